What follows belongs to an exercise in optimizing a design on an open flow for small area, a short achievable clock period and few clock cycles; a production flow would make more cautious choices. Only simulation tests tie the RTL to the original design; equivalence was not proved. The runs stand in the order in which they began. Some may have run side by side, so a run need not build on the results above it, and the first need not be the original design. The series may have gaps, and a smaller design here may also do less where the tests do not look.

===== flow/design.v =====
module DnCNN (
    input wire clk,
    input wire rst_n,
    input wire compute_start,
    output reg compute_finish,
    input wire [31:0] scale_C1,
    input wire [31:0] scale_C2,
    input wire [31:0] scale_C3,
    input wire [31:0] scale_C4,
    input wire [31:0] scale_C5,
    input wire [31:0] scale_C6,
    input wire [31:0] scale_C7,
    output wire [ 3:0] sram_weight_wea0,
    output reg [15:0] sram_weight_addr0,
    output wire [31:0] sram_weight_wdata0,
    input wire [31:0] sram_weight_rdata0,
    output wire [ 3:0] sram_weight_wea1,
    output reg [15:0] sram_weight_addr1,
    output wire [31:0] sram_weight_wdata1,
    input wire [31:0] sram_weight_rdata1,
    output reg [ 3:0] sram_act_wea0,
    output reg [15:0] sram_act_addr0,
    output reg [31:0] sram_act_wdata0,
    input wire [31:0] sram_act_rdata0,
    output reg [ 3:0] sram_act_wea1,
    output reg [15:0] sram_act_addr1,
    output reg [31:0] sram_act_wdata1,
    input wire [31:0] sram_act_rdata1
);
localparam ROT_IDLE = 2'd0, ROT_PASS = 2'd1, ROT_WRITE = 2'd2;
assign sram_weight_wdata0 = 32'd0;
assign sram_weight_wdata1 = 32'd0;
assign sram_weight_wea0 = 4'd0;
assign sram_weight_wea1 = 4'd0;
function [11:0] benc8;           
    input [7:0] w;
    integer i;
    reg b2, b1, b0;
    begin
        for (i = 0; i < 4; i = i + 1) begin
            b2 = w[2*i+1];
            b1 = w[2*i];
            b0 = (i == 0) ? 1'b0 : w[2*i-1];
            benc8[3*i]   = b2 & ~(b1 & b0);
            benc8[3*i+1] = b1 ^ b0;
            benc8[3*i+2] = (b2 & ~b1 & ~b0) | (~b2 & b1 & b0);
        end
    end
endfunction
function [35:0] benc23;          
    input [22:0] x;
    integer i;
    reg b2, b1, b0;
    reg [23:0] xe;
    begin
        xe = {x[22], x};
        for (i = 0; i < 12; i = i + 1) begin
            b2 = xe[2*i+1];
            b1 = xe[2*i];
            b0 = (i == 0) ? 1'b0 : xe[2*i-1];
            benc23[3*i]   = b2 & ~(b1 & b0);
            benc23[3*i+1] = b1 ^ b0;
            benc23[3*i+2] = (b2 & ~b1 & ~b0) | (~b2 & b1 & b0);
        end
    end
endfunction
function [7:0] negs;             
    input [11:0] e;
    negs = {1'b0, e[9], 1'b0, e[6], 1'b0, e[3], 1'b0, e[0]};
endfunction
reg        run;                  
reg        init_rot;             
reg [1:0]  phi;                  
reg [1:0]  cur_type;
reg [2:0]  p_lay;
reg [4:0]  p_s;
reg [3:0]  p_c;
reg        p_flush, p_last, p_clr0, p_clr1;
reg [2:0]  n_lay;
reg [2:0]  n_g;
reg [4:0]  n_s;
reg [3:0]  n_c;
reg        n_flush, n_done;
reg [1:0]  nx_type;              
reg [4:0]  since_last;           
reg        ft_valid, ft_short, ft_final;
reg [2:0]  ft_lay, ft_g;
reg [4:0]  ft_row;
reg        pair_ready;
reg [7:0]  wt_hi;
reg [4:0]  wt_row;
reg        wt_final;
reg [31:0] bufA0, bufA1, bufA2, bufA3, bufB0, bufB1, bufB2, bufB3;
wire [3:0] n_nin1 = (n_lay == 3'd0) ? 4'd0 : 4'd15;
wire [2:0] n_ng1  = (n_lay == 3'd6) ? 3'd0 : 3'd7;
wire       n_islast = n_flush || (n_c == n_nin1);
reg [1:0] decide;
always @* begin
    if (pair_ready) decide = ROT_WRITE;
    else if (n_done) decide = ROT_IDLE;
    else if (n_islast && since_last < (ft_short ? 5'd7 : 5'd15)) decide = ROT_IDLE;
    else decide = ROT_PASS;
end
wire [2:0] prev_lay = (n_g != 3'd0) ? n_lay : n_lay - 3'd1;
wire [2:0] prev_g   = (n_g != 3'd0) ? n_g - 3'd1 : 3'd7;
wire       prev_ok  = (n_g != 3'd0) || (n_lay != 3'd0);
wire start_pass = run && phi == 2'd3 && nx_type == ROT_PASS;
always @(posedge clk or negedge rst_n) begin
    if (!rst_n) begin
        run <= 1'b0; init_rot <= 1'b0; phi <= 2'd0;
        cur_type <= ROT_IDLE; nx_type <= ROT_IDLE;
        p_lay <= 3'd0; p_s <= 5'd0; p_c <= 4'd0;
        p_flush <= 1'b0; p_last <= 1'b0; p_clr0 <= 1'b0; p_clr1 <= 1'b0;
        n_lay <= 3'd0; n_g <= 3'd0; n_s <= 5'd0; n_c <= 4'd0; n_flush <= 1'b0; n_done <= 1'b0;
        since_last <= 5'd31;
        ft_valid <= 1'b0; ft_short <= 1'b0; ft_final <= 1'b0;
        ft_lay <= 3'd0; ft_g <= 3'd0; ft_row <= 5'd0;
    end else if (!run) begin
        phi <= 2'd0;
        cur_type <= ROT_IDLE; nx_type <= ROT_IDLE;
        if (compute_start) begin
            run <= 1'b1; init_rot <= 1'b1;
            n_lay <= 3'd0; n_g <= 3'd0; n_s <= 5'd0; n_c <= 4'd0; n_flush <= 1'b0; n_done <= 1'b0;
            since_last <= 5'd31;
            ft_short <= 1'b0;
        end
    end else begin
        phi <= phi + 2'd1;
        if (phi == 2'd2) nx_type <= decide;
        if (phi == 2'd3) begin
            init_rot <= 1'b0;
            cur_type <= nx_type;
            if (start_pass && n_islast) since_last <= 5'd0;
            else if (since_last != 5'd31) since_last <= since_last + 5'd1;
            if (start_pass) begin
                p_lay <= n_lay; p_s <= n_s; p_c <= n_c;
                p_flush <= n_flush; p_last <= n_islast;
                p_clr0 <= !n_flush && n_c == 4'd0;
                p_clr1 <= !n_flush && n_c == 4'd0 && n_s == 5'd0;
                if (n_islast) begin
                    ft_final <= n_flush;
                    ft_short <= n_flush || (n_s != 5'd0 && n_lay == 3'd6);
                    if (n_flush) begin
                        ft_valid <= 1'b1; ft_lay <= 3'd6; ft_g <= 3'd0; ft_row <= 5'd31;
                    end else if (n_s != 5'd0) begin
                        ft_valid <= 1'b1; ft_lay <= n_lay; ft_g <= n_g; ft_row <= n_s - 5'd1;
                    end else begin
                        ft_valid <= prev_ok; ft_lay <= prev_lay; ft_g <= prev_g; ft_row <= 5'd31;
                    end
                end
                if (n_flush) n_done <= 1'b1;
                else if (n_c != n_nin1) n_c <= n_c + 4'd1;
                else begin
                    n_c <= 4'd0;
                    if (n_s != 5'd31) n_s <= n_s + 5'd1;
                    else begin
                        n_s <= 5'd0;
                        if (n_g != n_ng1) n_g <= n_g + 3'd1;
                        else begin
                            n_g <= 3'd0;
                            if (n_lay != 3'd6) n_lay <= n_lay + 3'd1;
                            else n_flush <= 1'b1;
                        end
                    end
                end
            end
        end
        if (compute_finish) run <= 1'b0;
    end
end
reg [15:0] wbn;                  
reg [15:0] wbn_off;
always @(posedge clk) begin
    wbn <= (n_lay == 3'd0) ? {10'd0, n_g, 1'b0} + {11'd0, n_g, 2'b0}
                           : 16'd48 + {6'd0, n_lay - 3'd1, 8'd0} + {5'd0, n_lay - 3'd1, 9'd0}
                             + {7'd0, n_g, 5'd0} + {6'd0, n_g, 6'd0} + {12'd0, n_c} + {11'd0, n_c, 1'b0};
    wbn_off <= (n_lay == 3'd0) ? 16'd3 : 16'd48;
end
wire fetch = run && (init_rot || cur_type == ROT_PASS);
reg [1:0] wcap;                  
reg       wcap_v;
reg [1:0] wreq;
reg       wreq_v;
always @(posedge clk or negedge rst_n) begin
    if (!rst_n) begin
        sram_weight_addr0 <= 16'd0; sram_weight_addr1 <= 16'd0;
        wreq_v <= 1'b0; wreq <= 2'd0; wcap_v <= 1'b0; wcap <= 2'd0;
    end else begin
        wreq_v <= 1'b0;
        if (fetch && phi == 2'd1) begin
            sram_weight_addr0 <= wbn; sram_weight_addr1 <= wbn + wbn_off; wreq_v <= 1'b1; wreq <= 2'd0;
        end else if (wreq_v && wreq != 2'd2) begin
            sram_weight_addr0 <= sram_weight_addr0 + 16'd1; sram_weight_addr1 <= sram_weight_addr1 + 16'd1;
            wreq_v <= 1'b1; wreq <= wreq + 2'd1;
        end
        wcap_v <= wreq_v; wcap <= wreq;
    end
end
reg [23:0] W00, W01, W02, W10, W11, W12;       
always @(posedge clk) begin
    if (wcap_v) begin
        case (wcap)
            2'd0: begin W00 <= sram_weight_rdata0[23:0]; W10 <= sram_weight_rdata1[23:0]; end
            2'd1: begin W01 <= sram_weight_rdata0[23:0]; W11 <= sram_weight_rdata1[23:0]; end
            default: begin W02 <= sram_weight_rdata0[23:0]; W12 <= sram_weight_rdata1[23:0]; end
        endcase
    end
end
reg [35:0] E00, E01, E10, E11, E20, E21;
reg [7:0]  N00, N01, N10, N11, N20, N21;
wire [35:0] e00 = {benc8(W00[23:16]), benc8(W00[15:8]), benc8(W00[7:0])};
wire [35:0] e01 = {benc8(W10[23:16]), benc8(W10[15:8]), benc8(W10[7:0])};
wire [35:0] e10 = {benc8(W01[23:16]), benc8(W01[15:8]), benc8(W01[7:0])};
wire [35:0] e11 = {benc8(W11[23:16]), benc8(W11[15:8]), benc8(W11[7:0])};
wire [35:0] e20 = {benc8(W02[23:16]), benc8(W02[15:8]), benc8(W02[7:0])};
wire [35:0] e21 = {benc8(W12[23:16]), benc8(W12[15:8]), benc8(W12[7:0])};
always @(posedge clk) begin
    if (run && cur_type == ROT_PASS && phi == 2'd2) begin
        E00 <= e00; N00 <= negs(e00[11:0]) + negs(e00[23:12]) + negs(e00[35:24]);
        E01 <= e01; N01 <= negs(e01[11:0]) + negs(e01[23:12]) + negs(e01[35:24]);
        E10 <= e10; N10 <= negs(e10[11:0]) + negs(e10[23:12]) + negs(e10[35:24]);
        E11 <= e11; N11 <= negs(e11[11:0]) + negs(e11[23:12]) + negs(e11[35:24]);
        if (p_s == 5'd0) begin
            E20 <= 36'd0; N20 <= 8'd0; E21 <= 36'd0; N21 <= 8'd0;
        end else begin
            E20 <= e20; N20 <= negs(e20[11:0]) + negs(e20[23:12]) + negs(e20[35:24]);
            E21 <= e21; N21 <= negs(e21[11:0]) + negs(e21[23:12]) + negs(e21[35:24]);
        end
    end
end
reg        c0_v, c1_v, c2_v, c3_v, c4_v;
reg [1:0]  c0_j, c1_j, c2_j, c3_j, c4_j;
reg        c0_last, c1_last, c2_last, c3_last, c4_last;
reg        c0_clr0, c1_clr0, c2_clr0, c3_clr0, c4_clr0;
reg        c0_clr1, c1_clr1, c2_clr1, c3_clr1, c4_clr1;
reg        wr_final;
wire [7:0] n_rdhi = (n_lay == 3'd0) ? 8'd0 : {1'b0, n_lay - 3'd1, 4'd0} + 8'd1 + {4'd0, n_c};
wire [7:0] p_rdhi = (p_lay == 3'd0) ? 8'd0 : {1'b0, p_lay - 3'd1, 4'd0} + 8'd1 + {4'd0, p_c};
wire [1:0] nt  = (phi == 2'd3) ? nx_type : cur_type;
wire [1:0] nj  = phi + 2'd1;
always @(posedge clk or negedge rst_n) begin
    if (!rst_n) begin
        sram_act_wea0 <= 4'd0; sram_act_wea1 <= 4'd0;
        sram_act_addr0 <= 16'd0; sram_act_addr1 <= 16'd0;
        sram_act_wdata0 <= 32'd0; sram_act_wdata1 <= 32'd0;
        c0_v <= 1'b0; c0_j <= 2'd0; c0_last <= 1'b0; c0_clr0 <= 1'b0; c0_clr1 <= 1'b0;
        compute_finish <= 1'b0;
        pair_ready <= 1'b0;
        wr_final <= 1'b0;
    end else begin
        sram_act_wea0 <= 4'd0; sram_act_wea1 <= 4'd0;
        c0_v <= 1'b0; c0_j <= nj; c0_last <= 1'b0; c0_clr0 <= 1'b0; c0_clr1 <= 1'b0;
        compute_finish <= 1'b0;
        if (run && nt == ROT_PASS) begin
            if (phi == 2'd3) begin
                c0_v <= !n_flush; c0_last <= n_islast;
                c0_clr0 <= !n_flush && n_c == 4'd0;
                c0_clr1 <= !n_flush && n_c == 4'd0 && n_s == 5'd0;
                sram_act_addr0 <= {n_rdhi, n_s, 2'd0, 1'b0};
                sram_act_addr1 <= {n_rdhi, n_s, 2'd0, 1'b1};
            end else begin
                c0_v <= !p_flush; c0_last <= p_last; c0_clr0 <= p_clr0; c0_clr1 <= p_clr1;
                sram_act_addr0 <= {p_rdhi, p_s, nj, 1'b0};
                sram_act_addr1 <= {p_rdhi, p_s, nj, 1'b1};
            end
        end else if (run && nt == ROT_WRITE) begin
            sram_act_wea0 <= 4'hf; sram_act_wea1 <= 4'hf;
            sram_act_addr0 <= {wt_hi, wt_row, nj, 1'b0};
            sram_act_addr1 <= {wt_hi, wt_row, nj, 1'b1};
            case (nj)
                2'd0: begin sram_act_wdata0 <= bufA0; sram_act_wdata1 <= bufB0; end
                2'd1: begin sram_act_wdata0 <= bufA1; sram_act_wdata1 <= bufB1; end
                2'd2: begin sram_act_wdata0 <= bufA2; sram_act_wdata1 <= bufB2; end
                default: begin sram_act_wdata0 <= bufA3; sram_act_wdata1 <= bufB3; end
            endcase
            if (phi == 2'd3) pair_ready <= 1'b0;
        end
        if (run && cur_type == ROT_WRITE && phi == 2'd3 && wt_final) compute_finish <= 1'b1;
        if (q_pair) pair_ready <= 1'b1;
    end
end
always @(posedge clk) begin
    c1_v <= c0_v; c1_j <= c0_j; c1_last <= c0_last; c1_clr0 <= c0_clr0; c1_clr1 <= c0_clr1;
    c2_v <= c1_v; c2_j <= c1_j; c2_last <= c1_last; c2_clr0 <= c1_clr0; c2_clr1 <= c1_clr1;
    c3_v <= c2_v; c3_j <= c2_j; c3_last <= c2_last; c3_clr0 <= c2_clr0; c3_clr1 <= c2_clr1;
    c4_v <= c3_v; c4_j <= c3_j; c4_last <= c3_last; c4_clr0 <= c3_clr0; c4_clr1 <= c3_clr1;
end
reg [63:0] in_r;                 
reg [63:0] cur_r;                
reg [7:0]  lb_r, rb_r;           
always @(posedge clk) begin
    in_r  <= {sram_act_rdata1, sram_act_rdata0};
    rb_r  <= (c1_v && c1_j != 2'd0) ? sram_act_rdata0[7:0] : 8'd0;
    cur_r <= c2_v ? in_r : 64'd0;
    lb_r  <= (c2_v && c2_j != 2'd0) ? cur_r[63:56] : 8'd0;
end
wire [79:0] av = {rb_r, cur_r, lb_r};    
wire [22:0] ps [0:47];
wire [22:0] pc [0:47];
reg  [22:0] psr [0:47];
reg  [22:0] pcr [0:47];
genvar gr, gf, gi;
generate
    for (gr = 0; gr < 3; gr = gr + 1) begin : g_row
        for (gf = 0; gf < 2; gf = gf + 1) begin : g_fil
            wire [35:0] e = (gr == 0) ? (gf == 0 ? E00 : E01) : (gr == 1) ? (gf == 0 ? E10 : E11) : (gf == 0 ? E20 : E21);
            wire [7:0]  n = (gr == 0) ? (gf == 0 ? N00 : N01) : (gr == 1) ? (gf == 0 ? N10 : N11) : (gf == 0 ? N20 : N21);
            for (gi = 0; gi < 8; gi = gi + 1) begin : g_col
                dn_pe3 pe (.a0(av[8*gi+7:8*gi]), .a1(av[8*gi+15:8*gi+8]), .a2(av[8*gi+23:8*gi+16]),
                           .e0(e[11:0]), .e1(e[23:12]), .e2(e[35:24]), .n(n),
                           .s(ps[gr*16+gf*8+gi]), .c(pc[gr*16+gf*8+gi]));
                always @(posedge clk) begin
                    psr[gr*16+gf*8+gi] <= ps[gr*16+gf*8+gi];
                    pcr[gr*16+gf*8+gi] <= pc[gr*16+gf*8+gi];
                end
            end
        end
    end
endgenerate
reg [367:0] r0s0, r0s1, r0s2, r0s3;
reg [367:0] r1s0, r1s1, r1s2, r1s3;
reg [367:0] r2s0, r2s1, r2s2, r2s3;
reg [367:0] ds0, ds1, ds2, ds3;
wire [367:0] sum0, sum1, sum2;
generate
    for (gi = 0; gi < 16; gi = gi + 1) begin : g_acc
        assign sum0[23*gi+22:23*gi] = (c4_clr0 ? 23'd0 : r0s3[23*gi+22:23*gi]) + psr[gi] + pcr[gi];
        assign sum1[23*gi+22:23*gi] = (c4_clr1 ? 23'd0 : r1s3[23*gi+22:23*gi]) + psr[16+gi] + pcr[16+gi];
        assign sum2[23*gi+22:23*gi] = r2s3[23*gi+22:23*gi] + psr[32+gi] + pcr[32+gi];
    end
endgenerate
always @(posedge clk) begin
    r0s0 <= sum0;
    r1s0 <= c4_last ? sum0 : sum1;
    r2s0 <= c4_last ? sum1 : sum2;
    ds0  <= c4_last ? sum2 : ds3;
    r0s1 <= r0s0; r0s2 <= r0s1; r0s3 <= r0s2;
    r1s1 <= r1s0; r1s2 <= r1s1; r1s3 <= r1s2;
    r2s1 <= r2s0; r2s2 <= r2s1; r2s3 <= r2s2;
    ds1  <= ds0;  ds2  <= ds1;  ds3  <= ds2;
end
reg        dr_on;
reg [5:0]  dt;
reg        d_short, d_final, d_relu;
reg [2:0]  d_lay, d_g;
reg [4:0]  d_row;
reg [31:0] scale_q;
wire drain_start = c4_last && c4_j == 2'd3;
always @(posedge clk or negedge rst_n) begin
    if (!rst_n) begin
        dr_on <= 1'b0; dt <= 6'd0;
    end else begin
        if (drain_start && ft_valid && run) begin
            dr_on <= 1'b1; dt <= 6'd0;
        end else if (dr_on) begin
            dt <= dt + 6'd1;
            if (dt == (d_short ? 6'd31 : 6'd63)) dr_on <= 1'b0;
        end
    end
end
always @(posedge clk) begin
    if (drain_start) begin
        d_short <= ft_short; d_final <= ft_final; d_lay <= ft_lay; d_g <= ft_g; d_row <= ft_row;
        d_relu <= ft_lay != 3'd6;
        case (ft_lay)
            3'd0: scale_q <= scale_C1;
            3'd1: scale_q <= scale_C2;
            3'd2: scale_q <= scale_C3;
            3'd3: scale_q <= scale_C4;
            3'd4: scale_q <= scale_C5;
            3'd5: scale_q <= scale_C6;
            default: scale_q <= scale_C7;
        endcase
    end
end
wire [3:0] qsel = {dt[5], dt[4], dt[3:2]};
reg  [22:0] qx;
always @* begin
    qx = ds3[22:0];
    case (qsel)
        4'd0:  qx = ds3[23*0+22:23*0];
        4'd1:  qx = ds3[23*1+22:23*1];
        4'd2:  qx = ds3[23*2+22:23*2];
        4'd3:  qx = ds3[23*3+22:23*3];
        4'd4:  qx = ds3[23*4+22:23*4];
        4'd5:  qx = ds3[23*5+22:23*5];
        4'd6:  qx = ds3[23*6+22:23*6];
        4'd7:  qx = ds3[23*7+22:23*7];
        4'd8:  qx = ds3[23*8+22:23*8];
        4'd9:  qx = ds3[23*9+22:23*9];
        4'd10: qx = ds3[23*10+22:23*10];
        4'd11: qx = ds3[23*11+22:23*11];
        4'd12: qx = ds3[23*12+22:23*12];
        4'd13: qx = ds3[23*13+22:23*13];
        4'd14: qx = ds3[23*14+22:23*14];
        default: qx = ds3[23*15+22:23*15];
    endcase
end
reg [35:0] qe;
reg        qv1, qv2, qv3, qv4;
reg [5:0]  qt1, qt2, qt3, qt4;
reg [31:0] qs, qc;
reg [15:0] qh;
reg [7:0]  qb;
reg        qr2, qr3;
wire [31:0] qms, qmc;
dn_qmul qm (.e(qe), .y(scale_q), .s(qms), .c(qmc));
wire [31:0] qp = qs + qc;
wire signed [15:0] qhs = qh;
always @(posedge clk or negedge rst_n) begin
    if (!rst_n) begin
        qv1 <= 1'b0; qv2 <= 1'b0; qv3 <= 1'b0; qv4 <= 1'b0;
    end else begin
        qv1 <= dr_on; qv2 <= qv1; qv3 <= qv2; qv4 <= qv3;
    end
end
always @(posedge clk) begin
    qe <= benc23(qx); qt1 <= dt;
    qs <= qms; qc <= qmc; qt2 <= qt1; qr2 <= d_relu;
    qh <= qp[31:16]; qt3 <= qt2; qr3 <= qr2;
    if (qhs > 16'sd127) qb <= 8'd127;
    else if (qhs < -16'sd128) qb <= qr3 ? 8'd0 : 8'h80;
    else if (qhs[15] && qr3) qb <= 8'd0;
    else qb <= qh[7:0];
    qt4 <= qt3;
end
reg [119:0] wsr;
wire [127:0] blk = {qb, wsr};
wire q_pair = qv4 && qt4[3:0] == 4'd15 && qt4[4];
reg [2:0] q_lay, q_g;
reg [4:0] q_row;
reg       q_final;
always @(posedge clk) begin
    if (qv4 && qt4 == 6'd0) begin
        q_lay <= d_lay; q_g <= d_g; q_row <= d_row; q_final <= d_final;
    end
end
always @(posedge clk) begin
    if (qv4) begin
        wsr <= blk[127:8];
        if (qt4[3:0] == 4'd15) begin
            if (!qt4[4]) begin
                bufA0 <= {blk[8*12+7:8*12], blk[8*8+7:8*8], blk[8*4+7:8*4], blk[8*0+7:8*0]};
                bufA1 <= {blk[8*13+7:8*13], blk[8*9+7:8*9], blk[8*5+7:8*5], blk[8*1+7:8*1]};
                bufA2 <= {blk[8*14+7:8*14], blk[8*10+7:8*10], blk[8*6+7:8*6], blk[8*2+7:8*2]};
                bufA3 <= {blk[8*15+7:8*15], blk[8*11+7:8*11], blk[8*7+7:8*7], blk[8*3+7:8*3]};
            end else begin
                bufB0 <= {blk[8*12+7:8*12], blk[8*8+7:8*8], blk[8*4+7:8*4], blk[8*0+7:8*0]};
                bufB1 <= {blk[8*13+7:8*13], blk[8*9+7:8*9], blk[8*5+7:8*5], blk[8*1+7:8*1]};
                bufB2 <= {blk[8*14+7:8*14], blk[8*10+7:8*10], blk[8*6+7:8*6], blk[8*2+7:8*2]};
                bufB3 <= {blk[8*15+7:8*15], blk[8*11+7:8*11], blk[8*7+7:8*7], blk[8*3+7:8*3]};
                wt_hi <= {1'b0, q_lay, 4'd0} + 8'd1 + {4'd0, q_g, qt4[5]};
                wt_row <= q_row;
                wt_final <= q_final;
            end
        end
    end
end
endmodule
module dn_pe3(input [7:0] a0, input [7:0] a1, input [7:0] a2, input [11:0] e0, input [11:0] e1, input [11:0] e2, input [7:0] n, output [22:0] s, output [22:0] c);
wire t0 = ((e0[1] & a0[0])) ^ e0[0];
wire t1 = ((e0[1] & a0[1]) | (e0[2] & a0[0])) ^ e0[0];
wire t2 = ((e0[1] & a0[2]) | (e0[2] & a0[1])) ^ e0[0];
wire t3 = ((e0[1] & a0[3]) | (e0[2] & a0[2])) ^ e0[0];
wire t4 = ((e0[1] & a0[4]) | (e0[2] & a0[3])) ^ e0[0];
wire t5 = ((e0[1] & a0[5]) | (e0[2] & a0[4])) ^ e0[0];
wire t6 = ((e0[1] & a0[6]) | (e0[2] & a0[5])) ^ e0[0];
wire t7 = ((e0[1] & a0[7]) | (e0[2] & a0[6])) ^ e0[0];
wire t8 = ~(((e0[1] & a0[7]) | (e0[2] & a0[7])) ^ e0[0]);
wire t9 = ((e0[4] & a0[0])) ^ e0[3];
wire t10 = ((e0[4] & a0[1]) | (e0[5] & a0[0])) ^ e0[3];
wire t11 = ((e0[4] & a0[2]) | (e0[5] & a0[1])) ^ e0[3];
wire t12 = ((e0[4] & a0[3]) | (e0[5] & a0[2])) ^ e0[3];
wire t13 = ((e0[4] & a0[4]) | (e0[5] & a0[3])) ^ e0[3];
wire t14 = ((e0[4] & a0[5]) | (e0[5] & a0[4])) ^ e0[3];
wire t15 = ((e0[4] & a0[6]) | (e0[5] & a0[5])) ^ e0[3];
wire t16 = ((e0[4] & a0[7]) | (e0[5] & a0[6])) ^ e0[3];
wire t17 = ~(((e0[4] & a0[7]) | (e0[5] & a0[7])) ^ e0[3]);
wire t18 = ((e0[7] & a0[0])) ^ e0[6];
wire t19 = ((e0[7] & a0[1]) | (e0[8] & a0[0])) ^ e0[6];
wire t20 = ((e0[7] & a0[2]) | (e0[8] & a0[1])) ^ e0[6];
wire t21 = ((e0[7] & a0[3]) | (e0[8] & a0[2])) ^ e0[6];
wire t22 = ((e0[7] & a0[4]) | (e0[8] & a0[3])) ^ e0[6];
wire t23 = ((e0[7] & a0[5]) | (e0[8] & a0[4])) ^ e0[6];
wire t24 = ((e0[7] & a0[6]) | (e0[8] & a0[5])) ^ e0[6];
wire t25 = ((e0[7] & a0[7]) | (e0[8] & a0[6])) ^ e0[6];
wire t26 = ~(((e0[7] & a0[7]) | (e0[8] & a0[7])) ^ e0[6]);
wire t27 = ((e0[10] & a0[0])) ^ e0[9];
wire t28 = ((e0[10] & a0[1]) | (e0[11] & a0[0])) ^ e0[9];
wire t29 = ((e0[10] & a0[2]) | (e0[11] & a0[1])) ^ e0[9];
wire t30 = ((e0[10] & a0[3]) | (e0[11] & a0[2])) ^ e0[9];
wire t31 = ((e0[10] & a0[4]) | (e0[11] & a0[3])) ^ e0[9];
wire t32 = ((e0[10] & a0[5]) | (e0[11] & a0[4])) ^ e0[9];
wire t33 = ((e0[10] & a0[6]) | (e0[11] & a0[5])) ^ e0[9];
wire t34 = ((e0[10] & a0[7]) | (e0[11] & a0[6])) ^ e0[9];
wire t35 = ~(((e0[10] & a0[7]) | (e0[11] & a0[7])) ^ e0[9]);
wire t36 = ((e1[1] & a1[0])) ^ e1[0];
wire t37 = ((e1[1] & a1[1]) | (e1[2] & a1[0])) ^ e1[0];
wire t38 = ((e1[1] & a1[2]) | (e1[2] & a1[1])) ^ e1[0];
wire t39 = ((e1[1] & a1[3]) | (e1[2] & a1[2])) ^ e1[0];
wire t40 = ((e1[1] & a1[4]) | (e1[2] & a1[3])) ^ e1[0];
wire t41 = ((e1[1] & a1[5]) | (e1[2] & a1[4])) ^ e1[0];
wire t42 = ((e1[1] & a1[6]) | (e1[2] & a1[5])) ^ e1[0];
wire t43 = ((e1[1] & a1[7]) | (e1[2] & a1[6])) ^ e1[0];
wire t44 = ~(((e1[1] & a1[7]) | (e1[2] & a1[7])) ^ e1[0]);
wire t45 = ((e1[4] & a1[0])) ^ e1[3];
wire t46 = ((e1[4] & a1[1]) | (e1[5] & a1[0])) ^ e1[3];
wire t47 = ((e1[4] & a1[2]) | (e1[5] & a1[1])) ^ e1[3];
wire t48 = ((e1[4] & a1[3]) | (e1[5] & a1[2])) ^ e1[3];
wire t49 = ((e1[4] & a1[4]) | (e1[5] & a1[3])) ^ e1[3];
wire t50 = ((e1[4] & a1[5]) | (e1[5] & a1[4])) ^ e1[3];
wire t51 = ((e1[4] & a1[6]) | (e1[5] & a1[5])) ^ e1[3];
wire t52 = ((e1[4] & a1[7]) | (e1[5] & a1[6])) ^ e1[3];
wire t53 = ~(((e1[4] & a1[7]) | (e1[5] & a1[7])) ^ e1[3]);
wire t54 = ((e1[7] & a1[0])) ^ e1[6];
wire t55 = ((e1[7] & a1[1]) | (e1[8] & a1[0])) ^ e1[6];
wire t56 = ((e1[7] & a1[2]) | (e1[8] & a1[1])) ^ e1[6];
wire t57 = ((e1[7] & a1[3]) | (e1[8] & a1[2])) ^ e1[6];
wire t58 = ((e1[7] & a1[4]) | (e1[8] & a1[3])) ^ e1[6];
wire t59 = ((e1[7] & a1[5]) | (e1[8] & a1[4])) ^ e1[6];
wire t60 = ((e1[7] & a1[6]) | (e1[8] & a1[5])) ^ e1[6];
wire t61 = ((e1[7] & a1[7]) | (e1[8] & a1[6])) ^ e1[6];
wire t62 = ~(((e1[7] & a1[7]) | (e1[8] & a1[7])) ^ e1[6]);
wire t63 = ((e1[10] & a1[0])) ^ e1[9];
wire t64 = ((e1[10] & a1[1]) | (e1[11] & a1[0])) ^ e1[9];
wire t65 = ((e1[10] & a1[2]) | (e1[11] & a1[1])) ^ e1[9];
wire t66 = ((e1[10] & a1[3]) | (e1[11] & a1[2])) ^ e1[9];
wire t67 = ((e1[10] & a1[4]) | (e1[11] & a1[3])) ^ e1[9];
wire t68 = ((e1[10] & a1[5]) | (e1[11] & a1[4])) ^ e1[9];
wire t69 = ((e1[10] & a1[6]) | (e1[11] & a1[5])) ^ e1[9];
wire t70 = ((e1[10] & a1[7]) | (e1[11] & a1[6])) ^ e1[9];
wire t71 = ~(((e1[10] & a1[7]) | (e1[11] & a1[7])) ^ e1[9]);
wire t72 = ((e2[1] & a2[0])) ^ e2[0];
wire t73 = ((e2[1] & a2[1]) | (e2[2] & a2[0])) ^ e2[0];
wire t74 = ((e2[1] & a2[2]) | (e2[2] & a2[1])) ^ e2[0];
wire t75 = ((e2[1] & a2[3]) | (e2[2] & a2[2])) ^ e2[0];
wire t76 = ((e2[1] & a2[4]) | (e2[2] & a2[3])) ^ e2[0];
wire t77 = ((e2[1] & a2[5]) | (e2[2] & a2[4])) ^ e2[0];
wire t78 = ((e2[1] & a2[6]) | (e2[2] & a2[5])) ^ e2[0];
wire t79 = ((e2[1] & a2[7]) | (e2[2] & a2[6])) ^ e2[0];
wire t80 = ~(((e2[1] & a2[7]) | (e2[2] & a2[7])) ^ e2[0]);
wire t81 = ((e2[4] & a2[0])) ^ e2[3];
wire t82 = ((e2[4] & a2[1]) | (e2[5] & a2[0])) ^ e2[3];
wire t83 = ((e2[4] & a2[2]) | (e2[5] & a2[1])) ^ e2[3];
wire t84 = ((e2[4] & a2[3]) | (e2[5] & a2[2])) ^ e2[3];
wire t85 = ((e2[4] & a2[4]) | (e2[5] & a2[3])) ^ e2[3];
wire t86 = ((e2[4] & a2[5]) | (e2[5] & a2[4])) ^ e2[3];
wire t87 = ((e2[4] & a2[6]) | (e2[5] & a2[5])) ^ e2[3];
wire t88 = ((e2[4] & a2[7]) | (e2[5] & a2[6])) ^ e2[3];
wire t89 = ~(((e2[4] & a2[7]) | (e2[5] & a2[7])) ^ e2[3]);
wire t90 = ((e2[7] & a2[0])) ^ e2[6];
wire t91 = ((e2[7] & a2[1]) | (e2[8] & a2[0])) ^ e2[6];
wire t92 = ((e2[7] & a2[2]) | (e2[8] & a2[1])) ^ e2[6];
wire t93 = ((e2[7] & a2[3]) | (e2[8] & a2[2])) ^ e2[6];
wire t94 = ((e2[7] & a2[4]) | (e2[8] & a2[3])) ^ e2[6];
wire t95 = ((e2[7] & a2[5]) | (e2[8] & a2[4])) ^ e2[6];
wire t96 = ((e2[7] & a2[6]) | (e2[8] & a2[5])) ^ e2[6];
wire t97 = ((e2[7] & a2[7]) | (e2[8] & a2[6])) ^ e2[6];
wire t98 = ~(((e2[7] & a2[7]) | (e2[8] & a2[7])) ^ e2[6]);
wire t99 = ((e2[10] & a2[0])) ^ e2[9];
wire t100 = ((e2[10] & a2[1]) | (e2[11] & a2[0])) ^ e2[9];
wire t101 = ((e2[10] & a2[2]) | (e2[11] & a2[1])) ^ e2[9];
wire t102 = ((e2[10] & a2[3]) | (e2[11] & a2[2])) ^ e2[9];
wire t103 = ((e2[10] & a2[4]) | (e2[11] & a2[3])) ^ e2[9];
wire t104 = ((e2[10] & a2[5]) | (e2[11] & a2[4])) ^ e2[9];
wire t105 = ((e2[10] & a2[6]) | (e2[11] & a2[5])) ^ e2[9];
wire t106 = ((e2[10] & a2[7]) | (e2[11] & a2[6])) ^ e2[9];
wire t107 = ~(((e2[10] & a2[7]) | (e2[11] & a2[7])) ^ e2[9]);
wire t108 = t4 ^ t11;
wire t109 = t4 & t11;
wire t110 = t5 ^ t12 ^ t19;
wire t111 = (t5 & t12) | (t5 & t19) | (t12 & t19);
wire t112 = t6 ^ t13 ^ t20;
wire t113 = (t6 & t13) | (t6 & t20) | (t13 & t20);
wire t114 = t27 ^ t42 ^ t49;
wire t115 = (t27 & t42) | (t27 & t49) | (t42 & t49);
wire t116 = t56 ^ t63;
wire t117 = t56 & t63;
wire t118 = t7 ^ t14 ^ t21;
wire t119 = (t7 & t14) | (t7 & t21) | (t14 & t21);
wire t120 = t28 ^ t43 ^ t50;
wire t121 = (t28 & t43) | (t28 & t50) | (t43 & t50);
wire t122 = t57 ^ t64 ^ t79;
wire t123 = (t57 & t64) | (t57 & t79) | (t64 & t79);
wire t124 = t86 ^ t93;
wire t125 = t86 & t93;
wire t126 = t8 ^ t15 ^ t22;
wire t127 = (t8 & t15) | (t8 & t22) | (t15 & t22);
wire t128 = t29 ^ t44 ^ t51;
wire t129 = (t29 & t44) | (t29 & t51) | (t44 & t51);
wire t130 = t58 ^ t65 ^ t80;
wire t131 = (t58 & t65) | (t58 & t80) | (t65 & t80);
wire t132 = t87 ^ t94 ^ t101;
wire t133 = (t87 & t94) | (t87 & t101) | (t94 & t101);
wire t134 = t16 ^ t23 ^ t30;
wire t135 = (t16 & t23) | (t16 & t30) | (t23 & t30);
wire t136 = t52 ^ t59 ^ t66;
wire t137 = (t52 & t59) | (t52 & t66) | (t59 & t66);
wire t138 = t17 ^ t24 ^ t31;
wire t139 = (t17 & t24) | (t17 & t31) | (t24 & t31);
wire t140 = t2 ^ t9;
wire t141 = t2 & t9;
wire t142 = t3 ^ t10 ^ t39;
wire t143 = (t3 & t10) | (t3 & t39) | (t10 & t39);
wire t144 = t108 ^ t18 ^ t40;
wire t145 = (t108 & t18) | (t108 & t40) | (t18 & t40);
wire t146 = t47 ^ t54 ^ t76;
wire t147 = (t47 & t54) | (t47 & t76) | (t54 & t76);
wire t148 = t109 ^ t110 ^ t41;
wire t149 = (t109 & t110) | (t109 & t41) | (t110 & t41);
wire t150 = t48 ^ t55 ^ t77;
wire t151 = (t48 & t55) | (t48 & t77) | (t55 & t77);
wire t152 = t84 ^ t91;
wire t153 = t84 & t91;
wire t154 = t111 ^ t112 ^ t114;
wire t155 = (t111 & t112) | (t111 & t114) | (t112 & t114);
wire t156 = t116 ^ t78 ^ t85;
wire t157 = (t116 & t78) | (t116 & t85) | (t78 & t85);
wire t158 = t92 ^ t99 ^ n[6];
wire t159 = (t92 & t99) | (t92 & n[6]) | (t99 & n[6]);
wire t160 = t113 ^ t115 ^ t117;
wire t161 = (t113 & t115) | (t113 & t117) | (t115 & t117);
wire t162 = t118 ^ t120 ^ t122;
wire t163 = (t118 & t120) | (t118 & t122) | (t120 & t122);
wire t164 = t124 ^ t100 ^ n[7];
wire t165 = (t124 & t100) | (t124 & n[7]) | (t100 & n[7]);
wire t166 = t119 ^ t121 ^ t123;
wire t167 = (t119 & t121) | (t119 & t123) | (t121 & t123);
wire t168 = t125 ^ t126 ^ t128;
wire t169 = (t125 & t126) | (t125 & t128) | (t126 & t128);
wire t170 = t130 ^ t132 ^ 1'b1;
wire t171 = (t130 & t132) | (t130 & 1'b1) | (t132 & 1'b1);
wire t172 = t127 ^ t129 ^ t131;
wire t173 = (t127 & t129) | (t127 & t131) | (t129 & t131);
wire t174 = t133 ^ t134 ^ t136;
wire t175 = (t133 & t134) | (t133 & t136) | (t134 & t136);
wire t176 = t88 ^ t95 ^ t102;
wire t177 = (t88 & t95) | (t88 & t102) | (t95 & t102);
wire t178 = t135 ^ t137 ^ t138;
wire t179 = (t135 & t137) | (t135 & t138) | (t137 & t138);
wire t180 = t53 ^ t60 ^ t67;
wire t181 = (t53 & t60) | (t53 & t67) | (t60 & t67);
wire t182 = t89 ^ t96 ^ t103;
wire t183 = (t89 & t96) | (t89 & t103) | (t96 & t103);
wire t184 = t139 ^ t25 ^ t32;
wire t185 = (t139 & t25) | (t139 & t32) | (t25 & t32);
wire t186 = t61 ^ t68 ^ t97;
wire t187 = (t61 & t68) | (t61 & t97) | (t68 & t97);
wire t188 = t26 ^ t33 ^ t62;
wire t189 = (t26 & t33) | (t26 & t62) | (t33 & t62);
wire t190 = t140 ^ t38 ^ t45;
wire t191 = (t140 & t38) | (t140 & t45) | (t38 & t45);
wire t192 = t141 ^ t142 ^ t46;
wire t193 = (t141 & t142) | (t141 & t46) | (t142 & t46);
wire t194 = t75 ^ t82;
wire t195 = t75 & t82;
wire t196 = t143 ^ t144 ^ t146;
wire t197 = (t143 & t144) | (t143 & t146) | (t144 & t146);
wire t198 = t83 ^ t90 ^ n[4];
wire t199 = (t83 & t90) | (t83 & n[4]) | (t90 & n[4]);
wire t200 = t145 ^ t147 ^ t148;
wire t201 = (t145 & t147) | (t145 & t148) | (t147 & t148);
wire t202 = t150 ^ t152 ^ n[5];
wire t203 = (t150 & t152) | (t150 & n[5]) | (t152 & n[5]);
wire t204 = t149 ^ t151 ^ t153;
wire t205 = (t149 & t151) | (t149 & t153) | (t151 & t153);
wire t206 = t154 ^ t156 ^ t158;
wire t207 = (t154 & t156) | (t154 & t158) | (t156 & t158);
wire t208 = t155 ^ t157 ^ t159;
wire t209 = (t155 & t157) | (t155 & t159) | (t157 & t159);
wire t210 = t160 ^ t162 ^ t164;
wire t211 = (t160 & t162) | (t160 & t164) | (t162 & t164);
wire t212 = t161 ^ t163 ^ t165;
wire t213 = (t161 & t163) | (t161 & t165) | (t163 & t165);
wire t214 = t166 ^ t168 ^ t170;
wire t215 = (t166 & t168) | (t166 & t170) | (t168 & t170);
wire t216 = t167 ^ t169 ^ t171;
wire t217 = (t167 & t169) | (t167 & t171) | (t169 & t171);
wire t218 = t172 ^ t174 ^ t176;
wire t219 = (t172 & t174) | (t172 & t176) | (t174 & t176);
wire t220 = t173 ^ t175 ^ t177;
wire t221 = (t173 & t175) | (t173 & t177) | (t175 & t177);
wire t222 = t178 ^ t180 ^ t182;
wire t223 = (t178 & t180) | (t178 & t182) | (t180 & t182);
wire t224 = t179 ^ t181 ^ t183;
wire t225 = (t179 & t181) | (t179 & t183) | (t181 & t183);
wire t226 = t184 ^ t186 ^ t104;
wire t227 = (t184 & t186) | (t184 & t104) | (t186 & t104);
wire t228 = t185 ^ t187 ^ t188;
wire t229 = (t185 & t187) | (t185 & t188) | (t187 & t188);
wire t230 = t69 ^ t98 ^ t105;
wire t231 = (t69 & t98) | (t69 & t105) | (t98 & t105);
wire t232 = t189 ^ t34 ^ t70;
wire t233 = (t189 & t34) | (t189 & t70) | (t34 & t70);
wire t234 = t0 ^ t36;
wire t235 = t0 & t36;
wire t236 = t1 ^ t37 ^ t73;
wire t237 = (t1 & t37) | (t1 & t73) | (t37 & t73);
wire t238 = t190 ^ t74 ^ t81;
wire t239 = (t190 & t74) | (t190 & t81) | (t74 & t81);
wire t240 = t191 ^ t192 ^ t194;
wire t241 = (t191 & t192) | (t191 & t194) | (t192 & t194);
wire t242 = t193 ^ t195 ^ t196;
wire t243 = (t193 & t195) | (t193 & t196) | (t195 & t196);
wire t244 = t197 ^ t199 ^ t200;
wire t245 = (t197 & t199) | (t197 & t200) | (t199 & t200);
wire t246 = t201 ^ t203 ^ t204;
wire t247 = (t201 & t203) | (t201 & t204) | (t203 & t204);
wire t248 = t205 ^ t207 ^ t208;
wire t249 = (t205 & t207) | (t205 & t208) | (t207 & t208);
wire t250 = t209 ^ t211 ^ t212;
wire t251 = (t209 & t211) | (t209 & t212) | (t211 & t212);
wire t252 = t213 ^ t215 ^ t216;
wire t253 = (t213 & t215) | (t213 & t216) | (t215 & t216);
wire t254 = t217 ^ t219 ^ t220;
wire t255 = (t217 & t219) | (t217 & t220) | (t219 & t220);
wire t256 = t221 ^ t223 ^ t224;
wire t257 = (t221 & t223) | (t221 & t224) | (t223 & t224);
wire t258 = t225 ^ t227 ^ t228;
wire t259 = (t225 & t227) | (t225 & t228) | (t227 & t228);
wire t260 = t229 ^ t231 ^ t232;
wire t261 = (t229 & t231) | (t229 & t232) | (t231 & t232);
wire t262 = t233 ^ t35 ^ t71;
wire t263 = (t233 & t35) | (t233 & t71) | (t35 & t71);
wire t264 = t234 ^ t72;
wire t265 = t234 & t72;
wire t266 = t235 ^ t236 ^ n[1];
wire t267 = (t235 & t236) | (t235 & n[1]) | (t236 & n[1]);
wire t268 = t237 ^ t238 ^ n[2];
wire t269 = (t237 & t238) | (t237 & n[2]) | (t238 & n[2]);
wire t270 = t239 ^ t240 ^ n[3];
wire t271 = (t239 & t240) | (t239 & n[3]) | (t240 & n[3]);
wire t272 = t241 ^ t242 ^ t198;
wire t273 = (t241 & t242) | (t241 & t198) | (t242 & t198);
wire t274 = t243 ^ t244 ^ t202;
wire t275 = (t243 & t244) | (t243 & t202) | (t244 & t202);
wire t276 = t245 ^ t246 ^ t206;
wire t277 = (t245 & t246) | (t245 & t206) | (t246 & t206);
wire t278 = t247 ^ t248 ^ t210;
wire t279 = (t247 & t248) | (t247 & t210) | (t248 & t210);
wire t280 = t249 ^ t250 ^ t214;
wire t281 = (t249 & t250) | (t249 & t214) | (t250 & t214);
wire t282 = t251 ^ t252 ^ t218;
wire t283 = (t251 & t252) | (t251 & t218) | (t252 & t218);
wire t284 = t253 ^ t254 ^ t222;
wire t285 = (t253 & t254) | (t253 & t222) | (t254 & t222);
wire t286 = t255 ^ t256 ^ t226;
wire t287 = (t255 & t256) | (t255 & t226) | (t256 & t226);
wire t288 = t257 ^ t258 ^ t230;
wire t289 = (t257 & t258) | (t257 & t230) | (t258 & t230);
wire t290 = t259 ^ t260 ^ t106;
wire t291 = (t259 & t260) | (t259 & t106) | (t260 & t106);
wire t292 = t261 ^ t262 ^ t107;
wire t293 = (t261 & t262) | (t261 & t107) | (t262 & t107);
assign s = {1'b1, 1'b1, 1'b1, 1'b1, 1'b1, 1'b1, 1'b1, t293, t291, t289, t287, t285, t283, t281, t279, t277, t275, t273, t271, t269, t267, t265, t264};
assign c = {1'b0, 1'b0, 1'b0, 1'b0, 1'b0, 1'b0, 1'b0, t263, t292, t290, t288, t286, t284, t282, t280, t278, t276, t274, t272, t270, t268, t266, n[0]};
endmodule
module dn_qmul(input [35:0] e, input [31:0] y, output [31:0] s, output [31:0] c);
wire u0 = ((e[1] & y[0])) ^ e[0];
wire u1 = ((e[1] & y[1]) | (e[2] & y[0])) ^ e[0];
wire u2 = ((e[1] & y[2]) | (e[2] & y[1])) ^ e[0];
wire u3 = ((e[1] & y[3]) | (e[2] & y[2])) ^ e[0];
wire u4 = ((e[1] & y[4]) | (e[2] & y[3])) ^ e[0];
wire u5 = ((e[1] & y[5]) | (e[2] & y[4])) ^ e[0];
wire u6 = ((e[1] & y[6]) | (e[2] & y[5])) ^ e[0];
wire u7 = ((e[1] & y[7]) | (e[2] & y[6])) ^ e[0];
wire u8 = ((e[1] & y[8]) | (e[2] & y[7])) ^ e[0];
wire u9 = ((e[1] & y[9]) | (e[2] & y[8])) ^ e[0];
wire u10 = ((e[1] & y[10]) | (e[2] & y[9])) ^ e[0];
wire u11 = ((e[1] & y[11]) | (e[2] & y[10])) ^ e[0];
wire u12 = ((e[1] & y[12]) | (e[2] & y[11])) ^ e[0];
wire u13 = ((e[1] & y[13]) | (e[2] & y[12])) ^ e[0];
wire u14 = ((e[1] & y[14]) | (e[2] & y[13])) ^ e[0];
wire u15 = ((e[1] & y[15]) | (e[2] & y[14])) ^ e[0];
wire u16 = ((e[1] & y[16]) | (e[2] & y[15])) ^ e[0];
wire u17 = ((e[1] & y[17]) | (e[2] & y[16])) ^ e[0];
wire u18 = ((e[1] & y[18]) | (e[2] & y[17])) ^ e[0];
wire u19 = ((e[1] & y[19]) | (e[2] & y[18])) ^ e[0];
wire u20 = ((e[1] & y[20]) | (e[2] & y[19])) ^ e[0];
wire u21 = ((e[1] & y[21]) | (e[2] & y[20])) ^ e[0];
wire u22 = ((e[1] & y[22]) | (e[2] & y[21])) ^ e[0];
wire u23 = ((e[1] & y[23]) | (e[2] & y[22])) ^ e[0];
wire u24 = ((e[1] & y[24]) | (e[2] & y[23])) ^ e[0];
wire u25 = ((e[1] & y[25]) | (e[2] & y[24])) ^ e[0];
wire u26 = ((e[1] & y[26]) | (e[2] & y[25])) ^ e[0];
wire u27 = ((e[1] & y[27]) | (e[2] & y[26])) ^ e[0];
wire u28 = ((e[1] & y[28]) | (e[2] & y[27])) ^ e[0];
wire u29 = ((e[1] & y[29]) | (e[2] & y[28])) ^ e[0];
wire u30 = ((e[1] & y[30]) | (e[2] & y[29])) ^ e[0];
wire u31 = ((e[1] & y[31]) | (e[2] & y[30])) ^ e[0];
wire u32 = ((e[4] & y[0])) ^ e[3];
wire u33 = ((e[4] & y[1]) | (e[5] & y[0])) ^ e[3];
wire u34 = ((e[4] & y[2]) | (e[5] & y[1])) ^ e[3];
wire u35 = ((e[4] & y[3]) | (e[5] & y[2])) ^ e[3];
wire u36 = ((e[4] & y[4]) | (e[5] & y[3])) ^ e[3];
wire u37 = ((e[4] & y[5]) | (e[5] & y[4])) ^ e[3];
wire u38 = ((e[4] & y[6]) | (e[5] & y[5])) ^ e[3];
wire u39 = ((e[4] & y[7]) | (e[5] & y[6])) ^ e[3];
wire u40 = ((e[4] & y[8]) | (e[5] & y[7])) ^ e[3];
wire u41 = ((e[4] & y[9]) | (e[5] & y[8])) ^ e[3];
wire u42 = ((e[4] & y[10]) | (e[5] & y[9])) ^ e[3];
wire u43 = ((e[4] & y[11]) | (e[5] & y[10])) ^ e[3];
wire u44 = ((e[4] & y[12]) | (e[5] & y[11])) ^ e[3];
wire u45 = ((e[4] & y[13]) | (e[5] & y[12])) ^ e[3];
wire u46 = ((e[4] & y[14]) | (e[5] & y[13])) ^ e[3];
wire u47 = ((e[4] & y[15]) | (e[5] & y[14])) ^ e[3];
wire u48 = ((e[4] & y[16]) | (e[5] & y[15])) ^ e[3];
wire u49 = ((e[4] & y[17]) | (e[5] & y[16])) ^ e[3];
wire u50 = ((e[4] & y[18]) | (e[5] & y[17])) ^ e[3];
wire u51 = ((e[4] & y[19]) | (e[5] & y[18])) ^ e[3];
wire u52 = ((e[4] & y[20]) | (e[5] & y[19])) ^ e[3];
wire u53 = ((e[4] & y[21]) | (e[5] & y[20])) ^ e[3];
wire u54 = ((e[4] & y[22]) | (e[5] & y[21])) ^ e[3];
wire u55 = ((e[4] & y[23]) | (e[5] & y[22])) ^ e[3];
wire u56 = ((e[4] & y[24]) | (e[5] & y[23])) ^ e[3];
wire u57 = ((e[4] & y[25]) | (e[5] & y[24])) ^ e[3];
wire u58 = ((e[4] & y[26]) | (e[5] & y[25])) ^ e[3];
wire u59 = ((e[4] & y[27]) | (e[5] & y[26])) ^ e[3];
wire u60 = ((e[4] & y[28]) | (e[5] & y[27])) ^ e[3];
wire u61 = ((e[4] & y[29]) | (e[5] & y[28])) ^ e[3];
wire u62 = ((e[7] & y[0])) ^ e[6];
wire u63 = ((e[7] & y[1]) | (e[8] & y[0])) ^ e[6];
wire u64 = ((e[7] & y[2]) | (e[8] & y[1])) ^ e[6];
wire u65 = ((e[7] & y[3]) | (e[8] & y[2])) ^ e[6];
wire u66 = ((e[7] & y[4]) | (e[8] & y[3])) ^ e[6];
wire u67 = ((e[7] & y[5]) | (e[8] & y[4])) ^ e[6];
wire u68 = ((e[7] & y[6]) | (e[8] & y[5])) ^ e[6];
wire u69 = ((e[7] & y[7]) | (e[8] & y[6])) ^ e[6];
wire u70 = ((e[7] & y[8]) | (e[8] & y[7])) ^ e[6];
wire u71 = ((e[7] & y[9]) | (e[8] & y[8])) ^ e[6];
wire u72 = ((e[7] & y[10]) | (e[8] & y[9])) ^ e[6];
wire u73 = ((e[7] & y[11]) | (e[8] & y[10])) ^ e[6];
wire u74 = ((e[7] & y[12]) | (e[8] & y[11])) ^ e[6];
wire u75 = ((e[7] & y[13]) | (e[8] & y[12])) ^ e[6];
wire u76 = ((e[7] & y[14]) | (e[8] & y[13])) ^ e[6];
wire u77 = ((e[7] & y[15]) | (e[8] & y[14])) ^ e[6];
wire u78 = ((e[7] & y[16]) | (e[8] & y[15])) ^ e[6];
wire u79 = ((e[7] & y[17]) | (e[8] & y[16])) ^ e[6];
wire u80 = ((e[7] & y[18]) | (e[8] & y[17])) ^ e[6];
wire u81 = ((e[7] & y[19]) | (e[8] & y[18])) ^ e[6];
wire u82 = ((e[7] & y[20]) | (e[8] & y[19])) ^ e[6];
wire u83 = ((e[7] & y[21]) | (e[8] & y[20])) ^ e[6];
wire u84 = ((e[7] & y[22]) | (e[8] & y[21])) ^ e[6];
wire u85 = ((e[7] & y[23]) | (e[8] & y[22])) ^ e[6];
wire u86 = ((e[7] & y[24]) | (e[8] & y[23])) ^ e[6];
wire u87 = ((e[7] & y[25]) | (e[8] & y[24])) ^ e[6];
wire u88 = ((e[7] & y[26]) | (e[8] & y[25])) ^ e[6];
wire u89 = ((e[7] & y[27]) | (e[8] & y[26])) ^ e[6];
wire u90 = ((e[10] & y[0])) ^ e[9];
wire u91 = ((e[10] & y[1]) | (e[11] & y[0])) ^ e[9];
wire u92 = ((e[10] & y[2]) | (e[11] & y[1])) ^ e[9];
wire u93 = ((e[10] & y[3]) | (e[11] & y[2])) ^ e[9];
wire u94 = ((e[10] & y[4]) | (e[11] & y[3])) ^ e[9];
wire u95 = ((e[10] & y[5]) | (e[11] & y[4])) ^ e[9];
wire u96 = ((e[10] & y[6]) | (e[11] & y[5])) ^ e[9];
wire u97 = ((e[10] & y[7]) | (e[11] & y[6])) ^ e[9];
wire u98 = ((e[10] & y[8]) | (e[11] & y[7])) ^ e[9];
wire u99 = ((e[10] & y[9]) | (e[11] & y[8])) ^ e[9];
wire u100 = ((e[10] & y[10]) | (e[11] & y[9])) ^ e[9];
wire u101 = ((e[10] & y[11]) | (e[11] & y[10])) ^ e[9];
wire u102 = ((e[10] & y[12]) | (e[11] & y[11])) ^ e[9];
wire u103 = ((e[10] & y[13]) | (e[11] & y[12])) ^ e[9];
wire u104 = ((e[10] & y[14]) | (e[11] & y[13])) ^ e[9];
wire u105 = ((e[10] & y[15]) | (e[11] & y[14])) ^ e[9];
wire u106 = ((e[10] & y[16]) | (e[11] & y[15])) ^ e[9];
wire u107 = ((e[10] & y[17]) | (e[11] & y[16])) ^ e[9];
wire u108 = ((e[10] & y[18]) | (e[11] & y[17])) ^ e[9];
wire u109 = ((e[10] & y[19]) | (e[11] & y[18])) ^ e[9];
wire u110 = ((e[10] & y[20]) | (e[11] & y[19])) ^ e[9];
wire u111 = ((e[10] & y[21]) | (e[11] & y[20])) ^ e[9];
wire u112 = ((e[10] & y[22]) | (e[11] & y[21])) ^ e[9];
wire u113 = ((e[10] & y[23]) | (e[11] & y[22])) ^ e[9];
wire u114 = ((e[10] & y[24]) | (e[11] & y[23])) ^ e[9];
wire u115 = ((e[10] & y[25]) | (e[11] & y[24])) ^ e[9];
wire u116 = ((e[13] & y[0])) ^ e[12];
wire u117 = ((e[13] & y[1]) | (e[14] & y[0])) ^ e[12];
wire u118 = ((e[13] & y[2]) | (e[14] & y[1])) ^ e[12];
wire u119 = ((e[13] & y[3]) | (e[14] & y[2])) ^ e[12];
wire u120 = ((e[13] & y[4]) | (e[14] & y[3])) ^ e[12];
wire u121 = ((e[13] & y[5]) | (e[14] & y[4])) ^ e[12];
wire u122 = ((e[13] & y[6]) | (e[14] & y[5])) ^ e[12];
wire u123 = ((e[13] & y[7]) | (e[14] & y[6])) ^ e[12];
wire u124 = ((e[13] & y[8]) | (e[14] & y[7])) ^ e[12];
wire u125 = ((e[13] & y[9]) | (e[14] & y[8])) ^ e[12];
wire u126 = ((e[13] & y[10]) | (e[14] & y[9])) ^ e[12];
wire u127 = ((e[13] & y[11]) | (e[14] & y[10])) ^ e[12];
wire u128 = ((e[13] & y[12]) | (e[14] & y[11])) ^ e[12];
wire u129 = ((e[13] & y[13]) | (e[14] & y[12])) ^ e[12];
wire u130 = ((e[13] & y[14]) | (e[14] & y[13])) ^ e[12];
wire u131 = ((e[13] & y[15]) | (e[14] & y[14])) ^ e[12];
wire u132 = ((e[13] & y[16]) | (e[14] & y[15])) ^ e[12];
wire u133 = ((e[13] & y[17]) | (e[14] & y[16])) ^ e[12];
wire u134 = ((e[13] & y[18]) | (e[14] & y[17])) ^ e[12];
wire u135 = ((e[13] & y[19]) | (e[14] & y[18])) ^ e[12];
wire u136 = ((e[13] & y[20]) | (e[14] & y[19])) ^ e[12];
wire u137 = ((e[13] & y[21]) | (e[14] & y[20])) ^ e[12];
wire u138 = ((e[13] & y[22]) | (e[14] & y[21])) ^ e[12];
wire u139 = ((e[13] & y[23]) | (e[14] & y[22])) ^ e[12];
wire u140 = ((e[16] & y[0])) ^ e[15];
wire u141 = ((e[16] & y[1]) | (e[17] & y[0])) ^ e[15];
wire u142 = ((e[16] & y[2]) | (e[17] & y[1])) ^ e[15];
wire u143 = ((e[16] & y[3]) | (e[17] & y[2])) ^ e[15];
wire u144 = ((e[16] & y[4]) | (e[17] & y[3])) ^ e[15];
wire u145 = ((e[16] & y[5]) | (e[17] & y[4])) ^ e[15];
wire u146 = ((e[16] & y[6]) | (e[17] & y[5])) ^ e[15];
wire u147 = ((e[16] & y[7]) | (e[17] & y[6])) ^ e[15];
wire u148 = ((e[16] & y[8]) | (e[17] & y[7])) ^ e[15];
wire u149 = ((e[16] & y[9]) | (e[17] & y[8])) ^ e[15];
wire u150 = ((e[16] & y[10]) | (e[17] & y[9])) ^ e[15];
wire u151 = ((e[16] & y[11]) | (e[17] & y[10])) ^ e[15];
wire u152 = ((e[16] & y[12]) | (e[17] & y[11])) ^ e[15];
wire u153 = ((e[16] & y[13]) | (e[17] & y[12])) ^ e[15];
wire u154 = ((e[16] & y[14]) | (e[17] & y[13])) ^ e[15];
wire u155 = ((e[16] & y[15]) | (e[17] & y[14])) ^ e[15];
wire u156 = ((e[16] & y[16]) | (e[17] & y[15])) ^ e[15];
wire u157 = ((e[16] & y[17]) | (e[17] & y[16])) ^ e[15];
wire u158 = ((e[16] & y[18]) | (e[17] & y[17])) ^ e[15];
wire u159 = ((e[16] & y[19]) | (e[17] & y[18])) ^ e[15];
wire u160 = ((e[16] & y[20]) | (e[17] & y[19])) ^ e[15];
wire u161 = ((e[16] & y[21]) | (e[17] & y[20])) ^ e[15];
wire u162 = ((e[19] & y[0])) ^ e[18];
wire u163 = ((e[19] & y[1]) | (e[20] & y[0])) ^ e[18];
wire u164 = ((e[19] & y[2]) | (e[20] & y[1])) ^ e[18];
wire u165 = ((e[19] & y[3]) | (e[20] & y[2])) ^ e[18];
wire u166 = ((e[19] & y[4]) | (e[20] & y[3])) ^ e[18];
wire u167 = ((e[19] & y[5]) | (e[20] & y[4])) ^ e[18];
wire u168 = ((e[19] & y[6]) | (e[20] & y[5])) ^ e[18];
wire u169 = ((e[19] & y[7]) | (e[20] & y[6])) ^ e[18];
wire u170 = ((e[19] & y[8]) | (e[20] & y[7])) ^ e[18];
wire u171 = ((e[19] & y[9]) | (e[20] & y[8])) ^ e[18];
wire u172 = ((e[19] & y[10]) | (e[20] & y[9])) ^ e[18];
wire u173 = ((e[19] & y[11]) | (e[20] & y[10])) ^ e[18];
wire u174 = ((e[19] & y[12]) | (e[20] & y[11])) ^ e[18];
wire u175 = ((e[19] & y[13]) | (e[20] & y[12])) ^ e[18];
wire u176 = ((e[19] & y[14]) | (e[20] & y[13])) ^ e[18];
wire u177 = ((e[19] & y[15]) | (e[20] & y[14])) ^ e[18];
wire u178 = ((e[19] & y[16]) | (e[20] & y[15])) ^ e[18];
wire u179 = ((e[19] & y[17]) | (e[20] & y[16])) ^ e[18];
wire u180 = ((e[19] & y[18]) | (e[20] & y[17])) ^ e[18];
wire u181 = ((e[19] & y[19]) | (e[20] & y[18])) ^ e[18];
wire u182 = ((e[22] & y[0])) ^ e[21];
wire u183 = ((e[22] & y[1]) | (e[23] & y[0])) ^ e[21];
wire u184 = ((e[22] & y[2]) | (e[23] & y[1])) ^ e[21];
wire u185 = ((e[22] & y[3]) | (e[23] & y[2])) ^ e[21];
wire u186 = ((e[22] & y[4]) | (e[23] & y[3])) ^ e[21];
wire u187 = ((e[22] & y[5]) | (e[23] & y[4])) ^ e[21];
wire u188 = ((e[22] & y[6]) | (e[23] & y[5])) ^ e[21];
wire u189 = ((e[22] & y[7]) | (e[23] & y[6])) ^ e[21];
wire u190 = ((e[22] & y[8]) | (e[23] & y[7])) ^ e[21];
wire u191 = ((e[22] & y[9]) | (e[23] & y[8])) ^ e[21];
wire u192 = ((e[22] & y[10]) | (e[23] & y[9])) ^ e[21];
wire u193 = ((e[22] & y[11]) | (e[23] & y[10])) ^ e[21];
wire u194 = ((e[22] & y[12]) | (e[23] & y[11])) ^ e[21];
wire u195 = ((e[22] & y[13]) | (e[23] & y[12])) ^ e[21];
wire u196 = ((e[22] & y[14]) | (e[23] & y[13])) ^ e[21];
wire u197 = ((e[22] & y[15]) | (e[23] & y[14])) ^ e[21];
wire u198 = ((e[22] & y[16]) | (e[23] & y[15])) ^ e[21];
wire u199 = ((e[22] & y[17]) | (e[23] & y[16])) ^ e[21];
wire u200 = ((e[25] & y[0])) ^ e[24];
wire u201 = ((e[25] & y[1]) | (e[26] & y[0])) ^ e[24];
wire u202 = ((e[25] & y[2]) | (e[26] & y[1])) ^ e[24];
wire u203 = ((e[25] & y[3]) | (e[26] & y[2])) ^ e[24];
wire u204 = ((e[25] & y[4]) | (e[26] & y[3])) ^ e[24];
wire u205 = ((e[25] & y[5]) | (e[26] & y[4])) ^ e[24];
wire u206 = ((e[25] & y[6]) | (e[26] & y[5])) ^ e[24];
wire u207 = ((e[25] & y[7]) | (e[26] & y[6])) ^ e[24];
wire u208 = ((e[25] & y[8]) | (e[26] & y[7])) ^ e[24];
wire u209 = ((e[25] & y[9]) | (e[26] & y[8])) ^ e[24];
wire u210 = ((e[25] & y[10]) | (e[26] & y[9])) ^ e[24];
wire u211 = ((e[25] & y[11]) | (e[26] & y[10])) ^ e[24];
wire u212 = ((e[25] & y[12]) | (e[26] & y[11])) ^ e[24];
wire u213 = ((e[25] & y[13]) | (e[26] & y[12])) ^ e[24];
wire u214 = ((e[25] & y[14]) | (e[26] & y[13])) ^ e[24];
wire u215 = ((e[25] & y[15]) | (e[26] & y[14])) ^ e[24];
wire u216 = ((e[28] & y[0])) ^ e[27];
wire u217 = ((e[28] & y[1]) | (e[29] & y[0])) ^ e[27];
wire u218 = ((e[28] & y[2]) | (e[29] & y[1])) ^ e[27];
wire u219 = ((e[28] & y[3]) | (e[29] & y[2])) ^ e[27];
wire u220 = ((e[28] & y[4]) | (e[29] & y[3])) ^ e[27];
wire u221 = ((e[28] & y[5]) | (e[29] & y[4])) ^ e[27];
wire u222 = ((e[28] & y[6]) | (e[29] & y[5])) ^ e[27];
wire u223 = ((e[28] & y[7]) | (e[29] & y[6])) ^ e[27];
wire u224 = ((e[28] & y[8]) | (e[29] & y[7])) ^ e[27];
wire u225 = ((e[28] & y[9]) | (e[29] & y[8])) ^ e[27];
wire u226 = ((e[28] & y[10]) | (e[29] & y[9])) ^ e[27];
wire u227 = ((e[28] & y[11]) | (e[29] & y[10])) ^ e[27];
wire u228 = ((e[28] & y[12]) | (e[29] & y[11])) ^ e[27];
wire u229 = ((e[28] & y[13]) | (e[29] & y[12])) ^ e[27];
wire u230 = ((e[31] & y[0])) ^ e[30];
wire u231 = ((e[31] & y[1]) | (e[32] & y[0])) ^ e[30];
wire u232 = ((e[31] & y[2]) | (e[32] & y[1])) ^ e[30];
wire u233 = ((e[31] & y[3]) | (e[32] & y[2])) ^ e[30];
wire u234 = ((e[31] & y[4]) | (e[32] & y[3])) ^ e[30];
wire u235 = ((e[31] & y[5]) | (e[32] & y[4])) ^ e[30];
wire u236 = ((e[31] & y[6]) | (e[32] & y[5])) ^ e[30];
wire u237 = ((e[31] & y[7]) | (e[32] & y[6])) ^ e[30];
wire u238 = ((e[31] & y[8]) | (e[32] & y[7])) ^ e[30];
wire u239 = ((e[31] & y[9]) | (e[32] & y[8])) ^ e[30];
wire u240 = ((e[31] & y[10]) | (e[32] & y[9])) ^ e[30];
wire u241 = ((e[31] & y[11]) | (e[32] & y[10])) ^ e[30];
wire u242 = ((e[34] & y[0])) ^ e[33];
wire u243 = ((e[34] & y[1]) | (e[35] & y[0])) ^ e[33];
wire u244 = ((e[34] & y[2]) | (e[35] & y[1])) ^ e[33];
wire u245 = ((e[34] & y[3]) | (e[35] & y[2])) ^ e[33];
wire u246 = ((e[34] & y[4]) | (e[35] & y[3])) ^ e[33];
wire u247 = ((e[34] & y[5]) | (e[35] & y[4])) ^ e[33];
wire u248 = ((e[34] & y[6]) | (e[35] & y[5])) ^ e[33];
wire u249 = ((e[34] & y[7]) | (e[35] & y[6])) ^ e[33];
wire u250 = ((e[34] & y[8]) | (e[35] & y[7])) ^ e[33];
wire u251 = ((e[34] & y[9]) | (e[35] & y[8])) ^ e[33];
wire u252 = u16 ^ u46;
wire u253 = u16 & u46;
wire u254 = u17 ^ u47;
wire u255 = u17 & u47;
wire u256 = u18 ^ u48 ^ u76;
wire u257 = (u18 & u48) | (u18 & u76) | (u48 & u76);
wire u258 = u102 ^ u126;
wire u259 = u102 & u126;
wire u260 = u19 ^ u49 ^ u77;
wire u261 = (u19 & u49) | (u19 & u77) | (u49 & u77);
wire u262 = u103 ^ u127;
wire u263 = u103 & u127;
wire u264 = u20 ^ u50 ^ u78;
wire u265 = (u20 & u50) | (u20 & u78) | (u50 & u78);
wire u266 = u104 ^ u128 ^ u150;
wire u267 = (u104 & u128) | (u104 & u150) | (u128 & u150);
wire u268 = u170 ^ u188;
wire u269 = u170 & u188;
wire u270 = u21 ^ u51 ^ u79;
wire u271 = (u21 & u51) | (u21 & u79) | (u51 & u79);
wire u272 = u105 ^ u129 ^ u151;
wire u273 = (u105 & u129) | (u105 & u151) | (u129 & u151);
wire u274 = u171 ^ u189;
wire u275 = u171 & u189;
wire u276 = u22 ^ u52 ^ u80;
wire u277 = (u22 & u52) | (u22 & u80) | (u52 & u80);
wire u278 = u106 ^ u130 ^ u152;
wire u279 = (u106 & u130) | (u106 & u152) | (u130 & u152);
wire u280 = u172 ^ u190 ^ u206;
wire u281 = (u172 & u190) | (u172 & u206) | (u190 & u206);
wire u282 = u220 ^ u232;
wire u283 = u220 & u232;
wire u284 = u23 ^ u53 ^ u81;
wire u285 = (u23 & u53) | (u23 & u81) | (u53 & u81);
wire u286 = u107 ^ u131 ^ u153;
wire u287 = (u107 & u131) | (u107 & u153) | (u131 & u153);
wire u288 = u173 ^ u191 ^ u207;
wire u289 = (u173 & u191) | (u173 & u207) | (u191 & u207);
wire u290 = u221 ^ u233;
wire u291 = u221 & u233;
wire u292 = u24 ^ u54 ^ u82;
wire u293 = (u24 & u54) | (u24 & u82) | (u54 & u82);
wire u294 = u108 ^ u132 ^ u154;
wire u295 = (u108 & u132) | (u108 & u154) | (u132 & u154);
wire u296 = u174 ^ u192 ^ u208;
wire u297 = (u174 & u192) | (u174 & u208) | (u192 & u208);
wire u298 = u222 ^ u234;
wire u299 = u222 & u234;
wire u300 = u25 ^ u55 ^ u83;
wire u301 = (u25 & u55) | (u25 & u83) | (u55 & u83);
wire u302 = u109 ^ u133 ^ u155;
wire u303 = (u109 & u133) | (u109 & u155) | (u133 & u155);
wire u304 = u175 ^ u193 ^ u209;
wire u305 = (u175 & u193) | (u175 & u209) | (u193 & u209);
wire u306 = u223 ^ u235;
wire u307 = u223 & u235;
wire u308 = u26 ^ u56 ^ u84;
wire u309 = (u26 & u56) | (u26 & u84) | (u56 & u84);
wire u310 = u110 ^ u134 ^ u156;
wire u311 = (u110 & u134) | (u110 & u156) | (u134 & u156);
wire u312 = u176 ^ u194 ^ u210;
wire u313 = (u176 & u194) | (u176 & u210) | (u194 & u210);
wire u314 = u224 ^ u236;
wire u315 = u224 & u236;
wire u316 = u27 ^ u57 ^ u85;
wire u317 = (u27 & u57) | (u27 & u85) | (u57 & u85);
wire u318 = u111 ^ u135 ^ u157;
wire u319 = (u111 & u135) | (u111 & u157) | (u135 & u157);
wire u320 = u177 ^ u195 ^ u211;
wire u321 = (u177 & u195) | (u177 & u211) | (u195 & u211);
wire u322 = u225 ^ u237;
wire u323 = u225 & u237;
wire u324 = u28 ^ u58 ^ u86;
wire u325 = (u28 & u58) | (u28 & u86) | (u58 & u86);
wire u326 = u112 ^ u136 ^ u158;
wire u327 = (u112 & u136) | (u112 & u158) | (u136 & u158);
wire u328 = u178 ^ u196 ^ u212;
wire u329 = (u178 & u196) | (u178 & u212) | (u196 & u212);
wire u330 = u226 ^ u238;
wire u331 = u226 & u238;
wire u332 = u29 ^ u59 ^ u87;
wire u333 = (u29 & u59) | (u29 & u87) | (u59 & u87);
wire u334 = u113 ^ u137 ^ u159;
wire u335 = (u113 & u137) | (u113 & u159) | (u137 & u159);
wire u336 = u179 ^ u197 ^ u213;
wire u337 = (u179 & u197) | (u179 & u213) | (u197 & u213);
wire u338 = u227 ^ u239;
wire u339 = u227 & u239;
wire u340 = u30 ^ u60 ^ u88;
wire u341 = (u30 & u60) | (u30 & u88) | (u60 & u88);
wire u342 = u114 ^ u138 ^ u160;
wire u343 = (u114 & u138) | (u114 & u160) | (u138 & u160);
wire u344 = u180 ^ u198 ^ u214;
wire u345 = (u180 & u198) | (u180 & u214) | (u198 & u214);
wire u346 = u228 ^ u240;
wire u347 = u228 & u240;
wire u348 = u31 ^ u61 ^ u89;
wire u349 = (u31 & u61) | (u31 & u89) | (u61 & u89);
wire u350 = u115 ^ u139 ^ u161;
wire u351 = (u115 & u139) | (u115 & u161) | (u139 & u161);
wire u352 = u181 ^ u199 ^ u215;
wire u353 = (u181 & u199) | (u181 & u215) | (u199 & u215);
wire u354 = u229 ^ u241;
wire u355 = u229 & u241;
wire u356 = u10 ^ u40;
wire u357 = u10 & u40;
wire u358 = u11 ^ u41;
wire u359 = u11 & u41;
wire u360 = u12 ^ u42 ^ u70;
wire u361 = (u12 & u42) | (u12 & u70) | (u42 & u70);
wire u362 = u96 ^ u120;
wire u363 = u96 & u120;
wire u364 = u13 ^ u43 ^ u71;
wire u365 = (u13 & u43) | (u13 & u71) | (u43 & u71);
wire u366 = u97 ^ u121;
wire u367 = u97 & u121;
wire u368 = u14 ^ u44 ^ u72;
wire u369 = (u14 & u44) | (u14 & u72) | (u44 & u72);
wire u370 = u98 ^ u122 ^ u144;
wire u371 = (u98 & u122) | (u98 & u144) | (u122 & u144);
wire u372 = u164 ^ u182;
wire u373 = u164 & u182;
wire u374 = u15 ^ u45 ^ u73;
wire u375 = (u15 & u45) | (u15 & u73) | (u45 & u73);
wire u376 = u99 ^ u123 ^ u145;
wire u377 = (u99 & u123) | (u99 & u145) | (u123 & u145);
wire u378 = u165 ^ u183;
wire u379 = u165 & u183;
wire u380 = u252 ^ u74 ^ u100;
wire u381 = (u252 & u74) | (u252 & u100) | (u74 & u100);
wire u382 = u124 ^ u146 ^ u166;
wire u383 = (u124 & u146) | (u124 & u166) | (u146 & u166);
wire u384 = u184 ^ u200 ^ e[24];
wire u385 = (u184 & u200) | (u184 & e[24]) | (u200 & e[24]);
wire u386 = u253 ^ u254 ^ u75;
wire u387 = (u253 & u254) | (u253 & u75) | (u254 & u75);
wire u388 = u101 ^ u125 ^ u147;
wire u389 = (u101 & u125) | (u101 & u147) | (u125 & u147);
wire u390 = u167 ^ u185 ^ u201;
wire u391 = (u167 & u185) | (u167 & u201) | (u185 & u201);
wire u392 = u255 ^ u256 ^ u258;
wire u393 = (u255 & u256) | (u255 & u258) | (u256 & u258);
wire u394 = u148 ^ u168 ^ u186;
wire u395 = (u148 & u168) | (u148 & u186) | (u168 & u186);
wire u396 = u202 ^ u216 ^ e[27];
wire u397 = (u202 & u216) | (u202 & e[27]) | (u216 & e[27]);
wire u398 = u257 ^ u259 ^ u260;
wire u399 = (u257 & u259) | (u257 & u260) | (u259 & u260);
wire u400 = u262 ^ u149 ^ u169;
wire u401 = (u262 & u149) | (u262 & u169) | (u149 & u169);
wire u402 = u187 ^ u203 ^ u217;
wire u403 = (u187 & u203) | (u187 & u217) | (u203 & u217);
wire u404 = u261 ^ u263 ^ u264;
wire u405 = (u261 & u263) | (u261 & u264) | (u263 & u264);
wire u406 = u266 ^ u268 ^ u204;
wire u407 = (u266 & u268) | (u266 & u204) | (u268 & u204);
wire u408 = u218 ^ u230 ^ e[30];
wire u409 = (u218 & u230) | (u218 & e[30]) | (u230 & e[30]);
wire u410 = u265 ^ u267 ^ u269;
wire u411 = (u265 & u267) | (u265 & u269) | (u267 & u269);
wire u412 = u270 ^ u272 ^ u274;
wire u413 = (u270 & u272) | (u270 & u274) | (u272 & u274);
wire u414 = u205 ^ u219 ^ u231;
wire u415 = (u205 & u219) | (u205 & u231) | (u219 & u231);
wire u416 = u271 ^ u273 ^ u275;
wire u417 = (u271 & u273) | (u271 & u275) | (u273 & u275);
wire u418 = u276 ^ u278 ^ u280;
wire u419 = (u276 & u278) | (u276 & u280) | (u278 & u280);
wire u420 = u282 ^ u242 ^ e[33];
wire u421 = (u282 & u242) | (u282 & e[33]) | (u242 & e[33]);
wire u422 = u277 ^ u279 ^ u281;
wire u423 = (u277 & u279) | (u277 & u281) | (u279 & u281);
wire u424 = u283 ^ u284 ^ u286;
wire u425 = (u283 & u284) | (u283 & u286) | (u284 & u286);
wire u426 = u288 ^ u290 ^ u243;
wire u427 = (u288 & u290) | (u288 & u243) | (u290 & u243);
wire u428 = u285 ^ u287 ^ u289;
wire u429 = (u285 & u287) | (u285 & u289) | (u287 & u289);
wire u430 = u291 ^ u292 ^ u294;
wire u431 = (u291 & u292) | (u291 & u294) | (u292 & u294);
wire u432 = u296 ^ u298 ^ u244;
wire u433 = (u296 & u298) | (u296 & u244) | (u298 & u244);
wire u434 = u293 ^ u295 ^ u297;
wire u435 = (u293 & u295) | (u293 & u297) | (u295 & u297);
wire u436 = u299 ^ u300 ^ u302;
wire u437 = (u299 & u300) | (u299 & u302) | (u300 & u302);
wire u438 = u304 ^ u306 ^ u245;
wire u439 = (u304 & u306) | (u304 & u245) | (u306 & u245);
wire u440 = u301 ^ u303 ^ u305;
wire u441 = (u301 & u303) | (u301 & u305) | (u303 & u305);
wire u442 = u307 ^ u308 ^ u310;
wire u443 = (u307 & u308) | (u307 & u310) | (u308 & u310);
wire u444 = u312 ^ u314 ^ u246;
wire u445 = (u312 & u314) | (u312 & u246) | (u314 & u246);
wire u446 = u309 ^ u311 ^ u313;
wire u447 = (u309 & u311) | (u309 & u313) | (u311 & u313);
wire u448 = u315 ^ u316 ^ u318;
wire u449 = (u315 & u316) | (u315 & u318) | (u316 & u318);
wire u450 = u320 ^ u322 ^ u247;
wire u451 = (u320 & u322) | (u320 & u247) | (u322 & u247);
wire u452 = u317 ^ u319 ^ u321;
wire u453 = (u317 & u319) | (u317 & u321) | (u319 & u321);
wire u454 = u323 ^ u324 ^ u326;
wire u455 = (u323 & u324) | (u323 & u326) | (u324 & u326);
wire u456 = u328 ^ u330 ^ u248;
wire u457 = (u328 & u330) | (u328 & u248) | (u330 & u248);
wire u458 = u325 ^ u327 ^ u329;
wire u459 = (u325 & u327) | (u325 & u329) | (u327 & u329);
wire u460 = u331 ^ u332 ^ u334;
wire u461 = (u331 & u332) | (u331 & u334) | (u332 & u334);
wire u462 = u336 ^ u338 ^ u249;
wire u463 = (u336 & u338) | (u336 & u249) | (u338 & u249);
wire u464 = u333 ^ u335 ^ u337;
wire u465 = (u333 & u335) | (u333 & u337) | (u335 & u337);
wire u466 = u339 ^ u340 ^ u342;
wire u467 = (u339 & u340) | (u339 & u342) | (u340 & u342);
wire u468 = u344 ^ u346 ^ u250;
wire u469 = (u344 & u346) | (u344 & u250) | (u346 & u250);
wire u470 = u341 ^ u343 ^ u345;
wire u471 = (u341 & u343) | (u341 & u345) | (u343 & u345);
wire u472 = u347 ^ u348 ^ u350;
wire u473 = (u347 & u348) | (u347 & u350) | (u348 & u350);
wire u474 = u352 ^ u354 ^ u251;
wire u475 = (u352 & u354) | (u352 & u251) | (u354 & u251);
wire u476 = u6 ^ u36;
wire u477 = u6 & u36;
wire u478 = u7 ^ u37;
wire u479 = u7 & u37;
wire u480 = u8 ^ u38 ^ u66;
wire u481 = (u8 & u38) | (u8 & u66) | (u38 & u66);
wire u482 = u92 ^ u116;
wire u483 = u92 & u116;
wire u484 = u9 ^ u39 ^ u67;
wire u485 = (u9 & u39) | (u9 & u67) | (u39 & u67);
wire u486 = u93 ^ u117;
wire u487 = u93 & u117;
wire u488 = u356 ^ u68 ^ u94;
wire u489 = (u356 & u68) | (u356 & u94) | (u68 & u94);
wire u490 = u118 ^ u140 ^ e[15];
wire u491 = (u118 & u140) | (u118 & e[15]) | (u140 & e[15]);
wire u492 = u357 ^ u358 ^ u69;
wire u493 = (u357 & u358) | (u357 & u69) | (u358 & u69);
wire u494 = u95 ^ u119 ^ u141;
wire u495 = (u95 & u119) | (u95 & u141) | (u119 & u141);
wire u496 = u359 ^ u360 ^ u362;
wire u497 = (u359 & u360) | (u359 & u362) | (u360 & u362);
wire u498 = u142 ^ u162 ^ e[18];
wire u499 = (u142 & u162) | (u142 & e[18]) | (u162 & e[18]);
wire u500 = u361 ^ u363 ^ u364;
wire u501 = (u361 & u363) | (u361 & u364) | (u363 & u364);
wire u502 = u366 ^ u143 ^ u163;
wire u503 = (u366 & u143) | (u366 & u163) | (u143 & u163);
wire u504 = u365 ^ u367 ^ u368;
wire u505 = (u365 & u367) | (u365 & u368) | (u367 & u368);
wire u506 = u370 ^ u372 ^ e[21];
wire u507 = (u370 & u372) | (u370 & e[21]) | (u372 & e[21]);
wire u508 = u369 ^ u371 ^ u373;
wire u509 = (u369 & u371) | (u369 & u373) | (u371 & u373);
wire u510 = u374 ^ u376 ^ u378;
wire u511 = (u374 & u376) | (u374 & u378) | (u376 & u378);
wire u512 = u375 ^ u377 ^ u379;
wire u513 = (u375 & u377) | (u375 & u379) | (u377 & u379);
wire u514 = u380 ^ u382 ^ u384;
wire u515 = (u380 & u382) | (u380 & u384) | (u382 & u384);
wire u516 = u381 ^ u383 ^ u385;
wire u517 = (u381 & u383) | (u381 & u385) | (u383 & u385);
wire u518 = u386 ^ u388 ^ u390;
wire u519 = (u386 & u388) | (u386 & u390) | (u388 & u390);
wire u520 = u387 ^ u389 ^ u391;
wire u521 = (u387 & u389) | (u387 & u391) | (u389 & u391);
wire u522 = u392 ^ u394 ^ u396;
wire u523 = (u392 & u394) | (u392 & u396) | (u394 & u396);
wire u524 = u393 ^ u395 ^ u397;
wire u525 = (u393 & u395) | (u393 & u397) | (u395 & u397);
wire u526 = u398 ^ u400 ^ u402;
wire u527 = (u398 & u400) | (u398 & u402) | (u400 & u402);
wire u528 = u399 ^ u401 ^ u403;
wire u529 = (u399 & u401) | (u399 & u403) | (u401 & u403);
wire u530 = u404 ^ u406 ^ u408;
wire u531 = (u404 & u406) | (u404 & u408) | (u406 & u408);
wire u532 = u405 ^ u407 ^ u409;
wire u533 = (u405 & u407) | (u405 & u409) | (u407 & u409);
wire u534 = u410 ^ u412 ^ u414;
wire u535 = (u410 & u412) | (u410 & u414) | (u412 & u414);
wire u536 = u411 ^ u413 ^ u415;
wire u537 = (u411 & u413) | (u411 & u415) | (u413 & u415);
wire u538 = u416 ^ u418 ^ u420;
wire u539 = (u416 & u418) | (u416 & u420) | (u418 & u420);
wire u540 = u417 ^ u419 ^ u421;
wire u541 = (u417 & u419) | (u417 & u421) | (u419 & u421);
wire u542 = u422 ^ u424 ^ u426;
wire u543 = (u422 & u424) | (u422 & u426) | (u424 & u426);
wire u544 = u423 ^ u425 ^ u427;
wire u545 = (u423 & u425) | (u423 & u427) | (u425 & u427);
wire u546 = u428 ^ u430 ^ u432;
wire u547 = (u428 & u430) | (u428 & u432) | (u430 & u432);
wire u548 = u429 ^ u431 ^ u433;
wire u549 = (u429 & u431) | (u429 & u433) | (u431 & u433);
wire u550 = u434 ^ u436 ^ u438;
wire u551 = (u434 & u436) | (u434 & u438) | (u436 & u438);
wire u552 = u435 ^ u437 ^ u439;
wire u553 = (u435 & u437) | (u435 & u439) | (u437 & u439);
wire u554 = u440 ^ u442 ^ u444;
wire u555 = (u440 & u442) | (u440 & u444) | (u442 & u444);
wire u556 = u441 ^ u443 ^ u445;
wire u557 = (u441 & u443) | (u441 & u445) | (u443 & u445);
wire u558 = u446 ^ u448 ^ u450;
wire u559 = (u446 & u448) | (u446 & u450) | (u448 & u450);
wire u560 = u447 ^ u449 ^ u451;
wire u561 = (u447 & u449) | (u447 & u451) | (u449 & u451);
wire u562 = u452 ^ u454 ^ u456;
wire u563 = (u452 & u454) | (u452 & u456) | (u454 & u456);
wire u564 = u453 ^ u455 ^ u457;
wire u565 = (u453 & u455) | (u453 & u457) | (u455 & u457);
wire u566 = u458 ^ u460 ^ u462;
wire u567 = (u458 & u460) | (u458 & u462) | (u460 & u462);
wire u568 = u459 ^ u461 ^ u463;
wire u569 = (u459 & u461) | (u459 & u463) | (u461 & u463);
wire u570 = u464 ^ u466 ^ u468;
wire u571 = (u464 & u466) | (u464 & u468) | (u466 & u468);
wire u572 = u465 ^ u467 ^ u469;
wire u573 = (u465 & u467) | (u465 & u469) | (u467 & u469);
wire u574 = u470 ^ u472 ^ u474;
wire u575 = (u470 & u472) | (u470 & u474) | (u472 & u474);
wire u576 = u4 ^ u34;
wire u577 = u4 & u34;
wire u578 = u5 ^ u35;
wire u579 = u5 & u35;
wire u580 = u476 ^ u64 ^ u90;
wire u581 = (u476 & u64) | (u476 & u90) | (u64 & u90);
wire u582 = u477 ^ u478 ^ u65;
wire u583 = (u477 & u478) | (u477 & u65) | (u478 & u65);
wire u584 = u479 ^ u480 ^ u482;
wire u585 = (u479 & u480) | (u479 & u482) | (u480 & u482);
wire u586 = u481 ^ u483 ^ u484;
wire u587 = (u481 & u483) | (u481 & u484) | (u483 & u484);
wire u588 = u485 ^ u487 ^ u488;
wire u589 = (u485 & u487) | (u485 & u488) | (u487 & u488);
wire u590 = u489 ^ u491 ^ u492;
wire u591 = (u489 & u491) | (u489 & u492) | (u491 & u492);
wire u592 = u493 ^ u495 ^ u496;
wire u593 = (u493 & u495) | (u493 & u496) | (u495 & u496);
wire u594 = u497 ^ u499 ^ u500;
wire u595 = (u497 & u499) | (u497 & u500) | (u499 & u500);
wire u596 = u501 ^ u503 ^ u504;
wire u597 = (u501 & u503) | (u501 & u504) | (u503 & u504);
wire u598 = u505 ^ u507 ^ u508;
wire u599 = (u505 & u507) | (u505 & u508) | (u507 & u508);
wire u600 = u509 ^ u511 ^ u512;
wire u601 = (u509 & u511) | (u509 & u512) | (u511 & u512);
wire u602 = u513 ^ u515 ^ u516;
wire u603 = (u513 & u515) | (u513 & u516) | (u515 & u516);
wire u604 = u517 ^ u519 ^ u520;
wire u605 = (u517 & u519) | (u517 & u520) | (u519 & u520);
wire u606 = u521 ^ u523 ^ u524;
wire u607 = (u521 & u523) | (u521 & u524) | (u523 & u524);
wire u608 = u525 ^ u527 ^ u528;
wire u609 = (u525 & u527) | (u525 & u528) | (u527 & u528);
wire u610 = u529 ^ u531 ^ u532;
wire u611 = (u529 & u531) | (u529 & u532) | (u531 & u532);
wire u612 = u533 ^ u535 ^ u536;
wire u613 = (u533 & u535) | (u533 & u536) | (u535 & u536);
wire u614 = u537 ^ u539 ^ u540;
wire u615 = (u537 & u539) | (u537 & u540) | (u539 & u540);
wire u616 = u541 ^ u543 ^ u544;
wire u617 = (u541 & u543) | (u541 & u544) | (u543 & u544);
wire u618 = u545 ^ u547 ^ u548;
wire u619 = (u545 & u547) | (u545 & u548) | (u547 & u548);
wire u620 = u549 ^ u551 ^ u552;
wire u621 = (u549 & u551) | (u549 & u552) | (u551 & u552);
wire u622 = u553 ^ u555 ^ u556;
wire u623 = (u553 & u555) | (u553 & u556) | (u555 & u556);
wire u624 = u557 ^ u559 ^ u560;
wire u625 = (u557 & u559) | (u557 & u560) | (u559 & u560);
wire u626 = u561 ^ u563 ^ u564;
wire u627 = (u561 & u563) | (u561 & u564) | (u563 & u564);
wire u628 = u565 ^ u567 ^ u568;
wire u629 = (u565 & u567) | (u565 & u568) | (u567 & u568);
wire u630 = u569 ^ u571 ^ u572;
wire u631 = (u569 & u571) | (u569 & u572) | (u571 & u572);
wire u632 = u2 ^ u32;
wire u633 = u2 & u32;
wire u634 = u3 ^ u33;
wire u635 = u3 & u33;
wire u636 = u576 ^ u62 ^ e[6];
wire u637 = (u576 & u62) | (u576 & e[6]) | (u62 & e[6]);
wire u638 = u577 ^ u578 ^ u63;
wire u639 = (u577 & u578) | (u577 & u63) | (u578 & u63);
wire u640 = u579 ^ u580 ^ e[9];
wire u641 = (u579 & u580) | (u579 & e[9]) | (u580 & e[9]);
wire u642 = u581 ^ u582 ^ u91;
wire u643 = (u581 & u582) | (u581 & u91) | (u582 & u91);
wire u644 = u583 ^ u584 ^ e[12];
wire u645 = (u583 & u584) | (u583 & e[12]) | (u584 & e[12]);
wire u646 = u585 ^ u586 ^ u486;
wire u647 = (u585 & u586) | (u585 & u486) | (u586 & u486);
wire u648 = u587 ^ u588 ^ u490;
wire u649 = (u587 & u588) | (u587 & u490) | (u588 & u490);
wire u650 = u589 ^ u590 ^ u494;
wire u651 = (u589 & u590) | (u589 & u494) | (u590 & u494);
wire u652 = u591 ^ u592 ^ u498;
wire u653 = (u591 & u592) | (u591 & u498) | (u592 & u498);
wire u654 = u593 ^ u594 ^ u502;
wire u655 = (u593 & u594) | (u593 & u502) | (u594 & u502);
wire u656 = u595 ^ u596 ^ u506;
wire u657 = (u595 & u596) | (u595 & u506) | (u596 & u506);
wire u658 = u597 ^ u598 ^ u510;
wire u659 = (u597 & u598) | (u597 & u510) | (u598 & u510);
wire u660 = u599 ^ u600 ^ u514;
wire u661 = (u599 & u600) | (u599 & u514) | (u600 & u514);
wire u662 = u601 ^ u602 ^ u518;
wire u663 = (u601 & u602) | (u601 & u518) | (u602 & u518);
wire u664 = u603 ^ u604 ^ u522;
wire u665 = (u603 & u604) | (u603 & u522) | (u604 & u522);
wire u666 = u605 ^ u606 ^ u526;
wire u667 = (u605 & u606) | (u605 & u526) | (u606 & u526);
wire u668 = u607 ^ u608 ^ u530;
wire u669 = (u607 & u608) | (u607 & u530) | (u608 & u530);
wire u670 = u609 ^ u610 ^ u534;
wire u671 = (u609 & u610) | (u609 & u534) | (u610 & u534);
wire u672 = u611 ^ u612 ^ u538;
wire u673 = (u611 & u612) | (u611 & u538) | (u612 & u538);
wire u674 = u613 ^ u614 ^ u542;
wire u675 = (u613 & u614) | (u613 & u542) | (u614 & u542);
wire u676 = u615 ^ u616 ^ u546;
wire u677 = (u615 & u616) | (u615 & u546) | (u616 & u546);
wire u678 = u617 ^ u618 ^ u550;
wire u679 = (u617 & u618) | (u617 & u550) | (u618 & u550);
wire u680 = u619 ^ u620 ^ u554;
wire u681 = (u619 & u620) | (u619 & u554) | (u620 & u554);
wire u682 = u621 ^ u622 ^ u558;
wire u683 = (u621 & u622) | (u621 & u558) | (u622 & u558);
wire u684 = u623 ^ u624 ^ u562;
wire u685 = (u623 & u624) | (u623 & u562) | (u624 & u562);
wire u686 = u625 ^ u626 ^ u566;
wire u687 = (u625 & u626) | (u625 & u566) | (u626 & u566);
wire u688 = u627 ^ u628 ^ u570;
wire u689 = (u627 & u628) | (u627 & u570) | (u628 & u570);
wire u690 = u629 ^ u630 ^ u574;
wire u691 = (u629 & u630) | (u629 & u574) | (u630 & u574);
assign s = {u689, u687, u685, u683, u681, u679, u677, u675, u673, u671, u669, u667, u665, u663, u661, u659, u657, u655, u653, u651, u649, u647, u645, u643, u641, u639, u637, u635, u633, u632, u1, u0};
assign c = {u690, u688, u686, u684, u682, u680, u678, u676, u674, u672, u670, u668, u666, u664, u662, u660, u658, u656, u654, u652, u650, u648, u646, u644, u642, u640, u638, u636, u634, e[3], 1'b0, e[0]};
endmodule

===== flow/run.sh =====
#!/bin/bash
# synth_recipe.tcl (not shown) runs the flow's synth.tcl, then flattens the netlist and writes it again
# the make line also repeats each setting of config.mk as NAME=value (left out here)
make -C /OpenROAD-flow-scripts/flow DESIGN_CONFIG=/design/flow/config.mk WORK_HOME=/design/flow/orfs CLKGATE_MAP_FILE= SYNTH_SCRIPT=/design/flow/synth_recipe.tcl finish

===== flow/config.mk =====
export PLATFORM = sky130hd
export DESIGN_NAME = DnCNN
export DESIGN_NICKNAME = DnCNN
export VERILOG_FILES = /design/flow/design.v
export SDC_FILE = /design/flow/constraint.sdc
export NUM_CORES = 8
export LEC_CHECK = 0
export CAP_MARGIN = 20
export CORE_MARGIN = 2
export CORE_UTILIZATION = 45
export SLEW_MARGIN = 20

===== flow/constraint.sdc =====
create_clock -name core_clock -period 12.0 [get_ports {clk}]
set_input_delay 2.4000 -clock core_clock [delete_from_list [all_inputs] [get_ports {clk}]]
set_output_delay 2.4000 -clock core_clock [all_outputs]
set_load 0.01 [all_outputs]

==> out/results.ini, run 1 <==
[finish]
layout.nets = 49600
drive_above_1_share = 0.0827
utilization = 0.502
area_growth_pct = 11.1
fill_cells = 94000
final_area_mm2 = 0.532

[place]
dp.final_hpwl_um = 1350000
dp_slack_ps = 5570
gp_congestion = 0.982
placed_area_mm2 = 0.499
port_buffers = 474

[floorplanning]
io_pins = 564
dieWidth_um = 1040
die-area_mm2 = 1.07
rows = 378
die_h_um = 1040
initial_core_util = 0.452
core_area_mm2 = 1.06

[worst_hold_path]
hold_class = reg -> reg
hold_end = qt2[3]$_DFF_P_
hold_depth = 0
holdCritStartpoint = qt1[3]$_DFF_P_

[setup_path]
path_delay_family = compound AO/OA/AOI/OAI gates
path_cells = buf_4, buf_12, nor2b_1, fa_1, ha_1, fa_1, a21o_1, a21oi_1, o21ai_0, o211ai_1, a21oi_1, buf_4, a41oi_1, a21oi_1, a31oi_1, xnor2_1, mux2_2
start_kind = flip-flop
r2r_setup_slack_ps = 5370
crit_arrival_ps = 7720
end_kind = flip-flop
crit_buf_inv = 3
r2r-start = c4_clr1$_DFF_P_
critPathSlowestCell = a41oi_1
cp_max_fo = 82
cp_data_required_time_ps = 13100
critPathMaxStageDelay_ps = 950
rr_endpoint = r2s0[318]$_DFF_P_
critPathMostFrequentCell = a21oi_1
worst-setup-path-type = reg -> reg
r2r_cells = 17

[cts]
numCtsBuffers = 904
root_buffer = clkbuf_16
clock_latency_ps = 1260
cts_hold_buffers = 0
cts-resized-gates = 0
cts.sinks = 8765
clk_path_buf_depth = 5
clk_pin_slew_ps = 60
h-tree-depth = 6
post-cts-setup-buffers = 0
tritoncts = done

[drt]
drtPass1Iterations = 8
vias = 340000
wl_per_cell_um = 34.0
drc = 0
drt_iter0_drc = 43100
postRouteAntennaNets = 0
wl_um = 1960000
post_drt_via_cell_ratio = 5.90

[synth]
synth_flop_cell = dfxtp_1
ys.warnings.count = 5
async_flop_share = 0.0226
ys_ff_latch = 8765
synth.distinct_cells = 98
yosysTopAreaCellShare = 0.323
avgSynthCellArea_um2 = 11.0
yosys.cell_count.top_type = dfxtp_1
synth_area_leader_cell = dfxtp_1
ys_seq_area_frac = 0.387
syn_inst = 43300
syn_area_mm2 = 0.478
synthTopCellsByArea = dfxtp_1, fa_1, a22oi_1
ys_top_cells_by_count = dfxtp_1, fa_1, inv_1
synth_edf_count = 856

[timing]
layout_setup_ws_ps = 5370
report.final.slew_viol_count = 0
rsz0062_at_grt = no
hold_violations = 0
setup_violations = 0
post-route-period-util = 0.552
clock_skew_ps = 133
tns_ps = 0
slew-limit-headroom = 0.0805
clock.fmax_mhz = 151
final.min_clock_period_ps = 6630
worst_pin_slew_ps = 1370

[global_route]
antenna_found_initial = 257
grt_pass1_vias = 343000
busiest_layer = met2
gr-total-overflow = 0
grt_util_all_layers = 0.356
use_met1 = 0.465
use_met2 = 0.478
grt_pass1_wl_um = 2700000
met3_usage = 0.183
grt_max_degree = 115

[status]
status = timing/DRC/antenna clean

[job]
maxCapViolations = 0

registers in the layout (all words and copies together), names as in the netlist, 64 cells and up:
register and count:
r1s2 368, in_r 64, r1s1 368, r2s3 368, r0s1 368, r2s1 368
ds1 368, ds2 368, r0s3 368, psr 768, r1s0 368, wsr 120
pcr 726, cur_r 64, r2s0 368, ds3 368, r2s2 368, r1s3 368
r0s2 368, r0s0 368, ds0 368
final cells by class:
type	count	area (um2)	share of cell area
Timing Repair Buffer	1498	13800	0.0259
Sequential cell	8765	185000	0.349
Inverter	4758	17900	0.0336
Antenna cell	262	656	0.00123
Clock buffer	1242	26100	0.0490
Clock inverter	442	5940	0.0112
Multi-Input combinational cell	26600	264000	0.497
Tap cell	14100	17600	0.0331
metrics by stage:
stage / hold WS [ps] / std cells
finish: 221 / 57700
global route: 229 / 57400
CTS: 207 / 57400
detailed placement: 312 / 55700
global placement: 310 / 55700
floorplan: 310 / 43400
cells in the final DEF (no fill, tap or decap), types with 104 or more instances in the layout:
| cell type | n |
|---|---|
| nor2b_1 | 711 |
| edfxtp_1 | 856 |
| o21ai_0 | 730 |
| nor2_1 | 949 |
| dfxtp_1 | 7624 |
| nor3_1 | 151 |
| nand3_1 | 150 |
| clkbuf_8 | 164 |
| o21a_1 | 134 |
| nand2_1 | 2212 |
| buf_4 | 913 |
| diode_2 | 262 |
| a21oi_1 | 985 |
| xnor2_1 | 3395 |
| dfrtp_1 | 189 |
| fa_1 | 5047 |
| ha_1 | 1600 |
| buf_12 | 104 |
| a21o_1 | 379 |
| clkbuf_16 | 929 |
| clkinv_2 | 153 |
| nand2b_1 | 376 |
| xor2_1 | 3024 |
| mux2_2 | 609 |
| inv_1 | 4749 |
| clkbuf_1 | 148 |
| o21bai_1 | 163 |
| clkdlybuf4s50_1 | 473 |
| a22oi_1 | 4405 |
| and2_1 | 113 |
per-layer routing:
layer,part of all wire,wire length (um),vias up
li1,-,-,139000
met1,0.40,776000,172000
met2,0.39,759000,23100
met3,0.16,307000,5279
met4,0.061,120000,132
met5,0.00068,1330,-
cell families after synthesis:
| group | share of synthesized area |
|---|---|
| compound gates | 0.111 |
| xor+xnor | 0.119 |
| fa+ha+maj | 0.253 |
| buf+inv | 0.0637 |
| flops | 0.387 |
| mux | 0.0169 |
| other cells | 0.00000784 |
| simple gates | 0.0499 |
worst max-delay path by stage:
stage	start	end	slack, ps	depth (start not counted)
floorplan	qv4$_DFF_PN0_	bufB0[0]$_DFFE_PP_	2430	2
global placement	c4_clr1$_DFF_P_	r2s0[318]$_DFF_P_	5610	17
detailed placement	c4_clr1$_DFF_P_	r1s0[318]$_DFF_P_	5570	17
CTS	c4_clr1$_DFF_P_	r2s0[318]$_DFF_P_	5580	17
global route	c4_clr1$_DFF_P_	r2s0[320]$_DFF_P_	5230	17
finish	c4_clr1$_DFF_P_	r2s0[318]$_DFF_P_	5370	17
Testbench counts, summed over its fixed seeds: cycles 443,032.
Power of run 1 is not shown: default switching activity piles up to over one toggle a cycle in this logic, so the estimate is an artifact.
--- run 2: outline of the changes from run 1 ---
flow/design.v: 1453 -> 2177 lines; modules unchanged: 0
  DnCNN: edited, 459 -> 460 lines, shown in part
  dn_quant: new, 55 lines
  dn_pe21: new, 320 lines
  dn_pe22: new, 322 lines, not shown
  dn_pe23: new, 324 lines, not shown
  dn_qmul: edited, 696 -> 696 lines
  removed: dn_pe3
==> module DnCNN, changes in run 2, first 59 of 403 lines <==
@@ -48,21 +48,4 @@
     end
 endfunction
-function [35:0] benc23;          
-    input [22:0] x;
-    integer i;
-    reg b2, b1, b0;
-    reg [23:0] xe;
-    begin
-        xe = {x[22], x};
-        for (i = 0; i < 12; i = i + 1) begin
-            b2 = xe[2*i+1];
-            b1 = xe[2*i];
-            b0 = (i == 0) ? 1'b0 : xe[2*i-1];
-            benc23[3*i]   = b2 & ~(b1 & b0);
-            benc23[3*i+1] = b1 ^ b0;
-            benc23[3*i+2] = (b2 & ~b1 & ~b0) | (~b2 & b1 & b0);
-        end
-    end
-endfunction
 function [7:0] negs;             
     input [11:0] e;
@@ -92,12 +75,12 @@
 reg        wt_final;
 reg [31:0] bufA0, bufA1, bufA2, bufA3, bufB0, bufB1, bufB2, bufB3;
-wire [3:0] n_nin1 = (n_lay == 3'd0) ? 4'd0 : 4'd15;
+wire [3:0] n_nin1 = (n_lay == 3'd0) ? 4'd3 : 4'd15;
 wire [2:0] n_ng1  = (n_lay == 3'd6) ? 3'd0 : 3'd7;
 wire       n_islast = n_flush || (n_c == n_nin1);
 reg [1:0] decide;
 always @* begin
-    if (pair_ready) decide = ROT_WRITE;
-    else if (n_done) decide = ROT_IDLE;
-    else if (n_islast && since_last < (ft_short ? 5'd7 : 5'd15)) decide = ROT_IDLE;
+    if (!n_done && n_islast && since_last >= 5'd7) decide = ROT_PASS;
+    else if (pair_ready) decide = ROT_WRITE;
+    else if (n_done || n_islast) decide = ROT_IDLE;
     else decide = ROT_PASS;
 end
@@ -207,23 +190,48 @@
     end
 end
+function [23:0] wx;              
+    input [23:0] w;
+    input [1:0]  mode;           
+    case (mode)
+        2'd0: wx = w;
+        2'd1: wx = ~w;
+        default: wx = 24'h020202;
+    endcase
+endfunction
+function [35:0] erow;
+    input [23:0] w;
+    erow = {benc8(w[23:16]), benc8(w[15:8]), benc8(w[7:0])};
+endfunction
+function [22:0] nnrow;
+    input [35:0] e;
+    reg [7:0] n;
+    begin
==> module dn_quant as of run 2 <==
module dn_quant (
    input  wire         clk,
    input  wire [183:0] x,
    input  wire [2:0]   sel,
    input  wire [31:0]  scale,
    input  wire         relu,
    output reg  [7:0]   q
);
function [35:0] benc23;
    input [22:0] v;
    integer i;
    reg b2, b1, b0;
    reg [23:0] ve;
    begin
        ve = {v[22], v};
        for (i = 0; i < 12; i = i + 1) begin
            b2 = ve[2*i+1];
            b1 = ve[2*i];
            b0 = (i == 0) ? 1'b0 : ve[2*i-1];
            benc23[3*i]   = b2 & ~(b1 & b0);
            benc23[3*i+1] = b1 ^ b0;
            benc23[3*i+2] = (b2 & ~b1 & ~b0) | (~b2 & b1 & b0);
        end
    end
endfunction
reg  [22:0] xs;
always @* begin
    case (sel)
        3'd0: xs = x[23*0+22:23*0];
        3'd1: xs = x[23*1+22:23*1];
        3'd2: xs = x[23*2+22:23*2];
        3'd3: xs = x[23*3+22:23*3];
        3'd4: xs = x[23*4+22:23*4];
        3'd5: xs = x[23*5+22:23*5];
        3'd6: xs = x[23*6+22:23*6];
        default: xs = x[23*7+22:23*7];
    endcase
end
reg  [35:0] e;
reg  [31:0] ps, pc;
reg  [15:0] h;
wire [31:0] ms, mc;
dn_qmul m (.e(e), .y(scale), .s(ms), .c(mc));
wire [31:0] p = ps + pc;
wire signed [15:0] hs = h;
always @(posedge clk) begin
    e <= benc23(xs);
    ps <= ms; pc <= mc;
    h <= p[31:16];
    if (hs > 16'sd127) q <= 8'd127;
    else if (hs < -16'sd128) q <= relu ? 8'd0 : 8'h80;
    else if (hs[15] && relu) q <= 8'd0;
    else q <= h[7:0];
end
endmodule
==> module dn_pe21 as of run 2 <==
module dn_pe21(input [6:0] a0, input [6:0] a1, input [6:0] a2, input [11:0] e0, input [11:0] e1, input [11:0] e2, input [20:0] nn, input [20:0] acc, output [20:0] s, output [20:0] c);
wire t0 = ((e0[1] & a0[0])) ^ e0[0];
wire t1 = ((e0[1] & a0[1]) | (e0[2] & a0[0])) ^ e0[0];
wire t2 = ((e0[1] & a0[2]) | (e0[2] & a0[1])) ^ e0[0];
wire t3 = ((e0[1] & a0[3]) | (e0[2] & a0[2])) ^ e0[0];
wire t4 = ((e0[1] & a0[4]) | (e0[2] & a0[3])) ^ e0[0];
wire t5 = ((e0[1] & a0[5]) | (e0[2] & a0[4])) ^ e0[0];
wire t6 = ((e0[1] & a0[6]) | (e0[2] & a0[5])) ^ e0[0];
wire t7 = ((e0[2] & a0[6])) ^ e0[0];
wire t8 = ((e0[4] & a0[0])) ^ e0[3];
wire t9 = ((e0[4] & a0[1]) | (e0[5] & a0[0])) ^ e0[3];
wire t10 = ((e0[4] & a0[2]) | (e0[5] & a0[1])) ^ e0[3];
wire t11 = ((e0[4] & a0[3]) | (e0[5] & a0[2])) ^ e0[3];
wire t12 = ((e0[4] & a0[4]) | (e0[5] & a0[3])) ^ e0[3];
wire t13 = ((e0[4] & a0[5]) | (e0[5] & a0[4])) ^ e0[3];
wire t14 = ((e0[4] & a0[6]) | (e0[5] & a0[5])) ^ e0[3];
wire t15 = ((e0[5] & a0[6])) ^ e0[3];
wire t16 = ((e0[7] & a0[0])) ^ e0[6];
wire t17 = ((e0[7] & a0[1]) | (e0[8] & a0[0])) ^ e0[6];
wire t18 = ((e0[7] & a0[2]) | (e0[8] & a0[1])) ^ e0[6];
wire t19 = ((e0[7] & a0[3]) | (e0[8] & a0[2])) ^ e0[6];
wire t20 = ((e0[7] & a0[4]) | (e0[8] & a0[3])) ^ e0[6];
wire t21 = ((e0[7] & a0[5]) | (e0[8] & a0[4])) ^ e0[6];
wire t22 = ((e0[7] & a0[6]) | (e0[8] & a0[5])) ^ e0[6];
wire t23 = ((e0[8] & a0[6])) ^ e0[6];
wire t24 = ((e0[10] & a0[0])) ^ e0[9];
wire t25 = ((e0[10] & a0[1]) | (e0[11] & a0[0])) ^ e0[9];
wire t26 = ((e0[10] & a0[2]) | (e0[11] & a0[1])) ^ e0[9];
wire t27 = ((e0[10] & a0[3]) | (e0[11] & a0[2])) ^ e0[9];
wire t28 = ((e0[10] & a0[4]) | (e0[11] & a0[3])) ^ e0[9];
wire t29 = ((e0[10] & a0[5]) | (e0[11] & a0[4])) ^ e0[9];
wire t30 = ((e0[10] & a0[6]) | (e0[11] & a0[5])) ^ e0[9];
wire t31 = ((e0[11] & a0[6])) ^ e0[9];
wire t32 = ((e1[1] & a1[0])) ^ e1[0];
wire t33 = ((e1[1] & a1[1]) | (e1[2] & a1[0])) ^ e1[0];
wire t34 = ((e1[1] & a1[2]) | (e1[2] & a1[1])) ^ e1[0];
wire t35 = ((e1[1] & a1[3]) | (e1[2] & a1[2])) ^ e1[0];
wire t36 = ((e1[1] & a1[4]) | (e1[2] & a1[3])) ^ e1[0];
wire t37 = ((e1[1] & a1[5]) | (e1[2] & a1[4])) ^ e1[0];
wire t38 = ((e1[1] & a1[6]) | (e1[2] & a1[5])) ^ e1[0];
wire t39 = ((e1[2] & a1[6])) ^ e1[0];
wire t40 = ((e1[4] & a1[0])) ^ e1[3];
wire t41 = ((e1[4] & a1[1]) | (e1[5] & a1[0])) ^ e1[3];
wire t42 = ((e1[4] & a1[2]) | (e1[5] & a1[1])) ^ e1[3];
wire t43 = ((e1[4] & a1[3]) | (e1[5] & a1[2])) ^ e1[3];
wire t44 = ((e1[4] & a1[4]) | (e1[5] & a1[3])) ^ e1[3];
wire t45 = ((e1[4] & a1[5]) | (e1[5] & a1[4])) ^ e1[3];
wire t46 = ((e1[4] & a1[6]) | (e1[5] & a1[5])) ^ e1[3];
wire t47 = ((e1[5] & a1[6])) ^ e1[3];
wire t48 = ((e1[7] & a1[0])) ^ e1[6];
wire t49 = ((e1[7] & a1[1]) | (e1[8] & a1[0])) ^ e1[6];
wire t50 = ((e1[7] & a1[2]) | (e1[8] & a1[1])) ^ e1[6];
wire t51 = ((e1[7] & a1[3]) | (e1[8] & a1[2])) ^ e1[6];
wire t52 = ((e1[7] & a1[4]) | (e1[8] & a1[3])) ^ e1[6];
wire t53 = ((e1[7] & a1[5]) | (e1[8] & a1[4])) ^ e1[6];
wire t54 = ((e1[7] & a1[6]) | (e1[8] & a1[5])) ^ e1[6];
wire t55 = ((e1[8] & a1[6])) ^ e1[6];
wire t56 = ((e1[10] & a1[0])) ^ e1[9];
wire t57 = ((e1[10] & a1[1]) | (e1[11] & a1[0])) ^ e1[9];
wire t58 = ((e1[10] & a1[2]) | (e1[11] & a1[1])) ^ e1[9];
wire t59 = ((e1[10] & a1[3]) | (e1[11] & a1[2])) ^ e1[9];
wire t60 = ((e1[10] & a1[4]) | (e1[11] & a1[3])) ^ e1[9];
wire t61 = ((e1[10] & a1[5]) | (e1[11] & a1[4])) ^ e1[9];
wire t62 = ((e1[10] & a1[6]) | (e1[11] & a1[5])) ^ e1[9];
wire t63 = ((e1[11] & a1[6])) ^ e1[9];
wire t64 = ((e2[1] & a2[0])) ^ e2[0];
wire t65 = ((e2[1] & a2[1]) | (e2[2] & a2[0])) ^ e2[0];
wire t66 = ((e2[1] & a2[2]) | (e2[2] & a2[1])) ^ e2[0];
wire t67 = ((e2[1] & a2[3]) | (e2[2] & a2[2])) ^ e2[0];
wire t68 = ((e2[1] & a2[4]) | (e2[2] & a2[3])) ^ e2[0];
wire t69 = ((e2[1] & a2[5]) | (e2[2] & a2[4])) ^ e2[0];
wire t70 = ((e2[1] & a2[6]) | (e2[2] & a2[5])) ^ e2[0];
wire t71 = ((e2[2] & a2[6])) ^ e2[0];
wire t72 = ((e2[4] & a2[0])) ^ e2[3];
wire t73 = ((e2[4] & a2[1]) | (e2[5] & a2[0])) ^ e2[3];
wire t74 = ((e2[4] & a2[2]) | (e2[5] & a2[1])) ^ e2[3];
wire t75 = ((e2[4] & a2[3]) | (e2[5] & a2[2])) ^ e2[3];
wire t76 = ((e2[4] & a2[4]) | (e2[5] & a2[3])) ^ e2[3];
wire t77 = ((e2[4] & a2[5]) | (e2[5] & a2[4])) ^ e2[3];
wire t78 = ((e2[4] & a2[6]) | (e2[5] & a2[5])) ^ e2[3];
wire t79 = ((e2[5] & a2[6])) ^ e2[3];
wire t80 = ((e2[7] & a2[0])) ^ e2[6];
wire t81 = ((e2[7] & a2[1]) | (e2[8] & a2[0])) ^ e2[6];
wire t82 = ((e2[7] & a2[2]) | (e2[8] & a2[1])) ^ e2[6];
wire t83 = ((e2[7] & a2[3]) | (e2[8] & a2[2])) ^ e2[6];
wire t84 = ((e2[7] & a2[4]) | (e2[8] & a2[3])) ^ e2[6];
wire t85 = ((e2[7] & a2[5]) | (e2[8] & a2[4])) ^ e2[6];
wire t86 = ((e2[7] & a2[6]) | (e2[8] & a2[5])) ^ e2[6];
wire t87 = ((e2[8] & a2[6])) ^ e2[6];
wire t88 = ((e2[10] & a2[0])) ^ e2[9];
wire t89 = ((e2[10] & a2[1]) | (e2[11] & a2[0])) ^ e2[9];
wire t90 = ((e2[10] & a2[2]) | (e2[11] & a2[1])) ^ e2[9];
wire t91 = ((e2[10] & a2[3]) | (e2[11] & a2[2])) ^ e2[9];
wire t92 = ((e2[10] & a2[4]) | (e2[11] & a2[3])) ^ e2[9];
wire t93 = ((e2[10] & a2[5]) | (e2[11] & a2[4])) ^ e2[9];
wire t94 = ((e2[10] & a2[6]) | (e2[11] & a2[5])) ^ e2[9];
wire t95 = ((e2[11] & a2[6])) ^ e2[9];
wire t96 = acc[6] ^ nn[6];
wire t97 = acc[6] & nn[6];
wire t98 = acc[7] ^ nn[7] ^ t7;
wire t99 = (acc[7] & nn[7]) | (acc[7] & t7) | (nn[7] & t7);
wire t100 = acc[4] ^ nn[4] ^ t4;
wire t101 = (acc[4] & nn[4]) | (acc[4] & t4) | (nn[4] & t4);
wire t102 = acc[5] ^ nn[5] ^ t5;
wire t103 = (acc[5] & nn[5]) | (acc[5] & t5) | (nn[5] & t5);
wire t104 = t11 ^ t17;
wire t105 = t11 & t17;
wire t106 = t96 ^ t6 ^ t12;
wire t107 = (t96 & t6) | (t96 & t12) | (t6 & t12);
wire t108 = t18 ^ t24 ^ t38;
wire t109 = (t18 & t24) | (t18 & t38) | (t24 & t38);
wire t110 = t44 ^ t50 ^ t56;
wire t111 = (t44 & t50) | (t44 & t56) | (t50 & t56);
wire t112 = t97 ^ t98 ^ t13;
wire t113 = (t97 & t98) | (t97 & t13) | (t98 & t13);
wire t114 = t19 ^ t25 ^ t39;
wire t115 = (t19 & t25) | (t19 & t39) | (t25 & t39);
wire t116 = t45 ^ t51 ^ t57;
wire t117 = (t45 & t51) | (t45 & t57) | (t51 & t57);
wire t118 = t71 ^ t77;
wire t119 = t71 & t77;
wire t120 = t99 ^ acc[8] ^ nn[8];
wire t121 = (t99 & acc[8]) | (t99 & nn[8]) | (acc[8] & nn[8]);
wire t122 = t14 ^ t20 ^ t26;
wire t123 = (t14 & t20) | (t14 & t26) | (t20 & t26);
wire t124 = t46 ^ t52 ^ t58;
wire t125 = (t46 & t52) | (t46 & t58) | (t52 & t58);
wire t126 = t78 ^ t84;
wire t127 = t78 & t84;
wire t128 = acc[9] ^ nn[9] ^ t15;
wire t129 = (acc[9] & nn[9]) | (acc[9] & t15) | (nn[9] & t15);
wire t130 = t21 ^ t27 ^ t47;
wire t131 = (t21 & t27) | (t21 & t47) | (t27 & t47);
wire t132 = t53 ^ t59 ^ t79;
wire t133 = (t53 & t59) | (t53 & t79) | (t59 & t79);
wire t134 = acc[10] ^ nn[10] ^ t22;
wire t135 = (acc[10] & nn[10]) | (acc[10] & t22) | (nn[10] & t22);
wire t136 = acc[2] ^ nn[2] ^ t2;
wire t137 = (acc[2] & nn[2]) | (acc[2] & t2) | (nn[2] & t2);
wire t138 = acc[3] ^ nn[3] ^ t3;
wire t139 = (acc[3] & nn[3]) | (acc[3] & t3) | (nn[3] & t3);
wire t140 = t9 ^ t35;
wire t141 = t9 & t35;
wire t142 = t100 ^ t10 ^ t16;
wire t143 = (t100 & t10) | (t100 & t16) | (t10 & t16);
wire t144 = t36 ^ t42 ^ t48;
wire t145 = (t36 & t42) | (t36 & t48) | (t42 & t48);
wire t146 = t68 ^ t74;
wire t147 = t68 & t74;
wire t148 = t101 ^ t102 ^ t104;
wire t149 = (t101 & t102) | (t101 & t104) | (t102 & t104);
wire t150 = t37 ^ t43 ^ t49;
wire t151 = (t37 & t43) | (t37 & t49) | (t43 & t49);
wire t152 = t69 ^ t75 ^ t81;
wire t153 = (t69 & t75) | (t69 & t81) | (t75 & t81);
wire t154 = t103 ^ t105 ^ t106;
wire t155 = (t103 & t105) | (t103 & t106) | (t105 & t106);
wire t156 = t108 ^ t110 ^ t70;
wire t157 = (t108 & t110) | (t108 & t70) | (t110 & t70);
wire t158 = t76 ^ t82 ^ t88;
wire t159 = (t76 & t82) | (t76 & t88) | (t82 & t88);
wire t160 = t107 ^ t109 ^ t111;
wire t161 = (t107 & t109) | (t107 & t111) | (t109 & t111);
wire t162 = t112 ^ t114 ^ t116;
wire t163 = (t112 & t114) | (t112 & t116) | (t114 & t116);
wire t164 = t118 ^ t83 ^ t89;
wire t165 = (t118 & t83) | (t118 & t89) | (t83 & t89);
wire t166 = t113 ^ t115 ^ t117;
wire t167 = (t113 & t115) | (t113 & t117) | (t115 & t117);
wire t168 = t119 ^ t120 ^ t122;
wire t169 = (t119 & t120) | (t119 & t122) | (t120 & t122);
wire t170 = t124 ^ t126 ^ t90;
wire t171 = (t124 & t126) | (t124 & t90) | (t126 & t90);
wire t172 = t121 ^ t123 ^ t125;
wire t173 = (t121 & t123) | (t121 & t125) | (t123 & t125);
wire t174 = t127 ^ t128 ^ t130;
wire t175 = (t127 & t128) | (t127 & t130) | (t128 & t130);
wire t176 = t132 ^ t85 ^ t91;
wire t177 = (t132 & t85) | (t132 & t91) | (t85 & t91);
wire t178 = t129 ^ t131 ^ t133;
wire t179 = (t129 & t131) | (t129 & t133) | (t131 & t133);
wire t180 = t134 ^ t28 ^ t54;
wire t181 = (t134 & t28) | (t134 & t54) | (t28 & t54);
wire t182 = t60 ^ t86 ^ t92;
wire t183 = (t60 & t86) | (t60 & t92) | (t86 & t92);
wire t184 = t135 ^ acc[11] ^ nn[11];
wire t185 = (t135 & acc[11]) | (t135 & nn[11]) | (acc[11] & nn[11]);
wire t186 = t23 ^ t29 ^ t55;
wire t187 = (t23 & t29) | (t23 & t55) | (t29 & t55);
wire t188 = t61 ^ t87 ^ t93;
wire t189 = (t61 & t87) | (t61 & t93) | (t87 & t93);
wire t190 = acc[12] ^ nn[12] ^ t30;
wire t191 = (acc[12] & nn[12]) | (acc[12] & t30) | (nn[12] & t30);
wire t192 = acc[0] ^ nn[0];
wire t193 = acc[0] & nn[0];
wire t194 = acc[1] ^ nn[1] ^ t1;
wire t195 = (acc[1] & nn[1]) | (acc[1] & t1) | (nn[1] & t1);
wire t196 = t136 ^ t8 ^ t34;
wire t197 = (t136 & t8) | (t136 & t34) | (t8 & t34);
wire t198 = t40 ^ t66;
wire t199 = t40 & t66;
wire t200 = t137 ^ t138 ^ t140;
wire t201 = (t137 & t138) | (t137 & t140) | (t138 & t140);
wire t202 = t41 ^ t67 ^ t73;
wire t203 = (t41 & t67) | (t41 & t73) | (t67 & t73);
wire t204 = t139 ^ t141 ^ t142;
wire t205 = (t139 & t141) | (t139 & t142) | (t141 & t142);
wire t206 = t144 ^ t146 ^ t80;
wire t207 = (t144 & t146) | (t144 & t80) | (t146 & t80);
wire t208 = t143 ^ t145 ^ t147;
wire t209 = (t143 & t145) | (t143 & t147) | (t145 & t147);
wire t210 = t148 ^ t150 ^ t152;
wire t211 = (t148 & t150) | (t148 & t152) | (t150 & t152);
wire t212 = t149 ^ t151 ^ t153;
wire t213 = (t149 & t151) | (t149 & t153) | (t151 & t153);
wire t214 = t154 ^ t156 ^ t158;
wire t215 = (t154 & t156) | (t154 & t158) | (t156 & t158);
wire t216 = t155 ^ t157 ^ t159;
wire t217 = (t155 & t157) | (t155 & t159) | (t157 & t159);
wire t218 = t160 ^ t162 ^ t164;
wire t219 = (t160 & t162) | (t160 & t164) | (t162 & t164);
wire t220 = t161 ^ t163 ^ t165;
wire t221 = (t161 & t163) | (t161 & t165) | (t163 & t165);
wire t222 = t166 ^ t168 ^ t170;
wire t223 = (t166 & t168) | (t166 & t170) | (t168 & t170);
wire t224 = t167 ^ t169 ^ t171;
wire t225 = (t167 & t169) | (t167 & t171) | (t169 & t171);
wire t226 = t172 ^ t174 ^ t176;
wire t227 = (t172 & t174) | (t172 & t176) | (t174 & t176);
wire t228 = t173 ^ t175 ^ t177;
wire t229 = (t173 & t175) | (t173 & t177) | (t175 & t177);
wire t230 = t178 ^ t180 ^ t182;
wire t231 = (t178 & t180) | (t178 & t182) | (t180 & t182);
wire t232 = t179 ^ t181 ^ t183;
wire t233 = (t179 & t181) | (t179 & t183) | (t181 & t183);
wire t234 = t184 ^ t186 ^ t188;
wire t235 = (t184 & t186) | (t184 & t188) | (t186 & t188);
wire t236 = t185 ^ t187 ^ t189;
wire t237 = (t185 & t187) | (t185 & t189) | (t187 & t189);
wire t238 = t190 ^ t62 ^ t94;
wire t239 = (t190 & t62) | (t190 & t94) | (t62 & t94);
wire t240 = t191 ^ acc[13] ^ nn[13];
wire t241 = (t191 & acc[13]) | (t191 & nn[13]) | (acc[13] & nn[13]);
wire t242 = t31 ^ t63 ^ t95;
wire t243 = (t31 & t63) | (t31 & t95) | (t63 & t95);
wire t244 = t192 ^ t0;
wire t245 = t192 & t0;
wire t246 = t193 ^ t194 ^ t33;
wire t247 = (t193 & t194) | (t193 & t33) | (t194 & t33);
wire t248 = t195 ^ t196 ^ t198;
wire t249 = (t195 & t196) | (t195 & t198) | (t196 & t198);
wire t250 = t197 ^ t199 ^ t200;
wire t251 = (t197 & t199) | (t197 & t200) | (t199 & t200);
wire t252 = t201 ^ t203 ^ t204;
wire t253 = (t201 & t203) | (t201 & t204) | (t203 & t204);
wire t254 = t205 ^ t207 ^ t208;
wire t255 = (t205 & t207) | (t205 & t208) | (t207 & t208);
wire t256 = t209 ^ t211 ^ t212;
wire t257 = (t209 & t211) | (t209 & t212) | (t211 & t212);
wire t258 = t213 ^ t215 ^ t216;
wire t259 = (t213 & t215) | (t213 & t216) | (t215 & t216);
wire t260 = t217 ^ t219 ^ t220;
wire t261 = (t217 & t219) | (t217 & t220) | (t219 & t220);
wire t262 = t221 ^ t223 ^ t224;
wire t263 = (t221 & t223) | (t221 & t224) | (t223 & t224);
wire t264 = t225 ^ t227 ^ t228;
wire t265 = (t225 & t227) | (t225 & t228) | (t227 & t228);
wire t266 = t229 ^ t231 ^ t232;
wire t267 = (t229 & t231) | (t229 & t232) | (t231 & t232);
wire t268 = t233 ^ t235 ^ t236;
wire t269 = (t233 & t235) | (t233 & t236) | (t235 & t236);
wire t270 = t237 ^ t239 ^ t240;
wire t271 = (t237 & t239) | (t237 & t240) | (t239 & t240);
wire t272 = t241 ^ t243 ^ acc[14];
wire t273 = (t241 & t243) | (t241 & acc[14]) | (t243 & acc[14]);
wire t274 = t244 ^ t32;
wire t275 = t244 & t32;
wire t276 = t245 ^ t246 ^ t65;
wire t277 = (t245 & t246) | (t245 & t65) | (t246 & t65);
wire t278 = t247 ^ t248 ^ t72;
wire t279 = (t247 & t248) | (t247 & t72) | (t248 & t72);
wire t280 = t249 ^ t250 ^ t202;
wire t281 = (t249 & t250) | (t249 & t202) | (t250 & t202);
wire t282 = t251 ^ t252 ^ t206;
wire t283 = (t251 & t252) | (t251 & t206) | (t252 & t206);
wire t284 = t253 ^ t254 ^ t210;
wire t285 = (t253 & t254) | (t253 & t210) | (t254 & t210);
wire t286 = t255 ^ t256 ^ t214;
wire t287 = (t255 & t256) | (t255 & t214) | (t256 & t214);
wire t288 = t257 ^ t258 ^ t218;
wire t289 = (t257 & t258) | (t257 & t218) | (t258 & t218);
wire t290 = t259 ^ t260 ^ t222;
wire t291 = (t259 & t260) | (t259 & t222) | (t260 & t222);
wire t292 = t261 ^ t262 ^ t226;
wire t293 = (t261 & t262) | (t261 & t226) | (t262 & t226);
wire t294 = t263 ^ t264 ^ t230;
wire t295 = (t263 & t264) | (t263 & t230) | (t264 & t230);
wire t296 = t265 ^ t266 ^ t234;
wire t297 = (t265 & t266) | (t265 & t234) | (t266 & t234);
wire t298 = t267 ^ t268 ^ t238;
wire t299 = (t267 & t268) | (t267 & t238) | (t268 & t238);
wire t300 = t269 ^ t270 ^ t242;
wire t301 = (t269 & t270) | (t269 & t242) | (t270 & t242);
wire t302 = t271 ^ t272 ^ nn[14];
wire t303 = (t271 & t272) | (t271 & nn[14]) | (t272 & nn[14]);
wire t304 = t273 ^ acc[15] ^ nn[15];
wire t305 = (t273 & acc[15]) | (t273 & nn[15]) | (acc[15] & nn[15]);
wire t306 = acc[16] ^ nn[16];
wire t307 = acc[16] & nn[16];
wire t308 = acc[17] ^ nn[17];
wire t309 = acc[17] & nn[17];
wire t310 = acc[18] ^ nn[18];
wire t311 = acc[18] & nn[18];
wire t312 = acc[19] ^ nn[19];
wire t313 = acc[19] & nn[19];
wire t314 = acc[20] ^ nn[20];
wire t315 = acc[20] & nn[20];
assign s = {t313, t311, t309, t307, t305, t303, t301, t299, t297, t295, t293, t291, t289, t287, t285, t283, t281, t279, t277, t275, t274};
assign c = {t314, t312, t310, t308, t306, t304, t302, t300, t298, t296, t294, t292, t290, t288, t286, t284, t282, t280, t278, t276, t64};
endmodule
==> module dn_qmul, changes in run 2 <==
@@ -372,6 +372,6 @@
 wire u370 = u98 ^ u122 ^ u144;
 wire u371 = (u98 & u122) | (u98 & u144) | (u122 & u144);
-wire u372 = u164 ^ u182;
-wire u373 = u164 & u182;
+wire u372 = u164 ^ e[21];
+wire u373 = u164 & e[21];
 wire u374 = u15 ^ u45 ^ u73;
 wire u375 = (u15 & u45) | (u15 & u73) | (u45 & u73);
@@ -384,6 +384,6 @@
 wire u382 = u124 ^ u146 ^ u166;
 wire u383 = (u124 & u146) | (u124 & u166) | (u146 & u166);
-wire u384 = u184 ^ u200 ^ e[24];
-wire u385 = (u184 & u200) | (u184 & e[24]) | (u200 & e[24]);
+wire u384 = u184 ^ e[24] ^ u200;
+wire u385 = (u184 & e[24]) | (u184 & u200) | (e[24] & u200);
 wire u386 = u253 ^ u254 ^ u75;
 wire u387 = (u253 & u254) | (u253 & u75) | (u254 & u75);
@@ -396,6 +396,6 @@
 wire u394 = u148 ^ u168 ^ u186;
 wire u395 = (u148 & u168) | (u148 & u186) | (u168 & u186);
-wire u396 = u202 ^ u216 ^ e[27];
-wire u397 = (u202 & u216) | (u202 & e[27]) | (u216 & e[27]);
+wire u396 = u202 ^ e[27] ^ u216;
+wire u397 = (u202 & e[27]) | (u202 & u216) | (e[27] & u216);
 wire u398 = u257 ^ u259 ^ u260;
 wire u399 = (u257 & u259) | (u257 & u260) | (u259 & u260);
@@ -408,6 +408,6 @@
 wire u406 = u266 ^ u268 ^ u204;
 wire u407 = (u266 & u268) | (u266 & u204) | (u268 & u204);
-wire u408 = u218 ^ u230 ^ e[30];
-wire u409 = (u218 & u230) | (u218 & e[30]) | (u230 & e[30]);
+wire u408 = u218 ^ e[30] ^ u230;
+wire u409 = (u218 & e[30]) | (u218 & u230) | (e[30] & u230);
 wire u410 = u265 ^ u267 ^ u269;
 wire u411 = (u265 & u267) | (u265 & u269) | (u267 & u269);
@@ -420,6 +420,6 @@
 wire u418 = u276 ^ u278 ^ u280;
 wire u419 = (u276 & u278) | (u276 & u280) | (u278 & u280);
-wire u420 = u282 ^ u242 ^ e[33];
-wire u421 = (u282 & u242) | (u282 & e[33]) | (u242 & e[33]);
+wire u420 = u282 ^ e[33] ^ u242;
+wire u421 = (u282 & e[33]) | (u282 & u242) | (e[33] & u242);
 wire u422 = u277 ^ u279 ^ u281;
 wire u423 = (u277 & u279) | (u277 & u281) | (u279 & u281);
@@ -482,6 +482,6 @@
 wire u480 = u8 ^ u38 ^ u66;
 wire u481 = (u8 & u38) | (u8 & u66) | (u38 & u66);
-wire u482 = u92 ^ u116;
-wire u483 = u92 & u116;
+wire u482 = u92 ^ e[12];
+wire u483 = u92 & e[12];
 wire u484 = u9 ^ u39 ^ u67;
 wire u485 = (u9 & u39) | (u9 & u67) | (u39 & u67);
@@ -490,6 +490,6 @@
 wire u488 = u356 ^ u68 ^ u94;
 wire u489 = (u356 & u68) | (u356 & u94) | (u68 & u94);
-wire u490 = u118 ^ u140 ^ e[15];
-wire u491 = (u118 & u140) | (u118 & e[15]) | (u140 & e[15]);
+wire u490 = u118 ^ e[15] ^ u140;
+wire u491 = (u118 & e[15]) | (u118 & u140) | (e[15] & u140);
 wire u492 = u357 ^ u358 ^ u69;
 wire u493 = (u357 & u358) | (u357 & u69) | (u358 & u69);
@@ -498,6 +498,6 @@
 wire u496 = u359 ^ u360 ^ u362;
 wire u497 = (u359 & u360) | (u359 & u362) | (u360 & u362);
-wire u498 = u142 ^ u162 ^ e[18];
-wire u499 = (u142 & u162) | (u142 & e[18]) | (u162 & e[18]);
+wire u498 = u142 ^ e[18] ^ u162;
+wire u499 = (u142 & e[18]) | (u142 & u162) | (e[18] & u162);
 wire u500 = u361 ^ u363 ^ u364;
 wire u501 = (u361 & u363) | (u361 & u364) | (u363 & u364);
@@ -506,6 +506,6 @@
 wire u504 = u365 ^ u367 ^ u368;
 wire u505 = (u365 & u367) | (u365 & u368) | (u367 & u368);
-wire u506 = u370 ^ u372 ^ e[21];
-wire u507 = (u370 & u372) | (u370 & e[21]) | (u372 & e[21]);
+wire u506 = u370 ^ u372 ^ u182;
+wire u507 = (u370 & u372) | (u370 & u182) | (u372 & u182);
 wire u508 = u369 ^ u371 ^ u373;
 wire u509 = (u369 & u371) | (u369 & u373) | (u371 & u373);
@@ -580,6 +580,6 @@
 wire u578 = u5 ^ u35;
 wire u579 = u5 & u35;
-wire u580 = u476 ^ u64 ^ u90;
-wire u581 = (u476 & u64) | (u476 & u90) | (u64 & u90);
+wire u580 = u476 ^ u64 ^ e[9];
+wire u581 = (u476 & u64) | (u476 & e[9]) | (u64 & e[9]);
 wire u582 = u477 ^ u478 ^ u65;
 wire u583 = (u477 & u478) | (u477 & u65) | (u478 & u65);
@@ -632,18 +632,18 @@
 wire u630 = u569 ^ u571 ^ u572;
 wire u631 = (u569 & u571) | (u569 & u572) | (u571 & u572);
-wire u632 = u2 ^ u32;
-wire u633 = u2 & u32;
+wire u632 = u2 ^ e[3];
+wire u633 = u2 & e[3];
 wire u634 = u3 ^ u33;
 wire u635 = u3 & u33;
-wire u636 = u576 ^ u62 ^ e[6];
-wire u637 = (u576 & u62) | (u576 & e[6]) | (u62 & e[6]);
+wire u636 = u576 ^ e[6] ^ u62;
+wire u637 = (u576 & e[6]) | (u576 & u62) | (e[6] & u62);
 wire u638 = u577 ^ u578 ^ u63;
 wire u639 = (u577 & u578) | (u577 & u63) | (u578 & u63);
-wire u640 = u579 ^ u580 ^ e[9];
-wire u641 = (u579 & u580) | (u579 & e[9]) | (u580 & e[9]);
+wire u640 = u579 ^ u580 ^ u90;
+wire u641 = (u579 & u580) | (u579 & u90) | (u580 & u90);
 wire u642 = u581 ^ u582 ^ u91;
 wire u643 = (u581 & u582) | (u581 & u91) | (u582 & u91);
-wire u644 = u583 ^ u584 ^ e[12];
-wire u645 = (u583 & u584) | (u583 & e[12]) | (u584 & e[12]);
+wire u644 = u583 ^ u584 ^ u116;
+wire u645 = (u583 & u584) | (u583 & u116) | (u584 & u116);
 wire u646 = u585 ^ u586 ^ u486;
 wire u647 = (u585 & u586) | (u585 & u486) | (u586 & u486);
@@ -692,5 +692,5 @@
 wire u690 = u629 ^ u630 ^ u574;
 wire u691 = (u629 & u630) | (u629 & u574) | (u630 & u574);
-assign s = {u689, u687, u685, u683, u681, u679, u677, u675, u673, u671, u669, u667, u665, u663, u661, u659, u657, u655, u653, u651, u649, u647, u645, u643, u641, u639, u637, u635, u633, u632, u1, u0};
-assign c = {u690, u688, u686, u684, u682, u680, u678, u676, u674, u672, u670, u668, u666, u664, u662, u660, u658, u656, u654, u652, u650, u648, u646, u644, u642, u640, u638, u636, u634, e[3], 1'b0, e[0]};
+assign s = {u689, u687, u685, u683, u681, u679, u677, u675, u673, u671, u669, u667, u665, u663, u661, u659, u657, u655, u653, u651, u649, u647, u645, u643, u641, u639, u637, u635, u633, u632, u1, e[0]};
+assign c = {u690, u688, u686, u684, u682, u680, u678, u676, u674, u672, u670, u668, u666, u664, u662, u660, u658, u656, u654, u652, u650, u648, u646, u644, u642, u640, u638, u636, u634, u32, 1'b0, u0};
 endmodule
removed: flow/run.sh
==> flow/flow/run.sh (new file) <==
#!/bin/bash
# The standard layout (standard.sh, unchanged synthesis and steps),
# with timing repair asked to leave extra setup slack so that the layout runs
# well below the 12 ns clock period.
set -euo pipefail
bash standard.sh SETUP_SLACK_MARGIN=7.5 finish > layout.log 2>&1
==> flow/standard.sh (new file) <==
#!/bin/bash
# synth_recipe.tcl (not shown) runs the flow's synth.tcl, then flattens the netlist and writes it again
# the make line also repeats each setting of config.mk as NAME=value (left out here)
make -C /OpenROAD-flow-scripts/flow DESIGN_CONFIG=/design/flow/config.mk WORK_HOME=/design/flow/orfs CLKGATE_MAP_FILE= SYNTH_SCRIPT=/design/flow/synth_recipe.tcl "${@:-finish}"
--- a/flow/config.mk
+++ b/flow/config.mk
@@ -8,4 +8,4 @@
 export CAP_MARGIN = 20
 export CORE_MARGIN = 2
-export CORE_UTILIZATION = 45
+export CORE_UTILIZATION = 40
 export SLEW_MARGIN = 20
==> run 2 against run 1 <==
  * Now fails the layout checks on capacitance limit, slew limit
  * Maximum frequency rose by 44%
  * Clock-buffer cell count grew 10
  * Utilization shrank 4.5 points
  * Register-to-register slack improved by 2000 ps
  * Flip-flop and latch count is 338 lower
  * Wire length grew 6.8%
  * Synthesized cell count is 1.9% higher
  * Sequential share of layout area is 1.8 points lower
  * Global-route usage shrank 2.0 points
  * Clock skew up 25 ps
==> out/results.ini, run 2 <==
[status]
so_faults = capacitance limit, slew limit
status = finished with violations

[synth]
synth_edf_count = 1032
synthTopCellsByArea = dfxtp_1, fa_1, xor2_1
synth-xor-area-share = 0.114
ys_seq_area_frac = 0.376
syn_inst = 44200
yosys.cell_count.top_type = dfxtp_1
synth_flop_cell = dfxtp_1
async_flop_share = 0.0247
syn_area_mm2 = 0.479
ys.warnings.count = 2
yosysTopAreaCellShare = 0.301
synth_mux_area_frac = 0.0190
synth_top_family_by_area = adder cells
synthAdderAreaFrac = 0.260
avgSynthCellArea_um2 = 10.8
synth.distinct_cells = 106
ys_ff_latch = 8427
ys_top_cells_by_count = dfxtp_1, inv_1, fa_1
yosys.area_share.simple = 0.0528
synth_area_leader_cell = dfxtp_1
synth_compound_area_frac = 0.107

[floorplanning]
initial_core_util = 0.401
die-area_mm2 = 1.21
dieWidth_um = 1100
rows = 401
core_area_mm2 = 1.19
die_h_um = 1100
io_pins = 564

[finish]
utilization = 0.457
area_growth_pct = 14.0
layout.nets = 51400
final_cells = 61100
mostFrequentLayoutCell = dfxtp_1
mostFrequentLayoutCells = dfxtp_1, inv_1, fa_1
drive_above_1_share = 0.0933

[setup_path]
r2r_cells = 11
path_delay_family = adder cells
crit_buf_inv = 4
critPathMostFrequentCell = fa_1
worst-setup-path-type = reg -> reg
cp_data_required_time_ps = 13100
r2r-start = cur_r[5]$_SDFF_PP0_
cp-startpoint = cur_r[5]$_SDFF_PP0_
end_kind = flip-flop
path_cells = buf_6, a22oi_1, xor2_1, fa_1, fa_1, inv_1, fa_1, inv_1, fa_1, inv_1, fa_1
crit_arrival_ps = 5710
start_kind = flip-flop
r2r_setup_slack_ps = 7390
cp_max_fo = 33
critPathSlowestCell = fa_1
rr_endpoint = g_fil[1].g_col[1].k1[11]$_DFF_P_
critPathMaxStageDelay_ps = 610

[cts]
clk_pin_slew_ps = 60
tritoncts = done
clk_path_buf_depth = 5
cts.sinks = 8427
cts_hold_buffers = 0
numCtsBuffers = 909
root_buffer = clkbuf_16
h-tree-depth = 6
clock_latency_ps = 1280

[job]
maxCapViolations = 2

[timing]
clock.fmax_mhz = 217
slew-limit-headroom = -0.0578
clock_skew_ps = 158
tns_ps = 0
worst_pin_slew_ps = 1580
rsz0062_at_grt = yes
post-route-period-util = 0.384
hold_violations = 0
report.final.slew_viol_count = 4
setup_violations = 0
final.min_clock_period_ps = 4610

[drt]
drt_iter0_drc = 39700
wl_um = 2100000
post_drt_via_cell_ratio = 5.78
drtPass1Iterations = 10
drc = 0
vias = 353000
wl_per_cell_um = 34.3
postRouteAntennaNets = 0

[worst_hold_path]
hold_end = r1s1[308]$_DFF_P_
hold_depth = 0
hold_class = reg -> reg
holdCritStartpoint = r1s0[308]$_DFF_P_

[global_route]
grt_pass1_wl_um = 2850000
grt_pass1_vias = 363000
grt_util_all_layers = 0.337
grt_max_degree = 150
antenna_found_initial = 342
gr-total-overflow = 0

[place]
dp.final_hpwl_um = 1340000
port_buffers = 475
gp_congestion = 0.970
post-place-cells = 58600

[run 2: cell families (layout without fill, tap and decap cells)]
family | after synthesis | in the layout
muxes | 804 | 804
other | 1 | 388
AOI/OAI and AO/OA | 7358 | 7358
and+or+nand+nor | 5465 | 5466
xor gates and xnor gates | 6249 | 6249
buffers and inverters | 8896 | 9522
DFF | 8427 | 8427
adders and majority gates | 6953 | 6953
[run 2: through the flow]
step                      cell area [um2]  worst slack (ps)  hold WS, ps
final                              545000              7390          216
after global routing               545000              7410          217
after CTS                          541000              7400          214
after detailed placement           502000              6160          312
after global placement             502000              6200          310
after floorplan                    479000              5040          310
[run 2: metal layers]
metal  track usage  wire (um)
met1         0.386     732000
met4         0.305     234000
met3         0.107     242000
met5       0.00227       1130
met2         0.503     887000
[run 2: final cells by class]
| class | instances | area, um2 |
|---|---|---|
| diodes | 316 | 791 |
| inverters | 5810 | 21800 |
| clock buffers | 1252 | 26200 |
| flip-flops and latches | 8427 | 180000 |
| well taps | 15900 | 19900 |
| multi-input cells | 26900 | 267000 |
| fillers | 109000 | 647000 |
| repair buffers | 2009 | 23000 |
| clock inverters | 451 | 6260 |
[run 2: how the worst max path moves through the flow]
stage | end | slack (ps) | cells past startpoint
floorplan | bufA0[0]$_DFFE_PP_ | 5040 | 2
global placement | g_fil[0].g_col[6].k1[8]$_DFF_P_ | 6200 | 12
detailed placement | g_fil[0].g_col[6].k1[8]$_DFF_P_ | 6160 | 12
CTS | g_fil[0].g_col[6].k1[8]$_DFF_P_ | 7400 | 13
global route | NN20[15]$_SDFFCE_PN0P_ | 7410 | 15
finish | g_fil[1].g_col[1].k1[11]$_DFF_P_ | 7390 | 11
[run 2: what timing repair did]
action,4_1_cts,5_1_grt
cloned,26,33
buffers inserted,238,119
resized for setup,794,423
pin swaps,2,11
setup endpoints to repair,1349,358
[run 2: worst register-to-register path: stages, from the launching register on]
cell and delay [ps]:
dfxtp_4 520, buf_6 620, a22oi_1 250, xor2_1 210, fa_1 610, fa_1 480
inv_1 90, fa_1 480, inv_1 130, fa_1 590, inv_1 80, fa_1 440
Testbench counts for the RTL of run 2, summed over its fixed seeds: cycles 410,936.
Power of run 2 is not shown: the default activity estimate is doubtful for this run.
==> run 3: changes to the inputs <==
--- a/flow/design.v
+++ b/flow/design.v
@@ -59,4 +59,5 @@
 reg [4:0]  p_s;
 reg [3:0]  p_c;
+reg [1:0]  p_k;                  
 reg        p_flush, p_last, p_clr0, p_clr1;
 reg [2:0]  n_lay;
@@ -64,4 +65,5 @@
 reg [4:0]  n_s;
 reg [3:0]  n_c;
+reg [1:0]  n_k;
 reg        n_flush, n_done;
 reg [1:0]  nx_type;              
@@ -75,7 +77,7 @@
 reg        wt_final;
 reg [31:0] bufA0, bufA1, bufA2, bufA3, bufB0, bufB1, bufB2, bufB3;
-wire [3:0] n_nin1 = (n_lay == 3'd0) ? 4'd3 : 4'd15;
 wire [2:0] n_ng1  = (n_lay == 3'd6) ? 3'd0 : 3'd7;
-wire       n_islast = n_flush || (n_c == n_nin1);
+wire       n_islast = n_flush || ((n_lay == 3'd0) ? n_k == 2'd3 : n_c == 4'd15);
+wire       n_first = n_c == 4'd0 && n_k == 2'd0;
 reg [1:0] decide;
 always @* begin
@@ -93,7 +95,7 @@
         run <= 1'b0; init_rot <= 1'b0; phi <= 2'd0;
         cur_type <= ROT_IDLE; nx_type <= ROT_IDLE;
-        p_lay <= 3'd0; p_s <= 5'd0; p_c <= 4'd0;
+        p_lay <= 3'd0; p_s <= 5'd0; p_c <= 4'd0; p_k <= 2'd0;
         p_flush <= 1'b0; p_last <= 1'b0; p_clr0 <= 1'b0; p_clr1 <= 1'b0;
-        n_lay <= 3'd0; n_g <= 3'd0; n_s <= 5'd0; n_c <= 4'd0; n_flush <= 1'b0; n_done <= 1'b0;
+        n_lay <= 3'd0; n_g <= 3'd0; n_s <= 5'd0; n_c <= 4'd0; n_k <= 2'd0; n_flush <= 1'b0; n_done <= 1'b0;
         since_last <= 5'd31;
         ft_valid <= 1'b0; ft_short <= 1'b0; ft_final <= 1'b0;
@@ -104,5 +106,5 @@
         if (compute_start) begin
             run <= 1'b1; init_rot <= 1'b1;
-            n_lay <= 3'd0; n_g <= 3'd0; n_s <= 5'd0; n_c <= 4'd0; n_flush <= 1'b0; n_done <= 1'b0;
+            n_lay <= 3'd0; n_g <= 3'd0; n_s <= 5'd0; n_c <= 4'd0; n_k <= 2'd0; n_flush <= 1'b0; n_done <= 1'b0;
             since_last <= 5'd31;
             ft_short <= 1'b0;
@@ -117,8 +119,8 @@
             else if (since_last != 5'd31) since_last <= since_last + 5'd1;
             if (start_pass) begin
-                p_lay <= n_lay; p_s <= n_s; p_c <= n_c;
+                p_lay <= n_lay; p_s <= n_s; p_c <= n_c; p_k <= n_k;
                 p_flush <= n_flush; p_last <= n_islast;
-                p_clr0 <= !n_flush && n_c == 4'd0;
-                p_clr1 <= !n_flush && n_c == 4'd0 && n_s == 5'd0;
+                p_clr0 <= !n_flush && n_first;
+                p_clr1 <= !n_flush && n_first && n_s == 5'd0;
                 if (n_islast) begin
                     ft_final <= n_flush;
@@ -133,7 +135,8 @@
                 end
                 if (n_flush) n_done <= 1'b1;
-                else if (n_c != n_nin1) n_c <= n_c + 4'd1;
+                else if (n_lay == 3'd0 && n_k != 2'd3) n_k <= n_k + 2'd1;
+                else if (n_lay != 3'd0 && n_c != 4'd15) n_c <= n_c + 4'd1;
                 else begin
-                    n_c <= 4'd0;
+                    n_c <= 4'd0; n_k <= 2'd0;
                     if (n_s != 5'd31) n_s <= n_s + 5'd1;
                     else begin
@@ -152,12 +155,11 @@
     end
 end
-reg [15:0] wbn;                  
-reg [15:0] wbn_off;
-always @(posedge clk) begin
-    wbn <= (n_lay == 3'd0) ? {10'd0, n_g, 1'b0} + {11'd0, n_g, 2'b0}
-                           : 16'd48 + {6'd0, n_lay - 3'd1, 8'd0} + {5'd0, n_lay - 3'd1, 9'd0}
-                             + {7'd0, n_g, 5'd0} + {6'd0, n_g, 6'd0} + {12'd0, n_c} + {11'd0, n_c, 1'b0};
-    wbn_off <= (n_lay == 3'd0) ? 16'd3 : 16'd48;
-end
+reg  [15:0] wbn;
+wire [2:0]  n_lm1 = n_lay - 3'd1;
+wire [15:0] wb_l = (n_lay == 3'd0) ? 16'd0 : 16'd48 + {6'd0, n_lm1, 8'd0} + {5'd0, n_lm1, 9'd0};
+wire [15:0] wb_g = (n_lay == 3'd0) ? {10'd0, n_g, 1'b0} + {11'd0, n_g, 2'b0} : {7'd0, n_g, 5'd0} + {6'd0, n_g, 6'd0};
+wire [15:0] wb_c = {12'd0, n_c} + {11'd0, n_c, 1'b0};
+wire [15:0] wbn_off = (n_lay == 3'd0) ? 16'd3 : 16'd48;
+always @(posedge clk) wbn <= wb_l + wb_g + wb_c;
 wire fetch = run && (init_rot || cur_type == ROT_PASS);
 reg [1:0] wcap;                  
@@ -167,12 +169,10 @@
 always @(posedge clk or negedge rst_n) begin
     if (!rst_n) begin
-        sram_weight_addr0 <= 16'd0; sram_weight_addr1 <= 16'd0;
         wreq_v <= 1'b0; wreq <= 2'd0; wcap_v <= 1'b0; wcap <= 2'd0;
     end else begin
         wreq_v <= 1'b0;
         if (fetch && phi == 2'd1) begin
-            sram_weight_addr0 <= wbn; sram_weight_addr1 <= wbn + wbn_off; wreq_v <= 1'b1; wreq <= 2'd0;
+            wreq_v <= 1'b1; wreq <= 2'd0;
         end else if (wreq_v && wreq != 2'd2) begin
-            sram_weight_addr0 <= sram_weight_addr0 + 16'd1; sram_weight_addr1 <= sram_weight_addr1 + 16'd1;
             wreq_v <= 1'b1; wreq <= wreq + 2'd1;
         end
@@ -180,4 +180,11 @@
     end
 end
+always @(posedge clk) begin
+    if (fetch && phi == 2'd1) begin
+        sram_weight_addr0 <= wbn; sram_weight_addr1 <= wbn + wbn_off;
+    end else if (wreq_v && wreq != 2'd2) begin
+        sram_weight_addr0 <= sram_weight_addr0 + 16'd1; sram_weight_addr1 <= sram_weight_addr1 + 16'd1;
+    end
+end
 reg [23:0] W00, W01, W02, W10, W11, W12;       
 always @(posedge clk) begin
@@ -211,5 +218,5 @@
     end
 endfunction
-wire [1:0] wmode = (p_lay != 3'd0 || p_c == 4'd0) ? 2'd0 : (p_c == 4'd3) ? 2'd2 : 2'd1;
+wire [1:0] wmode = (p_k == 2'd0) ? 2'd0 : (p_k == 2'd3) ? 2'd2 : 2'd1;
 wire [35:0] e00 = erow(wx(W00, wmode));
 wire [35:0] e01 = erow(wx(W10, wmode));
@@ -251,6 +258,4 @@
     if (!rst_n) begin
         sram_act_wea0 <= 4'd0; sram_act_wea1 <= 4'd0;
-        sram_act_addr0 <= 16'd0; sram_act_addr1 <= 16'd0;
-        sram_act_wdata0 <= 32'd0; sram_act_wdata1 <= 32'd0;
         c0_v <= 1'b0; c0_j <= 2'd0; c0_last <= 1'b0; c0_clr0 <= 1'b0; c0_clr1 <= 1'b0; c0_hi <= 1'b0;
         compute_finish <= 1'b0;
@@ -264,25 +269,13 @@
             if (phi == 2'd3) begin
                 c0_v <= !n_flush; c0_last <= n_islast;
-                c0_clr0 <= !n_flush && n_c == 4'd0;
-                c0_clr1 <= !n_flush && n_c == 4'd0 && n_s == 5'd0;
-                c0_hi <= n_lay == 3'd0 && n_c != 4'd0;
-                sram_act_addr0 <= {n_rdhi, n_s, 2'd0, 1'b0};
-                sram_act_addr1 <= {n_rdhi, n_s, 2'd0, 1'b1};
+                c0_clr0 <= !n_flush && n_first;
+                c0_clr1 <= !n_flush && n_first && n_s == 5'd0;
+                c0_hi <= n_k != 2'd0;
             end else begin
                 c0_v <= !p_flush; c0_last <= p_last; c0_clr0 <= p_clr0; c0_clr1 <= p_clr1;
-                c0_hi <= p_lay == 3'd0 && p_c != 4'd0;
-                sram_act_addr0 <= {p_rdhi, p_s, nj, 1'b0};
-                sram_act_addr1 <= {p_rdhi, p_s, nj, 1'b1};
+                c0_hi <= p_k != 2'd0;
             end
         end else if (run && nt == ROT_WRITE) begin
             sram_act_wea0 <= 4'hf; sram_act_wea1 <= wt_short ? 4'h0 : 4'hf;
-            sram_act_addr0 <= {wt_hi, wt_row, nj, wt_h};
-            sram_act_addr1 <= {wt_hi1, wt_row, nj, wt_h};
-            case (nj)
-                2'd0: begin sram_act_wdata0 <= bufA0; sram_act_wdata1 <= bufB0; end
-                2'd1: begin sram_act_wdata0 <= bufA1; sram_act_wdata1 <= bufB1; end
-                2'd2: begin sram_act_wdata0 <= bufA2; sram_act_wdata1 <= bufB2; end
-                default: begin sram_act_wdata0 <= bufA3; sram_act_wdata1 <= bufB3; end
-            endcase
             if (phi == 2'd3) pair_ready <= 1'b0;
         end
@@ -292,4 +285,24 @@
 end
 always @(posedge clk) begin
+    if (run && nt == ROT_PASS) begin
+        if (phi == 2'd3) begin
+            sram_act_addr0 <= {n_rdhi, n_s, 2'd0, 1'b0};
+            sram_act_addr1 <= {n_rdhi, n_s, 2'd0, 1'b1};
+        end else begin
+            sram_act_addr0 <= {p_rdhi, p_s, nj, 1'b0};
+            sram_act_addr1 <= {p_rdhi, p_s, nj, 1'b1};
+        end
+    end else if (run && nt == ROT_WRITE) begin
+        sram_act_addr0 <= {wt_hi, wt_row, nj, wt_h};
+        sram_act_addr1 <= {wt_hi1, wt_row, nj, wt_h};
+        case (nj)
+            2'd0: begin sram_act_wdata0 <= bufA0; sram_act_wdata1 <= bufB0; end
+            2'd1: begin sram_act_wdata0 <= bufA1; sram_act_wdata1 <= bufB1; end
+            2'd2: begin sram_act_wdata0 <= bufA2; sram_act_wdata1 <= bufB2; end
+            default: begin sram_act_wdata0 <= bufA3; sram_act_wdata1 <= bufB3; end
+        endcase
+    end
+end
+always @(posedge clk) begin
     c1_v <= c0_v; c1_j <= c0_j; c1_last <= c0_last; c1_clr0 <= c0_clr0; c1_clr1 <= c0_clr1; c1_hi <= c0_hi;
     c2_v <= c1_v; c2_j <= c1_j; c2_last <= c1_last; c2_clr0 <= c1_clr0; c2_clr1 <= c1_clr1; c2_hi <= c1_hi;
@@ -319,4 +332,10 @@
 end
 wire [69:0] av = {rb_r, cur_r, lb_r};    
+reg [20:0] ND00, ND01;
+reg [21:0] ND10, ND11;
+reg [22:0] ND20, ND21;
+always @(posedge clk) begin
+    ND00 <= NN00; ND01 <= NN01; ND10 <= NN10; ND11 <= NN11; ND20 <= NN20; ND21 <= NN21;
+end
 reg [335:0] r0s0, r0s1, r0s2;
 reg [351:0] r1s0, r1s1, r1s2;
@@ -340,11 +359,11 @@
             dn_pe21 pe0 (.a0(x0), .a1(x1), .a2(x2),
                          .e0(gf ? E01[11:0] : E00[11:0]), .e1(gf ? E01[23:12] : E00[23:12]), .e2(gf ? E01[35:24] : E00[35:24]),
-                         .nn(gf ? NN01 : NN00), .acc(r0s2[21*V+20:21*V]), .s(ts0), .c(tc0));
+                         .acc(r0s2[21*V+20:21*V]), .s(ts0), .c(tc0));
             dn_pe22 pe1 (.a0(x0), .a1(x1), .a2(x2),
                          .e0(gf ? E11[11:0] : E10[11:0]), .e1(gf ? E11[23:12] : E10[23:12]), .e2(gf ? E11[35:24] : E10[35:24]),
-                         .nn(gf ? NN11 : NN10), .acc(r1s2[22*V+21:22*V]), .s(ts1), .c(tc1));
+                         .acc(r1s2[22*V+21:22*V]), .s(ts1), .c(tc1));
             dn_pe23 pe2 (.a0(x0), .a1(x1), .a2(x2),
                          .e0(gf ? E21[11:0] : E20[11:0]), .e1(gf ? E21[23:12] : E20[23:12]), .e2(gf ? E21[35:24] : E20[35:24]),
-                         .nn(gf ? NN21 : NN20), .acc(r2s2[23*V+22:23*V]), .s(ts2), .c(tc2));
+                         .acc(r2s2[23*V+22:23*V]), .s(ts2), .c(tc2));
             always @(posedge clk) begin
                 s0 <= ts0; k0 <= tc0;
@@ -352,7 +371,7 @@
                 s2 <= ts2; k2 <= tc2;
             end
-            assign sum0[21*V+20:21*V] = s0 + k0;
-            assign sum1[22*V+21:22*V] = s1 + k1;
-            assign sum2[23*V+22:23*V] = s2 + k2;
+            assign sum0[21*V+20:21*V] = s0 + k0 + (gf ? ND01 : ND00);
+            assign sum1[22*V+21:22*V] = s1 + k1 + (gf ? ND11 : ND10);
+            assign sum2[23*V+22:23*V] = s2 + k2 + (gf ? ND21 : ND20);
             assign sum1x[22*V+21:22*V] = {sum0[21*V+20], sum0[21*V+20:21*V]};
             assign sum2x[23*V+22:23*V] = {sum1[22*V+21], sum1[22*V+21:22*V]};
@@ -514,5 +533,5 @@
 end
 endmodule
-module dn_pe21(input [6:0] a0, input [6:0] a1, input [6:0] a2, input [11:0] e0, input [11:0] e1, input [11:0] e2, input [20:0] nn, input [20:0] acc, output [20:0] s, output [20:0] c);
+module dn_pe21(input [6:0] a0, input [6:0] a1, input [6:0] a2, input [11:0] e0, input [11:0] e1, input [11:0] e2, input [20:0] acc, output [20:0] s, output [20:0] c);
 wire t0 = ((e0[1] & a0[0])) ^ e0[0];
 wire t1 = ((e0[1] & a0[1]) | (e0[2] & a0[0])) ^ e0[0];
@@ -611,228 +630,186 @@
 wire t94 = ((e2[10] & a2[6]) | (e2[11] & a2[5])) ^ e2[9];
 wire t95 = ((e2[11] & a2[6])) ^ e2[9];
-wire t96 = acc[6] ^ nn[6];
-wire t97 = acc[6] & nn[6];
-wire t98 = acc[7] ^ nn[7] ^ t7;
-wire t99 = (acc[7] & nn[7]) | (acc[7] & t7) | (nn[7] & t7);
-wire t100 = acc[4] ^ nn[4] ^ t4;
-wire t101 = (acc[4] & nn[4]) | (acc[4] & t4) | (nn[4] & t4);
-wire t102 = acc[5] ^ nn[5] ^ t5;
-wire t103 = (acc[5] & nn[5]) | (acc[5] & t5) | (nn[5] & t5);
-wire t104 = t11 ^ t17;
-wire t105 = t11 & t17;
-wire t106 = t96 ^ t6 ^ t12;
-wire t107 = (t96 & t6) | (t96 & t12) | (t6 & t12);
-wire t108 = t18 ^ t24 ^ t38;
-wire t109 = (t18 & t24) | (t18 & t38) | (t24 & t38);
-wire t110 = t44 ^ t50 ^ t56;
-wire t111 = (t44 & t50) | (t44 & t56) | (t50 & t56);
-wire t112 = t97 ^ t98 ^ t13;
-wire t113 = (t97 & t98) | (t97 & t13) | (t98 & t13);
-wire t114 = t19 ^ t25 ^ t39;
-wire t115 = (t19 & t25) | (t19 & t39) | (t25 & t39);
-wire t116 = t45 ^ t51 ^ t57;
-wire t117 = (t45 & t51) | (t45 & t57) | (t51 & t57);
-wire t118 = t71 ^ t77;
-wire t119 = t71 & t77;
-wire t120 = t99 ^ acc[8] ^ nn[8];
-wire t121 = (t99 & acc[8]) | (t99 & nn[8]) | (acc[8] & nn[8]);
-wire t122 = t14 ^ t20 ^ t26;
-wire t123 = (t14 & t20) | (t14 & t26) | (t20 & t26);
-wire t124 = t46 ^ t52 ^ t58;
-wire t125 = (t46 & t52) | (t46 & t58) | (t52 & t58);
-wire t126 = t78 ^ t84;
-wire t127 = t78 & t84;
-wire t128 = acc[9] ^ nn[9] ^ t15;
-wire t129 = (acc[9] & nn[9]) | (acc[9] & t15) | (nn[9] & t15);
-wire t130 = t21 ^ t27 ^ t47;
-wire t131 = (t21 & t27) | (t21 & t47) | (t27 & t47);
-wire t132 = t53 ^ t59 ^ t79;
-wire t133 = (t53 & t59) | (t53 & t79) | (t59 & t79);
-wire t134 = acc[10] ^ nn[10] ^ t22;
-wire t135 = (acc[10] & nn[10]) | (acc[10] & t22) | (nn[10] & t22);
-wire t136 = acc[2] ^ nn[2] ^ t2;
-wire t137 = (acc[2] & nn[2]) | (acc[2] & t2) | (nn[2] & t2);
-wire t138 = acc[3] ^ nn[3] ^ t3;
-wire t139 = (acc[3] & nn[3]) | (acc[3] & t3) | (nn[3] & t3);
-wire t140 = t9 ^ t35;
-wire t141 = t9 & t35;
-wire t142 = t100 ^ t10 ^ t16;
-wire t143 = (t100 & t10) | (t100 & t16) | (t10 & t16);
-wire t144 = t36 ^ t42 ^ t48;
-wire t145 = (t36 & t42) | (t36 & t48) | (t42 & t48);
-wire t146 = t68 ^ t74;
-wire t147 = t68 & t74;
-wire t148 = t101 ^ t102 ^ t104;
-wire t149 = (t101 & t102) | (t101 & t104) | (t102 & t104);
-wire t150 = t37 ^ t43 ^ t49;
-wire t151 = (t37 & t43) | (t37 & t49) | (t43 & t49);
-wire t152 = t69 ^ t75 ^ t81;
-wire t153 = (t69 & t75) | (t69 & t81) | (t75 & t81);
-wire t154 = t103 ^ t105 ^ t106;
-wire t155 = (t103 & t105) | (t103 & t106) | (t105 & t106);
-wire t156 = t108 ^ t110 ^ t70;
-wire t157 = (t108 & t110) | (t108 & t70) | (t110 & t70);
-wire t158 = t76 ^ t82 ^ t88;
-wire t159 = (t76 & t82) | (t76 & t88) | (t82 & t88);
-wire t160 = t107 ^ t109 ^ t111;
-wire t161 = (t107 & t109) | (t107 & t111) | (t109 & t111);
-wire t162 = t112 ^ t114 ^ t116;
-wire t163 = (t112 & t114) | (t112 & t116) | (t114 & t116);
-wire t164 = t118 ^ t83 ^ t89;
-wire t165 = (t118 & t83) | (t118 & t89) | (t83 & t89);
-wire t166 = t113 ^ t115 ^ t117;
-wire t167 = (t113 & t115) | (t113 & t117) | (t115 & t117);
-wire t168 = t119 ^ t120 ^ t122;
-wire t169 = (t119 & t120) | (t119 & t122) | (t120 & t122);
-wire t170 = t124 ^ t126 ^ t90;
-wire t171 = (t124 & t126) | (t124 & t90) | (t126 & t90);
-wire t172 = t121 ^ t123 ^ t125;
-wire t173 = (t121 & t123) | (t121 & t125) | (t123 & t125);
-wire t174 = t127 ^ t128 ^ t130;
-wire t175 = (t127 & t128) | (t127 & t130) | (t128 & t130);
-wire t176 = t132 ^ t85 ^ t91;
-wire t177 = (t132 & t85) | (t132 & t91) | (t85 & t91);
-wire t178 = t129 ^ t131 ^ t133;
-wire t179 = (t129 & t131) | (t129 & t133) | (t131 & t133);
-wire t180 = t134 ^ t28 ^ t54;
-wire t181 = (t134 & t28) | (t134 & t54) | (t28 & t54);
-wire t182 = t60 ^ t86 ^ t92;
-wire t183 = (t60 & t86) | (t60 & t92) | (t86 & t92);
-wire t184 = t135 ^ acc[11] ^ nn[11];
-wire t185 = (t135 & acc[11]) | (t135 & nn[11]) | (acc[11] & nn[11]);
-wire t186 = t23 ^ t29 ^ t55;
-wire t187 = (t23 & t29) | (t23 & t55) | (t29 & t55);
-wire t188 = t61 ^ t87 ^ t93;
-wire t189 = (t61 & t87) | (t61 & t93) | (t87 & t93);
-wire t190 = acc[12] ^ nn[12] ^ t30;
-wire t191 = (acc[12] & nn[12]) | (acc[12] & t30) | (nn[12] & t30);
-wire t192 = acc[0] ^ nn[0];
-wire t193 = acc[0] & nn[0];
-wire t194 = acc[1] ^ nn[1] ^ t1;
-wire t195 = (acc[1] & nn[1]) | (acc[1] & t1) | (nn[1] & t1);
-wire t196 = t136 ^ t8 ^ t34;
-wire t197 = (t136 & t8) | (t136 & t34) | (t8 & t34);
-wire t198 = t40 ^ t66;
-wire t199 = t40 & t66;
-wire t200 = t137 ^ t138 ^ t140;
-wire t201 = (t137 & t138) | (t137 & t140) | (t138 & t140);
-wire t202 = t41 ^ t67 ^ t73;
-wire t203 = (t41 & t67) | (t41 & t73) | (t67 & t73);
-wire t204 = t139 ^ t141 ^ t142;
-wire t205 = (t139 & t141) | (t139 & t142) | (t141 & t142);
-wire t206 = t144 ^ t146 ^ t80;
-wire t207 = (t144 & t146) | (t144 & t80) | (t146 & t80);
-wire t208 = t143 ^ t145 ^ t147;
-wire t209 = (t143 & t145) | (t143 & t147) | (t145 & t147);
-wire t210 = t148 ^ t150 ^ t152;
-wire t211 = (t148 & t150) | (t148 & t152) | (t150 & t152);
-wire t212 = t149 ^ t151 ^ t153;
-wire t213 = (t149 & t151) | (t149 & t153) | (t151 & t153);
-wire t214 = t154 ^ t156 ^ t158;
-wire t215 = (t154 & t156) | (t154 & t158) | (t156 & t158);
-wire t216 = t155 ^ t157 ^ t159;
-wire t217 = (t155 & t157) | (t155 & t159) | (t157 & t159);
-wire t218 = t160 ^ t162 ^ t164;
-wire t219 = (t160 & t162) | (t160 & t164) | (t162 & t164);
-wire t220 = t161 ^ t163 ^ t165;
-wire t221 = (t161 & t163) | (t161 & t165) | (t163 & t165);
-wire t222 = t166 ^ t168 ^ t170;
-wire t223 = (t166 & t168) | (t166 & t170) | (t168 & t170);
-wire t224 = t167 ^ t169 ^ t171;
-wire t225 = (t167 & t169) | (t167 & t171) | (t169 & t171);
-wire t226 = t172 ^ t174 ^ t176;
-wire t227 = (t172 & t174) | (t172 & t176) | (t174 & t176);
-wire t228 = t173 ^ t175 ^ t177;
-wire t229 = (t173 & t175) | (t173 & t177) | (t175 & t177);
-wire t230 = t178 ^ t180 ^ t182;
-wire t231 = (t178 & t180) | (t178 & t182) | (t180 & t182);
-wire t232 = t179 ^ t181 ^ t183;
-wire t233 = (t179 & t181) | (t179 & t183) | (t181 & t183);
-wire t234 = t184 ^ t186 ^ t188;
-wire t235 = (t184 & t186) | (t184 & t188) | (t186 & t188);
-wire t236 = t185 ^ t187 ^ t189;
-wire t237 = (t185 & t187) | (t185 & t189) | (t187 & t189);
-wire t238 = t190 ^ t62 ^ t94;
-wire t239 = (t190 & t62) | (t190 & t94) | (t62 & t94);
-wire t240 = t191 ^ acc[13] ^ nn[13];
-wire t241 = (t191 & acc[13]) | (t191 & nn[13]) | (acc[13] & nn[13]);
-wire t242 = t31 ^ t63 ^ t95;
-wire t243 = (t31 & t63) | (t31 & t95) | (t63 & t95);
-wire t244 = t192 ^ t0;
-wire t245 = t192 & t0;
-wire t246 = t193 ^ t194 ^ t33;
-wire t247 = (t193 & t194) | (t193 & t33) | (t194 & t33);
-wire t248 = t195 ^ t196 ^ t198;
-wire t249 = (t195 & t196) | (t195 & t198) | (t196 & t198);
-wire t250 = t197 ^ t199 ^ t200;
-wire t251 = (t197 & t199) | (t197 & t200) | (t199 & t200);
-wire t252 = t201 ^ t203 ^ t204;
-wire t253 = (t201 & t203) | (t201 & t204) | (t203 & t204);
-wire t254 = t205 ^ t207 ^ t208;
-wire t255 = (t205 & t207) | (t205 & t208) | (t207 & t208);
-wire t256 = t209 ^ t211 ^ t212;
-wire t257 = (t209 & t211) | (t209 & t212) | (t211 & t212);
-wire t258 = t213 ^ t215 ^ t216;
-wire t259 = (t213 & t215) | (t213 & t216) | (t215 & t216);
-wire t260 = t217 ^ t219 ^ t220;
-wire t261 = (t217 & t219) | (t217 & t220) | (t219 & t220);
-wire t262 = t221 ^ t223 ^ t224;
-wire t263 = (t221 & t223) | (t221 & t224) | (t223 & t224);
-wire t264 = t225 ^ t227 ^ t228;
-wire t265 = (t225 & t227) | (t225 & t228) | (t227 & t228);
-wire t266 = t229 ^ t231 ^ t232;
-wire t267 = (t229 & t231) | (t229 & t232) | (t231 & t232);
-wire t268 = t233 ^ t235 ^ t236;
-wire t269 = (t233 & t235) | (t233 & t236) | (t235 & t236);
-wire t270 = t237 ^ t239 ^ t240;
-wire t271 = (t237 & t239) | (t237 & t240) | (t239 & t240);
-wire t272 = t241 ^ t243 ^ acc[14];
-wire t273 = (t241 & t243) | (t241 & acc[14]) | (t243 & acc[14]);
-wire t274 = t244 ^ t32;
-wire t275 = t244 & t32;
-wire t276 = t245 ^ t246 ^ t65;
-wire t277 = (t245 & t246) | (t245 & t65) | (t246 & t65);
-wire t278 = t247 ^ t248 ^ t72;
-wire t279 = (t247 & t248) | (t247 & t72) | (t248 & t72);
-wire t280 = t249 ^ t250 ^ t202;
-wire t281 = (t249 & t250) | (t249 & t202) | (t250 & t202);
-wire t282 = t251 ^ t252 ^ t206;
-wire t283 = (t251 & t252) | (t251 & t206) | (t252 & t206);
-wire t284 = t253 ^ t254 ^ t210;
-wire t285 = (t253 & t254) | (t253 & t210) | (t254 & t210);
-wire t286 = t255 ^ t256 ^ t214;
-wire t287 = (t255 & t256) | (t255 & t214) | (t256 & t214);
-wire t288 = t257 ^ t258 ^ t218;
-wire t289 = (t257 & t258) | (t257 & t218) | (t258 & t218);
-wire t290 = t259 ^ t260 ^ t222;
-wire t291 = (t259 & t260) | (t259 & t222) | (t260 & t222);
-wire t292 = t261 ^ t262 ^ t226;
-wire t293 = (t261 & t262) | (t261 & t226) | (t262 & t226);
-wire t294 = t263 ^ t264 ^ t230;
-wire t295 = (t263 & t264) | (t263 & t230) | (t264 & t230);
-wire t296 = t265 ^ t266 ^ t234;
-wire t297 = (t265 & t266) | (t265 & t234) | (t266 & t234);
-wire t298 = t267 ^ t268 ^ t238;
-wire t299 = (t267 & t268) | (t267 & t238) | (t268 & t238);
-wire t300 = t269 ^ t270 ^ t242;
-wire t301 = (t269 & t270) | (t269 & t242) | (t270 & t242);
-wire t302 = t271 ^ t272 ^ nn[14];
-wire t303 = (t271 & t272) | (t271 & nn[14]) | (t272 & nn[14]);
-wire t304 = t273 ^ acc[15] ^ nn[15];
-wire t305 = (t273 & acc[15]) | (t273 & nn[15]) | (acc[15] & nn[15]);
-wire t306 = acc[16] ^ nn[16];
-wire t307 = acc[16] & nn[16];
-wire t308 = acc[17] ^ nn[17];
-wire t309 = acc[17] & nn[17];
-wire t310 = acc[18] ^ nn[18];
-wire t311 = acc[18] & nn[18];
-wire t312 = acc[19] ^ nn[19];
-wire t313 = acc[19] & nn[19];
-wire t314 = acc[20] ^ nn[20];
-wire t315 = acc[20] & nn[20];
-assign s = {t313, t311, t309, t307, t305, t303, t301, t299, t297, t295, t293, t291, t289, t287, t285, t283, t281, t279, t277, t275, t274};
-assign c = {t314, t312, t310, t308, t306, t304, t302, t300, t298, t296, t294, t292, t290, t288, t286, t284, t282, t280, t278, t276, t64};
+wire t96 = acc[4] ^ t4;
+wire t97 = acc[4] & t4;
+wire t98 = acc[5] ^ t5 ^ t11;
+wire t99 = (acc[5] & t5) | (acc[5] & t11) | (t5 & t11);
+wire t100 = acc[6] ^ t6 ^ t12;
+wire t101 = (acc[6] & t6) | (acc[6] & t12) | (t6 & t12);
+wire t102 = t18 ^ t24 ^ t38;
+wire t103 = (t18 & t24) | (t18 & t38) | (t24 & t38);
+wire t104 = t44 ^ t50;
+wire t105 = t44 & t50;
+wire t106 = acc[7] ^ t7 ^ t13;
+wire t107 = (acc[7] & t7) | (acc[7] & t13) | (t7 & t13);
+wire t108 = t19 ^ t25 ^ t39;
+wire t109 = (t19 & t25) | (t19 & t39) | (t25 & t39);
+wire t110 = t45 ^ t51 ^ t57;
+wire t111 = (t45 & t51) | (t45 & t57) | (t51 & t57);
+wire t112 = t71 ^ t77;
+wire t113 = t71 & t77;
+wire t114 = acc[8] ^ t14 ^ t20;
+wire t115 = (acc[8] & t14) | (acc[8] & t20) | (t14 & t20);
+wire t116 = t26 ^ t46 ^ t52;
+wire t117 = (t26 & t46) | (t26 & t52) | (t46 & t52);
+wire t118 = t58 ^ t78;
+wire t119 = t58 & t78;
+wire t120 = acc[9] ^ t15 ^ t21;
+wire t121 = (acc[9] & t15) | (acc[9] & t21) | (t15 & t21);
+wire t122 = t27 ^ t47 ^ t53;
+wire t123 = (t27 & t47) | (t27 & t53) | (t47 & t53);
+wire t124 = acc[2] ^ t2;
+wire t125 = acc[2] & t2;
+wire t126 = acc[3] ^ t3 ^ t9;
+wire t127 = (acc[3] & t3) | (acc[3] & t9) | (t3 & t9);
+wire t128 = t96 ^ t10 ^ t16;
+wire t129 = (t96 & t10) | (t96 & t16) | (t10 & t16);
+wire t130 = t36 ^ t42 ^ t48;
+wire t131 = (t36 & t42) | (t36 & t48) | (t42 & t48);
+wire t132 = t97 ^ t98 ^ t17;
+wire t133 = (t97 & t98) | (t97 & t17) | (t98 & t17);
+wire t134 = t37 ^ t43 ^ t49;
+wire t135 = (t37 & t43) | (t37 & t49) | (t43 & t49);
+wire t136 = t69 ^ t75;
+wire t137 = t69 & t75;
+wire t138 = t99 ^ t100 ^ t102;
+wire t139 = (t99 & t100) | (t99 & t102) | (t100 & t102);
+wire t140 = t104 ^ t56 ^ t70;
+wire t141 = (t104 & t56) | (t104 & t70) | (t56 & t70);
+wire t142 = t76 ^ t82 ^ t88;
+wire t143 = (t76 & t82) | (t76 & t88) | (t82 & t88);
+wire t144 = t101 ^ t103 ^ t105;
+wire t145 = (t101 & t103) | (t101 & t105) | (t103 & t105);
+wire t146 = t106 ^ t108 ^ t110;
+wire t147 = (t106 & t108) | (t106 & t110) | (t108 & t110);
+wire t148 = t112 ^ t83 ^ t89;
+wire t149 = (t112 & t83) | (t112 & t89) | (t83 & t89);
+wire t150 = t107 ^ t109 ^ t111;
+wire t151 = (t107 & t109) | (t107 & t111) | (t109 & t111);
+wire t152 = t113 ^ t114 ^ t116;
+wire t153 = (t113 & t114) | (t113 & t116) | (t114 & t116);
+wire t154 = t118 ^ t84 ^ t90;
+wire t155 = (t118 & t84) | (t118 & t90) | (t84 & t90);
+wire t156 = t115 ^ t117 ^ t119;
+wire t157 = (t115 & t117) | (t115 & t119) | (t117 & t119);
+wire t158 = t120 ^ t122 ^ t59;
+wire t159 = (t120 & t122) | (t120 & t59) | (t122 & t59);
+wire t160 = t79 ^ t85 ^ t91;
+wire t161 = (t79 & t85) | (t79 & t91) | (t85 & t91);
+wire t162 = t121 ^ t123 ^ acc[10];
+wire t163 = (t121 & t123) | (t121 & acc[10]) | (t123 & acc[10]);
+wire t164 = t22 ^ t28 ^ t54;
+wire t165 = (t22 & t28) | (t22 & t54) | (t28 & t54);
+wire t166 = t60 ^ t86 ^ t92;
+wire t167 = (t60 & t86) | (t60 & t92) | (t86 & t92);
+wire t168 = acc[11] ^ t23 ^ t29;
+wire t169 = (acc[11] & t23) | (acc[11] & t29) | (t23 & t29);
+wire t170 = t55 ^ t61 ^ t87;
+wire t171 = (t55 & t61) | (t55 & t87) | (t61 & t87);
+wire t172 = t124 ^ t8 ^ t34;
+wire t173 = (t124 & t8) | (t124 & t34) | (t8 & t34);
+wire t174 = t125 ^ t126 ^ t35;
+wire t175 = (t125 & t126) | (t125 & t35) | (t126 & t35);
+wire t176 = t41 ^ t67;
+wire t177 = t41 & t67;
+wire t178 = t127 ^ t128 ^ t130;
+wire t179 = (t127 & t128) | (t127 & t130) | (t128 & t130);
+wire t180 = t68 ^ t74 ^ t80;
+wire t181 = (t68 & t74) | (t68 & t80) | (t74 & t80);
+wire t182 = t129 ^ t131 ^ t132;
+wire t183 = (t129 & t131) | (t129 & t132) | (t131 & t132);
+wire t184 = t134 ^ t136 ^ t81;
+wire t185 = (t134 & t136) | (t134 & t81) | (t136 & t81);
+wire t186 = t133 ^ t135 ^ t137;
+wire t187 = (t133 & t135) | (t133 & t137) | (t135 & t137);
+wire t188 = t138 ^ t140 ^ t142;
+wire t189 = (t138 & t140) | (t138 & t142) | (t140 & t142);
+wire t190 = t139 ^ t141 ^ t143;
+wire t191 = (t139 & t141) | (t139 & t143) | (t141 & t143);
+wire t192 = t144 ^ t146 ^ t148;
+wire t193 = (t144 & t146) | (t144 & t148) | (t146 & t148);
+wire t194 = t145 ^ t147 ^ t149;
+wire t195 = (t145 & t147) | (t145 & t149) | (t147 & t149);
+wire t196 = t150 ^ t152 ^ t154;
+wire t197 = (t150 & t152) | (t150 & t154) | (t152 & t154);
+wire t198 = t151 ^ t153 ^ t155;
+wire t199 = (t151 & t153) | (t151 & t155) | (t153 & t155);
+wire t200 = t156 ^ t158 ^ t160;
+wire t201 = (t156 & t158) | (t156 & t160) | (t158 & t160);
+wire t202 = t157 ^ t159 ^ t161;
+wire t203 = (t157 & t159) | (t157 & t161) | (t159 & t161);
+wire t204 = t162 ^ t164 ^ t166;
+wire t205 = (t162 & t164) | (t162 & t166) | (t164 & t166);
+wire t206 = t163 ^ t165 ^ t167;
+wire t207 = (t163 & t165) | (t163 & t167) | (t165 & t167);
+wire t208 = t168 ^ t170 ^ t93;
+wire t209 = (t168 & t170) | (t168 & t93) | (t170 & t93);
+wire t210 = t169 ^ t171 ^ acc[12];
+wire t211 = (t169 & t171) | (t169 & acc[12]) | (t171 & acc[12]);
+wire t212 = t30 ^ t62 ^ t94;
+wire t213 = (t30 & t62) | (t30 & t94) | (t62 & t94);
+wire t214 = acc[13] ^ t31 ^ t63;
+wire t215 = (acc[13] & t31) | (acc[13] & t63) | (t31 & t63);
+wire t216 = acc[0] ^ t0;
+wire t217 = acc[0] & t0;
+wire t218 = acc[1] ^ t1 ^ t33;
+wire t219 = (acc[1] & t1) | (acc[1] & t33) | (t1 & t33);
+wire t220 = t172 ^ t40 ^ t66;
+wire t221 = (t172 & t40) | (t172 & t66) | (t40 & t66);
+wire t222 = t173 ^ t174 ^ t176;
+wire t223 = (t173 & t174) | (t173 & t176) | (t174 & t176);
+wire t224 = t175 ^ t177 ^ t178;
+wire t225 = (t175 & t177) | (t175 & t178) | (t177 & t178);
+wire t226 = t179 ^ t181 ^ t182;
+wire t227 = (t179 & t181) | (t179 & t182) | (t181 & t182);
+wire t228 = t183 ^ t185 ^ t186;
+wire t229 = (t183 & t185) | (t183 & t186) | (t185 & t186);
+wire t230 = t187 ^ t189 ^ t190;
+wire t231 = (t187 & t189) | (t187 & t190) | (t189 & t190);
+wire t232 = t191 ^ t193 ^ t194;
+wire t233 = (t191 & t193) | (t191 & t194) | (t193 & t194);
+wire t234 = t195 ^ t197 ^ t198;
+wire t235 = (t195 & t197) | (t195 & t198) | (t197 & t198);
+wire t236 = t199 ^ t201 ^ t202;
+wire t237 = (t199 & t201) | (t199 & t202) | (t201 & t202);
+wire t238 = t203 ^ t205 ^ t206;
+wire t239 = (t203 & t205) | (t203 & t206) | (t205 & t206);
+wire t240 = t207 ^ t209 ^ t210;
+wire t241 = (t207 & t209) | (t207 & t210) | (t209 & t210);
+wire t242 = t211 ^ t213 ^ t214;
+wire t243 = (t211 & t213) | (t211 & t214) | (t213 & t214);
+wire t244 = t216 ^ t32;
+wire t245 = t216 & t32;
+wire t246 = t217 ^ t218 ^ t65;
+wire t247 = (t217 & t218) | (t217 & t65) | (t218 & t65);
+wire t248 = t219 ^ t220 ^ t72;
+wire t249 = (t219 & t220) | (t219 & t72) | (t220 & t72);
+wire t250 = t221 ^ t222 ^ t73;
+wire t251 = (t221 & t222) | (t221 & t73) | (t222 & t73);
+wire t252 = t223 ^ t224 ^ t180;
+wire t253 = (t223 & t224) | (t223 & t180) | (t224 & t180);
+wire t254 = t225 ^ t226 ^ t184;
+wire t255 = (t225 & t226) | (t225 & t184) | (t226 & t184);
+wire t256 = t227 ^ t228 ^ t188;
+wire t257 = (t227 & t228) | (t227 & t188) | (t228 & t188);
+wire t258 = t229 ^ t230 ^ t192;
+wire t259 = (t229 & t230) | (t229 & t192) | (t230 & t192);
+wire t260 = t231 ^ t232 ^ t196;
+wire t261 = (t231 & t232) | (t231 & t196) | (t232 & t196);
+wire t262 = t233 ^ t234 ^ t200;
+wire t263 = (t233 & t234) | (t233 & t200) | (t234 & t200);
+wire t264 = t235 ^ t236 ^ t204;
+wire t265 = (t235 & t236) | (t235 & t204) | (t236 & t204);
+wire t266 = t237 ^ t238 ^ t208;
+wire t267 = (t237 & t238) | (t237 & t208) | (t238 & t208);
+wire t268 = t239 ^ t240 ^ t212;
+wire t269 = (t239 & t240) | (t239 & t212) | (t240 & t212);
+wire t270 = t241 ^ t242 ^ t95;
+wire t271 = (t241 & t242) | (t241 & t95) | (t242 & t95);
+wire t272 = t243 ^ t215 ^ acc[14];
+wire t273 = (t243 & t215) | (t243 & acc[14]) | (t215 & acc[14]);
+assign s = {acc[20], acc[19], acc[18], acc[17], acc[16], t273, t271, t269, t267, t265, t263, t261, t259, t257, t255, t253, t251, t249, t247, t245, t244};
+assign c = {1'b0, 1'b0, 1'b0, 1'b0, 1'b0, acc[15], t272, t270, t268, t266, t264, t262, t260, t258, t256, t254, t252, t250, t248, t246, t64};
 endmodule
-module dn_pe22(input [6:0] a0, input [6:0] a1, input [6:0] a2, input [11:0] e0, input [11:0] e1, input [11:0] e2, input [21:0] nn, input [21:0] acc, output [21:0] s, output [21:0] c);
+module dn_pe22(input [6:0] a0, input [6:0] a1, input [6:0] a2, input [11:0] e0, input [11:0] e1, input [11:0] e2, input [21:0] acc, output [21:0] s, output [21:0] c);
 wire t0 = ((e0[1] & a0[0])) ^ e0[0];
 wire t1 = ((e0[1] & a0[1]) | (e0[2] & a0[0])) ^ e0[0];
@@ -931,230 +908,186 @@
 wire t94 = ((e2[10] & a2[6]) | (e2[11] & a2[5])) ^ e2[9];
 wire t95 = ((e2[11] & a2[6])) ^ e2[9];
-wire t96 = acc[6] ^ nn[6];
-wire t97 = acc[6] & nn[6];
-wire t98 = acc[7] ^ nn[7] ^ t7;
-wire t99 = (acc[7] & nn[7]) | (acc[7] & t7) | (nn[7] & t7);
-wire t100 = acc[4] ^ nn[4] ^ t4;
-wire t101 = (acc[4] & nn[4]) | (acc[4] & t4) | (nn[4] & t4);
-wire t102 = acc[5] ^ nn[5] ^ t5;
-wire t103 = (acc[5] & nn[5]) | (acc[5] & t5) | (nn[5] & t5);
-wire t104 = t11 ^ t17;
-wire t105 = t11 & t17;
-wire t106 = t96 ^ t6 ^ t12;
-wire t107 = (t96 & t6) | (t96 & t12) | (t6 & t12);
-wire t108 = t18 ^ t24 ^ t38;
-wire t109 = (t18 & t24) | (t18 & t38) | (t24 & t38);
-wire t110 = t44 ^ t50 ^ t56;
-wire t111 = (t44 & t50) | (t44 & t56) | (t50 & t56);
-wire t112 = t97 ^ t98 ^ t13;
-wire t113 = (t97 & t98) | (t97 & t13) | (t98 & t13);
-wire t114 = t19 ^ t25 ^ t39;
-wire t115 = (t19 & t25) | (t19 & t39) | (t25 & t39);
-wire t116 = t45 ^ t51 ^ t57;
-wire t117 = (t45 & t51) | (t45 & t57) | (t51 & t57);
-wire t118 = t71 ^ t77;
-wire t119 = t71 & t77;
-wire t120 = t99 ^ acc[8] ^ nn[8];
-wire t121 = (t99 & acc[8]) | (t99 & nn[8]) | (acc[8] & nn[8]);
-wire t122 = t14 ^ t20 ^ t26;
-wire t123 = (t14 & t20) | (t14 & t26) | (t20 & t26);
-wire t124 = t46 ^ t52 ^ t58;
-wire t125 = (t46 & t52) | (t46 & t58) | (t52 & t58);
-wire t126 = t78 ^ t84;
-wire t127 = t78 & t84;
-wire t128 = acc[9] ^ nn[9] ^ t15;
-wire t129 = (acc[9] & nn[9]) | (acc[9] & t15) | (nn[9] & t15);
-wire t130 = t21 ^ t27 ^ t47;
-wire t131 = (t21 & t27) | (t21 & t47) | (t27 & t47);
-wire t132 = t53 ^ t59 ^ t79;
-wire t133 = (t53 & t59) | (t53 & t79) | (t59 & t79);
-wire t134 = acc[10] ^ nn[10] ^ t22;
-wire t135 = (acc[10] & nn[10]) | (acc[10] & t22) | (nn[10] & t22);
-wire t136 = acc[2] ^ nn[2] ^ t2;
-wire t137 = (acc[2] & nn[2]) | (acc[2] & t2) | (nn[2] & t2);
-wire t138 = acc[3] ^ nn[3] ^ t3;
-wire t139 = (acc[3] & nn[3]) | (acc[3] & t3) | (nn[3] & t3);
-wire t140 = t9 ^ t35;
-wire t141 = t9 & t35;
-wire t142 = t100 ^ t10 ^ t16;
-wire t143 = (t100 & t10) | (t100 & t16) | (t10 & t16);
-wire t144 = t36 ^ t42 ^ t48;
-wire t145 = (t36 & t42) | (t36 & t48) | (t42 & t48);
-wire t146 = t68 ^ t74;
-wire t147 = t68 & t74;
-wire t148 = t101 ^ t102 ^ t104;
-wire t149 = (t101 & t102) | (t101 & t104) | (t102 & t104);
-wire t150 = t37 ^ t43 ^ t49;
-wire t151 = (t37 & t43) | (t37 & t49) | (t43 & t49);
-wire t152 = t69 ^ t75 ^ t81;
-wire t153 = (t69 & t75) | (t69 & t81) | (t75 & t81);
-wire t154 = t103 ^ t105 ^ t106;
-wire t155 = (t103 & t105) | (t103 & t106) | (t105 & t106);
-wire t156 = t108 ^ t110 ^ t70;
-wire t157 = (t108 & t110) | (t108 & t70) | (t110 & t70);
-wire t158 = t76 ^ t82 ^ t88;
-wire t159 = (t76 & t82) | (t76 & t88) | (t82 & t88);
-wire t160 = t107 ^ t109 ^ t111;
-wire t161 = (t107 & t109) | (t107 & t111) | (t109 & t111);
-wire t162 = t112 ^ t114 ^ t116;
-wire t163 = (t112 & t114) | (t112 & t116) | (t114 & t116);
-wire t164 = t118 ^ t83 ^ t89;
-wire t165 = (t118 & t83) | (t118 & t89) | (t83 & t89);
-wire t166 = t113 ^ t115 ^ t117;
-wire t167 = (t113 & t115) | (t113 & t117) | (t115 & t117);
-wire t168 = t119 ^ t120 ^ t122;
-wire t169 = (t119 & t120) | (t119 & t122) | (t120 & t122);
-wire t170 = t124 ^ t126 ^ t90;
-wire t171 = (t124 & t126) | (t124 & t90) | (t126 & t90);
-wire t172 = t121 ^ t123 ^ t125;
-wire t173 = (t121 & t123) | (t121 & t125) | (t123 & t125);
-wire t174 = t127 ^ t128 ^ t130;
-wire t175 = (t127 & t128) | (t127 & t130) | (t128 & t130);
-wire t176 = t132 ^ t85 ^ t91;
-wire t177 = (t132 & t85) | (t132 & t91) | (t85 & t91);
-wire t178 = t129 ^ t131 ^ t133;
-wire t179 = (t129 & t131) | (t129 & t133) | (t131 & t133);
-wire t180 = t134 ^ t28 ^ t54;
-wire t181 = (t134 & t28) | (t134 & t54) | (t28 & t54);
-wire t182 = t60 ^ t86 ^ t92;
-wire t183 = (t60 & t86) | (t60 & t92) | (t86 & t92);
-wire t184 = t135 ^ acc[11] ^ nn[11];
-wire t185 = (t135 & acc[11]) | (t135 & nn[11]) | (acc[11] & nn[11]);
-wire t186 = t23 ^ t29 ^ t55;
-wire t187 = (t23 & t29) | (t23 & t55) | (t29 & t55);
-wire t188 = t61 ^ t87 ^ t93;
-wire t189 = (t61 & t87) | (t61 & t93) | (t87 & t93);
-wire t190 = acc[12] ^ nn[12] ^ t30;
-wire t191 = (acc[12] & nn[12]) | (acc[12] & t30) | (nn[12] & t30);
-wire t192 = acc[0] ^ nn[0];
-wire t193 = acc[0] & nn[0];
-wire t194 = acc[1] ^ nn[1] ^ t1;
-wire t195 = (acc[1] & nn[1]) | (acc[1] & t1) | (nn[1] & t1);
-wire t196 = t136 ^ t8 ^ t34;
-wire t197 = (t136 & t8) | (t136 & t34) | (t8 & t34);
-wire t198 = t40 ^ t66;
-wire t199 = t40 & t66;
-wire t200 = t137 ^ t138 ^ t140;
-wire t201 = (t137 & t138) | (t137 & t140) | (t138 & t140);
-wire t202 = t41 ^ t67 ^ t73;
-wire t203 = (t41 & t67) | (t41 & t73) | (t67 & t73);
-wire t204 = t139 ^ t141 ^ t142;
-wire t205 = (t139 & t141) | (t139 & t142) | (t141 & t142);
-wire t206 = t144 ^ t146 ^ t80;
-wire t207 = (t144 & t146) | (t144 & t80) | (t146 & t80);
-wire t208 = t143 ^ t145 ^ t147;
-wire t209 = (t143 & t145) | (t143 & t147) | (t145 & t147);
-wire t210 = t148 ^ t150 ^ t152;
-wire t211 = (t148 & t150) | (t148 & t152) | (t150 & t152);
-wire t212 = t149 ^ t151 ^ t153;
-wire t213 = (t149 & t151) | (t149 & t153) | (t151 & t153);
-wire t214 = t154 ^ t156 ^ t158;
-wire t215 = (t154 & t156) | (t154 & t158) | (t156 & t158);
-wire t216 = t155 ^ t157 ^ t159;
-wire t217 = (t155 & t157) | (t155 & t159) | (t157 & t159);
-wire t218 = t160 ^ t162 ^ t164;
-wire t219 = (t160 & t162) | (t160 & t164) | (t162 & t164);
-wire t220 = t161 ^ t163 ^ t165;
-wire t221 = (t161 & t163) | (t161 & t165) | (t163 & t165);
-wire t222 = t166 ^ t168 ^ t170;
-wire t223 = (t166 & t168) | (t166 & t170) | (t168 & t170);
-wire t224 = t167 ^ t169 ^ t171;
-wire t225 = (t167 & t169) | (t167 & t171) | (t169 & t171);
-wire t226 = t172 ^ t174 ^ t176;
-wire t227 = (t172 & t174) | (t172 & t176) | (t174 & t176);
-wire t228 = t173 ^ t175 ^ t177;
-wire t229 = (t173 & t175) | (t173 & t177) | (t175 & t177);
-wire t230 = t178 ^ t180 ^ t182;
-wire t231 = (t178 & t180) | (t178 & t182) | (t180 & t182);
-wire t232 = t179 ^ t181 ^ t183;
-wire t233 = (t179 & t181) | (t179 & t183) | (t181 & t183);
-wire t234 = t184 ^ t186 ^ t188;
-wire t235 = (t184 & t186) | (t184 & t188) | (t186 & t188);
-wire t236 = t185 ^ t187 ^ t189;
-wire t237 = (t185 & t187) | (t185 & t189) | (t187 & t189);
-wire t238 = t190 ^ t62 ^ t94;
-wire t239 = (t190 & t62) | (t190 & t94) | (t62 & t94);
-wire t240 = t191 ^ acc[13] ^ nn[13];
-wire t241 = (t191 & acc[13]) | (t191 & nn[13]) | (acc[13] & nn[13]);
-wire t242 = t31 ^ t63 ^ t95;
-wire t243 = (t31 & t63) | (t31 & t95) | (t63 & t95);
-wire t244 = t192 ^ t0;
-wire t245 = t192 & t0;
-wire t246 = t193 ^ t194 ^ t33;
-wire t247 = (t193 & t194) | (t193 & t33) | (t194 & t33);
-wire t248 = t195 ^ t196 ^ t198;
-wire t249 = (t195 & t196) | (t195 & t198) | (t196 & t198);
-wire t250 = t197 ^ t199 ^ t200;
-wire t251 = (t197 & t199) | (t197 & t200) | (t199 & t200);
-wire t252 = t201 ^ t203 ^ t204;
-wire t253 = (t201 & t203) | (t201 & t204) | (t203 & t204);
-wire t254 = t205 ^ t207 ^ t208;
-wire t255 = (t205 & t207) | (t205 & t208) | (t207 & t208);
-wire t256 = t209 ^ t211 ^ t212;
-wire t257 = (t209 & t211) | (t209 & t212) | (t211 & t212);
-wire t258 = t213 ^ t215 ^ t216;
-wire t259 = (t213 & t215) | (t213 & t216) | (t215 & t216);
-wire t260 = t217 ^ t219 ^ t220;
-wire t261 = (t217 & t219) | (t217 & t220) | (t219 & t220);
-wire t262 = t221 ^ t223 ^ t224;
-wire t263 = (t221 & t223) | (t221 & t224) | (t223 & t224);
-wire t264 = t225 ^ t227 ^ t228;
-wire t265 = (t225 & t227) | (t225 & t228) | (t227 & t228);
-wire t266 = t229 ^ t231 ^ t232;
-wire t267 = (t229 & t231) | (t229 & t232) | (t231 & t232);
-wire t268 = t233 ^ t235 ^ t236;
-wire t269 = (t233 & t235) | (t233 & t236) | (t235 & t236);
-wire t270 = t237 ^ t239 ^ t240;
-wire t271 = (t237 & t239) | (t237 & t240) | (t239 & t240);
-wire t272 = t241 ^ t243 ^ acc[14];
-wire t273 = (t241 & t243) | (t241 & acc[14]) | (t243 & acc[14]);
-wire t274 = t244 ^ t32;
-wire t275 = t244 & t32;
-wire t276 = t245 ^ t246 ^ t65;
-wire t277 = (t245 & t246) | (t245 & t65) | (t246 & t65);
-wire t278 = t247 ^ t248 ^ t72;
-wire t279 = (t247 & t248) | (t247 & t72) | (t248 & t72);
-wire t280 = t249 ^ t250 ^ t202;
-wire t281 = (t249 & t250) | (t249 & t202) | (t250 & t202);
-wire t282 = t251 ^ t252 ^ t206;
-wire t283 = (t251 & t252) | (t251 & t206) | (t252 & t206);
-wire t284 = t253 ^ t254 ^ t210;
-wire t285 = (t253 & t254) | (t253 & t210) | (t254 & t210);
-wire t286 = t255 ^ t256 ^ t214;
-wire t287 = (t255 & t256) | (t255 & t214) | (t256 & t214);
-wire t288 = t257 ^ t258 ^ t218;
-wire t289 = (t257 & t258) | (t257 & t218) | (t258 & t218);
-wire t290 = t259 ^ t260 ^ t222;
-wire t291 = (t259 & t260) | (t259 & t222) | (t260 & t222);
-wire t292 = t261 ^ t262 ^ t226;
-wire t293 = (t261 & t262) | (t261 & t226) | (t262 & t226);
-wire t294 = t263 ^ t264 ^ t230;
-wire t295 = (t263 & t264) | (t263 & t230) | (t264 & t230);
-wire t296 = t265 ^ t266 ^ t234;
-wire t297 = (t265 & t266) | (t265 & t234) | (t266 & t234);
-wire t298 = t267 ^ t268 ^ t238;
-wire t299 = (t267 & t268) | (t267 & t238) | (t268 & t238);
-wire t300 = t269 ^ t270 ^ t242;
-wire t301 = (t269 & t270) | (t269 & t242) | (t270 & t242);
-wire t302 = t271 ^ t272 ^ nn[14];
-wire t303 = (t271 & t272) | (t271 & nn[14]) | (t272 & nn[14]);
-wire t304 = t273 ^ acc[15] ^ nn[15];
-wire t305 = (t273 & acc[15]) | (t273 & nn[15]) | (acc[15] & nn[15]);
-wire t306 = acc[16] ^ nn[16];
-wire t307 = acc[16] & nn[16];
-wire t308 = acc[17] ^ nn[17];
-wire t309 = acc[17] & nn[17];
-wire t310 = acc[18] ^ nn[18];
-wire t311 = acc[18] & nn[18];
-wire t312 = acc[19] ^ nn[19];
-wire t313 = acc[19] & nn[19];
-wire t314 = acc[20] ^ nn[20];
-wire t315 = acc[20] & nn[20];
-wire t316 = acc[21] ^ nn[21];
-wire t317 = acc[21] & nn[21];
-assign s = {t315, t313, t311, t309, t307, t305, t303, t301, t299, t297, t295, t293, t291, t289, t287, t285, t283, t281, t279, t277, t275, t274};
-assign c = {t316, t314, t312, t310, t308, t306, t304, t302, t300, t298, t296, t294, t292, t290, t288, t286, t284, t282, t280, t278, t276, t64};
+wire t96 = acc[4] ^ t4;
+wire t97 = acc[4] & t4;
+wire t98 = acc[5] ^ t5 ^ t11;
+wire t99 = (acc[5] & t5) | (acc[5] & t11) | (t5 & t11);
+wire t100 = acc[6] ^ t6 ^ t12;
+wire t101 = (acc[6] & t6) | (acc[6] & t12) | (t6 & t12);
+wire t102 = t18 ^ t24 ^ t38;
+wire t103 = (t18 & t24) | (t18 & t38) | (t24 & t38);
+wire t104 = t44 ^ t50;
+wire t105 = t44 & t50;
+wire t106 = acc[7] ^ t7 ^ t13;
+wire t107 = (acc[7] & t7) | (acc[7] & t13) | (t7 & t13);
+wire t108 = t19 ^ t25 ^ t39;
+wire t109 = (t19 & t25) | (t19 & t39) | (t25 & t39);
+wire t110 = t45 ^ t51 ^ t57;
+wire t111 = (t45 & t51) | (t45 & t57) | (t51 & t57);
+wire t112 = t71 ^ t77;
+wire t113 = t71 & t77;
+wire t114 = acc[8] ^ t14 ^ t20;
+wire t115 = (acc[8] & t14) | (acc[8] & t20) | (t14 & t20);
+wire t116 = t26 ^ t46 ^ t52;
+wire t117 = (t26 & t46) | (t26 & t52) | (t46 & t52);
+wire t118 = t58 ^ t78;
+wire t119 = t58 & t78;
+wire t120 = acc[9] ^ t15 ^ t21;
+wire t121 = (acc[9] & t15) | (acc[9] & t21) | (t15 & t21);
+wire t122 = t27 ^ t47 ^ t53;
+wire t123 = (t27 & t47) | (t27 & t53) | (t47 & t53);
+wire t124 = acc[2] ^ t2;
+wire t125 = acc[2] & t2;
+wire t126 = acc[3] ^ t3 ^ t9;
+wire t127 = (acc[3] & t3) | (acc[3] & t9) | (t3 & t9);
+wire t128 = t96 ^ t10 ^ t16;
+wire t129 = (t96 & t10) | (t96 & t16) | (t10 & t16);
+wire t130 = t36 ^ t42 ^ t48;
+wire t131 = (t36 & t42) | (t36 & t48) | (t42 & t48);
+wire t132 = t97 ^ t98 ^ t17;
+wire t133 = (t97 & t98) | (t97 & t17) | (t98 & t17);
+wire t134 = t37 ^ t43 ^ t49;
+wire t135 = (t37 & t43) | (t37 & t49) | (t43 & t49);
+wire t136 = t69 ^ t75;
+wire t137 = t69 & t75;
+wire t138 = t99 ^ t100 ^ t102;
+wire t139 = (t99 & t100) | (t99 & t102) | (t100 & t102);
+wire t140 = t104 ^ t56 ^ t70;
+wire t141 = (t104 & t56) | (t104 & t70) | (t56 & t70);
+wire t142 = t76 ^ t82 ^ t88;
+wire t143 = (t76 & t82) | (t76 & t88) | (t82 & t88);
+wire t144 = t101 ^ t103 ^ t105;
+wire t145 = (t101 & t103) | (t101 & t105) | (t103 & t105);
+wire t146 = t106 ^ t108 ^ t110;
+wire t147 = (t106 & t108) | (t106 & t110) | (t108 & t110);
+wire t148 = t112 ^ t83 ^ t89;
+wire t149 = (t112 & t83) | (t112 & t89) | (t83 & t89);
+wire t150 = t107 ^ t109 ^ t111;
+wire t151 = (t107 & t109) | (t107 & t111) | (t109 & t111);
+wire t152 = t113 ^ t114 ^ t116;
+wire t153 = (t113 & t114) | (t113 & t116) | (t114 & t116);
+wire t154 = t118 ^ t84 ^ t90;
+wire t155 = (t118 & t84) | (t118 & t90) | (t84 & t90);
+wire t156 = t115 ^ t117 ^ t119;
+wire t157 = (t115 & t117) | (t115 & t119) | (t117 & t119);
+wire t158 = t120 ^ t122 ^ t59;
+wire t159 = (t120 & t122) | (t120 & t59) | (t122 & t59);
+wire t160 = t79 ^ t85 ^ t91;
+wire t161 = (t79 & t85) | (t79 & t91) | (t85 & t91);
+wire t162 = t121 ^ t123 ^ acc[10];
+wire t163 = (t121 & t123) | (t121 & acc[10]) | (t123 & acc[10]);
+wire t164 = t22 ^ t28 ^ t54;
+wire t165 = (t22 & t28) | (t22 & t54) | (t28 & t54);
+wire t166 = t60 ^ t86 ^ t92;
+wire t167 = (t60 & t86) | (t60 & t92) | (t86 & t92);
+wire t168 = acc[11] ^ t23 ^ t29;
+wire t169 = (acc[11] & t23) | (acc[11] & t29) | (t23 & t29);
+wire t170 = t55 ^ t61 ^ t87;
+wire t171 = (t55 & t61) | (t55 & t87) | (t61 & t87);
+wire t172 = t124 ^ t8 ^ t34;
+wire t173 = (t124 & t8) | (t124 & t34) | (t8 & t34);
+wire t174 = t125 ^ t126 ^ t35;
+wire t175 = (t125 & t126) | (t125 & t35) | (t126 & t35);
+wire t176 = t41 ^ t67;
+wire t177 = t41 & t67;
+wire t178 = t127 ^ t128 ^ t130;
+wire t179 = (t127 & t128) | (t127 & t130) | (t128 & t130);
+wire t180 = t68 ^ t74 ^ t80;
+wire t181 = (t68 & t74) | (t68 & t80) | (t74 & t80);
+wire t182 = t129 ^ t131 ^ t132;
+wire t183 = (t129 & t131) | (t129 & t132) | (t131 & t132);
+wire t184 = t134 ^ t136 ^ t81;
+wire t185 = (t134 & t136) | (t134 & t81) | (t136 & t81);
+wire t186 = t133 ^ t135 ^ t137;
+wire t187 = (t133 & t135) | (t133 & t137) | (t135 & t137);
+wire t188 = t138 ^ t140 ^ t142;
+wire t189 = (t138 & t140) | (t138 & t142) | (t140 & t142);
+wire t190 = t139 ^ t141 ^ t143;
+wire t191 = (t139 & t141) | (t139 & t143) | (t141 & t143);
+wire t192 = t144 ^ t146 ^ t148;
+wire t193 = (t144 & t146) | (t144 & t148) | (t146 & t148);
+wire t194 = t145 ^ t147 ^ t149;
+wire t195 = (t145 & t147) | (t145 & t149) | (t147 & t149);
+wire t196 = t150 ^ t152 ^ t154;
+wire t197 = (t150 & t152) | (t150 & t154) | (t152 & t154);
+wire t198 = t151 ^ t153 ^ t155;
+wire t199 = (t151 & t153) | (t151 & t155) | (t153 & t155);
+wire t200 = t156 ^ t158 ^ t160;
+wire t201 = (t156 & t158) | (t156 & t160) | (t158 & t160);
+wire t202 = t157 ^ t159 ^ t161;
+wire t203 = (t157 & t159) | (t157 & t161) | (t159 & t161);
+wire t204 = t162 ^ t164 ^ t166;
+wire t205 = (t162 & t164) | (t162 & t166) | (t164 & t166);
+wire t206 = t163 ^ t165 ^ t167;
+wire t207 = (t163 & t165) | (t163 & t167) | (t165 & t167);
+wire t208 = t168 ^ t170 ^ t93;
+wire t209 = (t168 & t170) | (t168 & t93) | (t170 & t93);
+wire t210 = t169 ^ t171 ^ acc[12];
+wire t211 = (t169 & t171) | (t169 & acc[12]) | (t171 & acc[12]);
+wire t212 = t30 ^ t62 ^ t94;
+wire t213 = (t30 & t62) | (t30 & t94) | (t62 & t94);
+wire t214 = acc[13] ^ t31 ^ t63;
+wire t215 = (acc[13] & t31) | (acc[13] & t63) | (t31 & t63);
+wire t216 = acc[0] ^ t0;
+wire t217 = acc[0] & t0;
+wire t218 = acc[1] ^ t1 ^ t33;
+wire t219 = (acc[1] & t1) | (acc[1] & t33) | (t1 & t33);
+wire t220 = t172 ^ t40 ^ t66;
+wire t221 = (t172 & t40) | (t172 & t66) | (t40 & t66);
+wire t222 = t173 ^ t174 ^ t176;
+wire t223 = (t173 & t174) | (t173 & t176) | (t174 & t176);
+wire t224 = t175 ^ t177 ^ t178;
+wire t225 = (t175 & t177) | (t175 & t178) | (t177 & t178);
+wire t226 = t179 ^ t181 ^ t182;
+wire t227 = (t179 & t181) | (t179 & t182) | (t181 & t182);
+wire t228 = t183 ^ t185 ^ t186;
+wire t229 = (t183 & t185) | (t183 & t186) | (t185 & t186);
+wire t230 = t187 ^ t189 ^ t190;
+wire t231 = (t187 & t189) | (t187 & t190) | (t189 & t190);
+wire t232 = t191 ^ t193 ^ t194;
+wire t233 = (t191 & t193) | (t191 & t194) | (t193 & t194);
+wire t234 = t195 ^ t197 ^ t198;
+wire t235 = (t195 & t197) | (t195 & t198) | (t197 & t198);
+wire t236 = t199 ^ t201 ^ t202;
+wire t237 = (t199 & t201) | (t199 & t202) | (t201 & t202);
+wire t238 = t203 ^ t205 ^ t206;
+wire t239 = (t203 & t205) | (t203 & t206) | (t205 & t206);
+wire t240 = t207 ^ t209 ^ t210;
+wire t241 = (t207 & t209) | (t207 & t210) | (t209 & t210);
+wire t242 = t211 ^ t213 ^ t214;
+wire t243 = (t211 & t213) | (t211 & t214) | (t213 & t214);
+wire t244 = t216 ^ t32;
+wire t245 = t216 & t32;
+wire t246 = t217 ^ t218 ^ t65;
+wire t247 = (t217 & t218) | (t217 & t65) | (t218 & t65);
+wire t248 = t219 ^ t220 ^ t72;
+wire t249 = (t219 & t220) | (t219 & t72) | (t220 & t72);
+wire t250 = t221 ^ t222 ^ t73;
+wire t251 = (t221 & t222) | (t221 & t73) | (t222 & t73);
+wire t252 = t223 ^ t224 ^ t180;
+wire t253 = (t223 & t224) | (t223 & t180) | (t224 & t180);
+wire t254 = t225 ^ t226 ^ t184;
+wire t255 = (t225 & t226) | (t225 & t184) | (t226 & t184);
+wire t256 = t227 ^ t228 ^ t188;
+wire t257 = (t227 & t228) | (t227 & t188) | (t228 & t188);
+wire t258 = t229 ^ t230 ^ t192;
+wire t259 = (t229 & t230) | (t229 & t192) | (t230 & t192);
+wire t260 = t231 ^ t232 ^ t196;
+wire t261 = (t231 & t232) | (t231 & t196) | (t232 & t196);
+wire t262 = t233 ^ t234 ^ t200;
+wire t263 = (t233 & t234) | (t233 & t200) | (t234 & t200);
+wire t264 = t235 ^ t236 ^ t204;
+wire t265 = (t235 & t236) | (t235 & t204) | (t236 & t204);
+wire t266 = t237 ^ t238 ^ t208;
+wire t267 = (t237 & t238) | (t237 & t208) | (t238 & t208);
+wire t268 = t239 ^ t240 ^ t212;
+wire t269 = (t239 & t240) | (t239 & t212) | (t240 & t212);
+wire t270 = t241 ^ t242 ^ t95;
+wire t271 = (t241 & t242) | (t241 & t95) | (t242 & t95);
+wire t272 = t243 ^ t215 ^ acc[14];
+wire t273 = (t243 & t215) | (t243 & acc[14]) | (t215 & acc[14]);
+assign s = {acc[21], acc[20], acc[19], acc[18], acc[17], acc[16], t273, t271, t269, t267, t265, t263, t261, t259, t257, t255, t253, t251, t249, t247, t245, t244};
+assign c = {1'b0, 1'b0, 1'b0, 1'b0, 1'b0, 1'b0, acc[15], t272, t270, t268, t266, t264, t262, t260, t258, t256, t254, t252, t250, t248, t246, t64};
 endmodule
-module dn_pe23(input [6:0] a0, input [6:0] a1, input [6:0] a2, input [11:0] e0, input [11:0] e1, input [11:0] e2, input [22:0] nn, input [22:0] acc, output [22:0] s, output [22:0] c);
+module dn_pe23(input [6:0] a0, input [6:0] a1, input [6:0] a2, input [11:0] e0, input [11:0] e1, input [11:0] e2, input [22:0] acc, output [22:0] s, output [22:0] c);
 wire t0 = ((e0[1] & a0[0])) ^ e0[0];
 wire t1 = ((e0[1] & a0[1]) | (e0[2] & a0[0])) ^ e0[0];
@@ -1253,230 +1186,184 @@
 wire t94 = ((e2[10] & a2[6]) | (e2[11] & a2[5])) ^ e2[9];
 wire t95 = ((e2[11] & a2[6])) ^ e2[9];
-wire t96 = acc[6] ^ nn[6];
-wire t97 = acc[6] & nn[6];
-wire t98 = acc[7] ^ nn[7] ^ t7;
-wire t99 = (acc[7] & nn[7]) | (acc[7] & t7) | (nn[7] & t7);
-wire t100 = acc[4] ^ nn[4] ^ t4;
-wire t101 = (acc[4] & nn[4]) | (acc[4] & t4) | (nn[4] & t4);
-wire t102 = acc[5] ^ nn[5] ^ t5;
-wire t103 = (acc[5] & nn[5]) | (acc[5] & t5) | (nn[5] & t5);
-wire t104 = t11 ^ t17;
-wire t105 = t11 & t17;
-wire t106 = t96 ^ t6 ^ t12;
-wire t107 = (t96 & t6) | (t96 & t12) | (t6 & t12);
-wire t108 = t18 ^ t24 ^ t38;
-wire t109 = (t18 & t24) | (t18 & t38) | (t24 & t38);
-wire t110 = t44 ^ t50 ^ t56;
-wire t111 = (t44 & t50) | (t44 & t56) | (t50 & t56);
-wire t112 = t97 ^ t98 ^ t13;
-wire t113 = (t97 & t98) | (t97 & t13) | (t98 & t13);
-wire t114 = t19 ^ t25 ^ t39;
-wire t115 = (t19 & t25) | (t19 & t39) | (t25 & t39);
-wire t116 = t45 ^ t51 ^ t57;
-wire t117 = (t45 & t51) | (t45 & t57) | (t51 & t57);
-wire t118 = t71 ^ t77;
-wire t119 = t71 & t77;
-wire t120 = t99 ^ acc[8] ^ nn[8];
-wire t121 = (t99 & acc[8]) | (t99 & nn[8]) | (acc[8] & nn[8]);
-wire t122 = t14 ^ t20 ^ t26;
-wire t123 = (t14 & t20) | (t14 & t26) | (t20 & t26);
-wire t124 = t46 ^ t52 ^ t58;
-wire t125 = (t46 & t52) | (t46 & t58) | (t52 & t58);
-wire t126 = t78 ^ t84;
-wire t127 = t78 & t84;
-wire t128 = acc[9] ^ nn[9] ^ t15;
-wire t129 = (acc[9] & nn[9]) | (acc[9] & t15) | (nn[9] & t15);
-wire t130 = t21 ^ t27 ^ t47;
-wire t131 = (t21 & t27) | (t21 & t47) | (t27 & t47);
-wire t132 = t53 ^ t59 ^ t79;
-wire t133 = (t53 & t59) | (t53 & t79) | (t59 & t79);
-wire t134 = acc[10] ^ nn[10] ^ t22;
-wire t135 = (acc[10] & nn[10]) | (acc[10] & t22) | (nn[10] & t22);
-wire t136 = acc[2] ^ nn[2] ^ t2;
-wire t137 = (acc[2] & nn[2]) | (acc[2] & t2) | (nn[2] & t2);
-wire t138 = acc[3] ^ nn[3] ^ t3;
-wire t139 = (acc[3] & nn[3]) | (acc[3] & t3) | (nn[3] & t3);
-wire t140 = t9 ^ t35;
-wire t141 = t9 & t35;
-wire t142 = t100 ^ t10 ^ t16;
-wire t143 = (t100 & t10) | (t100 & t16) | (t10 & t16);
-wire t144 = t36 ^ t42 ^ t48;
-wire t145 = (t36 & t42) | (t36 & t48) | (t42 & t48);
-wire t146 = t68 ^ t74;
-wire t147 = t68 & t74;
-wire t148 = t101 ^ t102 ^ t104;
-wire t149 = (t101 & t102) | (t101 & t104) | (t102 & t104);
-wire t150 = t37 ^ t43 ^ t49;
-wire t151 = (t37 & t43) | (t37 & t49) | (t43 & t49);
-wire t152 = t69 ^ t75 ^ t81;
-wire t153 = (t69 & t75) | (t69 & t81) | (t75 & t81);
-wire t154 = t103 ^ t105 ^ t106;
-wire t155 = (t103 & t105) | (t103 & t106) | (t105 & t106);
-wire t156 = t108 ^ t110 ^ t70;
-wire t157 = (t108 & t110) | (t108 & t70) | (t110 & t70);
-wire t158 = t76 ^ t82 ^ t88;
-wire t159 = (t76 & t82) | (t76 & t88) | (t82 & t88);
-wire t160 = t107 ^ t109 ^ t111;
-wire t161 = (t107 & t109) | (t107 & t111) | (t109 & t111);
-wire t162 = t112 ^ t114 ^ t116;
-wire t163 = (t112 & t114) | (t112 & t116) | (t114 & t116);
-wire t164 = t118 ^ t83 ^ t89;
-wire t165 = (t118 & t83) | (t118 & t89) | (t83 & t89);
-wire t166 = t113 ^ t115 ^ t117;
-wire t167 = (t113 & t115) | (t113 & t117) | (t115 & t117);
-wire t168 = t119 ^ t120 ^ t122;
-wire t169 = (t119 & t120) | (t119 & t122) | (t120 & t122);
-wire t170 = t124 ^ t126 ^ t90;
-wire t171 = (t124 & t126) | (t124 & t90) | (t126 & t90);
-wire t172 = t121 ^ t123 ^ t125;
-wire t173 = (t121 & t123) | (t121 & t125) | (t123 & t125);
-wire t174 = t127 ^ t128 ^ t130;
-wire t175 = (t127 & t128) | (t127 & t130) | (t128 & t130);
-wire t176 = t132 ^ t85 ^ t91;
-wire t177 = (t132 & t85) | (t132 & t91) | (t85 & t91);
-wire t178 = t129 ^ t131 ^ t133;
-wire t179 = (t129 & t131) | (t129 & t133) | (t131 & t133);
-wire t180 = t134 ^ t28 ^ t54;
-wire t181 = (t134 & t28) | (t134 & t54) | (t28 & t54);
-wire t182 = t60 ^ t86 ^ t92;
-wire t183 = (t60 & t86) | (t60 & t92) | (t86 & t92);
-wire t184 = t135 ^ acc[11] ^ nn[11];
-wire t185 = (t135 & acc[11]) | (t135 & nn[11]) | (acc[11] & nn[11]);
-wire t186 = t23 ^ t29 ^ t55;
-wire t187 = (t23 & t29) | (t23 & t55) | (t29 & t55);
-wire t188 = t61 ^ t87 ^ t93;
-wire t189 = (t61 & t87) | (t61 & t93) | (t87 & t93);
-wire t190 = acc[12] ^ nn[12] ^ t30;
-wire t191 = (acc[12] & nn[12]) | (acc[12] & t30) | (nn[12] & t30);
-wire t192 = acc[0] ^ nn[0];
-wire t193 = acc[0] & nn[0];
-wire t194 = acc[1] ^ nn[1] ^ t1;
-wire t195 = (acc[1] & nn[1]) | (acc[1] & t1) | (nn[1] & t1);
-wire t196 = t136 ^ t8 ^ t34;
-wire t197 = (t136 & t8) | (t136 & t34) | (t8 & t34);
-wire t198 = t40 ^ t66;
-wire t199 = t40 & t66;
-wire t200 = t137 ^ t138 ^ t140;
-wire t201 = (t137 & t138) | (t137 & t140) | (t138 & t140);
-wire t202 = t41 ^ t67 ^ t73;
-wire t203 = (t41 & t67) | (t41 & t73) | (t67 & t73);
-wire t204 = t139 ^ t141 ^ t142;
-wire t205 = (t139 & t141) | (t139 & t142) | (t141 & t142);
-wire t206 = t144 ^ t146 ^ t80;
-wire t207 = (t144 & t146) | (t144 & t80) | (t146 & t80);
-wire t208 = t143 ^ t145 ^ t147;
-wire t209 = (t143 & t145) | (t143 & t147) | (t145 & t147);
-wire t210 = t148 ^ t150 ^ t152;
-wire t211 = (t148 & t150) | (t148 & t152) | (t150 & t152);
-wire t212 = t149 ^ t151 ^ t153;
-wire t213 = (t149 & t151) | (t149 & t153) | (t151 & t153);
-wire t214 = t154 ^ t156 ^ t158;
-wire t215 = (t154 & t156) | (t154 & t158) | (t156 & t158);
-wire t216 = t155 ^ t157 ^ t159;
-wire t217 = (t155 & t157) | (t155 & t159) | (t157 & t159);
-wire t218 = t160 ^ t162 ^ t164;
-wire t219 = (t160 & t162) | (t160 & t164) | (t162 & t164);
-wire t220 = t161 ^ t163 ^ t165;
-wire t221 = (t161 & t163) | (t161 & t165) | (t163 & t165);
-wire t222 = t166 ^ t168 ^ t170;
-wire t223 = (t166 & t168) | (t166 & t170) | (t168 & t170);
-wire t224 = t167 ^ t169 ^ t171;
-wire t225 = (t167 & t169) | (t167 & t171) | (t169 & t171);
-wire t226 = t172 ^ t174 ^ t176;
-wire t227 = (t172 & t174) | (t172 & t176) | (t174 & t176);
-wire t228 = t173 ^ t175 ^ t177;
-wire t229 = (t173 & t175) | (t173 & t177) | (t175 & t177);
-wire t230 = t178 ^ t180 ^ t182;
-wire t231 = (t178 & t180) | (t178 & t182) | (t180 & t182);
-wire t232 = t179 ^ t181 ^ t183;
-wire t233 = (t179 & t181) | (t179 & t183) | (t181 & t183);
-wire t234 = t184 ^ t186 ^ t188;
-wire t235 = (t184 & t186) | (t184 & t188) | (t186 & t188);
-wire t236 = t185 ^ t187 ^ t189;
-wire t237 = (t185 & t187) | (t185 & t189) | (t187 & t189);
-wire t238 = t190 ^ t62 ^ t94;
-wire t239 = (t190 & t62) | (t190 & t94) | (t62 & t94);
-wire t240 = t191 ^ acc[13] ^ nn[13];
-wire t241 = (t191 & acc[13]) | (t191 & nn[13]) | (acc[13] & nn[13]);
-wire t242 = t31 ^ t63 ^ t95;
-wire t243 = (t31 & t63) | (t31 & t95) | (t63 & t95);
-wire t244 = t192 ^ t0;
-wire t245 = t192 & t0;
-wire t246 = t193 ^ t194 ^ t33;
-wire t247 = (t193 & t194) | (t193 & t33) | (t194 & t33);
-wire t248 = t195 ^ t196 ^ t198;
-wire t249 = (t195 & t196) | (t195 & t198) | (t196 & t198);
-wire t250 = t197 ^ t199 ^ t200;
-wire t251 = (t197 & t199) | (t197 & t200) | (t199 & t200);
-wire t252 = t201 ^ t203 ^ t204;
-wire t253 = (t201 & t203) | (t201 & t204) | (t203 & t204);
-wire t254 = t205 ^ t207 ^ t208;
-wire t255 = (t205 & t207) | (t205 & t208) | (t207 & t208);
-wire t256 = t209 ^ t211 ^ t212;
-wire t257 = (t209 & t211) | (t209 & t212) | (t211 & t212);
-wire t258 = t213 ^ t215 ^ t216;
-wire t259 = (t213 & t215) | (t213 & t216) | (t215 & t216);
-wire t260 = t217 ^ t219 ^ t220;
-wire t261 = (t217 & t219) | (t217 & t220) | (t219 & t220);
-wire t262 = t221 ^ t223 ^ t224;
-wire t263 = (t221 & t223) | (t221 & t224) | (t223 & t224);
-wire t264 = t225 ^ t227 ^ t228;
-wire t265 = (t225 & t227) | (t225 & t228) | (t227 & t228);
-wire t266 = t229 ^ t231 ^ t232;
-wire t267 = (t229 & t231) | (t229 & t232) | (t231 & t232);
-wire t268 = t233 ^ t235 ^ t236;
-wire t269 = (t233 & t235) | (t233 & t236) | (t235 & t236);
-wire t270 = t237 ^ t239 ^ t240;
-wire t271 = (t237 & t239) | (t237 & t240) | (t239 & t240);
-wire t272 = t241 ^ t243 ^ acc[14];
-wire t273 = (t241 & t243) | (t241 & acc[14]) | (t243 & acc[14]);
-wire t274 = t244 ^ t32;
-wire t275 = t244 & t32;
-wire t276 = t245 ^ t246 ^ t65;
-wire t277 = (t245 & t246) | (t245 & t65) | (t246 & t65);
-wire t278 = t247 ^ t248 ^ t72;
-wire t279 = (t247 & t248) | (t247 & t72) | (t248 & t72);
-wire t280 = t249 ^ t250 ^ t202;
-wire t281 = (t249 & t250) | (t249 & t202) | (t250 & t202);
-wire t282 = t251 ^ t252 ^ t206;
-wire t283 = (t251 & t252) | (t251 & t206) | (t252 & t206);
-wire t284 = t253 ^ t254 ^ t210;
-wire t285 = (t253 & t254) | (t253 & t210) | (t254 & t210);
-wire t286 = t255 ^ t256 ^ t214;
-wire t287 = (t255 & t256) | (t255 & t214) | (t256 & t214);
-wire t288 = t257 ^ t258 ^ t218;
-wire t289 = (t257 & t258) | (t257 & t218) | (t258 & t218);
-wire t290 = t259 ^ t260 ^ t222;
-wire t291 = (t259 & t260) | (t259 & t222) | (t260 & t222);
-wire t292 = t261 ^ t262 ^ t226;
-wire t293 = (t261 & t262) | (t261 & t226) | (t262 & t226);
-wire t294 = t263 ^ t264 ^ t230;
-wire t295 = (t263 & t264) | (t263 & t230) | (t264 & t230);
-wire t296 = t265 ^ t266 ^ t234;
-wire t297 = (t265 & t266) | (t265 & t234) | (t266 & t234);
-wire t298 = t267 ^ t268 ^ t238;
-wire t299 = (t267 & t268) | (t267 & t238) | (t268 & t238);
-wire t300 = t269 ^ t270 ^ t242;
-wire t301 = (t269 & t270) | (t269 & t242) | (t270 & t242);
-wire t302 = t271 ^ t272 ^ nn[14];
-wire t303 = (t271 & t272) | (t271 & nn[14]) | (t272 & nn[14]);
-wire t304 = t273 ^ acc[15] ^ nn[15];
-wire t305 = (t273 & acc[15]) | (t273 & nn[15]) | (acc[15] & nn[15]);
-wire t306 = acc[16] ^ nn[16];
-wire t307 = acc[16] & nn[16];
-wire t308 = acc[17] ^ nn[17];
-wire t309 = acc[17] & nn[17];
-wire t310 = acc[18] ^ nn[18];
-wire t311 = acc[18] & nn[18];
-wire t312 = acc[19] ^ nn[19];
-wire t313 = acc[19] & nn[19];
-wire t314 = acc[20] ^ nn[20];
-wire t315 = acc[20] & nn[20];
-wire t316 = acc[21] ^ nn[21];
-wire t317 = acc[21] & nn[21];
-wire t318 = acc[22] ^ nn[22];
-wire t319 = acc[22] & nn[22];
-assign s = {t317, t315, t313, t311, t309, t307, t305, t303, t301, t299, t297, t295, t293, t291, t289, t287, t285, t283, t281, t279, t277, t275, t274};
-assign c = {t318, t316, t314, t312, t310, t308, t306, t304, t302, t300, t298, t296, t294, t292, t290, t288, t286, t284, t282, t280, t278, t276, t64};
+wire t96 = acc[4] ^ t4;
+wire t97 = acc[4] & t4;
+wire t98 = acc[5] ^ t5 ^ t11;
+wire t99 = (acc[5] & t5) | (acc[5] & t11) | (t5 & t11);
+wire t100 = acc[6] ^ t6 ^ t12;
+wire t101 = (acc[6] & t6) | (acc[6] & t12) | (t6 & t12);
+wire t102 = t18 ^ t24 ^ t38;
+wire t103 = (t18 & t24) | (t18 & t38) | (t24 & t38);
+wire t104 = t44 ^ t50;
+wire t105 = t44 & t50;
+wire t106 = acc[7] ^ t7 ^ t13;
+wire t107 = (acc[7] & t7) | (acc[7] & t13) | (t7 & t13);
+wire t108 = t19 ^ t25 ^ t39;
+wire t109 = (t19 & t25) | (t19 & t39) | (t25 & t39);
+wire t110 = t45 ^ t51 ^ t57;
+wire t111 = (t45 & t51) | (t45 & t57) | (t51 & t57);
+wire t112 = t71 ^ t77;
+wire t113 = t71 & t77;
+wire t114 = acc[8] ^ t14 ^ t20;
+wire t115 = (acc[8] & t14) | (acc[8] & t20) | (t14 & t20);
+wire t116 = t26 ^ t46 ^ t52;
+wire t117 = (t26 & t46) | (t26 & t52) | (t46 & t52);
+wire t118 = t58 ^ t78;
+wire t119 = t58 & t78;
+wire t120 = acc[9] ^ t15 ^ t21;
+wire t121 = (acc[9] & t15) | (acc[9] & t21) | (t15 & t21);
+wire t122 = t27 ^ t47 ^ t53;
+wire t123 = (t27 & t47) | (t27 & t53) | (t47 & t53);
+wire t124 = acc[2] ^ t2;
+wire t125 = acc[2] & t2;
+wire t126 = acc[3] ^ t3 ^ t9;
+wire t127 = (acc[3] & t3) | (acc[3] & t9) | (t3 & t9);
+wire t128 = t96 ^ t10 ^ t16;
+wire t129 = (t96 & t10) | (t96 & t16) | (t10 & t16);
+wire t130 = t36 ^ t42 ^ t48;
+wire t131 = (t36 & t42) | (t36 & t48) | (t42 & t48);
+wire t132 = t97 ^ t98 ^ t17;
+wire t133 = (t97 & t98) | (t97 & t17) | (t98 & t17);
+wire t134 = t37 ^ t43 ^ t49;
+wire t135 = (t37 & t43) | (t37 & t49) | (t43 & t49);
+wire t136 = t69 ^ t75;
+wire t137 = t69 & t75;
+wire t138 = t99 ^ t100 ^ t102;
+wire t139 = (t99 & t100) | (t99 & t102) | (t100 & t102);
+wire t140 = t104 ^ t56 ^ t70;
+wire t141 = (t104 & t56) | (t104 & t70) | (t56 & t70);
+wire t142 = t76 ^ t82 ^ t88;
+wire t143 = (t76 & t82) | (t76 & t88) | (t82 & t88);
+wire t144 = t101 ^ t103 ^ t105;
+wire t145 = (t101 & t103) | (t101 & t105) | (t103 & t105);
+wire t146 = t106 ^ t108 ^ t110;
+wire t147 = (t106 & t108) | (t106 & t110) | (t108 & t110);
+wire t148 = t112 ^ t83 ^ t89;
+wire t149 = (t112 & t83) | (t112 & t89) | (t83 & t89);
+wire t150 = t107 ^ t109 ^ t111;
+wire t151 = (t107 & t109) | (t107 & t111) | (t109 & t111);
+wire t152 = t113 ^ t114 ^ t116;
+wire t153 = (t113 & t114) | (t113 & t116) | (t114 & t116);
+wire t154 = t118 ^ t84 ^ t90;
+wire t155 = (t118 & t84) | (t118 & t90) | (t84 & t90);
+wire t156 = t115 ^ t117 ^ t119;
+wire t157 = (t115 & t117) | (t115 & t119) | (t117 & t119);
+wire t158 = t120 ^ t122 ^ t59;
+wire t159 = (t120 & t122) | (t120 & t59) | (t122 & t59);
+wire t160 = t79 ^ t85 ^ t91;
+wire t161 = (t79 & t85) | (t79 & t91) | (t85 & t91);
+wire t162 = t121 ^ t123 ^ acc[10];
+wire t163 = (t121 & t123) | (t121 & acc[10]) | (t123 & acc[10]);
+wire t164 = t22 ^ t28 ^ t54;
+wire t165 = (t22 & t28) | (t22 & t54) | (t28 & t54);
+wire t166 = t60 ^ t86 ^ t92;
+wire t167 = (t60 & t86) | (t60 & t92) | (t86 & t92);
+wire t168 = acc[11] ^ t23 ^ t29;
+wire t169 = (acc[11] & t23) | (acc[11] & t29) | (t23 & t29);
+wire t170 = t55 ^ t61 ^ t87;
+wire t171 = (t55 & t61) | (t55 & t87) | (t61 & t87);
+wire t172 = t124 ^ t8 ^ t34;
+wire t173 = (t124 & t8) | (t124 & t34) | (t8 & t34);
+wire t174 = t125 ^ t126 ^ t35;
+wire t175 = (t125 & t126) | (t125 & t35) | (t126 & t35);
+wire t176 = t41 ^ t67;
+wire t177 = t41 & t67;
+wire t178 = t127 ^ t128 ^ t130;
+wire t179 = (t127 & t128) | (t127 & t130) | (t128 & t130);
+wire t180 = t68 ^ t74 ^ t80;
+wire t181 = (t68 & t74) | (t68 & t80) | (t74 & t80);
+wire t182 = t129 ^ t131 ^ t132;
+wire t183 = (t129 & t131) | (t129 & t132) | (t131 & t132);
+wire t184 = t134 ^ t136 ^ t81;
+wire t185 = (t134 & t136) | (t134 & t81) | (t136 & t81);
+wire t186 = t133 ^ t135 ^ t137;
+wire t187 = (t133 & t135) | (t133 & t137) | (t135 & t137);
+wire t188 = t138 ^ t140 ^ t142;
+wire t189 = (t138 & t140) | (t138 & t142) | (t140 & t142);
+wire t190 = t139 ^ t141 ^ t143;
+wire t191 = (t139 & t141) | (t139 & t143) | (t141 & t143);
+wire t192 = t144 ^ t146 ^ t148;
+wire t193 = (t144 & t146) | (t144 & t148) | (t146 & t148);
+wire t194 = t145 ^ t147 ^ t149;
+wire t195 = (t145 & t147) | (t145 & t149) | (t147 & t149);
+wire t196 = t150 ^ t152 ^ t154;
+wire t197 = (t150 & t152) | (t150 & t154) | (t152 & t154);
+wire t198 = t151 ^ t153 ^ t155;
+wire t199 = (t151 & t153) | (t151 & t155) | (t153 & t155);
+wire t200 = t156 ^ t158 ^ t160;
+wire t201 = (t156 & t158) | (t156 & t160) | (t158 & t160);
+wire t202 = t157 ^ t159 ^ t161;
+wire t203 = (t157 & t159) | (t157 & t161) | (t159 & t161);
+wire t204 = t162 ^ t164 ^ t166;
+wire t205 = (t162 & t164) | (t162 & t166) | (t164 & t166);
+wire t206 = t163 ^ t165 ^ t167;
+wire t207 = (t163 & t165) | (t163 & t167) | (t165 & t167);
+wire t208 = t168 ^ t170 ^ t93;
+wire t209 = (t168 & t170) | (t168 & t93) | (t170 & t93);
+wire t210 = t169 ^ t171 ^ acc[12];
+wire t211 = (t169 & t171) | (t169 & acc[12]) | (t171 & acc[12]);
+wire t212 = t30 ^ t62 ^ t94;
+wire t213 = (t30 & t62) | (t30 & t94) | (t62 & t94);
+wire t214 = acc[13] ^ t31 ^ t63;
+wire t215 = (acc[13] & t31) | (acc[13] & t63) | (t31 & t63);
+wire t216 = acc[0] ^ t0;
+wire t217 = acc[0] & t0;
+wire t218 = acc[1] ^ t1 ^ t33;
+wire t219 = (acc[1] & t1) | (acc[1] & t33) | (t1 & t33);
+wire t220 = t172 ^ t40 ^ t66;
+wire t221 = (t172 & t40) | (t172 & t66) | (t40 & t66);
+wire t222 = t173 ^ t174 ^ t176;
+wire t223 = (t173 & t174) | (t173 & t176) | (t174 & t176);
+wire t224 = t175 ^ t177 ^ t178;
+wire t225 = (t175 & t177) | (t175 & t178) | (t177 & t178);
+wire t226 = t179 ^ t181 ^ t182;
+wire t227 = (t179 & t181) | (t179 & t182) | (t181 & t182);
+wire t228 = t183 ^ t185 ^ t186;
+wire t229 = (t183 & t185) | (t183 & t186) | (t185 & t186);
+wire t230 = t187 ^ t189 ^ t190;
+wire t231 = (t187 & t189) | (t187 & t190) | (t189 & t190);
+wire t232 = t191 ^ t193 ^ t194;
+wire t233 = (t191 & t193) | (t191 & t194) | (t193 & t194);
+wire t234 = t195 ^ t197 ^ t198;
+wire t235 = (t195 & t197) | (t195 & t198) | (t197 & t198);
+wire t236 = t199 ^ t201 ^ t202;
+wire t237 = (t199 & t201) | (t199 & t202) | (t201 & t202);
+wire t238 = t203 ^ t205 ^ t206;
+wire t239 = (t203 & t205) | (t203 & t206) | (t205 & t206);
+wire t240 = t207 ^ t209 ^ t210;
+wire t241 = (t207 & t209) | (t207 & t210) | (t209 & t210);
+wire t242 = t211 ^ t213 ^ t214;
+wire t243 = (t211 & t213) | (t211 & t214) | (t213 & t214);
+wire t244 = t216 ^ t32;
+wire t245 = t216 & t32;
+wire t246 = t217 ^ t218 ^ t65;
+wire t247 = (t217 & t218) | (t217 & t65) | (t218 & t65);
+wire t248 = t219 ^ t220 ^ t72;
+wire t249 = (t219 & t220) | (t219 & t72) | (t220 & t72);
+wire t250 = t221 ^ t222 ^ t73;
+wire t251 = (t221 & t222) | (t221 & t73) | (t222 & t73);
+wire t252 = t223 ^ t224 ^ t180;
+wire t253 = (t223 & t224) | (t223 & t180) | (t224 & t180);
+wire t254 = t225 ^ t226 ^ t184;
+wire t255 = (t225 & t226) | (t225 & t184) | (t226 & t184);
+wire t256 = t227 ^ t228 ^ t188;
+wire t257 = (t227 & t228) | (t227 & t188) | (t228 & t188);
+wire t258 = t229 ^ t230 ^ t192;
+wire t259 = (t229 & t230) | (t229 & t192) | (t230 & t192);
+wire t260 = t231 ^ t232 ^ t196;
+wire t261 = (t231 & t232) | (t231 & t196) | (t232 & t196);
+wire t262 = t233 ^ t234 ^ t200;
+wire t263 = (t233 & t234) | (t233 & t200) | (t234 & t200);
+wire t264 = t235 ^ t236 ^ t204;
+wire t265 = (t235 & t236) | (t235 & t204) | (t236 & t204);
+wire t266 = t237 ^ t238 ^ t208;
+wire t267 = (t237 & t238) | (t237 & t208) | (t238 & t208);
+wire t268 = t239 ^ t240 ^ t212;
+wire t269 = (t239 & t240) | (t239 & t212) | (t240 & t212);
+wire t270 = t241 ^ t242 ^ t95;
+wire t271 = (t241 & t242) | (t241 & t95) | (t242 & t95);
+wire t272 = t243 ^ t215 ^ acc[14];
+wire t273 = (t243 & t215) | (t243 & acc[14]) | (t215 & acc[14]);
+assign s = {acc[22], acc[21], acc[20], acc[19], acc[18], acc[17], acc[16], t273, t271, t269, t267, t265, t263, t261, t259, t257, t255, t253, t251, t249, t247, t245, t244};
+assign c = {1'b0, 1'b0, 1'b0, 1'b0, 1'b0, 1'b0, 1'b0, acc[15], t272, t270, t268, t266, t264, t262, t260, t258, t256, t254, t252, t250, t248, t246, t64};
 endmodule
 module dn_qmul(input [35:0] e, input [31:0] y, output [31:0] s, output [31:0] c);
==> flow/flow/run.sh (replaced) <==
#!/bin/bash
# The standard layout with two changes:
#  - synthesis runs the standard flow's synthesis script with Yosys's early ABC pass off
#    (synth -noabc), so that the hand-built carry-save trees reach full-adder
#    extraction as written; the result is used only if its flip-flops (names
#    and cell types) are exactly those of the standard synthesis, else the
#    standard synthesis is used;
#  - timing repair is asked to leave extra setup slack.
set -uo pipefail
RES=orfs/results/sky130hd/DnCNN/base
bash standard.sh WORK_HOME="$PWD/ref" synth > synth_ref.log 2>&1 || exit 1
bash standard.sh SYNTH_SCRIPT="$PWD/flow/synth_noabc.tcl" synth > synth_own.log 2>&1 || exit 1
python3 flow/ffs.py ref/results/sky130hd/DnCNN/base/1_2_yosys.v > ffs_ref.txt
python3 flow/ffs.py $RES/1_2_yosys.v > ffs_own.txt
if cmp -s ffs_ref.txt ffs_own.txt && [ -s ffs_ref.txt ]; then
  echo "own synthesis: same flip-flops as the standard one, using it" > synth_choice.log
else
  echo "own synthesis: flip-flops differ, using the standard synthesis" > synth_choice.log
  diff ffs_ref.txt ffs_own.txt | head -50 >> synth_choice.log
  rm -rf orfs
  bash standard.sh synth > synth_std.log 2>&1 || exit 1
fi
bash standard.sh SETUP_SLACK_MARGIN=7.8 finish > layout.log 2>&1
==> flow/flow/ffs.py (new file) <==
# Lists the flip-flops (instance name, cell type without drive strength) of a netlist.
import re, sys
txt = open(sys.argv[1]).read()
ffs = set()
for m in re.finditer(r'\b(sky130_fd_sc_hd__\w+)\s+(\\\S+|\S+)\s*\(', txt):
    cell, name = m.group(1), m.group(2)
    base = re.sub(r'_\d+$', '', cell)
    if re.match(r'sky130_fd_sc_hd__(e?dfx|dfr|dfs|dfb|sdf|sedf|df)', base):
        ffs.add(f"{name} {base}")
print("\n".join(sorted(ffs)))
==> flow/flow/synth_noabc.tcl (new file) <==
proc synth {args} { yosys synth -nofsm -noshare -noabc {*}$args }
source $::env(SCRIPTS_DIR)/synth.tcl
# left out here: clear keep_hierarchy, flatten, clean up, hide names made inside functions, write 1_2_yosys.v
--- a/flow/config.mk
+++ b/flow/config.mk
@@ -6,6 +6,6 @@
 export NUM_CORES = 8
 export LEC_CHECK = 0
-export CAP_MARGIN = 20
+export CAP_MARGIN = 40
 export CORE_MARGIN = 2
 export CORE_UTILIZATION = 40
-export SLEW_MARGIN = 20
+export SLEW_MARGIN = 40
==> run 3 against run 2 <==
  * Now clean on timing, DRC and antenna
  * Final cell count down 11%
  * Flip-flop and latch count decreased by 189
  * Global-route usage rose by 0.90 points
  * Hold slack got worse by 11 ps
  * Sequential share of layout area is 0.30 points higher
  * Utilization up 1.4 points
  * Highest routed layer unchanged
==> out/results.ini, run 3 <==
[worst_hold_path]
hold_class = reg -> reg
holdCritStartpoint = r2s1[364]$_DFF_P_

[global_route]
antenna_found_initial = 311
grt_pass1_wl_um = 2730000
grt_pass1_vias = 335000
grt_util_all_layers = 0.346
gr-total-overflow = 0
grt_max_degree = 161

[finish]
area_growth_pct = 17.7
mostFrequentLayoutCells = dfxtp_1, xnor2_1, fa_1
mostFrequentLayoutCell = dfxtp_1
drive_above_1_share = 0.137
layout.nets = 45500

[drt]
drc = 0
post_drt_via_cell_ratio = 6.15
postRouteAntennaNets = 0
drt_iter0_drc = 43900
wl_um = 2060000
drtPass1Iterations = 13
vias = 334000
wl_per_cell_um = 38.0

[floorplanning]
die_h_um = 1070
initial_core_util = 0.401
io_pins = 564
core_area_mm2 = 1.13
dieWidth_um = 1070
rows = 390
die-area_mm2 = 1.14

[cts]
numCtsBuffers = 897
root_buffer = clkbuf_16
tritoncts = done
clk_path_buf_depth = 5
h-tree-depth = 6
cts.sinks = 8238
clk_pin_slew_ps = 70
cts_hold_buffers = 0
clock_latency_ps = 1290

[timing]
setup_violations = 0
clock_skew_ps = 145
post-route-period-util = 0.373
final.min_clock_period_ps = 4470
worst_pin_slew_ps = 1210
report.final.slew_viol_count = 0
rsz0062_at_grt = yes
hold_violations = 0
tns_ps = 0
slew-limit-headroom = 0.191
clock.fmax_mhz = 224

[synth]
synth_area_leader_cell = dfxtp_1
synth_flop_cell = dfxtp_1
avgSynthCellArea_um2 = 12.0
syn_inst = 37800
ys_top_cells_by_count = dfxtp_1, xnor2_1, fa_1
ys_seq_area_frac = 0.392
ys.warnings.count = 2
synth.distinct_cells = 98
async_flop_share = 0.0110
ys_ff_latch = 8238
yosysTopAreaCellShare = 0.310
synth_edf_count = 1153
synthTopCellsByArea = dfxtp_1, fa_1, xnor2_1
yosys.cell_count.top_type = dfxtp_1
syn_area_mm2 = 0.452

[setup_path]
start_kind = flip-flop
r2r-start = p_k[0]$_DFFE_PN0P_
cp-startpoint = p_k[0]$_DFFE_PN0P_
end_kind = flip-flop
cp_max_fo = 63
worst-setup-path-type = reg -> reg
crit_arrival_ps = 5370
cp_data_required_time_ps = 12900

[place]
gp_congestion = 0.945
port_buffers = 475
dp.final_hpwl_um = 1240000

[status]
status = timing/DRC/antenna clean

[job]
maxCapViolations = 0

[run 3: cell types whose count changed after synthesis, moves of 65 or more]
cell,delta
ha_1,-65
xnor2_1,+3270
xor2_1,-3299
inv_1,-5353
nand2_1,-154
nor2_1,-104
a21oi_1,-137
edfxtp_1,+121
dfrtp_1,-117
fa_1,+66
o21ai_0,-94
mux2i_1,+129
dfxtp_1,-193
[run 3: worst max-delay path, cell delays in order, from the launching register on]
cell and delay (ps):
dfrtp_1 320, inv_1 70, ha_4 440, buf_4 420, buf_12 360, mux2_2 260, ha_1 160, nor2_1 80
fa_1 710, nor2_1 90, nand2_1 120, xor2_2 940
[run 3: stage by stage]
| step | utilization | std cells | hold WS (ps) | cell area [um2] | setup WS, ps |
|---|---|---|---|---|---|
| after floorplan | - | 37900 | 310 | 452000 | 5160 |
| after global placement | 0.420 | 51200 | 310 | 473000 | 5750 |
| after detailed placement | 0.422 | 51200 | 312 | 475000 | 6350 |
| after CTS | 0.463 | 53500 | 180 | 521000 | 7560 |
| after global routing | 0.471 | 54000 | 200 | 531000 | 7570 |
| final | 0.472 | 54200 | 205 | 531000 | 7530 |
[run 3: path summary, 6_finish.rpt]
kind / to / slack (ps) / depth (start not counted)
setup / recovery: NN11[12]$_DFFE_PP_ / 7530 / 11
hold / removal: r2s2[364]$_DFF_P_ / 200 / 0
setup reg to reg: NN11[12]$_DFFE_PP_ / 7530 / 11
hold reg to reg: r2s2[364]$_DFF_P_ / 200 / 0
max in group asynchronous: ft_lay[1]$_DFFE_PN0P_ / 9820 / 2
min in group asynchronous: n_c[1]$_DFFE_PN0P_ / 1030 / 1
[run 3: cell families (layout without fill, tap and decap cells)]
kind of cell,count (synthesis),after routing,synth area share
xor gates and xnor gates,6220,6220,0.121
and+or+nand+nor,4965,4965,0.0505
muxes,910,910,0.0226
adders and majority gates,6954,6954,0.277
DFF,8238,8238,0.392
AOI/OAI and AO/OA,6984,6984,0.108
buffers and inverters,3524,4598,0.0300
other,1,483,0.00000830
[run 3: cell type report]
cell class	count	area, um2
clock buffers	1211	25500
fillers	99600	595000
repair buffers	2459	32300
clock inverters	476	6870
multi-input cells	26100	268000
well taps	14900	18600
inverters	452	1720
diodes	411	1030
flip-flops and latches	8238	177000
[run 3: what timing repair did]
item / 4_1_cts / 5_1_grt
pin swaps: 186 / 278
setup buffers: 464 / 286
endpoints found under the setup margin: 1988 / 961
gates resized for setup: 2058 / 800
cloned: 83 / 90
[run 3: metal layers]
metal / GRT usage / vias to the layer above / wire, um
li1: - / 130000 / -
met1: 0.394 / 169000 / 699000
met2: 0.497 / 26300 / 847000
met3: 0.133 / 8850 / 273000
met4: 0.321 / 119 / 241000
met5: 0.00479 / - / 1990
Testbench counts for the RTL of run 3, summed over its fixed seeds: cycles 410,936.
Power of run 3 is not shown: the default activity estimate is doubtful for this run.
==> run 4: changes to the inputs <==
--- a/flow/design.v
+++ b/flow/design.v
@@ -72,9 +72,5 @@
 reg [2:0]  ft_lay, ft_g;
 reg [4:0]  ft_row;
-reg        pair_ready;
-reg [7:0]  wt_hi;
-reg [4:0]  wt_row;
-reg        wt_final;
-reg [31:0] bufA0, bufA1, bufA2, bufA3, bufB0, bufB1, bufB2, bufB3;
+reg [10:0] wmap;
 wire [2:0] n_ng1  = (n_lay == 3'd6) ? 3'd0 : 3'd7;
 wire       n_islast = n_flush || ((n_lay == 3'd0) ? n_k == 2'd3 : n_c == 4'd15);
@@ -82,7 +78,6 @@
 reg [1:0] decide;
 always @* begin
-    if (!n_done && n_islast && since_last >= 5'd7) decide = ROT_PASS;
-    else if (pair_ready) decide = ROT_WRITE;
-    else if (n_done || n_islast) decide = ROT_IDLE;
+    if (wmap[1]) decide = ROT_WRITE;
+    else if (n_done || (n_islast && since_last < 5'd7)) decide = ROT_IDLE;
     else decide = ROT_PASS;
 end
@@ -91,4 +86,5 @@
 wire       prev_ok  = (n_g != 3'd0) || (n_lay != 3'd0);
 wire start_pass = run && phi == 2'd3 && nx_type == ROT_PASS;
+wire fill_ok = n_flush || n_s != 5'd0 || prev_ok;      
 always @(posedge clk or negedge rst_n) begin
     if (!rst_n) begin
@@ -98,5 +94,5 @@
         p_flush <= 1'b0; p_last <= 1'b0; p_clr0 <= 1'b0; p_clr1 <= 1'b0;
         n_lay <= 3'd0; n_g <= 3'd0; n_s <= 5'd0; n_c <= 4'd0; n_k <= 2'd0; n_flush <= 1'b0; n_done <= 1'b0;
-        since_last <= 5'd31;
+        since_last <= 5'd31; wmap <= 11'd0;
         ft_valid <= 1'b0; ft_short <= 1'b0; ft_final <= 1'b0;
         ft_lay <= 3'd0; ft_g <= 3'd0; ft_row <= 5'd0;
@@ -107,5 +103,5 @@
             run <= 1'b1; init_rot <= 1'b1;
             n_lay <= 3'd0; n_g <= 3'd0; n_s <= 5'd0; n_c <= 4'd0; n_k <= 2'd0; n_flush <= 1'b0; n_done <= 1'b0;
-            since_last <= 5'd31;
+            since_last <= 5'd31; wmap <= 11'd0;
             ft_short <= 1'b0;
         end
@@ -118,4 +114,5 @@
             if (start_pass && n_islast) since_last <= 5'd0;
             else if (since_last != 5'd31) since_last <= since_last + 5'd1;
+            wmap <= {1'b0, wmap[10:1]} | ((start_pass && n_islast && fill_ok) ? 11'b10001000000 : 11'd0);
             if (start_pass) begin
                 p_lay <= n_lay; p_s <= n_s; p_c <= n_c; p_k <= n_k;
@@ -126,10 +123,11 @@
                     ft_final <= n_flush;
                     ft_short <= n_flush || (n_s != 5'd0 && n_lay == 3'd6);
+                    ft_valid <= fill_ok;
                     if (n_flush) begin
-                        ft_valid <= 1'b1; ft_lay <= 3'd6; ft_g <= 3'd0; ft_row <= 5'd31;
+                        ft_lay <= 3'd6; ft_g <= 3'd0; ft_row <= 5'd31;
                     end else if (n_s != 5'd0) begin
-                        ft_valid <= 1'b1; ft_lay <= n_lay; ft_g <= n_g; ft_row <= n_s - 5'd1;
+                        ft_lay <= n_lay; ft_g <= n_g; ft_row <= n_s - 5'd1;
                     end else begin
-                        ft_valid <= prev_ok; ft_lay <= prev_lay; ft_g <= prev_g; ft_row <= 5'd31;
+                        ft_lay <= prev_lay; ft_g <= prev_g; ft_row <= 5'd31;
                     end
                 end
@@ -260,5 +258,4 @@
         c0_v <= 1'b0; c0_j <= 2'd0; c0_last <= 1'b0; c0_clr0 <= 1'b0; c0_clr1 <= 1'b0; c0_hi <= 1'b0;
         compute_finish <= 1'b0;
-        pair_ready <= 1'b0;
         wr_final <= 1'b0;
     end else begin
@@ -276,10 +273,10 @@
                 c0_hi <= p_k != 2'd0;
             end
-        end else if (run && nt == ROT_WRITE) begin
-            sram_act_wea0 <= 4'hf; sram_act_wea1 <= wt_short ? 4'h0 : 4'hf;
-            if (phi == 2'd3) pair_ready <= 1'b0;
         end
-        if (run && cur_type == ROT_WRITE && phi == 2'd3 && wt_final) compute_finish <= 1'b1;
-        if (q_pair) pair_ready <= 1'b1;
+        if (q_word) begin
+            sram_act_wea0 <= 4'hf; sram_act_wea1 <= q_short ? 4'h0 : 4'hf;
+        end
+        wr_final <= q_word && q_final && qt3 == 5'd31;
+        compute_finish <= wr_final;
     end
 end
@@ -293,13 +290,9 @@
             sram_act_addr1 <= {p_rdhi, p_s, nj, 1'b1};
         end
-    end else if (run && nt == ROT_WRITE) begin
-        sram_act_addr0 <= {wt_hi, wt_row, nj, wt_h};
-        sram_act_addr1 <= {wt_hi1, wt_row, nj, wt_h};
-        case (nj)
-            2'd0: begin sram_act_wdata0 <= bufA0; sram_act_wdata1 <= bufB0; end
-            2'd1: begin sram_act_wdata0 <= bufA1; sram_act_wdata1 <= bufB1; end
-            2'd2: begin sram_act_wdata0 <= bufA2; sram_act_wdata1 <= bufB2; end
-            default: begin sram_act_wdata0 <= bufA3; sram_act_wdata1 <= bufB3; end
-        endcase
+    end else if (q_word) begin
+        sram_act_addr0 <= {q_hi, q_row, qt3[1:0], qt3[4]};
+        sram_act_addr1 <= {q_hi + 8'd1, q_row, qt3[1:0], qt3[4]};
+        sram_act_wdata0 <= {blkA[8*15+7:8*15], blkA[8*11+7:8*11], blkA[8*7+7:8*7], blkA[8*3+7:8*3]};
+        sram_act_wdata1 <= {blkB[8*15+7:8*15], blkB[8*11+7:8*11], blkB[8*7+7:8*7], blkB[8*3+7:8*3]};
     end
 end
@@ -423,56 +416,40 @@
     end
 end
-reg        qv1, qv2, qv3, qv4;
-reg [4:0]  qt1, qt2, qt3, qt4;
-reg        qr2, qr3;
+reg        qv1, qv2, qv3;
+reg [4:0]  qt1, qt2, qt3;
+reg        qr2;
 always @(posedge clk or negedge rst_n) begin
     if (!rst_n) begin
-        qv1 <= 1'b0; qv2 <= 1'b0; qv3 <= 1'b0; qv4 <= 1'b0;
+        qv1 <= 1'b0; qv2 <= 1'b0; qv3 <= 1'b0;
     end else begin
-        qv1 <= dr_on; qv2 <= qv1; qv3 <= qv2; qv4 <= qv3;
+        qv1 <= dr_on; qv2 <= qv1; qv3 <= qv2;
     end
 end
 always @(posedge clk) begin
-    qt1 <= dt; qt2 <= qt1; qt3 <= qt2; qt4 <= qt3;
-    qr2 <= d_relu; qr3 <= qr2;
+    qt1 <= dt; qt2 <= qt1; qt3 <= qt2;
+    qr2 <= d_relu;
 end
 wire [7:0]   qbA, qbB;
 wire [127:0] blkA, blkB;
-dn_quant quA (.clk(clk), .x(ds3[183:0]), .sel(dt[4:2]), .scale(scale_q), .relu(qr3), .q(qbA));
-dn_quant quB (.clk(clk), .x(ds3[367:184]), .sel(dt[4:2]), .scale(scale_q), .relu(qr3), .q(qbB));
+dn_quant quA (.clk(clk), .x(ds3[183:0]), .sel(dt[4:2]), .scale(scale_q), .relu(qr2), .q(qbA));
+dn_quant quB (.clk(clk), .x(ds3[367:184]), .sel(dt[4:2]), .scale(scale_q), .relu(qr2), .q(qbB));
 reg [119:0] wsrA, wsrB;
 assign blkA = {qbA, wsrA};
 assign blkB = {qbB, wsrB};
-wire q_pair = qv4 && qt4[3:0] == 4'd15;
+always @(posedge clk) begin
+    if (qv3) begin
+        wsrA <= blkA[127:8];
+        wsrB <= blkB[127:8];
+    end
+end
+wire q_word = qv3 && qt3[3:2] == 2'd3;
 reg [2:0] q_lay, q_g;
 reg [4:0] q_row;
 reg       q_final, q_short;
-reg [7:0] wt_hi1;
-reg       wt_h, wt_short;
+reg [7:0] q_hi;
 always @(posedge clk) begin
-    if (qv4 && qt4 == 5'd0) begin
+    if (qv3 && qt3 == 5'd0) begin
         q_lay <= d_lay; q_g <= d_g; q_row <= d_row; q_final <= d_final; q_short <= d_short;
-    end
-end
-always @(posedge clk) begin
-    if (qv4) begin
-        wsrA <= blkA[127:8];
-        wsrB <= blkB[127:8];
-        if (qt4[3:0] == 4'd15) begin
-            bufA0 <= {blkA[8*12+7:8*12], blkA[8*8+7:8*8], blkA[8*4+7:8*4], blkA[8*0+7:8*0]};
-            bufA1 <= {blkA[8*13+7:8*13], blkA[8*9+7:8*9], blkA[8*5+7:8*5], blkA[8*1+7:8*1]};
-            bufA2 <= {blkA[8*14+7:8*14], blkA[8*10+7:8*10], blkA[8*6+7:8*6], blkA[8*2+7:8*2]};
-            bufA3 <= {blkA[8*15+7:8*15], blkA[8*11+7:8*11], blkA[8*7+7:8*7], blkA[8*3+7:8*3]};
-            bufB0 <= {blkB[8*12+7:8*12], blkB[8*8+7:8*8], blkB[8*4+7:8*4], blkB[8*0+7:8*0]};
-            bufB1 <= {blkB[8*13+7:8*13], blkB[8*9+7:8*9], blkB[8*5+7:8*5], blkB[8*1+7:8*1]};
-            bufB2 <= {blkB[8*14+7:8*14], blkB[8*10+7:8*10], blkB[8*6+7:8*6], blkB[8*2+7:8*2]};
-            bufB3 <= {blkB[8*15+7:8*15], blkB[8*11+7:8*11], blkB[8*7+7:8*7], blkB[8*3+7:8*3]};
-            wt_hi  <= {1'b0, q_lay, 4'd0} + 8'd1 + {4'd0, q_g, 1'b0};
-            wt_hi1 <= {1'b0, q_lay, 4'd0} + 8'd2 + {4'd0, q_g, 1'b0};
-            wt_row <= q_row;
-            wt_h <= qt4[4];
-            wt_short <= q_short;
-            wt_final <= q_final && qt4[4];
-        end
+        q_hi <= {1'b0, d_lay, 4'd0} + 8'd1 + {4'd0, d_g, 1'b0};
     end
 end
@@ -518,17 +495,15 @@
 reg  [35:0] e;
 reg  [31:0] ps, pc;
-reg  [15:0] h;
 wire [31:0] ms, mc;
 dn_qmul m (.e(e), .y(scale), .s(ms), .c(mc));
 wire [31:0] p = ps + pc;
-wire signed [15:0] hs = h;
+wire signed [15:0] hs = p[31:16];
 always @(posedge clk) begin
     e <= benc23(xs);
     ps <= ms; pc <= mc;
-    h <= p[31:16];
     if (hs > 16'sd127) q <= 8'd127;
     else if (hs < -16'sd128) q <= relu ? 8'd0 : 8'h80;
     else if (hs[15] && relu) q <= 8'd0;
-    else q <= h[7:0];
+    else q <= p[23:16];
 end
 endmodule
--- a/flow/config.mk
+++ b/flow/config.mk
@@ -9,3 +9,5 @@
 export CORE_MARGIN = 2
 export CORE_UTILIZATION = 40
+export CTS_CLUSTER_DIAMETER = 120
+export CTS_CLUSTER_SIZE = 16
 export SLEW_MARGIN = 40
==> run 4 against run 3 <==
  * Synthesized area decreased by 2.6%
  * Non-clock buffer count decreased by 14
  * Die area decreased by 2.6%
  * Critical path type unchanged
  * Utilization decreased by 1.5 points
  * Clock-buffer cell count decreased by 510
  * Via count decreased by 3.3%
  * Maximum frequency decreased by 0.48%
  * Synthesized cell count decreased by 1.4%
  * Critical path depth decreased by 2
  * Final cell count decreased by 3.6%
  * Largest cell class unchanged
  * Wire length decreased by 4.5%
==> out/results.ini, run 4 <==
[status]
status = timing/DRC/antenna clean

[setup_path]
critPathMaxStageDelay_ps = 550
crit_buf_inv = 2
crit_arrival_ps = 5490
path_cells = buf_12, buf_16, a22oi_1, xnor2_1, fa_1, fa_1, fa_1, fa_1, fa_1
critPathSlowestCell = fa_1
critPathMostFrequentCell = fa_1
cp_max_fo = 50
worst-setup-path-type = reg -> reg
start_kind = flip-flop
end_kind = flip-flop
path_delay_family = adder cells
cp_data_required_time_ps = 12990

[timing]
clock_skew_ps = 122
rsz0062_at_grt = yes
report.final.slew_viol_count = 0
hold_violations = 0
tns_ps = 0
post-route-period-util = 0.374
setup_violations = 0
worst_pin_slew_ps = 1240
clock.fmax_mhz = 223
slew-limit-headroom = 0.171
final.min_clock_period_ps = 4490

[drt]
drc = 0
post_drt_via_cell_ratio = 6.16
drtPass1Iterations = 10
postRouteAntennaNets = 0
wl_per_cell_um = 37.7
drt_iter0_drc = 44600
vias = 322000
wl_um = 1970000

[global_route]
grt_max_degree = 135
use_met1 = 0.403
antenna_found_initial = 221
busiest_layer = met2
gr-total-overflow = 0
met3_usage = 0.131
grt_util_all_layers = 0.337
grt_pass1_wl_um = 2620000
grt_pass1_vias = 326000
use_met2 = 0.465

[synth]
synthTopCellsByArea = dfxtp_1, fa_1, xnor2_1
synth_flop_cell = dfxtp_1
synth_area_leader_cell = dfxtp_1
yosys.cell_count.top_type = dfxtp_1
avgSynthCellArea_um2 = 11.8
ys_seq_area_frac = 0.379
ys_ff_latch = 7884
yosysTopAreaCellShare = 0.317
syn_area_mm2 = 0.440
async_flop_share = 0.0127
ys_top_cells_by_count = dfxtp_1, xnor2_1, fa_1
syn_inst = 37300
ys.warnings.count = 2
synth_edf_count = 828
synth.distinct_cells = 102

[cts]
h-tree-depth = 6
clk_path_buf_depth = 5
clk_pin_slew_ps = 80
cts_hold_buffers = 0
clock_latency_ps = 1210
tritoncts = done
root_buffer = clkbuf_16
numCtsBuffers = 584
cts.sinks = 7884

[floorplanning]
io_pins = 564
dieWidth_um = 1050
initial_core_util = 0.401
rows = 385
die_h_um = 1050
die-area_mm2 = 1.11
core_area_mm2 = 1.10

[finish]
mostFrequentLayoutCells = dfxtp_1, xnor2_1, fa_1
layout.nets = 44600
area_growth_pct = 14.0
mostFrequentLayoutCell = dfxtp_1
drive_above_1_share = 0.117

[job]
maxCapViolations = 0

[place]
dp.final_hpwl_um = 1200000
gp_congestion = 0.960
port_buffers = 475

[worst_hold_path]
hold_class = reg -> reg

## run 4: logic make-up (layout without fill, tap and decap cells)
| family | count (synthesis) | count (layout) | synth area share |
|---|---|---|---|
| flip-flops | 7884 | 7884 | 0.379 |
| adder cells (fa/ha/maj) | 6949 | 6949 | 0.284 |
| AO/OA/AOI/OAI | 6863 | 6863 | 0.108 |
| XOR/XNOR | 6241 | 6241 | 0.124 |
| AND/OR/NAND/NOR | 5085 | 5085 | 0.0537 |
| buffers and inverters | 3407 | 3590 | 0.0298 |
| multiplexers | 825 | 825 | 0.0211 |
| other | 1 | 351 | 0.00000853 |
## run 4: per-stage QoR
stage          cells  setup WS (ps)  hold WS, ps  utilization  instance area (um2)
3_3_place_gp   50300           6200          310        0.420               461000
2_1_floorplan  37300           7900          310            -               440000
3_5_place_dp   50300           6380          312        0.422               463000
6_report       52300           7510          280        0.457               502000
5_1_grt        52100           7600          293        0.457               501000
4_1_cts        51600           7630          289        0.448               491000
## run 4: layout make-up
type,instances,area [um2]
diodes,279,698
clock buffers,701,15200
clock inverters,83,1460
fillers,99000,596000
inverters,361,1370
multi-input cells,26000,267000
flip-flops and latches,7884,167000
well taps,14500,18200
repair buffers,2445,31100
## run 4: timing repair
item | CTS | global route
gates cloned | 62 | 90
endpoints found under the setup margin | 2012 | 932
gates resized for setup | 1785 | 778
setup buffers | 406 | 359
pin swaps | 134 | 264
## run 4: worst reg2reg max path: stages (launching register included)
cell,delay [ps]
dfxtp_4,380
buf_12,160
buf_16,180
a22oi_1,880
xnor2_1,140
fa_1,550
fa_1,450
fa_1,510
fa_1,510
fa_1,550
## run 4: path summary, 6_finish.rpt
| path | depth (start not counted) | start | endpoint | slack (ps) |
|---|---|---|---|---|
| max | 9 | cur_r[18]$_SDFF_PP0_ | g_fil[1].g_col[3].s2[12]$_DFF_P_ | 7510 |
| max in group asynchronous | 2 | rst_n | dt[2]$_DFFE_PN0P_ | 9730 |
| max reg2reg | 9 | cur_r[18]$_SDFF_PP0_ | g_fil[1].g_col[3].s2[12]$_DFF_P_ | 7510 |
| min in group asynchronous | 1 | rst_n | ft_lay[0]$_DFFE_PN0P_ | 1130 |
| min reg2reg | 0 | r2s1[179]$_DFF_P_ | r2s2[179]$_DFF_P_ | 280 |
| min | 0 | r2s1[179]$_DFF_P_ | r2s2[179]$_DFF_P_ | 280 |
## run 4: layer usage
layer	share of wire	vias to the layer above
met5	0.0013	-
met4	0.12	76
met3	0.14	7747
met2	0.39	25400
met1	0.35	163000
li1	-	126000
Testbench counts for the RTL of run 4, summed over its fixed seeds: cycles 410,888.
Power of run 4 is not shown: default switching activity piles up to over one toggle a cycle in this logic, so the estimate is an artifact.
==> run 5: changes to the inputs <==
--- a/flow/config.mk
+++ b/flow/config.mk
@@ -8,5 +8,5 @@
 export CAP_MARGIN = 40
 export CORE_MARGIN = 2
-export CORE_UTILIZATION = 40
+export CORE_UTILIZATION = 50
 export CTS_CLUSTER_DIAMETER = 120
 export CTS_CLUSTER_SIZE = 16
==> run 5 against run 4 <==
  * Sequential share of layout area is 0.55 points higher
  * Utilization is 11 points higher
  * Design area is 1.6% lower
  * Synthesized cell count stayed put
  * Critical endpoint is now sram_act_wea1[0]
  * Die area is 20% lower
  * Worst setup slack better by 66 ps
  * Register-to-register slack better by 200 ps
  * First-iteration DRC count is 11% lower
  * Hold slack worse by 16 ps
  * Synthesized area stayed put
  * Final cell count is 6.2% lower
  * Global-route usage is 5.8 points higher
==> out/results.ini, run 5 <==
[synth]
async_flop_share = 0.0127
ys_ff_latch = 7884
syn_area_mm2 = 0.440
yosysTopAreaCellShare = 0.317
synth_edf_count = 828
ys_top_cells_by_count = dfxtp_1, xnor2_1, fa_1
synth.distinct_cells = 102
ys.warnings.count = 2
syn_inst = 37300
synth_flop_cell = dfxtp_1
ys_seq_area_frac = 0.379
synthTopCellsByArea = dfxtp_1, fa_1, xnor2_1
yosys.cell_count.top_type = dfxtp_1
avgSynthCellArea_um2 = 11.8
synth_area_leader_cell = dfxtp_1

[floorplanning]
dieWidth_um = 942
initial_core_util = 0.501
die-area_mm2 = 0.887
io_pins = 564
die_h_um = 942
rows = 344
core_area_mm2 = 0.877

[global_route]
grt_util_all_layers = 0.395
gr-total-overflow = 0
grt_max_degree = 143
met3_usage = 0.125
antenna_found_initial = 118
use_met1 = 0.477
grt_pass1_vias = 319000
use_met2 = 0.556
grt_pass1_wl_um = 2470000
busiest_layer = met2

[worst_hold_path]
hold_end = r2s1[279]$_DFF_P_
hold_class = reg -> reg
holdCritStartpoint = r2s0[279]$_DFF_P_
hold_depth = 0

[setup_path]
start_kind = flip-flop
cp_max_fo = 3
r2r-start = ND01[19]$_DFF_P_
r2r_setup_slack_ps = 7710
rr_endpoint = r1s0[306]$_DFF_P_
r2r_cells = 10
crit_arrival_ps = 2030
end_kind = output port
cp_data_required_time_ps = 9600
worst-setup-path-type = reg -> out

[drt]
wl_per_cell_um = 37.2
drtPass1Iterations = 9
drt_iter0_drc = 39500
drc = 0
vias = 311000
post_drt_via_cell_ratio = 6.35
wl_um = 1820000
postRouteAntennaNets = 0

[place]
port_buffers = 475
dp.final_hpwl_um = 1120000
post-place-cells = 47300
placed_area_mm2 = 0.459
gp_congestion = 0.962

[cts]
clk_path_buf_depth = 4
tritoncts = done
clk_pin_slew_ps = 80
cts_hold_buffers = 0
root_buffer = clkbuf_16
numCtsBuffers = 567
cts.sinks = 7884
h-tree-depth = 6
clock_latency_ps = 1310

[finish]
final_area_mm2 = 0.493
utilization = 0.563
mostFrequentLayoutCells = dfxtp_1, xnor2_1, fa_1
layout.nets = 44400
area_growth_pct = 12.2
drive_above_1_share = 0.110
final_cells = 49100
mostFrequentLayoutCell = dfxtp_1
fill_cells = 72400

[timing]
clock_skew_ps = 100
clock.fmax_mhz = 226
worst_pin_slew_ps = 1050
report.final.slew_viol_count = 0
rsz0062_at_grt = yes
post-route-period-util = 0.369
final.min_clock_period_ps = 4430
setup_violations = 0
tns_ps = 0
hold_violations = 0
slew-limit-headroom = 0.297

[job]
maxCapViolations = 0

[status]
status = timing/DRC/antenna clean

==> run 5: cell counts after synthesis <==
No cell type changed its count.
==> run 5: worst max-delay path by stage <==
stage / startpoint / end / slack, ps / cells past startpoint
floorplan: n_lay[0]$_DFFE_PN0P_ / wbn[13]$_DFF_P_ / 7900 / 19
global placement: ND00[1]$_DFF_P_ / r1s0[151]$_DFF_P_ / 6080 / 13
detailed placement: ND21[8]$_DFF_P_ / ds0[251]$_DFF_P_ / 6250 / 14
CTS: sram_act_wea1[2]$_DFF_PN0_ / sram_act_wea1[0] / 7530 / 3
global route: sram_act_wea1[2]$_DFF_PN0_ / sram_act_wea1[0] / 7550 / 3
finish: sram_act_wea1[2]$_DFF_PN0_ / sram_act_wea1[0] / 7570 / 3
==> run 5: through the flow <==
| step | hold slack (ps) | worst slack [ps] |
|---|---|---|
| after floorplan | 310 | 7900 |
| after global placement | 310 | 6080 |
| after detailed placement | 312 | 6250 |
| after CTS | 237 | 7530 |
| after global routing | 243 | 7550 |
| final | 264 | 7570 |
==> run 5: final cells by class <==
class | instances | area, um2 | share of cell area
timing repair buffer | 2249 | 27900 | 0.0566
antenna | 183 | 458 | 0.000928
clock buffer | 691 | 14700 | 0.0299
sequential | 7884 | 167000 | 0.339
clock inverter | 67 | 1340 | 0.00271
inverter | 361 | 1370 | 0.00277
multi-input combinational | 26000 | 266000 | 0.539
tap | 11600 | 14500 | 0.0294
==> run 5: kinds of logic after synthesis <==
family,share of synthesized area
adder cells (fa/ha/maj),0.284
XOR/XNOR,0.124
AO/OA/AOI/OAI,0.108
AND/OR/NAND/NOR,0.0537
buffers and inverters,0.0298
flip-flops,0.379
multiplexers,0.0211
other,0.00000853
==> run 5: routing by layer <==
metal | up-vias | wire, um | share of wire
li1 | 125000 | - | -
met1 | 158000 | 640000 | 0.35
met2 | 22100 | 737000 | 0.40
met3 | 6174 | 225000 | 0.12
met4 | 30 | 222000 | 0.12
met5 | - | 293 | 0.00016
==> run 5: critical path, stage by stage, from the launching register on <==
cell	delay (ps)
dfrtp_2	440
buf_6	140
buf_6	100
buf_6	110
==> run 5: repair_timing <==
item / 4_1_cts / 5_1_grt
gates cloned: 61 / 57
setup endpoints to repair: 1863 / 888
pin swaps: 109 / 175
buffers inserted: 401 / 289
resized for setup: 1667 / 728
Power of run 5 is left out for the same reason.
==> run 6: changes to the inputs <==
--- a/flow/flow/run.sh
+++ b/flow/flow/run.sh
@@ -21,3 +21,3 @@
   bash standard.sh synth > synth_std.log 2>&1 || exit 1
 fi
-bash standard.sh SETUP_SLACK_MARGIN=7.8 finish > layout.log 2>&1
+bash standard.sh SETUP_SLACK_MARGIN=8.1 finish > layout.log 2>&1
--- a/flow/config.mk
+++ b/flow/config.mk
@@ -8,5 +8,5 @@
 export CAP_MARGIN = 40
 export CORE_MARGIN = 2
-export CORE_UTILIZATION = 50
+export CORE_UTILIZATION = 40
 export CTS_CLUSTER_DIAMETER = 120
 export CTS_CLUSTER_SIZE = 16
==> run 6 against run 5 <==
  * Still clean on timing, DRC and antenna
  * Clock skew is 47 ps higher
  * First-iteration DRC count grew 33%
  * Maximum frequency grew 3.4%
  * Critical path type is now reg -> reg
  * Critical endpoint is now g_fil[1].g_col[6].k2[4]$_DFF_P_
==> out/results.ini, run 6 <==
[timing]
tns_ps = 0
post-route-period-util = 0.357
slew-limit-headroom = 0.178
hold_violations = 0
clock_skew_ps = 148
setup_violations = 0
final.min_clock_period_ps = 4280
report.final.slew_viol_count = 0
worst_pin_slew_ps = 1230
clock.fmax_mhz = 233
layout_setup_ws_ps = 7720
rsz0062_at_grt = yes

[setup_path]
worst-setup-path-type = reg -> reg
cp-startpoint = cur_r[38]$_SDFF_PP0_
path_cells = buf_12, buf_6, buf_6, buf_16, buf_16, buf_16, buf_6, a22oi_2, xnor2_1, ha_2, fa_2, fa_1, fa_2, fa_2
crit_buf_inv = 7
critPathSlowestCell = fa_2
cp_data_required_time_ps = 13060
crit_arrival_ps = 5340
path_delay_family = adder cells
critPathMaxStageDelay_ps = 580
start_kind = flip-flop
end_kind = flip-flop
cp_max_fo = 9
r2r-start = cur_r[38]$_SDFF_PP0_

[drt]
vias = 345000
wl_per_cell_um = 40.5
wl_um = 2190000
drc = 0
postRouteAntennaNets = 0
drtPass1Iterations = 14
drt_iter0_drc = 52600
post_drt_via_cell_ratio = 6.39

[synth]
synth_area_leader_cell = dfxtp_1
ys_seq_area_frac = 0.379
ys_top_cells_by_count = dfxtp_1, xnor2_1, fa_1
async_flop_share = 0.0127
ys.warnings.count = 2
ys_ff_latch = 7884
avgSynthCellArea_um2 = 11.8
synthTopCellsByArea = dfxtp_1, fa_1, xnor2_1
yosys.cell_count.top_type = dfxtp_1
syn_inst = 37300
synth_flop_cell = dfxtp_1
yosysTopAreaCellShare = 0.317
synth.distinct_cells = 102
syn_area_mm2 = 0.440
synth_edf_count = 828

[finish]
fill_cells = 94800
mostFrequentLayoutCells = dfxtp_1, xnor2_1, fa_1
drive_above_1_share = 0.217
layout.nets = 46100
utilization = 0.492
area_growth_pct = 22.8
final_area_mm2 = 0.540
mostFrequentLayoutCell = dfxtp_1

[cts]
clk_path_buf_depth = 5
cts_hold_buffers = 0
root_buffer = clkbuf_16
h-tree-depth = 6
clock_latency_ps = 1280
cts.sinks = 7884
numCtsBuffers = 583
clk_pin_slew_ps = 90
tritoncts = done

[floorplanning]
io_pins = 564
dieWidth_um = 1050
initial_core_util = 0.401
die_h_um = 1050
rows = 385
die-area_mm2 = 1.11
core_area_mm2 = 1.10

[worst_hold_path]
holdCritStartpoint = r2s1[349]$_DFF_P_
hold_class = reg -> reg

[global_route]
gr-total-overflow = 0
grt_pass1_wl_um = 2840000
grt_util_all_layers = 0.371
grt_max_degree = 109
antenna_found_initial = 299
grt_pass1_vias = 331000

[job]
maxCapViolations = 0

[place]
dp.final_hpwl_um = 1210000
placed_area_mm2 = 0.463
port_buffers = 475
gp_congestion = 0.954
dp_slack_ps = 6290

[status]
status = timing/DRC/antenna clean

run 6: changes by cell type in the layout (fill, tap and decap cells not counted), sizes merged, moves of 4 or more:
| cell | delta |
|---|---|
| clkbuf | +83 |
| buf | +1523 |
| clkdlybuf4s50 | -4 |
| bufbuf | +153 |
| diode | +211 |
run 6: area by class of cell:
cell class | count | area [um2] | share of cell area
diodes | 394 | 986 | 0.00183
flip-flops and latches | 7884 | 167000 | 0.309
multi-input cells | 26000 | 279000 | 0.517
clock inverters | 73 | 1400 | 0.00258
repair buffers | 3980 | 56500 | 0.105
clock buffers | 714 | 15300 | 0.0283
well taps | 14500 | 18200 | 0.0336
inverters | 361 | 1370 | 0.00254
run 6: what timing repair did:
item / 4_1_cts / 5_1_grt
setup buffers: 1137 / 838
pin swaps: 1210 / 2154
setup endpoints to repair: 2230 / 1434
gates cloned: 309 / 129
gates resized for setup: 4136 / 2654
run 6: path summary, 6_finish.rpt:
path                                                    to  cells after the start  slack [ps]
max reg2reg                g_fil[1].g_col[6].k2[4]$_DFF_P_                     14        7720
max                        g_fil[1].g_col[6].k2[4]$_DFF_P_                     14        7720
min in group asynchronous       sram_act_wea1[2]$_DFF_PN0_                      1        1240
min reg2reg                              r2s2[349]$_DFF_P_                      0         260
max in group asynchronous                dt[4]$_DFFE_PN0P_                      2        9670
min                                      r2s2[349]$_DFF_P_                      0         260
run 6: logic make-up after synthesis:
family,count (synthesis),share of synthesized area
compound gates,6863,0.108
xor+xnor,6241,0.124
fa+ha+maj,6949,0.284
buf+inv,3407,0.0298
flops,7884,0.379
mux,825,0.0211
other cells,1,0.00000853
simple gates,5085,0.0537
run 6: stage by stage:
stage | hold WS [ps] | cells
after floorplan | 310 | 37300
after global placement | 310 | 50300
after detailed placement | 312 | 50400
after CTS | 281 | 52600
after global routing | 287 | 53700
final | 262 | 54000
run 6: metal layers:
layer | track usage | up-vias | part of all wire
met5 | 0.0118 | - | 0.0024
met4 | 0.352 | 157 | 0.13
met3 | 0.182 | 10600 | 0.16
met2 | 0.495 | 31600 | 0.38
met1 | 0.428 | 173000 | 0.33
li1 | - | 129000 | -
Power of run 6 is left out for the same reason.
==> run 7: changes to the inputs <==
--- a/flow/flow/run.sh
+++ b/flow/flow/run.sh
@@ -21,3 +21,3 @@
   bash standard.sh synth > synth_std.log 2>&1 || exit 1
 fi
-bash standard.sh SETUP_SLACK_MARGIN=8.1 finish > layout.log 2>&1
+bash standard.sh SETUP_SLACK_MARGIN=7.8 finish > layout.log 2>&1
--- a/flow/config.mk
+++ b/flow/config.mk
@@ -8,5 +8,5 @@
 export CAP_MARGIN = 40
 export CORE_MARGIN = 2
-export CORE_UTILIZATION = 40
+export CORE_UTILIZATION = 58
 export CTS_CLUSTER_DIAMETER = 120
 export CTS_CLUSTER_SIZE = 16
==> run 7 against run 6 <==
  * First-iteration DRC count fell by 18%
  * Largest cell class unchanged
  * Flip-flop and latch count unchanged
  * Synthesized cell count unchanged
  * Clock skew decreased by 33 ps
  * Worst setup slack worse by 37 ps
  * Synthesized area did not move
  * Utilization increased by 16 points
  * Wire length decreased by 15%
  * Critical path type unchanged
  * Highest routed layer unchanged
==> out/results.ini, run 7 <==
[drt]
drt_iter0_drc = 43000
vias = 317000
drc = 0
drtPass1Iterations = 10
postRouteAntennaNets = 0
post_drt_via_cell_ratio = 6.67
wl_um = 1860000
wl_per_cell_um = 39.0

[synth]
ys_seq_area_frac = 0.379
synth.distinct_cells = 102
yosysTopAreaCellShare = 0.317
synth_edf_count = 828
ys.warnings.count = 2
synthTopCellsByArea = dfxtp_1, fa_1, xnor2_1
syn_inst = 37300
ys_top_cells_by_count = dfxtp_1, xnor2_1, fa_1
yosys.cell_count.top_type = dfxtp_1
async_flop_share = 0.0127
ys_ff_latch = 7884
synth_area_leader_cell = dfxtp_1
avgSynthCellArea_um2 = 11.8
syn_area_mm2 = 0.440
synth_flop_cell = dfxtp_1

[place]
dp.final_hpwl_um = 1120000
port_buffers = 475
gp_congestion = 0.974
post-place-cells = 45800

[cts]
h-tree-depth = 6
numCtsBuffers = 564
clk_path_buf_depth = 4
clock_latency_ps = 1250
cts_hold_buffers = 0
root_buffer = clkbuf_16
tritoncts = done
cts.sinks = 7884
clk_pin_slew_ps = 100

[finish]
area_growth_pct = 12.0
layout.nets = 44400
final_cells = 47600
mostFrequentLayoutCell = dfxtp_1
mostFrequentLayoutCells = dfxtp_1, xnor2_1, fa_1
drive_above_1_share = 0.112

[setup_path]
r2r_setup_slack_ps = 7680
crit_arrival_ps = 5390
start_kind = flip-flop
critPathSlowestCell = dfxtp_4
cp_max_fo = 7
path_cells = buf_4, fa_1, ha_1, fa_2, a21o_1, a21oi_4, o21ai_2, nand3_4, nand4_1, a41o_2, a31oi_4, xnor2_4, or2_2, o21ai_0
worst-setup-path-type = reg -> reg
cp_data_required_time_ps = 13070
critPathMaxStageDelay_ps = 450
end_kind = flip-flop

[floorplanning]
initial_core_util = 0.582
rows = 319
io_pins = 564
die_h_um = 875
core_area_mm2 = 0.755
die-area_mm2 = 0.765
dieWidth_um = 875

[timing]
post-route-period-util = 0.360
clock_skew_ps = 114
hold_violations = 0
worst_pin_slew_ps = 1030
final.min_clock_period_ps = 4320
clock.fmax_mhz = 231
report.final.slew_viol_count = 0
rsz0062_at_grt = yes
tns_ps = 0
slew-limit-headroom = 0.307
setup_violations = 0

[worst_hold_path]
hold_class = reg -> reg

[global_route]
grt_util_all_layers = 0.463
grt_pass1_vias = 320000
gr-total-overflow = 0
grt_max_degree = 116
antenna_found_initial = 139
grt_pass1_wl_um = 2480000

[job]
maxCapViolations = 0

[status]
status = timing/DRC/antenna clean

-- run 7: cell counts after synthesis --
No cell type changed its count.
-- run 7: cell families (layout without fill, tap and decap cells) --
family	after synthesis	in the layout	share of synthesized area
and+or+nand+nor	5085	5085	0.0537
other	1	233	0.00000853
AOI/OAI and AO/OA	6863	6863	0.108
adders and majority gates	6949	6949	0.284
DFF	7884	7884	0.379
xor gates and xnor gates	6241	6241	0.124
buffers and inverters	3407	3412	0.0298
muxes	825	825	0.0211
-- run 7: final timing paths --
check / startpoint / to / cells after the start
hold / removal: ds1[165]$_DFF_P_ / ds2[165]$_DFF_P_ / 0
max in group asynchronous: rst_n / qv3$_DFF_PN0_ / 2
setup reg to reg: ND10[8]$_DFF_P_ / r2s0[90]$_DFF_P_ / 14
min in group asynchronous: rst_n / sram_act_wea0[2]$_DFF_PN0_ / 1
setup / recovery: ND10[8]$_DFF_P_ / r2s0[90]$_DFF_P_ / 14
hold reg to reg: ds1[165]$_DFF_P_ / ds2[165]$_DFF_P_ / 0
-- run 7: metal layers --
metal / global-route usage / part of all wire / vias up
met2: 0.631 / 0.39 / 24900
met4: 0.452 / 0.13 / 64
met1: 0.560 / 0.34 / 160000
li1: - / - / 125000
met3: 0.168 / 0.14 / 7165
met5: 0.00868 / 0.00070 / -
-- run 7: area by class of cell --
class,instances,area (um2)
Multi-Input combinational cell,26000,266000
Fill cell,58000,263000
Sequential cell,7884,167000
Timing Repair Buffer,2282,28700
Clock buffer,708,14800
Tap cell,10100,12700
Inverter,361,1370
Clock inverter,61,1220
Antenna cell,161,403
-- run 7: timing repair --
| action | CTS | global route |
|---|---|---|
| resized for setup | 1638 | 879 |
| pin swaps | 101 | 190 |
| setup endpoints to repair | 1811 | 824 |
| buffers inserted | 383 | 311 |
| cloned | 46 | 83 |
-- run 7: worst max-delay path, delay by kind of cell, from the launching register on --
kind | cells | cell delay [ps]
AO/OA/AOI/OAI | 6 | 1380
XOR/XNOR | 1 | 230
adder cells (fa/ha/maj) | 3 | 1120
buffers and inverters | 1 | 180
flip-flops | 1 | 450
AND/OR/NAND/NOR | 3 | 740
-- run 7: stage by stage --
| stage | setup WS [ps] | hold WS (ps) | util | cell area, um2 |
|---|---|---|---|---|
| 6_report | 7680 | 263 | 0.652 | 493000 |
| 5_1_grt | 7670 | 277 | 0.652 | 492000 |
| 4_1_cts | 7650 | 249 | 0.640 | 483000 |
| 3_5_place_dp | 6440 | 312 | 0.605 | 457000 |
| 3_3_place_gp | 6430 | 310 | 0.602 | 454000 |
| 2_1_floorplan | 7900 | 310 | - | 440000 |
Power of run 7 is left out for the same reason.
==> run 8: changes to the inputs <==
--- a/flow/flow/run.sh
+++ b/flow/flow/run.sh
@@ -21,3 +21,3 @@
   bash standard.sh synth > synth_std.log 2>&1 || exit 1
 fi
-bash standard.sh SETUP_SLACK_MARGIN=7.8 finish > layout.log 2>&1
+bash standard.sh SETUP_SLACK_MARGIN=7.5 finish > layout.log 2>&1
--- a/flow/config.mk
+++ b/flow/config.mk
@@ -8,5 +8,5 @@
 export CAP_MARGIN = 40
 export CORE_MARGIN = 2
-export CORE_UTILIZATION = 58
+export CORE_UTILIZATION = 50
 export CTS_CLUSTER_DIAMETER = 120
 export CTS_CLUSTER_SIZE = 16
==> run 8 against run 7 <==
  * Still clean on timing, DRC and antenna
  * Synthesized cell count unchanged
  * Wire length is 6.1% lower
  * Maximum frequency down 5.1%
  * Largest cell class unchanged
  * Highest routed layer unchanged
==> out/results.ini, run 8 <==
[status]
status = timing/DRC/antenna clean

[synth]
syn_area_mm2 = 0.440
synth.distinct_cells = 102
ys_top_cells_by_count = dfxtp_1, xnor2_1, fa_1
synthTopCellsByArea = dfxtp_1, fa_1, xnor2_1
ys_ff_latch = 7884
ys_seq_area_frac = 0.379
ys.warnings.count = 2
yosysTopAreaCellShare = 0.317
synth_area_leader_cell = dfxtp_1
synth_flop_cell = dfxtp_1
syn_inst = 37300
async_flop_share = 0.0127
avgSynthCellArea_um2 = 11.8
synth_edf_count = 828
yosys.cell_count.top_type = dfxtp_1

[setup_path]
path_cells = buf_8, fa_1, ha_1, fa_1, a21o_1, a21oi_1, o21bai_1, a21o_1, a21oi_2, o211ai_1, a31o_2, a21oi_1, xnor2_1, mux2_2
crit_buf_inv = 1
rr_endpoint = r1s0[17]$_DFF_P_
cp_data_required_time_ps = 13070
end_kind = flip-flop
path_delay_family = compound AO/OA/AOI/OAI gates
critPathSlowestCell = fa_1
cp-startpoint = ND00[8]$_DFF_P_
r2r_setup_slack_ps = 7450
crit_cells = 14
critPathMaxStageDelay_ps = 480
r2r-start = ND00[8]$_DFF_P_
start_kind = flip-flop
cp_max_fo = 16
r2r_cells = 14
crit_arrival_ps = 5630
cp-endpoint = r1s0[17]$_DFF_P_
worst-setup-path-type = reg -> reg

[job]
maxCapViolations = 0

[timing]
post-route-period-util = 0.379
final.min_clock_period_ps = 4550
setup_violations = 0
rsz0062_at_grt = yes
tns_ps = 0
worst_pin_slew_ps = 1030
hold_violations = 0
report.final.slew_viol_count = 0
slew-limit-headroom = 0.313
clock.fmax_mhz = 220
clock_skew_ps = 86.9

[cts]
h-tree-depth = 6
cts.sinks = 7884
tritoncts = done
numCtsBuffers = 568
clock_latency_ps = 1220
clk_path_buf_depth = 4
clk_pin_slew_ps = 80
root_buffer = clkbuf_16
cts_hold_buffers = 0

[place]
port_buffers = 475
dp.final_hpwl_um = 1120000
gp_congestion = 0.960

[global_route]
grt_pass1_vias = 317000
gr-total-overflow = 0
grt_pass1_wl_um = 2420000
grt_max_degree = 139
antenna_found_initial = 103
grt_util_all_layers = 0.384

[floorplanning]
io_pins = 564
die-area_mm2 = 0.887
rows = 344
initial_core_util = 0.501
dieWidth_um = 942
core_area_mm2 = 0.877
die_h_um = 942

[worst_hold_path]
hold_class = reg -> reg

[finish]
area_growth_pct = 9.73
layout.nets = 43900
multi_input_area_mm2 = 0.264
fill_cells = 73800
ff_latch_area_mm2 = 0.167
drive_above_1_share = 0.0888
mostFrequentLayoutCell = dfxtp_1
mostFrequentLayoutCells = dfxtp_1, xnor2_1, fa_1

[drt]
drtPass1Iterations = 9
drt_iter0_drc = 36100
drc = 0
vias = 304000
wl_um = 1740000
postRouteAntennaNets = 0
wl_per_cell_um = 36.0
post_drt_via_cell_ratio = 6.27

## run 8: worst min-delay path by stage
stage,start,slack [ps],end,cells after the start
2_1_floorplan,c1_clr0$_DFF_P_,310,c2_clr0$_DFF_P_,0
3_3_place_gp,r1s0[329]$_DFF_P_,310,r1s1[329]$_DFF_P_,0
3_5_place_dp,ds2[303]$_DFF_P_,310,ds3[303]$_DFF_P_,0
4_1_cts,r2s0[258]$_DFF_P_,260,r2s1[258]$_DFF_P_,0
5_1_grt,r2s0[258]$_DFF_P_,270,r2s1[258]$_DFF_P_,0
6_report,r2s1[265]$_DFF_P_,270,r2s2[265]$_DFF_P_,0
## run 8: cells by family after synthesis
group,Yosys count,synth area share
XOR/XNOR,6241,0.124
other,1,0.00000853
adder cells (fa/ha/maj),6949,0.284
buffers and inverters,3407,0.0298
AND/OR/NAND/NOR,5085,0.0537
flip-flops,7884,0.379
multiplexers,825,0.0211
AO/OA/AOI/OAI,6863,0.108
## run 8: per-stage QoR
step	cell area [um2]	hold slack, ps	instances	util	setup WS (ps)
6_report	483000	274	48500	0.550	7450
5_1_grt	482000	267	48400	0.550	7390
4_1_cts	479000	256	48200	0.546	7470
3_5_place_dp	459000	312	47300	0.523	6410
3_3_place_gp	456000	310	47200	0.519	6120
2_1_floorplan	440000	310	37300	-	7580
## run 8: area by class of cell
class | count | area share
Antenna cell | 91 | 0.000472
Clock inverter | 64 | 0.00265
Tap cell | 11600 | 0.0300
Multi-Input combinational cell | 26000 | 0.547
Inverter | 361 | 0.00283
Timing Repair Buffer | 1760 | 0.0395
Sequential cell | 7884 | 0.346
Clock buffer | 697 | 0.0310
## run 8: routing by layer
metal	routed length (um)	share of wire	GRT usage	vias up
met2	713000	0.41	0.547	19800
met5	516	0.00030	0.00250	-
met4	201000	0.12	0.346	20
li1	-	-	-	124000
met3	197000	0.11	0.110	5189
met1	631000	0.36	0.473	155000
## run 8: what timing repair did
| item | in CTS | in global routing |
|---|---|---|
| gates resized for setup | 535 | 354 |
| endpoints found under the setup margin | 1439 | 672 |
| pin swaps | 29 | 34 |
| cloned | 4 | 14 |
| buffers inserted | 202 | 124 |
Power of run 8 is left out for the same reason.
==> run 9: changes to the inputs <==
--- a/flow/flow/run.sh
+++ b/flow/flow/run.sh
@@ -21,3 +21,3 @@
   bash standard.sh synth > synth_std.log 2>&1 || exit 1
 fi
-bash standard.sh SETUP_SLACK_MARGIN=7.5 finish > layout.log 2>&1
+bash standard.sh SETUP_SLACK_MARGIN=7.2 finish > layout.log 2>&1
==> run 9 against run 8 <==
  * Worst setup slack got worse by 260 ps
  * Hold slack better by 8.4 ps
  * Flip-flop and latch count stayed put
==> out/results.ini, run 9 <==
[drt]
wl_um = 1700000
drt_iter0_drc = 34600
drtPass1Iterations = 9
vias = 301000
post_drt_via_cell_ratio = 6.24
wl_per_cell_um = 35.3
drc = 0
postRouteAntennaNets = 0

[floorplanning]
rows = 344
core_area_mm2 = 0.877
die-area_mm2 = 0.887
die_h_um = 942
dieWidth_um = 942
io_pins = 564
initial_core_util = 0.501

[timing]
worst_pin_slew_ps = 1030
clock_skew_ps = 85.5
report.final.slew_viol_count = 0
tns_ps = 0
setup_violations = 0
final.min_clock_period_ps = 4810
clock.fmax_mhz = 208
layout_setup_ws_ps = 7190
slew-limit-headroom = 0.309
rsz0062_at_grt = no
post-route-period-util = 0.401
hold_violations = 0

[global_route]
antenna_found_initial = 95
grt_pass1_wl_um = 2390000
gr-total-overflow = 0
grt_max_degree = 139
grt_pass1_vias = 316000
grt_util_all_layers = 0.378

[synth]
ys_top_cells_by_count = dfxtp_1, xnor2_1, fa_1
avgSynthCellArea_um2 = 11.8
yosys.cell_count.top_type = dfxtp_1
async_flop_share = 0.0127
synth.distinct_cells = 102
synthTopCellsByArea = dfxtp_1, fa_1, xnor2_1
ys.warnings.count = 2
ys_ff_latch = 7884
synth_edf_count = 828
syn_inst = 37300
yosysTopAreaCellShare = 0.317
ys_seq_area_frac = 0.379
synth_area_leader_cell = dfxtp_1
syn_area_mm2 = 0.440
synth_flop_cell = dfxtp_1

[finish]
fill_cells = 74200
drive_above_1_share = 0.0793
layout.nets = 43700
mostFrequentLayoutCell = dfxtp_1
mostFrequentLayoutCells = dfxtp_1, xnor2_1, fa_1
area_growth_pct = 8.70
utilization = 0.545
final_cells = 48300

[cts]
root_buffer = clkbuf_16
numCtsBuffers = 568
cts.sinks = 7884
clk_pin_slew_ps = 70
clk_path_buf_depth = 4
cts_hold_buffers = 0
clock_latency_ps = 1200
h-tree-depth = 6
tritoncts = done

[setup_path]
cp_max_fo = 32
crit_arrival_ps = 5850
r2r_cells = 9
start_kind = flip-flop
critPathMaxStageDelay_ps = 630
end_kind = flip-flop
path_cells = buf_6, buf_4, a22oi_1, xnor2_1, fa_1, fa_1, fa_1, fa_1, fa_1
worst-setup-path-type = reg -> reg
critPathMostFrequentCell = fa_1
cp_data_required_time_ps = 13040
critPathSlowestCell = dfxtp_4

[place]
gp_congestion = 0.960
dp.final_hpwl_um = 1120000
dp_slack_ps = 6410
port_buffers = 475
post-place-cells = 47300

[worst_hold_path]
hold_depth = 0
hold_class = reg -> reg

[job]
maxCapViolations = 0

[status]
status = timing/DRC/antenna clean

run 9: worst paths after layout:
| check | startpoint | to | slack [ps] |
|---|---|---|---|
| min in group asynchronous | rst_n | sram_act_wea0[2]$_DFF_PN0_ | 1200 |
| max | cur_r[28]$_SDFF_PP0_ | g_fil[1].g_col[5].k2[8]$_DFF_P_ | 7190 |
| max in group asynchronous | rst_n | qv3$_DFF_PN0_ | 9750 |
| min | r2s0[258]$_DFF_P_ | r2s1[258]$_DFF_P_ | 280 |
| min reg2reg | r2s0[258]$_DFF_P_ | r2s1[258]$_DFF_P_ | 280 |
| max reg2reg | cur_r[28]$_SDFF_PP0_ | g_fil[1].g_col[5].k2[8]$_DFF_P_ | 7190 |
run 9: final cells by class:
class                   instances  area [um2]  area share
flip-flops and latches       7884      167000       0.349
multi-input cells           26000      263000       0.551
well taps                   11600       14500      0.0303
clock inverters                64        1280     0.00267
diodes                        107         268    0.000560
inverters                     361        1360     0.00285
repair buffers               1526       15400      0.0322
clock buffers                 697       14900      0.0313
run 9: kinds of logic (layout without fill, tap and decap cells):
group,after synthesis,after routing,synth area share
simple gates,5085,5085,0.0537
compound gates,6863,6863,0.108
mux,825,825,0.0211
buf+inv,3407,2648,0.0298
other cells,1,179,0.00000853
fa+ha+maj,6949,6949,0.284
xor+xnor,6241,6241,0.124
flops,7884,7884,0.379
run 9: timing repair:
action,in CTS,in global routing
gates resized for setup,154,151
pin swaps,11,11
endpoints found under the hold margin,0,0
setup endpoints to repair,791,405
setup buffers,58,44
run 9: metrics by stage:
step | area [um2] | hold slack (ps)
floorplan | 440000 | 310
global placement | 456000 | 310
detailed placement | 459000 | 312
CTS | 476000 | 256
global route | 478000 | 274
finish | 478000 | 282
run 9: critical path: cells and delay by family (launching register included):
family / cells / cell delay [ps]
AOI/OAI and AO/OA: 1 / 160
DFF: 1 / 630
xor gates and xnor gates: 1 / 230
buffers and inverters: 2 / 960
adders and majority gates: 5 / 2490
run 9: layer usage:
layer / wire length (um) / track usage / vias up
met4: 192000 / 0.334 / 18
met5: 377 / 0.00171 / -
met3: 187000 / 0.103 / 5047
li1: - / - / 124000
met1: 624000 / 0.468 / 153000
met2: 702000 / 0.544 / 19000
Power of run 9 is left out for the same reason.
==> run 10: changes to the inputs <==
--- a/flow/design.v
+++ b/flow/design.v
@@ -223,20 +223,16 @@
 wire [35:0] e20 = erow(wx(W02, wmode));
 wire [35:0] e21 = erow(wx(W12, wmode));
-wire [22:0] nn00 = nnrow(e00), nn01 = nnrow(e01), nn10 = nnrow(e10), nn11 = nnrow(e11), nn20 = nnrow(e20), nn21 = nnrow(e21);
 reg [35:0] E00, E01, E10, E11, E20, E21;
-reg [20:0] NN00, NN01;
-reg [21:0] NN10, NN11;
-reg [22:0] NN20, NN21;
 always @(posedge clk) begin
     if (run && cur_type == ROT_PASS && phi == 2'd2) begin
-        E00 <= e00; NN00 <= nn00[20:0];
-        E01 <= e01; NN01 <= nn01[20:0];
-        E10 <= e10; NN10 <= nn10[21:0];
-        E11 <= e11; NN11 <= nn11[21:0];
+        E00 <= e00; 
+        E01 <= e01; 
+        E10 <= e10; 
+        E11 <= e11; 
         if (p_s == 5'd0) begin
-            E20 <= 36'd0; NN20 <= 23'd0; E21 <= 36'd0; NN21 <= 23'd0;
+            E20 <= 36'd0; E21 <= 36'd0;
         end else begin
-            E20 <= e20; NN20 <= nn20;
-            E21 <= e21; NN21 <= nn21;
+            E20 <= e20; 
+            E21 <= e21; 
         end
     end
@@ -293,7 +289,7 @@
         sram_act_addr0 <= {q_hi, q_row, qt3[1:0], qt3[4]};
         sram_act_addr1 <= {q_hi + 8'd1, q_row, qt3[1:0], qt3[4]};
-        sram_act_wdata0 <= {blkA[8*15+7:8*15], blkA[8*11+7:8*11], blkA[8*7+7:8*7], blkA[8*3+7:8*3]};
-        sram_act_wdata1 <= {blkB[8*15+7:8*15], blkB[8*11+7:8*11], blkB[8*7+7:8*7], blkB[8*3+7:8*3]};
     end
+    sram_act_wdata0 <= {blkA[8*15+7:8*15], blkA[8*11+7:8*11], blkA[8*7+7:8*7], blkA[8*3+7:8*3]};
+    sram_act_wdata1 <= {blkB[8*15+7:8*15], blkB[8*11+7:8*11], blkB[8*7+7:8*7], blkB[8*3+7:8*3]};
 end
 always @(posedge clk) begin
@@ -325,9 +321,10 @@
 end
 wire [69:0] av = {rb_r, cur_r, lb_r};    
+wire [22:0] nd00 = nnrow(E00), nd01 = nnrow(E01), nd10 = nnrow(E10), nd11 = nnrow(E11), nd20 = nnrow(E20), nd21 = nnrow(E21);
 reg [20:0] ND00, ND01;
 reg [21:0] ND10, ND11;
 reg [22:0] ND20, ND21;
 always @(posedge clk) begin
-    ND00 <= NN00; ND01 <= NN01; ND10 <= NN10; ND11 <= NN11; ND20 <= NN20; ND21 <= NN21;
+    ND00 <= nd00[20:0]; ND01 <= nd01[20:0]; ND10 <= nd10[21:0]; ND11 <= nd11[21:0]; ND20 <= nd20; ND21 <= nd21;
 end
 reg [335:0] r0s0, r0s1, r0s2;
--- a/flow/flow/run.sh
+++ b/flow/flow/run.sh
@@ -21,3 +21,3 @@
   bash standard.sh synth > synth_std.log 2>&1 || exit 1
 fi
-bash standard.sh SETUP_SLACK_MARGIN=7.2 finish > layout.log 2>&1
+bash standard.sh SETUP_SLACK_MARGIN=7.8 finish > layout.log 2>&1
==> run 10 against run 9 <==
  * Critical path depth grew 5
  * Utilization rose by 1.9 points
  * Via count rose by 3.9%
  * Worst setup slack better by 450 ps
  * Clock skew decreased by 1.7 ps
  * Maximum frequency grew 10%
  * Register-to-register slack improved by 450 ps
  * Final cell count increased by 1.6%
  * Hold slack better by 9.2 ps
  * Synthesized area is 0.78% lower
  * Die area shrank 0.78%
  * Flip-flop and latch count shrank 96
==> out/results.ini, run 10 <==
[timing]
tns_ps = 0
setup_violations = 0
hold_violations = 0
post-route-period-util = 0.364
clock_skew_ps = 83.8
slew-limit-headroom = 0.290
clock.fmax_mhz = 229
worst_pin_slew_ps = 1060
final.min_clock_period_ps = 4360
rsz0062_at_grt = yes
report.final.slew_viol_count = 0

[job]
maxCapViolations = 0

[status]
status = timing/DRC/antenna clean

[setup_path]
cp_max_fo = 4
cp-endpoint = r1s0[261]$_DFF_P_
crit_arrival_ps = 5440
start_kind = flip-flop
worst-setup-path-type = reg -> reg
cp-startpoint = ND01[1]$_DFF_P_
rr_endpoint = r1s0[261]$_DFF_P_
r2r_cells = 14
end_kind = flip-flop
r2r_setup_slack_ps = 7640
cp_data_required_time_ps = 13080
r2r-start = ND01[1]$_DFF_P_

[global_route]
antenna_found_initial = 105
grt_pass1_vias = 314000
grt_util_all_layers = 0.407
gr-total-overflow = 0
grt_max_degree = 140
grt_pass1_wl_um = 2500000

[finish]
mostFrequentLayoutCells = dfxtp_1, xnor2_1, fa_1
layout.nets = 44400
area_growth_pct = 12.6
mostFrequentLayoutCell = dfxtp_1
drive_above_1_share = 0.113

[drt]
wl_per_cell_um = 38.1
post_drt_via_cell_ratio = 6.38
drc = 0
postRouteAntennaNets = 0
drtPass1Iterations = 9
drt_iter0_drc = 43900
wl_um = 1870000
vias = 313000

[synth]
yosys.cell_count.top_type = dfxtp_1
ys_ff_latch = 7788
synth_area_leader_cell = dfxtp_1
synth_edf_count = 668
synth.distinct_cells = 105
syn_area_mm2 = 0.436
ys_seq_area_frac = 0.374
syn_inst = 37100
async_flop_share = 0.0128
ys_top_cells_by_count = dfxtp_1, xnor2_1, fa_1
ys.warnings.count = 2
synthTopCellsByArea = dfxtp_1, fa_1, xnor2_1
yosysTopAreaCellShare = 0.322
synth_flop_cell = dfxtp_1
avgSynthCellArea_um2 = 11.8

[cts]
cts.sinks = 7788
cts_hold_buffers = 0
h-tree-depth = 6
numCtsBuffers = 559
clock_latency_ps = 1230
root_buffer = clkbuf_16
tritoncts = done
clk_pin_slew_ps = 80
clk_path_buf_depth = 4

[floorplanning]
die-area_mm2 = 0.880
dieWidth_um = 938
die_h_um = 938
io_pins = 564
rows = 343
initial_core_util = 0.501
core_area_mm2 = 0.871

[place]
port_buffers = 475
dp.final_hpwl_um = 1130000
gp_congestion = 0.943

[worst_hold_path]
hold_class = reg -> reg

run 10: cell type report:
| type | instances | area, um2 |
|---|---|---|
| Sequential cell | 7788 | 164000 |
| Clock buffer | 711 | 14800 |
| Tap cell | 11600 | 14500 |
| Inverter | 341 | 1290 |
| Timing Repair Buffer | 2352 | 29600 |
| Fill cell | 72500 | 380000 |
| Multi-Input combinational cell | 26000 | 266000 |
| Clock inverter | 57 | 1120 |
| Antenna cell | 212 | 531 |
run 10: logic make-up (layout without fill, tap and decap cells):
| group | count (synthesis) | after routing | synth area share |
|---|---|---|---|
| buffers and inverters | 3368 | 3461 | 0.0297 |
| adder cells (fa/ha/maj) | 6950 | 6950 | 0.286 |
| AND/OR/NAND/NOR | 5092 | 5092 | 0.0534 |
| multiplexers | 870 | 870 | 0.0229 |
| AO/OA/AOI/OAI | 6789 | 6789 | 0.109 |
| other | 1 | 284 | 0.00000859 |
| flip-flops | 7788 | 7788 | 0.374 |
| XOR/XNOR | 6243 | 6243 | 0.125 |
run 10: worst max-delay path, stage by stage, from the launching register on:
cell and delay [ps]:
dfxtp_4 380, fa_1 510, ha_4 200, fa_2 390
a21o_1 220, a21oi_4 230, nor2b_2 80, o41a_1 500
a41o_1 380, o211ai_1 230, buf_4 200, o22ai_4 80
o41a_1 410, xor2_4 210, a21o_1 170
run 10: timing repair:
action | in CTS | in global routing
cloned | 65 | 77
pin swaps | 179 | 288
resized for setup | 1600 | 763
endpoints found under the setup margin | 1876 | 845
setup buffers | 400 | 317
run 10: through the flow:
stage | setup WS [ps] | cells | hold slack (ps) | utilization | area [um2]
2_1_floorplan | 7830 | 37200 | 310 | - | 437000
3_3_place_gp | 6180 | 47100 | 310 | 0.520 | 453000
3_5_place_dp | 6190 | 47200 | 312 | 0.523 | 455000
4_1_cts | 7570 | 48400 | 287 | 0.554 | 483000
5_1_grt | 7610 | 48900 | 299 | 0.564 | 491000
6_report | 7640 | 49000 | 291 | 0.564 | 492000
run 10: worst min path at each step:
stage	from	endpoint	slack (ps)	cells after the start
global route	c3_j[1]$_DFF_P_	c4_j[1]$_DFF_P_	300	0
CTS	c3_j[1]$_DFF_P_	c4_j[1]$_DFF_P_	290	0
floorplan	c1_clr0$_DFF_P_	c2_clr0$_DFF_P_	310	0
detailed placement	ds2[2]$_DFF_P_	ds3[2]$_DFF_P_	310	0
finish	ds2[302]$_DFF_P_	ds3[302]$_DFF_P_	290	0
global placement	r1s0[114]$_DFF_P_	r1s1[114]$_DFF_P_	310	0
run 10: routing by layer:
layer / vias up / global-route usage / share of wire
met5: - / 0.00254 / 0.00027
met4: 42 / 0.340 / 0.11
met3: 5859 / 0.146 / 0.14
met2: 24400 / 0.558 / 0.39
met1: 158000 / 0.511 / 0.36
li1: 125000 / - / -
Testbench counts for the RTL of run 10, summed over its fixed seeds: cycles 410,888.
Power of run 10 is left out for the same reason.
==> run 11: changes to the inputs <==
--- a/flow/flow/run.sh
+++ b/flow/flow/run.sh
@@ -21,3 +21,3 @@
   bash standard.sh synth > synth_std.log 2>&1 || exit 1
 fi
-bash standard.sh SETUP_SLACK_MARGIN=7.8 finish > layout.log 2>&1
+bash standard.sh SETUP_SLACK_MARGIN=7.95 finish > layout.log 2>&1
--- a/flow/config.mk
+++ b/flow/config.mk
@@ -8,5 +8,5 @@
 export CAP_MARGIN = 40
 export CORE_MARGIN = 2
-export CORE_UTILIZATION = 50
+export CORE_UTILIZATION = 54
 export CTS_CLUSTER_DIAMETER = 120
 export CTS_CLUSTER_SIZE = 16
==> run 11 against run 10 <==
  * First-iteration DRC count up 6.6%
  * Worst setup slack better by 63 ps
  * Sequential share of layout area down 0.73 points
  * Clock-buffer cell count down 32
  * Non-clock buffer count up 481
  * Largest cell class unchanged
  * Global-route usage up 4.0 points
  * Synthesized cell count unchanged
  * Synthesized area unchanged
  * Maximum frequency up 1.5%
==> out/results.ini, run 11 <==
[finish]
ff_latch_area_mm2 = 0.164
area_growth_pct = 15.2
final_area_mm2 = 0.503
drive_above_1_share = 0.140
mostFrequentLayoutCells = dfxtp_1, xnor2_1, fa_1
layout.nets = 44800
final_cells = 48800
fill_cells = 63100
mostFrequentLayoutCell = dfxtp_1
multi_input_area_mm2 = 0.269

[drt]
postRouteAntennaNets = 0
wl_per_cell_um = 39.4
drtPass1Iterations = 13
post_drt_via_cell_ratio = 6.54
drt_iter0_drc = 46700
wl_um = 1920000
drc = 0
vias = 319000

[synth]
ys_ff_latch = 7788
yosysTopAreaCellShare = 0.322
synth_flop_cell = dfxtp_1
synth_area_leader_cell = dfxtp_1
async_flop_share = 0.0128
yosys.cell_count.top_type = dfxtp_1
syn_area_mm2 = 0.436
ys_seq_area_frac = 0.374
synth.distinct_cells = 105
synth_edf_count = 668
ys_top_cells_by_count = dfxtp_1, xnor2_1, fa_1
synthTopCellsByArea = dfxtp_1, fa_1, xnor2_1
syn_inst = 37100
ys.warnings.count = 2
avgSynthCellArea_um2 = 11.8

[cts]
tritoncts = done
cts.sinks = 7788
clk_path_buf_depth = 4
root_buffer = clkbuf_16
numCtsBuffers = 559
clock_latency_ps = 1250
h-tree-depth = 6
clk_pin_slew_ps = 80
cts_hold_buffers = 0

[global_route]
gr-total-overflow = 0
grt_max_degree = 115
grt_pass1_vias = 317000
antenna_found_initial = 140
grt_pass1_wl_um = 2540000
grt_util_all_layers = 0.447

[job]
maxCapViolations = 0

[worst_hold_path]
hold_end = r2s2[50]$_DFF_P_
hold_class = reg -> reg
hold_depth = 0
holdCritStartpoint = r2s1[50]$_DFF_P_

[setup_path]
crit_buf_inv = 2
start_kind = flip-flop
cp_data_required_time_ps = 9600
r2r_cells = 15
cp_max_fo = 2
path_cells = buf_6, buf_6
critPathMostFrequentCell = buf_6
critPathMaxStageDelay_ps = 440
worst-setup-path-type = reg -> out
end_kind = output port
critPathSlowestCell = edfxtp_1
crit_arrival_ps = 1900
rr_endpoint = r2s0[183]$_DFF_P_
r2r_setup_slack_ps = 7770
path_delay_family = flip-flops
r2r-start = ND10[1]$_DFF_P_

[floorplanning]
rows = 330
die-area_mm2 = 0.815
initial_core_util = 0.541
io_pins = 564
dieWidth_um = 903
die_h_um = 903
core_area_mm2 = 0.806

[place]
gp_congestion = 0.958
port_buffers = 475
dp.final_hpwl_um = 1130000
placed_area_mm2 = 0.454
post-place-cells = 46400

[timing]
post-route-period-util = 0.358
tns_ps = 0
final.min_clock_period_ps = 4300
worst_pin_slew_ps = 1100
slew-limit-headroom = 0.267
rsz0062_at_grt = yes
hold_violations = 0
clock_skew_ps = 86.5
setup_violations = 0
report.final.slew_viol_count = 0
clock.fmax_mhz = 232

[status]
status = timing/DRC/antenna clean

run 11: cell counts after synthesis:
No cell type changed its count.
run 11: routing by layer:
metal / global-route usage / vias up / wire, um
met5: 0.00367 / - / 1690
met4: 0.419 / 58 / 244000
met3: 0.172 / 6964 / 274000
met2: 0.599 / 25700 / 738000
met1: 0.548 / 160000 / 660000
li1: - / 126000 / -
run 11: cells by family (layout without fill, tap and decap cells):
kind of cell | Yosys count | count (layout) | synth area share
other | 1 | 322 | 0.00000859
DFF | 7788 | 7788 | 0.374
adders and majority gates | 6950 | 6950 | 0.286
and+or+nand+nor | 5092 | 5092 | 0.0534
buffers and inverters | 3368 | 3914 | 0.0297
xor gates and xnor gates | 6243 | 6243 | 0.125
AOI/OAI and AO/OA | 6789 | 6789 | 0.109
muxes | 870 | 870 | 0.0229
run 11: worst max-delay path by stage:
stage / from / to / slack, ps / depth (start not counted)
after floorplan: ND10[8]$_DFF_P_ / r1s0[175]$_DFF_P_ / 7960 / 13
after global routing: ND20[1]$_DFF_P_ / ds0[44]$_DFF_P_ / 7650 / 14
after detailed placement: ND00[8]$_DFF_P_ / r1s0[129]$_DFF_P_ / 6370 / 14
after global placement: ND00[8]$_DFF_P_ / r1s0[123]$_DFF_P_ / 5880 / 14
final: sram_act_addr0[2]$_DFFE_PP_ / sram_act_addr0[2] / 7700 / 2
after CTS: sram_act_addr0[2]$_DFFE_PP_ / sram_act_addr0[2] / 7650 / 2
run 11: metrics by stage:
stage           util  hold slack (ps)  setup slack [ps]
2_1_floorplan      -              310              7960
3_3_place_gp   0.560              310              5880
3_5_place_dp   0.563              312              6370
4_1_cts        0.606              263              7650
5_1_grt        0.623              266              7650
6_report       0.624              269              7700
run 11: what timing repair did:
item                                    in CTS  in global routing
gates cloned                               130                112
buffers inserted                           644                463
endpoints found under the setup margin    2062               1039
gates resized for setup                   2498               1323
pin swaps                                  423                732
run 11: area by class of cell:
type | instances | share of cell area
flip-flops and latches | 7788 | 0.325
diodes | 250 | 0.00124
clock inverters | 61 | 0.00236
clock buffers | 679 | 0.0289
inverters | 341 | 0.00257
multi-input cells | 26000 | 0.535
well taps | 10800 | 0.0268
repair buffers | 2833 | 0.0772
Power of run 11 is left out for the same reason.
==> run 12: changes to the inputs <==
--- a/flow/design.v
+++ b/flow/design.v
@@ -223,16 +223,20 @@
 wire [35:0] e20 = erow(wx(W02, wmode));
 wire [35:0] e21 = erow(wx(W12, wmode));
+wire [22:0] nn00 = nnrow(e00), nn01 = nnrow(e01), nn10 = nnrow(e10), nn11 = nnrow(e11), nn20 = nnrow(e20), nn21 = nnrow(e21);
 reg [35:0] E00, E01, E10, E11, E20, E21;
+reg [20:0] NN00, NN01;
+reg [21:0] NN10, NN11;
+reg [22:0] NN20, NN21;
 always @(posedge clk) begin
     if (run && cur_type == ROT_PASS && phi == 2'd2) begin
-        E00 <= e00; 
-        E01 <= e01; 
-        E10 <= e10; 
-        E11 <= e11; 
+        E00 <= e00; NN00 <= nn00[20:0];
+        E01 <= e01; NN01 <= nn01[20:0];
+        E10 <= e10; NN10 <= nn10[21:0];
+        E11 <= e11; NN11 <= nn11[21:0];
         if (p_s == 5'd0) begin
-            E20 <= 36'd0; E21 <= 36'd0;
+            E20 <= 36'd0; NN20 <= 23'd0; E21 <= 36'd0; NN21 <= 23'd0;
         end else begin
-            E20 <= e20; 
-            E21 <= e21; 
+            E20 <= e20; NN20 <= nn20;
+            E21 <= e21; NN21 <= nn21;
         end
     end
@@ -289,7 +293,7 @@
         sram_act_addr0 <= {q_hi, q_row, qt3[1:0], qt3[4]};
         sram_act_addr1 <= {q_hi + 8'd1, q_row, qt3[1:0], qt3[4]};
+        sram_act_wdata0 <= {blkA[8*15+7:8*15], blkA[8*11+7:8*11], blkA[8*7+7:8*7], blkA[8*3+7:8*3]};
+        sram_act_wdata1 <= {blkB[8*15+7:8*15], blkB[8*11+7:8*11], blkB[8*7+7:8*7], blkB[8*3+7:8*3]};
     end
-    sram_act_wdata0 <= {blkA[8*15+7:8*15], blkA[8*11+7:8*11], blkA[8*7+7:8*7], blkA[8*3+7:8*3]};
-    sram_act_wdata1 <= {blkB[8*15+7:8*15], blkB[8*11+7:8*11], blkB[8*7+7:8*7], blkB[8*3+7:8*3]};
 end
 always @(posedge clk) begin
@@ -321,10 +325,9 @@
 end
 wire [69:0] av = {rb_r, cur_r, lb_r};    
-wire [22:0] nd00 = nnrow(E00), nd01 = nnrow(E01), nd10 = nnrow(E10), nd11 = nnrow(E11), nd20 = nnrow(E20), nd21 = nnrow(E21);
 reg [20:0] ND00, ND01;
 reg [21:0] ND10, ND11;
 reg [22:0] ND20, ND21;
 always @(posedge clk) begin
-    ND00 <= nd00[20:0]; ND01 <= nd01[20:0]; ND10 <= nd10[21:0]; ND11 <= nd11[21:0]; ND20 <= nd20; ND21 <= nd21;
+    ND00 <= NN00; ND01 <= NN01; ND10 <= NN10; ND11 <= NN11; ND20 <= NN20; ND21 <= NN21;
 end
 reg [335:0] r0s0, r0s1, r0s2;
==> run 12 against run 11 <==
  * Still clean
  * Hold slack better by 12 ps
  * Sequential share of layout area up 0.37 points
  * Final cell count grew 0.42%
  * Non-clock buffer count up 82
  * Register-to-register slack improved by 80 ps
  * Critical path type unchanged
  * Largest cell class unchanged
==> out/results.ini, run 12 <==
[floorplanning]
die-area_mm2 = 0.822
dieWidth_um = 906
die_h_um = 906
rows = 331
core_area_mm2 = 0.812
io_pins = 564
initial_core_util = 0.542

[setup_path]
worst-setup-path-type = reg -> out
end_kind = output port
critPathSlowestCell = edfxtp_1
cp_max_fo = 2
path_cells = buf_6, buf_6
critPathMostFrequentCell = buf_6
crit_buf_inv = 2
start_kind = flip-flop
critPathMaxStageDelay_ps = 480
path_delay_family = flip-flops
cp_data_required_time_ps = 9600
crit_arrival_ps = 1950

[finish]
layout.nets = 45100
final_cells = 49000
fill_cells = 63500
mostFrequentLayoutCell = dfxtp_1
drive_above_1_share = 0.139
area_growth_pct = 15.4
mostFrequentLayoutCells = dfxtp_1, xnor2_1, fa_1

[timing]
rsz0062_at_grt = yes
hold_violations = 0
tns_ps = 0
clock.fmax_mhz = 230
slew-limit-headroom = 0.316
post-route-period-util = 0.363
worst_pin_slew_ps = 1020
final.min_clock_period_ps = 4350
setup_violations = 0
clock_skew_ps = 93.6
report.final.slew_viol_count = 0

[status]
status = timing/DRC/antenna clean

[cts]
clk_path_buf_depth = 4
tritoncts = done
root_buffer = clkbuf_16
numCtsBuffers = 565
clk_pin_slew_ps = 70
clock_latency_ps = 1250
cts_hold_buffers = 0
cts.sinks = 7884
h-tree-depth = 6

[synth]
synth_area_leader_cell = dfxtp_1
synth_flop_cell = dfxtp_1
synth.distinct_cells = 102
syn_inst = 37300
async_flop_share = 0.0127
yosysTopAreaCellShare = 0.317
ys_seq_area_frac = 0.379
ys_top_cells_by_count = dfxtp_1, xnor2_1, fa_1
syn_area_mm2 = 0.440
synth_edf_count = 828
avgSynthCellArea_um2 = 11.8
ys.warnings.count = 2
ys_ff_latch = 7884
synthTopCellsByArea = dfxtp_1, fa_1, xnor2_1
yosys.cell_count.top_type = dfxtp_1

[global_route]
antenna_found_initial = 171
grt_pass1_vias = 321000
gr-total-overflow = 0
grt_pass1_wl_um = 2590000
grt_util_all_layers = 0.454
grt_max_degree = 155

[job]
maxCapViolations = 0

[place]
port_buffers = 475
dp.final_hpwl_um = 1130000
post-place-cells = 46600
gp_congestion = 0.958

[drt]
drc = 0
wl_per_cell_um = 40.1
wl_um = 1960000
drt_iter0_drc = 44000
drtPass1Iterations = 11
post_drt_via_cell_ratio = 6.57
vias = 322000
postRouteAntennaNets = 0

[worst_hold_path]
hold_class = reg -> reg

-- run 12: changes by cell type after synthesis, moves of 29 or more --
cell,change
o21ai_0,+64
dfxtp_1,-64
mux2i_1,+50
o31ai_1,+29
a21oi_1,+55
o21ai_1,-51
mux2_2,-79
nand2_1,-68
edfxtp_1,+160
-- run 12: final timing paths --
path                                              from                              end  slack, ps  depth (start not counted)
max                        sram_act_addr0[1]$_DFFE_PP_                sram_act_addr0[1]       7650                          2
min                                  r2s1[302]$_DFF_P_                r2s2[302]$_DFF_P_        280                          0
max reg2reg                       cur_r[26]$_SDFF_PP0_  g_fil[0].g_col[3].s1[8]$_DFF_P_       7850                         10
min reg2reg                          r2s1[302]$_DFF_P_                r2s2[302]$_DFF_P_        280                          0
max in group asynchronous                        rst_n                dt[4]$_DFFE_PN0P_       9730                          2
min in group asynchronous                        rst_n               p_c[0]$_DFFE_PN0P_       1160                          1
-- run 12: per-layer routing --
layer / vias to the layer above / routed length (um) / track usage
li1: 127000 / - / -
met1: 162000 / 667000 / 0.540
met2: 25400 / 774000 / 0.625
met3: 7440 / 264000 / 0.164
met4: 58 / 256000 / 0.449
met5: - / 1450 / 0.00544
-- run 12: logic make-up (layout without fill, tap and decap cells) --
family                   Yosys count  count (layout)  share of synthesized area
AO/OA/AOI/OAI                   6863            6863                      0.108
multiplexers                     825             825                     0.0211
XOR/XNOR                        6241            6241                      0.124
other                              1             253                 0.00000853
flip-flops                      7884            7884                      0.379
AND/OR/NAND/NOR                 5085            5085                     0.0537
buffers and inverters           3407            4040                     0.0298
adder cells (fa/ha/maj)         6949            6949                      0.284
-- run 12: layout make-up --
type,instances,area [um2],area share
Clock buffer,699,14700,0.0290
Timing Repair Buffer,2915,40000,0.0789
Tap cell,10800,13500,0.0267
Clock inverter,65,1390,0.00273
Sequential cell,7884,167000,0.329
Multi-Input combinational cell,26000,269000,0.530
Antenna cell,181,453,0.000892
Inverter,361,1370,0.00270
-- run 12: through the flow --
stage                     hold WS (ps)  area, um2  worst slack, ps  utilization
after floorplan                    310     440000             7980            -
after global placement             310     455000             5820        0.560
after detailed placement           312     458000             6530        0.564
after CTS                          262     494000             7590        0.609
after global routing               266     507000             7610        0.625
final                              280     508000             7650        0.625
-- run 12: repair_timing --
item,CTS,global route
pin swaps,301,831
cloned,151,121
resized for setup,2252,1310
setup endpoints to repair,2083,1106
setup buffers,756,431
Testbench counts for the RTL of run 12, summed over its fixed seeds: cycles 410,888.
Power of run 12 is left out for the same reason.

what the ideal ports hide:
No port has a modelled driver above. Below, the same layouts with a new extraction and two added sets of constraints.
Step 1 sets driving cells, clkbuf_16 on the clock port and buf_2 on the other inputs (assumed; they add their load-dependent delay and slew).
Step 2 times the ports against the registers' clock, not the clock port: input delays grow and output delays shrink by t, the midpoint of the rising clock arrivals with the driver on.
Three values: ideal, step 1, step 2; two values: the first two.
run	t, ns	setup WS [ns]	hold WS [ns]	cell pins on the clock port's net
run 1	1.366	5.372 / 5.372 / 5.372	0.221 / 0.221 / 0.221	1
run 2	1.367	7.390 / 7.390 / 7.079	0.216 / 0.216 / 0.216	1
run 3	1.385	7.528 / 7.470 / 7.378	0.205 / 0.205 / 0.205	1
run 4	1.308	7.506 / 7.506 / 7.184	0.280 / 0.280 / 0.280	1
run 5	1.365	7.572 / 7.455 / 7.388	0.264 / 0.264 / 0.264	1
run 6	1.337	7.716 / 7.636 / 7.239	0.262 / 0.262 / 0.262	1
run 7	1.351	7.679 / 7.551 / 7.318	0.263 / 0.263 / 0.263	1
run 8	1.330	7.448 / 7.383 / 7.385	0.274 / 0.274 / 0.274	1
run 9	1.316	7.188 / 7.158 / 7.188	0.282 / 0.282 / 0.282	1
run 10	1.355	7.636 / 7.472 / 7.181	0.291 / 0.291 / 0.291	1
run 11	1.362	7.699 / 7.546 / 7.366	0.269 / 0.269 / 0.269	1
run 12	1.364	7.649 / 7.483 / 7.332	0.280 / 0.280 / 0.280	1
The setup slack of run 6, which loses most, moves by -0.080 ns with the drivers and by -0.477 ns with both steps.
